This design comes from an exercise in tuning for small area, a short achievable clock period and few clock cycles on the open sky130 flow, not from production work. At most, simulation tests tie the RTL to the original design; equivalence was not proved. The runs stand in the order in which they began. Some may have run side by side, so a run need not build on the results above it, and the first need not be the original design. Not every run is shown, and edits may drop behaviour that the tests do not exercise. Function not checked in runs 2 and 4: the RTL went through the layout flow alone. No activity file was given, so power comes from the tool's default toggle rates.

$ cat flow/config.mk
export PLATFORM = sky130hd
export DESIGN_NAME = cpu
export DESIGN_NICKNAME = cpu
export VERILOG_FILES = /design/flow/design.v
export SDC_FILE = /design/flow/constraint.sdc
export NUM_CORES = 4
export LEC_CHECK = 0
export CAP_MARGIN = 20
export CELL_PAD_IN_SITES_DETAIL_PLACEMENT = 1
export CELL_PAD_IN_SITES_GLOBAL_PLACEMENT = 2
export CORE_MARGIN = 2
export CORE_UTILIZATION = 30
export PLACE_DENSITY = 0.5
export SLEW_MARGIN = 20
$ cat flow/design.v
module Banco_reg (Clk, Reset, RegWrite, ReadReg1, ReadReg2, WriteReg, WriteData, ReadData1, ReadData2);
	input wire Clk;
	input wire Reset;
	input wire RegWrite;
	input wire [4:0] ReadReg1;
	input wire [4:0] ReadReg2;
	input wire [4:0] WriteReg;
	input wire [31:0] WriteData;
	output wire [31:0] ReadData1;
	output wire [31:0] ReadData2;
	reg [31:0] Reg [0:31];
	integer i;
	assign ReadData1 = Reg[ReadReg1];
	assign ReadData2 = Reg[ReadReg2];
	always @(posedge Clk or posedge Reset) begin
		if (Reset) begin
			for (i = 0; i < 32; i = i + 1)
				Reg[i] <= 32'b0;
		end else if (RegWrite)
			Reg[WriteReg] <= WriteData;
	end
endmodule
module Instr_Reg (Clk, Reset, Load_ir, Entrada, Instr31_26, Instr25_21, Instr20_16, Instr15_0);
	input wire Clk;
	input wire Reset;
	input wire Load_ir;
	input wire [31:0] Entrada;
	output reg [5:0] Instr31_26;
	output reg [4:0] Instr25_21;
	output reg [4:0] Instr20_16;
	output reg [15:0] Instr15_0;
	always @(posedge Clk or posedge Reset) begin
		if (Reset) begin
			Instr31_26 <= 6'b0;
			Instr25_21 <= 5'b0;
			Instr20_16 <= 5'b0;
			Instr15_0 <= 16'b0;
		end else if (Load_ir) begin
			Instr31_26 <= Entrada[31:26];
			Instr25_21 <= Entrada[25:21];
			Instr20_16 <= Entrada[20:16];
			Instr15_0 <= Entrada[15:0];
		end
	end
endmodule
module RegDesloc (Clk, Reset, Shift, N, Entrada, Saida);
	input wire Clk;
	input wire Reset;
	input wire [2:0] Shift;
	input wire [4:0] N;
	input wire [31:0] Entrada;
	output wire [31:0] Saida;
	reg [31:0] temp;
	wire [63:0] rot = {temp, temp};
	assign Saida = temp;
	always @(posedge Clk or posedge Reset) begin
		if (Reset)
			temp <= 32'b0;
		else begin
			case (Shift)
				3'b001: temp <= Entrada;
				3'b010: temp <= temp << N;
				3'b011: temp <= temp >> N;
				3'b100: temp <= $signed(temp) >>> N;
				3'b101: temp <= rot >> N;
				3'b110: temp <= rot[63:32] << N | temp >> (6'd32 - {1'b0, N});
				default: temp <= temp;
			endcase
		end
	end
endmodule
module Registrador (Clk, Reset, Load, Entrada, Saida);
	input wire Clk;
	input wire Reset;
	input wire Load;
	input wire [31:0] Entrada;
	output reg [31:0] Saida;
	always @(posedge Clk or posedge Reset) begin
		if (Reset)
			Saida <= 32'b0;
		else if (Load)
			Saida <= Entrada;
	end
endmodule
module control(
	input clk,
	input reset,
	input [5:0] opCode,
	input [5:0] funct,
	input overFlow, 
	input divZero,
    input multend,
    input divend,
	output reg [2:0] iord,
	output reg memrw,
	output reg irwrite,
	output reg [1:0] regdest,
	output reg [2:0] memtoreg,
	output reg regwrite,
	output reg awrite,
	output reg bwrite,
	output reg [1:0] alusrca,
	output reg [2:0] alusrcb,
	output reg [2:0] aluop,
	output reg aluoutwrite,
	output reg [2:0] pcsrc,
	output reg pcwrite,
	output reg pcwritecond,
	output reg [1:0] dsrcontrol,
	output reg inccontrol,
	output reg mdrwrite,
	output reg mloadab,
	output reg mult,
	output reg dloadab,
	output reg div,
	output reg muxhigh,
	output reg muxlow,
	output reg highwrite,
	output reg lowwrite,
	output reg [1:0] dlrcontrol,
	output reg shamtcontrol,
	output reg shiftval,
	output reg [2:0] shiftcontrol,
	output reg epcwrite,
	output reg [1:0] alulogic,
    output reg [5:0]state
);
parameter RESET = 6'd0;
parameter FETCH = 6'd1;
parameter WAIT = 6'd2;
parameter DECODE = 6'd3;
parameter ADD = 6'd4;
parameter AND = 6'd5;
parameter SUB = 6'd6;
parameter WRITERD_ARIT = 6'd7;
parameter SHIFT_SHAMT = 6'd8;
parameter SLL = 6'd9;
parameter SRA = 6'd10;
parameter SRL = 6'd11;
parameter SHIFT_REG = 6'd12;
parameter SLLV = 6'd13;
parameter SRAV = 6'd14;
parameter WRITERD_SHIFT = 6'd15;
parameter MFHI = 6'd16;
parameter MFLO = 6'd17;
parameter SLT = 6'd18;
parameter JR = 6'd19;
parameter RTE = 6'd20;
parameter BREAK = 6'd21;
parameter MULT_LOAD = 6'd22;
parameter MULT_CALC = 6'd23;
parameter MULT_RESULT = 6'd24;
parameter DIV_LOAD = 6'd25;
parameter DIV_CALC = 6'd26;
parameter DIV_RESULT = 6'd27;
parameter JAL = 6'd28;
parameter RETURN_ADDRESS = 6'd29;
parameter J = 6'd30;
parameter INCDEC = 6'd31;
parameter INCDEC_WAIT = 6'd32;
parameter DEC_OP = 6'd33;
parameter INC_OP = 6'd34;
parameter INCDEC_ST = 6'd35;
parameter ADDIU = 6'd36;
parameter ADDI = 6'd37;
parameter REG_WRITE = 6'd38;
parameter BEQ = 6'd39;
parameter BNE = 6'd40;
parameter BLE = 6'd41;
parameter BGT = 6'd42;
parameter LUI = 6'd43;
parameter SLTI = 6'd44;
parameter LS_CALC = 6'd45;
parameter LS_START = 6'd46;
parameter LS_WAIT = 6'd47;
parameter SB_END = 6'd48;
parameter SH_END = 6'd49;
parameter SW_END = 6'd50;
parameter LB_END = 6'd51;
parameter LH_END = 6'd52;
parameter LW_END = 6'd53;
parameter OVERFLOW = 6'd54;
parameter DIVZERO = 6'd55;
parameter NOPCODE = 6'd56;
parameter EXP_WAIT = 6'd57;
parameter EXP_WRITE = 6'd58;
parameter WAIT_2 = 6'd59;
parameter INCDEC_WAIT_2 = 6'd60;
parameter LS_WAIT_2 = 6'd61;
parameter EXP_WAIT_2 = 6'd62;
reg [5:0]nextState;
always@(posedge clk or posedge reset) begin
	if (reset)
		state <= RESET;
	else
		state <= nextState;
end 
always@(*) begin
	iord = 0;
	memrw = 0;
	irwrite = 0;
	regdest = 0;
	memtoreg = 0;
	regwrite = 0;
	awrite = 0;
	bwrite = 0;
	alusrca = 0;
	alusrcb = 0;
	aluop = 0;
	aluoutwrite = 0;
	pcsrc = 0;
	pcwrite = 0;
	pcwritecond = 0;
	dsrcontrol = 0;
	inccontrol = 0;
	mdrwrite = 0;
	mloadab = 0;
	mult = 0;
	dloadab = 0;
	div = 0;
	muxhigh = 0;
	muxlow = 0;
	highwrite = 0;
	lowwrite = 0;
	dlrcontrol = 0;
	shamtcontrol = 0;
	shiftval = 0;
	shiftcontrol = 0;
	epcwrite = 0;
	alulogic = 0;
	nextState = FETCH;
	case (state)
		RESET: begin
			iord = 3'b000;
			memrw = 1'b0;
			irwrite = 1'b0;
			regdest = 2'b11;
			memtoreg = 3'b000;
			regwrite = 1'b1;
			awrite = 1'b0;
			bwrite = 1'b0;
			alusrca = 2'b00; 
			alusrcb = 3'b000;
			aluop = 3'b000;
			aluoutwrite = 1'b0;
			pcsrc = 3'b000;
			pcwrite = 1'b0;
			pcwritecond = 1'b0;
			dsrcontrol = 2'b00;
			inccontrol = 1'b0;
			mdrwrite = 1'b0;
			mloadab= 1'b0;
			mult = 1'b0;
			dloadab = 1'b0;
			div = 1'b0;
			muxhigh = 1'b0;
			muxlow = 1'b0;
			highwrite = 1'b0;
			lowwrite = 1'b0;
			dlrcontrol = 2'b00;
			shamtcontrol =  1'b0;
			shiftval = 1'b0;
			shiftcontrol = 3'b000;
			epcwrite = 1'b0;
			alulogic = 2'b00;
			nextState = FETCH;
		end
        FETCH: begin
            iord = 3'b000;
            memrw = 1'b0;
            irwrite = 1'b0;
            regdest = 2'b00;
            memtoreg = 3'b000;
            regwrite = 1'b0;
            awrite = 1'b0;
            bwrite = 1'b0;
            alusrca = 2'b00; 
            alusrcb = 3'b010;
            aluop = 3'b001;
            aluoutwrite = 1'b0;
            pcsrc = 3'b000;
            pcwrite = 1'b1;
            pcwritecond = 1'b0;
            dsrcontrol = 2'b00;
            inccontrol = 1'b0;
            mdrwrite = 1'b0;
            mloadab= 1'b0;
            mult = 1'b0;
            dloadab = 1'b0;
            div = 1'b0;
            muxhigh = 1'b0;
            muxlow = 1'b0;
            highwrite = 1'b0;
            lowwrite = 1'b0;
            dlrcontrol = 2'b00;
            shamtcontrol =  1'b0;
            shiftval = 1'b0;
            shiftcontrol = 3'b000;
            epcwrite = 1'b0;
            alulogic = 2'b00;
            nextState = WAIT;
        end
        WAIT: begin
            iord = 3'b000;
            memrw = 1'b0;
            irwrite = 1'b0;
            regdest = 2'b00;
            memtoreg = 3'b000;
            regwrite = 1'b0;
            awrite = 1'b0;
            bwrite = 1'b0;
            alusrca = 2'b00; 
            alusrcb = 3'b000;
            aluop = 3'b000;
            aluoutwrite = 1'b0;
            pcsrc = 3'b000;
            pcwrite = 1'b0;
            pcwritecond = 1'b0;
            dsrcontrol = 2'b00;
            inccontrol = 1'b0;
            mdrwrite = 1'b0;
            mloadab= 1'b0;
            mult = 1'b0;
            dloadab = 1'b0;
            div = 1'b0;
            muxhigh = 1'b0;
            muxlow = 1'b0;
            highwrite = 1'b0;
            lowwrite = 1'b0;
            dlrcontrol = 2'b00;
            shamtcontrol =  1'b0;
            shiftval = 1'b0;
            shiftcontrol = 3'b000;
            epcwrite = 1'b0;
            alulogic = 2'b00;
            nextState = WAIT_2;
        end
         WAIT_2: begin
            iord = 3'b000;
            memrw = 1'b0;
            irwrite = 1'b1;
            regdest = 2'b00;
            memtoreg = 3'b000;
            regwrite = 1'b0;
            awrite = 1'b0;
            bwrite = 1'b0;
            alusrca = 2'b00; 
            alusrcb = 3'b000;
            aluop = 3'b000;
            aluoutwrite = 1'b0;
            pcsrc = 3'b000;
            pcwrite = 1'b0;
            pcwritecond = 1'b0;
            dsrcontrol = 2'b00;
            inccontrol = 1'b0;
            mdrwrite = 1'b0;
            mloadab= 1'b0;
            mult = 1'b0;
            dloadab = 1'b0;
            div = 1'b0;
            muxhigh = 1'b0;
            muxlow = 1'b0;
            highwrite = 1'b0;
            lowwrite = 1'b0;
            dlrcontrol = 2'b00;
            shamtcontrol =  1'b0;
            shiftval = 1'b0;
            shiftcontrol = 3'b000;
            epcwrite = 1'b0;
            alulogic = 2'b00;
            nextState = DECODE;
        end
        DECODE: begin
            iord = 3'b000;
            memrw = 1'b0;
            irwrite = 1'b0;
            regdest = 2'b00;
            memtoreg = 3'b000;
            regwrite = 1'b0;
            awrite = 1'b1;
            bwrite = 1'b1;
            alusrca = 2'b00; 
            alusrcb = 3'b100;
            aluop = 3'b001;
            aluoutwrite = 1'b1;
            pcsrc = 3'b000;
            pcwrite = 1'b0;
            pcwritecond = 1'b0;
            dsrcontrol = 2'b00;
            inccontrol = 1'b0;
            mdrwrite = 1'b0;
            mloadab= 1'b0;
            mult = 1'b0;
            dloadab = 1'b0;
            div = 1'b0;
            muxhigh = 1'b0;
            muxlow = 1'b0;
            highwrite = 1'b0;
            lowwrite = 1'b0;
            dlrcontrol = 2'b00;
            shamtcontrol =  1'b0;
            shiftval = 1'b0;
            shiftcontrol = 3'b000;
            epcwrite = 1'b0;
            alulogic = 2'b00;
            case (opCode)
                6'h0: begin
                    case(funct)
                        6'h20: nextState = ADD;
                        6'h24: nextState = AND;
                        6'h22: nextState = SUB;
                        6'h0: nextState = SHIFT_SHAMT;
                        6'h2: nextState = SHIFT_SHAMT;
                        6'h3: nextState = SHIFT_SHAMT;
                        6'h4: nextState = SHIFT_REG;
                        6'h7: nextState = SHIFT_REG;
                        6'h10: nextState = MFHI;
                        6'h12: nextState = MFLO;
                        6'h2a: nextState = SLT;
                        6'h8: nextState = JR;
                        6'h13: nextState = RTE;
                        6'hd: nextState = BREAK;
                        6'h18: nextState = MULT_LOAD;
                        6'h1a: nextState = DIV_LOAD;
                        default: nextState = NOPCODE;
                    endcase
                end
                6'h3: nextState = JAL;
                6'h2: nextState = J;
                6'h10: nextState = INCDEC;
                6'h11: nextState = INCDEC;
                6'h8: nextState = ADDI;
                6'h9: nextState = ADDIU;
                6'h4: nextState = BEQ;
                6'h5: nextState = BNE;
                6'h6: nextState = BLE;
                6'h7: nextState = BGT;
                6'hf: nextState = LUI;
                6'ha: nextState = SLTI;
                6'h28: nextState = LS_CALC;
                6'h29: nextState = LS_CALC;
                6'h2b: nextState = LS_CALC;
                6'h20: nextState = LS_CALC;
                6'h21: nextState = LS_CALC;
                6'h23: nextState = LS_CALC;
                default: nextState = NOPCODE;
            endcase
        end
        ADD: begin
            iord = 3'b000;
            memrw = 1'b0;
            irwrite = 1'b0;
            regdest = 2'b00;
            memtoreg = 3'b000;
            regwrite = 1'b0;
            awrite = 1'b0;
            bwrite = 1'b0;
            alusrca = 2'b10; 
            alusrcb = 3'b000;
            aluop = 3'b001;
            aluoutwrite = 1'b1;
            pcsrc = 3'b000;
            pcwrite = 1'b0;
            pcwritecond = 1'b0;
            dsrcontrol = 2'b00;
            inccontrol = 1'b0;
            mdrwrite = 1'b0;
            mloadab= 1'b0;
            mult = 1'b0;
            dloadab = 1'b0;
            div = 1'b0;
            muxhigh = 1'b0;
            muxlow = 1'b0;
            highwrite = 1'b0;
            lowwrite = 1'b0;
            dlrcontrol = 2'b00;
            shamtcontrol =  1'b0;
            shiftval = 1'b0;
            shiftcontrol = 3'b000;
            epcwrite = 1'b0;
            alulogic = 2'b00;
            if (overFlow)
                nextState = OVERFLOW;
            else
                nextState = WRITERD_ARIT;
        end
        SUB: begin
            iord = 3'b000;
            memrw = 1'b0;
            irwrite = 1'b0;
            regdest = 2'b00;
            memtoreg = 3'b000;
            regwrite = 1'b0;
            awrite = 1'b0;
            bwrite = 1'b0;
            alusrca = 2'b10; 
            alusrcb = 3'b000;
            aluop = 3'b010;
            aluoutwrite = 1'b1;
            pcsrc = 3'b000;
            pcwrite = 1'b0;
            pcwritecond = 1'b0;
            dsrcontrol = 2'b00;
            inccontrol = 1'b0;
            mdrwrite = 1'b0;
            mloadab= 1'b0;
            mult = 1'b0;
            dloadab = 1'b0;
            div = 1'b0;
            muxhigh = 1'b0;
            muxlow = 1'b0;
            highwrite = 1'b0;
            lowwrite = 1'b0;
            dlrcontrol = 2'b00;
            shamtcontrol =  1'b0;
            shiftval = 1'b0;
            shiftcontrol = 3'b000;
            epcwrite = 1'b0;
            alulogic = 2'b00;
            if (overFlow)
                nextState = OVERFLOW;
            else
                nextState = WRITERD_ARIT;
        end
        AND: begin
            iord = 3'b000;
            memrw = 1'b0;
            irwrite = 1'b0;
            regdest = 2'b00;
            memtoreg = 3'b000;
            regwrite = 1'b0;
            awrite = 1'b0;
            bwrite = 1'b0;
            alusrca = 2'b10; 
            alusrcb = 3'b000;
            aluop = 3'b011;
            aluoutwrite = 1'b1;
            pcsrc = 3'b000;
            pcwrite = 1'b0;
            pcwritecond = 1'b0;
            dsrcontrol = 2'b00;
            inccontrol = 1'b0;
            mdrwrite = 1'b0;
            mloadab= 1'b0;
            mult = 1'b0;
            dloadab = 1'b0;
            div = 1'b0;
            muxhigh = 1'b0;
            muxlow = 1'b0;
            highwrite = 1'b0;
            lowwrite = 1'b0;
            dlrcontrol = 2'b00;
            shamtcontrol =  1'b0;
            shiftval = 1'b0;
            shiftcontrol = 3'b000;
            epcwrite = 1'b0;
            alulogic = 2'b00;
            nextState = WRITERD_ARIT;
        end
        WRITERD_ARIT: begin
            iord = 3'b000;
            memrw = 1'b0;
            irwrite = 1'b0;
            regdest = 2'b01;
            memtoreg = 3'b011;
            regwrite = 1'b1;
            awrite = 1'b0;
            bwrite = 1'b0;
            alusrca = 2'b00; 
            alusrcb = 3'b000;
            aluop = 3'b000;
            aluoutwrite = 1'b0;
            pcsrc = 3'b000;
            pcwrite = 1'b0;
            pcwritecond = 1'b0;
            dsrcontrol = 2'b00;
            inccontrol = 1'b0;
            mdrwrite = 1'b0;
            mloadab= 1'b0;
            mult = 1'b0;
            dloadab = 1'b0;
            div = 1'b0;
            muxhigh = 1'b0;
            muxlow = 1'b0;
            highwrite = 1'b0;
            lowwrite = 1'b0;
            dlrcontrol = 2'b00;
            shamtcontrol =  1'b0;
            shiftval = 1'b0;
            shiftcontrol = 3'b000;
            epcwrite = 1'b0;
            alulogic = 2'b00;
            nextState = FETCH;
        end
        SHIFT_SHAMT: begin
            iord = 3'b000;
            memrw = 1'b0;
            irwrite = 1'b0;
            regdest = 2'b00;
            memtoreg = 3'b000;
            regwrite = 1'b0;
            awrite = 1'b0;
            bwrite = 1'b0;
            alusrca = 2'b00; 
            alusrcb = 3'b000;
            aluop = 3'b000;
            aluoutwrite = 1'b0;
            pcsrc = 3'b000;
            pcwrite = 1'b0;
            pcwritecond = 1'b0;
            dsrcontrol = 2'b00;
            inccontrol = 1'b0;
            mdrwrite = 1'b0;
            mloadab= 1'b0;
            mult = 1'b0;
            dloadab = 1'b0;
            div = 1'b0;
            muxhigh = 1'b0;
            muxlow = 1'b0;
            highwrite = 1'b0;
            lowwrite = 1'b0;
            dlrcontrol = 2'b00;
            shamtcontrol =  1'b0;
            shiftval = 1'b0;
            shiftcontrol = 3'b001;
            epcwrite = 1'b0;
            alulogic = 2'b00;
            case (funct)
                6'h0: nextState = SLL;
                6'h3: nextState = SRA;
                6'h2: nextState = SRL;
            endcase
        end
        SLL: begin
            iord = 3'b000;
            memrw = 1'b0;
            irwrite = 1'b0;
            regdest = 2'b00;
            memtoreg = 3'b000;
            regwrite = 1'b0;
            awrite = 1'b0;
            bwrite = 1'b0;
            alusrca = 2'b00; 
            alusrcb = 3'b000;
            aluop = 3'b000;
            aluoutwrite = 1'b0;
            pcsrc = 3'b000;
            pcwrite = 1'b0;
            pcwritecond = 1'b0;
            dsrcontrol = 2'b00;
            inccontrol = 1'b0;
            mdrwrite = 1'b0;
            mloadab= 1'b0;
            mult = 1'b0;
            dloadab = 1'b0;
            div = 1'b0;
            muxhigh = 1'b0;
            muxlow = 1'b0;
            highwrite = 1'b0;
            lowwrite = 1'b0;
            dlrcontrol = 2'b00;
            shamtcontrol =  1'b0;
            shiftval = 1'b0;
            shiftcontrol = 3'b010;
            epcwrite = 1'b0;
            alulogic = 2'b00;
            nextState = WRITERD_SHIFT;
        end
        SRA: begin
            iord = 3'b000;
            memrw = 1'b0;
            irwrite = 1'b0;
            regdest = 2'b00;
            memtoreg = 3'b000;
            regwrite = 1'b0;
            awrite = 1'b0;
            bwrite = 1'b0;
            alusrca = 2'b00; 
            alusrcb = 3'b000;
            aluop = 3'b000;
            aluoutwrite = 1'b0;
            pcsrc = 3'b000;
            pcwrite = 1'b0;
            pcwritecond = 1'b0;
            dsrcontrol = 2'b00;
            inccontrol = 1'b0;
            mdrwrite = 1'b0;
            mloadab= 1'b0;
            mult = 1'b0;
            dloadab = 1'b0;
            div = 1'b0;
            muxhigh = 1'b0;
            muxlow = 1'b0;
            highwrite = 1'b0;
            lowwrite = 1'b0;
            dlrcontrol = 2'b00;
            shamtcontrol =  1'b0;
            shiftval = 1'b0;
            shiftcontrol = 3'b100;
            epcwrite = 1'b0;
            alulogic = 2'b00;
            nextState = WRITERD_SHIFT;
        end
        SRL: begin
            iord = 3'b000;
            memrw = 1'b0;
            irwrite = 1'b0;
            regdest = 2'b00;
            memtoreg = 3'b000;
            regwrite = 1'b0;
            awrite = 1'b0;
            bwrite = 1'b0;
            alusrca = 2'b00; 
            alusrcb = 3'b000;
            aluop = 3'b000;
            aluoutwrite = 1'b0;
            pcsrc = 3'b000;
            pcwrite = 1'b0;
            pcwritecond = 1'b0;
            dsrcontrol = 2'b00;
            inccontrol = 1'b0;
            mdrwrite = 1'b0;
            mloadab= 1'b0;
            mult = 1'b0;
            dloadab = 1'b0;
            div = 1'b0;
            muxhigh = 1'b0;
            muxlow = 1'b0;
            highwrite = 1'b0;
            lowwrite = 1'b0;
            dlrcontrol = 2'b00;
            shamtcontrol =  1'b0;
            shiftval = 1'b0;
            shiftcontrol = 3'b011;
            epcwrite = 1'b0;
            alulogic = 2'b00;
            nextState = WRITERD_SHIFT;
        end
        SHIFT_REG: begin
            iord = 3'b000;
            memrw = 1'b0;
            irwrite = 1'b0;
            regdest = 2'b00;
            memtoreg = 3'b000;
            regwrite = 1'b0;
            awrite = 1'b0;
            bwrite = 1'b0;
            alusrca = 2'b00; 
            alusrcb = 3'b000;
            aluop = 3'b000;
            aluoutwrite = 1'b0;
            pcsrc = 3'b000;
            pcwrite = 1'b0;
            pcwritecond = 1'b0;
            dsrcontrol = 2'b00;
            inccontrol = 1'b0;
            mdrwrite = 1'b0;
            mloadab= 1'b0;
            mult = 1'b0;
            dloadab = 1'b0;
            div = 1'b0;
            muxhigh = 1'b0;
            muxlow = 1'b0;
            highwrite = 1'b0;
            lowwrite = 1'b0;
            dlrcontrol = 2'b00;
            shamtcontrol =  1'b1;
            shiftval = 1'b1;
            shiftcontrol = 3'b001;
            epcwrite = 1'b0;
            alulogic = 2'b00;
            case (funct)
                6'h4: nextState = SLLV;
                6'h7: nextState = SRAV;
            endcase
        end
        SLLV: begin
            iord = 3'b000;
            memrw = 1'b0;
            irwrite = 1'b0;
            regdest = 2'b00;
            memtoreg = 3'b000;
            regwrite = 1'b0;
            awrite = 1'b0;
            bwrite = 1'b0;
            alusrca = 2'b00; 
            alusrcb = 3'b000;
            aluop = 3'b000;
            aluoutwrite = 1'b0;
            pcsrc = 3'b000;
            pcwrite = 1'b0;
            pcwritecond = 1'b0;
            dsrcontrol = 2'b00;
            inccontrol = 1'b0;
            mdrwrite = 1'b0;
            mloadab= 1'b0;
            mult = 1'b0;
            dloadab = 1'b0;
            div = 1'b0;
            muxhigh = 1'b0;
            muxlow = 1'b0;
            highwrite = 1'b0;
            lowwrite = 1'b0;
            dlrcontrol = 2'b00;
            shamtcontrol =  1'b1;
            shiftval = 1'b1;
            shiftcontrol = 3'b010;
            epcwrite = 1'b0;
            alulogic = 2'b00;
            nextState = WRITERD_SHIFT;
        end
        SRAV: begin
            iord = 3'b000;
            memrw = 1'b0;
            irwrite = 1'b0;
            regdest = 2'b00;
            memtoreg = 3'b000;
            regwrite = 1'b0;
            awrite = 1'b0;
            bwrite = 1'b0;
            alusrca = 2'b00; 
            alusrcb = 3'b000;
            aluop = 3'b000;
            aluoutwrite = 1'b0;
            pcsrc = 3'b000;
            pcwrite = 1'b0;
            pcwritecond = 1'b0;
            dsrcontrol = 2'b00;
            inccontrol = 1'b0;
            mdrwrite = 1'b0;
            mloadab= 1'b0;
            mult = 1'b0;
            dloadab = 1'b0;
            div = 1'b0;
            muxhigh = 1'b0;
            muxlow = 1'b0;
            highwrite = 1'b0;
            lowwrite = 1'b0;
            dlrcontrol = 2'b00;
            shamtcontrol =  1'b1;
            shiftval = 1'b1;
            shiftcontrol = 3'b100;
            epcwrite = 1'b0;
            alulogic = 2'b00;
            nextState = WRITERD_SHIFT;
        end
        WRITERD_SHIFT: begin
            iord = 3'b000;
            memrw = 1'b0;
            irwrite = 1'b0;
            regdest = 2'b01;
            memtoreg = 3'b100;
            regwrite = 1'b1;
            awrite = 1'b0;
            bwrite = 1'b0;
            alusrca = 2'b00; 
            alusrcb = 3'b000;
            aluop = 3'b000;
            aluoutwrite = 1'b0;
            pcsrc = 3'b000;
            pcwrite = 1'b0;
            pcwritecond = 1'b0;
            dsrcontrol = 2'b00;
            inccontrol = 1'b0;
            mdrwrite = 1'b0;
            mloadab= 1'b0;
            mult = 1'b0;
            dloadab = 1'b0;
            div = 1'b0;
            muxhigh = 1'b0;
            muxlow = 1'b0;
            highwrite = 1'b0;
            lowwrite = 1'b0;
            dlrcontrol = 2'b00;
            shamtcontrol =  1'b0;
            shiftval = 1'b0;
            shiftcontrol = 3'b000;
            epcwrite = 1'b0;
            alulogic = 2'b00;
            nextState = FETCH;
        end
        MFHI: begin
            iord = 3'b000;
            memrw = 1'b0;
            irwrite = 1'b0;
            regdest = 2'b01;
            memtoreg = 3'b110;
            regwrite = 1'b1;
            awrite = 1'b0;
            bwrite = 1'b0;
            alusrca = 2'b00; 
            alusrcb = 3'b000;
            aluop = 3'b000;
            aluoutwrite = 1'b0;
            pcsrc = 3'b000;
            pcwrite = 1'b0;
            pcwritecond = 1'b0;
            dsrcontrol = 2'b00;
            inccontrol = 1'b0;
            mdrwrite = 1'b0;
            mloadab= 1'b0;
            mult = 1'b0;
            dloadab = 1'b0;
            div = 1'b0;
            muxhigh = 1'b0;
            muxlow = 1'b0;
            highwrite = 1'b0;
            lowwrite = 1'b0;
            dlrcontrol = 2'b00;
            shamtcontrol =  1'b0;
            shiftval = 1'b0;
            shiftcontrol = 3'b000;
            epcwrite = 1'b0;
            alulogic = 2'b00;
            nextState = FETCH;
        end
        MFLO: begin
            iord = 3'b000;
            memrw = 1'b0;
            irwrite = 1'b0;
            regdest = 2'b01;
            memtoreg = 3'b101;
            regwrite = 1'b1;
            awrite = 1'b0;
            bwrite = 1'b0;
            alusrca = 2'b00; 
            alusrcb = 3'b000;
            aluop = 3'b000;
            aluoutwrite = 1'b0;
            pcsrc = 3'b000;
            pcwrite = 1'b0;
            pcwritecond = 1'b0;
            dsrcontrol = 2'b00;
            inccontrol = 1'b0;
            mdrwrite = 1'b0;
            mloadab= 1'b0;
            mult = 1'b0;
            dloadab = 1'b0;
            div = 1'b0;
            muxhigh = 1'b0;
            muxlow = 1'b0;
            highwrite = 1'b0;
            lowwrite = 1'b0;
            dlrcontrol = 2'b00;
            shamtcontrol =  1'b0;
            shiftval = 1'b0;
            shiftcontrol = 3'b000;
            epcwrite = 1'b0;
            alulogic = 2'b00;
            nextState = FETCH;
        end
        SLT: begin
            iord = 3'b000;
            memrw = 1'b0;
            irwrite = 1'b0;
            regdest = 2'b01;
            memtoreg = 3'b010;
            regwrite = 1'b1;
            awrite = 1'b0;
            bwrite = 1'b0;
            alusrca = 2'b10; 
            alusrcb = 3'b000;
            aluop = 3'b111;
            aluoutwrite = 1'b0;
            pcsrc = 3'b000;
            pcwrite = 1'b0;
            pcwritecond = 1'b0;
            dsrcontrol = 2'b00;
            inccontrol = 1'b0;
            mdrwrite = 1'b0;
            mloadab= 1'b0;
            mult = 1'b0;
            dloadab = 1'b0;
            div = 1'b0;
            muxhigh = 1'b0;
            muxlow = 1'b0;
            highwrite = 1'b0;
            lowwrite = 1'b0;
            dlrcontrol = 2'b00;
            shamtcontrol =  1'b0;
            shiftval = 1'b0;
            shiftcontrol = 3'b000;
            epcwrite = 1'b0;
            alulogic = 2'b00;
            nextState = FETCH;
        end
        JR: begin
            iord = 3'b000;
            memrw = 1'b0;
            irwrite = 1'b0;
            regdest = 2'b00;
            memtoreg = 3'b000;
            regwrite = 1'b0;
            awrite = 1'b0;
            bwrite = 1'b0;
            alusrca = 2'b00; 
            alusrcb = 3'b000;
            aluop = 3'b000;
            aluoutwrite = 1'b0;
            pcsrc = 3'b101;
            pcwrite = 1'b1;
            pcwritecond = 1'b0;
            dsrcontrol = 2'b00;
            inccontrol = 1'b0;
            mdrwrite = 1'b0;
            mloadab= 1'b0;
            mult = 1'b0;
            dloadab = 1'b0;
            div = 1'b0;
            muxhigh = 1'b0;
            muxlow = 1'b0;
            highwrite = 1'b0;
            lowwrite = 1'b0;
            dlrcontrol = 2'b00;
            shamtcontrol =  1'b0;
            shiftval = 1'b0;
            shiftcontrol = 3'b000;
            epcwrite = 1'b0;
            alulogic = 2'b00;
            nextState = FETCH;
        end
        RTE: begin
            iord = 3'b000;
            memrw = 1'b0;
            irwrite = 1'b0;
            regdest = 2'b00;
            memtoreg = 3'b000;
            regwrite = 1'b0;
            awrite = 1'b0;
            bwrite = 1'b0;
            alusrca = 2'b00; 
            alusrcb = 3'b000;
            aluop = 3'b000;
            aluoutwrite = 1'b0;
            pcsrc = 3'b001;
            pcwrite = 1'b1;
            pcwritecond = 1'b0;
            dsrcontrol = 2'b00;
            inccontrol = 1'b0;
            mdrwrite = 1'b0;
            mloadab= 1'b0;
            mult = 1'b0;
            dloadab = 1'b0;
            div = 1'b0;
            muxhigh = 1'b0;
            muxlow = 1'b0;
            highwrite = 1'b0;
            lowwrite = 1'b0;
            dlrcontrol = 2'b00;
            shamtcontrol =  1'b0;
            shiftval = 1'b0;
            shiftcontrol = 3'b000;
            epcwrite = 1'b0;
            alulogic = 2'b00;
            nextState = FETCH;
        end
        BREAK: begin
            iord = 3'b000;
            memrw = 1'b0;
            irwrite = 1'b0;
            regdest = 2'b00;
            memtoreg = 3'b000;
            regwrite = 1'b0;
            awrite = 1'b0;
            bwrite = 1'b0;
            alusrca = 2'b00; 
            alusrcb = 3'b010;
            aluop = 3'b010;
            aluoutwrite = 1'b0;
            pcsrc = 3'b000;
            pcwrite = 1'b1;
            pcwritecond = 1'b0;
            dsrcontrol = 2'b00;
            inccontrol = 1'b0;
            mdrwrite = 1'b0;
            mloadab= 1'b0;
            mult = 1'b0;
            dloadab = 1'b0;
            div = 1'b0;
            muxhigh = 1'b0;
            muxlow = 1'b0;
            highwrite = 1'b0;
            lowwrite = 1'b0;
            dlrcontrol = 2'b00;
            shamtcontrol =  1'b0;
            shiftval = 1'b0;
            shiftcontrol = 3'b000;
            epcwrite = 1'b0;
            alulogic = 2'b00;
            nextState = FETCH;
        end
        MULT_LOAD: begin
            iord = 3'b000;
            memrw = 1'b0;
            irwrite = 1'b0;
            regdest = 2'b00;
            memtoreg = 3'b000;
            regwrite = 1'b0;
            awrite = 1'b0;
            bwrite = 1'b0;
            alusrca = 2'b00; 
            alusrcb = 3'b000;
            aluop = 3'b000;
            aluoutwrite = 1'b0;
            pcsrc = 3'b000;
            pcwrite = 1'b0;
            pcwritecond = 1'b0;
            dsrcontrol = 2'b00;
            inccontrol = 1'b0;
            mdrwrite = 1'b0;
            mloadab= 1'b1;
            mult = 1'b0;
            dloadab = 1'b0;
            div = 1'b0;
            muxhigh = 1'b0;
            muxlow = 1'b0;
            highwrite = 1'b0;
            lowwrite = 1'b0;
            dlrcontrol = 2'b00;
            shamtcontrol =  1'b0;
            shiftval = 1'b0;
            shiftcontrol = 3'b000;
            epcwrite = 1'b0;
            alulogic = 2'b00;
            nextState = MULT_CALC;
        end
        MULT_CALC: begin  
            iord = 3'b000;
            memrw = 1'b0;
            irwrite = 1'b0;
            regdest = 2'b00;
            memtoreg = 3'b000;
            regwrite = 1'b0;
            awrite = 1'b0;
            bwrite = 1'b0;
            alusrca = 2'b00; 
            alusrcb = 3'b000;
            aluop = 3'b000;
            aluoutwrite = 1'b0;
            pcsrc = 3'b000;
            pcwrite = 1'b0;
            pcwritecond = 1'b0;
            dsrcontrol = 2'b00;
            inccontrol = 1'b0;
            mdrwrite = 1'b0;
            mloadab= 1'b0;
            mult = 1'b0;
            dloadab = 1'b0;
            div = 1'b0;
            muxhigh = 1'b0;
            muxlow = 1'b0;
            highwrite = 1'b0;
            lowwrite = 1'b0;
            dlrcontrol = 2'b00;
            shamtcontrol =  1'b0;
            shiftval = 1'b0;
            shiftcontrol = 3'b000;
            epcwrite = 1'b0;
            alulogic = 2'b00;
            if (multend) 
                nextState = MULT_RESULT;
            else
                nextState = MULT_CALC;
        end
        MULT_RESULT: begin
            iord = 3'b000;
            memrw = 1'b0;
            irwrite = 1'b0;
            regdest = 2'b00;
            memtoreg = 3'b000;
            regwrite = 1'b0;
            awrite = 1'b0;
            bwrite = 1'b0;
            alusrca = 2'b00; 
            alusrcb = 3'b000;
            aluop = 3'b000;
            aluoutwrite = 1'b0;
            pcsrc = 3'b000;
            pcwrite = 1'b0;
            pcwritecond = 1'b0;
            dsrcontrol = 2'b00;
            inccontrol = 1'b0;
            mdrwrite = 1'b0;
            mloadab= 1'b0;
            mult = 1'b0;
            dloadab = 1'b0;
            div = 1'b0;
            muxhigh = 1'b0;
            muxlow = 1'b0;
            highwrite = 1'b1;
            lowwrite = 1'b1;
            dlrcontrol = 2'b00;
            shamtcontrol =  1'b0;
            shiftval = 1'b0;
            shiftcontrol = 3'b000;
            epcwrite = 1'b0;
            alulogic = 2'b00;
            nextState = FETCH;
        end
        DIV_LOAD: begin
            iord = 3'b000;
            memrw = 1'b0;
            irwrite = 1'b0;
            regdest = 2'b00;
            memtoreg = 3'b000;
            regwrite = 1'b0;
            awrite = 1'b0;
            bwrite = 1'b0;
            alusrca = 2'b00; 
            alusrcb = 3'b000;
            aluop = 3'b000;
            aluoutwrite = 1'b0;
            pcsrc = 3'b000;
            pcwrite = 1'b0;
            pcwritecond = 1'b0;
            dsrcontrol = 2'b00;
            inccontrol = 1'b0;
            mdrwrite = 1'b0;
            mloadab= 1'b0;
            mult = 1'b0;
            dloadab = 1'b1;
            div = 1'b0;
            muxhigh = 1'b0;
            muxlow = 1'b0;
            highwrite = 1'b0;
            lowwrite = 1'b0;
            dlrcontrol = 2'b00;
            shamtcontrol =  1'b0;
            shiftval = 1'b0;
            shiftcontrol = 3'b000;
            epcwrite = 1'b0;
            alulogic = 2'b00;
            nextState = DIV_CALC;
        end
        DIV_CALC: begin  
            iord = 3'b000;
            memrw = 1'b0;
            irwrite = 1'b0;
            regdest = 2'b00;
            memtoreg = 3'b000;
            regwrite = 1'b0;
            awrite = 1'b0;
            bwrite = 1'b0;
            alusrca = 2'b00; 
            alusrcb = 3'b000;
            aluop = 3'b000;
            aluoutwrite = 1'b0;
            pcsrc = 3'b000;
            pcwrite = 1'b0;
            pcwritecond = 1'b0;
            dsrcontrol = 2'b00;
            inccontrol = 1'b0;
            mdrwrite = 1'b0;
            mloadab= 1'b0;
            mult = 1'b0;
            dloadab = 1'b0;
            div = 1'b0;
            muxhigh = 1'b0;
            muxlow = 1'b0;
            highwrite = 1'b0;
            lowwrite = 1'b0;
            dlrcontrol = 2'b00;
            shamtcontrol =  1'b0;
            shiftval = 1'b0;
            shiftcontrol = 3'b000;
            epcwrite = 1'b0;
            alulogic = 2'b00;
			if (divZero)
				nextState = DIVZERO;
			else begin
				if (divend)
					nextState = DIV_RESULT;
				else 
					nextState = DIV_CALC;
			end
        end
        DIV_RESULT: begin
            iord = 3'b000;
            memrw = 1'b0;
            irwrite = 1'b0;
            regdest = 2'b00;
            memtoreg = 3'b000;
            regwrite = 1'b0;
            awrite = 1'b0;
            bwrite = 1'b0;
            alusrca = 2'b00; 
            alusrcb = 3'b000;
            aluop = 3'b000;
            aluoutwrite = 1'b0;
            pcsrc = 3'b000;
            pcwrite = 1'b0;
            pcwritecond = 1'b0;
            dsrcontrol = 2'b00;
            inccontrol = 1'b0;
            mdrwrite = 1'b0;
            mloadab= 1'b0;
            mult = 1'b0;
            dloadab = 1'b0;
            div = 1'b0;
            muxhigh = 1'b1;
            muxlow = 1'b1;
            highwrite = 1'b1;
            lowwrite = 1'b1;
            dlrcontrol = 2'b00;
            shamtcontrol =  1'b0;
            shiftval = 1'b0;
            shiftcontrol = 3'b000;
            epcwrite = 1'b0;
            alulogic = 2'b00;
            nextState = FETCH;
        end
        JAL: begin
            iord = 3'b000;
            memrw = 1'b0;
            irwrite = 1'b0;
            regdest = 2'b00;
            memtoreg = 3'b000;
            regwrite = 1'b0;
            awrite = 1'b0;
            bwrite = 1'b0;
            alusrca = 2'b00; 
            alusrcb = 3'b000;
            aluop = 3'b000;
            aluoutwrite = 1'b1;
            pcsrc = 3'b011;
            pcwrite = 1'b1;
            pcwritecond = 1'b0;
            dsrcontrol = 2'b00;
            inccontrol = 1'b0;
            mdrwrite = 1'b0;
            mloadab= 1'b0;
            mult = 1'b0;
            dloadab = 1'b0;
            div = 1'b0;
            muxhigh = 1'b0;
            muxlow = 1'b0;
            highwrite = 1'b0;
            lowwrite = 1'b0;
            dlrcontrol = 2'b00;
            shamtcontrol =  1'b0;
            shiftval = 1'b0;
            shiftcontrol = 3'b000;
            epcwrite = 1'b0;
            alulogic = 2'b00;
            nextState = RETURN_ADDRESS;
        end
        RETURN_ADDRESS: begin
            iord = 3'b000;
            memrw = 1'b0;
            irwrite = 1'b0;
            regdest = 2'b10;
            memtoreg = 3'b011;
            regwrite = 1'b1;
            awrite = 1'b0;
            bwrite = 1'b0;
            alusrca = 2'b00; 
            alusrcb = 3'b000;
            aluop = 3'b000;
            aluoutwrite = 1'b0;
            pcsrc = 3'b000;
            pcwrite = 1'b0;
            pcwritecond = 1'b0;
            dsrcontrol = 2'b00;
            inccontrol = 1'b0;
            mdrwrite = 1'b0;
            mloadab= 1'b0;
            mult = 1'b0;
            dloadab = 1'b0;
            div = 1'b0;
            muxhigh = 1'b0;
            muxlow = 1'b0;
            highwrite = 1'b0;
            lowwrite = 1'b0;
            dlrcontrol = 2'b00;
            shamtcontrol =  1'b0;
            shiftval = 1'b0;
            shiftcontrol = 3'b000;
            epcwrite = 1'b0;
            alulogic = 2'b00;
            nextState = FETCH;
        end
        J: begin
            iord = 3'b000;
            memrw = 1'b0;
            irwrite = 1'b0;
            regdest = 2'b00;
            memtoreg = 3'b000;
            regwrite = 1'b0;
            awrite = 1'b0;
            bwrite = 1'b0;
            alusrca = 2'b00; 
            alusrcb = 3'b000;
            aluop = 3'b000;
            aluoutwrite = 1'b0;
            pcsrc = 3'b011; 
            pcwrite = 1'b1; 
            pcwritecond = 1'b0;
            dsrcontrol = 2'b00;
            inccontrol = 1'b0;
            mdrwrite = 1'b0;
            mloadab= 1'b0;
            mult = 1'b0;
            dloadab = 1'b0;
            div = 1'b0;
            muxhigh = 1'b0;
            muxlow = 1'b0;
            highwrite = 1'b0;
            lowwrite = 1'b0;
            dlrcontrol = 2'b00;
            shamtcontrol =  1'b0;
            shiftval = 1'b0;
            shiftcontrol = 3'b000;
            epcwrite = 1'b0;
            alulogic = 2'b00;
            nextState = FETCH;
        end
        INCDEC: begin
            iord = 3'b001; 
            memrw = 1'b0;
            irwrite = 1'b0;
            regdest = 2'b00;
            memtoreg = 3'b000;
            regwrite = 1'b0;
            awrite = 1'b0;
            bwrite = 1'b0;
            alusrca = 2'b00; 
            alusrcb = 3'b000;
            aluop = 3'b000;
            aluoutwrite = 1'b0;
            pcsrc = 3'b000;
            pcwrite = 1'b0;
            pcwritecond = 1'b0;
            dsrcontrol = 2'b00;
            inccontrol = 1'b0;
            mdrwrite = 1'b0;
            mloadab= 1'b0;
            mult = 1'b0;
            dloadab = 1'b0;
            div = 1'b0;
            muxhigh = 1'b0;
            muxlow = 1'b0;
            highwrite = 1'b0;
            lowwrite = 1'b0;
            dlrcontrol = 2'b00;
            shamtcontrol =  1'b0;
            shiftval = 1'b0;
            shiftcontrol = 3'b000;
            epcwrite = 1'b0;
            alulogic = 2'b00;
            nextState = INCDEC_WAIT;
        end
        INCDEC_WAIT: begin
            iord = 3'b000;
            memrw = 1'b0;
            irwrite = 1'b0;
            regdest = 2'b00;
            memtoreg = 3'b000;
            regwrite = 1'b0;
            awrite = 1'b0;
            bwrite = 1'b0;
            alusrca = 2'b00; 
            alusrcb = 3'b000;
            aluop = 3'b000;
            aluoutwrite = 1'b0;
            pcsrc = 3'b000;
            pcwrite = 1'b0;
            pcwritecond = 1'b0;
            dsrcontrol = 2'b00;
            inccontrol = 1'b0;
            mdrwrite = 1'b0;
            mloadab= 1'b0;
            mult = 1'b0;
            dloadab = 1'b0;
            div = 1'b0;
            muxhigh = 1'b0;
            muxlow = 1'b0;
            highwrite = 1'b0;
            lowwrite = 1'b0;
            dlrcontrol = 2'b00;
            shamtcontrol =  1'b0;
            shiftval = 1'b0;
            shiftcontrol = 3'b000;
            epcwrite = 1'b0;
            alulogic = 2'b00;
            nextState = INCDEC_WAIT_2;
        end
        INCDEC_WAIT_2: begin
            iord = 3'b000;
            memrw = 1'b0;
            irwrite = 1'b0;
            regdest = 2'b00;
            memtoreg = 3'b000;
            regwrite = 1'b0;
            awrite = 1'b0;
            bwrite = 1'b0;
            alusrca = 2'b00; 
            alusrcb = 3'b000;
            aluop = 3'b000;
            aluoutwrite = 1'b0;
            pcsrc = 3'b000;
            pcwrite = 1'b0;
            pcwritecond = 1'b0;
            dsrcontrol = 2'b00;
            inccontrol = 1'b0;
            mdrwrite = 1'b1;
            mloadab= 1'b0;
            mult = 1'b0;
            dloadab = 1'b0;
            div = 1'b0;
            muxhigh = 1'b0;
            muxlow = 1'b0;
            highwrite = 1'b0;
            lowwrite = 1'b0;
            dlrcontrol = 2'b00;
            shamtcontrol =  1'b0;
            shiftval = 1'b0;
            shiftcontrol = 3'b000;
            epcwrite = 1'b0;
            alulogic = 2'b00;
            case (opCode)
                6'h11: nextState = DEC_OP;
                6'h10: nextState = INC_OP;
            endcase
        end
        DEC_OP: begin
            iord = 3'b000;
            memrw = 1'b0;
            irwrite = 1'b0;
            regdest = 2'b00;
            memtoreg = 3'b000;
            regwrite = 1'b0;
            awrite = 1'b0;
            bwrite = 1'b0;
            alusrca = 2'b01; 
            alusrcb = 3'b001; 
            aluop = 3'b010; 
            aluoutwrite = 1'b1; 
            pcsrc = 3'b000;
            pcwrite = 1'b0;
            pcwritecond = 1'b0;
            dsrcontrol = 2'b00;
            inccontrol = 1'b0;
            mdrwrite = 1'b0;
            mloadab= 1'b0;
            mult = 1'b0;
            dloadab = 1'b0;
            div = 1'b0;
            muxhigh = 1'b0;
            muxlow = 1'b0;
            highwrite = 1'b0;
            lowwrite = 1'b0;
            dlrcontrol = 2'b00;
            shamtcontrol =  1'b0;
            shiftval = 1'b0;
            shiftcontrol = 3'b000;
            epcwrite = 1'b0;
            alulogic = 2'b00;
            if (overFlow)
                nextState = OVERFLOW;
            else
                nextState = INCDEC_ST;
        end
        INC_OP: begin
            iord = 3'b000;
            memrw = 1'b0;
            irwrite = 1'b0;
            regdest = 2'b00;
            memtoreg = 3'b000;
            regwrite = 1'b0;
            awrite = 1'b0;
            bwrite = 1'b0;
            alusrca = 2'b01; 
            alusrcb = 3'b001; 
            aluop = 3'b001; 
            aluoutwrite = 1'b1; 
            pcsrc = 3'b000;
            pcwrite = 1'b0;
            pcwritecond = 1'b0;
            dsrcontrol = 2'b00;
            inccontrol = 1'b0;
            mdrwrite = 1'b0;
            mloadab= 1'b0;
            mult = 1'b0;
            dloadab = 1'b0;
            div = 1'b0;
            muxhigh = 1'b0;
            muxlow = 1'b0;
            highwrite = 1'b0;
            lowwrite = 1'b0;
            dlrcontrol = 2'b00;
            shamtcontrol =  1'b0;
            shiftval = 1'b0;
            shiftcontrol = 3'b000;
            epcwrite = 1'b0;
            alulogic = 2'b00;
            if (overFlow)
                nextState = OVERFLOW;
            else
                nextState = INCDEC_ST;
        end
        INCDEC_ST: begin
            iord = 3'b001; 
            memrw = 1'b1; 
            irwrite = 1'b0;
            regdest = 2'b00;
            memtoreg = 3'b000;
            regwrite = 1'b0;
            awrite = 1'b0;
            bwrite = 1'b0;
            alusrca = 2'b00; 
            alusrcb = 3'b000;
            aluop = 3'b000;
            aluoutwrite = 1'b0;
            pcsrc = 3'b000;
            pcwrite = 1'b0;
            pcwritecond = 1'b0;
            dsrcontrol = 2'b00;
            inccontrol = 1'b0;
            mdrwrite = 1'b0;
            mloadab= 1'b0;
            mult = 1'b0;
            dloadab = 1'b0;
            div = 1'b0;
            muxhigh = 1'b0;
            muxlow = 1'b0;
            highwrite = 1'b0;
            lowwrite = 1'b0;
            dlrcontrol = 2'b00;
            shamtcontrol =  1'b0;
            shiftval = 1'b0;
            shiftcontrol = 3'b000;
            epcwrite = 1'b0;
            alulogic = 2'b00;
            nextState = FETCH;
        end
        ADDI: begin
            iord = 3'b000;
            memrw = 1'b0;
            irwrite = 1'b0;
            regdest = 2'b00;
            memtoreg = 3'b000;
            regwrite = 1'b0;
            awrite = 1'b0;
            bwrite = 1'b0;
            alusrca = 2'b10; 
            alusrcb = 3'b011; 
            aluop = 3'b001; 
            aluoutwrite = 1'b1; 
            pcsrc = 3'b000;
            pcwrite = 1'b0;
            pcwritecond = 1'b0;
            dsrcontrol = 2'b00;
            inccontrol = 1'b0;
            mdrwrite = 1'b0;
            mloadab= 1'b0;
            mult = 1'b0;
            dloadab = 1'b0;
            div = 1'b0;
            muxhigh = 1'b0;
            muxlow = 1'b0;
            highwrite = 1'b0;
            lowwrite = 1'b0;
            dlrcontrol = 2'b00;
            shamtcontrol =  1'b0;
            shiftval = 1'b0;
            shiftcontrol = 3'b000;
            epcwrite = 1'b0;
            alulogic = 2'b00;
            if (overFlow)
                nextState = OVERFLOW;
            else
                nextState = REG_WRITE;
        end
        ADDIU: begin
            iord = 3'b000;
            memrw = 1'b0;
            irwrite = 1'b0;
            regdest = 2'b00;
            memtoreg = 3'b000;
            regwrite = 1'b0;
            awrite = 1'b0;
            bwrite = 1'b0;
            alusrca = 2'b10; 
            alusrcb = 3'b011; 
            aluop = 3'b001; 
            aluoutwrite = 1'b1; 
            pcsrc = 3'b000;
            pcwrite = 1'b0;
            pcwritecond = 1'b0;
            dsrcontrol = 2'b00;
            inccontrol = 1'b0;
            mdrwrite = 1'b0;
            mloadab= 1'b0;
            mult = 1'b0;
            dloadab = 1'b0;
            div = 1'b0;
            muxhigh = 1'b0;
            muxlow = 1'b0;
            highwrite = 1'b0;
            lowwrite = 1'b0;
            dlrcontrol = 2'b00;
            shamtcontrol =  1'b0;
            shiftval = 1'b0;
            shiftcontrol = 3'b000;
            epcwrite = 1'b0;
            alulogic = 2'b00;
            nextState = REG_WRITE;
        end
        REG_WRITE: begin
            iord = 3'b000;
            memrw = 1'b0;
            irwrite = 1'b0;
            regdest = 2'b00;
            memtoreg = 3'b011; 
            regwrite = 1'b1; 
            awrite = 1'b0;
            bwrite = 1'b0;
            alusrca = 2'b00; 
            alusrcb = 3'b000;
            aluop = 3'b000;
            aluoutwrite = 1'b0;
            pcsrc = 3'b000;
            pcwrite = 1'b0;
            pcwritecond = 1'b0;
            dsrcontrol = 2'b00;
            inccontrol = 1'b0;
            mdrwrite = 1'b0;
            mloadab= 1'b0;
            mult = 1'b0;
            dloadab = 1'b0;
            div = 1'b0;
            muxhigh = 1'b0;
            muxlow = 1'b0;
            highwrite = 1'b0;
            lowwrite = 1'b0;
            dlrcontrol = 2'b00;
            shamtcontrol =  1'b0;
            shiftval = 1'b0;
            shiftcontrol = 3'b000;
            epcwrite = 1'b0;
            alulogic = 2'b00;
            nextState = FETCH;
        end
        BEQ: begin
            iord = 3'b000;
            memrw = 1'b0;
            irwrite = 1'b0;
            regdest = 2'b00;
            memtoreg = 3'b000;
            regwrite = 1'b0;
            awrite = 1'b0;
            bwrite = 1'b0;
            alusrca = 2'b10; 
            alusrcb = 3'b000;
            aluop = 3'b111; 
            aluoutwrite = 1'b0;
            pcsrc = 3'b100; 
            pcwrite = 1'b0;
            pcwritecond = 1'b1; 
            dsrcontrol = 2'b00;
            inccontrol = 1'b0;
            mdrwrite = 1'b0;
            mloadab= 1'b0;
            mult = 1'b0;
            dloadab = 1'b0;
            div = 1'b0;
            muxhigh = 1'b0;
            muxlow = 1'b0;
            highwrite = 1'b0;
            lowwrite = 1'b0;
            dlrcontrol = 2'b00;
            shamtcontrol =  1'b0;
            shiftval = 1'b0;
            shiftcontrol = 3'b000;
            epcwrite = 1'b0;
            alulogic = 2'b00;
            nextState = FETCH;
        end
        BNE: begin
            iord = 3'b000;
            memrw = 1'b0;
            irwrite = 1'b0;
            regdest = 2'b00;
            memtoreg = 3'b000;
            regwrite = 1'b0;
            awrite = 1'b0;
            bwrite = 1'b0;
            alusrca = 2'b10; 
            alusrcb = 3'b000;
            aluop = 3'b111; 
            aluoutwrite = 1'b0;
            pcsrc = 3'b100; 
            pcwrite = 1'b0;
            pcwritecond = 1'b1; 
            dsrcontrol = 2'b00;
            inccontrol = 1'b0;
            mdrwrite = 1'b0;
            mloadab= 1'b0;
            mult = 1'b0;
            dloadab = 1'b0;
            div = 1'b0;
            muxhigh = 1'b0;
            muxlow = 1'b0;
            highwrite = 1'b0;
            lowwrite = 1'b0;
            dlrcontrol = 2'b00;
            shamtcontrol =  1'b0;
            shiftval = 1'b0;
            shiftcontrol = 3'b000;
            epcwrite = 1'b0;
            alulogic = 2'b01; 
            nextState = FETCH;
        end
        BLE: begin
            iord = 3'b000;
            memrw = 1'b0;
            irwrite = 1'b0;
            regdest = 2'b00;
            memtoreg = 3'b000;
            regwrite = 1'b0;
            awrite = 1'b0;
            bwrite = 1'b0;
            alusrca = 2'b10; 
            alusrcb = 3'b000;
            aluop = 3'b111; 
            aluoutwrite = 1'b0;
            pcsrc = 3'b100; 
            pcwrite = 1'b0;
            pcwritecond = 1'b1; 
            dsrcontrol = 2'b00;
            inccontrol = 1'b0;
            mdrwrite = 1'b0;
            mloadab= 1'b0;
            mult = 1'b0;
            dloadab = 1'b0;
            div = 1'b0;
            muxhigh = 1'b0;
            muxlow = 1'b0;
            highwrite = 1'b0;
            lowwrite = 1'b0;
            dlrcontrol = 2'b00;
            shamtcontrol =  1'b0;
            shiftval = 1'b0;
            shiftcontrol = 3'b000;
            epcwrite = 1'b0;
            alulogic = 2'b11; 
            nextState = FETCH;
        end
        BGT: begin
            iord = 3'b000;
            memrw = 1'b0;
            irwrite = 1'b0;
            regdest = 2'b00;
            memtoreg = 3'b000;
            regwrite = 1'b0;
            awrite = 1'b0;
            bwrite = 1'b0;
            alusrca = 2'b10; 
            alusrcb = 3'b000;
            aluop = 3'b111; 
            aluoutwrite = 1'b0;
            pcsrc = 3'b100; 
            pcwrite = 1'b0;
            pcwritecond = 1'b1; 
            dsrcontrol = 2'b00;
            inccontrol = 1'b0;
            mdrwrite = 1'b0;
            mloadab= 1'b0;
            mult = 1'b0;
            dloadab = 1'b0;
            div = 1'b0;
            muxhigh = 1'b0;
            muxlow = 1'b0;
            highwrite = 1'b0;
            lowwrite = 1'b0;
            dlrcontrol = 2'b00;
            shamtcontrol =  1'b0;
            shiftval = 1'b0;
            shiftcontrol = 3'b000;
            epcwrite = 1'b0;
            alulogic = 2'b10; 
            nextState = FETCH;
        end
        LUI: begin
            iord = 3'b000;
            memrw = 1'b0;
            irwrite = 1'b0;
            regdest = 2'b00;
            memtoreg = 3'b001; 
            regwrite = 1'b1; 
            awrite = 1'b0;
            bwrite = 1'b0;
            alusrca = 2'b00; 
            alusrcb = 3'b000;
            aluop = 3'b000;
            aluoutwrite = 1'b0;
            pcsrc = 3'b000;
            pcwrite = 1'b0;
            pcwritecond = 1'b0;
            dsrcontrol = 2'b00;
            inccontrol = 1'b0;
            mdrwrite = 1'b0;
            mloadab= 1'b0;
            mult = 1'b0;
            dloadab = 1'b0;
            div = 1'b0;
            muxhigh = 1'b0;
            muxlow = 1'b0;
            highwrite = 1'b0;
            lowwrite = 1'b0;
            dlrcontrol = 2'b00;
            shamtcontrol =  1'b0;
            shiftval = 1'b0;
            shiftcontrol = 3'b000;
            epcwrite = 1'b0;
            alulogic = 2'b00;
            nextState = FETCH;
        end
        SLTI: begin
            iord = 3'b000;
            memrw = 1'b0;
            irwrite = 1'b0;
            regdest = 2'b00;
            memtoreg = 3'b010; 
            regwrite = 1'b1; 
            awrite = 1'b0;
            bwrite = 1'b0;
            alusrca = 2'b10; 
            alusrcb = 3'b011; 
            aluop = 3'b111; 
            aluoutwrite = 1'b0;
            pcsrc = 3'b000;
            pcwrite = 1'b0;
            pcwritecond = 1'b0;
            dsrcontrol = 2'b00;
            inccontrol = 1'b0;
            mdrwrite = 1'b0;
            mloadab= 1'b0;
            mult = 1'b0;
            dloadab = 1'b0;
            div = 1'b0;
            muxhigh = 1'b0;
            muxlow = 1'b0;
            highwrite = 1'b0;
            lowwrite = 1'b0;
            dlrcontrol = 2'b00;
            shamtcontrol =  1'b0;
            shiftval = 1'b0;
            shiftcontrol = 3'b000;
            epcwrite = 1'b0;
            alulogic = 2'b00;
            nextState = FETCH;
        end
        LS_CALC: begin
            iord = 3'b000;
            memrw = 1'b0;
            irwrite = 1'b0;
            regdest = 2'b00;
            memtoreg = 3'b000;
            regwrite = 1'b0;
            awrite = 1'b0;
            bwrite = 1'b0;
            alusrca = 2'b10; 
            alusrcb = 3'b011; 
            aluop = 3'b001; 
            aluoutwrite = 1'b1; 
            pcsrc = 3'b000;
            pcwrite = 1'b0;
            pcwritecond = 1'b0;
            dsrcontrol = 2'b00;
            inccontrol = 1'b0;
            mdrwrite = 1'b0;
            mloadab= 1'b0;
            mult = 1'b0;
            dloadab = 1'b0;
            div = 1'b0;
            muxhigh = 1'b0;
            muxlow = 1'b0;
            highwrite = 1'b0;
            lowwrite = 1'b0;
            dlrcontrol = 2'b00;
            shamtcontrol =  1'b0;
            shiftval = 1'b0;
            shiftcontrol = 3'b000;
            epcwrite = 1'b0;
            alulogic = 2'b00;
            nextState = LS_START;
        end
        LS_START: begin
            iord = 3'b101; 
            memrw = 1'b0;
            irwrite = 1'b0;
            regdest = 2'b00;
            memtoreg = 3'b000;
            regwrite = 1'b0;
            awrite = 1'b0;
            bwrite = 1'b0;
            alusrca = 2'b00; 
            alusrcb = 3'b000;
            aluop = 3'b000;
            aluoutwrite = 1'b0;
            pcsrc = 3'b000;
            pcwrite = 1'b0;
            pcwritecond = 1'b0;
            dsrcontrol = 2'b00;
            inccontrol = 1'b0;
            mdrwrite = 1'b0; 
            mloadab= 1'b0;
            mult = 1'b0;
            dloadab = 1'b0;
            div = 1'b0;
            muxhigh = 1'b0;
            muxlow = 1'b0;
            highwrite = 1'b0;
            lowwrite = 1'b0;
            dlrcontrol = 2'b00;
            shamtcontrol =  1'b0;
            shiftval = 1'b0;
            shiftcontrol = 3'b000;
            epcwrite = 1'b0;
            alulogic = 2'b00;
            nextState = LS_WAIT;
        end
        LS_WAIT: begin
            iord = 3'b101;
            memrw = 1'b0;
            irwrite = 1'b0;
            regdest = 2'b00;
            memtoreg = 3'b000;
            regwrite = 1'b0;
            awrite = 1'b0;
            bwrite = 1'b0;
            alusrca = 2'b00; 
            alusrcb = 3'b000;
            aluop = 3'b000;
            aluoutwrite = 1'b0;
            pcsrc = 3'b000;
            pcwrite = 1'b0;
            pcwritecond = 1'b0;
            dsrcontrol = 2'b00;
            inccontrol = 1'b0;
            mdrwrite = 1'b0; 
            mloadab= 1'b0;
            mult = 1'b0;
            dloadab = 1'b0;
            div = 1'b0;
            muxhigh = 1'b0;
            muxlow = 1'b0;
            highwrite = 1'b0;
            lowwrite = 1'b0;
            dlrcontrol = 2'b00;
            shamtcontrol =  1'b0;
            shiftval = 1'b0;
            shiftcontrol = 3'b000;
            epcwrite = 1'b0;
            alulogic = 2'b00;
            nextState = LS_WAIT_2;
        end
        LS_WAIT_2: begin
            iord = 3'b000;
            memrw = 1'b0;
            irwrite = 1'b0;
            regdest = 2'b00;
            memtoreg = 3'b000;
            regwrite = 1'b0;
            awrite = 1'b0;
            bwrite = 1'b0;
            alusrca = 2'b00; 
            alusrcb = 3'b000;
            aluop = 3'b000;
            aluoutwrite = 1'b0;
            pcsrc = 3'b000;
            pcwrite = 1'b0;
            pcwritecond = 1'b0;
            dsrcontrol = 2'b00;
            inccontrol = 1'b0;
            mdrwrite = 1'b1;
            mloadab= 1'b0;
            mult = 1'b0;
            dloadab = 1'b0;
            div = 1'b0;
            muxhigh = 1'b0;
            muxlow = 1'b0;
            highwrite = 1'b0;
            lowwrite = 1'b0;
            dlrcontrol = 2'b00;
            shamtcontrol =  1'b0;
            shiftval = 1'b0;
            shiftcontrol = 3'b000;
            epcwrite = 1'b0;
            alulogic = 2'b00;
            case (opCode)
                6'h28: nextState = SB_END;
                6'h29: nextState = SH_END;
                6'h2b: nextState = SW_END;
                6'h20: nextState = LB_END;
                6'h21: nextState = LH_END;
                6'h23: nextState = LW_END;
            endcase
        end
        SB_END: begin
            iord = 3'b101;
            memrw = 1'b1; 
            irwrite = 1'b0;
            regdest = 2'b00;
            memtoreg = 3'b000;
            regwrite = 1'b0;
            awrite = 1'b0;
            bwrite = 1'b0;
            alusrca = 2'b00; 
            alusrcb = 3'b000;
            aluop = 3'b000;
            aluoutwrite = 1'b0;
            pcsrc = 3'b000;
            pcwrite = 1'b0;
            pcwritecond = 1'b0;
            dsrcontrol = 2'b00;
            inccontrol = 1'b1; 
            mdrwrite = 1'b0;
            mloadab= 1'b0;
            mult = 1'b0;
            dloadab = 1'b0;
            div = 1'b0;
            muxhigh = 1'b0;
            muxlow = 1'b0;
            highwrite = 1'b0;
            lowwrite = 1'b0;
            dlrcontrol = 2'b00;
            shamtcontrol =  1'b0;
            shiftval = 1'b0;
            shiftcontrol = 3'b000;
            epcwrite = 1'b0;
            alulogic = 2'b00;
            nextState = FETCH;
        end
        SH_END: begin
            iord = 3'b101;
            memrw = 1'b1; 
            irwrite = 1'b0;
            regdest = 2'b00;
            memtoreg = 3'b000;
            regwrite = 1'b0;
            awrite = 1'b0;
            bwrite = 1'b0;
            alusrca = 2'b00; 
            alusrcb = 3'b000;
            aluop = 3'b000;
            aluoutwrite = 1'b0;
            pcsrc = 3'b000;
            pcwrite = 1'b0;
            pcwritecond = 1'b0;
            dsrcontrol = 2'b01; 
            inccontrol = 1'b1; 
            mdrwrite = 1'b0;
            mloadab= 1'b0;
            mult = 1'b0;
            dloadab = 1'b0;
            div = 1'b0;
            muxhigh = 1'b0;
            muxlow = 1'b0;
            highwrite = 1'b0;
            lowwrite = 1'b0;
            dlrcontrol = 2'b00;
            shamtcontrol =  1'b0;
            shiftval = 1'b0;
            shiftcontrol = 3'b000;
            epcwrite = 1'b0;
            alulogic = 2'b00;
            nextState = FETCH;
        end
        SW_END: begin
            iord = 3'b101;
            memrw = 1'b1; 
            irwrite = 1'b0;
            regdest = 2'b00;
            memtoreg = 3'b000;
            regwrite = 1'b0;
            awrite = 1'b0;
            bwrite = 1'b0;
            alusrca = 2'b00; 
            alusrcb = 3'b000;
            aluop = 3'b000;
            aluoutwrite = 1'b0;
            pcsrc = 3'b000;
            pcwrite = 1'b0;
            pcwritecond = 1'b0;
            dsrcontrol = 2'b10; 
            inccontrol = 1'b1; 
            mdrwrite = 1'b0;
            mloadab= 1'b0;
            mult = 1'b0;
            dloadab = 1'b0;
            div = 1'b0;
            muxhigh = 1'b0;
            muxlow = 1'b0;
            highwrite = 1'b0;
            lowwrite = 1'b0;
            dlrcontrol = 2'b00;
            shamtcontrol =  1'b0;
            shiftval = 1'b0;
            shiftcontrol = 3'b000;
            epcwrite = 1'b0;
            alulogic = 2'b00;
            nextState = FETCH;
        end
        LB_END: begin
            iord = 3'b101;
            memrw = 1'b0;
            irwrite = 1'b0;
            regdest = 2'b00;
            memtoreg = 3'b111; 
            regwrite = 1'b1; 
            awrite = 1'b0;
            bwrite = 1'b0;
            alusrca = 2'b00; 
            alusrcb = 3'b000;
            aluop = 3'b000;
            aluoutwrite = 1'b0;
            pcsrc = 3'b000;
            pcwrite = 1'b0;
            pcwritecond = 1'b0;
            dsrcontrol = 2'b00;
            inccontrol = 1'b0;
            mdrwrite = 1'b0;
            mloadab= 1'b0;
            mult = 1'b0;
            dloadab = 1'b0;
            div = 1'b0;
            muxhigh = 1'b0;
            muxlow = 1'b0;
            highwrite = 1'b0;
            lowwrite = 1'b0;
            dlrcontrol = 2'b00;
            shamtcontrol =  1'b0;
            shiftval = 1'b0;
            shiftcontrol = 3'b000;
            epcwrite = 1'b0;
            alulogic = 2'b00;
            nextState = FETCH;
        end
        LH_END: begin
            iord = 3'b101;
            memrw = 1'b0;
            irwrite = 1'b0;
            regdest = 2'b00;
            memtoreg = 3'b111; 
            regwrite = 1'b1; 
            awrite = 1'b0;
            bwrite = 1'b0;
            alusrca = 2'b00; 
            alusrcb = 3'b000;
            aluop = 3'b000;
            aluoutwrite = 1'b0;
            pcsrc = 3'b000;
            pcwrite = 1'b0;
            pcwritecond = 1'b0;
            dsrcontrol = 2'b00;
            inccontrol = 1'b0;
            mdrwrite = 1'b0;
            mloadab= 1'b0;
            mult = 1'b0;
            dloadab = 1'b0;
            div = 1'b0;
            muxhigh = 1'b0;
            muxlow = 1'b0;
            highwrite = 1'b0;
            lowwrite = 1'b0;
            dlrcontrol = 2'b01; 
            shamtcontrol =  1'b0;
            shiftval = 1'b0;
            shiftcontrol = 3'b000;
            epcwrite = 1'b0;
            alulogic = 2'b00;
            nextState = FETCH;
        end
        LW_END: begin
            iord = 3'b101;
            memrw = 1'b0;
            irwrite = 1'b0;
            regdest = 2'b00;
            memtoreg = 3'b111; 
            regwrite = 1'b1; 
            awrite = 1'b0;
            bwrite = 1'b0;
            alusrca = 2'b00; 
            alusrcb = 3'b000;
            aluop = 3'b000;
            aluoutwrite = 1'b0;
            pcsrc = 3'b000;
            pcwrite = 1'b0;
            pcwritecond = 1'b0;
            dsrcontrol = 2'b00;
            inccontrol = 1'b0;
            mdrwrite = 1'b0;
            mloadab= 1'b0;
            mult = 1'b0;
            dloadab = 1'b0;
            div = 1'b0;
            muxhigh = 1'b0;
            muxlow = 1'b0;
            highwrite = 1'b0;
            lowwrite = 1'b0;
            dlrcontrol = 2'b10; 
            shamtcontrol =  1'b0;
            shiftval = 1'b0;
            shiftcontrol = 3'b000;
            epcwrite = 1'b0;
            alulogic = 2'b00;
            nextState = FETCH;
        end
        OVERFLOW: begin
            iord = 3'b011; 
            memrw = 1'b0;
            irwrite = 1'b0;
            regdest = 2'b00;
            memtoreg = 3'b000;
            regwrite = 1'b0;
            awrite = 1'b0;
            bwrite = 1'b0;
            alusrca = 2'b00; 
            alusrcb = 3'b010; 
            aluop = 3'b010; 
            aluoutwrite = 1'b0;
            pcsrc = 3'b000;
            pcwrite = 1'b0;
            pcwritecond = 1'b0;
            dsrcontrol = 2'b00;
            inccontrol = 1'b0;
            mdrwrite = 1'b0;
            mloadab= 1'b0;
            mult = 1'b0;
            dloadab = 1'b0;
            div = 1'b0;
            muxhigh = 1'b0;
            muxlow = 1'b0;
            highwrite = 1'b0;
            lowwrite = 1'b0;
            dlrcontrol = 2'b00;
            shamtcontrol =  1'b0;
            shiftval = 1'b0;
            shiftcontrol = 3'b000;
            epcwrite = 1'b1; 
            alulogic = 2'b00;
            nextState = EXP_WAIT;
        end
        DIVZERO: begin
            iord = 3'b100; 
            memrw = 1'b0;
            irwrite = 1'b0;
            regdest = 2'b00;
            memtoreg = 3'b000;
            regwrite = 1'b0;
            awrite = 1'b0;
            bwrite = 1'b0;
            alusrca = 2'b00; 
            alusrcb = 3'b010; 
            aluop = 3'b010; 
            aluoutwrite = 1'b0;
            pcsrc = 3'b000;
            pcwrite = 1'b0;
            pcwritecond = 1'b0;
            dsrcontrol = 2'b00;
            inccontrol = 1'b0;
            mdrwrite = 1'b0;
            mloadab= 1'b0;
            mult = 1'b0;
            dloadab = 1'b0;
            div = 1'b0;
            muxhigh = 1'b0;
            muxlow = 1'b0;
            highwrite = 1'b0;
            lowwrite = 1'b0;
            dlrcontrol = 2'b00;
            shamtcontrol =  1'b0;
            shiftval = 1'b0;
            shiftcontrol = 3'b000;
            epcwrite = 1'b1; 
            alulogic = 2'b00;
            nextState = EXP_WAIT;
        end
       NOPCODE: begin
            iord = 3'b010; 
            memrw = 1'b0;
            irwrite = 1'b0;
            regdest = 2'b00;
            memtoreg = 3'b000;
            regwrite = 1'b0;
            awrite = 1'b0;
            bwrite = 1'b0;
            alusrca = 2'b00; 
            alusrcb = 3'b010; 
            aluop = 3'b010; 
            aluoutwrite = 1'b0;
            pcsrc = 3'b000;
            pcwrite = 1'b0;
            pcwritecond = 1'b0;
            dsrcontrol = 2'b00;
            inccontrol = 1'b0;
            mdrwrite = 1'b0;
            mloadab= 1'b0;
            mult = 1'b0;
            dloadab = 1'b0;
            div = 1'b0;
            muxhigh = 1'b0;
            muxlow = 1'b0;
            highwrite = 1'b0;
            lowwrite = 1'b0;
            dlrcontrol = 2'b00;
            shamtcontrol =  1'b0;
            shiftval = 1'b0;
            shiftcontrol = 3'b000;
            epcwrite = 1'b1; 
            alulogic = 2'b00;
            nextState = EXP_WAIT;
        end
        EXP_WAIT: begin
            iord = 3'b000;
            memrw = 1'b0;
            irwrite = 1'b0;
            regdest = 2'b00;
            memtoreg = 3'b000;
            regwrite = 1'b0;
            awrite = 1'b0;
            bwrite = 1'b0;
            alusrca = 2'b00; 
            alusrcb = 3'b000;
            aluop = 3'b000;
            aluoutwrite = 1'b0;
            pcsrc = 3'b000;
            pcwrite = 1'b0;
            pcwritecond = 1'b0;
            dsrcontrol = 2'b00;
            inccontrol = 1'b0;
            mdrwrite = 1'b0;
            mloadab= 1'b0;
            mult = 1'b0;
            dloadab = 1'b0;
            div = 1'b0;
            muxhigh = 1'b0;
            muxlow = 1'b0;
            highwrite = 1'b0;
            lowwrite = 1'b0;
            dlrcontrol = 2'b00;
            shamtcontrol =  1'b0;
            shiftval = 1'b0;
            shiftcontrol = 3'b000;
            epcwrite = 1'b0;
            alulogic = 2'b00;
            nextState = EXP_WAIT_2;
        end
        EXP_WAIT_2: begin
            iord = 3'b000;
            memrw = 1'b0;
            irwrite = 1'b0;
            regdest = 2'b00;
            memtoreg = 3'b000;
            regwrite = 1'b0;
            awrite = 1'b0;
            bwrite = 1'b0;
            alusrca = 2'b00; 
            alusrcb = 3'b000;
            aluop = 3'b000;
            aluoutwrite = 1'b0;
            pcsrc = 3'b000;
            pcwrite = 1'b0;
            pcwritecond = 1'b0;
            dsrcontrol = 2'b00;
            inccontrol = 1'b0;
            mdrwrite = 1'b1;
            mloadab= 1'b0;
            mult = 1'b0;
            dloadab = 1'b0;
            div = 1'b0;
            muxhigh = 1'b0;
            muxlow = 1'b0;
            highwrite = 1'b0;
            lowwrite = 1'b0;
            dlrcontrol = 2'b00;
            shamtcontrol =  1'b0;
            shiftval = 1'b0;
            shiftcontrol = 3'b000;
            epcwrite = 1'b0;
            alulogic = 2'b00;
            nextState = EXP_WRITE;
        end
        EXP_WRITE: begin
            iord = 3'b000;
            memrw = 1'b0;
            irwrite = 1'b0;
            regdest = 2'b00;
            memtoreg = 3'b000;
            regwrite = 1'b0;
            awrite = 1'b0;
            bwrite = 1'b0;
            alusrca = 2'b00; 
            alusrcb = 3'b000;
            aluop = 3'b000;
            aluoutwrite = 1'b0;
            pcsrc = 3'b010;
            pcwrite = 1'b1; 
            pcwritecond = 1'b0;
            dsrcontrol = 2'b00;
            inccontrol = 1'b0;
            mdrwrite = 1'b0;
            mloadab= 1'b0;
            mult = 1'b0;
            dloadab = 1'b0;
            div = 1'b0;
            muxhigh = 1'b0;
            muxlow = 1'b0;
            highwrite = 1'b0;
            lowwrite = 1'b0;
            dlrcontrol = 2'b00;
            shamtcontrol =  1'b0;
            shiftval = 1'b0;
            shiftcontrol = 3'b000;
            epcwrite = 1'b0;
            alulogic = 2'b00;
            nextState = FETCH;
        end
    endcase
end
endmodule
module div(clk, div, div_end, div_zero, a, b, high, low, reset);
    input wire clk;
    input wire div;
    input wire reset;
    input wire [31:0] a;
    input wire [31:0] b;
    output reg [31:0] high;
    output reg [31:0] low;
    output reg div_end;
    output reg div_zero;
    integer cont;
    reg flag;
    reg flagdiv;
    reg [31:0] auxa;
    reg [31:0] auxb;
    reg [31:0] remainder;
    reg [63:0] divisor;
    reg [63:0] dividend;
    reg [63:0] diff;
    reg [31:0] quotient;
    reg [31:0] n_high;
    reg [31:0] n_low;
    reg [0:0] n_div_end;
    reg [0:0] n_div_zero;
    always @(posedge clk) begin
        n_high = high;
        n_low = low;
        n_div_end = div_end;
        n_div_zero = div_zero;
		n_div_zero = 1'b0;
        if(reset == 1'b1) begin
            flag = 1'b0;
            flagdiv = 1'b0;
            auxa = 32'b0;
            auxb = 32'b0;
            remainder = 32'b0;
            divisor = 32'b0;
            dividend = 32'b0;
            diff = 32'b0;
            quotient = 32'b0;
            n_high = 32'b0;
            n_low = 32'b0;
            n_div_end = 1'b0;
            n_div_zero = 1'b0;
            cont = -1;
        end
		if (div == 1'b1) begin    
            if ((a[31] && b[31]) || (~a[31] && ~b[31]))
                flag = 1'b0;
            else
                flag = 1'b1;
            if (!a[31])
                flagdiv = 1'b0;
            else
                flagdiv = 1'b1;
            if (a[31]) 
                auxa = (~a + 1'b1);
            else 
                auxa = a;
            if (b[31])
                auxb = (~b + 1'b1);
            else
                auxb = b;
			n_div_end = 1'b0;
            quotient = 32'b0;
            dividend = {32'b0, auxa};
            divisor = {1'b0, auxb, 31'b0};
            if (b == 32'b0)
				n_div_zero = 1'b1;
			else
				cont = 32;
        end
        else begin
            diff = dividend - divisor;
            quotient = quotient << 1;
            if (!diff[63]) begin
                dividend = diff;
                quotient[0] = 1'b1;
            end
            divisor = divisor >> 1;
            cont = cont - 1;
            if (cont == 0) begin
                if (flag)
                    n_low = (~quotient + 1'b1);
                else
                    n_low = quotient;
                if (flagdiv)
                    n_high = (~dividend[31:0] + 1'b1);
                else
                    n_high = dividend[31:0];
                n_div_end = 1'b1;
                remainder = 31'b0;
                divisor = 64'b0;
                dividend = 64'b0;
                quotient = 32'b0;
                diff = 64'b0;
                flag = 1'b0;
                cont = -1;
            end
        end
        high <= n_high;
        low <= n_low;
        div_end <= n_div_end;
        div_zero <= n_div_zero;
    end
endmodule
module dlr (data, dlrcontrol, out);
    input wire [31:0] data;
    input wire [1:0] dlrcontrol;
    output wire [31:0] out;
    assign out = (dlrcontrol[1]) ? data : ((dlrcontrol[0]) ? {16'b0000000000000000, data[15:0]} : {24'b000000000000000000000000, data[7:0]});  
endmodule
module dsr (b, data, dsrcontrol, out);
    input wire [31:0] b;
    input wire [31:0] data;
    input wire [1:0] dsrcontrol;
    output wire [31:0] out;
    assign out = (dsrcontrol[1]) ? b : ((dsrcontrol[0]) ? {data[31:16], b[15:0]} : {data[31:8], b[7:0]});  
endmodule
module mult(clk, mult, mult_end, a, b, high, low, reset);
    input wire clk;
    input wire mult;
    input wire reset;
    input wire [31:0] a;
    input wire [31:0] b;
    output reg [31:0] high;
    output reg [31:0] low;
    output reg mult_end;
    integer cont;
    reg [64:0] add, sub, prod;
    reg [31:0] comp;
    reg [31:0] n_high;
    reg [31:0] n_low;
    reg [0:0] n_mult_end;
    always @(posedge clk) begin
        n_high = high;
        n_low = low;
        n_mult_end = mult_end;
        if(reset == 1'b1) begin
            n_high = 32'b0;
            n_low = 32'b0;
            n_mult_end = 1'b0;
            add = 65'b0;
            sub = 65'b0;
            prod = 65'b0;
            comp = 32'b0;
            cont = -1;
        end
        if(mult == 1'b1) begin
            add = {a, 33'b0};
            comp = (~a + 1'b1);
            sub = {comp, 33'b0};
            prod = {32'b0, b, 1'b0};
            cont = 32;
            n_mult_end = 1'b0;
        end
        case (prod[1:0])
            2'b01: prod = prod + add;
            2'b10: prod = prod + sub;
        endcase
        prod = prod >> 1;
        if(prod[63] == 1'b1) begin
            prod[64] = 1'b1;
        end
        if(cont > 0) begin
            cont = (cont - 1);
        end
        if(cont == 0) begin
            n_high = prod[64:33];
            n_low = prod[32:1];
            n_mult_end = 1'b1;
            add = 65'b0;
            sub = 65'b0;
            prod = 65'b0;
            cont = -1;
        end
        high <= n_high;
        low <= n_low;
        mult_end <= n_mult_end;
    end
endmodule
module mux1_4x1 (a, b, c, d, sel, out);
	input wire a;
	input wire b;
	input wire c;
	input wire d;
	input wire [1:0]sel;
	output wire out;
	assign out = (sel[1]) ? ((sel[0]) ? d : c) : ((sel[0]) ? b : a);
endmodule
module mux32_2x1 (a, b, sel, out);
	input wire [31:0]a;
	input wire [31:0]b;
	input wire sel;
	output wire [31:0]out;
	assign out = (sel) ? b : a;
endmodule 
module mux32_4x1 (a, b, c, d, sel, out);
	input wire [31:0]a;
	input wire [31:0]b;
	input wire [31:0]c;
	input wire [31:0]d;
	input wire [1:0]sel;
	output wire [31:0]out;
	assign out = (sel[1]) ? ((sel[0]) ? d : c) : ((sel[0]) ? b : a);
endmodule
module mux32_8x1 (a, b, c, d, e, f, g, h, sel, out);
	input wire [31:0]a;
	input wire [31:0]b;
	input wire [31:0]c;
	input wire [31:0]d;
	input wire [31:0]e;
	input wire [31:0]f;
	input wire [31:0]g;
	input wire [31:0]h;
	input wire [2:0]sel;
	output wire [31:0]out;
	assign out = (sel[2]) ? ((sel[1]) ? ((sel[0]) ? h : g) : ((sel[0]) ? f : e)) :
							((sel[1]) ? ((sel[0]) ? d : c) : ((sel[0]) ? b : a));
endmodule
module mux5_2x1 (a, b, sel, out);
	input wire [4:0]a;
	input wire [4:0]b;
	input wire sel;
	output wire [4:0]out;
	assign out = (sel) ? b : a;
endmodule 
module mux5_4x1 (a, b, c, d, sel, out);
	input wire [4:0]a;
	input wire [4:0]b;
	input wire [4:0]c;
	input wire [4:0]d;
	input wire [1:0]sel;
	output wire [4:0]out;
	assign out = (sel[1]) ? ((sel[0]) ? d : c) : ((sel[0]) ? b : a);
endmodule
module shiftleft16_16_32 (imediate, imediate_shifted);
    input wire [15:0]imediate;
    output wire [31:0]imediate_shifted;
    assign imediate_shifted = {imediate, 16'b0000000000000000};
endmodule
module shiftleft2_26_28 (instruction_26, instruction_28);
    input wire [25:0]instruction_26;
    output wire [27:0]instruction_28;
    assign instruction_28 = {instruction_26, 2'b00};
endmodule
module shiftleft2_32_32 (imediate, imediate_shifted);
    input wire [31:0]imediate;
    output wire [31:0]imediate_shifted;
    assign imediate_shifted = imediate <<< 2;  
endmodule
module signextend16_32 (in, out);
    input wire [15:0]in;
    output wire [31:0]out;
    assign out = (in[15]) ? {16'b1111111111111111, in[15:0]} : {16'b0000000000000000, in[15:0]};
endmodule
module signextend1_32 (lt, lt_32);
    input wire lt;
    output wire [31:0]lt_32;
    assign lt_32 = 32'd0 + lt;
endmodule
module ula32 (A, B, Seletor, S, Overflow, Negativo, z, Igual, Maior, Menor);
	input wire [31:0] A;
	input wire [31:0] B;
	input wire [2:0] Seletor;
	output reg [31:0] S;
	output wire Overflow;
	output wire Negativo;
	output wire z;
	output wire Igual;
	output wire Maior;
	output wire Menor;
	reg [31:0] novo_B;
	wire [31:0] soma_temp;
	wire [32:0] carry;
	always @(*) begin
		case (Seletor)
			3'b001: novo_B = B;
			3'b100: novo_B = 32'd1;
			default: novo_B = ~B;
		endcase
	end
	assign carry[0] = Seletor[1];
	genvar k;
	generate
		for (k = 0; k < 32; k = k + 1) begin : g_add
			assign soma_temp[k] = A[k] ^ novo_B[k] ^ carry[k];
			assign carry[k+1] = (carry[k] & (A[k] | novo_B[k])) | (A[k] & novo_B[k]);
		end
	endgenerate
	always @(*) begin
		case (Seletor)
			3'b000: S = A;
			3'b001: S = soma_temp;
			3'b010: S = soma_temp;
			3'b011: S = A & B;
			3'b110: S = A ^ B;
			3'b101: S = ~A;
			3'b100: S = soma_temp;
			default: S = 32'b0;
		endcase
	end
	assign Overflow = carry[32] ^ carry[31];
	assign Negativo = S[31];
	assign z = (S == 32'b0);
	assign Igual = (soma_temp == 32'b0) ? ~Overflow : 1'b0;
	assign Maior = ((~soma_temp[31] & ~Overflow) | (Overflow & ~A[31])) & ~Igual;
	assign Menor = (soma_temp[31] & ~Overflow) | (Overflow & A[31]);
endmodule
module unsignextend26_32 (instruction_26, instruction_32);
    input wire [25:0]instruction_26;
    output wire [31:0]instruction_32;
    assign instruction_32 = {6'b000000, instruction_26};
endmodule
module cpu (clk, reset, mem_rdata, mem_addr, mem_wr, mem_wdata);
	input wire clk;
	input wire reset;
	input wire [31:0]mem_rdata;
	output wire [31:0]mem_addr;
	output wire mem_wr;
	output wire [31:0]mem_wdata;
	wire [31:0]pc_out;
	wire [31:0]reg_alu_out;
	wire [31:0]mem_adress_in;
	wire [31:0]mdr_out;
	wire [31:0]dsr_out;
	wire [31:0]dlr_out;
	wire [5:0]opcode;
	wire [4:0]rs;
	wire [4:0]rt;
	wire [31:0]epc_out;
	wire [5:0]stateout;
	wire [15:0]imediate;
	wire [4:0]rd = imediate[15:11];
	parameter stack_pointer = 5'd29;  
	parameter stack_top = 32'd227;
	parameter return_adress = 5'd31;  
	parameter opcode_exp = 32'd253;  
	parameter over_exp = 32'd254;  
	parameter div_exp = 32'd255;  
	parameter alu_4 = 32'd4;
	parameter alu_1 = 32'd1;
	parameter undefined = 32'd0; 
	wire lt;
	wire gt;
	wire et;
	wire [31:0]lt_32;
	wire [31:0]pc_in;
	wire [31:0]branch;
	wire [4:0]shift_amt;
	wire [31:0]shift_in;
	wire [5:0]funct = imediate[5:0];
	wire [31:0]incdecadr;
	wire [25:0]instruction_26 = {rs, rt, imediate};
	wire [27:0]instruction_28;
	wire [31:0]jump_adr = {pc_out[31:28], instruction_28};
	wire [31:0]read_data_a;
	wire [31:0]read_data_b;
	wire [31:0]reg_out_a;
	wire [31:0]reg_out_b;
	wire [4:0]write_register;
	wire [31:0]write_data;
	wire [31:0]write_data_mem;
	wire [31:0]alu_in_a;
	wire [31:0]alu_in_b;
	wire [31:0]alu_result;
	wire [31:0]shift_out;
	wire [31:0]imediate_lui;
	wire [31:0]mult_high_out;
	wire [31:0]mult_low_out;
	wire [31:0]div_high_out;
	wire [31:0]div_low_out;
	wire [31:0]high_in;
	wire [31:0]low_in;
	wire [31:0]high_out;
	wire [31:0]low_out;
	wire [31:0]imediate_extend;
	wire [31:0]mem_out;
	wire multend;
	wire divend;
	wire alu_logic_out;
	wire pcwrite;
	wire pcwritecond;
	wire pcwritecondand = pcwritecond & alu_logic_out;
	wire pcwriteor = pcwrite | pcwritecondand;
	wire inccontrol;
	wire memrw;
	wire irwrite;
	wire mdrwrite;
	wire mloadab;
	wire dloadab;
	wire mult;
	wire div;
	wire divzero;
	wire muxhigh;
	wire muxlow;
	wire highwrite;
	wire lowwrite;
	wire regwrite;
	wire awrite;
	wire bwrite;
	wire aluoutwrite;
	wire epcwrite;
	wire shamtcontrol;
	wire shiftval;
	wire overflowalu;
	wire [1:0]alulogic;
	wire [1:0]alusrca;
	wire [2:0]alusrcb;
	wire [1:0]regdest;
	wire [1:0]dlrcontrol;
	wire [1:0]dsrcontrol;
	wire [2:0]iord;
	wire [2:0]memtoreg;
	wire [2:0]aluop;
	wire [2:0]shiftcontrol;
	wire [2:0]pcsrc;
	control ctrl (
		.clk(clk),
		.reset(reset),
		.opCode(opcode),
		.funct(funct),
		.overFlow(overflowalu), 
		.divZero(divzero),
		.multend(multend),
		.divend(divend),
		.iord(iord),
		.memrw(memrw),
		.irwrite(irwrite),
		.regdest(regdest),
		.memtoreg(memtoreg),
		.regwrite(regwrite),
		.awrite(awrite),
		.bwrite(bwrite),
		.alusrca(alusrca),
		.alusrcb(alusrcb),
		.aluop(aluop),
		.aluoutwrite(aluoutwrite),
		.pcsrc(pcsrc),
		.pcwrite(pcwrite),
		.pcwritecond(pcwritecond),
		.dsrcontrol(dsrcontrol),
		.inccontrol(inccontrol),
		.mdrwrite(mdrwrite),
		.mloadab(mloadab),
		.mult(mult),
		.dloadab(dloadab),
		.div(div),
		.muxhigh(muxhigh),
		.muxlow(muxlow),
		.highwrite(highwrite),
		.lowwrite(lowwrite),
		.dlrcontrol(dlrcontrol),
		.shamtcontrol(shamtcontrol),
		.shiftval(shiftval),
		.shiftcontrol(shiftcontrol),
		.epcwrite(epcwrite),
		.alulogic(alulogic),
		.state(stateout)
	);
	signextend16_32 extend16_32 (.in(imediate), .out(imediate_extend));
	shiftleft2_32_32 shift_extend32_32 (.imediate(imediate_extend), .imediate_shifted(branch));
	shiftleft2_26_28 shift_extend26_28 (.instruction_26(instruction_26), .instruction_28(instruction_28));
	shiftleft16_16_32 shift_extend16_32 (.imediate(imediate), .imediate_shifted(imediate_lui));
	signextend1_32 extend1_32 (.lt(lt), .lt_32(lt_32));
	unsignextend26_32 extend26_32 (.instruction_26(instruction_26), .instruction_32(incdecadr));
	Registrador pc (.Clk(clk), .Reset(reset), .Load(pcwriteor), .Entrada(pc_in), .Saida(pc_out));
	Registrador rega (.Clk(clk), .Reset(reset), .Load(awrite), .Entrada(read_data_a), .Saida(reg_out_a));
	Registrador regb (.Clk(clk), .Reset(reset), .Load(bwrite), .Entrada(read_data_b), .Saida(reg_out_b));
	Registrador aluout (.Clk(clk), .Reset(reset), .Load(aluoutwrite), .Entrada(alu_result), .Saida(reg_alu_out));
	Registrador epc (.Clk(clk), .Reset(reset), .Load(epcwrite), .Entrada(alu_result), .Saida(epc_out));
	Registrador high (.Clk(clk), .Reset(reset), .Load(highwrite), .Entrada(high_in), .Saida(high_out));
	Registrador low (.Clk(clk), .Reset(reset), .Load(lowwrite), .Entrada(low_in), .Saida(low_out));
	Registrador mdr (.Clk(clk), .Reset(reset), .Load(mdrwrite), .Entrada(mem_out), .Saida(mdr_out));
	Instr_Reg ir (.Clk(clk), .Reset(reset), .Load_ir(irwrite), .Entrada(mem_out), .Instr31_26(opcode), .Instr25_21(rs), .Instr20_16(rt), .Instr15_0(imediate));
	mux32_8x1 mux_iord (  
		.a(pc_out),
		.b(incdecadr),
		.c(opcode_exp),
		.d(over_exp),
		.e(div_exp),
		.f(reg_alu_out),
		.g(undefined),  
		.h(undefined),  
		.sel(iord),
		.out(mem_adress_in)
	);
	mux5_4x1 mux_regdest (  
		.a(rt), 
		.b(rd), 
		.c(return_adress), 
		.d(stack_pointer), 
		.sel(regdest), 
		.out(write_register)
	);
	mux32_8x1 mux_memtoreg (  
		.a(stack_top),
		.b(imediate_lui),
		.c(lt_32),
		.d(reg_alu_out),
		.e(shift_out),
		.f(low_out), 
		.g(high_out),
		.h(dlr_out), 
		.sel(memtoreg),
		.out(write_data)
	);
	mux32_4x1 mux_alusrca (  
		.a(pc_out),
		.b(mdr_out),
		.c(reg_out_a),
		.d(undefined),  
		.sel(alusrca),
		.out(alu_in_a)
	);
	mux32_8x1 mux_alusrcb (  
		.a(reg_out_b),
		.b(alu_1),
		.c(alu_4),
		.d(imediate_extend),
		.e(branch),
		.f(undefined),  
		.g(undefined),  
		.h(undefined),  
		.sel(alusrcb), 
		.out(alu_in_b)
	);
	mux32_8x1 mux_pcsrc (  
		.a(alu_result),
		.b(epc_out),
		.c(dlr_out),
		.d(jump_adr),
		.e(reg_alu_out),
		.f(reg_out_a),
		.g(undefined),  
		.h(undefined),  
		.sel(pcsrc),
		.out(pc_in)
	);
	mux5_2x1 mux_shamtcontrol (  
		.a(imediate[10:6]),
		.b(reg_out_b[4:0]),
		.sel(shamtcontrol),
		.out(shift_amt)
	);
	mux32_2x1 mux_shiftval (  
		.a(reg_out_b),
		.b(reg_out_a),
		.sel(shiftval),
		.out(shift_in)
	);
	mux32_2x1 mux_high (  
		.a(mult_high_out),
		.b(div_high_out),
		.sel(muxhigh),
		.out(high_in)
	);
	mux32_2x1 mux_low (  
		.a(mult_low_out),
		.b(div_low_out),
		.sel(muxlow),
		.out(low_in)
	);
	mux32_2x1 mux_inc (  
		.a(reg_alu_out),
		.b(dsr_out),
		.sel(inccontrol),
		.out(write_data_mem)
	);
	mux1_4x1 mux_alulogic (  
		.a(et),
		.b(~et),
		.c(gt),
		.d(~gt),
		.sel(alulogic),
		.out(alu_logic_out)
	);
	Banco_reg bancoreg (  
		.Clk(clk),
		.Reset(reset),
		.RegWrite(regwrite),
		.ReadReg1(rs),
		.ReadReg2(rt),
		.WriteReg(write_register),
		.WriteData(write_data),
		.ReadData1(read_data_a),
		.ReadData2(read_data_b)
	);
	RegDesloc shift_reg (  
		.Clk(clk),
		.Reset(reset),
		.Shift(shiftcontrol),
		.N(shift_amt),
		.Entrada(shift_in),
		.Saida(shift_out)
	);
	ula32 alu (  
		.A(alu_in_a),
		.B(alu_in_b),
		.Seletor(aluop),
		.S(alu_result),
		.Overflow(overflowalu),
		.Menor(lt),
		.Igual(et),
		.Maior(gt)
	);
	mult MULT (
		.clk(clk),
		.mult(mloadab),
		.reset(reset),
		.a(reg_out_a),
		.b(reg_out_b),
		.high(mult_high_out),
		.low(mult_low_out),
		.mult_end(multend)
	);
	div DIV (
		.clk(clk),
		.reset(reset),
		.div(dloadab),
		.div_end(divend),
		.div_zero(divzero),
		.a(reg_out_a),
		.b(reg_out_b),
		.high(div_high_out),
		.low(div_low_out)
	);
	assign mem_addr = mem_adress_in;
	assign mem_wr = memrw;
	assign mem_wdata = write_data_mem;
	assign mem_out = mem_rdata;
	dlr DLR (
		.data(mdr_out),
		.dlrcontrol(dlrcontrol),
		.out(dlr_out)
	);
	dsr DSR (
		.b(reg_out_b),
		.data(mdr_out),
		.dsrcontrol(dsrcontrol),
		.out(dsr_out)
	);
endmodule
$ cat flow/constraint.sdc
create_clock -name core_clock -period 17.0 [get_ports {clk}]
set_input_delay 3.4000 -clock core_clock [delete_from_list [all_inputs] [get_ports {clk}]]
set_output_delay 3.4000 -clock core_clock [all_outputs]
set_load 0.01 [all_outputs]
$ cat flow/run.sh
#!/bin/bash
# synth_recipe.tcl (not shown) runs the flow's synth.tcl, then flattens the netlist and writes it again
# the make line also repeats each setting of config.mk as NAME=value (left out here)
make -C /OpenROAD-flow-scripts/flow DESIGN_CONFIG=/design/flow/config.mk WORK_HOME=/design/flow/orfs CLKGATE_MAP_FILE= SYNTH_SCRIPT=/design/flow/synth_recipe.tcl finish
==> impl_results.md, run 1 <==
* Status: complete, no violations
* Pin slew with the least headroom to its limit at roughly 1.3 ns
* Yosys warning total at 9
* Worst Path Class, Setup: flip-flop to flip-flop
* First-pass GRT wire length at about 910000 um
* #FFs+latches synth at roughly 1900
* Average routed wire per standard cell at between 30 and 40 um
* TritonCTS sink count at approximately 1900
* Vias in the first global route at 104771
* Clk latency of the worst-skew pair at 1.01 ns
* Number of DRC markers in iteration 0 at roughly 11000
* Max FO, Critical Path at 29
* Leading cell type in the layout, fill and taps excluded: sky130_fd_sc_hd__nor2_1
* Maximum achievable frequency at 0.0614 GHz
* Fill cell instance count of the final layout at about 40000
* Number of distinct library cells after synthesis at 97
* Area fraction of the dominant cell type after synthesis at 0.320
* Count of cell instances traversed by the critical path at 53
* Gr ovfl total at 0
* Final weighted congestion of routability-driven global placement at around 0.96
* Max Root-Sink Buffers at 4
* Primary flip-flop cell chosen by synthesis mapping: sky130_fd_sc_hd__dfrtp_1
* Num rows at 217
* Critical path capture point: pc.Saida[8]
* Leakage power figure at 49.9 nW
* Initial antenna violation count at between 50 and 60
* Gates resized, CTS repair at 0
* CTS Hold Buffers Added at 0
* Final critical delay including setup and external delays at 16.29 ns
* # H-tree levels at 4
* RSZ-0062 raised after global routing: no
* Library cell occupying the most area in the post-synthesis netlist: sky130_fd_sc_hd__dfrtp_1
* Total wire length at about 670000 um
* Fin cells at roughly 17000
* Kind of launch point of the worst setup path: flip-flop
* Slowest Stage Delay on Critical Path at around 0.67 ns
* Aggregate global-route resource usage at 0.365
* Post-CTS setup buffer count at 0
* Number of endpoints failing setup at the final stage at 0
* Area delta synth->final at 15.1%
* Summed instance area of the synthesized netlist at ~110000 um2
* Flop2flop setup slack at a little over 0.7 ns
* Floorplan die area at ~360000 um2
* Top library cells by usage in the layout, fill and taps aside: 1685 x sky130_fd_sc_hd__nor2_1, 1519 x sky130_fd_sc_hd__a21oi_1, 1343 x sky130_fd_sc_hd__dfrtp_1, 1227 x sky130_fd_sc_hd__nand2_1, 770 x sky130_fd_sc_hd__o21ai_0
* CP endpoint kind: flip-flop
* Cell with the biggest individual delay on the critical path: sky130_fd_sc_hd__dfrtp_2
* Post-layout util at 0.348
* Timing startpoint of the critical path: ctrl.state[2]
* Final count of hold timing violations at 0
* Share of async-settable or async-resettable flops after synthesis at 0.711
* Final critical-path setup slack at 0.706 ns
* PD cells at around 220 nW/um2
* Number of DRC violations after detailed routing at 0
* Sequential fraction of the synthesis area at 0.429
* Width of the die at 598 um
* Worst slack, placed at 1.01 ns
* Worst Path Arrival at between 15 and 20 ns
* Sum of net half-perimeters after detailed placement at about 440000 um
* Number of top-level pins at 99
* Die Height at around 600 um
* Starting Density at 0.302
* Length of the first detailed-routing pass in iterations at 6
* Headroom to the max-slew limit at 0.128
* VDD IR-drop max at 0.123 mV
* Maximum number of pins on one net before global-route repair at between 150 and 200
* Vias at about 110k
* Number of I/O port buffers at ~100
* Via density per instance at between 6 and 7
* Total nets after synthesis at about 13000
* Post-synthesis area per instance at about 8.5 um2
* Cell types with the largest area share after synthesis: sky130_fd_sc_hd__dfrtp_1 32%, sky130_fd_sc_hd__dfxtp_1 9.2%, sky130_fd_sc_hd__a21oi_1 7.3%
* Root Driver: sky130_fd_sc_hd__clkbuf_16
* Classification of the worst-slack hold path: flip-flop to flip-flop
* Gate count of the mapped netlist at 12502
* Total Neg Setup Slack at 0 ns
* Cell type with the highest occurrence count on the critical path: sky130_fd_sc_hd__fa_1
* Capture instance of the worst register-to-register path: pc.Saida[8]
* Ratio of cells with drive above 1 in the final layout at 0.101
* Antenna viol nets, final at 0
* Crit path required time at around 18 ns
* R2R depth at 53
* Max-cap viol count at 0
* Cell class contributing the biggest share of worst-path delay: adder cells
* Number of buffers created by CTS at around 240
* Core area at approximately 350000 um2
* Maximum clock skew at final layout at 0.102 ns
* Share of the clock period used by the worst path after layout at 0.958
* Post-layout nets at roughly 12000
* Clock tree from TritonCTS: built
* Buffering stage count on the worst path with inverters included at 6
* Post-synth EDFFs at 63
* Max-slew violation count at 0
* Placed cell count at about 17000
* Crit Reg-Reg Startpoint: ctrl.state[2]
* Clock input transition at the sequential cells of the worst setup and hold paths at 0.06 ns
==> stage by stage <==
step | area, um2 | hold WS [ns] | total power [mW]
floorplan | 106000 | 0.431 | 14.5
finish | 122000 | 0.455 | 27.3
global route | 122000 | 0.484 | 28.4
CTS | 121000 | 0.461 | 27.0
global placement | 113000 | 0.445 | 21.3
detailed placement | 113000 | 0.449 | 21.4
==> power by group <==
part	internal (mW)	switching, mW	total [mW]
registers	6.05	1.92	7.97
clock network	3.20	2.30	5.50
logic	4.27	9.53	13.8
==> cell type report <==
| class | instances | area [um2] | share of cell area |
|---|---|---|---|
| clock inverter | 98 | 1270 | 0.0105 |
| timing repair buffer | 564 | 4650 | 0.0382 |
| clock buffer | 343 | 6930 | 0.0570 |
| tap | 4599 | 5750 | 0.0473 |
| antenna | 35 | 87.6 | 0.000720 |
| multi-input combinational | 9347 | 57100 | 0.469 |
| inverter | 120 | 458 | 0.00377 |
| sequential | 1898 | 45400 | 0.373 |
==> layer usage <==
layer / routed length (um) / track usage / vias up
met5: 124 / 0 / -
met4: 45600 / 0.214 / 22
met3: 44600 / 0.0647 / 1576
met2: 301000 / 0.575 / 4635
met1: 279000 / 0.468 / 54720
li1: - / - / 44710
==> registers in the layout, summed over array words and instances, names as in the netlist, 63 cells and up <==
name	cells
bancoreg.Reg	1024
MULT.add	65
MULT.sub	65
DIV.dividend	64
MULT.prod	64
DIV.divisor	63
==> worst min-delay path: stages (launching register included) <==
cell and delay [ns]:
sky130_fd_sc_hd__dfxtp_1 0.30, sky130_fd_sc_hd__nand2_1 0.08, sky130_fd_sc_hd__nor2_1 0.04
==> cell families (layout without fill, tap and decap cells) <==
kind of cell | after synthesis | count (layout) | share of synthesized area
compound gates | 4227 | 4227 | 0.255
simple gates | 4181 | 4181 | 0.174
flops | 1898 | 1898 | 0.429
buf+inv | 1257 | 1125 | 0.0454
mux | 419 | 419 | 0.0433
xor+xnor | 312 | 312 | 0.0259
fa+ha+maj | 208 | 208 | 0.0271
other cells | 0 | 35 | 0
==> worst min path at each step <==
stage,cells after the start,slack (ns),start,endpoint
after global placement,2,0.44,DIV.divisor[31],DIV.divisor[30]
after CTS,2,0.46,DIV.low[5],DIV.low[5]
after detailed placement,2,0.45,DIV.divisor[31],DIV.divisor[30]
final,2,0.46,DIV.divisor[11],DIV.divisor[10]
after floorplan,2,0.43,DIV.divisor[31],DIV.divisor[30]
after global routing,2,0.48,DIV.low[5],DIV.low[5]
==> synth_stat cells, drive strengths merged (41+ instances only) <==
cell type	instances
o32ai	68
ha	173
nor4	51
nor2b	97
a21oi	1541
nand2b	66
o31ai	74
o22ai	107
o21a	41
a22o	342
or3	73
a22oi	339
clkbuf	1010
mux2i	299
o211ai	55
nand3	208
a31oi	118
nor3	141
dfrtp	1350
a221oi	401
mux2	99
dfxtp	485
nand4	190
buf	127
edfxtp	63
o21ai	789
and3	161
nand2	1238
nor2	1785
and2	56
a21o	110
xnor2	181
inv	116
xor2	131
Testbench counts, summed over its fixed seeds: cycles 322,332.
==> run 2: changes to the inputs <==
==> flow/design.v (replaced) <==
module cpu (clk, reset, mem_rdata, mem_addr, mem_wr, mem_wdata);
	input wire clk;
	input wire reset;
	input wire [31:0] mem_rdata;
	output wire [31:0] mem_addr;
	output wire mem_wr;
	output wire [31:0] mem_wdata;
	reg [31:0] fpc, hpc;
	reg ft1, ft2, fen;
	reg [1:0] qn;
	reg [31:0] q0, q1, q2;
	reg bus_d, dwr;
	reg [31:0] daddr, wdata;
	reg [31:0] epc;
	reg ex_v;
	reg [2:0] es;
	reg exc;
	reg [31:0] ex_a, ex_b, x_pc, x_alt;
	reg [25:0] x_imm;
	reg [4:0] x_wa;
	reg x_wr, x_ovf, x_sub, x_useimm;
	reg r_sum, r_and, r_slt, r_sh, r_hi, r_lo, r_a;
	reg x_shv, x_shl, x_sha;
	reg x_br, x_pred;
	reg [1:0] x_brk;
	reg x_ld, x_sw, x_sbsh, x_incdec, x_mult, x_div, x_unk;
	reg [1:0] x_sz;
	localparam S_IDLE = 3'd0, S_RD1 = 3'd1, S_RD2 = 3'd2, S_RD3 = 3'd3, S_INC = 3'd4;
	assign mem_addr = bus_d ? daddr : fpc;
	assign mem_wr = dwr;
	assign mem_wdata = wdata;
	wire rf_we;
	wire [4:0] rf_wa;
	wire [31:0] rf_wd;
	wire [31:0] rf_r1, rf_r2;
	wire [5:0] op = q0[31:26];
	wire [4:0] rs = q0[25:21];
	wire [4:0] rt = q0[20:16];
	wire [4:0] rd = q0[15:11];
	wire [5:0] fn = q0[5:0];
	wire [15:0] imm = q0[15:0];
	regfile rf (.clk(clk), .reset(reset), .we(rf_we), .wa(rf_wa), .wd(rf_wd),
		.ra1(rs), .ra2(rt), .rd1(rf_r1), .rd2(rf_r2));
	wire md_busy;
	wire md_start_mult, md_start_div;
	wire [31:0] hi, lo;
	mdu md (.clk(clk), .reset(reset), .start_mult(md_start_mult), .start_div(md_start_div),
		.a(ex_a), .b(ex_b), .busy(md_busy), .hi(hi), .lo(lo));
	wire dv = (qn != 2'd0);
	wire rtype = (op == 6'h00);
	wire d_add  = rtype & (fn == 6'h20);
	wire d_sub  = rtype & (fn == 6'h22);
	wire d_and  = rtype & (fn == 6'h24);
	wire d_sll  = rtype & (fn == 6'h00);
	wire d_srl  = rtype & (fn == 6'h02);
	wire d_sra  = rtype & (fn == 6'h03);
	wire d_sllv = rtype & (fn == 6'h04);
	wire d_srav = rtype & (fn == 6'h07);
	wire d_slt  = rtype & (fn == 6'h2a);
	wire d_mfhi = rtype & (fn == 6'h10);
	wire d_mflo = rtype & (fn == 6'h12);
	wire d_mult = rtype & (fn == 6'h18);
	wire d_div  = rtype & (fn == 6'h1a);
	wire d_jr   = rtype & (fn == 6'h08);
	wire d_rte  = rtype & (fn == 6'h13);
	wire d_brk  = rtype & (fn == 6'h0d);
	wire d_j    = (op == 6'h02);
	wire d_jal  = (op == 6'h03);
	wire d_beq  = (op == 6'h04);
	wire d_bne  = (op == 6'h05);
	wire d_ble  = (op == 6'h06);
	wire d_bgt  = (op == 6'h07);
	wire d_addi = (op == 6'h08);
	wire d_addiu= (op == 6'h09);
	wire d_slti = (op == 6'h0a);
	wire d_lui  = (op == 6'h0f);
	wire d_inc  = (op == 6'h10);
	wire d_dec  = (op == 6'h11);
	wire d_lb   = (op == 6'h20);
	wire d_lh   = (op == 6'h21);
	wire d_lw   = (op == 6'h23);
	wire d_sb   = (op == 6'h28);
	wire d_sh   = (op == 6'h29);
	wire d_sw   = (op == 6'h2b);
	wire d_br   = d_beq | d_bne | d_ble | d_bgt;
	wire d_ld   = d_lb | d_lh | d_lw;
	wire d_known = d_add | d_sub | d_and | d_sll | d_srl | d_sra | d_sllv | d_srav | d_slt |
		d_mfhi | d_mflo | d_mult | d_div | d_jr | d_rte | d_brk | d_j | d_jal | d_br |
		d_addi | d_addiu | d_slti | d_lui | d_inc | d_dec | d_ld | d_sb | d_sh | d_sw;
	wire d_rwr  = d_add | d_sub | d_and | d_sll | d_srl | d_sra | d_sllv | d_srav | d_slt |
		d_mfhi | d_mflo;
	wire d_iwr  = d_addi | d_addiu | d_slti | d_lui;
	wire fwd_en;
	wire [31:0] rs_val = (fwd_en && rf_wa == rs) ? rf_wd : rf_r1;
	wire [31:0] rt_val = (fwd_en && rf_wa == rt) ? rf_wd : rf_r2;
	wire [31:0] hpc4 = hpc + 32'd4;
	wire [31:0] br_tgt = hpc4 + {{14{imm[15]}}, imm, 2'b00};
	wire d_pred = d_br & imm[15];
	wire d_redir = d_j | d_jal | d_jr | d_rte | d_brk | d_pred;
	wire [31:0] d_tgt = (d_j | d_jal) ? {hpc4[31:28], q0[25:0], 2'b00} :
		d_jr ? rs_val : d_rte ? epc : d_brk ? hpc : br_tgt;
	wire [31:0] y = x_useimm ? {{16{x_imm[15]}}, x_imm[15:0]} : ex_b;
	wire [31:0] yn = x_sub ? ~y : y;
	wire [31:0] sum = ex_a + yn + {31'b0, x_sub};
	wire ovf = (ex_a[31] == yn[31]) & (sum[31] != ex_a[31]);
	wire lt = sum[31] ^ ovf;
	wire eq = (ex_a == ex_b);
	wire gt = ~lt & ~eq;
	wire taken = (x_brk == 2'd0) ? eq : (x_brk == 2'd1) ? ~eq : (x_brk == 2'd2) ? ~gt : gt;
	wire [31:0] sh_val = x_shv ? ex_a : ex_b;
	wire [4:0] sh_amt = x_shv ? ex_b[4:0] : x_imm[10:6];
	wire [31:0] sh_l = sh_val << sh_amt;
	wire [31:0] sh_r = $signed({x_sha & sh_val[31], sh_val}) >>> sh_amt;
	wire [31:0] sh_res = x_shl ? sh_l : sh_r;
	wire [31:0] alu_res = ({32{r_sum}} & sum) | ({32{r_and}} & (ex_a & ex_b)) |
		({32{r_slt}} & {31'b0, lt}) | ({32{r_sh}} & sh_res) | ({32{r_hi}} & hi) |
		({32{r_lo}} & lo) | ({32{r_a}} & ex_a);
	wire idle = (es == S_IDLE);
	wire md_op = x_mult | x_div | r_hi | r_lo;
	wire md_wait = md_op & md_busy;
	wire mem_seq = x_ld | x_sbsh | x_incdec;
	wire exc_raise = ex_v & ((idle & ~md_wait & (x_unk | (x_ovf & ovf) | (x_div & (ex_b == 32'd0)))) |
		(es == S_INC & ovf));
	wire [1:0] exc_code = (idle & x_unk) ? 2'd1 : (idle & x_div) ? 2'd3 : 2'd2;
	wire mispred = ex_v & idle & x_br & (taken != x_pred);
	wire ex_flush = exc_raise | mispred;
	wire ex_accept = ~ex_v | (idle & ~mem_seq & ~md_wait) |
		(es == S_RD3 & (exc | x_ld | x_sbsh)) | (es == S_INC);
	assign md_start_mult = ex_v & idle & x_mult & ~md_busy;
	assign md_start_div = ex_v & idle & x_div & ~md_busy & (ex_b != 32'd0);
	wire [31:0] ld_data = (x_sz == 2'd0) ? {24'b0, mem_rdata[7:0]} :
		(x_sz == 2'd1) ? {16'b0, mem_rdata[15:0]} : mem_rdata;
	assign fwd_en = (ex_v & idle & x_wr) | (es == S_RD3 & x_ld & ~exc);
	assign rf_we = (ex_v & idle & x_wr & ~(x_ovf & ovf) & ~md_wait) | (es == S_RD3 & x_ld & ~exc);
	assign rf_wa = x_wa;
	assign rf_wd = (es == S_RD3) ? ld_data : alu_res;
	wire d_haz = d_jr & (es == S_RD3) & x_ld & (x_wa == rs);
	wire fire = dv & ex_accept & ~d_haz;      
	wire d_flush = fire & d_redir;
	wire [1:0] qn_pop = qn - {1'b0, fire};
	wire [2:0] qn_after = {1'b0, qn_pop} + {2'b0, ft2};
	wire issue = ~bus_d & fen & ((qn_after + {2'b0, ft1}) <= 3'd2);
	wire [31:0] s0 = fire ? q1 : q0;
	wire [31:0] s1 = fire ? q2 : q1;
	always @(posedge clk) begin
		q0 <= (ft2 && qn_pop == 2'd0) ? mem_rdata : s0;
		q1 <= (ft2 && qn_pop == 2'd1) ? mem_rdata : s1;
		q2 <= (ft2 && qn_pop == 2'd2) ? mem_rdata : q2;
	end
	always @(posedge clk or posedge reset) begin
		if (reset) begin
			fpc <= 32'd0;
			hpc <= 32'd0;
			ft1 <= 1'b0;
			ft2 <= 1'b0;
			fen <= 1'b1;
			qn <= 2'd0;
		end else begin
			if (es == S_RD3 && exc) begin
				fpc <= {24'b0, mem_rdata[7:0]};
				hpc <= {24'b0, mem_rdata[7:0]};
				fen <= 1'b1;
				ft1 <= 1'b0;
				ft2 <= 1'b0;
				qn <= 2'd0;
			end else if (mispred) begin
				fpc <= x_alt;
				hpc <= x_alt;
				ft1 <= 1'b0;
				ft2 <= 1'b0;
				qn <= 2'd0;
			end else if (exc_raise) begin
				fen <= 1'b0;
				ft1 <= 1'b0;
				ft2 <= 1'b0;
				qn <= 2'd0;
			end else if (d_flush) begin
				fpc <= d_tgt;
				hpc <= d_tgt;
				ft1 <= 1'b0;
				ft2 <= 1'b0;
				qn <= 2'd0;
			end else begin
				if (issue) fpc <= fpc + 32'd4;
				if (fire) hpc <= hpc4;
				ft1 <= issue;
				ft2 <= ft1;
				qn <= qn_after[1:0];
			end
		end
	end
	always @(posedge clk) begin
		if (fire & ex_accept) begin
			ex_a <= d_jal ? hpc4 : d_lui ? {imm, 16'b0} : rs_val;
			ex_b <= (d_inc | d_dec) ? 32'd1 : rt_val;
			x_pc <= hpc;
			x_alt <= d_pred ? hpc4 : br_tgt;
			x_imm <= q0[25:0];
			x_wa <= d_jal ? 5'd31 : rtype ? rd : rt;
			x_wr <= d_rwr | d_iwr | d_jal;
			x_ovf <= d_add | d_sub | d_addi;
			x_sub <= d_sub | d_slt | d_slti | d_br | d_dec;
			x_useimm <= d_addi | d_addiu | d_slti | d_ld | d_sb | d_sh | d_sw;
			r_sum <= d_add | d_sub | d_addi | d_addiu;
			r_and <= d_and;
			r_slt <= d_slt | d_slti;
			r_sh <= d_sll | d_srl | d_sra | d_sllv | d_srav;
			r_hi <= d_mfhi;
			r_lo <= d_mflo;
			r_a <= d_jal | d_lui;
			x_shv <= d_sllv | d_srav;
			x_shl <= d_sll | d_sllv;
			x_sha <= d_sra | d_srav;
			x_br <= d_br;
			x_pred <= d_pred;
			x_brk <= d_beq ? 2'd0 : d_bne ? 2'd1 : d_ble ? 2'd2 : 2'd3;
			x_ld <= d_ld;
			x_sz <= (d_lb | d_sb) ? 2'd0 : (d_lh | d_sh) ? 2'd1 : 2'd2;
			x_sw <= d_sw;
			x_sbsh <= d_sb | d_sh;
			x_incdec <= d_inc | d_dec;
			x_mult <= d_mult;
			x_div <= d_div;
			x_unk <= ~d_known;
		end else if (es == S_RD3 && x_incdec && !exc) begin
			ex_a <= mem_rdata;
		end
	end
	always @(posedge clk or posedge reset) begin
		if (reset) begin
			ex_v <= 1'b0;
			es <= S_IDLE;
			exc <= 1'b0;
			bus_d <= 1'b0;
			dwr <= 1'b0;
			epc <= 32'd0;
		end else begin
			bus_d <= 1'b0;
			dwr <= 1'b0;
			if (exc_raise) begin
				epc <= x_pc;
				exc <= 1'b1;
				es <= S_RD1;
				bus_d <= 1'b1;
				ex_v <= 1'b1;
			end else begin
				case (es)
				S_IDLE: begin
					if (ex_v & mem_seq & ~mispred) begin
						es <= S_RD1;
						bus_d <= 1'b1;
					end else if (ex_v & x_sw) begin
						bus_d <= 1'b1;
						dwr <= 1'b1;
					end
				end
				S_RD1: es <= S_RD2;
				S_RD2: es <= S_RD3;
				S_RD3: begin
					if (exc) begin
						es <= S_IDLE;
						exc <= 1'b0;
					end else if (x_incdec) begin
						es <= S_INC;
					end else begin
						es <= S_IDLE;
						if (x_sbsh) begin
							bus_d <= 1'b1;
							dwr <= 1'b1;
						end
					end
				end
				S_INC: begin
					es <= S_IDLE;
					bus_d <= 1'b1;
					dwr <= 1'b1;
				end
				default: es <= S_IDLE;
				endcase
				if (ex_accept & !(es == S_IDLE & ex_v & mem_seq))
					ex_v <= fire & ~mispred;
			end
		end
	end
	always @(posedge clk) begin
		if (exc_raise) begin
			daddr <= {30'b0, exc_code} + 32'd252;
		end else if (es == S_IDLE) begin
			daddr <= x_incdec ? {6'b0, x_imm} : sum;
			wdata <= ex_b;
		end else if (es == S_RD3) begin
			wdata <= (x_sz == 2'd0) ? {mem_rdata[31:8], ex_b[7:0]} : {mem_rdata[31:16], ex_b[15:0]};
		end else if (es == S_INC) begin
			wdata <= sum;
		end
	end
endmodule
module regfile (clk, reset, we, wa, wd, ra1, ra2, rd1, rd2);
	input wire clk, reset, we;
	input wire [4:0] wa, ra1, ra2;
	input wire [31:0] wd;
	output wire [31:0] rd1, rd2;
	reg [31:0] r [0:31];
	reg [31:0] v;
	integer i;
	always @(posedge clk)
		if (we) r[wa] <= wd;
	always @(posedge clk or posedge reset)
		if (reset) v <= 32'b0;
		else if (we) v[wa] <= 1'b1;
	wire [31:0] init1 = (ra1 == 5'd29) ? 32'd227 : 32'd0;
	wire [31:0] init2 = (ra2 == 5'd29) ? 32'd227 : 32'd0;
	assign rd1 = v[ra1] ? r[ra1] : init1;
	assign rd2 = v[ra2] ? r[ra2] : init2;
endmodule
module mdu (clk, reset, start_mult, start_div, a, b, busy, hi, lo);
	input wire clk, reset, start_mult, start_div;
	input wire [31:0] a, b;
	output reg busy;
	output reg [31:0] hi, lo;
	localparam P_MUL = 3'd0, P_NEGA = 3'd1, P_NEGB = 3'd2, P_DIV = 3'd3, P_FIXQ = 3'd4, P_FIXR = 3'd5;
	reg [2:0] ph;
	reg [5:0] cnt;
	reg [2:0] ext;
	reg [32:0] m;
	reg prev, sq, sr;
	wire [2:0] dig = {lo[1:0], prev};
	wire d_zero = (dig == 3'b000) | (dig == 3'b111);
	wire d_two = (dig == 3'b011) | (dig == 3'b100);
	wire d_neg = dig[2];
	wire [34:0] mm = d_two ? {m[32], m, 1'b0} : {{2{m[32]}}, m};
	reg [34:0] pa, pb;
	reg cin;
	always @(*) begin
		pa = 35'd0;
		pb = 35'd0;
		cin = 1'b0;
		case (ph)
		P_MUL: begin
			pa = {ext, hi};
			pb = d_zero ? 35'd0 : (d_neg ? ~mm : mm);
			cin = ~d_zero & d_neg;
		end
		P_NEGA: begin pb = ~{3'b0, lo}; cin = 1'b1; end
		P_NEGB: begin pb = ~{2'b0, m}; cin = 1'b1; end
		P_DIV: begin pa = {2'b0, hi, lo[31]}; pb = ~{3'b0, m[31:0]}; cin = 1'b1; end
		P_FIXQ: begin pb = ~{3'b0, lo}; cin = 1'b1; end
		default: begin pb = ~{3'b0, hi}; cin = 1'b1; end
		endcase
	end
	wire [34:0] s = pa + pb + {34'b0, cin};
	always @(posedge clk or posedge reset) begin
		if (reset) begin
			busy <= 1'b0;
			hi <= 32'd0;
			lo <= 32'd0;
			ph <= P_MUL;
			cnt <= 6'd0;
			ext <= 3'd0;
			m <= 33'd0;
			prev <= 1'b0;
			sq <= 1'b0;
			sr <= 1'b0;
		end else if (start_mult) begin
			busy <= 1'b1;
			ph <= P_MUL;
			cnt <= 6'd15;
			hi <= 32'd0;
			ext <= 3'd0;
			lo <= b;
			prev <= 1'b0;
			m <= {a[31] & (a[30:0] != 31'd0), a};
		end else if (start_div) begin
			busy <= 1'b1;
			ph <= a[31] ? P_NEGA : b[31] ? P_NEGB : P_DIV;
			cnt <= 6'd31;
			hi <= 32'd0;
			lo <= a;
			m <= {1'b0, b};
			sq <= a[31] ^ b[31];
			sr <= a[31];
		end else if (busy) begin
			case (ph)
			P_MUL: begin
				{ext, hi} <= {s[34], s[34], s[34:2]};
				lo <= {s[1:0], lo[31:2]};
				prev <= lo[1];
				cnt <= cnt - 6'd1;
				if (cnt == 6'd0) busy <= 1'b0;
			end
			P_NEGA: begin
				lo <= s[31:0];
				ph <= m[31] ? P_NEGB : P_DIV;
			end
			P_NEGB: begin
				m <= {1'b0, s[31:0]};
				ph <= P_DIV;
			end
			P_DIV: begin
				if (!s[34]) begin
					hi <= s[31:0];
					lo <= {lo[30:0], 1'b1};
				end else begin
					hi <= {hi[30:0], lo[31]};
					lo <= {lo[30:0], 1'b0};
				end
				cnt <= cnt - 6'd1;
				if (cnt == 6'd0) begin
					ph <= sq ? P_FIXQ : sr ? P_FIXR : P_MUL;
					if (!sq && !sr) busy <= 1'b0;
				end
			end
			P_FIXQ: begin
				lo <= s[31:0];
				ph <= sr ? P_FIXR : P_MUL;
				if (!sr) busy <= 1'b0;
			end
			default: begin
				hi <= s[31:0];
				ph <= P_MUL;
				busy <= 1'b0;
			end
			endcase
		end
	end
endmodule
==> run 2 against run 1 <==
Die area decreased by 12%. Critical path type unchanged. Critical endpoint is now hpc[5]. Critical path depth is 31 lower. Non-clock buffer count fell by 144. Global-route usage fell by 8.0 points. First-iteration DRC count fell by 32%. Register-to-register slack gained 8.6 ns. Via count down 33%. Worst setup slack better by 8.6 ns. Utilization decreased by 0.22 points. Fmax is 110% higher. Still clean. Synthesized cell count is 41% lower. Sequential cell count fell by 269.
==> impl_results.md, run 2 <==
* Classification of the worst-slack hold path: flip-flop to flip-flop
* Hold path start: x_pc[23]
* Worst Path Class, Setup: flip-flop to flip-flop
* Xor and xnor fraction of the mapped netlist area at 0.0181 (-0.00776)
* Cell types with the largest area share after synthesis: sky130_fd_sc_hd__edfxtp_1 44%, sky130_fd_sc_hd__mux4_2 15%, sky130_fd_sc_hd__dfrtp_1 6.7%
* Pin slew with the least headroom to its limit at 1.21 ns (-0.0909 ns)
* Headroom to the max-slew limit at 0.183 (+0.0558)
* Slowest Stage Delay on Critical Path at 0.80 ns (+0.13 ns)
* Crit path required time at 17.77 ns (-0.03 ns)
* Initial antenna violation count at 39 (-30%)
* Ratio of cells with drive above 1 in the final layout at 0.209 (+0.108)
* Top library cells by usage in the layout, fill and taps aside: 1368 x sky130_fd_sc_hd__edfxtp_1, 630 x sky130_fd_sc_hd__mux4_2, 603 x sky130_fd_sc_hd__nand2_1, 511 x sky130_fd_sc_hd__nor2_1, 490 x sky130_fd_sc_hd__a21oi_1
* Final count of hold timing violations at 0 (unchanged)
* Post-CTS setup buffer count at 0 (unchanged)
* Summed instance area of the synthesized netlist at 92900 um2 (-12%)
* Area fraction of the dominant cell type after synthesis at 0.442 (+0.122)
* Max-slew violation count at 0 (unchanged)
* Starting Density at 0.301 (-0.000849)
* Number of I/O port buffers at 98 (unchanged)
* Number of top-level pins at 99 (unchanged)
* Sequential fraction of the synthesis area at 0.512 (+0.0824)
* Length of the first detailed-routing pass in iterations at 5 (-1)
* Max-cap viol count at 0 (unchanged)
* Yosys warning total at 3 (-6)
* Share of synthesized cell area in and, or, nand and nor gates at 0.0949 (-0.0789)
* Hold worst-path end: epc[23]
* First-pass GRT wire length at 628000 um (-31%)
* Leading cell type in the layout, fill and taps excluded: sky130_fd_sc_hd__edfxtp_1
* Maximum number of pins on one net before global-route repair at 99 (-39%)
* Vias in the first global route at 71716 (-32%)
* Die Height at 561 um (-6.2%)
* R2R depth at 22 (-58%)
* Compound-cell area share of the yosys netlist at 0.129 (-0.126)
* Cell class contributing the biggest share of worst-path delay: simple AND/OR/NAND/NOR gates
* Final critical-path setup slack at 9.30 ns (+8.59 ns)
* Max FO, Critical Path at 17 (-41%)
* Maximum clock skew at final layout at 0.0735 ns (-0.0288 ns)
* Count of cell instances traversed by the critical path at 22 (-58%)
* Capture instance of the worst register-to-register path: hpc[5]
* Max Root-Sink Buffers at 4 (unchanged)
* Area delta synth->final at 14.7%
* Number of DRC markers in iteration 0 at 7525 (-32%)
* Gr ovfl total at 0 (unchanged)
* Total Neg Setup Slack at 0 ns (unchanged)
* Cell with the biggest individual delay on the critical path: sky130_fd_sc_hd__nor3_2
* #FFs+latches synth at 1629 (-14%)
* Final weighted congestion of routability-driven global placement at 0.916 (-4.3%)
* Average routed wire per standard cell at 39.0 um (-1.0%)
* Aggregate global-route resource usage at 0.285 (-0.0804)
* Total wire length at 456000 um (-32%)
* CP endpoint kind: flip-flop
* Clock input transition at the sequential cells of the worst setup and hold paths at 0.06 ns (about the same)
* Crit Reg-Reg Startpoint: x_useimm
* Number of buffers created by CTS at 203 (-14%)
* Total nets after synthesis at 7499 (-41%)
* Flop2flop setup slack at 9.30 ns (+8.59 ns)
* Library cell occupying the most area in the post-synthesis netlist: sky130_fd_sc_hd__edfxtp_1
* Floorplan die area at 314000 um2 (-12%)
* Post-synthesis area per instance at 12.7 um2 (+50%)
* Number of stages on the worst hold path at 2 (unchanged)
* Share of the clock period used by the worst path after layout at 0.453 (-0.505)
* Post-synth EDFFs at 1368 (+2100%)
* # H-tree levels at 4 (unchanged)
* Fill cell instance count of the final layout at 32428 (-20%)
* Largest register FFs at 1024 (unchanged)
* Final hold slack at 0.446 ns (-0.00948 ns)
* Share of async-settable or async-resettable flops after synthesis at 0.154 (-0.557)
* Root Driver: sky130_fd_sc_hd__clkbuf_16
* Synth cell count leaders: 1368 x sky130_fd_sc_hd__edfxtp_1, 630 x sky130_fd_sc_hd__mux4_2, 606 x sky130_fd_sc_hd__nand2_1
* Ordered list of cells on the worst path: buf_4, clkinv_1, a21oi_1, xnor2_1, ha_1, and2_1, a221o_1, a31oi_1, o21ai_0, a21oi_1, o21ai_0, a21oi_1, fa_1, nand2_1, o21ai_0, mux2_2, nor3_2, nand2_1, nor2_1, a211oi_1, or3_1, o311ai_1
* Gate count of the mapped netlist at 7322 (-41%)
* Worst slack, placed at 9.38 ns (+8.38 ns)
* Core area at 309000 um2 (-12%)
* Timing startpoint of the critical path: x_useimm
* Buffering stage count on the worst path with inverters included at 2 (-4)
* Vias at 70533 (-33%)
* Number of endpoints failing setup at the final stage at 0 (unchanged)
* Worst Path Arrival at 8.48 ns (-8.61 ns)
* Gates resized, CTS repair at 0 (unchanged)
* CTS Hold Buffers Added at 0 (unchanged)
* Final critical delay including setup and external delays at 7.70 ns (-8.59 ns)
* Number of DRC violations after detailed routing at 0 (unchanged)
* Kind of launch point of the worst setup path: flip-flop
* Number of distinct library cells after synthesis at 101 (+4.1%)
* Num rows at 204 (-6.0%)
* RSZ-0062 raised after global routing: no
* Via density per instance at 6.03 (-2.9%)
* Most frequent cell after synthesis: sky130_fd_sc_hd__edfxtp_1
* Sum of net half-perimeters after detailed placement at 320000 um (-28%)
* Most flop-heavy register: rf.r
* Post-layout nets at 7571 (-39%)
* TritonCTS sink count at 1629 (-14%)
* Multiplexer share of the synthesized area at 0.198 (+0.155)
* Maximum achievable frequency at 0.130 GHz (+110%)
* Status: complete, no violations
* Primary flip-flop cell chosen by synthesis mapping: sky130_fd_sc_hd__edfxtp_1
* Post-synthesis adder-cell area fraction at 0.0198 (-0.00726)
* Clk latency of the worst-skew pair at 0.92 ns (-0.09 ns)
* Combinational family with the most area after synthesis: multiplexers
* Clock tree from TritonCTS: built
* Width of the die at 561 um (-6.2%)
* Antenna viol nets, final at 0 (unchanged)
## run 2: cell families (layout without fill, tap and decap cells)
kind of cell | Yosys count | count (layout)
other | 0 | 16
AO/OA/AOI/OAI | 1818 | 1818
adder cells (fa/ha/maj) | 144 | 144
buffers and inverters | 637 | 871
flip-flops | 1629 | 1629
AND/OR/NAND/NOR | 1871 | 1871
XOR/XNOR | 192 | 192
multiplexers | 1031 | 1031
## run 2: how the worst max path moves through the flow
stage	end	slack, ns
6_report	hpc[5]	9.30
5_1_grt	rf.r[9][17]	8.95
4_1_cts	rf.r[8][4]	9.40
3_5_place_dp	rf.r[8][21]	9.38
3_3_place_gp	rf.r[8][25]	9.40
2_1_floorplan	bus_d	6.70
## run 2: tightest hold or removal path: stages (launching register included)
cell                       delay [ns]
sky130_fd_sc_hd__edfxtp_1        0.32
sky130_fd_sc_hd__nand2_1         0.04
sky130_fd_sc_hd__nand2_1         0.05
## run 2: per-layer routing
| layer | vias to the layer above | wire length, um | share of wire | GRT usage |
|---|---|---|---|---|
| li1 | 29494 | - | - | - |
| met1 | 38062 | 205000 | 0.45 | 0.402 |
| met2 | 2463 | 212000 | 0.46 | 0.455 |
| met3 | 510 | 24600 | 0.054 | 0.0370 |
| met4 | 4 | 14400 | 0.032 | 0.0842 |
| met5 | - | 20 | 0.000044 | 0 |
## run 2: final cells by class
| cell class | instances | area [um2] | share of cell area |
|---|---|---|---|
| repair buffers | 420 | 3470 | 0.0325 |
| well taps | 4120 | 5150 | 0.0484 |
| diodes | 16 | 40.0 | 0.000376 |
| clock buffers | 264 | 5490 | 0.0515 |
| clock inverters | 103 | 935 | 0.00877 |
| flip-flops and latches | 1629 | 47600 | 0.447 |
| inverters | 84 | 330 | 0.00310 |
| multi-input cells | 5056 | 43600 | 0.409 |
## run 2: metrics by stage
stage                     std cells  utilization  area (um2)
after global routing          11680        0.345      107000
after detailed placement      11308        0.324      100000
after CTS                     11675        0.345      106000
after global placement        11307        0.324      100000
final                         11692        0.345      107000
after floorplan                7322            -       92900
Power of run 2 is not shown: the default activity estimate is doubtful for this run.
==> run 3: changes to the inputs <==
==> flow/design.v (replaced) <==
module cpu (clk, reset, mem_rdata, mem_addr, mem_wr, mem_wdata);
	input wire clk;
	input wire reset;
	input wire [31:0] mem_rdata;
	output wire [31:0] mem_addr;
	output wire mem_wr;
	output wire [31:0] mem_wdata;
	localparam K_LD = 2'd0, K_SBSH = 2'd1, K_INC = 2'd2, K_EXC = 2'd3;
	localparam S_IDLE = 2'd0, S_WAIT = 2'd1, S_INC = 2'd2, S_XQ = 2'd3;
	reg [31:0] fpc, hpc;
	reg ft1, ft2, fp1, fp2, fen;
	reg [1:0] qn;
	reg [31:0] q0, q1, q2;
	reg qp0, qp1, qp2;
	reg btb_v;
	reg [31:0] btb_pc, btb_tgt;
	reg bus_d, dwr;
	reg [31:0] daddr, wdata;
	reg t1_v, t2_v, t3_v;
	reg [1:0] t1_k, t2_k, t3_k, t1_sz, t2_sz, t3_sz;
	reg [4:0] t1_wa, t2_wa, t3_wa;
	reg [31:0] epc;
	reg ex_v;
	reg [1:0] es;
	reg [31:0] ex_a, ex_b, x_pc, x_alt;
	reg [25:0] x_imm;
	reg [4:0] x_wa;
	reg x_wr, x_ovf, x_sub, x_useimm;
	reg r_sum, r_and, r_slt, r_sh, r_hi, r_lo, r_a;
	reg x_shv, x_shl, x_sha;
	reg x_br, x_pred;
	reg [1:0] x_brk;
	reg x_ld, x_sw, x_sbsh, x_incdec, x_mult, x_div, x_unk;
	reg [1:0] x_sz;
	reg wb_v;
	reg [4:0] wb_wa;
	reg [31:0] wb_wd;
	assign mem_addr = bus_d ? daddr : fpc;
	assign mem_wr = dwr;
	assign mem_wdata = wdata;
	wire [31:0] rf_r1, rf_r2;
	wire [5:0] op = q0[31:26];
	wire [4:0] rs = q0[25:21];
	wire [4:0] rt = q0[20:16];
	wire [4:0] rd = q0[15:11];
	wire [5:0] fn = q0[5:0];
	wire [15:0] imm = q0[15:0];
	regfile rf (.clk(clk), .reset(reset), .we(wb_v), .wa(wb_wa), .wd(wb_wd),
		.ra1(rs), .ra2(rt), .rd1(rf_r1), .rd2(rf_r2));
	wire md_busy;
	wire md_start_mult, md_start_div;
	wire [31:0] hi, lo;
	mdu md (.clk(clk), .reset(reset), .start_mult(md_start_mult), .start_div(md_start_div),
		.a(ex_a), .b(ex_b), .busy(md_busy), .hi(hi), .lo(lo));
	wire dv = (qn != 2'd0);
	wire rtype = (op == 6'h00);
	wire d_add  = rtype & (fn == 6'h20);
	wire d_sub  = rtype & (fn == 6'h22);
	wire d_and  = rtype & (fn == 6'h24);
	wire d_sll  = rtype & (fn == 6'h00);
	wire d_srl  = rtype & (fn == 6'h02);
	wire d_sra  = rtype & (fn == 6'h03);
	wire d_sllv = rtype & (fn == 6'h04);
	wire d_srav = rtype & (fn == 6'h07);
	wire d_slt  = rtype & (fn == 6'h2a);
	wire d_mfhi = rtype & (fn == 6'h10);
	wire d_mflo = rtype & (fn == 6'h12);
	wire d_mult = rtype & (fn == 6'h18);
	wire d_div  = rtype & (fn == 6'h1a);
	wire d_jr   = rtype & (fn == 6'h08);
	wire d_rte  = rtype & (fn == 6'h13);
	wire d_brk  = rtype & (fn == 6'h0d);
	wire d_j    = (op == 6'h02);
	wire d_jal  = (op == 6'h03);
	wire d_beq  = (op == 6'h04);
	wire d_bne  = (op == 6'h05);
	wire d_ble  = (op == 6'h06);
	wire d_bgt  = (op == 6'h07);
	wire d_addi = (op == 6'h08);
	wire d_addiu= (op == 6'h09);
	wire d_slti = (op == 6'h0a);
	wire d_lui  = (op == 6'h0f);
	wire d_inc  = (op == 6'h10);
	wire d_dec  = (op == 6'h11);
	wire d_lb   = (op == 6'h20);
	wire d_lh   = (op == 6'h21);
	wire d_lw   = (op == 6'h23);
	wire d_sb   = (op == 6'h28);
	wire d_sh   = (op == 6'h29);
	wire d_sw   = (op == 6'h2b);
	wire d_br   = d_beq | d_bne | d_ble | d_bgt;
	wire d_ld   = d_lb | d_lh | d_lw;
	wire d_known = d_add | d_sub | d_and | d_sll | d_srl | d_sra | d_sllv | d_srav | d_slt |
		d_mfhi | d_mflo | d_mult | d_div | d_jr | d_rte | d_brk | d_j | d_jal | d_br |
		d_addi | d_addiu | d_slti | d_lui | d_inc | d_dec | d_ld | d_sb | d_sh | d_sw;
	wire d_rwr  = d_add | d_sub | d_and | d_sll | d_srl | d_sra | d_sllv | d_srav | d_slt |
		d_mfhi | d_mflo;
	wire d_iwr  = d_addi | d_addiu | d_slti | d_lui;
	wire ex_fw;
	wire [31:0] alu_res;
	wire [31:0] rs_val = (ex_fw && x_wa == rs) ? alu_res : (wb_v && wb_wa == rs) ? wb_wd : rf_r1;
	wire [31:0] rt_val = (ex_fw && x_wa == rt) ? alu_res : (wb_v && wb_wa == rt) ? wb_wd : rf_r2;
	wire ex_ldp = ex_v & (es == S_IDLE) & x_ld;
	function pend;
		input [4:0] r;
		pend = (ex_ldp && x_wa == r) || (t1_v && t1_k == K_LD && t1_wa == r) ||
			(t2_v && t2_k == K_LD && t2_wa == r) || (t3_v && t3_k == K_LD && t3_wa == r);
	endfunction
	wire d_haz = pend(rs) | pend(rt) | (d_rwr & pend(rd)) | (d_jal & pend(5'd31)) |
		(d_jr & ex_fw & (x_wa == rs));
	wire [31:0] hpc4 = hpc + 32'd4;
	wire [31:0] br_tgt = hpc4 + {{14{imm[15]}}, imm, 2'b00};
	wire d_pred = d_br & imm[15];
	wire d_redir = d_j | d_jal | d_jr | d_rte | d_brk | d_pred;
	wire [31:0] d_tgt = (d_j | d_jal) ? {hpc4[31:28], q0[25:0], 2'b00} :
		d_jr ? rs_val : d_rte ? epc : d_brk ? hpc : br_tgt;
	wire [31:0] d_newpc = d_redir ? d_tgt : hpc4;
	wire [31:0] y = x_useimm ? {{16{x_imm[15]}}, x_imm[15:0]} : ex_b;
	wire [31:0] yn = x_sub ? ~y : y;
	wire [32:0] sum1 = {ex_a, 1'b1} + {yn, x_sub};
	wire [31:0] sum = sum1[32:1];
	wire ovf = (ex_a[31] == yn[31]) & (sum[31] != ex_a[31]);
	wire lt = sum[31] ^ ovf;
	wire eq = (ex_a == ex_b);
	wire gt = ~lt & ~eq;
	wire taken = (x_brk == 2'd0) ? eq : (x_brk == 2'd1) ? ~eq : (x_brk == 2'd2) ? ~gt : gt;
	wire [31:0] sh_val = x_shv ? ex_a : ex_b;
	wire [4:0] sh_amt = x_shv ? ex_b[4:0] : x_imm[10:6];
	wire [31:0] sh_l = sh_val << sh_amt;
	wire [31:0] sh_r = $signed({x_sha & sh_val[31], sh_val}) >>> sh_amt;
	wire [31:0] sh_res = x_shl ? sh_l : sh_r;
	assign alu_res = ({32{r_sum}} & sum) | ({32{r_and}} & (ex_a & ex_b)) |
		({32{r_slt}} & {31'b0, lt}) | ({32{r_sh}} & sh_res) | ({32{r_hi}} & hi) |
		({32{r_lo}} & lo) | ({32{r_a}} & ex_a);
	wire idle = (es == S_IDLE);
	wire t3_ld = t3_v & (t3_k == K_LD);
	wire t3_sbsh = t3_v & (t3_k == K_SBSH);
	wire t3_inc = t3_v & (t3_k == K_INC);
	wire t3_exc = t3_v & (t3_k == K_EXC);
	wire sbsh_pend = (t1_v & (t1_k == K_SBSH)) | (t2_v & (t2_k == K_SBSH)) | t3_sbsh;
	wire md_op = x_mult | x_div | r_hi | r_lo;
	wire md_wait = md_op & md_busy;
	wire x_mem = x_ld | x_sw | x_sbsh | x_incdec;
	wire mem_wait = x_mem & sbsh_pend;
	wire ex_hold = x_wr & t3_ld;           
	wire ex_go = ex_v & idle & ~md_wait & ~mem_wait & ~ex_hold;
	assign ex_fw = ex_v & idle & x_wr & ~ex_hold;
	wire exc_raise = (ex_go & (x_unk | (x_ovf & ovf) | (x_div & (ex_b == 32'd0)))) |
		(ex_v & (es == S_INC) & ovf);
	wire [1:0] exc_code = (idle & x_unk) ? 2'd1 : (idle & x_div) ? 2'd3 : 2'd2;
	wire mispred = ex_go & x_br & (taken != x_pred);
	wire ex_accept = ~ex_v | (ex_go & ~x_incdec) | (es == S_INC);
	assign md_start_mult = ex_go & x_mult;
	assign md_start_div = ex_go & x_div & (ex_b != 32'd0);
	wire [31:0] ld_data = (t3_sz == 2'd0) ? {24'b0, mem_rdata[7:0]} :
		(t3_sz == 2'd1) ? {16'b0, mem_rdata[15:0]} : mem_rdata;
	wire fire = dv & ex_accept & ~d_haz;      
	wire d_flush = fire & (qp0 ? ~d_pred : d_redir);
	wire [1:0] qn_pop = qn - {1'b0, fire};
	wire [2:0] qn_after = {1'b0, qn_pop} + {2'b0, ft2};
	wire issue = ~bus_d & fen & ((qn_after + {2'b0, ft1}) <= 3'd2);
	wire btb_hit = btb_v & (fpc == btb_pc);
	always @(posedge clk) begin
		q0 <= (ft2 && qn_pop == 2'd0) ? mem_rdata : fire ? q1 : q0;
		q1 <= (ft2 && qn_pop == 2'd1) ? mem_rdata : fire ? q2 : q1;
		q2 <= (ft2 && qn_pop == 2'd2) ? mem_rdata : q2;
		qp0 <= (ft2 && qn_pop == 2'd0) ? fp2 : fire ? qp1 : qp0;
		qp1 <= (ft2 && qn_pop == 2'd1) ? fp2 : fire ? qp2 : qp1;
		qp2 <= (ft2 && qn_pop == 2'd2) ? fp2 : qp2;
	end
	always @(posedge clk or posedge reset) begin
		if (reset) begin
			fpc <= 32'd0;
			hpc <= 32'd0;
			ft1 <= 1'b0;
			ft2 <= 1'b0;
			fp1 <= 1'b0;
			fp2 <= 1'b0;
			fen <= 1'b1;
			qn <= 2'd0;
			btb_v <= 1'b0;
			btb_pc <= 32'd0;
			btb_tgt <= 32'd0;
		end else begin
			fp1 <= issue & btb_hit;
			fp2 <= fp1;
			if (t3_exc) begin
				fpc <= {24'b0, mem_rdata[7:0]};
				hpc <= {24'b0, mem_rdata[7:0]};
				fen <= 1'b1;
				ft1 <= 1'b0;
				ft2 <= 1'b0;
				qn <= 2'd0;
			end else if (mispred) begin
				fpc <= x_alt;
				hpc <= x_alt;
				ft1 <= 1'b0;
				ft2 <= 1'b0;
				qn <= 2'd0;
			end else if (exc_raise) begin
				fen <= 1'b0;
				ft1 <= 1'b0;
				ft2 <= 1'b0;
				qn <= 2'd0;
			end else if (d_flush) begin
				fpc <= d_newpc;
				hpc <= d_newpc;
				ft1 <= 1'b0;
				ft2 <= 1'b0;
				qn <= 2'd0;
				if (d_pred) begin
					btb_v <= 1'b1;
					btb_pc <= hpc;
					btb_tgt <= br_tgt;
				end
			end else begin
				if (issue) fpc <= btb_hit ? btb_tgt : fpc + 32'd4;
				if (fire) hpc <= d_newpc;
				ft1 <= issue;
				ft2 <= ft1;
				qn <= qn_after[1:0];
			end
		end
	end
	always @(posedge clk) begin
		if (fire) begin
			ex_a <= d_jal ? hpc4 : d_lui ? {imm, 16'b0} : rs_val;
			ex_b <= (d_inc | d_dec) ? 32'd1 : rt_val;
			x_pc <= hpc;
			x_alt <= d_pred ? hpc4 : br_tgt;
			x_imm <= q0[25:0];
			x_wa <= d_jal ? 5'd31 : rtype ? rd : rt;
			x_wr <= d_rwr | d_iwr | d_jal;
			x_ovf <= d_add | d_sub | d_addi;
			x_sub <= d_sub | d_slt | d_slti | d_br | d_dec;
			x_useimm <= d_addi | d_addiu | d_slti | d_ld | d_sb | d_sh | d_sw;
			r_sum <= d_add | d_sub | d_addi | d_addiu;
			r_and <= d_and;
			r_slt <= d_slt | d_slti;
			r_sh <= d_sll | d_srl | d_sra | d_sllv | d_srav;
			r_hi <= d_mfhi;
			r_lo <= d_mflo;
			r_a <= d_jal | d_lui;
			x_shv <= d_sllv | d_srav;
			x_shl <= d_sll | d_sllv;
			x_sha <= d_sra | d_srav;
			x_br <= d_br;
			x_pred <= d_pred;
			x_brk <= d_beq ? 2'd0 : d_bne ? 2'd1 : d_ble ? 2'd2 : 2'd3;
			x_ld <= d_ld;
			x_sz <= (d_lb | d_sb) ? 2'd0 : (d_lh | d_sh) ? 2'd1 : 2'd2;
			x_sw <= d_sw;
			x_sbsh <= d_sb | d_sh;
			x_incdec <= d_inc | d_dec;
			x_mult <= d_mult;
			x_div <= d_div;
			x_unk <= ~d_known;
		end else if (t3_inc) begin
			ex_a <= mem_rdata;
		end
	end
	always @(posedge clk or posedge reset) begin
		if (reset) begin
			wb_v <= 1'b0;
		end else begin
			wb_v <= t3_ld | (ex_go & x_wr & ~(x_ovf & ovf));
		end
	end
	always @(posedge clk) begin
		wb_wa <= t3_ld ? t3_wa : x_wa;
		wb_wd <= t3_ld ? ld_data : alu_res;
	end
	reg [1:0] xcode;
	wire sched_exc = exc_raise & ~sbsh_pend;
	wire sched_xq = (es == S_XQ) & ~sbsh_pend;
	wire sched_mem = ex_go & x_mem;
	always @(posedge clk or posedge reset) begin
		if (reset) begin
			ex_v <= 1'b0;
			es <= S_IDLE;
			bus_d <= 1'b0;
			dwr <= 1'b0;
			epc <= 32'd0;
			xcode <= 2'd0;
			t1_v <= 1'b0;
			t2_v <= 1'b0;
			t3_v <= 1'b0;
		end else begin
			bus_d <= 1'b0;
			dwr <= 1'b0;
			t1_v <= 1'b0;
			t2_v <= t1_v;
			t3_v <= t2_v;
			if (t3_sbsh) begin
				bus_d <= 1'b1;
				dwr <= 1'b1;
			end
			if (exc_raise) begin
				epc <= x_pc;
				ex_v <= 1'b1;
				xcode <= exc_code;
				if (sched_exc) begin
					es <= S_WAIT;
					bus_d <= 1'b1;
					t1_v <= 1'b1;
				end else begin
					es <= S_XQ;
				end
			end else begin
				case (es)
				S_IDLE: begin
					if (sched_mem) begin
						bus_d <= 1'b1;
						if (x_sw) dwr <= 1'b1;
						else t1_v <= 1'b1;
						if (x_incdec) es <= S_WAIT;
					end
				end
				S_XQ: begin
					if (sched_xq) begin
						es <= S_WAIT;
						bus_d <= 1'b1;
						t1_v <= 1'b1;
					end
				end
				S_WAIT: begin
					if (t3_inc) es <= S_INC;
					if (t3_exc) begin
						es <= S_IDLE;
						ex_v <= 1'b0;
					end
				end
				default: begin   
					es <= S_IDLE;
					bus_d <= 1'b1;
					dwr <= 1'b1;
				end
				endcase
				if (ex_accept)
					ex_v <= fire & ~mispred;
			end
		end
	end
	always @(posedge clk) begin
		t2_k <= t1_k; t2_wa <= t1_wa; t2_sz <= t1_sz;
		t3_k <= t2_k; t3_wa <= t2_wa; t3_sz <= t2_sz;
		if (sched_exc) begin
			daddr <= {30'b0, exc_code} + 32'd252;
			t1_k <= K_EXC;
		end else if (sched_xq) begin
			daddr <= {30'b0, xcode} + 32'd252;
			t1_k <= K_EXC;
		end else if (sched_mem) begin
			daddr <= x_incdec ? {6'b0, x_imm} : sum;
			t1_k <= x_ld ? K_LD : x_sbsh ? K_SBSH : K_INC;
			t1_wa <= x_wa;
			t1_sz <= x_sz;
		end
		if (t3_sbsh)
			wdata <= (t3_sz == 2'd0) ? {mem_rdata[31:8], wdata[7:0]} : {mem_rdata[31:16], wdata[15:0]};
		else if (sched_mem)
			wdata <= ex_b;
		else if (es == S_INC)
			wdata <= sum;
	end
endmodule
module regfile (clk, reset, we, wa, wd, ra1, ra2, rd1, rd2);
	input wire clk, reset, we;
	input wire [4:0] wa, ra1, ra2;
	input wire [31:0] wd;
	output wire [31:0] rd1, rd2;
	reg [31:0] r [0:31];
	reg [31:0] v;
	always @(posedge clk)
		if (we) r[wa] <= wd;
	always @(posedge clk or posedge reset)
		if (reset) v <= 32'b0;
		else if (we) v[wa] <= 1'b1;
	wire [31:0] init1 = (ra1 == 5'd29) ? 32'd227 : 32'd0;
	wire [31:0] init2 = (ra2 == 5'd29) ? 32'd227 : 32'd0;
	assign rd1 = v[ra1] ? r[ra1] : init1;
	assign rd2 = v[ra2] ? r[ra2] : init2;
endmodule
module mdu (clk, reset, start_mult, start_div, a, b, busy, hi, lo);
	input wire clk, reset, start_mult, start_div;
	input wire [31:0] a, b;
	output reg busy;
	output reg [31:0] hi, lo;
	localparam P_MUL = 3'd0, P_NEGA = 3'd1, P_NEGB = 3'd2, P_DIV = 3'd3, P_FIXQ = 3'd4, P_FIXR = 3'd5;
	reg [2:0] ph;
	reg [5:0] cnt;
	reg [4:0] ext;
	reg [32:0] m;
	reg prev, sq, sr;
	wire [2:0] dg0 = {lo[1:0], prev};
	wire [2:0] dg1 = lo[3:1];
	wire z0 = (dg0 == 3'b000) | (dg0 == 3'b111);
	wire w0 = (dg0 == 3'b011) | (dg0 == 3'b100);
	wire n0 = dg0[2] & ~z0;
	wire z1 = (dg1 == 3'b000) | (dg1 == 3'b111);
	wire w1 = (dg1 == 3'b011) | (dg1 == 3'b100);
	wire n1 = dg1[2] & ~z1;
	wire [36:0] mm0 = z0 ? 37'd0 : w0 ? {{3{m[32]}}, m, 1'b0} : {{4{m[32]}}, m};
	wire [36:0] mm1 = z1 ? 37'd0 : w1 ? {{1{m[32]}}, m, 3'b0} : {{2{m[32]}}, m, 2'b0};
	wire [36:0] pp0 = n0 ? ~mm0 : mm0;
	wire [36:0] pp1 = n1 ? ~mm1 : mm1;
	wire [36:0] msum = {ext, hi} + pp0 + pp1 + {35'd0, n0 & n1, n0 ^ n1};
	reg [34:0] pa, pb;
	always @(*) begin
		pa = 35'd0;
		pb = 35'd0;
		case (ph)
		P_NEGA: pb = ~{3'b0, lo};
		P_NEGB: pb = ~{2'b0, m};
		P_DIV: begin pa = {2'b0, hi, lo[31]}; pb = ~{3'b0, m[31:0]}; end
		P_FIXQ: pb = ~{3'b0, lo};
		default: pb = ~{3'b0, hi};
		endcase
	end
	wire [35:0] s1 = {pa, 1'b1} + {pb, 1'b1};
	wire [34:0] s = s1[35:1];
	wire skip = (hi == 32'd0) & (lo[31:28] == 4'd0) & (cnt >= 6'd4);
	always @(posedge clk or posedge reset) begin
		if (reset) begin
			busy <= 1'b0;
			hi <= 32'd0;
			lo <= 32'd0;
			ph <= P_MUL;
			cnt <= 6'd0;
			ext <= 5'd0;
			m <= 33'd0;
			prev <= 1'b0;
			sq <= 1'b0;
			sr <= 1'b0;
		end else if (start_mult) begin
			busy <= 1'b1;
			ph <= P_MUL;
			cnt <= 6'd7;
			hi <= 32'd0;
			ext <= 5'd0;
			lo <= b;
			prev <= 1'b0;
			m <= {a[31] & (a[30:0] != 31'd0), a};
		end else if (start_div) begin
			busy <= 1'b1;
			ph <= a[31] ? P_NEGA : b[31] ? P_NEGB : P_DIV;
			cnt <= 6'd32;
			hi <= 32'd0;
			lo <= a;
			m <= {1'b0, b};
			sq <= a[31] ^ b[31];
			sr <= a[31];
		end else if (busy) begin
			case (ph)
			P_MUL: begin
				{ext, hi} <= {{4{msum[36]}}, msum[36:4]};
				lo <= {msum[3:0], lo[31:4]};
				prev <= lo[3];
				cnt <= cnt - 6'd1;
				if (cnt == 6'd0) busy <= 1'b0;
			end
			P_NEGA: begin
				lo <= s[31:0];
				ph <= m[31] ? P_NEGB : P_DIV;
			end
			P_NEGB: begin
				m <= {1'b0, s[31:0]};
				ph <= P_DIV;
			end
			P_DIV: begin
				if (skip) begin
					lo <= {lo[27:0], 4'b0};
					cnt <= cnt - 6'd4;
				end else begin
					if (!s[34]) begin
						hi <= s[31:0];
						lo <= {lo[30:0], 1'b1};
					end else begin
						hi <= {hi[30:0], lo[31]};
						lo <= {lo[30:0], 1'b0};
					end
					cnt <= cnt - 6'd1;
				end
				if (cnt == 6'd1 || (skip && cnt == 6'd4)) begin
					ph <= sq ? P_FIXQ : sr ? P_FIXR : P_MUL;
					if (!sq && !sr) busy <= 1'b0;
				end
			end
			P_FIXQ: begin
				lo <= s[31:0];
				ph <= sr ? P_FIXR : P_MUL;
				if (!sr) busy <= 1'b0;
			end
			default: begin
				hi <= s[31:0];
				ph <= P_MUL;
				busy <= 1'b0;
			end
			endcase
		end
	end
endmodule
==> run 3 against run 2 <==
Routed wire length increased by 14%. Count of clock-buffer cells in the layout increased by 28. Critical endpoint is now fpc[31]. Cell count increased by 12%. Fmax decreased by 2.1%. Area after synthesis increased by 11%. Still clean on timing, DRC and antenna. Clock skew increased by 0.039 ns. Critical path depth decreased by 2. Die area increased by 11%. Worst hold slack got worse by 0.11 ns. Sequential cell count increased by 136. Sequential share of layout area decreased by 1.5 points. Non-clock buffer count increased by 49.
==> impl_results.md, run 3 <==
* Status: complete, no violations
* Floorplan die area at 348000 um2 (+11%)
* Gate count of the mapped netlist at 8346 (+14%)
* Sum of net half-perimeters after detailed placement at 362000 um (+13%)
* Synth cell count leaders: 1378 x sky130_fd_sc_hd__edfxtp_1, 702 x sky130_fd_sc_hd__nand2_1, 645 x sky130_fd_sc_hd__mux4_2
* Die Height at 590 um (+5.2%)
* Most flop-heavy register: rf.r
* Aggregate global-route resource usage at 0.294 (+0.00999)
* Library cell occupying the most area in the post-synthesis netlist: sky130_fd_sc_hd__edfxtp_1
* Primary flip-flop cell chosen by synthesis mapping: sky130_fd_sc_hd__edfxtp_1
* Length of the first detailed-routing pass in iterations at 6 (+1)
* Number of endpoints failing setup at the final stage at 0 (unchanged)
* Total Neg Setup Slack at 0 ns (unchanged)
* Vias in the first global route at 80441 (+12%)
* Width of the die at 590 um (+5.2%)
* Area of combinational cells with multiple inputs at 49800 um2 (+14%)
* Average routed wire per standard cell at 39.7 um (+1.9%)
* Number of DRC violations after detailed routing at 0 (unchanged)
* Slowest Stage Delay on Critical Path at 0.76 ns (-0.04 ns)
* Share of async-settable or async-resettable flops after synthesis at 0.181 (+0.0272)
* CTS Hold Buffers Added at 0 (unchanged)
* Maximum clock skew at final layout at 0.113 ns (+0.0393 ns)
* Antenna viol nets, final at 0 (unchanged)
* Clock input transition at the sequential cells of the worst setup and hold paths at 0.06 ns (about the same)
* Clk latency of the worst-skew pair at 0.95 ns (+0.03 ns)
* Initial antenna violation count at 48 (+23%)
* Worst Path Class, Setup: flip-flop to flip-flop
* Fill cell instance count of the final layout at 36204 (+12%)
* Number of buffers created by CTS at 219 (+7.9%)
* Leading cell type in the layout, fill and taps excluded: sky130_fd_sc_hd__edfxtp_1
* Maximum number of pins on one net before global-route repair at 93 (-6.1%)
* Placed instance area at 110000 um2 (+10%)
* Final count of hold timing violations at 0 (unchanged)
* Total nets after synthesis at 8637 (+15%)
* Root Driver: sky130_fd_sc_hd__clkbuf_16
* Pin slew with the least headroom to its limit at 1.25 ns (+0.0370 ns)
* Ordered list of cells on the worst path: inv_1, ha_1, nand4_1, nor3_4, buf_4, nand2_1, nand4_1, nor2_4, ha_1, inv_1, ha_1, ha_1, fa_1, a211oi_1, nand2_1, nor2_1, a211o_1, nand2_1, nor3_1, a21oi_1
* Post-layout nets at 8670 (+15%)
* Number of DRC markers in iteration 0 at 8526 (+13%)
* Num rows at 215 (+5.4%)
* Sequential cell area in the final layout at 50800 um2 (+6.7%)
* Area fraction of the dominant cell type after synthesis at 0.402 (-0.0401)
* Gates resized, CTS repair at 0 (unchanged)
* Post-CTS setup buffer count at 0 (unchanged)
* CP endpoint kind: flip-flop
* Post-synthesis area per instance at 12.3 um2 (-2.8%)
* Max Root-Sink Buffers at 4 (unchanged)
* Final critical delay including setup and external delays at 7.87 ns (+0.165 ns)
* Vias at 79500 (+13%)
* Area delta synth->final at 14.2%
* Starting Density at 0.301 (about the same)
* Most frequent cell after synthesis: sky130_fd_sc_hd__edfxtp_1
* Core area at 342000 um2 (+11%)
* Post-layout util at 0.344 (-0.00174)
* Yosys warning total at 3 (unchanged)
* Ratio of cells with drive above 1 in the final layout at 0.195 (-0.0143)
* Largest register FFs at 1024 (unchanged)
* Total wire length at 522000 um (+14%)
* Via density per instance at 6.05 (+0.33%)
* Sequential fraction of the synthesis area at 0.493 (-0.0190)
* Top library cells by usage in the layout, fill and taps aside: 1378 x sky130_fd_sc_hd__edfxtp_1, 700 x sky130_fd_sc_hd__nand2_1, 645 x sky130_fd_sc_hd__mux4_2, 486 x sky130_fd_sc_hd__nor2_1, 461 x sky130_fd_sc_hd__a21oi_1
* First-pass GRT wire length at 714000 um (+14%)
* Crit path required time at 17.82 ns (+0.05 ns)
* Post-layout instance area at 118000 um2 (+10%)
* Kind of launch point of the worst setup path: flip-flop
* Cell type with the highest occurrence count on the critical path: sky130_fd_sc_hd__ha_1
* # H-tree levels at 4 (unchanged)
* Max-slew violation count at 0 (unchanged)
* Share of the clock period used by the worst path after layout at 0.463 (+0.00968)
* Cell types with the largest area share after synthesis: sky130_fd_sc_hd__edfxtp_1 40%, sky130_fd_sc_hd__mux4_2 14%, sky130_fd_sc_hd__dfrtp_1 7.8%
* TritonCTS sink count at 1765 (+8.3%)
* Number of distinct library cells after synthesis at 100 (-0.99%)
* #FFs+latches synth at 1765 (+8.3%)
* Max-cap viol count at 0 (unchanged)
* Number of I/O port buffers at 98 (unchanged)
* Headroom to the max-slew limit at 0.160 (-0.0232)
* Number of top-level pins at 99 (unchanged)
* Summed instance area of the synthesized netlist at 103000 um2 (+11%)
* Clock tree from TritonCTS: built
* Maximum achievable frequency at 0.127 GHz (-2.1%)
* Gr ovfl total at 0 (unchanged)
* Final weighted congestion of routability-driven global placement at 0.949 (+3.6%)
* Post-synth EDFFs at 1378 (+0.73%)
* Max FO, Critical Path at 36 (+19)
* Classification of the worst-slack hold path: flip-flop to flip-flop
* RSZ-0062 raised after global routing: no
* Cell with the biggest individual delay on the critical path: sky130_fd_sc_hd__nand4_1
* Worst Path Arrival at 8.69 ns (+0.21 ns)
run 3: worst max-delay path: cells and delay by family, from the launching register on:
family | cells | cell delay [ns]
simple gates | 9 | 3.72
fa+ha+maj | 5 | 1.82
compound gates | 3 | 1.02
buf+inv | 3 | 0.74
flops | 1 | 0.41
run 3: cell families (layout without fill, tap and decap cells):
logic type,Yosys count,after routing,synth area share
adder cells (fa/ha/maj),257,257,0.0341
XOR/XNOR,374,374,0.0318
other,0,18,0
buffers and inverters,755,969,0.0292
AND/OR/NAND/NOR,2107,2107,0.0975
multiplexers,1070,1070,0.185
AO/OA/AOI/OAI,2018,2018,0.130
flip-flops,1765,1765,0.493
run 3: area by class of cell:
| cell class | instances | area share |
|---|---|---|
| multi-input combinational | 5826 | 0.424 |
| clock inverter | 110 | 0.00812 |
| inverter | 98 | 0.00319 |
| antenna | 18 | 0.000383 |
| sequential | 1765 | 0.432 |
| clock buffer | 292 | 0.0510 |
| tap | 4557 | 0.0485 |
| timing repair buffer | 469 | 0.0330 |
run 3: path summary, 6_finish.rpt:
path	start	end	slack, ns	cells past startpoint
worst max-delay path	es[0]	fpc[31]	9.13	20
worst min register to register	t2_sz[1]	t3_sz[1]	0.34	0
worst min-delay path	t2_sz[1]	t3_sz[1]	0.34	0
min in group asynchronous	reset	wb_v	3.10	2
max in group asynchronous	reset	fpc[8]	10.97	5
worst max register to register	es[0]	fpc[31]	9.13	20
run 3: metrics by stage:
step / std cells / hold WS, ns / worst slack [ns]
final: 13135 / 0.338 / 9.13
after global routing: 13121 / 0.334 / 8.78
after CTS: 13111 / 0.334 / 9.27
after detailed placement: 12709 / 0.319 / 9.29
after global placement: 12708 / 0.315 / 9.42
after floorplan: 8346 / 0.310 / 4.75
run 3: layer usage:
metal,GRT usage,up-vias,share of wire
li1,-,33054,-
met1,0.420,42931,0.45
met2,0.463,2861,0.45
met3,0.0415,646,0.058
met4,0.0890,8,0.033
met5,0,-,0.00011
Testbench counts for the RTL of run 3, summed over its fixed seeds: cycles 76,140.
Power of run 3 is not shown: the default activity estimate is doubtful for this run.
==> run 4: changes to the inputs <==
--- a/flow/design.v
+++ b/flow/design.v
@@ -7,11 +7,12 @@
 	output wire [31:0] mem_wdata;
 	localparam K_LD = 2'd0, K_SBSH = 2'd1, K_INC = 2'd2, K_EXC = 2'd3;
 	localparam S_IDLE = 2'd0, S_WAIT = 2'd1, S_INC = 2'd2, S_XQ = 2'd3;
-	reg [31:0] fpc, hpc;
+	reg [31:0] fpc, hpc, maddr;
 	reg ft1, ft2, fp1, fp2, fen;
-	reg [1:0] qn;
-	reg [31:0] q0, q1, q2;
-	reg qp0, qp1, qp2;
+	reg [2:0] qn;
+	reg [31:0] q0, q1, q2, q3;
+	reg qp0, qp1, qp2, qp3;
+	reg [31:0] oh_rs, oh_rt;
 	reg btb_v;
 	reg [31:0] btb_pc, btb_tgt;
 	reg bus_d, dwr;
@@ -20,6 +21,7 @@
 	reg [1:0] t1_k, t2_k, t3_k, t1_sz, t2_sz, t3_sz;
 	reg [4:0] t1_wa, t2_wa, t3_wa;
 	reg [31:0] epc;
+	reg [1:0] xcode;
 	reg ex_v;
 	reg [1:0] es;
 	reg [31:0] ex_a, ex_b, x_pc, x_alt;
@@ -35,7 +37,7 @@
 	reg wb_v;
 	reg [4:0] wb_wa;
 	reg [31:0] wb_wd;
-	assign mem_addr = bus_d ? daddr : fpc;
+	assign mem_addr = maddr;
 	assign mem_wr = dwr;
 	assign mem_wdata = wdata;
 	wire [31:0] rf_r1, rf_r2;
@@ -46,13 +48,13 @@
 	wire [5:0] fn = q0[5:0];
 	wire [15:0] imm = q0[15:0];
 	regfile rf (.clk(clk), .reset(reset), .we(wb_v), .wa(wb_wa), .wd(wb_wd),
-		.ra1(rs), .ra2(rt), .rd1(rf_r1), .rd2(rf_r2));
+		.sel1(oh_rs), .sel2(oh_rt), .rd1(rf_r1), .rd2(rf_r2));
 	wire md_busy;
 	wire md_start_mult, md_start_div;
 	wire [31:0] hi, lo;
 	mdu md (.clk(clk), .reset(reset), .start_mult(md_start_mult), .start_div(md_start_div),
 		.a(ex_a), .b(ex_b), .busy(md_busy), .hi(hi), .lo(lo));
-	wire dv = (qn != 2'd0);
+	wire dv = (qn != 3'd0);
 	wire rtype = (op == 6'h00);
 	wire d_add  = rtype & (fn == 6'h20);
 	wire d_sub  = rtype & (fn == 6'h22);
@@ -156,17 +158,36 @@
 		(t3_sz == 2'd1) ? {16'b0, mem_rdata[15:0]} : mem_rdata;
 	wire fire = dv & ex_accept & ~d_haz;      
 	wire d_flush = fire & (qp0 ? ~d_pred : d_redir);
-	wire [1:0] qn_pop = qn - {1'b0, fire};
-	wire [2:0] qn_after = {1'b0, qn_pop} + {2'b0, ft2};
-	wire issue = ~bus_d & fen & ((qn_after + {2'b0, ft1}) <= 3'd2);
+	wire [2:0] qn_pop = qn - {2'b0, fire};
+	wire [2:0] occ = qn + {2'b0, ft1} + {2'b0, ft2};
+	wire issue = ~bus_d & fen & (occ <= 3'd3);
 	wire btb_hit = btb_v & (fpc == btb_pc);
+	wire [31:0] q0_n = (ft2 && qn_pop == 3'd0) ? mem_rdata : fire ? q1 : q0;
 	always @(posedge clk) begin
-		q0 <= (ft2 && qn_pop == 2'd0) ? mem_rdata : fire ? q1 : q0;
-		q1 <= (ft2 && qn_pop == 2'd1) ? mem_rdata : fire ? q2 : q1;
-		q2 <= (ft2 && qn_pop == 2'd2) ? mem_rdata : q2;
-		qp0 <= (ft2 && qn_pop == 2'd0) ? fp2 : fire ? qp1 : qp0;
-		qp1 <= (ft2 && qn_pop == 2'd1) ? fp2 : fire ? qp2 : qp1;
-		qp2 <= (ft2 && qn_pop == 2'd2) ? fp2 : qp2;
+		q0 <= q0_n;
+		q1 <= (ft2 && qn_pop == 3'd1) ? mem_rdata : fire ? q2 : q1;
+		q2 <= (ft2 && qn_pop == 3'd2) ? mem_rdata : fire ? q3 : q2;
+		q3 <= (ft2 && qn_pop == 3'd3) ? mem_rdata : q3;
+		qp0 <= (ft2 && qn_pop == 3'd0) ? fp2 : fire ? qp1 : qp0;
+		qp1 <= (ft2 && qn_pop == 3'd1) ? fp2 : fire ? qp2 : qp1;
+		qp2 <= (ft2 && qn_pop == 3'd2) ? fp2 : fire ? qp3 : qp2;
+		qp3 <= (ft2 && qn_pop == 3'd3) ? fp2 : qp3;
+		oh_rs <= 32'd1 << q0_n[25:21];
+		oh_rt <= 32'd1 << q0_n[20:16];
+	end
+	reg [31:0] fpc_n;
+	reg flush_q;
+	always @(*) begin
+		fpc_n = fpc;
+		flush_q = 1'b1;
+		if (t3_exc) fpc_n = {24'b0, mem_rdata[7:0]};
+		else if (mispred) fpc_n = x_alt;
+		else if (exc_raise) fpc_n = fpc;
+		else if (d_flush) fpc_n = d_newpc;
+		else begin
+			flush_q = 1'b0;
+			if (issue) fpc_n = btb_hit ? btb_tgt : fpc + 32'd4;
+		end
 	end
 	always @(posedge clk or posedge reset) begin
 		if (reset) begin
@@ -177,53 +198,42 @@
 			fp1 <= 1'b0;
 			fp2 <= 1'b0;
 			fen <= 1'b1;
-			qn <= 2'd0;
+			qn <= 3'd0;
 			btb_v <= 1'b0;
 			btb_pc <= 32'd0;
 			btb_tgt <= 32'd0;
 		end else begin
+			fpc <= fpc_n;
 			fp1 <= issue & btb_hit;
 			fp2 <= fp1;
+			if (flush_q) begin
+				ft1 <= 1'b0;
+				ft2 <= 1'b0;
+				qn <= 3'd0;
+			end else begin
+				ft1 <= issue;
+				ft2 <= ft1;
+				qn <= qn_pop + {2'b0, ft2};
+			end
 			if (t3_exc) begin
-				fpc <= {24'b0, mem_rdata[7:0]};
 				hpc <= {24'b0, mem_rdata[7:0]};
 				fen <= 1'b1;
-				ft1 <= 1'b0;
-				ft2 <= 1'b0;
-				qn <= 2'd0;
 			end else if (mispred) begin
-				fpc <= x_alt;
 				hpc <= x_alt;
-				ft1 <= 1'b0;
-				ft2 <= 1'b0;
-				qn <= 2'd0;
 			end else if (exc_raise) begin
 				fen <= 1'b0;
-				ft1 <= 1'b0;
-				ft2 <= 1'b0;
-				qn <= 2'd0;
-			end else if (d_flush) begin
-				fpc <= d_newpc;
+			end else if (fire) begin
 				hpc <= d_newpc;
-				ft1 <= 1'b0;
-				ft2 <= 1'b0;
-				qn <= 2'd0;
-				if (d_pred) begin
+				if (d_flush && d_pred) begin
 					btb_v <= 1'b1;
 					btb_pc <= hpc;
 					btb_tgt <= br_tgt;
 				end
-			end else begin
-				if (issue) fpc <= btb_hit ? btb_tgt : fpc + 32'd4;
-				if (fire) hpc <= d_newpc;
-				ft1 <= issue;
-				ft2 <= ft1;
-				qn <= qn_after[1:0];
 			end
 		end
 	end
 	always @(posedge clk) begin
-		if (fire) begin
+		if (ex_accept) begin
 			ex_a <= d_jal ? hpc4 : d_lui ? {imm, 16'b0} : rs_val;
 			ex_b <= (d_inc | d_dec) ? 32'd1 : rt_val;
 			x_pc <= hpc;
@@ -270,88 +280,95 @@
 		wb_wa <= t3_ld ? t3_wa : x_wa;
 		wb_wd <= t3_ld ? ld_data : alu_res;
 	end
-	reg [1:0] xcode;
-	wire sched_exc = exc_raise & ~sbsh_pend;
 	wire sched_xq = (es == S_XQ) & ~sbsh_pend;
 	wire sched_mem = ex_go & x_mem;
+	reg [1:0] es_n;
+	reg ex_v_n, bus_d_n, dwr_n, t1_n;
+	reg [31:0] daddr_n;
+	always @(*) begin
+		es_n = es;
+		ex_v_n = ex_v;
+		bus_d_n = 1'b0;
+		dwr_n = 1'b0;
+		t1_n = 1'b0;
+		daddr_n = daddr;
+		if (t3_sbsh) begin
+			bus_d_n = 1'b1;
+			dwr_n = 1'b1;
+		end
+		if (exc_raise) begin
+			ex_v_n = 1'b1;
+			es_n = S_XQ;
+		end else begin
+			case (es)
+			S_IDLE: begin
+				if (sched_mem) begin
+					bus_d_n = 1'b1;
+					dwr_n = x_sw;
+					t1_n = ~x_sw;
+					daddr_n = x_incdec ? {6'b0, x_imm} : sum;
+					if (x_incdec) es_n = S_WAIT;
+				end
+			end
+			S_XQ: begin
+				if (sched_xq) begin
+					es_n = S_WAIT;
+					bus_d_n = 1'b1;
+					t1_n = 1'b1;
+					daddr_n = {30'b0, xcode} + 32'd252;
+				end
+			end
+			S_WAIT: begin
+				if (t3_inc) es_n = S_INC;
+				if (t3_exc) begin
+					es_n = S_IDLE;
+					ex_v_n = 1'b0;
+				end
+			end
+			default: begin   
+				es_n = S_IDLE;
+				bus_d_n = 1'b1;
+				dwr_n = 1'b1;
+			end
+			endcase
+			if (ex_accept)
+				ex_v_n = fire & ~mispred;
+		end
+	end
 	always @(posedge clk or posedge reset) begin
 		if (reset) begin
 			ex_v <= 1'b0;
 			es <= S_IDLE;
 			bus_d <= 1'b0;
 			dwr <= 1'b0;
+			maddr <= 32'd0;
 			epc <= 32'd0;
 			xcode <= 2'd0;
 			t1_v <= 1'b0;
 			t2_v <= 1'b0;
 			t3_v <= 1'b0;
 		end else begin
-			bus_d <= 1'b0;
-			dwr <= 1'b0;
-			t1_v <= 1'b0;
+			ex_v <= ex_v_n;
+			es <= es_n;
+			bus_d <= bus_d_n;
+			dwr <= dwr_n;
+			maddr <= bus_d_n ? daddr_n : fpc_n;
+			t1_v <= t1_n;
 			t2_v <= t1_v;
 			t3_v <= t2_v;
-			if (t3_sbsh) begin
-				bus_d <= 1'b1;
-				dwr <= 1'b1;
-			end
 			if (exc_raise) begin
 				epc <= x_pc;
-				ex_v <= 1'b1;
 				xcode <= exc_code;
-				if (sched_exc) begin
-					es <= S_WAIT;
-					bus_d <= 1'b1;
-					t1_v <= 1'b1;
-				end else begin
-					es <= S_XQ;
-				end
-			end else begin
-				case (es)
-				S_IDLE: begin
-					if (sched_mem) begin
-						bus_d <= 1'b1;
-						if (x_sw) dwr <= 1'b1;
-						else t1_v <= 1'b1;
-						if (x_incdec) es <= S_WAIT;
-					end
-				end
-				S_XQ: begin
-					if (sched_xq) begin
-						es <= S_WAIT;
-						bus_d <= 1'b1;
-						t1_v <= 1'b1;
-					end
-				end
-				S_WAIT: begin
-					if (t3_inc) es <= S_INC;
-					if (t3_exc) begin
-						es <= S_IDLE;
-						ex_v <= 1'b0;
-					end
-				end
-				default: begin   
-					es <= S_IDLE;
-					bus_d <= 1'b1;
-					dwr <= 1'b1;
-				end
-				endcase
-				if (ex_accept)
-					ex_v <= fire & ~mispred;
 			end
 		end
 	end
 	always @(posedge clk) begin
+		daddr <= daddr_n;
 		t2_k <= t1_k; t2_wa <= t1_wa; t2_sz <= t1_sz;
 		t3_k <= t2_k; t3_wa <= t2_wa; t3_sz <= t2_sz;
-		if (sched_exc) begin
-			daddr <= {30'b0, exc_code} + 32'd252;
-			t1_k <= K_EXC;
-		end else if (sched_xq) begin
-			daddr <= {30'b0, xcode} + 32'd252;
+		if (sched_xq) begin
 			t1_k <= K_EXC;
 		end else if (sched_mem) begin
-			daddr <= x_incdec ? {6'b0, x_imm} : sum;
 			t1_k <= x_ld ? K_LD : x_sbsh ? K_SBSH : K_INC;
 			t1_wa <= x_wa;
 			t1_sz <= x_sz;
@@ -364,30 +381,36 @@
 			wdata <= sum;
 	end
 endmodule
-module regfile (clk, reset, we, wa, wd, ra1, ra2, rd1, rd2);
+module regfile (clk, reset, we, wa, wd, sel1, sel2, rd1, rd2);
 	input wire clk, reset, we;
-	input wire [4:0] wa, ra1, ra2;
-	input wire [31:0] wd;
-	output wire [31:0] rd1, rd2;
+	input wire [4:0] wa;
+	input wire [31:0] wd, sel1, sel2;
+	output reg [31:0] rd1, rd2;
 	reg [31:0] r [0:31];
 	reg [31:0] v;
+	integer i;
 	always @(posedge clk)
 		if (we) r[wa] <= wd;
 	always @(posedge clk or posedge reset)
 		if (reset) v <= 32'b0;
 		else if (we) v[wa] <= 1'b1;
-	wire [31:0] init1 = (ra1 == 5'd29) ? 32'd227 : 32'd0;
-	wire [31:0] init2 = (ra2 == 5'd29) ? 32'd227 : 32'd0;
-	assign rd1 = v[ra1] ? r[ra1] : init1;
-	assign rd2 = v[ra2] ? r[ra2] : init2;
+	wire [31:0] s1 = sel1 & v;
+	wire [31:0] s2 = sel2 & v;
+	always @(*) begin
+		rd1 = (sel1[29] & ~v[29]) ? 32'd227 : 32'd0;
+		rd2 = (sel2[29] & ~v[29]) ? 32'd227 : 32'd0;
+		for (i = 0; i < 32; i = i + 1) begin
+			rd1 = rd1 | ({32{s1[i]}} & r[i]);
+			rd2 = rd2 | ({32{s2[i]}} & r[i]);
+		end
+	end
 endmodule
 module mdu (clk, reset, start_mult, start_div, a, b, busy, hi, lo);
 	input wire clk, reset, start_mult, start_div;
 	input wire [31:0] a, b;
 	output reg busy;
 	output reg [31:0] hi, lo;
-	localparam P_MUL = 3'd0, P_NEGA = 3'd1, P_NEGB = 3'd2, P_DIV = 3'd3, P_FIXQ = 3'd4, P_FIXR = 3'd5;
-	reg [2:0] ph;
+	reg p_mul, p_nega, p_negb, p_div, p_fixq, p_fixr;
 	reg [5:0] cnt;
 	reg [4:0] ext;
 	reg [32:0] m;
@@ -405,18 +428,9 @@
 	wire [36:0] pp0 = n0 ? ~mm0 : mm0;
 	wire [36:0] pp1 = n1 ? ~mm1 : mm1;
 	wire [36:0] msum = {ext, hi} + pp0 + pp1 + {35'd0, n0 & n1, n0 ^ n1};
-	reg [34:0] pa, pb;
-	always @(*) begin
-		pa = 35'd0;
-		pb = 35'd0;
-		case (ph)
-		P_NEGA: pb = ~{3'b0, lo};
-		P_NEGB: pb = ~{2'b0, m};
-		P_DIV: begin pa = {2'b0, hi, lo[31]}; pb = ~{3'b0, m[31:0]}; end
-		P_FIXQ: pb = ~{3'b0, lo};
-		default: pb = ~{3'b0, hi};
-		endcase
-	end
+	wire [34:0] pa = p_div ? {2'b0, hi, lo[31]} : 35'd0;
+	wire [31:0] nx = p_negb ? m[31:0] : p_fixr ? hi : lo;
+	wire [34:0] pb = p_div ? ~{3'b0, m[31:0]} : ~{3'b0, nx};
 	wire [35:0] s1 = {pa, 1'b1} + {pb, 1'b1};
 	wire [34:0] s = s1[35:1];
 	wire skip = (hi == 32'd0) & (lo[31:28] == 4'd0) & (cnt >= 6'd4);
@@ -425,7 +439,12 @@
 			busy <= 1'b0;
 			hi <= 32'd0;
 			lo <= 32'd0;
-			ph <= P_MUL;
+			p_mul <= 1'b0;
+			p_nega <= 1'b0;
+			p_negb <= 1'b0;
+			p_div <= 1'b0;
+			p_fixq <= 1'b0;
+			p_fixr <= 1'b0;
 			cnt <= 6'd0;
 			ext <= 5'd0;
 			m <= 33'd0;
@@ -434,7 +453,7 @@
 			sr <= 1'b0;
 		end else if (start_mult) begin
 			busy <= 1'b1;
-			ph <= P_MUL;
+			p_mul <= 1'b1;
 			cnt <= 6'd7;
 			hi <= 32'd0;
 			ext <= 5'd0;
@@ -443,31 +462,38 @@
 			m <= {a[31] & (a[30:0] != 31'd0), a};
 		end else if (start_div) begin
 			busy <= 1'b1;
-			ph <= a[31] ? P_NEGA : b[31] ? P_NEGB : P_DIV;
+			p_nega <= a[31];
+			p_negb <= ~a[31] & b[31];
+			p_div <= ~a[31] & ~b[31];
 			cnt <= 6'd32;
 			hi <= 32'd0;
 			lo <= a;
 			m <= {1'b0, b};
 			sq <= a[31] ^ b[31];
 			sr <= a[31];
-		end else if (busy) begin
-			case (ph)
-			P_MUL: begin
+		end else begin
+			if (p_mul) begin
 				{ext, hi} <= {{4{msum[36]}}, msum[36:4]};
 				lo <= {msum[3:0], lo[31:4]};
 				prev <= lo[3];
 				cnt <= cnt - 6'd1;
-				if (cnt == 6'd0) busy <= 1'b0;
+				if (cnt == 6'd0) begin
+					busy <= 1'b0;
+					p_mul <= 1'b0;
+				end
 			end
-			P_NEGA: begin
+			if (p_nega) begin
 				lo <= s[31:0];
-				ph <= m[31] ? P_NEGB : P_DIV;
+				p_nega <= 1'b0;
+				p_negb <= m[31];
+				p_div <= ~m[31];
 			end
-			P_NEGB: begin
+			if (p_negb) begin
 				m <= {1'b0, s[31:0]};
-				ph <= P_DIV;
+				p_negb <= 1'b0;
+				p_div <= 1'b1;
 			end
-			P_DIV: begin
+			if (p_div) begin
 				if (skip) begin
 					lo <= {lo[27:0], 4'b0};
 					cnt <= cnt - 6'd4;
@@ -482,21 +508,23 @@
 					cnt <= cnt - 6'd1;
 				end
 				if (cnt == 6'd1 || (skip && cnt == 6'd4)) begin
-					ph <= sq ? P_FIXQ : sr ? P_FIXR : P_MUL;
+					p_div <= 1'b0;
+					p_fixq <= sq;
+					p_fixr <= ~sq & sr;
 					if (!sq && !sr) busy <= 1'b0;
 				end
 			end
-			P_FIXQ: begin
+			if (p_fixq) begin
 				lo <= s[31:0];
-				ph <= sr ? P_FIXR : P_MUL;
+				p_fixq <= 1'b0;
+				p_fixr <= sr;
 				if (!sr) busy <= 1'b0;
 			end
-			default: begin
+			if (p_fixr) begin
 				hi <= s[31:0];
-				ph <= P_MUL;
+				p_fixr <= 1'b0;
 				busy <= 1'b0;
 			end
-			endcase
 		end
 	end
 endmodule
==> flow/flow/run.sh (new file) <==
#!/bin/bash
cp standard.sh standard.sh.txt 2>/dev/null
export SETUP_SLACK_MARGIN=11.5
bash standard.sh > standard_flow.log 2>&1
==> flow/standard.sh (new file) <==
#!/bin/bash
# synth_recipe.tcl (not shown) runs the flow's synth.tcl, then flattens the netlist and writes it again
# the make line also repeats each setting of config.mk as NAME=value (left out here)
make -C /OpenROAD-flow-scripts/flow DESIGN_CONFIG=/design/flow/config.mk WORK_HOME=/design/flow/orfs CLKGATE_MAP_FILE= SYNTH_SCRIPT=/design/flow/synth_recipe.tcl "${@:-finish}"
--- a/flow/config.mk
+++ b/flow/config.mk
@@ -5,10 +5,10 @@
 export SDC_FILE = /design/flow/constraint.sdc
 export NUM_CORES = 4
 export LEC_CHECK = 0
-export CAP_MARGIN = 20
+export CAP_MARGIN = 60
 export CELL_PAD_IN_SITES_DETAIL_PLACEMENT = 1
 export CELL_PAD_IN_SITES_GLOBAL_PLACEMENT = 2
 export CORE_MARGIN = 2
 export CORE_UTILIZATION = 30
 export PLACE_DENSITY = 0.5
-export SLEW_MARGIN = 20
+export SLEW_MARGIN = 60
removed: flow/run.sh
==> run 4 against run 3 <==
Utilization rose by 3.4 points. Fmax rose by 27%. Die area fell by 0.45%. Cell count rose by 13%. Clock skew fell by 0.0094 ns. First-iteration DRC count rose by 61%. Still clean. Largest cell class unchanged. Sequential share of layout area fell by 1.7 points. Area after synthesis fell by 0.45%. Count of clock-buffer cells in the layout fell by 4. Design area rose by 9.3%. Critical path depth rose by 6. Global-route usage rose by 9.4 points.
==> impl_results.md, run 4 <==
* Status: complete, no violations
* Yosys warning total at 3 (unchanged)
* Summed instance area of the synthesized netlist at 102000 um2 (-0.45%)
* Number of buffers created by CTS at 228 (+4.1%)
* Crit path required time at 17.87 ns (+0.05 ns)
* Flop2flop setup slack at 10.80 ns (+1.67 ns)
* Max-slew violation count at 0 (unchanged)
* CTS Hold Buffers Added at 0 (unchanged)
* Average routed wire per standard cell at 47.0 um (+18%)
* Worst Path Arrival at 7.07 ns (-1.62 ns)
* Routed met3 length at 65500 um (+110%)
* TritonCTS sink count at 1888 (+7.0%)
* Hold path start: t2_sz[1]
* Post-layout util at 0.378 (+0.0343)
* Final critical delay including setup and external delays at 6.20 ns (-1.67 ns)
* R2R depth at 26 (+30%)
* Number of I/O port buffers at 98 (unchanged)
* Post-layout nets at 10409 (+20%)
* Max FO, Critical Path at 6 (-83%)
* Area delta synth->final at 25.4%
* Total Neg Setup Slack at 0 ns (unchanged)
* Width of the die at 589 um (-0.22%)
* Max Root-Sink Buffers at 4 (unchanged)
* Post-synth EDFFs at 1369 (-0.65%)
* Via density per instance at 6.61 (+9.1%)
* Gate count of the mapped netlist at 9676 (+16%)
* Final weighted congestion of routability-driven global placement at 0.962 (+1.4%)
* Placed instance area at 114000 um2 (+3.3%)
* Classification of the worst-slack hold path: flip-flop to flip-flop
* Antenna viol nets, final at 0 (unchanged)
* Number of stages on the worst hold path at 0 (unchanged)
* Number of DRC markers in iteration 0 at 13713 (+61%)
* Vias at 98184 (+24%)
* Synth cell count leaders: 1369 x sky130_fd_sc_hd__edfxtp_1, 919 x sky130_fd_sc_hd__nand2_1, 761 x sky130_fd_sc_hd__a22oi_1
* Initial antenna violation count at 74 (+54%)
* Number of DRC violations after detailed routing at 0 (unchanged)
* Largest register FFs at 1024 (unchanged)
* Primary flip-flop cell chosen by synthesis mapping: sky130_fd_sc_hd__edfxtp_1
* Num rows at 214 (-0.47%)
* Final count of hold timing violations at 0 (unchanged)
* Ratio of cells with drive above 1 in the final layout at 0.227 (+0.0322)
* Root Driver: sky130_fd_sc_hd__clkbuf_16
* Die Height at 589 um (-0.22%)
* Headroom to the max-slew limit at 0.388 (+0.228)
* Length of the first detailed-routing pass in iterations at 8 (+2)
* Capture instance of the worst register-to-register path: maddr[20]
* Core area at 340000 um2 (-0.62%)
* Maximum achievable frequency at 0.161 GHz (+27%)
* Worst Path Class, Setup: flip-flop to flip-flop
* Timing startpoint of the critical path: x_useimm
* Wire length the detailed router placed on met1 at 293000 um (+24%)
* #FFs+latches synth at 1888 (+7.0%)
* Most flop-heavy register: rf.r
* Leading cell type in the layout, fill and taps excluded: sky130_fd_sc_hd__edfxtp_1
* Aggregate global-route resource usage at 0.388 (+0.0937)
* Number of endpoints failing setup at the final stage at 0 (unchanged)
* Total wire length at 698000 um (+34%)
* Gr ovfl total at 0 (unchanged)
* RSZ-0062 raised after global routing: yes
* Post-synthesis area per instance at 10.6 um2 (-14%)
* Max layer used: met5
* Worst slack, placed at 9.37 ns (+0.0858 ns)
* Share of the clock period used by the worst path after layout at 0.365 (-0.0983)
* Number of top-level pins at 99 (unchanged)
* Starting Density at 0.301 (+0.000524)
* Pin slew with the least headroom to its limit at 0.892 ns (-0.359 ns)
* DR WL met2 at 303000 um (+27%)
* Top library cells by usage in the layout, fill and taps aside: 1369 x sky130_fd_sc_hd__edfxtp_1, 757 x sky130_fd_sc_hd__a22oi_1, 753 x sky130_fd_sc_hd__nand2_1, 572 x sky130_fd_sc_hd__nor2_1, 473 x sky130_fd_sc_hd__buf_4
* Floorplan die area at 346000 um2 (-0.45%)
* Total nets after synthesis at 9970 (+15%)
* Crit Reg-Reg Startpoint: x_useimm
* Kind of launch point of the worst setup path: flip-flop
* Library cell occupying the most area in the post-synthesis netlist: sky130_fd_sc_hd__edfxtp_1
* Sum of net half-perimeters after detailed placement at 481000 um (+33%)
* Max-cap viol count at 0 (unchanged)
* Maximum clock skew at final layout at 0.103 ns (-0.00940 ns)
* Vias in the first global route at 94580 (+18%)
* Most frequent cell after synthesis: sky130_fd_sc_hd__edfxtp_1
* Clock input transition at the sequential cells of the worst setup and hold paths at 0.06 ns (about the same)
* Cell types with the largest area share after synthesis: sky130_fd_sc_hd__edfxtp_1 40%, sky130_fd_sc_hd__dfrtp_1 8.7%, sky130_fd_sc_hd__a22oi_1 5.6%
* Final critical-path setup slack at 10.80 ns (+1.67 ns)
* Hold worst-path end: t3_sz[1]
* Sequential fraction of the synthesis area at 0.520 (+0.0271)
* CP endpoint kind: flip-flop
* Clk latency of the worst-skew pair at 1.00 ns (+0.05 ns)
* Post-layout instance area at 128000 um2 (+9.3%)
* First-pass GRT wire length at 916000 um (+28%)
* Share of async-settable or async-resettable flops after synthesis at 0.189 (+0.00726)
* Maximum number of pins on one net before global-route repair at 100 (+7.5%)
* Clock tree from TritonCTS: built
* Number of distinct library cells after synthesis at 108 (+8.0%)
* # H-tree levels at 4 (unchanged)
* Area fraction of the dominant cell type after synthesis at 0.401 (-0.000826)
## run 4: cell types whose count changed in the layout (fill, tap and decap cells not counted), sizes merged, moves of 126 or more
cell / before / now
mux4: 645 / 10
a22oi: 189 / 761
buf: 371 / 843
nand4: 79 / 308
nand2: 702 / 921
a22o: 22 / 195
a221oi: 88 / 250
nor2: 534 / 672
nand3: 176 / 302
## run 4: logic make-up (layout without fill, tap and decap cells)
group,count (synthesis),after routing,synth area share
buf+inv,855,1472,0.0324
xor+xnor,358,358,0.0306
compound gates,2992,2993,0.206
simple gates,3002,3013,0.143
flops,1888,1888,0.520
fa+ha+maj,260,260,0.0347
other cells,0,24,0
mux,321,321,0.0343
## run 4: final cells by class
type	count	area, um2
Antenna cell	24	60.1
Tap cell	4536	5680
Timing Repair inverter	3	62.6
Clock inverter	132	1360
Multi-Input combinational cell	6945	51500
Timing Repair Buffer	938	9750
Sequential cell	1888	53400
Inverter	111	469
Clock buffer	288	6290
Fill cell	36294	212000
## run 4: metrics by stage
step	hold slack (ns)	cells
floorplan	0.310	9676
global placement	0.313	14020
detailed placement	0.313	14152
CTS	0.328	14752
global route	0.336	14843
finish	0.329	14865
## run 4: how the worst max path moves through the flow
stage	cells past startpoint	slack, ns	to
after floorplan	1	8.83	btb_pc[0]
after global placement	22	9.29	maddr[2]
after detailed placement	25	9.37	maddr[2]
after CTS	24	10.88	maddr[20]
after global routing	29	10.69	maddr[21]
final	26	10.80	maddr[20]
## run 4: repair_timing
item | in CTS | in global routing
endpoints found under the setup margin | 400 | 352
resized for setup | 513 | 326
pin swaps | 165 | 168
cloned | 35 | 10
setup buffers | 145 | 64
## run 4: critical path, stage by stage, from the launching register on
cell and delay (ns):
sky130_fd_sc_hd__edfxtp_1 0.47, sky130_fd_sc_hd__buf_12 0.18, sky130_fd_sc_hd__buf_16 0.14, sky130_fd_sc_hd__mux2i_4 0.19
sky130_fd_sc_hd__xnor2_2 0.15, sky130_fd_sc_hd__ha_2 0.22, sky130_fd_sc_hd__buf_4 0.15, sky130_fd_sc_hd__a21oi_1 0.35
sky130_fd_sc_hd__a211oi_4 0.15, sky130_fd_sc_hd__o2111ai_4 0.18, sky130_fd_sc_hd__o2111ai_4 0.19, sky130_fd_sc_hd__and2_4 0.21
sky130_fd_sc_hd__a31o_4 0.23, sky130_fd_sc_hd__a31o_4 0.23, sky130_fd_sc_hd__a21oi_4 0.14, sky130_fd_sc_hd__fa_2 0.47
sky130_fd_sc_hd__and4_1 0.22, sky130_fd_sc_hd__o21ai_1 0.12, sky130_fd_sc_hd__nand2_1 0.10, sky130_fd_sc_hd__o31a_4 0.39
sky130_fd_sc_hd__or2_4 0.28, sky130_fd_sc_hd__buf_12 0.14, sky130_fd_sc_hd__buf_16 0.15, sky130_fd_sc_hd__or3_4 0.39
sky130_fd_sc_hd__buf_12 0.16, sky130_fd_sc_hd__o31ai_4 0.26, sky130_fd_sc_hd__mux2_4 0.21
## run 4: metal layers
layer | vias to the layer above | global-route usage
li1 | 38662 | -
met1 | 51830 | 0.532
met2 | 6221 | 0.589
met3 | 1445 | 0.0802
met4 | 26 | 0.173
met5 | - | 0
Power of run 4 is not shown: the default activity estimate is doubtful for this run.
==> run 5: changes to the inputs <==
--- a/flow/design.v
+++ b/flow/design.v
@@ -12,7 +12,6 @@
 	reg [2:0] qn;
 	reg [31:0] q0, q1, q2, q3;
 	reg qp0, qp1, qp2, qp3;
-	reg [31:0] oh_rs, oh_rt;
 	reg btb_v;
 	reg [31:0] btb_pc, btb_tgt;
 	reg bus_d, dwr;
@@ -24,7 +23,8 @@
 	reg [1:0] xcode;
 	reg ex_v;
 	reg [1:0] es;
-	reg [31:0] ex_a, ex_b, x_pc, x_alt;
+	reg [31:0] ex_a, ex_b;
+	reg [31:0] x_pc;     
 	reg [25:0] x_imm;
 	reg [4:0] x_wa;
 	reg x_wr, x_ovf, x_sub, x_useimm;
@@ -48,7 +48,7 @@
 	wire [5:0] fn = q0[5:0];
 	wire [15:0] imm = q0[15:0];
 	regfile rf (.clk(clk), .reset(reset), .we(wb_v), .wa(wb_wa), .wd(wb_wd),
-		.sel1(oh_rs), .sel2(oh_rt), .rd1(rf_r1), .rd2(rf_r2));
+		.ra1_n(q0_n[25:21]), .ra2_n(q0_n[20:16]), .rd1(rf_r1), .rd2(rf_r2));
 	wire md_busy;
 	wire md_start_mult, md_start_div;
 	wire [31:0] hi, lo;
@@ -128,9 +128,14 @@
 	wire taken = (x_brk == 2'd0) ? eq : (x_brk == 2'd1) ? ~eq : (x_brk == 2'd2) ? ~gt : gt;
 	wire [31:0] sh_val = x_shv ? ex_a : ex_b;
 	wire [4:0] sh_amt = x_shv ? ex_b[4:0] : x_imm[10:6];
-	wire [31:0] sh_l = sh_val << sh_amt;
-	wire [31:0] sh_r = $signed({x_sha & sh_val[31], sh_val}) >>> sh_amt;
-	wire [31:0] sh_res = x_shl ? sh_l : sh_r;
+	function [31:0] rev;
+		input [31:0] x;
+		integer k;
+		for (k = 0; k < 32; k = k + 1) rev[k] = x[31 - k];
+	endfunction
+	wire [31:0] sh_in = x_shl ? rev(sh_val) : sh_val;
+	wire [31:0] sh_r = $signed({x_sha & sh_in[31], sh_in}) >>> sh_amt;
+	wire [31:0] sh_res = x_shl ? rev(sh_r) : sh_r;
 	assign alu_res = ({32{r_sum}} & sum) | ({32{r_and}} & (ex_a & ex_b)) |
 		({32{r_slt}} & {31'b0, lt}) | ({32{r_sh}} & sh_res) | ({32{r_hi}} & hi) |
 		({32{r_lo}} & lo) | ({32{r_a}} & ex_a);
@@ -147,8 +152,9 @@
 	wire ex_hold = x_wr & t3_ld;           
 	wire ex_go = ex_v & idle & ~md_wait & ~mem_wait & ~ex_hold;
 	assign ex_fw = ex_v & idle & x_wr & ~ex_hold;
+	reg inc_ovf;    
 	wire exc_raise = (ex_go & (x_unk | (x_ovf & ovf) | (x_div & (ex_b == 32'd0)))) |
-		(ex_v & (es == S_INC) & ovf);
+		(ex_v & (es == S_INC) & inc_ovf);
 	wire [1:0] exc_code = (idle & x_unk) ? 2'd1 : (idle & x_div) ? 2'd3 : 2'd2;
 	wire mispred = ex_go & x_br & (taken != x_pred);
 	wire ex_accept = ~ex_v | (ex_go & ~x_incdec) | (es == S_INC);
@@ -159,10 +165,11 @@
 	wire fire = dv & ex_accept & ~d_haz;      
 	wire d_flush = fire & (qp0 ? ~d_pred : d_redir);
 	wire [2:0] qn_pop = qn - {2'b0, fire};
+	wire [31:0] q0_n;
 	wire [2:0] occ = qn + {2'b0, ft1} + {2'b0, ft2};
 	wire issue = ~bus_d & fen & (occ <= 3'd3);
 	wire btb_hit = btb_v & (fpc == btb_pc);
-	wire [31:0] q0_n = (ft2 && qn_pop == 3'd0) ? mem_rdata : fire ? q1 : q0;
+	assign q0_n = (ft2 && qn_pop == 3'd0) ? mem_rdata : fire ? q1 : q0;
 	always @(posedge clk) begin
 		q0 <= q0_n;
 		q1 <= (ft2 && qn_pop == 3'd1) ? mem_rdata : fire ? q2 : q1;
@@ -172,8 +179,6 @@
 		qp1 <= (ft2 && qn_pop == 3'd1) ? fp2 : fire ? qp2 : qp1;
 		qp2 <= (ft2 && qn_pop == 3'd2) ? fp2 : fire ? qp3 : qp2;
 		qp3 <= (ft2 && qn_pop == 3'd3) ? fp2 : qp3;
-		oh_rs <= 32'd1 << q0_n[25:21];
-		oh_rt <= 32'd1 << q0_n[20:16];
 	end
 	reg [31:0] fpc_n;
 	reg flush_q;
@@ -181,13 +186,10 @@
 		fpc_n = fpc;
 		flush_q = 1'b1;
 		if (t3_exc) fpc_n = {24'b0, mem_rdata[7:0]};
-		else if (mispred) fpc_n = x_alt;
-		else if (exc_raise) fpc_n = fpc;
+		else if (mispred) fpc_n = x_pc;
 		else if (d_flush) fpc_n = d_newpc;
-		else begin
-			flush_q = 1'b0;
-			if (issue) fpc_n = btb_hit ? btb_tgt : fpc + 32'd4;
-		end
+		else if (issue) fpc_n = btb_hit ? btb_tgt : fpc + 32'd4;
+		if (!t3_exc && !mispred && !exc_raise && !d_flush) flush_q = 1'b0;
 	end
 	always @(posedge clk or posedge reset) begin
 		if (reset) begin
@@ -215,20 +217,15 @@
 				ft2 <= ft1;
 				qn <= qn_pop + {2'b0, ft2};
 			end
-			if (t3_exc) begin
-				hpc <= {24'b0, mem_rdata[7:0]};
-				fen <= 1'b1;
-			end else if (mispred) begin
-				hpc <= x_alt;
-			end else if (exc_raise) begin
-				fen <= 1'b0;
-			end else if (fire) begin
-				hpc <= d_newpc;
-				if (d_flush && d_pred) begin
-					btb_v <= 1'b1;
-					btb_pc <= hpc;
-					btb_tgt <= br_tgt;
-				end
+			if (t3_exc) fen <= 1'b1;
+			else if (exc_raise) fen <= 1'b0;
+			if (t3_exc) hpc <= {24'b0, mem_rdata[7:0]};
+			else if (mispred) hpc <= x_pc;
+			else if (fire) hpc <= d_newpc;
+			if (fire && !qp0 && d_pred) begin
+				btb_v <= 1'b1;
+				btb_pc <= hpc;
+				btb_tgt <= br_tgt;
 			end
 		end
 	end
@@ -236,8 +233,7 @@
 		if (ex_accept) begin
 			ex_a <= d_jal ? hpc4 : d_lui ? {imm, 16'b0} : rs_val;
 			ex_b <= (d_inc | d_dec) ? 32'd1 : rt_val;
-			x_pc <= hpc;
-			x_alt <= d_pred ? hpc4 : br_tgt;
+			x_pc <= ~d_br ? hpc : d_pred ? hpc4 : br_tgt;
 			x_imm <= q0[25:0];
 			x_wa <= d_jal ? 5'd31 : rtype ? rd : rt;
 			x_wr <= d_rwr | d_iwr | d_jal;
@@ -268,6 +264,8 @@
 		end else if (t3_inc) begin
 			ex_a <= mem_rdata;
 		end
+		if (t3_inc)
+			inc_ovf <= (mem_rdata == (x_sub ? 32'h80000000 : 32'h7fffffff));
 	end
 	always @(posedge clk or posedge reset) begin
 		if (reset) begin
@@ -296,28 +294,28 @@
 			bus_d_n = 1'b1;
 			dwr_n = 1'b1;
 		end
+		if (sched_mem) begin
+			bus_d_n = 1'b1;
+			dwr_n = x_sw;
+			t1_n = ~x_sw;
+			daddr_n = x_incdec ? {6'b0, x_imm} : sum;
+		end
+		if (sched_xq) begin
+			bus_d_n = 1'b1;
+			t1_n = 1'b1;
+			daddr_n = {30'b0, xcode} + 32'd252;
+		end
+		if (es == S_INC && !inc_ovf) begin
+			bus_d_n = 1'b1;
+			dwr_n = 1'b1;
+		end
 		if (exc_raise) begin
 			ex_v_n = 1'b1;
 			es_n = S_XQ;
 		end else begin
 			case (es)
-			S_IDLE: begin
-				if (sched_mem) begin
-					bus_d_n = 1'b1;
-					dwr_n = x_sw;
-					t1_n = ~x_sw;
-					daddr_n = x_incdec ? {6'b0, x_imm} : sum;
-					if (x_incdec) es_n = S_WAIT;
-				end
-			end
-			S_XQ: begin
-				if (sched_xq) begin
-					es_n = S_WAIT;
-					bus_d_n = 1'b1;
-					t1_n = 1'b1;
-					daddr_n = {30'b0, xcode} + 32'd252;
-				end
-			end
+			S_IDLE: if (sched_mem && x_incdec) es_n = S_WAIT;
+			S_XQ: if (sched_xq) es_n = S_WAIT;
 			S_WAIT: begin
 				if (t3_inc) es_n = S_INC;
 				if (t3_exc) begin
@@ -325,11 +323,7 @@
 					ex_v_n = 1'b0;
 				end
 			end
-			default: begin   
-				es_n = S_IDLE;
-				bus_d_n = 1'b1;
-				dwr_n = 1'b1;
-			end
+			default: es_n = S_IDLE;
 			endcase
 			if (ex_accept)
 				ex_v_n = fire & ~mispred;
@@ -381,24 +375,32 @@
 			wdata <= sum;
 	end
 endmodule
-module regfile (clk, reset, we, wa, wd, sel1, sel2, rd1, rd2);
+module regfile (clk, reset, we, wa, wd, ra1_n, ra2_n, rd1, rd2);
 	input wire clk, reset, we;
-	input wire [4:0] wa;
-	input wire [31:0] wd, sel1, sel2;
+	input wire [4:0] wa, ra1_n, ra2_n;
+	input wire [31:0] wd;
 	output reg [31:0] rd1, rd2;
 	reg [31:0] r [0:31];
 	reg [31:0] v;
+	reg [31:0] s1, s2;
+	reg i1, i2;
 	integer i;
+	wire [31:0] wsel = we ? (32'd1 << wa) : 32'd0;
+	wire [31:0] v_n = v | wsel;
 	always @(posedge clk)
 		if (we) r[wa] <= wd;
 	always @(posedge clk or posedge reset)
 		if (reset) v <= 32'b0;
-		else if (we) v[wa] <= 1'b1;
-	wire [31:0] s1 = sel1 & v;
-	wire [31:0] s2 = sel2 & v;
+		else v <= v_n;
+	always @(posedge clk) begin
+		s1 <= (32'd1 << ra1_n) & v_n;
+		s2 <= (32'd1 << ra2_n) & v_n;
+		i1 <= (ra1_n == 5'd29) & ~v_n[29];
+		i2 <= (ra2_n == 5'd29) & ~v_n[29];
+	end
 	always @(*) begin
-		rd1 = (sel1[29] & ~v[29]) ? 32'd227 : 32'd0;
-		rd2 = (sel2[29] & ~v[29]) ? 32'd227 : 32'd0;
+		rd1 = i1 ? 32'd227 : 32'd0;
+		rd2 = i2 ? 32'd227 : 32'd0;
 		for (i = 0; i < 32; i = i + 1) begin
 			rd1 = rd1 | ({32{s1[i]}} & r[i]);
 			rd2 = rd2 | ({32{s2[i]}} & r[i]);
@@ -427,12 +429,13 @@
 	wire [36:0] mm1 = z1 ? 37'd0 : w1 ? {{1{m[32]}}, m, 3'b0} : {{2{m[32]}}, m, 2'b0};
 	wire [36:0] pp0 = n0 ? ~mm0 : mm0;
 	wire [36:0] pp1 = n1 ? ~mm1 : mm1;
-	wire [36:0] msum = {ext, hi} + pp0 + pp1 + {35'd0, n0 & n1, n0 ^ n1};
-	wire [34:0] pa = p_div ? {2'b0, hi, lo[31]} : 35'd0;
 	wire [31:0] nx = p_negb ? m[31:0] : p_fixr ? hi : lo;
-	wire [34:0] pb = p_div ? ~{3'b0, m[31:0]} : ~{3'b0, nx};
-	wire [35:0] s1 = {pa, 1'b1} + {pb, 1'b1};
-	wire [34:0] s = s1[35:1];
+	wire [36:0] pa = p_mul ? {ext, hi} : p_div ? {4'b0, hi, lo[31]} : 37'd0;
+	wire [36:0] pb = p_mul ? pp0 : p_div ? ~{5'b0, m[31:0]} : ~{5'b0, nx};
+	wire [36:0] pc = p_mul ? pp1 : 37'd0;
+	wire [1:0] cc = p_mul ? {n0 & n1, n0 ^ n1} : 2'b01;
+	wire [36:0] msum = pa + pb + pc + {35'd0, cc};
+	wire [34:0] s = msum[34:0];
 	wire skip = (hi == 32'd0) & (lo[31:28] == 4'd0) & (cnt >= 6'd4);
 	always @(posedge clk or posedge reset) begin
 		if (reset) begin
==> flow/flow/run.sh (replaced) <==
#!/bin/bash
# The standard layout (standard.sh, unchanged synthesis and steps), with
# ORFS's timing repair asked to leave a setup margin below the 17 ns clock.
# The clock period and the constraints are the design's.
export SETUP_SLACK_MARGIN=12.5
bash standard.sh > standard_flow.log 2>&1
--- a/flow/config.mk
+++ b/flow/config.mk
@@ -9,6 +9,6 @@
 export CELL_PAD_IN_SITES_DETAIL_PLACEMENT = 1
 export CELL_PAD_IN_SITES_GLOBAL_PLACEMENT = 2
 export CORE_MARGIN = 2
-export CORE_UTILIZATION = 30
-export PLACE_DENSITY = 0.5
+export CORE_UTILIZATION = 45
+export PLACE_DENSITY = 0.6
 export SLEW_MARGIN = 60
==> run 5 against run 4 <==
Worst setup slack better by 0.63 ns. Fmax up 11%. Worst hold slack better by 0.0030 ns. Synthesized cell count fell by 3.3%. Clock skew is 0.025 ns lower. Via count increased by 4.0%. Critical path depth decreased by 4. Sequential cell count shrank 27. Design area fell by 0.11%.
==> impl_results.md, run 5 <==
* Top library cells by usage in the layout, fill and taps aside: 1340 x sky130_fd_sc_hd__edfxtp_1, 843 x sky130_fd_sc_hd__a22oi_1, 650 x sky130_fd_sc_hd__nand2_1, 647 x sky130_fd_sc_hd__buf_4, 592 x sky130_fd_sc_hd__nor2_1
* Clock tree from TritonCTS: built
* Number of endpoints failing setup at the final stage at 0 (unchanged)
* Max Root-Sink Buffers at 3 (-1)
* Final count of hold timing violations at 0 (unchanged)
* Placed instance area at 109000 um2 (-4.8%)
* Maximum number of pins on one net before global-route repair at 73 (-27%)
* Cell class contributing the biggest share of worst-path delay: compound AO/OA/AOI/OAI gates
* Num rows at 172 (-20%)
* Yosys warning total at 3 (unchanged)
* Kind of launch point of the worst setup path: flip-flop
* Final weighted congestion of routability-driven global placement at 1.06 (+10%)
* Width of the die at 475 um (-19%)
* Ratio of cells with drive above 1 in the final layout at 0.278 (+0.0516)
* Via density per instance at 7.74 (+17%)
* Final critical delay including setup and external delays at 5.57 ns (-0.631 ns)
* Ordered list of cells on the worst path: clkbuf_16, or3b_4, nor2_4, a221oi_4, a21oi_2, fa_1, fa_2, ha_4, a21o_1, a21o_1, a211oi_2, or2_4, a31o_4, o21ai_4, buf_6, buf_6, o211ai_1, o211ai_1, buf_4, buf_4, buf_6, a221oi_4
* Post-synth EDFFs at 1340 (-2.1%)
* Sum of net half-perimeters after detailed placement at 377000 um (-22%)
* RSZ-0062 raised after global routing: yes
* Number of top-level pins at 99 (unchanged)
* Synth cell count leaders: 1340 x sky130_fd_sc_hd__edfxtp_1, 850 x sky130_fd_sc_hd__a22oi_1, 703 x sky130_fd_sc_hd__nand2_1
* Slowest Stage Delay on Critical Path at 0.50 ns (+0.03 ns)
* First-pass GRT wire length at 810000 um (-12%)
* Total wire length at 611000 um (-12%)
* TritonCTS sink count at 1861 (-1.4%)
* #FFs+latches synth at 1861 (-1.4%)
* Library cell occupying the most area in the post-synthesis netlist: sky130_fd_sc_hd__edfxtp_1
* Most flop-heavy register: rf.r
* Area delta synth->final at 28.6%
* Largest register FFs at 1024 (unchanged)
* Primary flip-flop cell chosen by synthesis mapping: sky130_fd_sc_hd__edfxtp_1
* Length of the first detailed-routing pass in iterations at 10 (+2)
* Post-layout nets at 10273 (-1.3%)
* Headroom to the max-slew limit at 0.461 (+0.0726)
* Gate count of the mapped netlist at 9356 (-3.3%)
* Worst slack, placed at 10.45 ns (+1.08 ns)
* Die Height at 475 um (-19%)
* Buffering stage count on the worst path with inverters included at 6 (unchanged)
* Summed instance area of the synthesized netlist at 99800 um2 (-2.6%)
* Aggregate global-route resource usage at 0.517 (+0.129)
* Max FO, Critical Path at 5 (-1)
* Number of DRC violations after detailed routing at 0 (unchanged)
* Core area at 220000 um2 (-35%)
* Initial antenna violation count at 57 (-23%)
* Share of the clock period used by the worst path after layout at 0.327 (-0.0371)
* Max-slew violation count at 0 (unchanged)
* Antenna viol nets, final at 0 (unchanged)
* Vias at 102094 (+4.0%)
* Share of async-settable or async-resettable flops after synthesis at 0.191 (+0.00274)
* Post-layout instance area at 128000 um2 (-0.11%)
* Status: complete, no violations
* Pin slew with the least headroom to its limit at 0.809 ns (-0.0833 ns)
* Worst Path Class, Setup: flip-flop to flip-flop
* Cell with the biggest individual delay on the critical path: sky130_fd_sc_hd__or3b_4
* Maximum clock skew at final layout at 0.0785 ns (-0.0249 ns)
* CTS Hold Buffers Added at 0 (unchanged)
* Clk latency of the worst-skew pair at 0.92 ns (-0.08 ns)
* Gr ovfl total at 0 (unchanged)
* Total nets after synthesis at 9613 (-3.6%)
* Starting Density at 0.453 (+0.152)
* Max-cap viol count at 0 (unchanged)
* Maximum achievable frequency at 0.180 GHz (+11%)
* Post-layout util at 0.583 (+0.205)
* Vias in the first global route at 97543 (+3.1%)
* Worst Path Arrival at 6.36 ns (-0.71 ns)
* Root Driver: sky130_fd_sc_hd__clkbuf_16
* Leading cell type in the layout, fill and taps excluded: sky130_fd_sc_hd__edfxtp_1
* Post-synthesis area per instance at 10.7 um2 (+0.69%)
* Crit path required time at 17.79 ns (-0.08 ns)
* Average routed wire per standard cell at 46.3 um (-1.4%)
* Number of buffers created by CTS at 201 (-12%)
* Floorplan die area at 226000 um2 (-35%)
* Number of distinct library cells after synthesis at 97 (-10%)
* Cell type with the highest occurrence count on the critical path: sky130_fd_sc_hd__buf_6
* Final critical-path setup slack at 11.43 ns (+0.631 ns)
* Number of I/O port buffers at 98 (unchanged)
* Number of DRC markers in iteration 0 at 18629 (+36%)
* Area fraction of the dominant cell type after synthesis at 0.403 (+0.00216)
* Total Neg Setup Slack at 0 ns (unchanged)
* Classification of the worst-slack hold path: flip-flop to flip-flop
* # H-tree levels at 4 (unchanged)
* Most frequent cell after synthesis: sky130_fd_sc_hd__edfxtp_1
* CP endpoint kind: flip-flop
* Sequential fraction of the synthesis area at 0.526 (+0.00578)
* Clock input transition at the sequential cells of the worst setup and hold paths at 0.06 ns (about the same)
* Cell types with the largest area share after synthesis: sky130_fd_sc_hd__edfxtp_1 40%, sky130_fd_sc_hd__dfrtp_1 8.9%, sky130_fd_sc_hd__a22oi_1 6.4%
## run 5: cell types whose count changed in the layout (fill, tap and decap cells not counted), sizes merged, moves of 43 or more
| cell | change |
|---|---|
| nand3 | -59 |
| inv | +80 |
| clkdlybuf4s50 | -69 |
| a22oi | +89 |
| and2 | -96 |
| a21oi | +45 |
| nand4 | -108 |
| buf | +309 |
| nand2 | -216 |
| nor3 | +55 |
| xor2 | -52 |
| mux2 | +43 |
## run 5: path summary, 6_finish.rpt
check	from	endpoint	slack [ns]	cells after the start
setup / recovery	md.lo[1]	md.hi[3]	11.43	22
hold / removal	t2_sz[1]	t3_sz[1]	0.33	0
hold reg to reg	t2_sz[1]	t3_sz[1]	0.33	0
max in group asynchronous	reset	md.lo[2]	12.63	6
min in group asynchronous	reset	rf.v[12]	3.11	3
setup reg to reg	md.lo[1]	md.hi[3]	11.43	22
## run 5: logic make-up (layout without fill, tap and decap cells)
logic type      Yosys count  in the layout  share of synthesized area
flops                  1861           1861                      0.526
compound gates         3116           3119                      0.220
buf+inv                 947           1770                     0.0363
simple gates           2520           2526                      0.120
fa+ha+maj               223            223                     0.0310
xor+xnor                321            321                     0.0282
mux                     368            368                     0.0395
other cells               0             44                          0
## run 5: layout make-up
cell class / count / area (um2)
repair buffers: 1195 / 12600
clock buffers: 273 / 5690
clock inverters: 102 / 1340
multi-input cells: 6557 / 51300
diodes: 44 / 110
repair inverters: 5 / 81.3
well taps: 2958 / 3700
fillers: 22157 / 91800
flip-flops and latches: 1861 / 52700
inverters: 195 / 825
## run 5: metrics by stage
stage | hold WS, ns | std cells
5_1_grt | 0.332 | 13150
3_5_place_dp | 0.316 | 12168
4_1_cts | 0.330 | 12922
2_1_floorplan | 0.310 | 9356
3_3_place_gp | 0.314 | 12073
6_report | 0.332 | 13190
## run 5: repair_timing
| action | in CTS | in global routing |
|---|---|---|
| setup buffers | 333 | 200 |
| endpoints found under the setup margin | 852 | 483 |
| hold endpoints to repair | 0 | 0 |
| gates cloned | 46 | 8 |
| pin swaps | 306 | 279 |
| gates resized for setup | 1122 | 523 |
## run 5: per-layer routing
layer / vias to the layer above / global-route usage / part of all wire / wire (um)
li1: 37940 / - / - / -
met1: 50725 / 0.626 / 0.34 / 207000
met2: 9964 / 0.731 / 0.41 / 249000
met3: 3413 / 0.193 / 0.15 / 90000
met4: 52 / 0.423 / 0.11 / 64700
met5: - / 0.00151 / 0.00067 / 409
Testbench counts for the RTL of run 5, summed over its fixed seeds: cycles 76,101.
Power of run 5 is not shown: the default activity estimate is doubtful for this run.
==> run 6: changes to the inputs <==
--- a/flow/design.v
+++ b/flow/design.v
@@ -9,6 +9,7 @@
 	localparam S_IDLE = 2'd0, S_WAIT = 2'd1, S_INC = 2'd2, S_XQ = 2'd3;
 	reg [31:0] fpc, hpc, maddr;
 	reg ft1, ft2, fp1, fp2, fen;
+	reg [3:0] fh1, fh2;    
 	reg [2:0] qn;
 	reg [31:0] q0, q1, q2, q3;
 	reg qp0, qp1, qp2, qp3;
@@ -163,7 +164,7 @@
 	wire [31:0] ld_data = (t3_sz == 2'd0) ? {24'b0, mem_rdata[7:0]} :
 		(t3_sz == 2'd1) ? {16'b0, mem_rdata[15:0]} : mem_rdata;
 	wire fire = dv & ex_accept & ~d_haz;      
-	wire d_flush = fire & (qp0 ? ~d_pred : d_redir);
+	wire d_flush = fire & (qp0 ? ~(d_pred | d_j | d_jal) : d_redir);
 	wire [2:0] qn_pop = qn - {2'b0, fire};
 	wire [31:0] q0_n;
 	wire [2:0] occ = qn + {2'b0, ft1} + {2'b0, ft2};
@@ -175,11 +176,13 @@
 		q1 <= (ft2 && qn_pop == 3'd1) ? mem_rdata : fire ? q2 : q1;
 		q2 <= (ft2 && qn_pop == 3'd2) ? mem_rdata : fire ? q3 : q2;
 		q3 <= (ft2 && qn_pop == 3'd3) ? mem_rdata : q3;
-		qp0 <= (ft2 && qn_pop == 3'd0) ? fp2 : fire ? qp1 : qp0;
-		qp1 <= (ft2 && qn_pop == 3'd1) ? fp2 : fire ? qp2 : qp1;
-		qp2 <= (ft2 && qn_pop == 3'd2) ? fp2 : fire ? qp3 : qp2;
-		qp3 <= (ft2 && qn_pop == 3'd3) ? fp2 : qp3;
+		qp0 <= (ft2 && qn_pop == 3'd0) ? (fp2 | early_j) : fire ? qp1 : qp0;
+		qp1 <= (ft2 && qn_pop == 3'd1) ? (fp2 | early_j) : fire ? qp2 : qp1;
+		qp2 <= (ft2 && qn_pop == 3'd2) ? (fp2 | early_j) : fire ? qp3 : qp2;
+		qp3 <= (ft2 && qn_pop == 3'd3) ? (fp2 | early_j) : qp3;
 	end
+	wire early_j = ft2 & ~fp2 & (mem_rdata[31:27] == 5'b00001);
+	wire [31:0] fpc4 = fpc + 32'd4;
 	reg [31:0] fpc_n;
 	reg flush_q;
 	always @(*) begin
@@ -188,7 +191,8 @@
 		if (t3_exc) fpc_n = {24'b0, mem_rdata[7:0]};
 		else if (mispred) fpc_n = x_pc;
 		else if (d_flush) fpc_n = d_newpc;
-		else if (issue) fpc_n = btb_hit ? btb_tgt : fpc + 32'd4;
+		else if (early_j) fpc_n = {fh2, mem_rdata[25:0], 2'b00};
+		else if (issue) fpc_n = btb_hit ? btb_tgt : fpc4;
 		if (!t3_exc && !mispred && !exc_raise && !d_flush) flush_q = 1'b0;
 	end
 	always @(posedge clk or posedge reset) begin
@@ -199,6 +203,8 @@
 			ft2 <= 1'b0;
 			fp1 <= 1'b0;
 			fp2 <= 1'b0;
+			fh1 <= 4'd0;
+			fh2 <= 4'd0;
 			fen <= 1'b1;
 			qn <= 3'd0;
 			btb_v <= 1'b0;
@@ -208,13 +214,15 @@
 			fpc <= fpc_n;
 			fp1 <= issue & btb_hit;
 			fp2 <= fp1;
+			fh1 <= fpc4[31:28];
+			fh2 <= fh1;
 			if (flush_q) begin
 				ft1 <= 1'b0;
 				ft2 <= 1'b0;
 				qn <= 3'd0;
 			end else begin
-				ft1 <= issue;
-				ft2 <= ft1;
+				ft1 <= issue & ~early_j;
+				ft2 <= ft1 & ~early_j;
 				qn <= qn_pop + {2'b0, ft2};
 			end
 			if (t3_exc) fen <= 1'b1;
@@ -412,7 +420,7 @@
 	input wire [31:0] a, b;
 	output reg busy;
 	output reg [31:0] hi, lo;
-	reg p_mul, p_nega, p_negb, p_div, p_fixq, p_fixr;
+	reg p_mul, p_nega, p_negb, p_div, p_corr, p_fixq, p_fixr;
 	reg [5:0] cnt;
 	reg [4:0] ext;
 	reg [32:0] m;
@@ -429,14 +437,15 @@
 	wire [36:0] mm1 = z1 ? 37'd0 : w1 ? {{1{m[32]}}, m, 3'b0} : {{2{m[32]}}, m, 2'b0};
 	wire [36:0] pp0 = n0 ? ~mm0 : mm0;
 	wire [36:0] pp1 = n1 ? ~mm1 : mm1;
+	wire [36:0] msum = {ext, hi} + pp0 + pp1 + {35'd0, n0 & n1, n0 ^ n1};
+	wire rneg = ext[1];
 	wire [31:0] nx = p_negb ? m[31:0] : p_fixr ? hi : lo;
-	wire [36:0] pa = p_mul ? {ext, hi} : p_div ? {4'b0, hi, lo[31]} : 37'd0;
-	wire [36:0] pb = p_mul ? pp0 : p_div ? ~{5'b0, m[31:0]} : ~{5'b0, nx};
-	wire [36:0] pc = p_mul ? pp1 : 37'd0;
-	wire [1:0] cc = p_mul ? {n0 & n1, n0 ^ n1} : 2'b01;
-	wire [36:0] msum = pa + pb + pc + {35'd0, cc};
-	wire [34:0] s = msum[34:0];
-	wire skip = (hi == 32'd0) & (lo[31:28] == 4'd0) & (cnt >= 6'd4);
+	wire [33:0] dx = p_div ? {ext[0], hi, lo[31]} : p_corr ? {ext[1:0], hi} : 34'd0;
+	wire [33:0] dy = (p_div | p_corr) ? {2'b0, m[31:0]} : {2'b0, nx};
+	wire dsub = p_div ? ~rneg : ~p_corr;
+	wire [34:0] ds1 = {dx, 1'b1} + {dsub ? ~dy : dy, dsub};
+	wire [33:0] ds = ds1[34:1];
+	wire skip = ({ext[1:0], hi} == 34'd0) & (lo[31:28] == 4'd0) & (cnt >= 6'd4);
 	always @(posedge clk or posedge reset) begin
 		if (reset) begin
 			busy <= 1'b0;
@@ -446,11 +455,11 @@
 			p_nega <= 1'b0;
 			p_negb <= 1'b0;
 			p_div <= 1'b0;
+			p_corr <= 1'b0;
 			p_fixq <= 1'b0;
 			p_fixr <= 1'b0;
 			cnt <= 6'd0;
 			ext <= 5'd0;
-			m <= 33'd0;
 			prev <= 1'b0;
 			sq <= 1'b0;
 			sr <= 1'b0;
@@ -462,7 +471,6 @@
 			ext <= 5'd0;
 			lo <= b;
 			prev <= 1'b0;
-			m <= {a[31] & (a[30:0] != 31'd0), a};
 		end else if (start_div) begin
 			busy <= 1'b1;
 			p_nega <= a[31];
@@ -470,8 +478,8 @@
 			p_div <= ~a[31] & ~b[31];
 			cnt <= 6'd32;
 			hi <= 32'd0;
+			ext <= 5'd0;
 			lo <= a;
-			m <= {1'b0, b};
 			sq <= a[31] ^ b[31];
 			sr <= a[31];
 		end else begin
@@ -486,13 +494,12 @@
 				end
 			end
 			if (p_nega) begin
-				lo <= s[31:0];
+				lo <= ds[31:0];
 				p_nega <= 1'b0;
 				p_negb <= m[31];
 				p_div <= ~m[31];
 			end
 			if (p_negb) begin
-				m <= {1'b0, s[31:0]};
 				p_negb <= 1'b0;
 				p_div <= 1'b1;
 			end
@@ -501,33 +508,44 @@
 					lo <= {lo[27:0], 4'b0};
 					cnt <= cnt - 6'd4;
 				end else begin
-					if (!s[34]) begin
-						hi <= s[31:0];
-						lo <= {lo[30:0], 1'b1};
-					end else begin
-						hi <= {hi[30:0], lo[31]};
-						lo <= {lo[30:0], 1'b0};
-					end
+					{ext[1:0], hi} <= ds;
+					lo <= {lo[30:0], ~ds[33]};
 					cnt <= cnt - 6'd1;
 				end
 				if (cnt == 6'd1 || (skip && cnt == 6'd4)) begin
 					p_div <= 1'b0;
-					p_fixq <= sq;
-					p_fixr <= ~sq & sr;
-					if (!sq && !sr) busy <= 1'b0;
+					if (!skip && ds[33]) begin
+						p_corr <= 1'b1;
+					end else begin
+						p_fixq <= sq;
+						p_fixr <= ~sq & sr;
+						if (!sq && !sr) busy <= 1'b0;
+					end
 				end
 			end
+			if (p_corr) begin
+				if (rneg) {ext[1:0], hi} <= ds;
+				p_corr <= 1'b0;
+				p_fixq <= sq;
+				p_fixr <= ~sq & sr;
+				if (!sq && !sr) busy <= 1'b0;
+			end
 			if (p_fixq) begin
-				lo <= s[31:0];
+				lo <= ds[31:0];
 				p_fixq <= 1'b0;
 				p_fixr <= sr;
 				if (!sr) busy <= 1'b0;
 			end
 			if (p_fixr) begin
-				hi <= s[31:0];
+				hi <= ds[31:0];
 				p_fixr <= 1'b0;
 				busy <= 1'b0;
 			end
 		end
 	end
+	always @(posedge clk) begin
+		if (start_mult) m <= {a[31] & (a[30:0] != 31'd0), a};
+		else if (start_div) m <= {1'b0, b};
+		else if (p_negb) m[31:0] <= ds[31:0];
+	end
 endmodule
==> run 6 against run 5 <==
Still clean on timing, DRC and antenna. Sequential cell count rose by 11. Synthesized cell count decreased by 1.2%. Die area up 0.53%. Routed wire length down 4.9%.
==> impl_results.md, run 6 <==
* TritonCTS sink count at 1872 (+0.59%)
* Max-cap viol count at 0 (unchanged)
* Final weighted congestion of routability-driven global placement at 1.03 (-3.0%)
* Primary flip-flop cell chosen by synthesis mapping: sky130_fd_sc_hd__edfxtp_1
* Number of I/O port buffers at 98 (unchanged)
* Average routed wire per standard cell at 44.6 um (-3.7%)
* Vias in the first global route at 94273 (-3.4%)
* GRT Max-Usage Layer: met2
* #FFs+latches synth at 1872 (+0.59%)
* Area delta synth->final at 26.6%
* Fin cells at 13026 (-1.2%)
* Final critical delay including setup and external delays at 5.31 ns (-0.257 ns)
* Max Root-Sink Buffers at 3 (unchanged)
* Most flop-heavy register: rf.r
* Largest register FFs at 1024 (unchanged)
* Post-layout instance area at 127000 um2 (-1.0%)
* Worst slack, placed at 10.40 ns (-0.0539 ns)
* Slowest Stage Delay on Critical Path at 0.51 ns (about the same)
* Total nets after synthesis at 9533 (-0.83%)
* Total wire length at 581000 um (-4.9%)
* Length of the first detailed-routing pass in iterations at 7 (-3)
* Classification of the worst-slack hold path: flip-flop to flip-flop
* Die Height at 476 um (+0.26%)
* Floorplan die area at 227000 um2 (+0.53%)
* Vias at 98216 (-3.8%)
* Placed instance area at 109000 um2 (+0.52%)
* Headroom to the max-slew limit at 0.509 (+0.0480)
* Number of endpoints failing setup at the final stage at 0 (unchanged)
* Total Neg Setup Slack at 0 ns (unchanged)
* Summed instance area of the synthesized netlist at 100000 um2 (+0.53%)
* Width of the die at 476 um (+0.26%)
* Root Driver: sky130_fd_sc_hd__clkbuf_16
* Gate count of the mapped netlist at 9243 (-1.2%)
* Number of top-level pins at 99 (unchanged)
* Worst Path Class, Setup: flip-flop to flip-flop
* Worst Path Arrival at 6.09 ns (-0.27 ns)
* Post-layout nets at 10123 (-1.5%)
* Leading cell type in the layout, fill and taps excluded: sky130_fd_sc_hd__edfxtp_1
* Via density per instance at 7.54 (-2.6%)
* Library cell occupying the most area in the post-synthesis netlist: sky130_fd_sc_hd__edfxtp_1
* Number of distinct library cells after synthesis at 103 (+6.2%)
* Pin slew with the least headroom to its limit at 0.729 ns (-0.0797 ns)
* Placed cell count at 12091 (-0.63%)
* Num rows at 173 (+0.58%)
* Crit path required time at 17.78 ns (about the same)
* Maximum clock skew at final layout at 0.103 ns (+0.0250 ns)
* Initial antenna violation count at 50 (-12%)
* Top library cells by usage in the layout, fill and taps aside: 1373 x sky130_fd_sc_hd__edfxtp_1, 859 x sky130_fd_sc_hd__a22oi_1, 617 x sky130_fd_sc_hd__buf_4, 589 x sky130_fd_sc_hd__nor2_1, 560 x sky130_fd_sc_hd__nand2_1
* # H-tree levels at 4 (unchanged)
* Cell types with the largest area share after synthesis: sky130_fd_sc_hd__edfxtp_1 41%, sky130_fd_sc_hd__dfrtp_1 8.3%, sky130_fd_sc_hd__a22oi_1 6.6%
* Number of DRC violations after detailed routing at 0 (unchanged)
* Aggregate global-route resource usage at 0.491 (-0.0255)
* Cell with the biggest individual delay on the critical path: sky130_fd_sc_hd__fa_2
* Core area at 222000 um2 (+0.78%)
* Clk latency of the worst-skew pair at 0.94 ns (+0.02 ns)
* Global-route track usage on met1 at 0.617 (-0.00837)
* First-pass GRT wire length at 784000 um (-3.2%)
* Yosys warning total at 3 (unchanged)
* Clock input transition at the sequential cells of the worst setup and hold paths at 0.06 ns (about the same)
* Max-slew violation count at 0 (unchanged)
* Synth cell count leaders: 1373 x sky130_fd_sc_hd__edfxtp_1, 884 x sky130_fd_sc_hd__a22oi_1, 702 x sky130_fd_sc_hd__nor2_1
* Max FO, Critical Path at 5 (unchanged)
* Sum of net half-perimeters after detailed placement at 367000 um (-2.6%)
* Antenna viol nets, final at 0 (unchanged)
* Ratio of cells with drive above 1 in the final layout at 0.271 (-0.00722)
* Post-synth EDFFs at 1373 (+2.5%)
* Status: complete, no violations
* Maximum achievable frequency at 0.188 GHz (+4.8%)
* Fraction of met3 tracks used by global routing at 0.165 (-0.0276)
* Most frequent cell after synthesis: sky130_fd_sc_hd__edfxtp_1
* Ordered list of cells on the worst path: buf_6, buf_6, mux2i_4, xnor2_2, ha_4, nand2_1, mux2_4, a21oi_4, o211ai_1, a211oi_2, o21ai_1, a211o_1, o21bai_2, a21oi_2, fa_2, or3_4, a21boi_2, a211oi_2, o21ai_4, buf_12, buf_12, buf_6, buf_16, mux2_4
* RSZ-0062 raised after global routing: yes
* Starting Density at 0.452 (-0.00110)
* Share of async-settable or async-resettable flops after synthesis at 0.178 (-0.0129)
* CP endpoint kind: flip-flop
* Post-synthesis area per instance at 10.9 um2 (+1.8%)
* Share of the clock period used by the worst path after layout at 0.312 (-0.0151)
* Met2 capacity usage during global routing at 0.705 (-0.0261)
* Gr ovfl total at 0 (unchanged)
* Clock tree from TritonCTS: built
* Number of DRC markers in iteration 0 at 17693 (-5.0%)
* Final critical-path setup slack at 11.69 ns (+0.257 ns)
* Maximum number of pins on one net before global-route repair at 75 (+2.7%)
* Area fraction of the dominant cell type after synthesis at 0.411 (+0.00774)
* Kind of launch point of the worst setup path: flip-flop
* Number of buffers created by CTS at 204 (+1.5%)
* Cell type with the highest occurrence count on the critical path: sky130_fd_sc_hd__buf_6
* Sequential fraction of the synthesis area at 0.527 (+0.00160)
* Final count of hold timing violations at 0 (unchanged)
-- run 6: cell types whose count changed after synthesis, moves of 35 or more --
cell / change
sky130_fd_sc_hd__nand2_1: -89
sky130_fd_sc_hd__inv_1: -64
sky130_fd_sc_hd__xor2_1: +52
sky130_fd_sc_hd__a221oi_1: -47
sky130_fd_sc_hd__clkbuf_1: -40
sky130_fd_sc_hd__nor4_1: -38
sky130_fd_sc_hd__ha_1: +35
-- run 6: per-stage QoR --
stage / hold slack (ns) / util
floorplan: 0.310 / -
global placement: 0.314 / 0.478
detailed placement: 0.314 / 0.492
CTS: 0.328 / 0.555
global route: 0.342 / 0.572
finish: 0.330 / 0.572
-- run 6: worst max-delay path, delay by kind of cell, from the launching register on --
family	cells	cell delay (ns)
compound gates	10	1.84
buf+inv	6	0.78
fa+ha+maj	2	0.81
xor+xnor	1	0.17
mux	3	0.79
simple gates	2	0.39
flops	1	0.41
-- run 6: worst paths after layout --
check,end,start,cells past startpoint,slack [ns]
setup / recovery,epc[20],x_useimm,24,11.69
hold / removal,t3_sz[1],t2_sz[1],0,0.33
setup reg to reg,epc[20],x_useimm,24,11.69
hold reg to reg,t3_sz[1],t2_sz[1],0,0.33
max in group asynchronous,fpc[12],reset,7,12.62
min in group asynchronous,md.p_corr,reset,3,2.96
-- run 6: per-layer routing --
metal,part of all wire,up-vias
met2,0.42,8883
li1,-,37421
met1,0.35,49121
met3,0.14,2757
met5,0.00047,-
met4,0.091,34
-- run 6: repair_timing --
item / in CTS / in global routing
pin swaps: 289 / 280
setup buffers: 304 / 136
cloned: 46 / 6
endpoints found under the setup margin: 709 / 481
resized for setup: 1129 / 420
hold buffers: 0 / 0
-- run 6: kinds of logic after synthesis --
logic type,after synthesis,synth area share
AO/OA/AOI/OAI,3081,0.215
multiplexers,398,0.0435
flip-flops,1872,0.527
adder cells (fa/ha/maj),256,0.0348
buffers and inverters,872,0.0337
XOR/XNOR,386,0.0337
AND/OR/NAND/NOR,2378,0.112
-- run 6: layout make-up --
type / instances / area, um2
Timing Repair Buffer: 1121 / 11700
Clock buffer: 265 / 5510
Sequential cell: 1872 / 53200
Timing Repair inverter: 1 / 8.76
Fill cell: 22396 / 94900
Tap cell: 2975 / 3720
Antenna cell: 38 / 95.1
Multi-Input combinational cell: 6503 / 50900
Inverter: 130 / 523
Clock inverter: 121 / 1400
Testbench counts for the RTL of run 6, summed over its fixed seeds: cycles 74,838.
Power of run 6 is not shown: the default activity estimate is doubtful for this run.
==> run 7: changes to the inputs <==
--- a/flow/design.v
+++ b/flow/design.v
@@ -26,9 +26,9 @@
 	reg [1:0] es;
 	reg [31:0] ex_a, ex_b;
 	reg [31:0] x_pc;     
-	reg [25:0] x_imm;
 	reg [4:0] x_wa;
-	reg x_wr, x_ovf, x_sub, x_useimm;
+	reg [31:0] ex_y;     
+	reg x_wr, x_ovf, x_sub;
 	reg r_sum, r_and, r_slt, r_sh, r_hi, r_lo, r_a;
 	reg x_shv, x_shl, x_sha;
 	reg x_br, x_pred;
@@ -118,17 +118,18 @@
 	wire [31:0] d_tgt = (d_j | d_jal) ? {hpc4[31:28], q0[25:0], 2'b00} :
 		d_jr ? rs_val : d_rte ? epc : d_brk ? hpc : br_tgt;
 	wire [31:0] d_newpc = d_redir ? d_tgt : hpc4;
-	wire [31:0] y = x_useimm ? {{16{x_imm[15]}}, x_imm[15:0]} : ex_b;
-	wire [31:0] yn = x_sub ? ~y : y;
+	wire [31:0] yn = x_sub ? ~ex_y : ex_y;
 	wire [32:0] sum1 = {ex_a, 1'b1} + {yn, x_sub};
 	wire [31:0] sum = sum1[32:1];
 	wire ovf = (ex_a[31] == yn[31]) & (sum[31] != ex_a[31]);
 	wire lt = sum[31] ^ ovf;
 	wire eq = (ex_a == ex_b);
 	wire gt = ~lt & ~eq;
-	wire taken = (x_brk == 2'd0) ? eq : (x_brk == 2'd1) ? ~eq : (x_brk == 2'd2) ? ~gt : gt;
+	reg bc_rdy, bc_gt;
+	wire br_wait = x_br & x_brk[1] & ~bc_rdy;
+	wire taken = (x_brk == 2'd0) ? eq : (x_brk == 2'd1) ? ~eq : (x_brk == 2'd2) ? ~bc_gt : bc_gt;
 	wire [31:0] sh_val = x_shv ? ex_a : ex_b;
-	wire [4:0] sh_amt = x_shv ? ex_b[4:0] : x_imm[10:6];
+	wire [4:0] sh_amt = ex_y[4:0];    
 	function [31:0] rev;
 		input [31:0] x;
 		integer k;
@@ -151,12 +152,15 @@
 	wire x_mem = x_ld | x_sw | x_sbsh | x_incdec;
 	wire mem_wait = x_mem & sbsh_pend;
 	wire ex_hold = x_wr & t3_ld;           
-	wire ex_go = ex_v & idle & ~md_wait & ~mem_wait & ~ex_hold;
+	reg xpend;      
+	wire ex_go = ex_v & idle & ~md_wait & ~mem_wait & ~ex_hold & ~br_wait & ~xpend;
 	assign ex_fw = ex_v & idle & x_wr & ~ex_hold;
 	reg inc_ovf;    
-	wire exc_raise = (ex_go & (x_unk | (x_ovf & ovf) | (x_div & (ex_b == 32'd0)))) |
+	wire exc_det = (ex_go & (x_unk | (x_ovf & ovf) | (x_div & (ex_b == 32'd0)))) |
 		(ex_v & (es == S_INC) & inc_ovf);
-	wire [1:0] exc_code = (idle & x_unk) ? 2'd1 : (idle & x_div) ? 2'd3 : 2'd2;
+	wire exc_raise = xpend;
+	wire exc_cand = (ex_go & (x_unk | x_ovf | x_div)) | (ex_v & (es == S_INC));
+	reg [31:0] epc_c;
 	wire mispred = ex_go & x_br & (taken != x_pred);
 	wire ex_accept = ~ex_v | (ex_go & ~x_incdec) | (es == S_INC);
 	assign md_start_mult = ex_go & x_mult;
@@ -239,15 +243,16 @@
 	end
 	always @(posedge clk) begin
 		if (ex_accept) begin
-			ex_a <= d_jal ? hpc4 : d_lui ? {imm, 16'b0} : rs_val;
-			ex_b <= (d_inc | d_dec) ? 32'd1 : rt_val;
+			ex_a <= d_jal ? hpc4 : d_lui ? {imm, 16'b0} : (d_inc | d_dec) ? {6'b0, q0[25:0]} : rs_val;
+			ex_b <= rt_val;
+			ex_y <= (d_inc | d_dec) ? 32'd1 :
+				(d_addi | d_addiu | d_slti | d_ld | d_sb | d_sh | d_sw) ? {{16{imm[15]}}, imm} :
+				(d_sll | d_srl | d_sra) ? {27'b0, q0[10:6]} : rt_val;
 			x_pc <= ~d_br ? hpc : d_pred ? hpc4 : br_tgt;
-			x_imm <= q0[25:0];
 			x_wa <= d_jal ? 5'd31 : rtype ? rd : rt;
 			x_wr <= d_rwr | d_iwr | d_jal;
 			x_ovf <= d_add | d_sub | d_addi;
 			x_sub <= d_sub | d_slt | d_slti | d_br | d_dec;
-			x_useimm <= d_addi | d_addiu | d_slti | d_ld | d_sb | d_sh | d_sw;
 			r_sum <= d_add | d_sub | d_addi | d_addiu;
 			r_and <= d_and;
 			r_slt <= d_slt | d_slti;
@@ -275,6 +280,11 @@
 		if (t3_inc)
 			inc_ovf <= (mem_rdata == (x_sub ? 32'h80000000 : 32'h7fffffff));
 	end
+	always @(posedge clk) bc_gt <= gt;
+	always @(posedge clk or posedge reset) begin
+		if (reset) bc_rdy <= 1'b0;
+		else bc_rdy <= ex_v & idle & br_wait;
+	end
 	always @(posedge clk or posedge reset) begin
 		if (reset) begin
 			wb_v <= 1'b0;
@@ -306,7 +316,7 @@
 			bus_d_n = 1'b1;
 			dwr_n = x_sw;
 			t1_n = ~x_sw;
-			daddr_n = x_incdec ? {6'b0, x_imm} : sum;
+			daddr_n = x_incdec ? ex_a : sum;    
 		end
 		if (sched_xq) begin
 			bus_d_n = 1'b1;
@@ -345,7 +355,9 @@
 			dwr <= 1'b0;
 			maddr <= 32'd0;
 			epc <= 32'd0;
+			epc_c <= 32'd0;
 			xcode <= 2'd0;
+			xpend <= 1'b0;
 			t1_v <= 1'b0;
 			t2_v <= 1'b0;
 			t3_v <= 1'b0;
@@ -358,10 +370,13 @@
 			t1_v <= t1_n;
 			t2_v <= t1_v;
 			t3_v <= t2_v;
-			if (exc_raise) begin
-				epc <= x_pc;
-				xcode <= exc_code;
+			xpend <= exc_det;
+			if (exc_cand) begin
+				epc_c <= x_pc;
+				xcode <= (idle & x_unk) ? 2'd1 : (idle & x_div) ? 2'd3 : 2'd2;
 			end
+			if (exc_raise)
+				epc <= epc_c;
 		end
 	end
 	always @(posedge clk) begin
==> flow/flow/run.sh (replaced) <==
#!/bin/bash
# The standard layout (standard.sh, unchanged synthesis and steps), with
# ORFS's timing repair asked to leave a setup margin below the 17 ns clock.
# The clock period and the constraints are the design's.
export SETUP_SLACK_MARGIN=12.0
bash standard.sh > standard_flow.log 2>&1
==> run 7 against run 6 <==
Utilization down 3.7 points. Non-clock buffer count decreased by 364. Sequential share of layout area rose by 2.8 points. Global-route usage fell by 0.80 points. Fmax is 3.8% higher. Still clean on timing, DRC and antenna. Design area fell by 4.5%. Routed wire length down 0.93%. Worst hold slack worse by 0.0014 ns. Register-to-register slack better by 0.20 ns. Synthesized cell count is 1.9% higher. Cell count is 1.4% lower. Critical path depth fell by 8.
==> impl_results.md, run 7 <==
* Status: complete, no violations
* Gr ovfl total at 0 (unchanged)
* Largest register FFs at 1024 (unchanged)
* Placed instance area at 111000 um2 (+1.2%)
* Post-layout instance area at 121000 um2 (-4.5%)
* Number of buffers created by CTS at 208 (+2.0%)
* Number of top-level pins at 99 (unchanged)
* CP endpoint kind: flip-flop
* Number of DRC markers in iteration 0 at 17605 (-0.50%)
* Library cell occupying the most area in the post-synthesis netlist: sky130_fd_sc_hd__edfxtp_1
* Length of the first detailed-routing pass in iterations at 7 (unchanged)
* Aggregate global-route resource usage at 0.483 (-0.00800)
* Number of DRC violations after detailed routing at 0 (unchanged)
* R2R depth at 16 (-33%)
* Number of I/O port buffers at 98 (unchanged)
* Flop2flop setup slack at 11.89 ns (+0.20 ns)
* Cell types with the largest area share after synthesis: sky130_fd_sc_hd__edfxtp_1 40%, sky130_fd_sc_hd__dfrtp_1 9.0%, sky130_fd_sc_hd__a22oi_1 6.3%
* Width of the die at 481 um (+0.98%)
* Maximum number of pins on one net before global-route repair at 83 (+11%)
* Final hold slack at 0.329 ns (-0.00142 ns)
* Headroom to the max-slew limit at 0.503 (-0.00603)
* Ratio of cells with drive above 1 in the final layout at 0.202 (-0.0690)
* Hold worst-path end: t3_sz[0]
* Area delta synth->final at 18.6%
* Summed instance area of the synthesized netlist at 102000 um2 (+2.0%)
* Initial antenna violation count at 44 (-12%)
* Most frequent cell after synthesis: sky130_fd_sc_hd__edfxtp_1
* Primary flip-flop cell chosen by synthesis mapping: sky130_fd_sc_hd__edfxtp_1
* Final weighted congestion of routability-driven global placement at 1.02 (-0.88%)
* Clock input transition at the sequential cells of the worst setup and hold paths at 0.06 ns (about the same)
* Number of stages on the worst hold path at 0 (unchanged)
* Number of distinct library cells after synthesis at 101 (-1.9%)
* # H-tree levels at 4 (unchanged)
* Maximum clock skew at final layout at 0.0936 ns (-0.00976 ns)
* Post-synthesis area per instance at 10.9 um2 (about the same)
* Sum of net half-perimeters after detailed placement at 380000 um (+3.5%)
* Post-synth EDFFs at 1378 (+0.36%)
* Total Neg Setup Slack at 0 ns (unchanged)
* Core area at 227000 um2 (+2.1%)
* Max Root-Sink Buffers at 3 (unchanged)
* Yosys warning total at 3 (unchanged)
* Hold path start: t2_sz[0]
* Clk latency of the worst-skew pair at 0.93 ns (about the same)
* Crit path required time at 17.60 ns (-0.18 ns)
* First-pass GRT wire length at 778000 um (-0.75%)
* Leading cell type in the layout, fill and taps excluded: sky130_fd_sc_hd__edfxtp_1
* Starting Density at 0.451 (-0.000691)
* CTS Hold Buffers Added at 0 (unchanged)
* Maximum achievable frequency at 0.196 GHz (+3.8%)
* Num rows at 175 (+1.2%)
* Antenna viol nets, final at 0 (unchanged)
* Die Height at 481 um (+0.98%)
* Worst Path Arrival at 5.71 ns (-0.38 ns)
* Post-layout nets at 9910 (-2.1%)
* Root Driver: sky130_fd_sc_hd__clkbuf_16
* Number of endpoints failing setup at the final stage at 0 (unchanged)
* Vias in the first global route at 93256 (-1.1%)
* Max FO, Critical Path at 9 (+4)
* Floorplan die area at 231000 um2 (+2.0%)
* Capture instance of the worst register-to-register path: ex_y[26]
* Sequential fraction of the synthesis area at 0.527 (about the same)
* Share of the clock period used by the worst path after layout at 0.301 (-0.0115)
* Area fraction of the dominant cell type after synthesis at 0.404 (-0.00654)
* Clock tree from TritonCTS: built
* Top library cells by usage in the layout, fill and taps aside: 1378 x sky130_fd_sc_hd__edfxtp_1, 860 x sky130_fd_sc_hd__a22oi_1, 777 x sky130_fd_sc_hd__nand2_1, 590 x sky130_fd_sc_hd__nor2_1, 507 x sky130_fd_sc_hd__a21oi_1
* Pin slew with the least headroom to its limit at 0.746 ns (+0.0168 ns)
* Synth cell count leaders: 1378 x sky130_fd_sc_hd__edfxtp_1, 864 x sky130_fd_sc_hd__a22oi_1, 807 x sky130_fd_sc_hd__nand2_1
* Total wire length at 575000 um (-0.93%)
* Via density per instance at 7.57 (+0.35%)
* Max-slew violation count at 0 (unchanged)
* Share of async-settable or async-resettable flops after synthesis at 0.192 (+0.0140)
* Final critical delay including setup and external delays at 5.11 ns (-0.196 ns)
* Vias at 97136 (-1.1%)
* Final count of hold timing violations at 0 (unchanged)
* RSZ-0062 raised after global routing: yes
* Worst Path Class, Setup: flip-flop to flip-flop
* Fill cell instance count of the final layout at 23352 (+4.3%)
* Kind of launch point of the worst setup path: flip-flop
* #FFs+latches synth at 1912 (+2.1%)
* Gate count of the mapped netlist at 9418 (+1.9%)
* Average routed wire per standard cell at 44.8 um (+0.52%)
* Max-cap viol count at 0 (unchanged)
* Crit Reg-Reg Startpoint: x_sub
* Total nets after synthesis at 9707 (+1.8%)
* Classification of the worst-slack hold path: flip-flop to flip-flop
* Most flop-heavy register: rf.r
* TritonCTS sink count at 1912 (+2.1%)
==> run 7: cell types whose count changed after synthesis, moves of 21 or more <==
cell	change
sky130_fd_sc_hd__clkbuf_1	+48
sky130_fd_sc_hd__dfrtp_1	+34
sky130_fd_sc_hd__mux2i_1	-75
sky130_fd_sc_hd__mux4_2	+61
sky130_fd_sc_hd__nand2_1	+193
sky130_fd_sc_hd__nand3_1	+32
sky130_fd_sc_hd__nor2_1	-49
sky130_fd_sc_hd__nor3_1	-47
sky130_fd_sc_hd__o21ai_0	+21
sky130_fd_sc_hd__o21ai_1	+41
sky130_fd_sc_hd__o22ai_1	-26
==> run 7: final cells by class <==
type                       count  area (um2)  area share
antenna                       25        62.6    0.000516
timing repair buffer         757        7200      0.0594
timing repair inverter         2        17.5    0.000144
tap                         3009        3760      0.0310
clock inverter               119        1490      0.0123
clock buffer                 274        5650      0.0465
inverter                     126         505     0.00417
sequential                  1912       54200       0.447
multi-input combinational   6614       48500       0.399
==> run 7: per-layer routing <==
| layer | share of wire | vias up | track usage | routed length, um |
|---|---|---|---|---|
| li1 | - | 37064 | - | - |
| met3 | 0.14 | 2553 | 0.167 | 80800 |
| met2 | 0.41 | 8628 | 0.690 | 238000 |
| met5 | 0.00042 | - | 0.000414 | 239 |
| met1 | 0.36 | 48857 | 0.618 | 207000 |
| met4 | 0.084 | 34 | 0.323 | 48500 |
==> run 7: per-stage QoR <==
step | setup WS [ns] | cells | utilization
after floorplan | 8.66 | 9418 | -
after global placement | 9.96 | 12136 | 0.475
after detailed placement | 10.60 | 12261 | 0.488
after CTS | 12.00 | 12747 | 0.527
after global routing | 11.93 | 12816 | 0.535
final | 11.89 | 12838 | 0.535
==> run 7: worst max-delay path: stages (launching register included) <==
cell	delay [ns]
sky130_fd_sc_hd__edfxtp_1	0.43
sky130_fd_sc_hd__buf_12	0.18
sky130_fd_sc_hd__buf_12	0.15
sky130_fd_sc_hd__buf_8	0.15
sky130_fd_sc_hd__xor2_1	0.18
sky130_fd_sc_hd__ha_2	0.48
sky130_fd_sc_hd__nand4_1	0.24
sky130_fd_sc_hd__buf_4	0.22
sky130_fd_sc_hd__nor3_1	0.36
sky130_fd_sc_hd__nor3_4	0.13
sky130_fd_sc_hd__a21oi_1	0.30
sky130_fd_sc_hd__mux2i_1	0.12
sky130_fd_sc_hd__nor2_1	0.41
sky130_fd_sc_hd__a21o_1	0.58
sky130_fd_sc_hd__mux2_2	0.37
sky130_fd_sc_hd__nand2_1	0.08
sky130_fd_sc_hd__a21oi_1	0.42
==> run 7: what timing repair did <==
action	in CTS	in global routing
endpoints found under the setup margin	541	197
pin swaps	55	66
gates cloned	18	2
gates resized for setup	299	165
buffers inserted	75	47
==> run 7: worst max-delay path by stage <==
stage	start	endpoint	cells after the start	slack, ns
floorplan	reset	bc_rdy	1	8.66
global placement	reset	rf.v[16]	5	9.96
detailed placement	mem_rdata[30]	maddr[8]	9	10.60
CTS	mem_rdata[29]	maddr[24]	11	12.00
global route	r_hi	rf.s2[29]	21	11.93
finish	x_sub	ex_y[26]	16	11.89
==> run 7: kinds of logic (layout without fill, tap and decap cells) <==
family	after synthesis	after routing	share of synthesized area
buffers and inverters	898	1278	0.0343
muxes	399	399	0.0505
AOI/OAI and AO/OA	3064	3064	0.207
adders and majority gates	255	255	0.0340
and+or+nand+nor	2500	2506	0.114
xor gates and xnor gates	390	390	0.0335
other	0	25	0
DFF	1912	1912	0.527
Testbench counts for the RTL of run 7, summed over its fixed seeds: cycles 75,289.
Power of run 7 is not shown: the default activity estimate is doubtful for this run.
==> run 8: changes to the inputs <==
--- a/flow/design.v
+++ b/flow/design.v
@@ -101,16 +101,20 @@
 	wire d_iwr  = d_addi | d_addiu | d_slti | d_lui;
 	wire ex_fw;
 	wire [31:0] alu_res;
-	wire [31:0] rs_val = (ex_fw && x_wa == rs) ? alu_res : (wb_v && wb_wa == rs) ? wb_wd : rf_r1;
-	wire [31:0] rt_val = (ex_fw && x_wa == rt) ? alu_res : (wb_v && wb_wa == rt) ? wb_wd : rf_r2;
+	wire [31:0] ld_data;
+	wire t3_ld;
+	wire [31:0] rs_val = (ex_fw && x_wa == rs) ? alu_res : (t3_ld && t3_wa == rs) ? ld_data :
+		(wb_v && wb_wa == rs) ? wb_wd : rf_r1;
+	wire [31:0] rt_val = (ex_fw && x_wa == rt) ? alu_res : (t3_ld && t3_wa == rt) ? ld_data :
+		(wb_v && wb_wa == rt) ? wb_wd : rf_r2;
 	wire ex_ldp = ex_v & (es == S_IDLE) & x_ld;
 	function pend;
 		input [4:0] r;
 		pend = (ex_ldp && x_wa == r) || (t1_v && t1_k == K_LD && t1_wa == r) ||
-			(t2_v && t2_k == K_LD && t2_wa == r) || (t3_v && t3_k == K_LD && t3_wa == r);
+			(t2_v && t2_k == K_LD && t2_wa == r);
 	endfunction
 	wire d_haz = pend(rs) | pend(rt) | (d_rwr & pend(rd)) | (d_jal & pend(5'd31)) |
-		(d_jr & ex_fw & (x_wa == rs));
+		(d_jr & ex_fw & (x_wa == rs)) | (d_jr & t3_ld & (t3_wa == rs));
 	wire [31:0] hpc4 = hpc + 32'd4;
 	wire [31:0] br_tgt = hpc4 + {{14{imm[15]}}, imm, 2'b00};
 	wire d_pred = d_br & imm[15];
@@ -142,7 +146,7 @@
 		({32{r_slt}} & {31'b0, lt}) | ({32{r_sh}} & sh_res) | ({32{r_hi}} & hi) |
 		({32{r_lo}} & lo) | ({32{r_a}} & ex_a);
 	wire idle = (es == S_IDLE);
-	wire t3_ld = t3_v & (t3_k == K_LD);
+	assign t3_ld = t3_v & (t3_k == K_LD);
 	wire t3_sbsh = t3_v & (t3_k == K_SBSH);
 	wire t3_inc = t3_v & (t3_k == K_INC);
 	wire t3_exc = t3_v & (t3_k == K_EXC);
@@ -165,7 +169,7 @@
 	wire ex_accept = ~ex_v | (ex_go & ~x_incdec) | (es == S_INC);
 	assign md_start_mult = ex_go & x_mult;
 	assign md_start_div = ex_go & x_div & (ex_b != 32'd0);
-	wire [31:0] ld_data = (t3_sz == 2'd0) ? {24'b0, mem_rdata[7:0]} :
+	assign ld_data = (t3_sz == 2'd0) ? {24'b0, mem_rdata[7:0]} :
 		(t3_sz == 2'd1) ? {16'b0, mem_rdata[15:0]} : mem_rdata;
 	wire fire = dv & ex_accept & ~d_haz;      
 	wire d_flush = fire & (qp0 ? ~(d_pred | d_j | d_jal) : d_redir);
==> run 8 against run 7 <==
Still clean. Register-to-register slack got worse by 0.10 ns. Routed wire length is 2.8% lower. Global-route usage shrank 1.7 points. Worst setup slack worse by 0.10 ns. Cell count grew 0.10%. Critical path depth grew 5. Die area increased by 0.55%. Utilization rose by 0.060 points. Count of clock-buffer cells in the layout down 3. Critical path type unchanged. Critical endpoint is now maddr[0]. Largest cell class unchanged.
==> impl_results.md, run 8 <==
* CTS Hold Buffers Added at 0 (unchanged)
* Worst Path Class, Setup: flip-flop to flip-flop
* #FFs+latches synth at 1912 (unchanged)
* Total wire length at 559000 um (-2.8%)
* Num rows at 175 (unchanged)
* Fill cell instance count of the final layout at 23464 (+0.48%)
* Sequential cell area in the final layout at 54200 um2 (about the same)
* Starting Density at 0.453 (+0.00117)
* Headroom to the max-slew limit at 0.520 (+0.0167)
* Total nets after synthesis at 9747 (+0.41%)
* Leading cell type in the layout, fill and taps excluded: sky130_fd_sc_hd__edfxtp_1
* Final weighted congestion of routability-driven global placement at 1.00 (-1.7%)
* # H-tree levels at 4 (unchanged)
* Width of the die at 482 um (+0.27%)
* Ratio of cells with drive above 1 in the final layout at 0.195 (-0.00715)
* Most frequent cell after synthesis: sky130_fd_sc_hd__edfxtp_1
* Maximum achievable frequency at 0.192 GHz (-2.0%)
* Classification of the worst-slack hold path: flip-flop to flip-flop
* Clock input transition at the sequential cells of the worst setup and hold paths at 0.07 ns (about the same)
* TritonCTS sink count at 1912 (unchanged)
* Area fraction of the dominant cell type after synthesis at 0.402 (-0.00221)
* Average routed wire per standard cell at 43.5 um (-2.9%)
* Length of the first detailed-routing pass in iterations at 9 (+2)
* Die Height at 482 um (+0.27%)
* Pin slew with the least headroom to its limit at 0.721 ns (-0.0251 ns)
* Max layer used: met5
* Root Driver: sky130_fd_sc_hd__clkbuf_16
* Core area at 227000 um2 (+0.29%)
* Antenna viol nets, final at 0 (unchanged)
* Largest register FFs at 1024 (unchanged)
* Clock tree from TritonCTS: built
* Vias at 95544 (-1.6%)
* Number of distinct library cells after synthesis at 102 (+0.99%)
* Final critical delay including setup and external delays at 5.22 ns (+0.105 ns)
* Top library cells by usage in the layout, fill and taps aside: 1378 x sky130_fd_sc_hd__edfxtp_1, 871 x sky130_fd_sc_hd__a22oi_1, 676 x sky130_fd_sc_hd__nand2_1, 599 x sky130_fd_sc_hd__nor2_1, 518 x sky130_fd_sc_hd__a21oi_1
* Kind of launch point of the worst setup path: flip-flop
* Number of stages on the worst hold path at 0 (unchanged)
* Area delta synth->final at 18.4%
* Sum of net half-perimeters after detailed placement at 364000 um (-4.2%)
* First-pass GRT wire length at 759000 um (-2.5%)
* Clk latency of the worst-skew pair at 0.94 ns (about the same)
* Sequential fraction of the synthesis area at 0.524 (-0.00288)
* Share of the clock period used by the worst path after layout at 0.307 (+0.00616)
* DR WL met2 at 235000 um (-1.6%)
* Initial antenna violation count at 27 (-39%)
* Total Neg Setup Slack at 0 ns (unchanged)
* Floorplan die area at 232000 um2 (+0.55%)
* RSZ-0062 raised after global routing: yes
* Number of endpoints failing setup at the final stage at 0 (unchanged)
* Most flop-heavy register: rf.r
* Area of combinational cells with multiple inputs at 48800 um2 (+0.76%)
* Max FO, Critical Path at 6 (-3)
* Worst Path Arrival at 5.95 ns (+0.24 ns)
* Maximum clock skew at final layout at 0.100 ns (+0.00675 ns)
* Summed instance area of the synthesized netlist at 103000 um2 (+0.55%)
* Maximum number of pins on one net before global-route repair at 99 (+19%)
* Library cell occupying the most area in the post-synthesis netlist: sky130_fd_sc_hd__edfxtp_1
* Routed met3 length at 74000 um (-8.4%)
* Max Root-Sink Buffers at 3 (unchanged)
* Number of buffers created by CTS at 207 (-0.48%)
* Number of I/O port buffers at 98 (unchanged)
* Wire length the detailed router placed on met1 at 205000 um (-1.3%)
* Gate count of the mapped netlist at 9458 (+0.42%)
* Via density per instance at 7.43 (-1.7%)
* Number of DRC markers in iteration 0 at 15723 (-11%)
* Gr ovfl total at 0 (unchanged)
* Post-layout nets at 9938 (+0.28%)
* Final count of hold timing violations at 0 (unchanged)
* Aggregate global-route resource usage at 0.466 (-0.0168)
* Post-synthesis area per instance at 10.9 um2 (+0.12%)
* Primary flip-flop cell chosen by synthesis mapping: sky130_fd_sc_hd__edfxtp_1
* Max-cap viol count at 0 (unchanged)
* Vias in the first global route at 92363 (-0.96%)
* Crit path required time at 17.73 ns (+0.13 ns)
* Number of DRC violations after detailed routing at 0 (unchanged)
* Share of async-settable or async-resettable flops after synthesis at 0.192 (unchanged)
* Yosys warning total at 3 (unchanged)
* Cell types with the largest area share after synthesis: sky130_fd_sc_hd__edfxtp_1 40%, sky130_fd_sc_hd__dfrtp_1 8.9%, sky130_fd_sc_hd__a22oi_1 6.4%
* Max-slew violation count at 0 (unchanged)
* Number of top-level pins at 99 (unchanged)
* Status: complete, no violations
* R2R depth at 21 (+5)
* Synth cell count leaders: 1378 x sky130_fd_sc_hd__edfxtp_1, 873 x sky130_fd_sc_hd__a22oi_1, 696 x sky130_fd_sc_hd__nand2_1
* Post-synth EDFFs at 1378 (unchanged)
* CP endpoint kind: flip-flop
run 8: cell count changes after synthesis, sizes merged, moves of 14 or more:
cell,change
o21ai,+25
inv,+30
o22ai,-60
nand2,-113
xor2,-24
mux2i,+38
mux2,+27
mux4,-14
o211ai,-14
clkbuf,-17
a22o,+17
a211oi,+31
run 8: metal layers:
layer | vias to the layer above | global-route usage
met5 | - | 0.00286
met4 | 22 | 0.311
met3 | 2254 | 0.141
met2 | 7830 | 0.676
met1 | 48201 | 0.601
li1 | 37237 | -
run 8: area by class of cell:
class	count	area share
tap	3009	0.0309
inverter	157	0.00510
clock inverter	119	0.0114
timing repair inverter	1	0.0000719
timing repair buffer	737	0.0593
antenna	12	0.000247
clock buffer	271	0.0472
sequential	1912	0.445
multi-input combinational	6633	0.401
run 8: logic make-up (layout without fill, tap and decap cells):
group / after synthesis / count (layout) / share of synthesized area
fa+ha+maj: 255 / 255 / 0.0339
buf+inv: 915 / 1285 / 0.0342
simple gates: 2403 / 2405 / 0.110
other cells: 0 / 12 / 0
xor+xnor: 376 / 376 / 0.0320
flops: 1912 / 1912 / 0.524
compound gates: 3147 / 3147 / 0.212
mux: 450 / 450 / 0.0537
run 8: worst paths after layout:
| kind | from | endpoint | slack [ns] |
|---|---|---|---|
| setup reg to reg | x_sub | maddr[0] | 11.78 |
| setup / recovery | x_sub | maddr[0] | 11.78 |
| max in group asynchronous | reset | hpc[20] | 12.18 |
| hold reg to reg | t2_sz[0] | t3_sz[0] | 0.33 |
| min in group asynchronous | reset | md.cnt[3] | 2.95 |
| hold / removal | t2_sz[0] | t3_sz[0] | 0.33 |
run 8: repair_timing:
| item | CTS | global route |
|---|---|---|
| cloned | 9 | 9 |
| setup endpoints to repair | 592 | 265 |
| pin swaps | 43 | 72 |
| setup buffers | 65 | 67 |
| resized for setup | 269 | 191 |
run 8: critical path: stages (launching register included):
cell,delay [ns]
sky130_fd_sc_hd__edfxtp_1,0.39
sky130_fd_sc_hd__buf_8,0.17
sky130_fd_sc_hd__buf_12,0.16
sky130_fd_sc_hd__xor2_1,0.17
sky130_fd_sc_hd__ha_1,0.33
sky130_fd_sc_hd__o21a_1,0.19
sky130_fd_sc_hd__o21ai_2,0.09
sky130_fd_sc_hd__nand3b_1,0.19
sky130_fd_sc_hd__nand3_2,0.12
sky130_fd_sc_hd__o211a_4,0.27
sky130_fd_sc_hd__o21ai_4,0.18
sky130_fd_sc_hd__a41oi_4,0.13
sky130_fd_sc_hd__o21bai_1,0.19
sky130_fd_sc_hd__a21oi_2,0.09
sky130_fd_sc_hd__fa_2,0.45
sky130_fd_sc_hd__a222oi_1,0.56
sky130_fd_sc_hd__o211a_2,0.44
sky130_fd_sc_hd__nand3_4,0.12
sky130_fd_sc_hd__a31oi_4,0.27
sky130_fd_sc_hd__a221oi_2,0.10
sky130_fd_sc_hd__a21o_1,0.18
sky130_fd_sc_hd__mux2_2,0.26
run 8: metrics by stage:
stage	instances	cell area [um2]	hold WS, ns	utilization	setup WS (ns)
after global placement	12148	108000	0.315	0.475	9.90
final	12851	122000	0.332	0.536	11.78
after CTS	12748	120000	0.336	0.527	11.78
after global routing	12842	122000	0.353	0.536	11.78
after floorplan	9458	103000	0.310	-	8.66
after detailed placement	12284	111000	0.322	0.489	10.47
Testbench counts for the RTL of run 8, summed over its fixed seeds: cycles 75,027.
Power of run 8 is not shown: the default activity estimate is doubtful for this run.
==> run 9: changes to the inputs <==
--- a/flow/config.mk
+++ b/flow/config.mk
@@ -5,10 +5,10 @@
 export SDC_FILE = /design/flow/constraint.sdc
 export NUM_CORES = 4
 export LEC_CHECK = 0
-export CAP_MARGIN = 60
+export CAP_MARGIN = 20
 export CELL_PAD_IN_SITES_DETAIL_PLACEMENT = 1
 export CELL_PAD_IN_SITES_GLOBAL_PLACEMENT = 2
 export CORE_MARGIN = 2
 export CORE_UTILIZATION = 45
 export PLACE_DENSITY = 0.6
-export SLEW_MARGIN = 60
+export SLEW_MARGIN = 20
==> run 9 against run 8 <==
Worst hold slack improved by 0.0074 ns. Critical path type unchanged. Count of clock-buffer cells in the layout decreased by 2. Fmax decreased by 1.3%. Register-to-register slack got worse by 0.07 ns. Global-route usage about the same. Area after synthesis unchanged. Sequential share of layout area increased by 0.99 points. Sequential cell count unchanged. Die area unchanged.
==> impl_results.md, run 9 <==
* Status: complete, no violations
* Length of the first detailed-routing pass in iterations at 9 (unchanged)
* Area delta synth->final at 15.5%
* Leading cell type in the layout, fill and taps excluded: sky130_fd_sc_hd__edfxtp_1
* Most flop-heavy register: rf.r
* # H-tree levels at 4 (unchanged)
* Area fraction of the dominant cell type after synthesis at 0.402 (unchanged)
* Most frequent cell after synthesis: sky130_fd_sc_hd__edfxtp_1
* Max-slew violation count at 0 (unchanged)
* CTS Hold Buffers Added at 0 (unchanged)
* R2R depth at 21 (unchanged)
* Top library cells by usage in the layout, fill and taps aside: 1378 x sky130_fd_sc_hd__edfxtp_1, 871 x sky130_fd_sc_hd__a22oi_1, 683 x sky130_fd_sc_hd__nand2_1, 605 x sky130_fd_sc_hd__nor2_1, 530 x sky130_fd_sc_hd__a21oi_1
* Maximum clock skew at final layout at 0.107 ns (+0.00637 ns)
* Total Neg Setup Slack at 0 ns (unchanged)
* TritonCTS sink count at 1912 (unchanged)
* Worst Path Arrival at 6.01 ns (+0.06 ns)
* Sequential fraction of the synthesis area at 0.524 (unchanged)
* Share of the clock period used by the worst path after layout at 0.311 (+0.00400)
* Number of endpoints failing setup at the final stage at 0 (unchanged)
* Number of distinct library cells after synthesis at 102 (unchanged)
* RSZ-0062 raised after global routing: yes
* Final critical delay including setup and external delays at 5.29 ns (+0.0680 ns)
* Yosys warning total at 3 (unchanged)
* Number of buffers created by CTS at 209 (+0.97%)
* Post-layout util at 0.523 (-0.0130)
* Clk latency of the worst-skew pair at 0.94 ns (about the same)
* Average routed wire per standard cell at 43.8 um (+0.73%)
* Headroom to the max-slew limit at 0.114 (-0.405)
* Via density per instance at 7.47 (+0.48%)
* Starting Density at 0.453 (unchanged)
* Primary flip-flop cell chosen by synthesis mapping: sky130_fd_sc_hd__edfxtp_1
* Share of async-settable or async-resettable flops after synthesis at 0.192 (unchanged)
* Maximum achievable frequency at 0.189 GHz (-1.3%)
* Initial antenna violation count at 34 (+26%)
* Post-synth EDFFs at 1378 (unchanged)
* Die Height at 482 um (unchanged)
* Num rows at 175 (unchanged)
* Post-synthesis area per instance at 10.9 um2 (unchanged)
* Max-cap viol count at 0 (unchanged)
* Ordered list of cells on the worst path: buf_8, buf_12, xor2_2, ha_4, o21a_1, o211ai_1, inv_1, nand3_2, o211a_4, o21ai_4, a41oi_2, o21bai_1, a21oi_2, fa_2, a222oi_1, o211a_2, nand3_4, a31oi_4, a221oi_2, a21o_1, mux2_4
* Pin slew with the least headroom to its limit at 1.33 ns (+0.608 ns)
* Antenna viol nets, final at 0 (unchanged)
* Slowest Stage Delay on Critical Path at 0.54 ns (-0.02 ns)
* Worst Path Class, Setup: flip-flop to flip-flop
* Max Root-Sink Buffers at 3 (unchanged)
* Width of the die at 482 um (unchanged)
* Clock input transition at the sequential cells of the worst setup and hold paths at 0.06 ns (about the same)
* Number of top-level pins at 99 (unchanged)
* Synth cell count leaders: 1378 x sky130_fd_sc_hd__edfxtp_1, 873 x sky130_fd_sc_hd__a22oi_1, 696 x sky130_fd_sc_hd__nand2_1
* Number of DRC violations after detailed routing at 0 (unchanged)
* Number of I/O port buffers at 98 (unchanged)
* Kind of launch point of the worst setup path: flip-flop
* Post-layout nets at 9800 (-1.4%)
* CP endpoint kind: flip-flop
* Max FO, Critical Path at 6 (unchanged)
* Maximum number of pins on one net before global-route repair at 99 (unchanged)
* Ratio of cells with drive above 1 in the final layout at 0.167 (-0.0285)
* Cell types with the largest area share after synthesis: sky130_fd_sc_hd__edfxtp_1 40%, sky130_fd_sc_hd__dfrtp_1 8.9%, sky130_fd_sc_hd__a22oi_1 6.4%
* Library cell occupying the most area in the post-synthesis netlist: sky130_fd_sc_hd__edfxtp_1
* First-pass GRT wire length at 759000 um (about the same)
* #FFs+latches synth at 1912 (unchanged)
* Vias in the first global route at 92070 (-0.32%)
* Clock tree from TritonCTS: built
* Gr ovfl total at 0 (unchanged)
* Vias at 95117 (-0.45%)
* Summed instance area of the synthesized netlist at 103000 um2 (unchanged)
* Classification of the worst-slack hold path: flip-flop to flip-flop
* Largest register FFs at 1024 (unchanged)
* Total nets after synthesis at 9747 (unchanged)
* Final weighted congestion of routability-driven global placement at 1.00 (unchanged)
* Gate count of the mapped netlist at 9458 (unchanged)
* Core area at 227000 um2 (unchanged)
* Number of stages on the worst hold path at 0 (unchanged)
* Number of DRC markers in iteration 0 at 15453 (-1.7%)
* Total wire length at 558000 um (-0.21%)
* Aggregate global-route resource usage at 0.466 (about the same)
* Crit path required time at 17.72 ns (about the same)
* Cell with the biggest individual delay on the critical path: sky130_fd_sc_hd__a222oi_1
* Root Driver: sky130_fd_sc_hd__clkbuf_16
* Floorplan die area at 232000 um2 (unchanged)
* Sum of net half-perimeters after detailed placement at 355000 um (-2.5%)
* Final count of hold timing violations at 0 (unchanged)
run 9: changes by cell type in the layout (fill, tap and decap cells not counted), sizes merged, moves of 3 or more:
cell         delta
bufinv          +6
dlygate4sd2     -3
buf           -132
diode          +14
clkinv          +4
clkbuf         -12
run 9: critical path, delay by kind of cell (launching register included):
family                     cells  cell delay (ns)
AOI/OAI and AO/OA             12             2.77
adders and majority gates      2             0.76
buffers and inverters          3             0.49
DFF                            1             0.40
muxes                          1             0.28
and+or+nand+nor                2             0.22
xor gates and xnor gates       1             0.20
run 9: per-stage QoR:
step | cells | hold WS [ns] | worst slack, ns | instance area (um2)
floorplan | 9458 | 0.310 | 8.66 | 103000
global placement | 12148 | 0.315 | 9.90 | 108000
detailed placement | 12150 | 0.324 | 9.81 | 108000
CTS | 12621 | 0.336 | 11.79 | 117000
global route | 12710 | 0.343 | 11.71 | 119000
finish | 12732 | 0.340 | 11.71 | 119000
run 9: cell families after synthesis:
logic type	after synthesis	share of synthesized area
AND/OR/NAND/NOR	2403	0.110
XOR/XNOR	376	0.0320
AO/OA/AOI/OAI	3147	0.212
flip-flops	1912	0.524
multiplexers	450	0.0537
buffers and inverters	915	0.0342
adder cells (fa/ha/maj)	255	0.0339
run 9: final timing paths:
check                      slack [ns]        end  startpoint
setup / recovery                11.71   maddr[0]       x_sub
hold / removal                   0.34   t3_sz[1]    t2_sz[1]
setup reg to reg                11.71   maddr[0]       x_sub
hold reg to reg                  0.34   t3_sz[1]    t2_sz[1]
max in group asynchronous       12.20  maddr[25]       reset
min in group asynchronous        3.01  md.cnt[1]       reset
run 9: cell type report:
type / count / area [um2]
Timing Repair inverter: 1 / 8.76
Tap cell: 3009 / 3760
Antenna cell: 26 / 65.1
Fill cell: 23587 / 108000
Sequential cell: 1912 / 54100
Timing Repair Buffer: 594 / 5320
Multi-Input combinational cell: 6636 / 47700
Clock buffer: 269 / 5690
Clock inverter: 128 / 1590
Inverter: 157 / 617
run 9: repair_timing:
item                                    4_1_cts  5_1_grt
setup buffers                                61       77
pin swaps                                    41       88
resized for setup                           330      192
endpoints found under the hold margin         0        0
gates cloned                                 13        7
endpoints found under the setup margin      894      375
run 9: per-layer routing:
layer / GRT usage / up-vias / wire (um)
met5: 0 / - / 228
met1: 0.599 / 48003 / 204000
met4: 0.303 / 34 / 44800
met2: 0.679 / 7812 / 235000
li1: - / 36979 / -
met3: 0.146 / 2289 / 74300
Power of run 9 is not shown: the default activity estimate is doubtful for this run.
==> run 10: changes to the inputs <==
--- a/flow/design.v
+++ b/flow/design.v
@@ -11,8 +11,8 @@
 	reg ft1, ft2, fp1, fp2, fen;
 	reg [3:0] fh1, fh2;    
 	reg [2:0] qn;
-	reg [31:0] q0, q1, q2, q3;
-	reg qp0, qp1, qp2, qp3;
+	reg [31:0] q0, q1, q2;
+	reg qp0, qp1, qp2;
 	reg btb_v;
 	reg [31:0] btb_pc, btb_tgt;
 	reg bus_d, dwr;
@@ -176,18 +176,16 @@
 	wire [2:0] qn_pop = qn - {2'b0, fire};
 	wire [31:0] q0_n;
 	wire [2:0] occ = qn + {2'b0, ft1} + {2'b0, ft2};
-	wire issue = ~bus_d & fen & (occ <= 3'd3);
+	wire issue = ~bus_d & fen & ((occ <= 3'd2) | (fire & (occ == 3'd3)));
 	wire btb_hit = btb_v & (fpc == btb_pc);
 	assign q0_n = (ft2 && qn_pop == 3'd0) ? mem_rdata : fire ? q1 : q0;
 	always @(posedge clk) begin
 		q0 <= q0_n;
 		q1 <= (ft2 && qn_pop == 3'd1) ? mem_rdata : fire ? q2 : q1;
-		q2 <= (ft2 && qn_pop == 3'd2) ? mem_rdata : fire ? q3 : q2;
-		q3 <= (ft2 && qn_pop == 3'd3) ? mem_rdata : q3;
+		q2 <= (ft2 && qn_pop == 3'd2) ? mem_rdata : q2;
 		qp0 <= (ft2 && qn_pop == 3'd0) ? (fp2 | early_j) : fire ? qp1 : qp0;
 		qp1 <= (ft2 && qn_pop == 3'd1) ? (fp2 | early_j) : fire ? qp2 : qp1;
-		qp2 <= (ft2 && qn_pop == 3'd2) ? (fp2 | early_j) : fire ? qp3 : qp2;
-		qp3 <= (ft2 && qn_pop == 3'd3) ? (fp2 | early_j) : qp3;
+		qp2 <= (ft2 && qn_pop == 3'd2) ? (fp2 | early_j) : qp2;
 	end
 	wire early_j = ft2 & ~fp2 & (mem_rdata[31:27] == 5'b00001);
 	wire [31:0] fpc4 = fpc + 32'd4;
@@ -444,14 +442,12 @@
 	reg [4:0] ext;
 	reg [32:0] m;
 	reg prev, sq, sr;
-	wire [2:0] dg0 = {lo[1:0], prev};
-	wire [2:0] dg1 = lo[3:1];
-	wire z0 = (dg0 == 3'b000) | (dg0 == 3'b111);
-	wire w0 = (dg0 == 3'b011) | (dg0 == 3'b100);
-	wire n0 = dg0[2] & ~z0;
-	wire z1 = (dg1 == 3'b000) | (dg1 == 3'b111);
-	wire w1 = (dg1 == 3'b011) | (dg1 == 3'b100);
-	wire n1 = dg1[2] & ~z1;
+	function [2:0] booth;
+		input [2:0] d;
+		booth = {(d == 3'b000) | (d == 3'b111), (d == 3'b011) | (d == 3'b100),
+			d[2] & ~((d == 3'b000) | (d == 3'b111))};
+	endfunction
+	reg z0, w0, n0, z1, w1, n1;
 	wire [36:0] mm0 = z0 ? 37'd0 : w0 ? {{3{m[32]}}, m, 1'b0} : {{4{m[32]}}, m};
 	wire [36:0] mm1 = z1 ? 37'd0 : w1 ? {{1{m[32]}}, m, 3'b0} : {{2{m[32]}}, m, 2'b0};
 	wire [36:0] pp0 = n0 ? ~mm0 : mm0;
@@ -563,6 +559,15 @@
 		end
 	end
 	always @(posedge clk) begin
+		if (start_mult) begin
+			{z0, w0, n0} <= booth({b[1:0], 1'b0});
+			{z1, w1, n1} <= booth(b[3:1]);
+		end else begin
+			{z0, w0, n0} <= booth(lo[5:3]);
+			{z1, w1, n1} <= booth(lo[7:5]);
+		end
+	end
+	always @(posedge clk) begin
 		if (start_mult) m <= {a[31] & (a[30:0] != 31'd0), a};
 		else if (start_div) m <= {1'b0, b};
 		else if (p_negb) m[31:0] <= ds[31:0];
--- a/flow/config.mk
+++ b/flow/config.mk
@@ -5,10 +5,10 @@
 export SDC_FILE = /design/flow/constraint.sdc
 export NUM_CORES = 4
 export LEC_CHECK = 0
-export CAP_MARGIN = 20
+export CAP_MARGIN = 60
 export CELL_PAD_IN_SITES_DETAIL_PLACEMENT = 1
 export CELL_PAD_IN_SITES_GLOBAL_PLACEMENT = 2
 export CORE_MARGIN = 2
 export CORE_UTILIZATION = 45
 export PLACE_DENSITY = 0.6
-export SLEW_MARGIN = 20
+export SLEW_MARGIN = 60
==> run 10 against run 9 <==
Worst hold slack lost 0.010 ns. Cell count rose by 0.93%. Largest cell class unchanged. Area after synthesis is 1.1% lower. Synthesized cell count grew 0.33%. Register-to-register slack gained 0.14 ns. Non-clock buffer count up 94. First-iteration DRC count grew 11%. Utilization rose by 0.86 points. Die area fell by 1.1%. Critical path depth down 6. Clock skew down 0.015 ns. Routed wire length grew 2.1%.
==> impl_results.md, run 10 <==
* Total Neg Setup Slack at 0 ns (unchanged)
* First-pass GRT wire length at 770000 um (+1.5%)
* Kind of launch point of the worst setup path: flip-flop
* Share of the clock period used by the worst path after layout at 0.303 (-0.00809)
* Number of stages on the worst hold path at 0 (unchanged)
* R2R depth at 15 (-29%)
* Width of the die at 480 um (-0.53%)
* Gate count of the mapped netlist at 9489 (+0.33%)
* Crit path required time at 17.82 ns (+0.10 ns)
* Hold path start: t2_sz[1]
* Number of buffers created by CTS at 204 (-2.4%)
* Post-layout nets at 9929 (+1.3%)
* Final critical delay including setup and external delays at 5.15 ns (-0.137 ns)
* Area delta synth->final at 17.4%
* Final count of hold timing violations at 0 (unchanged)
* RSZ-0062 raised after global routing: yes
* Headroom to the max-slew limit at 0.511 (+0.397)
* Worst Path Class, Setup: flip-flop to flip-flop
* Top library cells by usage in the layout, fill and taps aside: 1345 x sky130_fd_sc_hd__edfxtp_1, 832 x sky130_fd_sc_hd__nand2_1, 733 x sky130_fd_sc_hd__a22oi_1, 631 x sky130_fd_sc_hd__nor2_1, 483 x sky130_fd_sc_hd__a21oi_1
* Vias at 96959 (+1.9%)
* Maximum achievable frequency at 0.194 GHz (+2.7%)
* Clk latency of the worst-skew pair at 0.93 ns (about the same)
* Root Driver: sky130_fd_sc_hd__clkbuf_16
* Max-slew violation count at 0 (unchanged)
* CP endpoint kind: flip-flop
* Crit Reg-Reg Startpoint: q0[30]
* Gr ovfl total at 0 (unchanged)
* Most frequent cell after synthesis: sky130_fd_sc_hd__edfxtp_1
* Maximum clock skew at final layout at 0.0920 ns (-0.0147 ns)
* #FFs+latches synth at 1884 (-1.5%)
* Number of DRC violations after detailed routing at 0 (unchanged)
* Capture instance of the worst register-to-register path: maddr[27]
* Sum of net half-perimeters after detailed placement at 375000 um (+5.6%)
* TritonCTS sink count at 1884 (-1.5%)
* Leading cell type in the layout, fill and taps excluded: sky130_fd_sc_hd__edfxtp_1
* Length of the first detailed-routing pass in iterations at 8 (-1)
* Maximum number of pins on one net before global-route repair at 68 (-31%)
* Average routed wire per standard cell at 44.3 um (+1.1%)
* Die Height at 480 um (-0.53%)
* Vias in the first global route at 92953 (+0.96%)
* Max-cap viol count at 0 (unchanged)
* Num rows at 174 (-0.57%)
* Aggregate global-route resource usage at 0.479 (+0.0126)
* Flop2flop setup slack at 11.85 ns (+0.14 ns)
* Number of distinct library cells after synthesis at 101 (-0.98%)
* Number of DRC markers in iteration 0 at 17114 (+11%)
* Largest register FFs at 1024 (unchanged)
* Max Root-Sink Buffers at 3 (unchanged)
* Core area at 225000 um2 (-1.1%)
* Synth cell count leaders: 1345 x sky130_fd_sc_hd__edfxtp_1, 857 x sky130_fd_sc_hd__nand2_1, 734 x sky130_fd_sc_hd__a22oi_1
* # H-tree levels at 4 (unchanged)
* Initial antenna violation count at 48 (+41%)
* Worst Path Arrival at 5.97 ns (-0.04 ns)
* Classification of the worst-slack hold path: flip-flop to flip-flop
* Clock input transition at the sequential cells of the worst setup and hold paths at 0.06 ns (about the same)
* Number of I/O port buffers at 98 (unchanged)
* Clock tree from TritonCTS: built
* Starting Density at 0.453 (about the same)
* Total nets after synthesis at 9778 (+0.32%)
* Via density per instance at 7.54 (+0.99%)
* Floorplan die area at 230000 um2 (-1.1%)
* Pin slew with the least headroom to its limit at 0.733 ns (-0.595 ns)
* Share of async-settable or async-resettable flops after synthesis at 0.195 (+0.00233)
* Summed instance area of the synthesized netlist at 102000 um2 (-1.1%)
* Ratio of cells with drive above 1 in the final layout at 0.180 (+0.0130)
* Sequential fraction of the synthesis area at 0.521 (-0.00311)
* Status: complete, no violations
* Cell types with the largest area share after synthesis: sky130_fd_sc_hd__edfxtp_1 40%, sky130_fd_sc_hd__dfrtp_1 9.0%, sky130_fd_sc_hd__a22oi_1 5.4%
* Final weighted congestion of routability-driven global placement at 1.01 (+0.82%)
* Number of top-level pins at 99 (unchanged)
* Area fraction of the dominant cell type after synthesis at 0.397 (-0.00537)
* Yosys warning total at 3 (unchanged)
* Most flop-heavy register: rf.r
* Post-synth EDFFs at 1345 (-2.4%)
* Number of endpoints failing setup at the final stage at 0 (unchanged)
* Post-synthesis area per instance at 10.7 um2 (-1.4%)
* Antenna viol nets, final at 0 (unchanged)
* Fill cell instance count of the final layout at 23384 (-0.86%)
* Max FO, Critical Path at 45 (+39)
* Total wire length at 570000 um (+2.1%)
* Hold worst-path end: t3_sz[1]
* Primary flip-flop cell chosen by synthesis mapping: sky130_fd_sc_hd__edfxtp_1
* Library cell occupying the most area in the post-synthesis netlist: sky130_fd_sc_hd__edfxtp_1
## run 10: changes by cell type after synthesis, sizes merged, moves of 36 or more
| cell | delta |
|---|---|
| a21oi | -40 |
| a221oi | +38 |
| a22oi | -138 |
| mux2 | -56 |
| mux2i | +36 |
| nand2 | +160 |
| nor2 | +41 |
| o21ai | -53 |
| o22ai | +73 |
## run 10: worst max-delay path by stage
stage | start | end | slack, ns
after detailed placement | reset | fen | 10.41
after global placement | reset | rf.v[0] | 9.95
after CTS | hpc[3] | maddr[30] | 12.00
after floorplan | reset | bc_rdy | 8.68
after global routing | hpc[3] | maddr[30] | 11.88
final | q0[30] | maddr[27] | 11.85
## run 10: layer usage
metal / wire length [um] / track usage / part of all wire
met5: 483 / 0.00663 / 0.00085
met3: 81200 / 0.168 / 0.14
met2: 236000 / 0.687 / 0.41
met1: 203000 / 0.603 / 0.36
met4: 49300 / 0.334 / 0.087
## run 10: repair_timing
action,4_1_cts,5_1_grt
gates cloned,3,10
endpoints found under the setup margin,593,222
resized for setup,289,152
setup buffers,42,51
pin swaps,20,54
hold buffers,0,0
## run 10: cell type report
| class | instances | area (um2) | area share |
|---|---|---|---|
| timing repair buffer | 688 | 6690 | 0.0559 |
| clock inverter | 118 | 1230 | 0.0103 |
| sequential | 1884 | 53300 | 0.446 |
| multi-input combinational | 6729 | 48400 | 0.405 |
| inverter | 132 | 528 | 0.00442 |
| timing repair inverter | 1 | 8.76 | 0.0000733 |
| tap | 2992 | 3740 | 0.0313 |
| antenna | 41 | 103 | 0.000858 |
| clock buffer | 266 | 5480 | 0.0458 |
## run 10: critical path: stages, from the launching register on
cell and delay, ns:
sky130_fd_sc_hd__edfxtp_1 0.55, sky130_fd_sc_hd__nor2_1 0.25, sky130_fd_sc_hd__nand3b_1 0.15, sky130_fd_sc_hd__buf_6 0.25, sky130_fd_sc_hd__inv_4 0.31, sky130_fd_sc_hd__nand2_1 0.19, sky130_fd_sc_hd__inv_2 0.24, sky130_fd_sc_hd__or2_2 0.48
sky130_fd_sc_hd__nor3_4 0.18, sky130_fd_sc_hd__o21ai_1 0.50, sky130_fd_sc_hd__and3_1 0.23, sky130_fd_sc_hd__buf_4 0.38, sky130_fd_sc_hd__nand2_1 0.47, sky130_fd_sc_hd__a211oi_2 0.47, sky130_fd_sc_hd__a221o_1 0.22, sky130_fd_sc_hd__o2bb2ai_1 0.12
## run 10: cell families (layout without fill, tap and decap cells)
family                     count (synthesis)  in the layout  share of synthesized area
DFF                                     1884           1884                      0.521
AOI/OAI and AO/OA                       3047           3047                      0.210
and+or+nand+nor                         2619           2619                      0.119
buffers and inverters                    877           1205                     0.0331
muxes                                    421            422                     0.0497
other                                      0             41                          0
xor gates and xnor gates                 386            386                     0.0332
adders and majority gates                255            255                     0.0342
## run 10: per-stage QoR
step	utilization	cells	hold slack [ns]	instance area (um2)	setup slack, ns
after floorplan	-	9489	0.310	102000	8.68
after global placement	0.476	12183	0.314	107000	9.95
after detailed placement	0.488	12301	0.316	110000	10.41
after CTS	0.522	12730	0.329	117000	12.00
after global routing	0.531	12823	0.340	119000	11.88
final	0.531	12851	0.330	120000	11.85
Testbench counts for the RTL of run 10, summed over its fixed seeds: cycles 75,195.
Power of run 10 is not shown: the default activity estimate is doubtful for this run.
==> run 11: changes to the inputs <==
==> flow/flow/run.sh (replaced) <==
#!/bin/bash
# The standard layout (standard.sh, unchanged synthesis and steps), with
# ORFS's timing repair asked to leave a setup margin below the 17 ns clock
# and the port buffers made with buf_4 cells.  Every port still gets its
# buffer; the clock period and the constraints are the design's.
export SETUP_SLACK_MARGIN=12.3
export BUFFER_PORTS_ARGS="-buffer_cell sky130_fd_sc_hd__buf_4"
bash standard.sh > standard_flow.log 2>&1
==> run 11 against run 10 <==
Utilization rose by 1.1 points. Global-route usage down 0.056 points. Count of clock-buffer cells in the layout up 2. Critical path depth is 5 lower. Sequential share of layout area is 0.93 points lower. Design area increased by 2.1%. Die area unchanged. Cell count rose by 0.57%. Fmax is 4.0% higher. Non-clock buffer count increased by 85. Sequential cell count unchanged. Area after synthesis unchanged.
==> impl_results.md, run 11 <==
* Leading cell type in the layout, fill and taps excluded: sky130_fd_sc_hd__edfxtp_1
* Share of the clock period used by the worst path after layout at 0.291 (-0.0116)
* Most flop-heavy register: rf.r
* Post-synthesis area per instance at 10.7 um2 (unchanged)
* Initial antenna violation count at 29 (-40%)
* Status: complete, no violations
* Antenna viol nets, final at 0 (unchanged)
* Average routed wire per standard cell at 44.1 um (-0.61%)
* Num rows at 174 (unchanged)
* Max-slew violation count at 0 (unchanged)
* Placed instance area at 109000 um2 (-0.32%)
* Number of DRC markers in iteration 0 at 17118 (+0.023%)
* Library cell occupying the most area in the post-synthesis netlist: sky130_fd_sc_hd__edfxtp_1
* Width of the die at 480 um (unchanged)
* Summed instance area of the synthesized netlist at 102000 um2 (unchanged)
* Aggregate global-route resource usage at 0.478 (-0.000560)
* Post-layout nets at 10015 (+0.87%)
* Sequential fraction of the synthesis area at 0.521 (unchanged)
* Final critical delay including setup and external delays at 4.95 ns (-0.197 ns)
* TritonCTS sink count at 1884 (unchanged)
* Top library cells by usage in the layout, fill and taps aside: 1345 x sky130_fd_sc_hd__edfxtp_1, 825 x sky130_fd_sc_hd__nand2_1, 731 x sky130_fd_sc_hd__a22oi_1, 627 x sky130_fd_sc_hd__nor2_1, 485 x sky130_fd_sc_hd__buf_4
* Total Neg Setup Slack at 0 ns (unchanged)
* Largest register FFs at 1024 (unchanged)
* Share of async-settable or async-resettable flops after synthesis at 0.195 (unchanged)
* Clk latency of the worst-skew pair at 0.93 ns (about the same)
* Sum of net half-perimeters after detailed placement at 374000 um (-0.18%)
* Number of top-level pins at 99 (unchanged)
* Most frequent cell after synthesis: sky130_fd_sc_hd__edfxtp_1
* Die Height at 480 um (unchanged)
* Vias at 97074 (+0.12%)
* CP endpoint kind: flip-flop
* Area fraction of the dominant cell type after synthesis at 0.397 (unchanged)
* Classification of the worst-slack hold path: flip-flop to flip-flop
* Primary flip-flop cell chosen by synthesis mapping: sky130_fd_sc_hd__edfxtp_1
* Pin slew with the least headroom to its limit at 0.700 ns (-0.0334 ns)
* Floorplan die area at 230000 um2 (unchanged)
* Root Driver: sky130_fd_sc_hd__clkbuf_16
* Area delta synth->final at 19.9%
* Ratio of cells with drive above 1 in the final layout at 0.209 (+0.0291)
* Max FO, Critical Path at 5 (-89%)
* First-pass GRT wire length at 771000 um (+0.13%)
* Number of I/O port buffers at 98 (unchanged)
* Length of the first detailed-routing pass in iterations at 8 (unchanged)
* Starting Density at 0.453 (unchanged)
* Final weighted congestion of routability-driven global placement at 1.00 (-0.82%)
* Clock input transition at the sequential cells of the worst setup and hold paths at 0.06 ns (about the same)
* Flop2flop setup slack at 12.09 ns (+0.24 ns)
* Total nets after synthesis at 9778 (unchanged)
* Core area at 225000 um2 (unchanged)
* Maximum clock skew at final layout at 0.105 ns (+0.0127 ns)
* Max-cap viol count at 0 (unchanged)
* Cell with the biggest individual delay on the critical path: sky130_fd_sc_hd__or4b_4
* Worst Path Class, Setup: input pin to flip-flop
* Maximum achievable frequency at 0.202 GHz (+4.0%)
* Crit path required time at 17.75 ns (-0.07 ns)
* Post-layout instance area at 122000 um2 (+2.1%)
* Number of distinct library cells after synthesis at 101 (unchanged)
* Post-synth EDFFs at 1345 (unchanged)
* Number of endpoints failing setup at the final stage at 0 (unchanged)
* #FFs+latches synth at 1884 (unchanged)
* Worst Path Arrival at 5.70 ns (-0.27 ns)
* CTS Hold Buffers Added at 0 (unchanged)
* Headroom to the max-slew limit at 0.529 (+0.0174)
* Slowest Stage Delay on Critical Path at 0.60 ns (+0.05 ns)
* Number of buffers created by CTS at 205 (+0.49%)
* Number of DRC violations after detailed routing at 0 (unchanged)
* # H-tree levels at 4 (unchanged)
* Kind of launch point of the worst setup path: input pin
* Max Root-Sink Buffers at 3 (unchanged)
* Cell type with the highest occurrence count on the critical path: sky130_fd_sc_hd__buf_12
* Synth cell count leaders: 1345 x sky130_fd_sc_hd__edfxtp_1, 857 x sky130_fd_sc_hd__nand2_1, 734 x sky130_fd_sc_hd__a22oi_1
* Via density per instance at 7.51 (-0.45%)
* Vias in the first global route at 92722 (-0.25%)
* Final count of hold timing violations at 0 (unchanged)
* RSZ-0062 raised after global routing: yes
* Maximum number of pins on one net before global-route repair at 75 (+10%)
* Gate count of the mapped netlist at 9489 (unchanged)
* Yosys warning total at 3 (unchanged)
* Final hold slack at 0.328 ns (-0.00201 ns)
* Total wire length at 569000 um (about the same)
* Gr ovfl total at 0 (unchanged)
* Cell types with the largest area share after synthesis: sky130_fd_sc_hd__edfxtp_1 40%, sky130_fd_sc_hd__dfrtp_1 9.0%, sky130_fd_sc_hd__a22oi_1 5.4%
* Ordered list of cells on the worst path: buf_12, or3_4, or4b_4, buf_12, buf_16, buf_4, o211ai_1, a211oi_2, a21oi_2, nand3_1
* Clock tree from TritonCTS: built
## run 11: cell types whose count changed in the layout (fill, tap and decap cells not counted), sizes merged, moves of 2 or more
cell,delta
clkdlybuf4s18,-2
clkdlybuf4s50,-26
clkdlybuf4s15,-15
bufbuf,+5
clkbuf,-3
buf,+164
bufinv,+6
clkinv,-3
dlygate4sd2,-37
diode,-15
## run 11: repair_timing
action,4_1_cts,5_1_grt
cloned,14,7
resized for setup,372,236
setup buffers,93,96
pin swaps,75,125
setup endpoints to repair,520,364
## run 11: through the flow
stage,utilization,setup WS (ns),instances
after floorplan,-,8.68,9489
after global placement,0.473,10.30,12148
after detailed placement,0.486,10.70,12287
after CTS,0.530,12.07,12781
after global routing,0.542,11.97,12903
final,0.542,12.05,12924
## run 11: worst paths after layout
path | startpoint | endpoint | depth (start not counted)
max | mem_rdata[28] | maddr[8] | 10
min | t2_sz[1] | t3_sz[1] | 0
max reg2reg | x_sub | fpc[31] | 22
min reg2reg | t2_sz[1] | t3_sz[1] | 0
max in group asynchronous | reset | t2_v | 8
min in group asynchronous | reset | rf.v[29] | 2
## run 11: area by class of cell
class	count	area [um2]
Antenna cell	26	65.1
Clock buffer	268	5580
Clock inverter	119	1490
Fill cell	23141	103000
Inverter	132	542
Multi-Input combinational cell	6728	49500
Sequential cell	1884	53300
Tap cell	2992	3740
Timing Repair Buffer	773	7720
Timing Repair inverter	2	17.5
## run 11: worst max-delay path: cells and delay by family
kind | cells | cell delay, ns
AOI/OAI and AO/OA | 3 | 0.54
buffers and inverters | 4 | 0.57
and+or+nand+nor | 3 | 1.16
## run 11: routing by layer
layer | GRT usage | vias up | share of wire
met2 | 0.682 | 8434 | 0.41
met5 | 0.00104 | - | 0.00080
li1 | - | 37398 | -
met3 | 0.178 | 2585 | 0.14
met4 | 0.320 | 28 | 0.085
met1 | 0.605 | 48629 | 0.36
## run 11: logic make-up (layout without fill, tap and decap cells)
logic type | Yosys count | count (layout) | share of synthesized area
XOR/XNOR | 386 | 386 | 0.0332
buffers and inverters | 877 | 1294 | 0.0331
AND/OR/NAND/NOR | 2619 | 2619 | 0.119
other | 0 | 26 | 0
flip-flops | 1884 | 1884 | 0.521
adder cells (fa/ha/maj) | 255 | 255 | 0.0342
multiplexers | 421 | 421 | 0.0497
AO/OA/AOI/OAI | 3047 | 3047 | 0.210
Power of run 11 is not shown: the default activity estimate is doubtful for this run.
==> run 12: changes to the inputs <==
--- a/flow/config.mk
+++ b/flow/config.mk
@@ -10,5 +10,7 @@
 export CELL_PAD_IN_SITES_GLOBAL_PLACEMENT = 2
 export CORE_MARGIN = 2
 export CORE_UTILIZATION = 45
+export CTS_CLUSTER_DIAMETER = 80
+export CTS_CLUSTER_SIZE = 25
 export PLACE_DENSITY = 0.6
 export SLEW_MARGIN = 60
==> run 12 against run 11 <==
First-iteration DRC count fell by 1.2%. Non-clock buffer count rose by 7. Synthesized cell count did not move. Highest routed layer unchanged. Area after synthesis did not move. Via count fell by 0.92%. Count of clock-buffer cells in the layout fell by 111.
==> impl_results.md, run 12 <==
* Summed instance area of the synthesized netlist at 102000 um2 (unchanged)
* RSZ-0062 raised after global routing: yes
* Area delta synth->final at 17.6%
* #FFs+latches synth at 1884 (unchanged)
* Cell types with the largest area share after synthesis: sky130_fd_sc_hd__edfxtp_1 40%, sky130_fd_sc_hd__dfrtp_1 9.0%, sky130_fd_sc_hd__a22oi_1 5.4%
* Antenna viol nets, final at 0 (unchanged)
* Area fraction of the dominant cell type after synthesis at 0.397 (unchanged)
* Leading cell type in the layout, fill and taps excluded: sky130_fd_sc_hd__edfxtp_1
* Most flop-heavy register: rf.r
* Total Neg Setup Slack at 0 ns (unchanged)
* Gr ovfl total at 0 (unchanged)
* Core area at 225000 um2 (unchanged)
* First-pass GRT wire length at 765000 um (-0.75%)
* Worst Path Class, Setup: flip-flop to flip-flop
* Final critical delay including setup and external delays at 5.00 ns (+0.0482 ns)
* Width of the die at 480 um (unchanged)
* Max-cap viol count at 0 (unchanged)
* Number of DRC violations after detailed routing at 0 (unchanged)
* Maximum number of pins on one net before global-route repair at 75 (unchanged)
* Total wire length at 566000 um (-0.60%)
* Length of the first detailed-routing pass in iterations at 10 (+2)
* Max-slew violation count at 0 (unchanged)
* Maximum achievable frequency at 0.200 GHz (-0.96%)
* Most frequent cell after synthesis: sky130_fd_sc_hd__edfxtp_1
* Aggregate global-route resource usage at 0.475 (-0.00355)
* Primary flip-flop cell chosen by synthesis mapping: sky130_fd_sc_hd__edfxtp_1
* Kind of launch point of the worst setup path: flip-flop
* Post-synth EDFFs at 1345 (unchanged)
* Sequential fraction of the synthesis area at 0.521 (unchanged)
* Yosys warning total at 3 (unchanged)
* Share of the clock period used by the worst path after layout at 0.294 (+0.00284)
* Max FO, Critical Path at 8 (+3)
* Status: complete, no violations
* Ratio of cells with drive above 1 in the final layout at 0.201 (-0.00794)
* Total nets after synthesis at 9778 (unchanged)
* Number of top-level pins at 99 (unchanged)
* Final weighted congestion of routability-driven global placement at 1.00 (unchanged)
* Classification of the worst-slack hold path: flip-flop to flip-flop
* Vias in the first global route at 91875 (-0.91%)
* Number of distinct library cells after synthesis at 101 (unchanged)
* Headroom to the max-slew limit at 0.517 (-0.0115)
* # H-tree levels at 3 (-1)
* Largest register FFs at 1024 (unchanged)
* CTS Hold Buffers Added at 0 (unchanged)
* Maximum clock skew at final layout at 0.0962 ns (-0.00855 ns)
* Number of endpoints failing setup at the final stage at 0 (unchanged)
* Starting Density at 0.453 (unchanged)
* Number of I/O port buffers at 98 (unchanged)
* Clk latency of the worst-skew pair at 0.92 ns (about the same)
* Gate count of the mapped netlist at 9489 (unchanged)
* Via density per instance at 7.54 (+0.33%)
* Library cell occupying the most area in the post-synthesis netlist: sky130_fd_sc_hd__edfxtp_1
* Floorplan die area at 230000 um2 (unchanged)
* Clock tree from TritonCTS: built
* Post-layout nets at 9936 (-0.79%)
* Post-synthesis area per instance at 10.7 um2 (unchanged)
* Number of DRC markers in iteration 0 at 16914 (-1.2%)
* Num rows at 174 (unchanged)
* Root Driver: sky130_fd_sc_hd__clkbuf_16
* Crit path required time at 17.76 ns (about the same)
* Fill cell instance count of the final layout at 23272 (+0.57%)
* Clock input transition at the sequential cells of the worst setup and hold paths at 0.10 ns (+0.04 ns)
* Average routed wire per standard cell at 44.3 um (+0.66%)
* Top library cells by usage in the layout, fill and taps aside: 1345 x sky130_fd_sc_hd__edfxtp_1, 823 x sky130_fd_sc_hd__nand2_1, 730 x sky130_fd_sc_hd__a22oi_1, 622 x sky130_fd_sc_hd__nor2_1, 479 x sky130_fd_sc_hd__buf_4
* Final count of hold timing violations at 0 (unchanged)
* Number of buffers created by CTS at 120 (-41%)
* Initial antenna violation count at 43 (+48%)
* Synth cell count leaders: 1345 x sky130_fd_sc_hd__edfxtp_1, 857 x sky130_fd_sc_hd__nand2_1, 734 x sky130_fd_sc_hd__a22oi_1
* Share of async-settable or async-resettable flops after synthesis at 0.195 (unchanged)
* Worst Path Arrival at 5.76 ns (+0.06 ns)
* Max Root-Sink Buffers at 3 (unchanged)
* TritonCTS sink count at 1884 (unchanged)
* Die Height at 480 um (unchanged)
* Pin slew with the least headroom to its limit at 0.717 ns (+0.0170 ns)
* Vias at 96183 (-0.92%)
* CP endpoint kind: flip-flop
* Sum of net half-perimeters after detailed placement at 374000 um (unchanged)
[run 12: cell counts after synthesis]
Identical to the previous run, type by type.
[run 12: kinds of logic (layout without fill, tap and decap cells)]
family,after synthesis,count (layout),synth area share
muxes,421,421,0.0497
and+or+nand+nor,2619,2619,0.119
other,0,16,0
DFF,1884,1884,0.521
AOI/OAI and AO/OA,3047,3047,0.210
buffers and inverters,877,1143,0.0331
xor gates and xnor gates,386,386,0.0332
adders and majority gates,255,255,0.0342
[run 12: what timing repair did]
action / 4_1_cts / 5_1_grt
gates cloned: 15 / 6
setup buffers: 104 / 84
setup endpoints to repair: 521 / 323
pin swaps: 88 / 110
gates resized for setup: 409 / 251
[run 12: cell type report]
type	instances	area (um2)	share of cell area
timing repair buffer	780	7960	0.0666
antenna	16	40.0	0.000335
inverter	132	548	0.00458
multi-input combinational	6728	49600	0.415
clock inverter	73	1170	0.00975
clock buffer	157	3250	0.0272
tap	2992	3740	0.0313
timing repair inverter	1	8.76	0.0000732
sequential	1884	53300	0.445
[run 12: final timing paths]
check / start / to / slack (ns) / depth (start not counted)
worst max-delay path: x_sub / fpc[31] / 12.00 / 22
worst min-delay path: t2_sz[1] / t3_sz[1] / 0.33 / 0
worst max register to register: x_sub / fpc[31] / 12.00 / 22
worst min register to register: t2_sz[1] / t3_sz[1] / 0.33 / 0
max in group asynchronous: reset / xpend / 12.50 / 8
min in group asynchronous: reset / rf.v[28] / 2.53 / 2
[run 12: through the flow]
step | hold slack (ns) | worst slack [ns] | util | cells | area [um2]
global route | 0.332 | 11.96 | 0.532 | 12751 | 120000
global placement | 0.314 | 10.30 | 0.473 | 12148 | 106000
CTS | 0.312 | 12.08 | 0.520 | 12636 | 117000
finish | 0.335 | 12.00 | 0.532 | 12763 | 120000
detailed placement | 0.314 | 10.70 | 0.486 | 12287 | 109000
floorplan | 0.310 | 8.68 | - | 9489 | 102000
[run 12: per-layer routing]
layer	wire length (um)	part of all wire	up-vias	GRT usage
li1	-	-	37185	-
met2	234000	0.41	8359	0.684
met4	47400	0.084	48	0.312
met5	345	0.00061	-	0
met3	81200	0.14	2434	0.164
met1	203000	0.36	48157	0.605
[run 12: critical path, cell delays in order (launching register included)]
cell and delay [ns]:
sky130_fd_sc_hd__edfxtp_1 0.41, sky130_fd_sc_hd__buf_6 0.18, sky130_fd_sc_hd__buf_12 0.13, sky130_fd_sc_hd__buf_16 0.15, sky130_fd_sc_hd__xor2_1 0.19, sky130_fd_sc_hd__ha_4 0.33
sky130_fd_sc_hd__and4_4 0.25, sky130_fd_sc_hd__o211ai_1 0.13, sky130_fd_sc_hd__a211oi_4 0.33, sky130_fd_sc_hd__nor3_4 0.09, sky130_fd_sc_hd__a21boi_2 0.18, sky130_fd_sc_hd__a21o_1 0.15
sky130_fd_sc_hd__a21o_1 0.13, sky130_fd_sc_hd__a21oi_2 0.06, sky130_fd_sc_hd__fa_2 0.58, sky130_fd_sc_hd__o211ai_1 0.11, sky130_fd_sc_hd__buf_4 0.21, sky130_fd_sc_hd__o21ai_2 0.11
sky130_fd_sc_hd__and2_4 0.21, sky130_fd_sc_hd__nor2_4 0.07, sky130_fd_sc_hd__a211o_1 0.34, sky130_fd_sc_hd__a311o_1 0.31, sky130_fd_sc_hd__nor3b_2 0.17
Power of run 12 is not shown: the default activity estimate is doubtful for this run.
==> run 13: changes to the inputs <==
--- a/flow/config.mk
+++ b/flow/config.mk
@@ -5,7 +5,7 @@
 export SDC_FILE = /design/flow/constraint.sdc
 export NUM_CORES = 4
 export LEC_CHECK = 0
-export CAP_MARGIN = 60
+export CAP_MARGIN = 20
 export CELL_PAD_IN_SITES_DETAIL_PLACEMENT = 1
 export CELL_PAD_IN_SITES_GLOBAL_PLACEMENT = 2
 export CORE_MARGIN = 2
@@ -13,4 +13,4 @@
 export CTS_CLUSTER_DIAMETER = 80
 export CTS_CLUSTER_SIZE = 25
 export PLACE_DENSITY = 0.6
-export SLEW_MARGIN = 60
+export SLEW_MARGIN = 20
==> run 13 against run 12 <==
First-iteration DRC count grew 2.8%. Via count is essentially flat. Register-to-register slack lost 0.05 ns. Sequential share of layout area grew 0.96 points. Utilization down 1.2 points. Worst setup slack got worse by 0.046 ns. Sequential cell count stayed put. Global-route usage shrank 0.091 points. Fmax decreased by 0.91%. Cell count fell by 0.97%. Routed wire length shrank 0.13%.
==> impl_results.md, run 13 <==
* Area delta synth->final at 14.8%
* Headroom to the max-slew limit at 0.143 (-0.374)
* TritonCTS sink count at 1884 (unchanged)
* CTS Hold Buffers Added at 0 (unchanged)
* Library cell occupying the most area in the post-synthesis netlist: sky130_fd_sc_hd__edfxtp_1
* Sum of net half-perimeters after detailed placement at 364000 um (-2.8%)
* Maximum achievable frequency at 0.198 GHz (-0.91%)
* Width of the die at 480 um (unchanged)
* Starting Density at 0.453 (unchanged)
* Max-cap viol count at 0 (unchanged)
* Cell type with the highest occurrence count on the critical path: sky130_fd_sc_hd__o21ai_0
* Sequential fraction of the synthesis area at 0.521 (unchanged)
* Kind of launch point of the worst setup path: flip-flop
* Aggregate global-route resource usage at 0.474 (-0.000915)
* Synth cell count leaders: 1345 x sky130_fd_sc_hd__edfxtp_1, 857 x sky130_fd_sc_hd__nand2_1, 734 x sky130_fd_sc_hd__a22oi_1
* #FFs+latches synth at 1884 (unchanged)
* Gate count of the mapped netlist at 9489 (unchanged)
* Via density per instance at 7.61 (+1.0%)
* Worst Path Class, Setup: flip-flop to flip-flop
* Max Root-Sink Buffers at 3 (unchanged)
* Buffering stage count on the worst path with inverters included at 0 (-4)
* Hold worst-path end: t3_sz[1]
* Length of the first detailed-routing pass in iterations at 8 (-2)
* R2R depth at 11 (-50%)
* Total nets after synthesis at 9778 (unchanged)
* Post-layout nets at 9814 (-1.2%)
* RSZ-0062 raised after global routing: yes
* Core area at 225000 um2 (unchanged)
* Most flop-heavy register: rf.r
* Final count of hold timing violations at 0 (unchanged)
* Cell class contributing the biggest share of worst-path delay: compound AO/OA/AOI/OAI gates
* Post-synthesis area per instance at 10.7 um2 (unchanged)
* Clock input transition at the sequential cells of the worst setup and hold paths at 0.09 ns (about the same)
* Classification of the worst-slack hold path: flip-flop to flip-flop
* Final critical delay including setup and external delays at 5.05 ns (+0.0461 ns)
* Crit Reg-Reg Startpoint: ex_b[29]
* Slowest Stage Delay on Critical Path at 0.93 ns (+0.35 ns)
* Final weighted congestion of routability-driven global placement at 1.00 (unchanged)
* Antenna viol nets, final at 0 (unchanged)
* Global-route track usage on met1 at 0.605 (about the same)
* Area fraction of the dominant cell type after synthesis at 0.397 (unchanged)
* Share of async-settable or async-resettable flops after synthesis at 0.195 (unchanged)
* Primary flip-flop cell chosen by synthesis mapping: sky130_fd_sc_hd__edfxtp_1
* Floorplan die area at 230000 um2 (unchanged)
* Pin slew with the least headroom to its limit at 1.28 ns (+0.558 ns)
* Total Neg Setup Slack at 0 ns (unchanged)
* Crit path required time at 17.81 ns (+0.05 ns)
* Clk latency of the worst-skew pair at 0.92 ns (about the same)
* Maximum number of pins on one net before global-route repair at 106 (+41%)
* Average routed wire per standard cell at 44.7 um (+0.85%)
* Status: complete, no violations
* Root Driver: sky130_fd_sc_hd__clkbuf_16
* Hold path start: t2_sz[1]
* Ordered list of cells on the worst path: mux4_2, mux2i_1, o21ai_0, a211oi_1, o32a_1, o21ai_0, a211o_1, nand3_1, o2bb2ai_1, o221ai_4, a22o_1
* Ratio of cells with drive above 1 in the final layout at 0.177 (-0.0239)
* Fill cell instance count of the final layout at 23333 (+0.26%)
* Largest register FFs at 1024 (unchanged)
* Post-synth EDFFs at 1345 (unchanged)
* Most frequent cell after synthesis: sky130_fd_sc_hd__edfxtp_1
* Summed instance area of the synthesized netlist at 102000 um2 (unchanged)
* Number of I/O port buffers at 98 (unchanged)
* Capture instance of the worst register-to-register path: maddr[9]
* Max FO, Critical Path at 9 (+1)
* Maximum clock skew at final layout at 0.0952 ns (-0.00101 ns)
* Number of DRC markers in iteration 0 at 17391 (+2.8%)
* Total wire length at 565000 um (-0.13%)
* Number of stages on the worst hold path at 0 (unchanged)
* Top library cells by usage in the layout, fill and taps aside: 1345 x sky130_fd_sc_hd__edfxtp_1, 821 x sky130_fd_sc_hd__nand2_1, 732 x sky130_fd_sc_hd__a22oi_1, 638 x sky130_fd_sc_hd__nor2_1, 504 x sky130_fd_sc_hd__buf_4
* # H-tree levels at 3 (unchanged)
* Die Height at 480 um (unchanged)
* Number of distinct library cells after synthesis at 101 (unchanged)
* GRT Max-Usage Layer: met2
* Cell with the biggest individual delay on the critical path: sky130_fd_sc_hd__o21ai_0
* Vias at 96201 (+0.019%)
* Gr ovfl total at 0 (unchanged)
* Number of endpoints failing setup at the final stage at 0 (unchanged)
* CP endpoint kind: flip-flop
* Share of the clock period used by the worst path after layout at 0.297 (+0.00271)
* Initial antenna violation count at 44 (+2.3%)
* Number of buffers created by CTS at 117 (-2.5%)
* Cell types with the largest area share after synthesis: sky130_fd_sc_hd__edfxtp_1 40%, sky130_fd_sc_hd__dfrtp_1 9.0%, sky130_fd_sc_hd__a22oi_1 5.4%
* Number of DRC violations after detailed routing at 0 (unchanged)
* Max-slew violation count at 0 (unchanged)
* Worst Path Arrival at 5.85 ns (+0.09 ns)
* Vias in the first global route at 91344 (-0.58%)
* Met2 capacity usage during global routing at 0.681 (-0.00308)
* Final hold slack at 0.334 ns (-0.000830 ns)
* Flop2flop setup slack at 11.95 ns (-0.05 ns)
* Number of top-level pins at 99 (unchanged)
* Clock tree from TritonCTS: built
* Fraction of met3 tracks used by global routing at 0.163 (-0.000503)
* Num rows at 174 (unchanged)
* Leading cell type in the layout, fill and taps excluded: sky130_fd_sc_hd__edfxtp_1
* Yosys warning total at 3 (unchanged)
* First-pass GRT wire length at 763000 um (-0.26%)
[run 13: cell type report]
type	instances	area, um2	share of cell area
clock inverter	71	1050	0.00899
inverter	132	552	0.00472
multi-input combinational	6731	48900	0.419
antenna	20	50.0	0.000428
tap	2992	3740	0.0320
clock buffer	150	3160	0.0271
timing repair inverter	2	13.8	0.000118
sequential	1884	53200	0.455
timing repair buffer	657	6190	0.0530
[run 13: logic make-up after synthesis]
| family | count (synthesis) | share of synthesized area |
|---|---|---|
| AOI/OAI and AO/OA | 3047 | 0.210 |
| xor gates and xnor gates | 386 | 0.0332 |
| muxes | 421 | 0.0497 |
| DFF | 1884 | 0.521 |
| adders and majority gates | 255 | 0.0342 |
| and+or+nand+nor | 2619 | 0.119 |
| buffers and inverters | 877 | 0.0331 |
[run 13: worst max path at each step]
stage                   from     endpoint  cells after the start
floorplan              reset       bc_rdy                      1
global placement       reset        xpend                      5
detailed placement     reset        xpend                      5
CTS                 maddr[5]  mem_addr[5]                      1
global route           x_sub    maddr[31]                     21
finish              ex_b[29]     maddr[9]                     11
[run 13: repair_timing]
item | CTS | global route
buffers inserted | 130 | 92
endpoints found under the setup margin | 956 | 435
gates cloned | 19 | 6
pin swaps | 75 | 137
resized for setup | 433 | 316
[run 13: per-stage QoR]
stage / std cells / setup WS (ns) / util / cell area, um2
final: 12639 / 11.95 / 0.520 / 117000
after global routing: 12621 / 11.93 / 0.519 / 117000
after CTS: 12519 / 12.10 / 0.508 / 114000
after detailed placement: 12149 / 10.19 / 0.473 / 106000
after global placement: 12148 / 10.30 / 0.473 / 106000
after floorplan: 9489 / 8.68 / - / 102000
[run 13: layer usage]
metal / wire, um / up-vias
met1: 204000 / 48276
met5: 558 / -
met4: 47100 / 46
met2: 235000 / 8473
met3: 79400 / 2496
li1: - / 36910
Power of run 13 is not shown: the default activity estimate is doubtful for this run.
==> run 14: changes to the inputs <==
==> flow/config.mk (replaced) <==
export PLATFORM = sky130hd
export DESIGN_NAME = cpu
export DESIGN_NICKNAME = cpu
export VERILOG_FILES = /design/flow/design.v
export SDC_FILE = /design/flow/constraint.sdc
export NUM_CORES = 4
export LEC_CHECK = 0
export CAP_MARGIN = 60
export CELL_PAD_IN_SITES_DETAIL_PLACEMENT = 1
export CELL_PAD_IN_SITES_GLOBAL_PLACEMENT = 2
export CORE_MARGIN = 2
export CORE_UTILIZATION = 45
export CTS_CLUSTER_DIAMETER = 60
export CTS_CLUSTER_SIZE = 20
export PLACE_DENSITY = 0.6
export SLEW_MARGIN = 60
==> run 14 against run 13 <==
Cell count up 1.7%. Fmax increased by 1.4%. Count of clock-buffer cells in the layout is 44 higher. First-iteration DRC count decreased by 1.5%. Utilization is 1.9 points higher. Worst hold slack worse by 0.0051 ns. Die area unchanged. Design area increased by 3.6%. Area after synthesis unchanged. Global-route usage increased by 0.29 points. Non-clock buffer count grew 121. Largest cell class unchanged.
==> impl_results.md, run 14 <==
* Die Height at 480 um (unchanged)
* Final hold slack at 0.329 ns (-0.00511 ns)
* Yosys warning total at 3 (unchanged)
* Fin cells at 12852 (+1.7%)
* #FFs+latches synth at 1884 (unchanged)
* Share of the clock period used by the worst path after layout at 0.293 (-0.00419)
* Clk latency of the worst-skew pair at 0.91 ns (about the same)
* Total Neg Setup Slack at 0 ns (unchanged)
* Max FO, Critical Path at 10 (+1)
* Number of DRC violations after detailed routing at 0 (unchanged)
* Fill cell instance count of the final layout at 23193 (-0.60%)
* Number of distinct library cells after synthesis at 101 (unchanged)
* CTS Hold Buffers Added at 0 (unchanged)
* Post-synth EDFFs at 1345 (unchanged)
* First-pass GRT wire length at 767000 um (+0.59%)
* Number of endpoints failing setup at the final stage at 0 (unchanged)
* Initial antenna violation count at 44 (unchanged)
* Area fraction of the dominant cell type after synthesis at 0.397 (unchanged)
* Cell types with the largest area share after synthesis: sky130_fd_sc_hd__edfxtp_1 40%, sky130_fd_sc_hd__dfrtp_1 9.0%, sky130_fd_sc_hd__a22oi_1 5.4%
* Gate count of the mapped netlist at 9489 (unchanged)
* Number of buffers created by CTS at 166 (+42%)
* Max Root-Sink Buffers at 3 (unchanged)
* Maximum clock skew at final layout at 0.0578 ns (-0.0374 ns)
* Starting Density at 0.453 (unchanged)
* Vias in the first global route at 92555 (+1.3%)
* Total nets after synthesis at 9778 (unchanged)
* Vias at 97245 (+1.1%)
* Max-slew violation count at 0 (unchanged)
* Width of the die at 480 um (unchanged)
* Largest register FFs at 1024 (unchanged)
* # H-tree levels at 4 (+1)
* Clock input transition at the sequential cells of the worst setup and hold paths at 0.08 ns (about the same)
* Floorplan die area at 230000 um2 (unchanged)
* Sequential fraction of the synthesis area at 0.521 (unchanged)
* Final count of hold timing violations at 0 (unchanged)
* Number of I/O port buffers at 98 (unchanged)
* Most frequent cell after synthesis: sky130_fd_sc_hd__edfxtp_1
* Classification of the worst-slack hold path: flip-flop to flip-flop
* Synth cell count leaders: 1345 x sky130_fd_sc_hd__edfxtp_1, 857 x sky130_fd_sc_hd__nand2_1, 734 x sky130_fd_sc_hd__a22oi_1
* TritonCTS sink count at 1884 (unchanged)
* Post-layout nets at 9980 (+1.7%)
* Pin slew with the least headroom to its limit at 0.729 ns (-0.546 ns)
* Max-cap viol count at 0 (unchanged)
* Placed cell count at 12287 (+1.1%)
* Number of DRC markers in iteration 0 at 17125 (-1.5%)
* Average routed wire per standard cell at 44.2 um (-1.2%)
* Maximum number of pins on one net before global-route repair at 75 (-29%)
* Worst Path Arrival at 5.78 ns (-0.07 ns)
* Aggregate global-route resource usage at 0.477 (+0.00294)
* Maximum achievable frequency at 0.201 GHz (+1.4%)
* Crit path required time at 17.81 ns (about the same)
* Antenna viol nets, final at 0 (unchanged)
* Num rows at 174 (unchanged)
* Total wire length at 568000 um (+0.49%)
* RSZ-0062 raised after global routing: yes
* Sum of net half-perimeters after detailed placement at 374000 um (+2.8%)
* Post-synthesis area per instance at 10.7 um2 (unchanged)
* Leading cell type in the layout, fill and taps excluded: sky130_fd_sc_hd__edfxtp_1
* Ratio of cells with drive above 1 in the final layout at 0.209 (+0.0321)
* Gr ovfl total at 0 (unchanged)
* Most flop-heavy register: rf.r
* Root Driver: sky130_fd_sc_hd__clkbuf_16
* Core area at 225000 um2 (unchanged)
* Status: complete, no violations
* Clock tree from TritonCTS: built
* Share of async-settable or async-resettable flops after synthesis at 0.195 (unchanged)
* Library cell occupying the most area in the post-synthesis netlist: sky130_fd_sc_hd__edfxtp_1
* Area delta synth->final at 19.0%
* Summed instance area of the synthesized netlist at 102000 um2 (unchanged)
* CP endpoint kind: flip-flop
* Top library cells by usage in the layout, fill and taps aside: 1345 x sky130_fd_sc_hd__edfxtp_1, 822 x sky130_fd_sc_hd__nand2_1, 731 x sky130_fd_sc_hd__a22oi_1, 624 x sky130_fd_sc_hd__nor2_1, 487 x sky130_fd_sc_hd__buf_4
* Final critical delay including setup and external delays at 4.97 ns (-0.0713 ns)
* Headroom to the max-slew limit at 0.509 (+0.366)
* Kind of launch point of the worst setup path: input pin
* Final weighted congestion of routability-driven global placement at 1.00 (unchanged)
* Length of the first detailed-routing pass in iterations at 8 (unchanged)
* Primary flip-flop cell chosen by synthesis mapping: sky130_fd_sc_hd__edfxtp_1
* Via density per instance at 7.57 (-0.59%)
* Worst Path Class, Setup: input pin to flip-flop
* Number of top-level pins at 99 (unchanged)
==> run 14: per-stage QoR <==
stage / setup slack [ns] / area, um2 / util
floorplan: 8.68 / 102000 / -
global placement: 10.30 / 106000 / 0.473
detailed placement: 10.70 / 109000 / 0.486
CTS: 12.09 / 118000 / 0.525
global route: 11.98 / 121000 / 0.538
finish: 12.03 / 121000 / 0.539
==> run 14: final cells by class <==
class	count	area, um2	area share
diodes	29	72.6	0.000599
clock buffers	194	4370	0.0361
clock inverters	114	1510	0.0125
inverters	132	541	0.00446
multi-input cells	6728	49700	0.411
flip-flops and latches	1884	53300	0.440
well taps	2992	3740	0.0309
repair buffers	778	7860	0.0649
repair inverters	1	8.76	0.0000723
==> run 14: critical path, stage by stage <==
cell and delay (ns):
sky130_fd_sc_hd__buf_6 0.14, sky130_fd_sc_hd__or3_4 0.43, sky130_fd_sc_hd__buf_6 0.15, sky130_fd_sc_hd__nor4b_4 0.42
sky130_fd_sc_hd__buf_12 0.19, sky130_fd_sc_hd__buf_12 0.11, sky130_fd_sc_hd__a21oi_1 0.08, sky130_fd_sc_hd__nor4_1 0.33
sky130_fd_sc_hd__a221o_1 0.34, sky130_fd_sc_hd__o2bb2ai_1 0.16
==> run 14: per-layer routing <==
metal / wire length [um] / GRT usage / share of wire / vias to the layer above
li1: - / - / - / 37304
met1: 202000 / 0.605 / 0.36 / 48615
met2: 235000 / 0.682 / 0.41 / 8687
met4: 48300 / 0.321 / 0.085 / 36
met3: 81900 / 0.171 / 0.14 / 2603
met5: 292 / 0 / 0.00051 / -
==> run 14: logic make-up (layout without fill, tap and decap cells) <==
kind of cell,count (synthesis),after routing,share of synthesized area
adders and majority gates,255,255,0.0342
and+or+nand+nor,2619,2619,0.119
DFF,1884,1884,0.521
other,0,29,0
xor gates and xnor gates,386,386,0.0332
AOI/OAI and AO/OA,3047,3047,0.210
buffers and inverters,877,1219,0.0331
muxes,421,421,0.0497
==> run 14: final timing paths <==
kind	start	to	slack, ns	depth (start not counted)
worst min register to register	t2_sz[1]	t3_sz[1]	0.33	0
worst max register to register	x_sub	maddr[27]	12.03	20
max in group asynchronous	reset	xpend	12.53	8
worst min-delay path	t2_sz[1]	t3_sz[1]	0.33	0
worst max-delay path	mem_rdata[30]	maddr[19]	12.03	10
min in group asynchronous	reset	rf.v[28]	2.55	2
==> run 14: repair_timing <==
action	4_1_cts	5_1_grt
cloned	14	7
resized for setup	384	283
setup buffers	100	95
endpoints found under the setup margin	522	313
endpoints found under the hold margin	0	0
pin swaps	82	133
Power of run 14 is not shown: the default activity estimate is doubtful for this run.
==> run 15: changes to the inputs <==
==> flow/flow/run.sh (replaced) <==
#!/bin/bash
# The standard layout (standard.sh, unchanged synthesis and steps), with
# ORFS's timing repair asked to leave a setup margin below the 17 ns clock
# and the port buffers made with buf_4 cells.  Every port still gets its
# buffer; the clock period and the constraints are the design's.
export SETUP_SLACK_MARGIN=12.4
export BUFFER_PORTS_ARGS="-buffer_cell sky130_fd_sc_hd__buf_4"
bash standard.sh > standard_flow.log 2>&1
==> flow/config.mk (replaced) <==
export PLATFORM = sky130hd
export DESIGN_NAME = cpu
export DESIGN_NICKNAME = cpu
export VERILOG_FILES = /design/flow/design.v
export SDC_FILE = /design/flow/constraint.sdc
export NUM_CORES = 4
export LEC_CHECK = 0
export CAP_MARGIN = 20
export CELL_PAD_IN_SITES_DETAIL_PLACEMENT = 1
export CELL_PAD_IN_SITES_GLOBAL_PLACEMENT = 2
export CORE_MARGIN = 2
export CORE_UTILIZATION = 50
export CTS_CLUSTER_DIAMETER = 80
export CTS_CLUSTER_SIZE = 25
export PLACE_DENSITY = 0.62
export SLEW_MARGIN = 20
==> run 15 against run 14 <==
Now fails the layout checks on max-capacitance violations, max-slew violations. Cell count shrank 3.5%. Die area shrank 9.9%. Register-to-register slack worse by 0.10 ns. Sequential cell count unchanged. Global-route usage grew 4.5 points. Critical endpoint is now maddr[1]. Largest cell class unchanged. Highest routed layer unchanged.
==> impl_results.md, run 15 <==
* Number of endpoints failing setup at the final stage at 0 (unchanged)
* Length of the first detailed-routing pass in iterations at 13 (+5)
* Floorplan die area at 207000 um2 (-9.9%)
* Status: finished with violations
* Checks that blocked a clean result: max-capacitance violations, max-slew violations
* Yosys warning total at 3 (unchanged)
* Via density per instance at 7.96 (+5.2%)
* Total wire length at 560000 um (-1.4%)
* Initial antenna violation count at 49 (+11%)
* Number of DRC violations after detailed routing at 0 (unchanged)
* #FFs+latches synth at 1884 (unchanged)
* Cell with the biggest individual delay on the critical path: sky130_fd_sc_hd__o2bb2ai_1
* Final weighted congestion of routability-driven global placement at 1.03 (+2.9%)
* Starting Density at 0.503 (+0.0505)
* Cell types with the largest area share after synthesis: sky130_fd_sc_hd__edfxtp_1 40%, sky130_fd_sc_hd__dfrtp_1 9.0%, sky130_fd_sc_hd__a22oi_1 5.4%
* Core area at 202000 um2 (-10%)
* Ratio of cells with drive above 1 in the final layout at 0.187 (-0.0219)
* Num rows at 165 (-5.2%)
* CTS Hold Buffers Added at 0 (unchanged)
* Clk latency of the worst-skew pair at 0.90 ns (about the same)
* TritonCTS sink count at 1884 (unchanged)
* Gr ovfl total at 0 (unchanged)
* Clock tree from TritonCTS: built
* Fin cells at 12397 (-3.5%)
* Width of the die at 455 um (-5.1%)
* R2R depth at 11 (-45%)
* Most flop-heavy register: rf.r
* Maximum achievable frequency at 0.197 GHz (-2.0%)
* Classification of the worst-slack hold path: flip-flop to flip-flop
* # H-tree levels at 3 (-1)
* Cell class contributing the biggest share of worst-path delay: compound AO/OA/AOI/OAI gates
* CP endpoint kind: flip-flop
* Synth cell count leaders: 1345 x sky130_fd_sc_hd__edfxtp_1, 857 x sky130_fd_sc_hd__nand2_1, 734 x sky130_fd_sc_hd__a22oi_1
* Aggregate global-route resource usage at 0.522 (+0.0449)
* Maximum number of pins on one net before global-route repair at 88 (+17%)
* Area fraction of the dominant cell type after synthesis at 0.397 (unchanged)
* Average routed wire per standard cell at 45.2 um (+2.2%)
* Final critical delay including setup and external delays at 5.08 ns (+0.101 ns)
* Post-synth EDFFs at 1345 (unchanged)
* Post-layout nets at 9881 (-0.99%)
* Post-layout util at 0.580 (+0.0411)
* Placed instance area at 106000 um2 (-3.2%)
* Buffering stage count on the worst path with inverters included at 0 (-4)
* Worst Path Arrival at 5.87 ns (+0.09 ns)
* Number of stages on the worst hold path at 0 (unchanged)
* Worst Path Class, Setup: flip-flop to flip-flop
* Most frequent cell after synthesis: sky130_fd_sc_hd__edfxtp_1
* Largest register FFs at 1024 (unchanged)
* Max-cap viol count at 1 (+1)
* Placed cell count at 11802 (-3.9%)
* Number of top-level pins at 99 (unchanged)
* Share of async-settable or async-resettable flops after synthesis at 0.195 (unchanged)
* Fill cell instance count of the final layout at 20822 (-10%)
* Max Root-Sink Buffers at 3 (unchanged)
* Number of distinct library cells after synthesis at 101 (unchanged)
* Post-layout instance area at 117000 um2 (-3.2%)
* Max FO, Critical Path at 15 (+5)
* Ordered list of cells on the worst path: mux4_2, mux2i_1, o21a_1, mux4_2, o211ai_1, nand3_1, o2bb2ai_1, a21oi_1, o211ai_1, o21a_1, mux2_2
* Gate count of the mapped netlist at 9489 (unchanged)
* Count of cell instances traversed by the critical path at 11 (+1)
* Kind of launch point of the worst setup path: flip-flop
* Number of buffers created by CTS at 111 (-33%)
* Library cell occupying the most area in the post-synthesis netlist: sky130_fd_sc_hd__edfxtp_1
* Vias in the first global route at 93567 (+1.1%)
* Antenna viol nets, final at 0 (unchanged)
* Final count of hold timing violations at 0 (unchanged)
* Leading cell type in the layout, fill and taps excluded: sky130_fd_sc_hd__edfxtp_1
* Maximum clock skew at final layout at 0.108 ns (+0.0498 ns)
* Vias at 98693 (+1.5%)
* RSZ-0062 raised after global routing: yes
* Number of I/O port buffers at 98 (unchanged)
* Die Height at 455 um (-5.1%)
* Total nets after synthesis at 9778 (unchanged)
* Area delta synth->final at 15.2%
* Post-synthesis area per instance at 10.7 um2 (unchanged)
* Summed instance area of the synthesized netlist at 102000 um2 (unchanged)
* Max-slew violation count at 4 (+4)
* Number of DRC markers in iteration 0 at 19470 (+14%)
* Top library cells by usage in the layout, fill and taps aside: 1345 x sky130_fd_sc_hd__edfxtp_1, 819 x sky130_fd_sc_hd__nand2_1, 731 x sky130_fd_sc_hd__a22oi_1, 636 x sky130_fd_sc_hd__nor2_1, 557 x sky130_fd_sc_hd__buf_4
* Root Driver: sky130_fd_sc_hd__clkbuf_16
* Pin slew with the least headroom to its limit at 1.51 ns (+0.778 ns)
* Crit path required time at 17.80 ns (about the same)
* First-pass GRT wire length at 755000 um (-1.7%)
* Sequential fraction of the synthesis area at 0.521 (unchanged)
* Share of the clock period used by the worst path after layout at 0.299 (+0.00594)
* Sum of net half-perimeters after detailed placement at 348000 um (-6.8%)
* Primary flip-flop cell chosen by synthesis mapping: sky130_fd_sc_hd__edfxtp_1
* Headroom to the max-slew limit at -0.00445 (-0.513)
* Clock input transition at the sequential cells of the worst setup and hold paths at 0.09 ns (about the same)
* Slowest Stage Delay on Critical Path at 1.24 ns (+0.81 ns)
* Total Neg Setup Slack at 0 ns (unchanged)
## run 15: cell counts after synthesis
No cell type changed its count.
## run 15: logic make-up after synthesis
kind of cell             Yosys count  synth area share
buffers and inverters            877            0.0331
adder cells (fa/ha/maj)          255            0.0342
AND/OR/NAND/NOR                 2619             0.119
XOR/XNOR                         386            0.0332
multiplexers                     421            0.0497
AO/OA/AOI/OAI                   3047             0.210
flip-flops                      1884             0.521
## run 15: timing repair
action | in CTS | in global routing
gates resized for setup | 488 | 363
cloned | 27 | 5
pin swaps | 94 | 161
hold endpoints to repair | 0 | 0
setup buffers | 179 | 136
endpoints found under the setup margin | 915 | 458
## run 15: worst register-to-register path: stages, from the launching register on
cell and delay [ns]:
sky130_fd_sc_hd__edfxtp_1 1.00, sky130_fd_sc_hd__mux4_2 0.44, sky130_fd_sc_hd__mux2i_1 0.16, sky130_fd_sc_hd__o21a_1 0.29
sky130_fd_sc_hd__mux4_2 0.55, sky130_fd_sc_hd__o211ai_1 0.20, sky130_fd_sc_hd__nand3_1 0.19, sky130_fd_sc_hd__o2bb2ai_1 1.24
sky130_fd_sc_hd__a21oi_1 0.42, sky130_fd_sc_hd__o211ai_1 0.27, sky130_fd_sc_hd__o21a_1 0.17, sky130_fd_sc_hd__mux2_2 0.15
## run 15: area by class of cell
| type | instances | area [um2] | area share |
|---|---|---|---|
| Antenna cell | 35 | 87.6 | 0.000747 |
| Clock buffer | 147 | 2950 | 0.0252 |
| Clock inverter | 64 | 921 | 0.00785 |
| Inverter | 132 | 566 | 0.00482 |
| Multi-Input combinational cell | 6736 | 49300 | 0.420 |
| Sequential cell | 1884 | 53200 | 0.453 |
| Tap cell | 2672 | 3340 | 0.0285 |
| Timing Repair Buffer | 723 | 6900 | 0.0588 |
| Timing Repair inverter | 4 | 33.8 | 0.000288 |
## run 15: metrics by stage
| stage | hold slack (ns) | worst slack [ns] |
|---|---|---|
| after floorplan | 0.310 | 8.68 |
| after global placement | 0.315 | 10.26 |
| after detailed placement | 0.313 | 10.13 |
| after CTS | 0.339 | 12.09 |
| after global routing | 0.350 | 12.01 |
| final | 0.342 | 11.92 |
## run 15: routing by layer
layer  GRT usage  part of all wire
met2       0.724              0.40
met3       0.236              0.16
met1       0.637              0.34
met4       0.379             0.094
met5      0.0195            0.0014
## run 15: worst paths after layout
| kind | start | endpoint | slack (ns) |
|---|---|---|---|
| max in group asynchronous | reset | maddr[6] | 12.67 |
| worst min register to register | t2_sz[0] | t3_sz[0] | 0.34 |
| worst min-delay path | t2_sz[0] | t3_sz[0] | 0.34 |
| min in group asynchronous | reset | md.hi[15] | 2.71 |
| worst max register to register | ex_b[1] | maddr[1] | 11.92 |
| worst max-delay path | ex_b[1] | maddr[1] | 11.92 |
Power of run 15 is not shown: the default activity estimate is doubtful for this run.
==> run 16: changes to the inputs <==
==> flow/flow/run.sh (replaced) <==
#!/bin/bash
# The standard layout (standard.sh, unchanged synthesis and steps), with
# ORFS's timing repair asked to leave a setup margin below the 17 ns clock
# and the port buffers made with buf_4 cells.  Every port still gets its
# buffer; the clock period and the constraints are the design's.
export SETUP_SLACK_MARGIN=12.3
export BUFFER_PORTS_ARGS="-buffer_cell sky130_fd_sc_hd__buf_4"
bash standard.sh > standard_flow.log 2>&1
--- a/flow/config.mk
+++ b/flow/config.mk
@@ -9,8 +9,8 @@
 export CELL_PAD_IN_SITES_DETAIL_PLACEMENT = 1
 export CELL_PAD_IN_SITES_GLOBAL_PLACEMENT = 2
 export CORE_MARGIN = 2
-export CORE_UTILIZATION = 50
-export CTS_CLUSTER_DIAMETER = 80
-export CTS_CLUSTER_SIZE = 25
-export PLACE_DENSITY = 0.62
+export CORE_UTILIZATION = 45
+export CTS_CLUSTER_DIAMETER = 60
+export CTS_CLUSTER_SIZE = 20
+export PLACE_DENSITY = 0.6
 export SLEW_MARGIN = 20
==> run 16 against run 15 <==
Critical path depth increased by 5. Fmax increased by 1.0%. Count of clock-buffer cells in the layout increased by 46. Die area increased by 11%. Via count decreased by 1.9%. Clock skew decreased by 0.0059 ns. Sequential share of layout area decreased by 0.45 points. The run now finishes clean. Largest cell class unchanged. Register-to-register slack improved by 0.05 ns. Utilization decreased by 5.3 points. Area after synthesis unchanged.
==> impl_results.md, run 16 <==
* Status: complete, no violations
* Timing startpoint of the critical path: x_sub
* RSZ-0062 raised after global routing: yes
* Leading cell type in the layout, fill and taps excluded: sky130_fd_sc_hd__edfxtp_1
* Sequential fraction of the synthesis area at 0.521 (unchanged)
* Post-layout nets at 9867 (-0.14%)
* Capture instance of the worst register-to-register path: maddr[17]
* Number of endpoints failing setup at the final stage at 0 (unchanged)
* Length of the first detailed-routing pass in iterations at 9 (-4)
* # H-tree levels at 4 (+1)
* Final weighted congestion of routability-driven global placement at 1.00 (-2.8%)
* Total Neg Setup Slack at 0 ns (unchanged)
* Area of combinational cells with multiple inputs at 48700 um2 (-1.3%)
* Post-synth EDFFs at 1345 (unchanged)
* Gate count of the mapped netlist at 9489 (unchanged)
* Core area at 225000 um2 (+11%)
* Primary flip-flop cell chosen by synthesis mapping: sky130_fd_sc_hd__edfxtp_1
* Vias in the first global route at 92094 (-1.6%)
* Crit path required time at 17.74 ns (-0.06 ns)
* Most frequent cell after synthesis: sky130_fd_sc_hd__edfxtp_1
* Sum of net half-perimeters after detailed placement at 364000 um (+4.4%)
* Share of async-settable or async-resettable flops after synthesis at 0.195 (unchanged)
* Synth cell count leaders: 1345 x sky130_fd_sc_hd__edfxtp_1, 857 x sky130_fd_sc_hd__nand2_1, 734 x sky130_fd_sc_hd__a22oi_1
* Vias at 96819 (-1.9%)
* Number of buffers created by CTS at 170 (+53%)
* Number of top-level pins at 99 (unchanged)
* Cell types with the largest area share after synthesis: sky130_fd_sc_hd__edfxtp_1 40%, sky130_fd_sc_hd__dfrtp_1 9.0%, sky130_fd_sc_hd__a22oi_1 5.4%
* Most flop-heavy register: rf.r
* Met2 capacity usage during global routing at 0.682 (-0.0416)
* Max-slew violation count at 0 (-4)
* Kind of launch point of the worst setup path: flip-flop
* Critical path capture point: maddr[17]
* Summed instance area of the synthesized netlist at 102000 um2 (unchanged)
* Sequential cell area in the final layout at 53200 um2 (about the same)
* R2R depth at 16 (+5)
* Aggregate global-route resource usage at 0.475 (-0.0464)
* Pin slew with the least headroom to its limit at 1.30 ns (-0.209 ns)
* Fill cell instance count of the final layout at 23253 (+12%)
* Number of distinct library cells after synthesis at 101 (unchanged)
* Global-route track usage on met1 at 0.606 (-0.0310)
* Total nets after synthesis at 9778 (unchanged)
* Maximum number of pins on one net before global-route repair at 106 (+20%)
* Fraction of met3 tracks used by global routing at 0.167 (-0.0697)
* Post-synthesis area per instance at 10.7 um2 (unchanged)
* Ratio of cells with drive above 1 in the final layout at 0.183 (-0.00404)
* Clock input transition at the sequential cells of the worst setup and hold paths at 0.07 ns (-0.02 ns)
* Yosys warning total at 3 (unchanged)
* Width of the die at 480 um (+5.4%)
* #FFs+latches synth at 1884 (unchanged)
* Maximum achievable frequency at 0.199 GHz (+1.0%)
* Headroom to the max-slew limit at 0.128 (+0.133)
* Max FO, Critical Path at 5 (-10)
* Crit Reg-Reg Startpoint: x_sub
* Average routed wire per standard cell at 44.5 um (-1.5%)
* Final critical delay including setup and external delays at 5.02 ns (-0.0519 ns)
* Classification of the worst-slack hold path: flip-flop to flip-flop
* Antenna viol nets, final at 0 (unchanged)
* Starting Density at 0.453 (-0.0505)
* Gr ovfl total at 0 (unchanged)
* Largest register FFs at 1024 (unchanged)
* Initial antenna violation count at 46 (-6.1%)
* Total wire length at 567000 um (+1.2%)
* Worst Path Arrival at 5.77 ns (-0.10 ns)
* Max Root-Sink Buffers at 3 (unchanged)
* Die Height at 480 um (+5.4%)
* Area fraction of the dominant cell type after synthesis at 0.397 (unchanged)
* Share of the clock period used by the worst path after layout at 0.296 (-0.00305)
* Floorplan die area at 230000 um2 (+11%)
* Clock tree from TritonCTS: built
* TritonCTS sink count at 1884 (unchanged)
* Root Driver: sky130_fd_sc_hd__clkbuf_16
* Worst Path Class, Setup: flip-flop to flip-flop
* Top library cells by usage in the layout, fill and taps aside: 1345 x sky130_fd_sc_hd__edfxtp_1, 824 x sky130_fd_sc_hd__nand2_1, 731 x sky130_fd_sc_hd__a22oi_1, 640 x sky130_fd_sc_hd__nor2_1, 503 x sky130_fd_sc_hd__buf_4
* Flop2flop setup slack at 11.98 ns (+0.05 ns)
* Clk latency of the worst-skew pair at 0.90 ns (about the same)
* Library cell occupying the most area in the post-synthesis netlist: sky130_fd_sc_hd__edfxtp_1
* Via density per instance at 7.60 (-4.5%)
* Area delta synth->final at 16.4%
* Number of I/O port buffers at 98 (unchanged)
* Maximum clock skew at final layout at 0.102 ns (-0.00592 ns)
* Number of DRC violations after detailed routing at 0 (unchanged)
* Num rows at 174 (+5.5%)
* Final count of hold timing violations at 0 (unchanged)
* GRT Max-Usage Layer: met2
* Number of DRC markers in iteration 0 at 17422 (-11%)
* Max-cap viol count at 0 (-1)
* First-pass GRT wire length at 765000 um (+1.4%)
* CP endpoint kind: flip-flop
## run 16: per-layer routing
| layer | share of wire | wire, um |
|---|---|---|
| met1 | 0.36 | 204000 |
| met2 | 0.42 | 236000 |
| met5 | 0.00058 | 331 |
| met3 | 0.14 | 80300 |
| met4 | 0.081 | 46200 |
## run 16: cells by family (layout without fill, tap and decap cells)
logic type / count (synthesis) / after routing / synth area share
adder cells (fa/ha/maj): 255 / 255 / 0.0342
buffers and inverters: 877 / 1103 / 0.0331
multiplexers: 421 / 421 / 0.0497
other: 0 / 30 / 0
flip-flops: 1884 / 1884 / 0.521
XOR/XNOR: 386 / 386 / 0.0332
AND/OR/NAND/NOR: 2619 / 2622 / 0.119
AO/OA/AOI/OAI: 3047 / 3047 / 0.210
## run 16: how the worst min path moves through the flow
| stage | startpoint | endpoint | cells past startpoint |
|---|---|---|---|
| finish | t2_sz[1] | t3_sz[1] | 0 |
| global route | t2_sz[1] | t3_sz[1] | 0 |
| CTS | t2_sz[1] | t3_sz[1] | 0 |
| detailed placement | t2_sz[1] | t3_sz[1] | 0 |
| global placement | t2_sz[0] | t3_sz[0] | 0 |
| floorplan | t2_sz[0] | t3_sz[0] | 0 |
## run 16: cell type report
type	count	share of cell area
Timing Repair Buffer	657	0.0524
Timing Repair inverter	2	0.000116
Multi-Input combinational cell	6731	0.411
Clock inverter	119	0.0135
Antenna cell	30	0.000634
Tap cell	2992	0.0316
Sequential cell	1884	0.449
Clock buffer	193	0.0376
Inverter	132	0.00457
## run 16: what timing repair did
item                       4_1_cts  5_1_grt
pin swaps                       74      113
gates cloned                    18        7
hold buffers                     0        0
resized for setup              437      273
setup endpoints to repair      928      379
buffers inserted               133       88
## run 16: critical path: stages (launching register included)
cell and delay [ns]:
sky130_fd_sc_hd__edfxtp_1 0.42, sky130_fd_sc_hd__buf_8 0.18, sky130_fd_sc_hd__buf_12 0.16, sky130_fd_sc_hd__xor2_1 0.16, sky130_fd_sc_hd__ha_2 0.39, sky130_fd_sc_hd__nand2_2 0.08, sky130_fd_sc_hd__or3_4 0.40, sky130_fd_sc_hd__a211oi_4 0.31
sky130_fd_sc_hd__buf_4 0.18, sky130_fd_sc_hd__or3_1 0.26, sky130_fd_sc_hd__o22ai_1 0.26, sky130_fd_sc_hd__a2111o_1 0.61, sky130_fd_sc_hd__o21bai_2 0.53, sky130_fd_sc_hd__o211a_1 0.45, sky130_fd_sc_hd__nand2_1 0.09, sky130_fd_sc_hd__o21ai_0 0.21
sky130_fd_sc_hd__o31ai_1 0.13
## run 16: per-stage QoR
stage | hold WS (ns) | instances | utilization | cell area (um2) | setup WS [ns]
2_1_floorplan | 0.310 | 9489 | - | 102000 | 8.68
3_3_place_gp | 0.314 | 12148 | 0.473 | 106000 | 10.30
4_1_cts | 0.329 | 12612 | 0.516 | 116000 | 12.09
6_report | 0.330 | 12740 | 0.527 | 118000 | 11.98
5_1_grt | 0.341 | 12715 | 0.527 | 118000 | 11.98
3_5_place_dp | 0.314 | 12149 | 0.473 | 106000 | 10.19
Power of run 16 is not shown: the default activity estimate is doubtful for this run.

-- afterwards: timing with drivers on the ports --
The results above use ideal ports. As a check the final layouts listed here were re-extracted and re-timed, cells and wires unchanged. Step 1 sets driving cells, clkbuf_16 on the clock port and buf_2 on the other inputs (assumed; they add their load-dependent delay and slew). Step 2 moves the port delays by t, midway between the first and last clock arrival at a register: inputs arrive t later, outputs are due t later. That takes back most of the time a late clock gives input paths. Three values: no drivers, after step 1, after step 2; two values: the first two.
run	shift t [ns]	setup slack, ns	worst data-port slew with drivers (ns)
run 1	1.067	0.706 / 0.706 / 0.706	0.08
run 2	0.973	9.296 / 9.296 / 9.296	0.04
run 3	0.995	9.132 / 9.132 / 9.132	0.23
run 4	1.052	10.803 / 10.803 / 10.803	0.04
run 5	1.000	11.434 / 11.434 / 11.434	0.06
run 6	0.998	11.691 / 11.691 / 11.041	0.05
run 7	0.991	11.887 / 11.887 / 11.109	0.04
run 8	0.996	11.782 / 11.782 / 10.968	0.05
run 9	0.990	11.714 / 11.714 / 10.846	0.05
run 10	1.000	11.851 / 11.851 / 11.036	0.05
run 11	0.984	12.048 / 11.985 / 11.109	0.08
run 12	0.984	12.000 / 11.983 / 11.147	0.08
run 13	0.975	11.954 / 11.954 / 11.143	0.08
run 14	0.982	12.025 / 11.999 / 11.092	0.08
run 15	0.953	11.924 / 11.924 / 11.201	0.09
run 16	0.966	11.976 / 11.976 / 11.153	0.09
The setup slack of run 11, which loses most, moves by -0.063 ns with the drivers and by -0.939 ns with both steps.
